This design comes from an exercise in tuning for small area on the open sky130 flow, not from production work.
Only simulation tests tie the RTL to the original design; equivalence was not proved.
Runs are listed by start time; runs that overlapped did not see each other's results, and the first one shown may already differ from the original design.
Not every run is shown, and edits may drop behaviour that the tests do not exercise.
Power and IR drop assume default switching activity.

==> design.v <==
module RsDecodeMult(
   A,  
   B,  
   P   
);
   input  [5:0]   A;  
   input  [5:0]   B;  
   output [5:0]   P;  
   wire [10:0]   M;
   assign M[0]  = (A[0] & B[0]);
   assign M[1]  = (A[0] & B[1]) ^ (A[1] & B[0]);
   assign M[2]  = (A[0] & B[2]) ^ (A[1] & B[1]) ^ (A[2] & B[0]);
   assign M[3]  = (A[0] & B[3]) ^ (A[1] & B[2]) ^ (A[2] & B[1]) ^ (A[3] & B[0]);
   assign M[4]  = (A[0] & B[4]) ^ (A[1] & B[3]) ^ (A[2] & B[2]) ^ (A[3] & B[1]) ^ (A[4] & B[0]);
   assign M[5]  = (A[0] & B[5]) ^ (A[1] & B[4]) ^ (A[2] & B[3]) ^ (A[3] & B[2]) ^ (A[4] & B[1]) ^ (A[5] & B[0]);
   assign M[6]  = (A[1] & B[5]) ^ (A[2] & B[4]) ^ (A[3] & B[3]) ^ (A[4] & B[2]) ^ (A[5] & B[1]);
   assign M[7]  = (A[2] & B[5]) ^ (A[3] & B[4]) ^ (A[4] & B[3]) ^ (A[5] & B[2]);
   assign M[8]  = (A[3] & B[5]) ^ (A[4] & B[4]) ^ (A[5] & B[3]);
   assign M[9]  = (A[4] & B[5]) ^ (A[5] & B[4]);
   assign M[10] = (A[5] & B[5]);
   assign P[0] =  M[0] ^ M[6] ^ M[7] ^ M[9] ^ M[10] ;
   assign P[1] =  M[1] ^ M[6] ^ M[8] ^ M[9] ;
   assign P[2] =  M[2] ^ M[7] ^ M[9] ^ M[10] ;
   assign P[3] =  M[3] ^ M[8] ^ M[10] ;
   assign P[4] =  M[4] ^ M[6] ^ M[7] ^ M[10] ;
   assign P[5] =  M[5] ^ M[6] ^ M[8] ^ M[9] ^ M[10] ;
endmodule
module RsDecodeInv(
   B,    
   R     
 );
   input  [5:0]   B;  
   output [5:0]   R;  
   reg [5:0]   R;
   always @(B) begin
      case (B)
         6'd0: begin
            R = 6'd0;
         end
         6'd1: begin
            R = 6'd1;
         end
         6'd2: begin
            R = 6'd57;
         end
         6'd3: begin
            R = 6'd46;
         end
         6'd4: begin
            R = 6'd37;
         end
         6'd5: begin
            R = 6'd26;
         end
         6'd6: begin
            R = 6'd23;
         end
         6'd7: begin
            R = 6'd33;
         end
         6'd8: begin
            R = 6'd43;
         end
         6'd9: begin
            R = 6'd31;
         end
         6'd10: begin
            R = 6'd13;
         end
         6'd11: begin
            R = 6'd51;
         end
         6'd12: begin
            R = 6'd50;
         end
         6'd13: begin
            R = 6'd10;
         end
         6'd14: begin
            R = 6'd41;
         end
         6'd15: begin
            R = 6'd39;
         end
         6'd16: begin
            R = 6'd44;
         end
         6'd17: begin
            R = 6'd29;
         end
         6'd18: begin
            R = 6'd54;
         end
         6'd19: begin
            R = 6'd35;
         end
         6'd20: begin
            R = 6'd63;
         end
         6'd21: begin
            R = 6'd60;
         end
         6'd22: begin
            R = 6'd32;
         end
         6'd23: begin
            R = 6'd6;
         end
         6'd24: begin
            R = 6'd25;
         end
         6'd25: begin
            R = 6'd24;
         end
         6'd26: begin
            R = 6'd5;
         end
         6'd27: begin
            R = 6'd36;
         end
         6'd28: begin
            R = 6'd45;
         end
         6'd29: begin
            R = 6'd17;
         end
         6'd30: begin
            R = 6'd42;
         end
         6'd31: begin
            R = 6'd9;
         end
         6'd32: begin
            R = 6'd22;
         end
         6'd33: begin
            R = 6'd7;
         end
         6'd34: begin
            R = 6'd55;
         end
         6'd35: begin
            R = 6'd19;
         end
         6'd36: begin
            R = 6'd27;
         end
         6'd37: begin
            R = 6'd4;
         end
         6'd38: begin
            R = 6'd40;
         end
         6'd39: begin
            R = 6'd15;
         end
         6'd40: begin
            R = 6'd38;
         end
         6'd41: begin
            R = 6'd14;
         end
         6'd42: begin
            R = 6'd30;
         end
         6'd43: begin
            R = 6'd8;
         end
         6'd44: begin
            R = 6'd16;
         end
         6'd45: begin
            R = 6'd28;
         end
         6'd46: begin
            R = 6'd3;
         end
         6'd47: begin
            R = 6'd56;
         end
         6'd48: begin
            R = 6'd53;
         end
         6'd49: begin
            R = 6'd58;
         end
         6'd50: begin
            R = 6'd12;
         end
         6'd51: begin
            R = 6'd11;
         end
         6'd52: begin
            R = 6'd59;
         end
         6'd53: begin
            R = 6'd48;
         end
         6'd54: begin
            R = 6'd18;
         end
         6'd55: begin
            R = 6'd34;
         end
         6'd56: begin
            R = 6'd47;
         end
         6'd57: begin
            R = 6'd2;
         end
         6'd58: begin
            R = 6'd49;
         end
         6'd59: begin
            R = 6'd52;
         end
         6'd60: begin
            R = 6'd21;
         end
         6'd61: begin
            R = 6'd62;
         end
         6'd62: begin
            R = 6'd61;
         end
         default: begin
            R = 6'd20;
         end
      endcase
   end
endmodule
module RsDecodeDegree(
   polynom_0,
   polynom_1,
   polynom_2,
   polynom_3,
   polynom_4,
   polynom_5,
   polynom_6,
   polynom_7,
   polynom_8,
   polynom_9,
   polynom_10,
   polynom_11,
   polynom_12,
   polynom_13,
   polynom_14,
   polynom_15,
   polynom_16,
   polynom_17,
   polynom_18,
   polynom_19,
   degree
);
   input  [5:0]   polynom_0;     
   input  [5:0]   polynom_1;     
   input  [5:0]   polynom_2;     
   input  [5:0]   polynom_3;     
   input  [5:0]   polynom_4;     
   input  [5:0]   polynom_5;     
   input  [5:0]   polynom_6;     
   input  [5:0]   polynom_7;     
   input  [5:0]   polynom_8;     
   input  [5:0]   polynom_9;     
   input  [5:0]   polynom_10;    
   input  [5:0]   polynom_11;    
   input  [5:0]   polynom_12;    
   input  [5:0]   polynom_13;    
   input  [5:0]   polynom_14;    
   input  [5:0]   polynom_15;    
   input  [5:0]   polynom_16;    
   input  [5:0]   polynom_17;    
   input  [5:0]   polynom_18;    
   input  [5:0]   polynom_19;    
   output [4:0]   degree;        
wire [4:0]   winner0Step0;
assign winner0Step0 =(polynom_1 [5:0] == 6'd0) ? ((polynom_0 [5:0] == 6'd0) ? 5'd0 : 5'd0):  5'd1;
wire [4:0]   winner1Step0;
assign winner1Step0 =(polynom_3 [5:0] == 6'd0) ? ((polynom_2 [5:0] == 6'd0) ? 5'd0 : 5'd2):  5'd3;
wire [4:0]   winner2Step0;
assign winner2Step0 =(polynom_5 [5:0] == 6'd0) ? ((polynom_4 [5:0] == 6'd0) ? 5'd0 : 5'd4):  5'd5;
wire [4:0]   winner3Step0;
assign winner3Step0 =(polynom_7 [5:0] == 6'd0) ? ((polynom_6 [5:0] == 6'd0) ? 5'd0 : 5'd6):  5'd7;
wire [4:0]   winner4Step0;
assign winner4Step0 =(polynom_9 [5:0] == 6'd0) ? ((polynom_8 [5:0] == 6'd0) ? 5'd0 : 5'd8):  5'd9;
wire [4:0]   winner5Step0;
assign winner5Step0 =(polynom_11 [5:0] == 6'd0) ? ((polynom_10 [5:0] == 6'd0) ? 5'd0 : 5'd10):  5'd11;
wire [4:0]   winner6Step0;
assign winner6Step0 =(polynom_13 [5:0] == 6'd0) ? ((polynom_12 [5:0] == 6'd0) ? 5'd0 : 5'd12):  5'd13;
wire [4:0]   winner7Step0;
assign winner7Step0 =(polynom_15 [5:0] == 6'd0) ? ((polynom_14 [5:0] == 6'd0) ? 5'd0 : 5'd14):  5'd15;
wire [4:0]   winner8Step0;
assign winner8Step0 =(polynom_17 [5:0] == 6'd0) ? ((polynom_16 [5:0] == 6'd0) ? 5'd0 : 5'd16):  5'd17;
wire [4:0]   winner9Step0;
assign winner9Step0 =(polynom_19 [5:0] == 6'd0) ? ((polynom_18 [5:0] == 6'd0) ? 5'd0 : 5'd18):  5'd19;
wire [4:0]   winner0Step1;
assign winner0Step1 =( winner1Step0 [4:0] < winner0Step0  [4:0]) ? winner0Step0  [4:0]:  winner1Step0  [4:0];
wire [4:0]   winner1Step1;
assign winner1Step1 =( winner3Step0 [4:0] < winner2Step0  [4:0]) ? winner2Step0  [4:0]:  winner3Step0  [4:0];
wire [4:0]   winner2Step1;
assign winner2Step1 =( winner5Step0 [4:0] < winner4Step0  [4:0]) ? winner4Step0  [4:0]:  winner5Step0  [4:0];
wire [4:0]   winner3Step1;
assign winner3Step1 =( winner7Step0 [4:0] < winner6Step0  [4:0]) ? winner6Step0  [4:0]:  winner7Step0  [4:0];
wire [4:0]   winner4Step1;
assign winner4Step1 =( winner9Step0 [4:0] < winner8Step0  [4:0]) ? winner8Step0  [4:0]:  winner9Step0  [4:0];
wire [4:0]   winner0Step2;
assign winner0Step2 =( winner1Step1 [4:0] < winner0Step1  [4:0]) ? winner0Step1  [4:0]:  winner1Step1  [4:0];
wire [4:0]   winner1Step2;
assign winner1Step2 =( winner3Step1 [4:0] < winner2Step1  [4:0]) ? winner2Step1  [4:0]:  winner3Step1  [4:0];
wire [4:0]   winner0Step3;
assign winner0Step3 =( winner1Step2 [4:0] < winner0Step2  [4:0]) ? winner0Step2  [4:0]:  winner1Step2  [4:0];
wire [4:0]   winner0Step4;
assign winner0Step4 =( winner4Step1 [4:0] < winner0Step3  [4:0]) ? winner0Step3  [4:0]:  winner4Step1  [4:0];
assign degree [4:0] =  winner0Step4 [4:0] ;
endmodule
module RsDecodeDpRam ( 
   q,
   clock,
   data,
   rdaddress,
   rden,
   wraddress,
   wren
   );
   output [6:0]   q;
   input          clock;
   input  [6:0]   data;
   input  [7:0]   rdaddress;
   input  [7:0]   wraddress;
   input          rden;
   input          wren;
   reg [6:0]   mem[0:142];
    always@(posedge clock) begin
       if (wren)
         mem[wraddress] <= data;
    end
    reg [7:0] rRdAddr;
    always@(posedge clock) begin
       rRdAddr <= rdaddress;
    end
    reg  rRdEn;
    always@(posedge clock) begin
       rRdEn <= rden;
    end
    reg [6:0] q;
    always@(posedge clock) begin
       if (rRdEn)
          q <= mem[rRdAddr];
    end
 endmodule
module RsDecodeDelay(
   CLK,       
   RESET,     
   enable,    
   dataIn,    
   dataOut    
);
   input          CLK;        
   input          RESET;      
   input          enable;     
   input  [6:0]   dataIn;     
   output [6:0]   dataOut;    
   reg  [7:0]   writePointer;
   reg  [7:0]   readPointer;
   wire [6:0]   dpramRdData;
   RsDecodeDpRam RsDecodeDpRam(
      .q(dpramRdData),
      .clock(CLK),
      .data(dataIn [6:0]),
      .rdaddress(readPointer),
      .rden(enable),
      .wraddress(writePointer),
      .wren(enable)
   );
   assign dataOut[6:0] = dpramRdData;
   always @(posedge CLK or negedge RESET) begin
      if (~RESET) begin
         writePointer   <= 8'd142;
      end
      else if (enable == 1'b1) begin
         if (writePointer == 8'd142) begin
            writePointer <= 8'd0;
         end
         else begin
            writePointer <= writePointer + 8'd1;
         end
      end
   end
   always @(posedge CLK or negedge RESET) begin
      if (~RESET) begin
         readPointer  [7:0] <= 8'd0;
      end 
      else if (enable == 1'b1) begin
         if (readPointer == 8'd142) begin
            readPointer <= 8'd0;
         end
         else begin
            readPointer <= readPointer + 8'd1;
         end
      end
   end
endmodule
module RsDecodeSyndrome(
   CLK,            
   RESET,          
   enable,         
   sync,           
   dataIn,         
   syndrome_0,     
   syndrome_1,     
   syndrome_2,     
   syndrome_3,     
   syndrome_4,     
   syndrome_5,     
   syndrome_6,     
   syndrome_7,     
   syndrome_8,     
   syndrome_9,     
   syndrome_10,    
   syndrome_11,    
   syndrome_12,    
   syndrome_13,    
   syndrome_14,    
   syndrome_15,    
   syndrome_16,    
   syndrome_17,    
   syndrome_18,    
   syndrome_19,    
   done            
);
   input          CLK;            
   input          RESET;          
   input          enable;         
   input          sync;           
   input  [5:0]   dataIn;         
   output [5:0]   syndrome_0;     
   output [5:0]   syndrome_1;     
   output [5:0]   syndrome_2;     
   output [5:0]   syndrome_3;     
   output [5:0]   syndrome_4;     
   output [5:0]   syndrome_5;     
   output [5:0]   syndrome_6;     
   output [5:0]   syndrome_7;     
   output [5:0]   syndrome_8;     
   output [5:0]   syndrome_9;     
   output [5:0]   syndrome_10;    
   output [5:0]   syndrome_11;    
   output [5:0]   syndrome_12;    
   output [5:0]   syndrome_13;    
   output [5:0]   syndrome_14;    
   output [5:0]   syndrome_15;    
   output [5:0]   syndrome_16;    
   output [5:0]   syndrome_17;    
   output [5:0]   syndrome_18;    
   output [5:0]   syndrome_19;    
   output         done;           
   reg    [5:0]   count;
   always @(posedge CLK or negedge RESET) begin
      if (~RESET) begin
         count [5:0] <= 6'd0;
      end
      else if (enable == 1'b1) begin
         if (sync == 1'b1) begin
            count[5:0] <= 6'd1;
         end
         else if ( (count[5:0] ==6'd0) || (count[5:0] ==6'd54)) begin
            count[5:0] <= 6'd0;
         end
         else begin
            count[5:0] <= count[5:0] + 6'd1;
         end
      end
   end
   reg         done;
   always @(count) begin
      if (count ==6'd54) begin
         done = 1'b1;
      end
      else begin
         done = 1'b0;
      end
   end
   wire [5:0]   product_0;
   wire [5:0]   product_1;
   wire [5:0]   product_2;
   wire [5:0]   product_3;
   wire [5:0]   product_4;
   wire [5:0]   product_5;
   wire [5:0]   product_6;
   wire [5:0]   product_7;
   wire [5:0]   product_8;
   wire [5:0]   product_9;
   wire [5:0]   product_10;
   wire [5:0]   product_11;
   wire [5:0]   product_12;
   wire [5:0]   product_13;
   wire [5:0]   product_14;
   wire [5:0]   product_15;
   wire [5:0]   product_16;
   wire [5:0]   product_17;
   wire [5:0]   product_18;
   wire [5:0]   product_19;
   reg  [5:0]    reg_0;
   reg  [5:0]    reg_1;
   reg  [5:0]    reg_2;
   reg  [5:0]    reg_3;
   reg  [5:0]    reg_4;
   reg  [5:0]    reg_5;
   reg  [5:0]    reg_6;
   reg  [5:0]    reg_7;
   reg  [5:0]    reg_8;
   reg  [5:0]    reg_9;
   reg  [5:0]    reg_10;
   reg  [5:0]    reg_11;
   reg  [5:0]    reg_12;
   reg  [5:0]    reg_13;
   reg  [5:0]    reg_14;
   reg  [5:0]    reg_15;
   reg  [5:0]    reg_16;
   reg  [5:0]    reg_17;
   reg  [5:0]    reg_18;
   reg  [5:0]    reg_19;
   assign product_0 [0] = reg_0[0];
   assign product_0 [1] = reg_0[1];
   assign product_0 [2] = reg_0[2];
   assign product_0 [3] = reg_0[3];
   assign product_0 [4] = reg_0[4];
   assign product_0 [5] = reg_0[5];
   assign product_1 [0] = reg_1[5];
   assign product_1 [1] = reg_1[0] ^ reg_1[5];
   assign product_1 [2] = reg_1[1];
   assign product_1 [3] = reg_1[2];
   assign product_1 [4] = reg_1[3] ^ reg_1[5];
   assign product_1 [5] = reg_1[4] ^ reg_1[5];
   assign product_2 [0] = reg_2[4] ^ reg_2[5];
   assign product_2 [1] = reg_2[4];
   assign product_2 [2] = reg_2[0] ^ reg_2[5];
   assign product_2 [3] = reg_2[1];
   assign product_2 [4] = reg_2[2] ^ reg_2[4] ^ reg_2[5];
   assign product_2 [5] = reg_2[3] ^ reg_2[4];
   assign product_3 [0] = reg_3[3] ^ reg_3[4];
   assign product_3 [1] = reg_3[3] ^ reg_3[5];
   assign product_3 [2] = reg_3[4];
   assign product_3 [3] = reg_3[0] ^ reg_3[5];
   assign product_3 [4] = reg_3[1] ^ reg_3[3] ^ reg_3[4];
   assign product_3 [5] = reg_3[2] ^ reg_3[3] ^ reg_3[5];
   assign product_4 [0] = reg_4[2] ^ reg_4[3] ^ reg_4[5];
   assign product_4 [1] = reg_4[2] ^ reg_4[4] ^ reg_4[5];
   assign product_4 [2] = reg_4[3] ^ reg_4[5];
   assign product_4 [3] = reg_4[4];
   assign product_4 [4] = reg_4[0] ^ reg_4[2] ^ reg_4[3];
   assign product_4 [5] = reg_4[1] ^ reg_4[2] ^ reg_4[4] ^ reg_4[5];
   assign product_5 [0] = reg_5[1] ^ reg_5[2] ^ reg_5[4] ^ reg_5[5];
   assign product_5 [1] = reg_5[1] ^ reg_5[3] ^ reg_5[4];
   assign product_5 [2] = reg_5[2] ^ reg_5[4] ^ reg_5[5];
   assign product_5 [3] = reg_5[3] ^ reg_5[5];
   assign product_5 [4] = reg_5[1] ^ reg_5[2] ^ reg_5[5];
   assign product_5 [5] = reg_5[0] ^ reg_5[1] ^ reg_5[3] ^ reg_5[4] ^ reg_5[5];
   assign product_6 [0] = reg_6[0] ^ reg_6[1] ^ reg_6[3] ^ reg_6[4] ^ reg_6[5];
   assign product_6 [1] = reg_6[0] ^ reg_6[2] ^ reg_6[3];
   assign product_6 [2] = reg_6[1] ^ reg_6[3] ^ reg_6[4];
   assign product_6 [3] = reg_6[2] ^ reg_6[4] ^ reg_6[5];
   assign product_6 [4] = reg_6[0] ^ reg_6[1] ^ reg_6[4];
   assign product_6 [5] = reg_6[0] ^ reg_6[2] ^ reg_6[3] ^ reg_6[4];
   assign product_7 [0] = reg_7[0] ^ reg_7[2] ^ reg_7[3] ^ reg_7[4];
   assign product_7 [1] = reg_7[1] ^ reg_7[2] ^ reg_7[5];
   assign product_7 [2] = reg_7[0] ^ reg_7[2] ^ reg_7[3];
   assign product_7 [3] = reg_7[1] ^ reg_7[3] ^ reg_7[4];
   assign product_7 [4] = reg_7[0] ^ reg_7[3] ^ reg_7[5];
   assign product_7 [5] = reg_7[1] ^ reg_7[2] ^ reg_7[3];
   assign product_8 [0] = reg_8[1] ^ reg_8[2] ^ reg_8[3];
   assign product_8 [1] = reg_8[0] ^ reg_8[1] ^ reg_8[4];
   assign product_8 [2] = reg_8[1] ^ reg_8[2] ^ reg_8[5];
   assign product_8 [3] = reg_8[0] ^ reg_8[2] ^ reg_8[3];
   assign product_8 [4] = reg_8[2] ^ reg_8[4];
   assign product_8 [5] = reg_8[0] ^ reg_8[1] ^ reg_8[2] ^ reg_8[5];
   assign product_9 [0] = reg_9[0] ^ reg_9[1] ^ reg_9[2] ^ reg_9[5];
   assign product_9 [1] = reg_9[0] ^ reg_9[3] ^ reg_9[5];
   assign product_9 [2] = reg_9[0] ^ reg_9[1] ^ reg_9[4];
   assign product_9 [3] = reg_9[1] ^ reg_9[2] ^ reg_9[5];
   assign product_9 [4] = reg_9[1] ^ reg_9[3] ^ reg_9[5];
   assign product_9 [5] = reg_9[0] ^ reg_9[1] ^ reg_9[4] ^ reg_9[5];
   assign product_10 [0] = reg_10[0] ^ reg_10[1] ^ reg_10[4] ^ reg_10[5];
   assign product_10 [1] = reg_10[2] ^ reg_10[4];
   assign product_10 [2] = reg_10[0] ^ reg_10[3] ^ reg_10[5];
   assign product_10 [3] = reg_10[0] ^ reg_10[1] ^ reg_10[4];
   assign product_10 [4] = reg_10[0] ^ reg_10[2] ^ reg_10[4];
   assign product_10 [5] = reg_10[0] ^ reg_10[3] ^ reg_10[4];
   assign product_11 [0] = reg_11[0] ^ reg_11[3] ^ reg_11[4];
   assign product_11 [1] = reg_11[1] ^ reg_11[3] ^ reg_11[5];
   assign product_11 [2] = reg_11[2] ^ reg_11[4];
   assign product_11 [3] = reg_11[0] ^ reg_11[3] ^ reg_11[5];
   assign product_11 [4] = reg_11[1] ^ reg_11[3];
   assign product_11 [5] = reg_11[2] ^ reg_11[3];
   assign product_12 [0] = reg_12[2] ^ reg_12[3];
   assign product_12 [1] = reg_12[0] ^ reg_12[2] ^ reg_12[4];
   assign product_12 [2] = reg_12[1] ^ reg_12[3] ^ reg_12[5];
   assign product_12 [3] = reg_12[2] ^ reg_12[4];
   assign product_12 [4] = reg_12[0] ^ reg_12[2] ^ reg_12[5];
   assign product_12 [5] = reg_12[1] ^ reg_12[2];
   assign product_13 [0] = reg_13[1] ^ reg_13[2];
   assign product_13 [1] = reg_13[1] ^ reg_13[3];
   assign product_13 [2] = reg_13[0] ^ reg_13[2] ^ reg_13[4];
   assign product_13 [3] = reg_13[1] ^ reg_13[3] ^ reg_13[5];
   assign product_13 [4] = reg_13[1] ^ reg_13[4];
   assign product_13 [5] = reg_13[0] ^ reg_13[1] ^ reg_13[5];
   assign product_14 [0] = reg_14[0] ^ reg_14[1] ^ reg_14[5];
   assign product_14 [1] = reg_14[0] ^ reg_14[2] ^ reg_14[5];
   assign product_14 [2] = reg_14[1] ^ reg_14[3];
   assign product_14 [3] = reg_14[0] ^ reg_14[2] ^ reg_14[4];
   assign product_14 [4] = reg_14[0] ^ reg_14[3];
   assign product_14 [5] = reg_14[0] ^ reg_14[4] ^ reg_14[5];
   assign product_15 [0] = reg_15[0] ^ reg_15[4] ^ reg_15[5];
   assign product_15 [1] = reg_15[1] ^ reg_15[4];
   assign product_15 [2] = reg_15[0] ^ reg_15[2] ^ reg_15[5];
   assign product_15 [3] = reg_15[1] ^ reg_15[3];
   assign product_15 [4] = reg_15[2] ^ reg_15[5];
   assign product_15 [5] = reg_15[3] ^ reg_15[4] ^ reg_15[5];
   assign product_16 [0] = reg_16[3] ^ reg_16[4] ^ reg_16[5];
   assign product_16 [1] = reg_16[0] ^ reg_16[3];
   assign product_16 [2] = reg_16[1] ^ reg_16[4];
   assign product_16 [3] = reg_16[0] ^ reg_16[2] ^ reg_16[5];
   assign product_16 [4] = reg_16[1] ^ reg_16[4] ^ reg_16[5];
   assign product_16 [5] = reg_16[2] ^ reg_16[3] ^ reg_16[4];
   assign product_17 [0] = reg_17[2] ^ reg_17[3] ^ reg_17[4];
   assign product_17 [1] = reg_17[2] ^ reg_17[5];
   assign product_17 [2] = reg_17[0] ^ reg_17[3];
   assign product_17 [3] = reg_17[1] ^ reg_17[4];
   assign product_17 [4] = reg_17[0] ^ reg_17[3] ^ reg_17[4] ^ reg_17[5];
   assign product_17 [5] = reg_17[1] ^ reg_17[2] ^ reg_17[3] ^ reg_17[5];
   assign product_18 [0] = reg_18[1] ^ reg_18[2] ^ reg_18[3] ^ reg_18[5];
   assign product_18 [1] = reg_18[1] ^ reg_18[4] ^ reg_18[5];
   assign product_18 [2] = reg_18[2] ^ reg_18[5];
   assign product_18 [3] = reg_18[0] ^ reg_18[3];
   assign product_18 [4] = reg_18[2] ^ reg_18[3] ^ reg_18[4] ^ reg_18[5];
   assign product_18 [5] = reg_18[0] ^ reg_18[1] ^ reg_18[2] ^ reg_18[4];
   assign product_19 [0] = reg_19[0] ^ reg_19[1] ^ reg_19[2] ^ reg_19[4];
   assign product_19 [1] = reg_19[0] ^ reg_19[3] ^ reg_19[4] ^ reg_19[5];
   assign product_19 [2] = reg_19[1] ^ reg_19[4] ^ reg_19[5];
   assign product_19 [3] = reg_19[2] ^ reg_19[5];
   assign product_19 [4] = reg_19[1] ^ reg_19[2] ^ reg_19[3] ^ reg_19[4];
   assign product_19 [5] = reg_19[0] ^ reg_19[1] ^ reg_19[3] ^ reg_19[5];
   always @(posedge CLK or negedge RESET) begin
      if (~RESET) begin
         reg_0 [5:0]  <= 6'd0;
         reg_1 [5:0]  <= 6'd0;
         reg_2 [5:0]  <= 6'd0;
         reg_3 [5:0]  <= 6'd0;
         reg_4 [5:0]  <= 6'd0;
         reg_5 [5:0]  <= 6'd0;
         reg_6 [5:0]  <= 6'd0;
         reg_7 [5:0]  <= 6'd0;
         reg_8 [5:0]  <= 6'd0;
         reg_9 [5:0]  <= 6'd0;
         reg_10 [5:0] <= 6'd0;
         reg_11 [5:0] <= 6'd0;
         reg_12 [5:0] <= 6'd0;
         reg_13 [5:0] <= 6'd0;
         reg_14 [5:0] <= 6'd0;
         reg_15 [5:0] <= 6'd0;
         reg_16 [5:0] <= 6'd0;
         reg_17 [5:0] <= 6'd0;
         reg_18 [5:0] <= 6'd0;
         reg_19 [5:0] <= 6'd0;
      end
      else if (enable == 1'b1) begin
         if (sync == 1'b1) begin
            reg_0 [5:0]  <= dataIn[5:0];
            reg_1 [5:0]  <= dataIn[5:0];
            reg_2 [5:0]  <= dataIn[5:0];
            reg_3 [5:0]  <= dataIn[5:0];
            reg_4 [5:0]  <= dataIn[5:0];
            reg_5 [5:0]  <= dataIn[5:0];
            reg_6 [5:0]  <= dataIn[5:0];
            reg_7 [5:0]  <= dataIn[5:0];
            reg_8 [5:0]  <= dataIn[5:0];
            reg_9 [5:0]  <= dataIn[5:0];
            reg_10 [5:0] <= dataIn[5:0];
            reg_11 [5:0] <= dataIn[5:0];
            reg_12 [5:0] <= dataIn[5:0];
            reg_13 [5:0] <= dataIn[5:0];
            reg_14 [5:0] <= dataIn[5:0];
            reg_15 [5:0] <= dataIn[5:0];
            reg_16 [5:0] <= dataIn[5:0];
            reg_17 [5:0] <= dataIn[5:0];
            reg_18 [5:0] <= dataIn[5:0];
            reg_19 [5:0] <= dataIn[5:0];
         end
         else begin
            reg_0 [5:0]  <= dataIn [5:0] ^ product_0[5:0];
            reg_1 [5:0]  <= dataIn [5:0] ^ product_1[5:0];
            reg_2 [5:0]  <= dataIn [5:0] ^ product_2[5:0];
            reg_3 [5:0]  <= dataIn [5:0] ^ product_3[5:0];
            reg_4 [5:0]  <= dataIn [5:0] ^ product_4[5:0];
            reg_5 [5:0]  <= dataIn [5:0] ^ product_5[5:0];
            reg_6 [5:0]  <= dataIn [5:0] ^ product_6[5:0];
            reg_7 [5:0]  <= dataIn [5:0] ^ product_7[5:0];
            reg_8 [5:0]  <= dataIn [5:0] ^ product_8[5:0];
            reg_9 [5:0]  <= dataIn [5:0] ^ product_9[5:0];
            reg_10 [5:0] <= dataIn [5:0] ^ product_10[5:0];
            reg_11 [5:0] <= dataIn [5:0] ^ product_11[5:0];
            reg_12 [5:0] <= dataIn [5:0] ^ product_12[5:0];
            reg_13 [5:0] <= dataIn [5:0] ^ product_13[5:0];
            reg_14 [5:0] <= dataIn [5:0] ^ product_14[5:0];
            reg_15 [5:0] <= dataIn [5:0] ^ product_15[5:0];
            reg_16 [5:0] <= dataIn [5:0] ^ product_16[5:0];
            reg_17 [5:0] <= dataIn [5:0] ^ product_17[5:0];
            reg_18 [5:0] <= dataIn [5:0] ^ product_18[5:0];
            reg_19 [5:0] <= dataIn [5:0] ^ product_19[5:0];
         end
      end
   end
   assign   syndrome_0[5:0]  = reg_0[5:0];
   assign   syndrome_1[5:0]  = reg_1[5:0];
   assign   syndrome_2[5:0]  = reg_2[5:0];
   assign   syndrome_3[5:0]  = reg_3[5:0];
   assign   syndrome_4[5:0]  = reg_4[5:0];
   assign   syndrome_5[5:0]  = reg_5[5:0];
   assign   syndrome_6[5:0]  = reg_6[5:0];
   assign   syndrome_7[5:0]  = reg_7[5:0];
   assign   syndrome_8[5:0]  = reg_8[5:0];
   assign   syndrome_9[5:0]  = reg_9[5:0];
   assign   syndrome_10[5:0] = reg_10[5:0];
   assign   syndrome_11[5:0] = reg_11[5:0];
   assign   syndrome_12[5:0] = reg_12[5:0];
   assign   syndrome_13[5:0] = reg_13[5:0];
   assign   syndrome_14[5:0] = reg_14[5:0];
   assign   syndrome_15[5:0] = reg_15[5:0];
   assign   syndrome_16[5:0] = reg_16[5:0];
   assign   syndrome_17[5:0] = reg_17[5:0];
   assign   syndrome_18[5:0] = reg_18[5:0];
   assign   syndrome_19[5:0] = reg_19[5:0];
endmodule
module RsDecodeErasure(
   CLK,           
   RESET,         
   enable,        
   sync,          
   erasureIn,     
   epsilon_0,     
   epsilon_1,     
   epsilon_2,     
   epsilon_3,     
   epsilon_4,     
   epsilon_5,     
   epsilon_6,     
   epsilon_7,     
   epsilon_8,     
   epsilon_9,     
   epsilon_10,    
   epsilon_11,    
   epsilon_12,    
   epsilon_13,    
   epsilon_14,    
   epsilon_15,    
   epsilon_16,    
   epsilon_17,    
   epsilon_18,    
   epsilon_19,    
   epsilon_20,    
   numErasure,    
   fail,          
   done           
);
   input          CLK;            
   input          RESET;          
   input          enable;         
   input          sync;           
   input          erasureIn;      
   output [5:0]   epsilon_0;      
   output [5:0]   epsilon_1;      
   output [5:0]   epsilon_2;      
   output [5:0]   epsilon_3;      
   output [5:0]   epsilon_4;      
   output [5:0]   epsilon_5;      
   output [5:0]   epsilon_6;      
   output [5:0]   epsilon_7;      
   output [5:0]   epsilon_8;      
   output [5:0]   epsilon_9;      
   output [5:0]   epsilon_10;     
   output [5:0]   epsilon_11;     
   output [5:0]   epsilon_12;     
   output [5:0]   epsilon_13;     
   output [5:0]   epsilon_14;     
   output [5:0]   epsilon_15;     
   output [5:0]   epsilon_16;     
   output [5:0]   epsilon_17;     
   output [5:0]   epsilon_18;     
   output [5:0]   epsilon_19;     
   output [5:0]   epsilon_20;     
   output [4:0]   numErasure;     
   output         fail;           
   output         done;           
   parameter erasureInitialPower = 6'd61;
  reg    [5:0]   count;
   always @(posedge CLK or negedge RESET) begin
      if (~RESET) begin
         count [5:0] <= 6'd0;
      end
      else if (enable == 1'b1) begin
         if (sync == 1'b1) begin
            count[5:0] <= 6'd1;
         end
         else if ( (count[5:0] ==6'd0) || (count[5:0] ==6'd54)) begin
            count[5:0] <= 6'd0;
         end
         else begin
            count[5:0] <= count[5:0] + 6'd1;
         end
      end
   end
   reg         done;
   always @(count) begin
      if (count ==6'd54) begin
         done = 1'b1;
      end
      else begin
         done = 1'b0;
      end
   end
   reg    [5:0]   erasureCount;
   always @(posedge CLK or negedge RESET) begin
      if (~RESET) begin
         erasureCount [5:0] <= 6'd0;
      end
      else if (enable == 1'b1) begin
         if (sync == 1'b1) begin
            if (erasureIn == 1'b1) begin
               erasureCount [5:0] <= 6'd1;
            end
            else begin
               erasureCount [5:0] <= 6'd0;
            end
         end
         else if (erasureIn == 1'b1) begin
            erasureCount [5:0] <= erasureCount [5:0] + 6'd1;
         end
      end
   end
   reg         fail;
   always @(erasureCount) begin
      if (erasureCount [5:0]> 6'd20) begin
         fail = 1'b1;
      end
      else begin
         fail = 1'b0;
      end
   end
   reg    [5:0]    powerReg;
   wire    [5:0]   powerNew;
   wire    [5:0]   powerInitialNew;
   assign powerInitialNew [0] = erasureInitialPower[5];
   assign powerInitialNew [1] = erasureInitialPower[0] ^ erasureInitialPower[5];
   assign powerInitialNew [2] = erasureInitialPower[1];
   assign powerInitialNew [3] = erasureInitialPower[2];
   assign powerInitialNew [4] = erasureInitialPower[3] ^ erasureInitialPower[5];
   assign powerInitialNew [5] = erasureInitialPower[4] ^ erasureInitialPower[5];
   assign powerNew [0] = powerReg[5];
   assign powerNew [1] = powerReg[0] ^ powerReg[5];
   assign powerNew [2] = powerReg[1];
   assign powerNew [3] = powerReg[2];
   assign powerNew [4] = powerReg[3] ^ powerReg[5];
   assign powerNew [5] = powerReg[4] ^ powerReg[5];
   always @(posedge CLK or negedge RESET) begin
      if (~RESET) begin
         powerReg [5:0] <= 6'd0;
      end
      else if (enable == 1'b1) begin
         if (sync == 1'b1) begin
            powerReg[5:0] <= powerInitialNew[5:0];
         end
         else begin
            powerReg[5:0] <= powerNew[5:0];
         end
      end
   end
   wire [5:0]   product_0;
   wire [5:0]   product_1;
   wire [5:0]   product_2;
   wire [5:0]   product_3;
   wire [5:0]   product_4;
   wire [5:0]   product_5;
   wire [5:0]   product_6;
   wire [5:0]   product_7;
   wire [5:0]   product_8;
   wire [5:0]   product_9;
   wire [5:0]   product_10;
   wire [5:0]   product_11;
   wire [5:0]   product_12;
   wire [5:0]   product_13;
   wire [5:0]   product_14;
   wire [5:0]   product_15;
   wire [5:0]   product_16;
   wire [5:0]   product_17;
   wire [5:0]   product_18;
   wire [5:0]   product_19;
   wire [5:0]   product_20;
   reg  [5:0]    epsilonReg_0;
   reg  [5:0]    epsilonReg_1;
   reg  [5:0]    epsilonReg_2;
   reg  [5:0]    epsilonReg_3;
   reg  [5:0]    epsilonReg_4;
   reg  [5:0]    epsilonReg_5;
   reg  [5:0]    epsilonReg_6;
   reg  [5:0]    epsilonReg_7;
   reg  [5:0]    epsilonReg_8;
   reg  [5:0]    epsilonReg_9;
   reg  [5:0]    epsilonReg_10;
   reg  [5:0]    epsilonReg_11;
   reg  [5:0]    epsilonReg_12;
   reg  [5:0]    epsilonReg_13;
   reg  [5:0]    epsilonReg_14;
   reg  [5:0]    epsilonReg_15;
   reg  [5:0]    epsilonReg_16;
   reg  [5:0]    epsilonReg_17;
   reg  [5:0]    epsilonReg_18;
   reg  [5:0]    epsilonReg_19;
   reg  [5:0]    epsilonReg_20;
   RsDecodeMult   RsDecodeMult_0 (.A(powerReg[5:0]), .B(epsilonReg_0[5:0]), .P(product_0[5:0]));
   RsDecodeMult   RsDecodeMult_1 (.A(powerReg[5:0]), .B(epsilonReg_1[5:0]), .P(product_1[5:0]));
   RsDecodeMult   RsDecodeMult_2 (.A(powerReg[5:0]), .B(epsilonReg_2[5:0]), .P(product_2[5:0]));
   RsDecodeMult   RsDecodeMult_3 (.A(powerReg[5:0]), .B(epsilonReg_3[5:0]), .P(product_3[5:0]));
   RsDecodeMult   RsDecodeMult_4 (.A(powerReg[5:0]), .B(epsilonReg_4[5:0]), .P(product_4[5:0]));
   RsDecodeMult   RsDecodeMult_5 (.A(powerReg[5:0]), .B(epsilonReg_5[5:0]), .P(product_5[5:0]));
   RsDecodeMult   RsDecodeMult_6 (.A(powerReg[5:0]), .B(epsilonReg_6[5:0]), .P(product_6[5:0]));
   RsDecodeMult   RsDecodeMult_7 (.A(powerReg[5:0]), .B(epsilonReg_7[5:0]), .P(product_7[5:0]));
   RsDecodeMult   RsDecodeMult_8 (.A(powerReg[5:0]), .B(epsilonReg_8[5:0]), .P(product_8[5:0]));
   RsDecodeMult   RsDecodeMult_9 (.A(powerReg[5:0]), .B(epsilonReg_9[5:0]), .P(product_9[5:0]));
   RsDecodeMult   RsDecodeMult_10 (.A(powerReg[5:0]), .B(epsilonReg_10[5:0]), .P(product_10[5:0]));
   RsDecodeMult   RsDecodeMult_11 (.A(powerReg[5:0]), .B(epsilonReg_11[5:0]), .P(product_11[5:0]));
   RsDecodeMult   RsDecodeMult_12 (.A(powerReg[5:0]), .B(epsilonReg_12[5:0]), .P(product_12[5:0]));
   RsDecodeMult   RsDecodeMult_13 (.A(powerReg[5:0]), .B(epsilonReg_13[5:0]), .P(product_13[5:0]));
   RsDecodeMult   RsDecodeMult_14 (.A(powerReg[5:0]), .B(epsilonReg_14[5:0]), .P(product_14[5:0]));
   RsDecodeMult   RsDecodeMult_15 (.A(powerReg[5:0]), .B(epsilonReg_15[5:0]), .P(product_15[5:0]));
   RsDecodeMult   RsDecodeMult_16 (.A(powerReg[5:0]), .B(epsilonReg_16[5:0]), .P(product_16[5:0]));
   RsDecodeMult   RsDecodeMult_17 (.A(powerReg[5:0]), .B(epsilonReg_17[5:0]), .P(product_17[5:0]));
   RsDecodeMult   RsDecodeMult_18 (.A(powerReg[5:0]), .B(epsilonReg_18[5:0]), .P(product_18[5:0]));
   RsDecodeMult   RsDecodeMult_19 (.A(powerReg[5:0]), .B(epsilonReg_19[5:0]), .P(product_19[5:0]));
   RsDecodeMult   RsDecodeMult_20 (.A(powerReg[5:0]), .B(epsilonReg_20[5:0]), .P(product_20[5:0]));
   always @(posedge CLK or negedge RESET) begin
      if (~RESET) begin
         epsilonReg_0 [5:0]  <= 6'd0;
         epsilonReg_1 [5:0]  <= 6'd0;
         epsilonReg_2 [5:0]  <= 6'd0;
         epsilonReg_3 [5:0]  <= 6'd0;
         epsilonReg_4 [5:0]  <= 6'd0;
         epsilonReg_5 [5:0]  <= 6'd0;
         epsilonReg_6 [5:0]  <= 6'd0;
         epsilonReg_7 [5:0]  <= 6'd0;
         epsilonReg_8 [5:0]  <= 6'd0;
         epsilonReg_9 [5:0]  <= 6'd0;
         epsilonReg_10 [5:0] <= 6'd0;
         epsilonReg_11 [5:0] <= 6'd0;
         epsilonReg_12 [5:0] <= 6'd0;
         epsilonReg_13 [5:0] <= 6'd0;
         epsilonReg_14 [5:0] <= 6'd0;
         epsilonReg_15 [5:0] <= 6'd0;
         epsilonReg_16 [5:0] <= 6'd0;
         epsilonReg_17 [5:0] <= 6'd0;
         epsilonReg_18 [5:0] <= 6'd0;
         epsilonReg_19 [5:0] <= 6'd0;
         epsilonReg_20 [5:0] <= 6'd0;
      end
      else if (enable == 1'b1) begin
         if (sync == 1'b1) begin
            if (erasureIn == 1'b1) begin
               epsilonReg_0 [5:0]   <= erasureInitialPower[5:0];
               epsilonReg_1 [5:0]   <= 6'd1;
               epsilonReg_2 [5:0]   <= 6'd0;
               epsilonReg_3 [5:0]   <= 6'd0;
               epsilonReg_4 [5:0]   <= 6'd0;
               epsilonReg_5 [5:0]   <= 6'd0;
               epsilonReg_6 [5:0]   <= 6'd0;
               epsilonReg_7 [5:0]   <= 6'd0;
               epsilonReg_8 [5:0]   <= 6'd0;
               epsilonReg_9 [5:0]   <= 6'd0;
               epsilonReg_10 [5:0]  <= 6'd0;
               epsilonReg_11 [5:0]  <= 6'd0;
               epsilonReg_12 [5:0]  <= 6'd0;
               epsilonReg_13 [5:0]  <= 6'd0;
               epsilonReg_14 [5:0]  <= 6'd0;
               epsilonReg_15 [5:0]  <= 6'd0;
               epsilonReg_16 [5:0]  <= 6'd0;
               epsilonReg_17 [5:0]  <= 6'd0;
               epsilonReg_18 [5:0]  <= 6'd0;
               epsilonReg_19 [5:0]  <= 6'd0;
               epsilonReg_20 [5:0]  <= 6'd0;
            end
            else begin
               epsilonReg_0 [5:0]  <= 6'd1;
               epsilonReg_1 [5:0]  <= 6'd0;
               epsilonReg_2 [5:0]  <= 6'd0;
               epsilonReg_3 [5:0]  <= 6'd0;
               epsilonReg_4 [5:0]  <= 6'd0;
               epsilonReg_5 [5:0]  <= 6'd0;
               epsilonReg_6 [5:0]  <= 6'd0;
               epsilonReg_7 [5:0]  <= 6'd0;
               epsilonReg_8 [5:0]  <= 6'd0;
               epsilonReg_9 [5:0]  <= 6'd0;
               epsilonReg_10 [5:0] <= 6'd0;
               epsilonReg_11 [5:0] <= 6'd0;
               epsilonReg_12 [5:0] <= 6'd0;
               epsilonReg_13 [5:0] <= 6'd0;
               epsilonReg_14 [5:0] <= 6'd0;
               epsilonReg_15 [5:0] <= 6'd0;
               epsilonReg_16 [5:0] <= 6'd0;
               epsilonReg_17 [5:0] <= 6'd0;
               epsilonReg_18 [5:0] <= 6'd0;
               epsilonReg_19 [5:0] <= 6'd0;
               epsilonReg_20 [5:0] <= 6'd0;
            end
         end
         else if (erasureIn == 1'b1) begin
            epsilonReg_0 [5:0]  <= product_0[5:0];
            epsilonReg_1 [5:0]  <= epsilonReg_0 [5:0] ^ product_1[5:0];
            epsilonReg_2 [5:0]  <= epsilonReg_1 [5:0] ^ product_2[5:0];
            epsilonReg_3 [5:0]  <= epsilonReg_2 [5:0] ^ product_3[5:0];
            epsilonReg_4 [5:0]  <= epsilonReg_3 [5:0] ^ product_4[5:0];
            epsilonReg_5 [5:0]  <= epsilonReg_4 [5:0] ^ product_5[5:0];
            epsilonReg_6 [5:0]  <= epsilonReg_5 [5:0] ^ product_6[5:0];
            epsilonReg_7 [5:0]  <= epsilonReg_6 [5:0] ^ product_7[5:0];
            epsilonReg_8 [5:0]  <= epsilonReg_7 [5:0] ^ product_8[5:0];
            epsilonReg_9 [5:0]  <= epsilonReg_8 [5:0] ^ product_9[5:0];
            epsilonReg_10 [5:0] <= epsilonReg_9 [5:0] ^ product_10[5:0];
            epsilonReg_11 [5:0] <= epsilonReg_10 [5:0] ^ product_11[5:0];
            epsilonReg_12 [5:0] <= epsilonReg_11 [5:0] ^ product_12[5:0];
            epsilonReg_13 [5:0] <= epsilonReg_12 [5:0] ^ product_13[5:0];
            epsilonReg_14 [5:0] <= epsilonReg_13 [5:0] ^ product_14[5:0];
            epsilonReg_15 [5:0] <= epsilonReg_14 [5:0] ^ product_15[5:0];
            epsilonReg_16 [5:0] <= epsilonReg_15 [5:0] ^ product_16[5:0];
            epsilonReg_17 [5:0] <= epsilonReg_16 [5:0] ^ product_17[5:0];
            epsilonReg_18 [5:0] <= epsilonReg_17 [5:0] ^ product_18[5:0];
            epsilonReg_19 [5:0] <= epsilonReg_18 [5:0] ^ product_19[5:0];
            epsilonReg_20 [5:0] <= epsilonReg_19 [5:0] ^ product_20[5:0];
         end
      end
   end
   assign epsilon_0 [5:0]   = epsilonReg_0[5:0];
   assign epsilon_1 [5:0]   = epsilonReg_1[5:0];
   assign epsilon_2 [5:0]   = epsilonReg_2[5:0];
   assign epsilon_3 [5:0]   = epsilonReg_3[5:0];
   assign epsilon_4 [5:0]   = epsilonReg_4[5:0];
   assign epsilon_5 [5:0]   = epsilonReg_5[5:0];
   assign epsilon_6 [5:0]   = epsilonReg_6[5:0];
   assign epsilon_7 [5:0]   = epsilonReg_7[5:0];
   assign epsilon_8 [5:0]   = epsilonReg_8[5:0];
   assign epsilon_9 [5:0]   = epsilonReg_9[5:0];
   assign epsilon_10 [5:0]  = epsilonReg_10[5:0];
   assign epsilon_11 [5:0]  = epsilonReg_11[5:0];
   assign epsilon_12 [5:0]  = epsilonReg_12[5:0];
   assign epsilon_13 [5:0]  = epsilonReg_13[5:0];
   assign epsilon_14 [5:0]  = epsilonReg_14[5:0];
   assign epsilon_15 [5:0]  = epsilonReg_15[5:0];
   assign epsilon_16 [5:0]  = epsilonReg_16[5:0];
   assign epsilon_17 [5:0]  = epsilonReg_17[5:0];
   assign epsilon_18 [5:0]  = epsilonReg_18[5:0];
   assign epsilon_19 [5:0]  = epsilonReg_19[5:0];
   assign epsilon_20 [5:0]  = epsilonReg_20[5:0];
   assign numErasure   = erasureCount[4:0];
endmodule
module RsDecodePolymul(
   CLK,               
   RESET,             
   enable,            
   sync,              
   syndromeIn_0,      
   syndromeIn_1,      
   syndromeIn_2,      
   syndromeIn_3,      
   syndromeIn_4,      
   syndromeIn_5,      
   syndromeIn_6,      
   syndromeIn_7,      
   syndromeIn_8,      
   syndromeIn_9,      
   syndromeIn_10,     
   syndromeIn_11,     
   syndromeIn_12,     
   syndromeIn_13,     
   syndromeIn_14,     
   syndromeIn_15,     
   syndromeIn_16,     
   syndromeIn_17,     
   syndromeIn_18,     
   syndromeIn_19,     
   epsilon_0,         
   epsilon_1,         
   epsilon_2,         
   epsilon_3,         
   epsilon_4,         
   epsilon_5,         
   epsilon_6,         
   epsilon_7,         
   epsilon_8,         
   epsilon_9,         
   epsilon_10,        
   epsilon_11,        
   epsilon_12,        
   epsilon_13,        
   epsilon_14,        
   epsilon_15,        
   epsilon_16,        
   epsilon_17,        
   epsilon_18,        
   epsilon_19,        
   epsilon_20,        
   syndromeOut_0,     
   syndromeOut_1,     
   syndromeOut_2,     
   syndromeOut_3,     
   syndromeOut_4,     
   syndromeOut_5,     
   syndromeOut_6,     
   syndromeOut_7,     
   syndromeOut_8,     
   syndromeOut_9,     
   syndromeOut_10,    
   syndromeOut_11,    
   syndromeOut_12,    
   syndromeOut_13,    
   syndromeOut_14,    
   syndromeOut_15,    
   syndromeOut_16,    
   syndromeOut_17,    
   syndromeOut_18,    
   syndromeOut_19,    
   done               
);
   input          CLK;               
   input          RESET;             
   input          enable;            
   input          sync;              
   input  [5:0]   syndromeIn_0;      
   input  [5:0]   syndromeIn_1;      
   input  [5:0]   syndromeIn_2;      
   input  [5:0]   syndromeIn_3;      
   input  [5:0]   syndromeIn_4;      
   input  [5:0]   syndromeIn_5;      
   input  [5:0]   syndromeIn_6;      
   input  [5:0]   syndromeIn_7;      
   input  [5:0]   syndromeIn_8;      
   input  [5:0]   syndromeIn_9;      
   input  [5:0]   syndromeIn_10;     
   input  [5:0]   syndromeIn_11;     
   input  [5:0]   syndromeIn_12;     
   input  [5:0]   syndromeIn_13;     
   input  [5:0]   syndromeIn_14;     
   input  [5:0]   syndromeIn_15;     
   input  [5:0]   syndromeIn_16;     
   input  [5:0]   syndromeIn_17;     
   input  [5:0]   syndromeIn_18;     
   input  [5:0]   syndromeIn_19;     
   input  [5:0]   epsilon_0;         
   input  [5:0]   epsilon_1;         
   input  [5:0]   epsilon_2;         
   input  [5:0]   epsilon_3;         
   input  [5:0]   epsilon_4;         
   input  [5:0]   epsilon_5;         
   input  [5:0]   epsilon_6;         
   input  [5:0]   epsilon_7;         
   input  [5:0]   epsilon_8;         
   input  [5:0]   epsilon_9;         
   input  [5:0]   epsilon_10;        
   input  [5:0]   epsilon_11;        
   input  [5:0]   epsilon_12;        
   input  [5:0]   epsilon_13;        
   input  [5:0]   epsilon_14;        
   input  [5:0]   epsilon_15;        
   input  [5:0]   epsilon_16;        
   input  [5:0]   epsilon_17;        
   input  [5:0]   epsilon_18;        
   input  [5:0]   epsilon_19;        
   input  [5:0]   epsilon_20;        
   output [5:0]   syndromeOut_0;     
   output [5:0]   syndromeOut_1;     
   output [5:0]   syndromeOut_2;     
   output [5:0]   syndromeOut_3;     
   output [5:0]   syndromeOut_4;     
   output [5:0]   syndromeOut_5;     
   output [5:0]   syndromeOut_6;     
   output [5:0]   syndromeOut_7;     
   output [5:0]   syndromeOut_8;     
   output [5:0]   syndromeOut_9;     
   output [5:0]   syndromeOut_10;    
   output [5:0]   syndromeOut_11;    
   output [5:0]   syndromeOut_12;    
   output [5:0]   syndromeOut_13;    
   output [5:0]   syndromeOut_14;    
   output [5:0]   syndromeOut_15;    
   output [5:0]   syndromeOut_16;    
   output [5:0]   syndromeOut_17;    
   output [5:0]   syndromeOut_18;    
   output [5:0]   syndromeOut_19;    
   output         done;              
   reg    [4:0]   count;
   always @(posedge CLK or negedge RESET) begin
      if (~RESET) begin
         count [4:0] <= 5'd0;
      end
      else if (enable == 1'b1) begin
         if (sync == 1'b1) begin
            count[4:0] <= 5'd1;
         end
         else if ((count[4:0] ==5'd0) || (count[4:0] ==5'd21)) begin
            count[4:0] <= 5'd0;
         end
         else begin
            count[4:0] <= count[4:0] + 5'd1;
         end
      end
   end
   reg         done;
   always @(count) begin
      if (count[4:0] == 5'd21) begin
         done = 1'b1;
      end
      else begin
         done = 1'b0;
      end
   end
   reg [5:0]   syndromeReg_0;
   reg [5:0]   syndromeReg_1;
   reg [5:0]   syndromeReg_2;
   reg [5:0]   syndromeReg_3;
   reg [5:0]   syndromeReg_4;
   reg [5:0]   syndromeReg_5;
   reg [5:0]   syndromeReg_6;
   reg [5:0]   syndromeReg_7;
   reg [5:0]   syndromeReg_8;
   reg [5:0]   syndromeReg_9;
   reg [5:0]   syndromeReg_10;
   reg [5:0]   syndromeReg_11;
   reg [5:0]   syndromeReg_12;
   reg [5:0]   syndromeReg_13;
   reg [5:0]   syndromeReg_14;
   reg [5:0]   syndromeReg_15;
   reg [5:0]   syndromeReg_16;
   reg [5:0]   syndromeReg_17;
   reg [5:0]   syndromeReg_18;
   reg [5:0]   syndromeReg_19;
   always @(posedge CLK or negedge RESET) begin
      if (~RESET) begin
         syndromeReg_0 [5:0]  <= 6'd0;
         syndromeReg_1 [5:0]  <= 6'd0;
         syndromeReg_2 [5:0]  <= 6'd0;
         syndromeReg_3 [5:0]  <= 6'd0;
         syndromeReg_4 [5:0]  <= 6'd0;
         syndromeReg_5 [5:0]  <= 6'd0;
         syndromeReg_6 [5:0]  <= 6'd0;
         syndromeReg_7 [5:0]  <= 6'd0;
         syndromeReg_8 [5:0]  <= 6'd0;
         syndromeReg_9 [5:0]  <= 6'd0;
         syndromeReg_10 [5:0] <= 6'd0;
         syndromeReg_11 [5:0] <= 6'd0;
         syndromeReg_12 [5:0] <= 6'd0;
         syndromeReg_13 [5:0] <= 6'd0;
         syndromeReg_14 [5:0] <= 6'd0;
         syndromeReg_15 [5:0] <= 6'd0;
         syndromeReg_16 [5:0] <= 6'd0;
         syndromeReg_17 [5:0] <= 6'd0;
         syndromeReg_18 [5:0] <= 6'd0;
         syndromeReg_19 [5:0] <= 6'd0;
      end 
      else if ((enable == 1'b1) && (sync == 1'b1)) begin
         syndromeReg_0 [5:0]  <= syndromeIn_0 [5:0];
         syndromeReg_1 [5:0]  <= syndromeIn_1 [5:0];
         syndromeReg_2 [5:0]  <= syndromeIn_2 [5:0];
         syndromeReg_3 [5:0]  <= syndromeIn_3 [5:0];
         syndromeReg_4 [5:0]  <= syndromeIn_4 [5:0];
         syndromeReg_5 [5:0]  <= syndromeIn_5 [5:0];
         syndromeReg_6 [5:0]  <= syndromeIn_6 [5:0];
         syndromeReg_7 [5:0]  <= syndromeIn_7 [5:0];
         syndromeReg_8 [5:0]  <= syndromeIn_8 [5:0];
         syndromeReg_9 [5:0]  <= syndromeIn_9 [5:0];
         syndromeReg_10 [5:0] <= syndromeIn_10 [5:0];
         syndromeReg_11 [5:0] <= syndromeIn_11 [5:0];
         syndromeReg_12 [5:0] <= syndromeIn_12 [5:0];
         syndromeReg_13 [5:0] <= syndromeIn_13 [5:0];
         syndromeReg_14 [5:0] <= syndromeIn_14 [5:0];
         syndromeReg_15 [5:0] <= syndromeIn_15 [5:0];
         syndromeReg_16 [5:0] <= syndromeIn_16 [5:0];
         syndromeReg_17 [5:0] <= syndromeIn_17 [5:0];
         syndromeReg_18 [5:0] <= syndromeIn_18 [5:0];
         syndromeReg_19 [5:0] <= syndromeIn_19 [5:0];
      end
   end
   reg [5:0]   epsilonReg_0;
   reg [5:0]   epsilonReg_1;
   reg [5:0]   epsilonReg_2;
   reg [5:0]   epsilonReg_3;
   reg [5:0]   epsilonReg_4;
   reg [5:0]   epsilonReg_5;
   reg [5:0]   epsilonReg_6;
   reg [5:0]   epsilonReg_7;
   reg [5:0]   epsilonReg_8;
   reg [5:0]   epsilonReg_9;
   reg [5:0]   epsilonReg_10;
   reg [5:0]   epsilonReg_11;
   reg [5:0]   epsilonReg_12;
   reg [5:0]   epsilonReg_13;
   reg [5:0]   epsilonReg_14;
   reg [5:0]   epsilonReg_15;
   reg [5:0]   epsilonReg_16;
   reg [5:0]   epsilonReg_17;
   reg [5:0]   epsilonReg_18;
   reg [5:0]   epsilonReg_19;
   reg [5:0]   epsilonReg_20;
   always @(posedge CLK or negedge RESET) begin
      if (~RESET) begin
         epsilonReg_0 [5:0]  <= 6'd0;
         epsilonReg_1 [5:0]  <= 6'd0;
         epsilonReg_2 [5:0]  <= 6'd0;
         epsilonReg_3 [5:0]  <= 6'd0;
         epsilonReg_4 [5:0]  <= 6'd0;
         epsilonReg_5 [5:0]  <= 6'd0;
         epsilonReg_6 [5:0]  <= 6'd0;
         epsilonReg_7 [5:0]  <= 6'd0;
         epsilonReg_8 [5:0]  <= 6'd0;
         epsilonReg_9 [5:0]  <= 6'd0;
         epsilonReg_10 [5:0] <= 6'd0;
         epsilonReg_11 [5:0] <= 6'd0;
         epsilonReg_12 [5:0] <= 6'd0;
         epsilonReg_13 [5:0] <= 6'd0;
         epsilonReg_14 [5:0] <= 6'd0;
         epsilonReg_15 [5:0] <= 6'd0;
         epsilonReg_16 [5:0] <= 6'd0;
         epsilonReg_17 [5:0] <= 6'd0;
         epsilonReg_18 [5:0] <= 6'd0;
         epsilonReg_19 [5:0] <= 6'd0;
         epsilonReg_20 [5:0] <= 6'd0;
      end
      else if (enable == 1'b1) begin
         if (sync == 1'b1) begin
            epsilonReg_0 [5:0]  <= 6'd0;
            epsilonReg_1 [5:0]  <= epsilon_0[5:0];
            epsilonReg_2 [5:0]  <= epsilon_1[5:0];
            epsilonReg_3 [5:0]  <= epsilon_2[5:0];
            epsilonReg_4 [5:0]  <= epsilon_3[5:0];
            epsilonReg_5 [5:0]  <= epsilon_4[5:0];
            epsilonReg_6 [5:0]  <= epsilon_5[5:0];
            epsilonReg_7 [5:0]  <= epsilon_6[5:0];
            epsilonReg_8 [5:0]  <= epsilon_7[5:0];
            epsilonReg_9 [5:0]  <= epsilon_8[5:0];
            epsilonReg_10 [5:0] <= epsilon_9[5:0];
            epsilonReg_11 [5:0] <= epsilon_10[5:0];
            epsilonReg_12 [5:0] <= epsilon_11[5:0];
            epsilonReg_13 [5:0] <= epsilon_12[5:0];
            epsilonReg_14 [5:0] <= epsilon_13[5:0];
            epsilonReg_15 [5:0] <= epsilon_14[5:0];
            epsilonReg_16 [5:0] <= epsilon_15[5:0];
            epsilonReg_17 [5:0] <= epsilon_16[5:0];
            epsilonReg_18 [5:0] <= epsilon_17[5:0];
            epsilonReg_19 [5:0] <= epsilon_18[5:0];
            epsilonReg_20 [5:0] <= epsilon_19[5:0];
         end
         else begin
            epsilonReg_0 [5:0]  <= 6'd0;
            epsilonReg_1 [5:0]  <= epsilonReg_0[5:0];
            epsilonReg_2 [5:0]  <= epsilonReg_1[5:0];
            epsilonReg_3 [5:0]  <= epsilonReg_2[5:0];
            epsilonReg_4 [5:0]  <= epsilonReg_3[5:0];
            epsilonReg_5 [5:0]  <= epsilonReg_4[5:0];
            epsilonReg_6 [5:0]  <= epsilonReg_5[5:0];
            epsilonReg_7 [5:0]  <= epsilonReg_6[5:0];
            epsilonReg_8 [5:0]  <= epsilonReg_7[5:0];
            epsilonReg_9 [5:0]  <= epsilonReg_8[5:0];
            epsilonReg_10 [5:0] <= epsilonReg_9[5:0];
            epsilonReg_11 [5:0] <= epsilonReg_10[5:0];
            epsilonReg_12 [5:0] <= epsilonReg_11[5:0];
            epsilonReg_13 [5:0] <= epsilonReg_12[5:0];
            epsilonReg_14 [5:0] <= epsilonReg_13[5:0];
            epsilonReg_15 [5:0] <= epsilonReg_14[5:0];
            epsilonReg_16 [5:0] <= epsilonReg_15[5:0];
            epsilonReg_17 [5:0] <= epsilonReg_16[5:0];
            epsilonReg_18 [5:0] <= epsilonReg_17[5:0];
            epsilonReg_19 [5:0] <= epsilonReg_18[5:0];
            epsilonReg_20 [5:0] <= epsilonReg_19[5:0];
         end
      end
   end
    reg [5:0]   epsilonMsb;
   always @(sync or epsilon_20 or epsilonReg_20 ) begin
      if (sync == 1'b1) begin
         epsilonMsb [5:0] = epsilon_20 [5:0];
      end
      else begin
         epsilonMsb [5:0] = epsilonReg_20 [5:0];
      end
   end
   wire [5:0]   product_0;
   wire [5:0]   product_1;
   wire [5:0]   product_2;
   wire [5:0]   product_3;
   wire [5:0]   product_4;
   wire [5:0]   product_5;
   wire [5:0]   product_6;
   wire [5:0]   product_7;
   wire [5:0]   product_8;
   wire [5:0]   product_9;
   wire [5:0]   product_10;
   wire [5:0]   product_11;
   wire [5:0]   product_12;
   wire [5:0]   product_13;
   wire [5:0]   product_14;
   wire [5:0]   product_15;
   wire [5:0]   product_16;
   wire [5:0]   product_17;
   wire [5:0]   product_18;
   wire [5:0]   product_19;
    RsDecodeMult  RsDecodeMult_0  (  .A(epsilonMsb[5:0]), .B(syndromeReg_0[5:0]), .P(product_0[5:0]));
    RsDecodeMult  RsDecodeMult_1  (  .A(epsilonMsb[5:0]), .B(syndromeReg_1[5:0]), .P(product_1[5:0]));
    RsDecodeMult  RsDecodeMult_2  (  .A(epsilonMsb[5:0]), .B(syndromeReg_2[5:0]), .P(product_2[5:0]));
    RsDecodeMult  RsDecodeMult_3  (  .A(epsilonMsb[5:0]), .B(syndromeReg_3[5:0]), .P(product_3[5:0]));
    RsDecodeMult  RsDecodeMult_4  (  .A(epsilonMsb[5:0]), .B(syndromeReg_4[5:0]), .P(product_4[5:0]));
    RsDecodeMult  RsDecodeMult_5  (  .A(epsilonMsb[5:0]), .B(syndromeReg_5[5:0]), .P(product_5[5:0]));
    RsDecodeMult  RsDecodeMult_6  (  .A(epsilonMsb[5:0]), .B(syndromeReg_6[5:0]), .P(product_6[5:0]));
    RsDecodeMult  RsDecodeMult_7  (  .A(epsilonMsb[5:0]), .B(syndromeReg_7[5:0]), .P(product_7[5:0]));
    RsDecodeMult  RsDecodeMult_8  (  .A(epsilonMsb[5:0]), .B(syndromeReg_8[5:0]), .P(product_8[5:0]));
    RsDecodeMult  RsDecodeMult_9  (  .A(epsilonMsb[5:0]), .B(syndromeReg_9[5:0]), .P(product_9[5:0]));
    RsDecodeMult  RsDecodeMult_10 (  .A(epsilonMsb[5:0]), .B(syndromeReg_10[5:0]), .P(product_10[5:0]));
    RsDecodeMult  RsDecodeMult_11 (  .A(epsilonMsb[5:0]), .B(syndromeReg_11[5:0]), .P(product_11[5:0]));
    RsDecodeMult  RsDecodeMult_12 (  .A(epsilonMsb[5:0]), .B(syndromeReg_12[5:0]), .P(product_12[5:0]));
    RsDecodeMult  RsDecodeMult_13 (  .A(epsilonMsb[5:0]), .B(syndromeReg_13[5:0]), .P(product_13[5:0]));
    RsDecodeMult  RsDecodeMult_14 (  .A(epsilonMsb[5:0]), .B(syndromeReg_14[5:0]), .P(product_14[5:0]));
    RsDecodeMult  RsDecodeMult_15 (  .A(epsilonMsb[5:0]), .B(syndromeReg_15[5:0]), .P(product_15[5:0]));
    RsDecodeMult  RsDecodeMult_16 (  .A(epsilonMsb[5:0]), .B(syndromeReg_16[5:0]), .P(product_16[5:0]));
    RsDecodeMult  RsDecodeMult_17 (  .A(epsilonMsb[5:0]), .B(syndromeReg_17[5:0]), .P(product_17[5:0]));
    RsDecodeMult  RsDecodeMult_18 (  .A(epsilonMsb[5:0]), .B(syndromeReg_18[5:0]), .P(product_18[5:0]));
    RsDecodeMult  RsDecodeMult_19 (  .A(epsilonMsb[5:0]), .B(syndromeReg_19[5:0]), .P(product_19[5:0]));
   reg [5:0]   sumReg_0;
   reg [5:0]   sumReg_1;
   reg [5:0]   sumReg_2;
   reg [5:0]   sumReg_3;
   reg [5:0]   sumReg_4;
   reg [5:0]   sumReg_5;
   reg [5:0]   sumReg_6;
   reg [5:0]   sumReg_7;
   reg [5:0]   sumReg_8;
   reg [5:0]   sumReg_9;
   reg [5:0]   sumReg_10;
   reg [5:0]   sumReg_11;
   reg [5:0]   sumReg_12;
   reg [5:0]   sumReg_13;
   reg [5:0]   sumReg_14;
   reg [5:0]   sumReg_15;
   reg [5:0]   sumReg_16;
   reg [5:0]   sumReg_17;
   reg [5:0]   sumReg_18;
   reg [5:0]   sumReg_19;
   always @(posedge CLK or negedge RESET) begin
      if (~RESET) begin
         sumReg_0 [5:0]  <= 6'd0;
         sumReg_1 [5:0]  <= 6'd0;
         sumReg_2 [5:0]  <= 6'd0;
         sumReg_3 [5:0]  <= 6'd0;
         sumReg_4 [5:0]  <= 6'd0;
         sumReg_5 [5:0]  <= 6'd0;
         sumReg_6 [5:0]  <= 6'd0;
         sumReg_7 [5:0]  <= 6'd0;
         sumReg_8 [5:0]  <= 6'd0;
         sumReg_9 [5:0]  <= 6'd0;
         sumReg_10 [5:0] <= 6'd0;
         sumReg_11 [5:0] <= 6'd0;
         sumReg_12 [5:0] <= 6'd0;
         sumReg_13 [5:0] <= 6'd0;
         sumReg_14 [5:0] <= 6'd0;
         sumReg_15 [5:0] <= 6'd0;
         sumReg_16 [5:0] <= 6'd0;
         sumReg_17 [5:0] <= 6'd0;
         sumReg_18 [5:0] <= 6'd0;
         sumReg_19 [5:0] <= 6'd0;
      end
      else if (enable == 1'b1) begin
         if (sync == 1'b1) begin
            if (epsilon_20[5:0] != 6'd0) begin
               sumReg_0 [5:0]  <= syndromeIn_0 [5:0];
               sumReg_1 [5:0]  <= syndromeIn_1 [5:0];
               sumReg_2 [5:0]  <= syndromeIn_2 [5:0];
               sumReg_3 [5:0]  <= syndromeIn_3 [5:0];
               sumReg_4 [5:0]  <= syndromeIn_4 [5:0];
               sumReg_5 [5:0]  <= syndromeIn_5 [5:0];
               sumReg_6 [5:0]  <= syndromeIn_6 [5:0];
               sumReg_7 [5:0]  <= syndromeIn_7 [5:0];
               sumReg_8 [5:0]  <= syndromeIn_8 [5:0];
               sumReg_9 [5:0]  <= syndromeIn_9 [5:0];
               sumReg_10 [5:0] <= syndromeIn_10 [5:0];
               sumReg_11 [5:0] <= syndromeIn_11 [5:0];
               sumReg_12 [5:0] <= syndromeIn_12 [5:0];
               sumReg_13 [5:0] <= syndromeIn_13 [5:0];
               sumReg_14 [5:0] <= syndromeIn_14 [5:0];
               sumReg_15 [5:0] <= syndromeIn_15 [5:0];
               sumReg_16 [5:0] <= syndromeIn_16 [5:0];
               sumReg_17 [5:0] <= syndromeIn_17 [5:0];
               sumReg_18 [5:0] <= syndromeIn_18 [5:0];
               sumReg_19 [5:0] <= syndromeIn_19 [5:0];
            end
            else begin
               sumReg_0 [5:0]  <= 6'd0;
               sumReg_1 [5:0]  <= 6'd0;
               sumReg_2 [5:0]  <= 6'd0;
               sumReg_3 [5:0]  <= 6'd0;
               sumReg_4 [5:0]  <= 6'd0;
               sumReg_5 [5:0]  <= 6'd0;
               sumReg_6 [5:0]  <= 6'd0;
               sumReg_7 [5:0]  <= 6'd0;
               sumReg_8 [5:0]  <= 6'd0;
               sumReg_9 [5:0]  <= 6'd0;
               sumReg_10 [5:0] <= 6'd0;
               sumReg_11 [5:0] <= 6'd0;
               sumReg_12 [5:0] <= 6'd0;
               sumReg_13 [5:0] <= 6'd0;
               sumReg_14 [5:0] <= 6'd0;
               sumReg_15 [5:0] <= 6'd0;
               sumReg_16 [5:0] <= 6'd0;
               sumReg_17 [5:0] <= 6'd0;
               sumReg_18 [5:0] <= 6'd0;
               sumReg_19 [5:0] <= 6'd0;
            end
         end
         else begin
            sumReg_0 [5:0]  <= product_0 [5:0];
            sumReg_1  [5:0] <= sumReg_0  [5:0] ^ product_1  [5:0];
            sumReg_2  [5:0] <= sumReg_1  [5:0] ^ product_2  [5:0];
            sumReg_3  [5:0] <= sumReg_2  [5:0] ^ product_3  [5:0];
            sumReg_4  [5:0] <= sumReg_3  [5:0] ^ product_4  [5:0];
            sumReg_5  [5:0] <= sumReg_4  [5:0] ^ product_5  [5:0];
            sumReg_6  [5:0] <= sumReg_5  [5:0] ^ product_6  [5:0];
            sumReg_7  [5:0] <= sumReg_6  [5:0] ^ product_7  [5:0];
            sumReg_8  [5:0] <= sumReg_7  [5:0] ^ product_8  [5:0];
            sumReg_9  [5:0] <= sumReg_8  [5:0] ^ product_9  [5:0];
            sumReg_10 [5:0] <= sumReg_9 [5:0] ^ product_10 [5:0];
            sumReg_11 [5:0] <= sumReg_10 [5:0] ^ product_11 [5:0];
            sumReg_12 [5:0] <= sumReg_11 [5:0] ^ product_12 [5:0];
            sumReg_13 [5:0] <= sumReg_12 [5:0] ^ product_13 [5:0];
            sumReg_14 [5:0] <= sumReg_13 [5:0] ^ product_14 [5:0];
            sumReg_15 [5:0] <= sumReg_14 [5:0] ^ product_15 [5:0];
            sumReg_16 [5:0] <= sumReg_15 [5:0] ^ product_16 [5:0];
            sumReg_17 [5:0] <= sumReg_16 [5:0] ^ product_17 [5:0];
            sumReg_18 [5:0] <= sumReg_17 [5:0] ^ product_18 [5:0];
            sumReg_19 [5:0] <= sumReg_18 [5:0] ^ product_19 [5:0];
         end
      end
   end
   assign   syndromeOut_0  [5:0] = sumReg_0 [5:0];
   assign   syndromeOut_1  [5:0] = sumReg_1 [5:0];
   assign   syndromeOut_2  [5:0] = sumReg_2 [5:0];
   assign   syndromeOut_3  [5:0] = sumReg_3 [5:0];
   assign   syndromeOut_4  [5:0] = sumReg_4 [5:0];
   assign   syndromeOut_5  [5:0] = sumReg_5 [5:0];
   assign   syndromeOut_6  [5:0] = sumReg_6 [5:0];
   assign   syndromeOut_7  [5:0] = sumReg_7 [5:0];
   assign   syndromeOut_8  [5:0] = sumReg_8 [5:0];
   assign   syndromeOut_9  [5:0] = sumReg_9 [5:0];
   assign   syndromeOut_10 [5:0] = sumReg_10 [5:0];
   assign   syndromeOut_11 [5:0] = sumReg_11 [5:0];
   assign   syndromeOut_12 [5:0] = sumReg_12 [5:0];
   assign   syndromeOut_13 [5:0] = sumReg_13 [5:0];
   assign   syndromeOut_14 [5:0] = sumReg_14 [5:0];
   assign   syndromeOut_15 [5:0] = sumReg_15 [5:0];
   assign   syndromeOut_16 [5:0] = sumReg_16 [5:0];
   assign   syndromeOut_17 [5:0] = sumReg_17 [5:0];
   assign   syndromeOut_18 [5:0] = sumReg_18 [5:0];
   assign   syndromeOut_19 [5:0] = sumReg_19 [5:0];
endmodule
module RsDecodeEuclide(
   CLK,            
   RESET,          
   enable,         
   sync,           
   syndrome_0,     
   syndrome_1,     
   syndrome_2,     
   syndrome_3,     
   syndrome_4,     
   syndrome_5,     
   syndrome_6,     
   syndrome_7,     
   syndrome_8,     
   syndrome_9,     
   syndrome_10,    
   syndrome_11,    
   syndrome_12,    
   syndrome_13,    
   syndrome_14,    
   syndrome_15,    
   syndrome_16,    
   syndrome_17,    
   syndrome_18,    
   syndrome_19,    
   numErasure,     
   lambda_0,       
   lambda_1,       
   lambda_2,       
   lambda_3,       
   lambda_4,       
   lambda_5,       
   lambda_6,       
   lambda_7,       
   lambda_8,       
   lambda_9,       
   lambda_10,      
   lambda_11,      
   lambda_12,      
   lambda_13,      
   lambda_14,      
   lambda_15,      
   lambda_16,      
   lambda_17,      
   lambda_18,      
   lambda_19,      
   omega_0,        
   omega_1,        
   omega_2,        
   omega_3,        
   omega_4,        
   omega_5,        
   omega_6,        
   omega_7,        
   omega_8,        
   omega_9,        
   omega_10,       
   omega_11,       
   omega_12,       
   omega_13,       
   omega_14,       
   omega_15,       
   omega_16,       
   omega_17,       
   omega_18,       
   omega_19,       
   numShifted,     
   done            
);
   input          CLK;            
   input          RESET;          
   input          enable;         
   input          sync;           
   input  [5:0]   syndrome_0;     
   input  [5:0]   syndrome_1;     
   input  [5:0]   syndrome_2;     
   input  [5:0]   syndrome_3;     
   input  [5:0]   syndrome_4;     
   input  [5:0]   syndrome_5;     
   input  [5:0]   syndrome_6;     
   input  [5:0]   syndrome_7;     
   input  [5:0]   syndrome_8;     
   input  [5:0]   syndrome_9;     
   input  [5:0]   syndrome_10;    
   input  [5:0]   syndrome_11;    
   input  [5:0]   syndrome_12;    
   input  [5:0]   syndrome_13;    
   input  [5:0]   syndrome_14;    
   input  [5:0]   syndrome_15;    
   input  [5:0]   syndrome_16;    
   input  [5:0]   syndrome_17;    
   input  [5:0]   syndrome_18;    
   input  [5:0]   syndrome_19;    
   input  [4:0]   numErasure;     
   output [5:0]   lambda_0;        
   output [5:0]   lambda_1;        
   output [5:0]   lambda_2;        
   output [5:0]   lambda_3;        
   output [5:0]   lambda_4;        
   output [5:0]   lambda_5;        
   output [5:0]   lambda_6;        
   output [5:0]   lambda_7;        
   output [5:0]   lambda_8;        
   output [5:0]   lambda_9;        
   output [5:0]   lambda_10;       
   output [5:0]   lambda_11;       
   output [5:0]   lambda_12;       
   output [5:0]   lambda_13;       
   output [5:0]   lambda_14;       
   output [5:0]   lambda_15;       
   output [5:0]   lambda_16;       
   output [5:0]   lambda_17;       
   output [5:0]   lambda_18;       
   output [5:0]   lambda_19;       
   output [5:0]   omega_0;         
   output [5:0]   omega_1;         
   output [5:0]   omega_2;         
   output [5:0]   omega_3;         
   output [5:0]   omega_4;         
   output [5:0]   omega_5;         
   output [5:0]   omega_6;         
   output [5:0]   omega_7;         
   output [5:0]   omega_8;         
   output [5:0]   omega_9;         
   output [5:0]   omega_10;        
   output [5:0]   omega_11;        
   output [5:0]   omega_12;        
   output [5:0]   omega_13;        
   output [5:0]   omega_14;        
   output [5:0]   omega_15;        
   output [5:0]   omega_16;        
   output [5:0]   omega_17;        
   output [5:0]   omega_18;        
   output [5:0]   omega_19;        
   output [4:0]   numShifted;      
   output         done;            
   reg [5:0]   omegaBkp_0;
   reg [5:0]   omegaBkp_1;
   reg [5:0]   omegaBkp_2;
   reg [5:0]   omegaBkp_3;
   reg [5:0]   omegaBkp_4;
   reg [5:0]   omegaBkp_5;
   reg [5:0]   omegaBkp_6;
   reg [5:0]   omegaBkp_7;
   reg [5:0]   omegaBkp_8;
   reg [5:0]   omegaBkp_9;
   reg [5:0]   omegaBkp_10;
   reg [5:0]   omegaBkp_11;
   reg [5:0]   omegaBkp_12;
   reg [5:0]   omegaBkp_13;
   reg [5:0]   omegaBkp_14;
   reg [5:0]   omegaBkp_15;
   reg [5:0]   omegaBkp_16;
   reg [5:0]   omegaBkp_17;
   reg [5:0]   omegaBkp_18;
   reg [5:0]   omegaBkp_19;
   reg [5:0]   lambdaBkp_0;
   reg [5:0]   lambdaBkp_1;
   reg [5:0]   lambdaBkp_2;
   reg [5:0]   lambdaBkp_3;
   reg [5:0]   lambdaBkp_4;
   reg [5:0]   lambdaBkp_5;
   reg [5:0]   lambdaBkp_6;
   reg [5:0]   lambdaBkp_7;
   reg [5:0]   lambdaBkp_8;
   reg [5:0]   lambdaBkp_9;
   reg [5:0]   lambdaBkp_10;
   reg [5:0]   lambdaBkp_11;
   reg [5:0]   lambdaBkp_12;
   reg [5:0]   lambdaBkp_13;
   reg [5:0]   lambdaBkp_14;
   reg [5:0]   lambdaBkp_15;
   reg [5:0]   lambdaBkp_16;
   reg [5:0]   lambdaBkp_17;
   reg [5:0]   lambdaBkp_18;
   reg [5:0]   lambdaBkp_19;
   reg [5:0]   lambdaInner_0;
   reg [5:0]   lambdaInner_1;
   reg [5:0]   lambdaInner_2;
   reg [5:0]   lambdaInner_3;
   reg [5:0]   lambdaInner_4;
   reg [5:0]   lambdaInner_5;
   reg [5:0]   lambdaInner_6;
   reg [5:0]   lambdaInner_7;
   reg [5:0]   lambdaInner_8;
   reg [5:0]   lambdaInner_9;
   reg [5:0]   lambdaInner_10;
   reg [5:0]   lambdaInner_11;
   reg [5:0]   lambdaInner_12;
   reg [5:0]   lambdaInner_13;
   reg [5:0]   lambdaInner_14;
   reg [5:0]   lambdaInner_15;
   reg [5:0]   lambdaInner_16;
   reg [5:0]   lambdaInner_17;
   reg [5:0]   lambdaInner_18;
   reg [5:0]   lambdaInner_19;
   reg [5:0]   lambdaXorReg_0;
   reg [5:0]   lambdaXorReg_1;
   reg [5:0]   lambdaXorReg_2;
   reg [5:0]   lambdaXorReg_3;
   reg [5:0]   lambdaXorReg_4;
   reg [5:0]   lambdaXorReg_5;
   reg [5:0]   lambdaXorReg_6;
   reg [5:0]   lambdaXorReg_7;
   reg [5:0]   lambdaXorReg_8;
   reg [5:0]   lambdaXorReg_9;
   reg [5:0]   lambdaXorReg_10;
   reg [5:0]   lambdaXorReg_11;
   reg [5:0]   lambdaXorReg_12;
   reg [5:0]   lambdaXorReg_13;
   reg [5:0]   lambdaXorReg_14;
   reg [5:0]   lambdaXorReg_15;
   reg [5:0]   lambdaXorReg_16;
   reg [5:0]   lambdaXorReg_17;
   reg [5:0]   lambdaXorReg_18;
   wire [5:0]   omegaMultqNew_0;
   wire [5:0]   omegaMultqNew_1;
   wire [5:0]   omegaMultqNew_2;
   wire [5:0]   omegaMultqNew_3;
   wire [5:0]   omegaMultqNew_4;
   wire [5:0]   omegaMultqNew_5;
   wire [5:0]   omegaMultqNew_6;
   wire [5:0]   omegaMultqNew_7;
   wire [5:0]   omegaMultqNew_8;
   wire [5:0]   omegaMultqNew_9;
   wire [5:0]   omegaMultqNew_10;
   wire [5:0]   omegaMultqNew_11;
   wire [5:0]   omegaMultqNew_12;
   wire [5:0]   omegaMultqNew_13;
   wire [5:0]   omegaMultqNew_14;
   wire [5:0]   omegaMultqNew_15;
   wire [5:0]   omegaMultqNew_16;
   wire [5:0]   omegaMultqNew_17;
   wire [5:0]   omegaMultqNew_18;
   wire [5:0]   lambdaMultqNew_0;
   wire [5:0]   lambdaMultqNew_1;
   wire [5:0]   lambdaMultqNew_2;
   wire [5:0]   lambdaMultqNew_3;
   wire [5:0]   lambdaMultqNew_4;
   wire [5:0]   lambdaMultqNew_5;
   wire [5:0]   lambdaMultqNew_6;
   wire [5:0]   lambdaMultqNew_7;
   wire [5:0]   lambdaMultqNew_8;
   wire [5:0]   lambdaMultqNew_9;
   wire [5:0]   lambdaMultqNew_10;
   wire [5:0]   lambdaMultqNew_11;
   wire [5:0]   lambdaMultqNew_12;
   wire [5:0]   lambdaMultqNew_13;
   wire [5:0]   lambdaMultqNew_14;
   wire [5:0]   lambdaMultqNew_15;
   wire [5:0]   lambdaMultqNew_16;
   wire [5:0]   lambdaMultqNew_17;
   wire [5:0]   lambdaMultqNew_18;
   wire [5:0]   lambdaMultqNew_19;
   reg  [4:0]   offset;
   reg  [4:0]   numShiftedReg;
   reg     [1:0]   phase;
   always @(posedge CLK or negedge RESET) begin
      if (~RESET) begin
         phase [1:0] <= 2'd0;
      end
      else if (enable == 1'b1) begin
         if (sync == 1'b1) begin
            phase [1:0] <= 2'd1;
         end
         else if (phase [1:0] == 2'd2) begin
            phase [1:0] <= 2'd0;
         end
         else begin
            phase [1:0] <= phase [1:0] + 2'd1;
         end
      end
   end
   reg     [5:0]   count;
   always @(posedge CLK or negedge RESET) begin
      if (~RESET) begin
         count [5:0] <= 6'd0;
      end
      else if (enable == 1'b1) begin
         if (sync == 1'b1) begin
            count [5:0] <= 6'd1;
         end
         else if ( (count [5:0]==6'd0) ||  (count [5:0]==6'd63) ) begin
            count [5:0] <= 6'd0;
         end
         else begin
            count [5:0] <=  count [5:0] + 6'd1;
         end
      end
   end
   reg [5:0]   omegaInner_0;
   reg [5:0]   omegaInner_1;
   reg [5:0]   omegaInner_2;
   reg [5:0]   omegaInner_3;
   reg [5:0]   omegaInner_4;
   reg [5:0]   omegaInner_5;
   reg [5:0]   omegaInner_6;
   reg [5:0]   omegaInner_7;
   reg [5:0]   omegaInner_8;
   reg [5:0]   omegaInner_9;
   reg [5:0]   omegaInner_10;
   reg [5:0]   omegaInner_11;
   reg [5:0]   omegaInner_12;
   reg [5:0]   omegaInner_13;
   reg [5:0]   omegaInner_14;
   reg [5:0]   omegaInner_15;
   reg [5:0]   omegaInner_16;
   reg [5:0]   omegaInner_17;
   reg [5:0]   omegaInner_18;
   reg [5:0]   omegaInner_19;
   reg         skip;
   always @(omegaInner_19) begin
      if (omegaInner_19 [5:0] == 6'd0) begin
         skip   = 1'b1;
      end else begin
         skip   = 1'b0;
      end
   end
   reg         done;
   always @(count) begin
      if (count[5:0] == 6'd63) begin
         done = 1'b1;
      end
      else begin
         done = 1'b0;
      end
   end
   reg     [5:0]   euclideSteps;
   always @(posedge CLK or negedge RESET) begin
      if (~RESET) begin
         euclideSteps <= 6'd0;
      end
      else if (sync) begin
      case (numErasure[4:0])
         5'd0: begin
            euclideSteps[5:0] <=  6'd63;  
         end
         5'd1: begin
            euclideSteps[5:0] <=  6'd57;  
         end
         5'd2: begin
            euclideSteps[5:0] <=  6'd57;  
         end
         5'd3: begin
            euclideSteps[5:0] <=  6'd51;  
         end
         5'd4: begin
            euclideSteps[5:0] <=  6'd51;  
         end
         5'd5: begin
            euclideSteps[5:0] <=  6'd45;  
         end
         5'd6: begin
            euclideSteps[5:0] <=  6'd45;  
         end
         5'd7: begin
            euclideSteps[5:0] <=  6'd39;  
         end
         5'd8: begin
            euclideSteps[5:0] <=  6'd39;  
         end
         5'd9: begin
            euclideSteps[5:0] <=  6'd33;  
         end
         5'd10: begin
            euclideSteps[5:0] <=  6'd33;  
         end
         5'd11: begin
            euclideSteps[5:0] <=  6'd27;  
         end
         5'd12: begin
            euclideSteps[5:0] <=  6'd27;  
         end
         5'd13: begin
            euclideSteps[5:0] <=  6'd21;  
         end
         5'd14: begin
            euclideSteps[5:0] <=  6'd21;  
         end
         5'd15: begin
            euclideSteps[5:0] <=  6'd15;  
         end
         5'd16: begin
            euclideSteps[5:0] <=  6'd15;  
         end
         5'd17: begin
            euclideSteps[5:0] <=  6'd9;  
         end
         5'd18: begin
            euclideSteps[5:0] <=  6'd9;  
         end
         5'd19: begin
            euclideSteps[5:0] <=  6'd3;  
         end
         5'd20: begin
            euclideSteps[5:0] <=  6'd3;  
         end
         default: begin
            euclideSteps[5:0] <= 6'd0;
         end
      endcase
     end
   end
   reg          enable_E;
   always @(sync or count or enable or numErasure or euclideSteps) begin
      if (numErasure[4:0] <= 5'd20) begin
         if ((sync == 1'b1) || (count[5:0] <= euclideSteps[5:0])) begin
            enable_E   = enable;
         end
         else begin
            enable_E   = 1'b0;
         end
      end
      else begin
         if ((sync == 1'b1) || (count[5:0] <= 6'd3)) begin
            enable_E   = enable;
         end
         else begin
            enable_E   = 1'b0;
         end
      end
   end
   wire   [5:0]   omegaInv;
   reg    [5:0]   omegaInvReg;
   wire   [5:0]   qNew;
   reg    [5:0]   qNewReg;
   reg    [5:0]   omegaBkpReg;
   RsDecodeInv RsDecodeInv_Q (.B(omegaInner_19[5:0]), .R(omegaInv[5:0]));
   RsDecodeMult RsDecodeMult_Q (.A(omegaBkpReg[5:0]), .B(omegaInvReg[5:0]), .P(qNew[5:0]) );
   always @(posedge CLK or negedge RESET) begin
      if (~RESET) begin
         omegaInvReg   <= 6'd0;
      end
      else if (enable == 1'b1) begin
         omegaInvReg   <= omegaInv;
      end
   end
   always @(posedge CLK or negedge RESET) begin
      if (~RESET) begin
         omegaBkpReg   <= 6'd0;
      end
      else if (enable == 1'b1) begin
         omegaBkpReg   <= omegaBkp_19[5:0];
      end
   end
   always @(posedge CLK or negedge RESET) begin
      if (~RESET) begin
         qNewReg   <= 6'd0;
      end
      else if (enable == 1'b1) begin
         qNewReg   <= qNew;
      end
   end
   RsDecodeMult   RsDecodeMult_PDIV0 (.A(qNewReg[5:0]), .B(omegaInner_0[5:0]), .P(omegaMultqNew_0[5:0]) );
   RsDecodeMult   RsDecodeMult_PDIV1 (.A(qNewReg[5:0]), .B(omegaInner_1[5:0]), .P(omegaMultqNew_1[5:0]) );
   RsDecodeMult   RsDecodeMult_PDIV2 (.A(qNewReg[5:0]), .B(omegaInner_2[5:0]), .P(omegaMultqNew_2[5:0]) );
   RsDecodeMult   RsDecodeMult_PDIV3 (.A(qNewReg[5:0]), .B(omegaInner_3[5:0]), .P(omegaMultqNew_3[5:0]) );
   RsDecodeMult   RsDecodeMult_PDIV4 (.A(qNewReg[5:0]), .B(omegaInner_4[5:0]), .P(omegaMultqNew_4[5:0]) );
   RsDecodeMult   RsDecodeMult_PDIV5 (.A(qNewReg[5:0]), .B(omegaInner_5[5:0]), .P(omegaMultqNew_5[5:0]) );
   RsDecodeMult   RsDecodeMult_PDIV6 (.A(qNewReg[5:0]), .B(omegaInner_6[5:0]), .P(omegaMultqNew_6[5:0]) );
   RsDecodeMult   RsDecodeMult_PDIV7 (.A(qNewReg[5:0]), .B(omegaInner_7[5:0]), .P(omegaMultqNew_7[5:0]) );
   RsDecodeMult   RsDecodeMult_PDIV8 (.A(qNewReg[5:0]), .B(omegaInner_8[5:0]), .P(omegaMultqNew_8[5:0]) );
   RsDecodeMult   RsDecodeMult_PDIV9 (.A(qNewReg[5:0]), .B(omegaInner_9[5:0]), .P(omegaMultqNew_9[5:0]) );
   RsDecodeMult   RsDecodeMult_PDIV10 (.A(qNewReg[5:0]), .B(omegaInner_10[5:0]), .P(omegaMultqNew_10[5:0]) );
   RsDecodeMult   RsDecodeMult_PDIV11 (.A(qNewReg[5:0]), .B(omegaInner_11[5:0]), .P(omegaMultqNew_11[5:0]) );
   RsDecodeMult   RsDecodeMult_PDIV12 (.A(qNewReg[5:0]), .B(omegaInner_12[5:0]), .P(omegaMultqNew_12[5:0]) );
   RsDecodeMult   RsDecodeMult_PDIV13 (.A(qNewReg[5:0]), .B(omegaInner_13[5:0]), .P(omegaMultqNew_13[5:0]) );
   RsDecodeMult   RsDecodeMult_PDIV14 (.A(qNewReg[5:0]), .B(omegaInner_14[5:0]), .P(omegaMultqNew_14[5:0]) );
   RsDecodeMult   RsDecodeMult_PDIV15 (.A(qNewReg[5:0]), .B(omegaInner_15[5:0]), .P(omegaMultqNew_15[5:0]) );
   RsDecodeMult   RsDecodeMult_PDIV16 (.A(qNewReg[5:0]), .B(omegaInner_16[5:0]), .P(omegaMultqNew_16[5:0]) );
   RsDecodeMult   RsDecodeMult_PDIV17 (.A(qNewReg[5:0]), .B(omegaInner_17[5:0]), .P(omegaMultqNew_17[5:0]) );
   RsDecodeMult   RsDecodeMult_PDIV18 (.A(qNewReg[5:0]), .B(omegaInner_18[5:0]), .P(omegaMultqNew_18[5:0]) );
   RsDecodeMult   RsDecodeMult_PMUL0 (.A(qNewReg[5:0]), .B(lambdaInner_0[5:0]), .P(lambdaMultqNew_0[5:0]) );
   RsDecodeMult   RsDecodeMult_PMUL1 (.A(qNewReg[5:0]), .B(lambdaInner_1[5:0]), .P(lambdaMultqNew_1[5:0]) );
   RsDecodeMult   RsDecodeMult_PMUL2 (.A(qNewReg[5:0]), .B(lambdaInner_2[5:0]), .P(lambdaMultqNew_2[5:0]) );
   RsDecodeMult   RsDecodeMult_PMUL3 (.A(qNewReg[5:0]), .B(lambdaInner_3[5:0]), .P(lambdaMultqNew_3[5:0]) );
   RsDecodeMult   RsDecodeMult_PMUL4 (.A(qNewReg[5:0]), .B(lambdaInner_4[5:0]), .P(lambdaMultqNew_4[5:0]) );
   RsDecodeMult   RsDecodeMult_PMUL5 (.A(qNewReg[5:0]), .B(lambdaInner_5[5:0]), .P(lambdaMultqNew_5[5:0]) );
   RsDecodeMult   RsDecodeMult_PMUL6 (.A(qNewReg[5:0]), .B(lambdaInner_6[5:0]), .P(lambdaMultqNew_6[5:0]) );
   RsDecodeMult   RsDecodeMult_PMUL7 (.A(qNewReg[5:0]), .B(lambdaInner_7[5:0]), .P(lambdaMultqNew_7[5:0]) );
   RsDecodeMult   RsDecodeMult_PMUL8 (.A(qNewReg[5:0]), .B(lambdaInner_8[5:0]), .P(lambdaMultqNew_8[5:0]) );
   RsDecodeMult   RsDecodeMult_PMUL9 (.A(qNewReg[5:0]), .B(lambdaInner_9[5:0]), .P(lambdaMultqNew_9[5:0]) );
   RsDecodeMult   RsDecodeMult_PMUL10 (.A(qNewReg[5:0]), .B(lambdaInner_10[5:0]), .P(lambdaMultqNew_10[5:0]) );
   RsDecodeMult   RsDecodeMult_PMUL11 (.A(qNewReg[5:0]), .B(lambdaInner_11[5:0]), .P(lambdaMultqNew_11[5:0]) );
   RsDecodeMult   RsDecodeMult_PMUL12 (.A(qNewReg[5:0]), .B(lambdaInner_12[5:0]), .P(lambdaMultqNew_12[5:0]) );
   RsDecodeMult   RsDecodeMult_PMUL13 (.A(qNewReg[5:0]), .B(lambdaInner_13[5:0]), .P(lambdaMultqNew_13[5:0]) );
   RsDecodeMult   RsDecodeMult_PMUL14 (.A(qNewReg[5:0]), .B(lambdaInner_14[5:0]), .P(lambdaMultqNew_14[5:0]) );
   RsDecodeMult   RsDecodeMult_PMUL15 (.A(qNewReg[5:0]), .B(lambdaInner_15[5:0]), .P(lambdaMultqNew_15[5:0]) );
   RsDecodeMult   RsDecodeMult_PMUL16 (.A(qNewReg[5:0]), .B(lambdaInner_16[5:0]), .P(lambdaMultqNew_16[5:0]) );
   RsDecodeMult   RsDecodeMult_PMUL17 (.A(qNewReg[5:0]), .B(lambdaInner_17[5:0]), .P(lambdaMultqNew_17[5:0]) );
   RsDecodeMult   RsDecodeMult_PMUL18 (.A(qNewReg[5:0]), .B(lambdaInner_18[5:0]), .P(lambdaMultqNew_18[5:0]) );
   RsDecodeMult   RsDecodeMult_PMUL19 (.A(qNewReg[5:0]), .B(lambdaInner_19[5:0]), .P(lambdaMultqNew_19[5:0]) );
      always @(posedge CLK or negedge RESET) begin
         if (~RESET) begin
            omegaBkp_0 [5:0]   <= 6'd0;
            omegaBkp_1 [5:0]   <= 6'd0;
            omegaBkp_2 [5:0]   <= 6'd0;
            omegaBkp_3 [5:0]   <= 6'd0;
            omegaBkp_4 [5:0]   <= 6'd0;
            omegaBkp_5 [5:0]   <= 6'd0;
            omegaBkp_6 [5:0]   <= 6'd0;
            omegaBkp_7 [5:0]   <= 6'd0;
            omegaBkp_8 [5:0]   <= 6'd0;
            omegaBkp_9 [5:0]   <= 6'd0;
            omegaBkp_10 [5:0]  <= 6'd0;
            omegaBkp_11 [5:0]  <= 6'd0;
            omegaBkp_12 [5:0]  <= 6'd0;
            omegaBkp_13 [5:0]  <= 6'd0;
            omegaBkp_14 [5:0]  <= 6'd0;
            omegaBkp_15 [5:0]  <= 6'd0;
            omegaBkp_16 [5:0]  <= 6'd0;
            omegaBkp_17 [5:0]  <= 6'd0;
            omegaBkp_18 [5:0]  <= 6'd0;
            omegaBkp_19 [5:0]  <= 6'd0;
         end
         else if (enable_E == 1'b1) begin
            if (sync == 1'b1) begin
                omegaBkp_0 [5:0]   <= 6'd0;
                omegaBkp_1 [5:0]   <= 6'd0;
                omegaBkp_2 [5:0]   <= 6'd0;
                omegaBkp_3 [5:0]   <= 6'd0;
                omegaBkp_4 [5:0]   <= 6'd0;
                omegaBkp_5 [5:0]   <= 6'd0;
                omegaBkp_6 [5:0]   <= 6'd0;
                omegaBkp_7 [5:0]   <= 6'd0;
                omegaBkp_8 [5:0]   <= 6'd0;
                omegaBkp_9 [5:0]   <= 6'd0;
                omegaBkp_10 [5:0]  <= 6'd0;
                omegaBkp_11 [5:0]  <= 6'd0;
                omegaBkp_12 [5:0]  <= 6'd0;
                omegaBkp_13 [5:0]  <= 6'd0;
                omegaBkp_14 [5:0]  <= 6'd0;
                omegaBkp_15 [5:0]  <= 6'd0;
                omegaBkp_16 [5:0]  <= 6'd0;
                omegaBkp_17 [5:0]  <= 6'd0;
                omegaBkp_18 [5:0]  <= 6'd0;
                omegaBkp_19[5:0]   <= 6'd1;
            end
            else if (phase[1:0] == 2'b00) begin
               if ((skip== 1'b0) && (offset == 5'd0)) begin
                  omegaBkp_0 [5:0]   <= omegaInner_0[5:0];
                  omegaBkp_1 [5:0]   <= omegaInner_1[5:0];
                  omegaBkp_2 [5:0]   <= omegaInner_2[5:0];
                  omegaBkp_3 [5:0]   <= omegaInner_3[5:0];
                  omegaBkp_4 [5:0]   <= omegaInner_4[5:0];
                  omegaBkp_5 [5:0]   <= omegaInner_5[5:0];
                  omegaBkp_6 [5:0]   <= omegaInner_6[5:0];
                  omegaBkp_7 [5:0]   <= omegaInner_7[5:0];
                  omegaBkp_8 [5:0]   <= omegaInner_8[5:0];
                  omegaBkp_9 [5:0]   <= omegaInner_9[5:0];
                  omegaBkp_10 [5:0]  <= omegaInner_10[5:0];
                  omegaBkp_11 [5:0]  <= omegaInner_11[5:0];
                  omegaBkp_12 [5:0]  <= omegaInner_12[5:0];
                  omegaBkp_13 [5:0]  <= omegaInner_13[5:0];
                  omegaBkp_14 [5:0]  <= omegaInner_14[5:0];
                  omegaBkp_15 [5:0]  <= omegaInner_15[5:0];
                  omegaBkp_16 [5:0]  <= omegaInner_16[5:0];
                  omegaBkp_17 [5:0]  <= omegaInner_17[5:0];
                  omegaBkp_18 [5:0]  <= omegaInner_18[5:0];
                  omegaBkp_19 [5:0]  <= omegaInner_19[5:0];
               end
               else if (skip== 1'b0) begin
                  omegaBkp_0 [5:0]   <= 6'd0;
                  omegaBkp_1 [5:0]   <= omegaMultqNew_0[5:0] ^ omegaBkp_0[5:0];
                  omegaBkp_2 [5:0]   <= omegaMultqNew_1[5:0] ^ omegaBkp_1[5:0];
                  omegaBkp_3 [5:0]   <= omegaMultqNew_2[5:0] ^ omegaBkp_2[5:0];
                  omegaBkp_4 [5:0]   <= omegaMultqNew_3[5:0] ^ omegaBkp_3[5:0];
                  omegaBkp_5 [5:0]   <= omegaMultqNew_4[5:0] ^ omegaBkp_4[5:0];
                  omegaBkp_6 [5:0]   <= omegaMultqNew_5[5:0] ^ omegaBkp_5[5:0];
                  omegaBkp_7 [5:0]   <= omegaMultqNew_6[5:0] ^ omegaBkp_6[5:0];
                  omegaBkp_8 [5:0]   <= omegaMultqNew_7[5:0] ^ omegaBkp_7[5:0];
                  omegaBkp_9 [5:0]   <= omegaMultqNew_8[5:0] ^ omegaBkp_8[5:0];
                  omegaBkp_10 [5:0]  <= omegaMultqNew_9[5:0] ^ omegaBkp_9[5:0];
                  omegaBkp_11 [5:0]  <= omegaMultqNew_10[5:0] ^ omegaBkp_10[5:0];
                  omegaBkp_12 [5:0]  <= omegaMultqNew_11[5:0] ^ omegaBkp_11[5:0];
                  omegaBkp_13 [5:0]  <= omegaMultqNew_12[5:0] ^ omegaBkp_12[5:0];
                  omegaBkp_14 [5:0]  <= omegaMultqNew_13[5:0] ^ omegaBkp_13[5:0];
                  omegaBkp_15 [5:0]  <= omegaMultqNew_14[5:0] ^ omegaBkp_14[5:0];
                  omegaBkp_16 [5:0]  <= omegaMultqNew_15[5:0] ^ omegaBkp_15[5:0];
                  omegaBkp_17 [5:0]  <= omegaMultqNew_16[5:0] ^ omegaBkp_16[5:0];
                  omegaBkp_18 [5:0]  <= omegaMultqNew_17[5:0] ^ omegaBkp_17[5:0];
                  omegaBkp_19 [5:0]  <= omegaMultqNew_18[5:0] ^ omegaBkp_18[5:0];
               end
            end
         end
      end
   always @(posedge CLK or negedge RESET) begin
      if (~RESET) begin
         omegaInner_0 [5:0]  <= 6'd0;
         omegaInner_1 [5:0]  <= 6'd0;
         omegaInner_2 [5:0]  <= 6'd0;
         omegaInner_3 [5:0]  <= 6'd0;
         omegaInner_4 [5:0]  <= 6'd0;
         omegaInner_5 [5:0]  <= 6'd0;
         omegaInner_6 [5:0]  <= 6'd0;
         omegaInner_7 [5:0]  <= 6'd0;
         omegaInner_8 [5:0]  <= 6'd0;
         omegaInner_9 [5:0]  <= 6'd0;
         omegaInner_10 [5:0] <= 6'd0;
         omegaInner_11 [5:0] <= 6'd0;
         omegaInner_12 [5:0] <= 6'd0;
         omegaInner_13 [5:0] <= 6'd0;
         omegaInner_14 [5:0] <= 6'd0;
         omegaInner_15 [5:0] <= 6'd0;
         omegaInner_16 [5:0] <= 6'd0;
         omegaInner_17 [5:0] <= 6'd0;
         omegaInner_18 [5:0] <= 6'd0;
         omegaInner_19 [5:0] <= 6'd0;
      end
      else if (enable_E == 1'b1) begin
         if (sync == 1'b1) begin
            omegaInner_0 [5:0]  <= syndrome_0[5:0];
            omegaInner_1 [5:0]  <= syndrome_1[5:0];
            omegaInner_2 [5:0]  <= syndrome_2[5:0];
            omegaInner_3 [5:0]  <= syndrome_3[5:0];
            omegaInner_4 [5:0]  <= syndrome_4[5:0];
            omegaInner_5 [5:0]  <= syndrome_5[5:0];
            omegaInner_6 [5:0]  <= syndrome_6[5:0];
            omegaInner_7 [5:0]  <= syndrome_7[5:0];
            omegaInner_8 [5:0]  <= syndrome_8[5:0];
            omegaInner_9 [5:0]  <= syndrome_9[5:0];
            omegaInner_10 [5:0] <= syndrome_10[5:0];
            omegaInner_11 [5:0] <= syndrome_11[5:0];
            omegaInner_12 [5:0] <= syndrome_12[5:0];
            omegaInner_13 [5:0] <= syndrome_13[5:0];
            omegaInner_14 [5:0] <= syndrome_14[5:0];
            omegaInner_15 [5:0] <= syndrome_15[5:0];
            omegaInner_16 [5:0] <= syndrome_16[5:0];
            omegaInner_17 [5:0] <= syndrome_17[5:0];
            omegaInner_18 [5:0] <= syndrome_18[5:0];
            omegaInner_19 [5:0] <= syndrome_19[5:0];
         end
         else if (phase == 2'b00) begin
            if ((skip == 1'b0) && (offset == 5'd0)) begin
               omegaInner_0 [5:0]  <= 6'd0;
               omegaInner_1 [5:0]  <= omegaMultqNew_0 [5:0] ^ omegaBkp_0 [5:0];
               omegaInner_2 [5:0]  <= omegaMultqNew_1 [5:0] ^ omegaBkp_1 [5:0];
               omegaInner_3 [5:0]  <= omegaMultqNew_2 [5:0] ^ omegaBkp_2 [5:0];
               omegaInner_4 [5:0]  <= omegaMultqNew_3 [5:0] ^ omegaBkp_3 [5:0];
               omegaInner_5 [5:0]  <= omegaMultqNew_4 [5:0] ^ omegaBkp_4 [5:0];
               omegaInner_6 [5:0]  <= omegaMultqNew_5 [5:0] ^ omegaBkp_5 [5:0];
               omegaInner_7 [5:0]  <= omegaMultqNew_6 [5:0] ^ omegaBkp_6 [5:0];
               omegaInner_8 [5:0]  <= omegaMultqNew_7 [5:0] ^ omegaBkp_7 [5:0];
               omegaInner_9 [5:0]  <= omegaMultqNew_8 [5:0] ^ omegaBkp_8 [5:0];
               omegaInner_10 [5:0] <= omegaMultqNew_9 [5:0] ^ omegaBkp_9 [5:0];
               omegaInner_11 [5:0] <= omegaMultqNew_10 [5:0] ^ omegaBkp_10 [5:0];
               omegaInner_12 [5:0] <= omegaMultqNew_11 [5:0] ^ omegaBkp_11 [5:0];
               omegaInner_13 [5:0] <= omegaMultqNew_12 [5:0] ^ omegaBkp_12 [5:0];
               omegaInner_14 [5:0] <= omegaMultqNew_13 [5:0] ^ omegaBkp_13 [5:0];
               omegaInner_15 [5:0] <= omegaMultqNew_14 [5:0] ^ omegaBkp_14 [5:0];
               omegaInner_16 [5:0] <= omegaMultqNew_15 [5:0] ^ omegaBkp_15 [5:0];
               omegaInner_17 [5:0] <= omegaMultqNew_16 [5:0] ^ omegaBkp_16 [5:0];
               omegaInner_18 [5:0] <= omegaMultqNew_17 [5:0] ^ omegaBkp_17 [5:0];
               omegaInner_19 [5:0] <= omegaMultqNew_18 [5:0] ^ omegaBkp_18 [5:0];
            end
            else if (skip == 1'b1) begin
               omegaInner_0 [5:0]  <= 6'd0;
               omegaInner_1 [5:0]  <= omegaInner_0 [5:0];
               omegaInner_2 [5:0]  <= omegaInner_1 [5:0];
               omegaInner_3 [5:0]  <= omegaInner_2 [5:0];
               omegaInner_4 [5:0]  <= omegaInner_3 [5:0];
               omegaInner_5 [5:0]  <= omegaInner_4 [5:0];
               omegaInner_6 [5:0]  <= omegaInner_5 [5:0];
               omegaInner_7 [5:0]  <= omegaInner_6 [5:0];
               omegaInner_8 [5:0]  <= omegaInner_7 [5:0];
               omegaInner_9 [5:0]  <= omegaInner_8 [5:0];
               omegaInner_10 [5:0] <= omegaInner_9 [5:0];
               omegaInner_11 [5:0] <= omegaInner_10 [5:0];
               omegaInner_12 [5:0] <= omegaInner_11 [5:0];
               omegaInner_13 [5:0] <= omegaInner_12 [5:0];
               omegaInner_14 [5:0] <= omegaInner_13 [5:0];
               omegaInner_15 [5:0] <= omegaInner_14 [5:0];
               omegaInner_16 [5:0] <= omegaInner_15 [5:0];
               omegaInner_17 [5:0] <= omegaInner_16 [5:0];
               omegaInner_18 [5:0] <= omegaInner_17 [5:0];
               omegaInner_19 [5:0] <= omegaInner_18 [5:0];
            end
         end
      end
   end
   always @(posedge CLK or negedge RESET) begin
      if (~RESET) begin
         lambdaBkp_0 [5:0]   <= 6'd0;
         lambdaBkp_1 [5:0]   <= 6'd0;
         lambdaBkp_2 [5:0]   <= 6'd0;
         lambdaBkp_3 [5:0]   <= 6'd0;
         lambdaBkp_4 [5:0]   <= 6'd0;
         lambdaBkp_5 [5:0]   <= 6'd0;
         lambdaBkp_6 [5:0]   <= 6'd0;
         lambdaBkp_7 [5:0]   <= 6'd0;
         lambdaBkp_8 [5:0]   <= 6'd0;
         lambdaBkp_9 [5:0]   <= 6'd0;
         lambdaBkp_10 [5:0]  <= 6'd0;
         lambdaBkp_11 [5:0]  <= 6'd0;
         lambdaBkp_12 [5:0]  <= 6'd0;
         lambdaBkp_13 [5:0]  <= 6'd0;
         lambdaBkp_14 [5:0]  <= 6'd0;
         lambdaBkp_15 [5:0]  <= 6'd0;
         lambdaBkp_16 [5:0]  <= 6'd0;
         lambdaBkp_17 [5:0]  <= 6'd0;
         lambdaBkp_18 [5:0]  <= 6'd0;
         lambdaBkp_19 [5:0]  <= 6'd0;
      end
      else if (enable_E == 1'b1) begin
         if (sync == 1'b1) begin
            lambdaBkp_0 [5:0]  <= 6'd0;
            lambdaBkp_1 [5:0]  <= 6'd0;
            lambdaBkp_2 [5:0]  <= 6'd0;
            lambdaBkp_3 [5:0]  <= 6'd0;
            lambdaBkp_4 [5:0]  <= 6'd0;
            lambdaBkp_5 [5:0]  <= 6'd0;
            lambdaBkp_6 [5:0]  <= 6'd0;
            lambdaBkp_7 [5:0]  <= 6'd0;
            lambdaBkp_8 [5:0]  <= 6'd0;
            lambdaBkp_9 [5:0]  <= 6'd0;
            lambdaBkp_10 [5:0] <= 6'd0;
            lambdaBkp_11 [5:0] <= 6'd0;
            lambdaBkp_12 [5:0] <= 6'd0;
            lambdaBkp_13 [5:0] <= 6'd0;
            lambdaBkp_14 [5:0] <= 6'd0;
            lambdaBkp_15 [5:0] <= 6'd0;
            lambdaBkp_16 [5:0] <= 6'd0;
            lambdaBkp_17 [5:0] <= 6'd0;
            lambdaBkp_18 [5:0] <= 6'd0;
            lambdaBkp_19 [5:0] <= 6'd0;
         end
         else if ((phase == 2'b00) && (skip == 1'b0) && (offset == 5'd0)) begin
            lambdaBkp_0 [5:0]  <= lambdaInner_0[5:0];
            lambdaBkp_1 [5:0]  <= lambdaInner_1[5:0];
            lambdaBkp_2 [5:0]  <= lambdaInner_2[5:0];
            lambdaBkp_3 [5:0]  <= lambdaInner_3[5:0];
            lambdaBkp_4 [5:0]  <= lambdaInner_4[5:0];
            lambdaBkp_5 [5:0]  <= lambdaInner_5[5:0];
            lambdaBkp_6 [5:0]  <= lambdaInner_6[5:0];
            lambdaBkp_7 [5:0]  <= lambdaInner_7[5:0];
            lambdaBkp_8 [5:0]  <= lambdaInner_8[5:0];
            lambdaBkp_9 [5:0]  <= lambdaInner_9[5:0];
            lambdaBkp_10 [5:0] <= lambdaInner_10[5:0];
            lambdaBkp_11 [5:0] <= lambdaInner_11[5:0];
            lambdaBkp_12 [5:0] <= lambdaInner_12[5:0];
            lambdaBkp_13 [5:0] <= lambdaInner_13[5:0];
            lambdaBkp_14 [5:0] <= lambdaInner_14[5:0];
            lambdaBkp_15 [5:0] <= lambdaInner_15[5:0];
            lambdaBkp_16 [5:0] <= lambdaInner_16[5:0];
            lambdaBkp_17 [5:0] <= lambdaInner_17[5:0];
            lambdaBkp_18 [5:0] <= lambdaInner_18[5:0];
            lambdaBkp_19 [5:0] <= lambdaInner_19[5:0];
         end
      end
   end
   always @(posedge CLK or negedge RESET) begin
      if (~RESET) begin
         lambdaInner_0 [5:0]  <= 6'd0;
         lambdaInner_1 [5:0]  <= 6'd0;
         lambdaInner_2 [5:0]  <= 6'd0;
         lambdaInner_3 [5:0]  <= 6'd0;
         lambdaInner_4 [5:0]  <= 6'd0;
         lambdaInner_5 [5:0]  <= 6'd0;
         lambdaInner_6 [5:0]  <= 6'd0;
         lambdaInner_7 [5:0]  <= 6'd0;
         lambdaInner_8 [5:0]  <= 6'd0;
         lambdaInner_9 [5:0]  <= 6'd0;
         lambdaInner_10 [5:0] <= 6'd0;
         lambdaInner_11 [5:0] <= 6'd0;
         lambdaInner_12 [5:0] <= 6'd0;
         lambdaInner_13 [5:0] <= 6'd0;
         lambdaInner_14 [5:0] <= 6'd0;
         lambdaInner_15 [5:0] <= 6'd0;
         lambdaInner_16 [5:0] <= 6'd0;
         lambdaInner_17 [5:0] <= 6'd0;
         lambdaInner_18 [5:0] <= 6'd0;
         lambdaInner_19 [5:0] <= 6'd0;
      end
      else if (enable_E == 1'b1) begin
         if (sync == 1'b1) begin
            lambdaInner_0 [5:0]  <= 6'd1;
            lambdaInner_1 [5:0]  <= 6'd0;
            lambdaInner_2 [5:0]  <= 6'd0;
            lambdaInner_3 [5:0]  <= 6'd0;
            lambdaInner_4 [5:0]  <= 6'd0;
            lambdaInner_5 [5:0]  <= 6'd0;
            lambdaInner_6 [5:0]  <= 6'd0;
            lambdaInner_7 [5:0]  <= 6'd0;
            lambdaInner_8 [5:0]  <= 6'd0;
            lambdaInner_9 [5:0]  <= 6'd0;
            lambdaInner_10 [5:0] <= 6'd0;
            lambdaInner_11 [5:0] <= 6'd0;
            lambdaInner_12 [5:0] <= 6'd0;
            lambdaInner_13 [5:0] <= 6'd0;
            lambdaInner_14 [5:0] <= 6'd0;
            lambdaInner_15 [5:0] <= 6'd0;
            lambdaInner_16 [5:0] <= 6'd0;
            lambdaInner_17 [5:0] <= 6'd0;
            lambdaInner_18 [5:0] <= 6'd0;
            lambdaInner_19 [5:0] <= 6'd0;
         end
         else if ((phase[1:0] == 2'b00) && (skip == 1'b0) && (offset== 5'd0)) begin
            lambdaInner_0 [5:0]  <= lambdaBkp_0 [5:0] ^ lambdaMultqNew_0 [5:0];
            lambdaInner_1 [5:0]  <= lambdaBkp_1 [5:0] ^ lambdaMultqNew_1 [5:0] ^ lambdaXorReg_0 [5:0];
            lambdaInner_2 [5:0]  <= lambdaBkp_2 [5:0] ^ lambdaMultqNew_2 [5:0] ^ lambdaXorReg_1 [5:0];
            lambdaInner_3 [5:0]  <= lambdaBkp_3 [5:0] ^ lambdaMultqNew_3 [5:0] ^ lambdaXorReg_2 [5:0];
            lambdaInner_4 [5:0]  <= lambdaBkp_4 [5:0] ^ lambdaMultqNew_4 [5:0] ^ lambdaXorReg_3 [5:0];
            lambdaInner_5 [5:0]  <= lambdaBkp_5 [5:0] ^ lambdaMultqNew_5 [5:0] ^ lambdaXorReg_4 [5:0];
            lambdaInner_6 [5:0]  <= lambdaBkp_6 [5:0] ^ lambdaMultqNew_6 [5:0] ^ lambdaXorReg_5 [5:0];
            lambdaInner_7 [5:0]  <= lambdaBkp_7 [5:0] ^ lambdaMultqNew_7 [5:0] ^ lambdaXorReg_6 [5:0];
            lambdaInner_8 [5:0]  <= lambdaBkp_8 [5:0] ^ lambdaMultqNew_8 [5:0] ^ lambdaXorReg_7 [5:0];
            lambdaInner_9 [5:0]  <= lambdaBkp_9 [5:0] ^ lambdaMultqNew_9 [5:0] ^ lambdaXorReg_8 [5:0];
            lambdaInner_10 [5:0] <= lambdaBkp_10 [5:0] ^ lambdaMultqNew_10 [5:0] ^ lambdaXorReg_9 [5:0];
            lambdaInner_11 [5:0] <= lambdaBkp_11 [5:0] ^ lambdaMultqNew_11 [5:0] ^ lambdaXorReg_10 [5:0];
            lambdaInner_12 [5:0] <= lambdaBkp_12 [5:0] ^ lambdaMultqNew_12 [5:0] ^ lambdaXorReg_11 [5:0];
            lambdaInner_13 [5:0] <= lambdaBkp_13 [5:0] ^ lambdaMultqNew_13 [5:0] ^ lambdaXorReg_12 [5:0];
            lambdaInner_14 [5:0] <= lambdaBkp_14 [5:0] ^ lambdaMultqNew_14 [5:0] ^ lambdaXorReg_13 [5:0];
            lambdaInner_15 [5:0] <= lambdaBkp_15 [5:0] ^ lambdaMultqNew_15 [5:0] ^ lambdaXorReg_14 [5:0];
            lambdaInner_16 [5:0] <= lambdaBkp_16 [5:0] ^ lambdaMultqNew_16 [5:0] ^ lambdaXorReg_15 [5:0];
            lambdaInner_17 [5:0] <= lambdaBkp_17 [5:0] ^ lambdaMultqNew_17 [5:0] ^ lambdaXorReg_16 [5:0];
            lambdaInner_18 [5:0] <= lambdaBkp_18 [5:0] ^ lambdaMultqNew_18 [5:0] ^ lambdaXorReg_17 [5:0];
            lambdaInner_19 [5:0] <= lambdaBkp_19 [5:0] ^ lambdaMultqNew_19 [5:0] ^ lambdaXorReg_18 [5:0];
         end
      end
   end
   always @(posedge CLK or negedge RESET) begin
      if (~RESET) begin
         lambdaXorReg_0 [5:0]  <= 6'd0;
         lambdaXorReg_1 [5:0]  <= 6'd0;
         lambdaXorReg_2 [5:0]  <= 6'd0;
         lambdaXorReg_3 [5:0]  <= 6'd0;
         lambdaXorReg_4 [5:0]  <= 6'd0;
         lambdaXorReg_5 [5:0]  <= 6'd0;
         lambdaXorReg_6 [5:0]  <= 6'd0;
         lambdaXorReg_7 [5:0]  <= 6'd0;
         lambdaXorReg_8 [5:0]  <= 6'd0;
         lambdaXorReg_9 [5:0]  <= 6'd0;
         lambdaXorReg_10 [5:0] <= 6'd0;
         lambdaXorReg_11 [5:0] <= 6'd0;
         lambdaXorReg_12 [5:0] <= 6'd0;
         lambdaXorReg_13 [5:0] <= 6'd0;
         lambdaXorReg_14 [5:0] <= 6'd0;
         lambdaXorReg_15 [5:0] <= 6'd0;
         lambdaXorReg_16 [5:0] <= 6'd0;
         lambdaXorReg_17 [5:0] <= 6'd0;
         lambdaXorReg_18 [5:0] <= 6'd0;
      end
      else if (enable_E == 1'b1) begin
         if (sync == 1'b1) begin
            lambdaXorReg_0 [5:0]  <= 6'd0;
            lambdaXorReg_1 [5:0]  <= 6'd0;
            lambdaXorReg_2 [5:0]  <= 6'd0;
            lambdaXorReg_3 [5:0]  <= 6'd0;
            lambdaXorReg_4 [5:0]  <= 6'd0;
            lambdaXorReg_5 [5:0]  <= 6'd0;
            lambdaXorReg_6 [5:0]  <= 6'd0;
            lambdaXorReg_7 [5:0]  <= 6'd0;
            lambdaXorReg_8 [5:0]  <= 6'd0;
            lambdaXorReg_9 [5:0]  <= 6'd0;
            lambdaXorReg_10 [5:0] <= 6'd0;
            lambdaXorReg_11 [5:0] <= 6'd0;
            lambdaXorReg_12 [5:0] <= 6'd0;
            lambdaXorReg_13 [5:0] <= 6'd0;
            lambdaXorReg_14 [5:0] <= 6'd0;
            lambdaXorReg_15 [5:0] <= 6'd0;
            lambdaXorReg_16 [5:0] <= 6'd0;
            lambdaXorReg_17 [5:0] <= 6'd0;
            lambdaXorReg_18 [5:0] <= 6'd0;
         end
         else if (phase == 2'b00) begin
            if ((skip == 1'b0) && (offset == 5'd0)) begin
               lambdaXorReg_0 [5:0]  <= 6'd0;
               lambdaXorReg_1 [5:0]  <= 6'd0;
               lambdaXorReg_2 [5:0]  <= 6'd0;
               lambdaXorReg_3 [5:0]  <= 6'd0;
               lambdaXorReg_4 [5:0]  <= 6'd0;
               lambdaXorReg_5 [5:0]  <= 6'd0;
               lambdaXorReg_6 [5:0]  <= 6'd0;
               lambdaXorReg_7 [5:0]  <= 6'd0;
               lambdaXorReg_8 [5:0]  <= 6'd0;
               lambdaXorReg_9 [5:0]  <= 6'd0;
               lambdaXorReg_10 [5:0] <= 6'd0;
               lambdaXorReg_11 [5:0] <= 6'd0;
               lambdaXorReg_12 [5:0] <= 6'd0;
               lambdaXorReg_13 [5:0] <= 6'd0;
               lambdaXorReg_14 [5:0] <= 6'd0;
               lambdaXorReg_15 [5:0] <= 6'd0;
               lambdaXorReg_16 [5:0] <= 6'd0;
               lambdaXorReg_17 [5:0] <= 6'd0;
               lambdaXorReg_18 [5:0] <= 6'd0;
            end
            else if (skip == 1'b0) begin
               lambdaXorReg_0 [5:0]  <= lambdaMultqNew_0 [5:0];
               lambdaXorReg_1 [5:0]  <= lambdaMultqNew_1 [5:0] ^ lambdaXorReg_0[5:0];
               lambdaXorReg_2 [5:0]  <= lambdaMultqNew_2 [5:0] ^ lambdaXorReg_1[5:0];
               lambdaXorReg_3 [5:0]  <= lambdaMultqNew_3 [5:0] ^ lambdaXorReg_2[5:0];
               lambdaXorReg_4 [5:0]  <= lambdaMultqNew_4 [5:0] ^ lambdaXorReg_3[5:0];
               lambdaXorReg_5 [5:0]  <= lambdaMultqNew_5 [5:0] ^ lambdaXorReg_4[5:0];
               lambdaXorReg_6 [5:0]  <= lambdaMultqNew_6 [5:0] ^ lambdaXorReg_5[5:0];
               lambdaXorReg_7 [5:0]  <= lambdaMultqNew_7 [5:0] ^ lambdaXorReg_6[5:0];
               lambdaXorReg_8 [5:0]  <= lambdaMultqNew_8 [5:0] ^ lambdaXorReg_7[5:0];
               lambdaXorReg_9 [5:0]  <= lambdaMultqNew_9 [5:0] ^ lambdaXorReg_8[5:0];
               lambdaXorReg_10 [5:0] <= lambdaMultqNew_10 [5:0] ^ lambdaXorReg_9[5:0];
               lambdaXorReg_11 [5:0] <= lambdaMultqNew_11 [5:0] ^ lambdaXorReg_10[5:0];
               lambdaXorReg_12 [5:0] <= lambdaMultqNew_12 [5:0] ^ lambdaXorReg_11[5:0];
               lambdaXorReg_13 [5:0] <= lambdaMultqNew_13 [5:0] ^ lambdaXorReg_12[5:0];
               lambdaXorReg_14 [5:0] <= lambdaMultqNew_14 [5:0] ^ lambdaXorReg_13[5:0];
               lambdaXorReg_15 [5:0] <= lambdaMultqNew_15 [5:0] ^ lambdaXorReg_14[5:0];
               lambdaXorReg_16 [5:0] <= lambdaMultqNew_16 [5:0] ^ lambdaXorReg_15[5:0];
               lambdaXorReg_17 [5:0] <= lambdaMultqNew_17 [5:0] ^ lambdaXorReg_16[5:0];
               lambdaXorReg_18 [5:0] <= lambdaMultqNew_18 [5:0] ^ lambdaXorReg_17[5:0];
            end
         end
      end
   end
   always @(posedge CLK or negedge RESET) begin
      if (~RESET) begin
         offset [4:0] <= 5'd0;
      end
      else if (enable_E == 1'b1) begin
         if (sync == 1'b1) begin
            offset [4:0] <= 5'd1;
         end
         else if (phase [1:0] == 2'b00) begin
            if ((skip == 1'b0) && (offset[4:0]==5'd0)) begin
               offset [4:0] <= 5'd1;
            end
            else if (skip == 1'b1) begin
               offset [4:0] <= offset [4:0] + 5'd1;
            end
            else begin
               offset [4:0] <= offset [4:0] - 5'd1;
            end
         end
      end
   end
   always @(posedge CLK or negedge RESET) begin
      if (~RESET) begin
         numShiftedReg   [4:0] <= 5'd0;
      end
      else if (enable_E == 1'b1) begin
         if (sync == 1'b1) begin
            numShiftedReg   <= 5'd0;
         end
         else if (phase == 2'd0) begin
            if ((skip == 1'b0) && (offset == 5'd0)) begin
               numShiftedReg   <= numShiftedReg + 5'd1;
            end
            else if (skip == 1'b1) begin
               numShiftedReg   <= numShiftedReg + 5'd1;
            end
         end
      end
   end
   assign lambda_0 [5:0]  = lambdaInner_0 [5:0];
   assign lambda_1 [5:0]  = lambdaInner_1 [5:0];
   assign lambda_2 [5:0]  = lambdaInner_2 [5:0];
   assign lambda_3 [5:0]  = lambdaInner_3 [5:0];
   assign lambda_4 [5:0]  = lambdaInner_4 [5:0];
   assign lambda_5 [5:0]  = lambdaInner_5 [5:0];
   assign lambda_6 [5:0]  = lambdaInner_6 [5:0];
   assign lambda_7 [5:0]  = lambdaInner_7 [5:0];
   assign lambda_8 [5:0]  = lambdaInner_8 [5:0];
   assign lambda_9 [5:0]  = lambdaInner_9 [5:0];
   assign lambda_10 [5:0] = lambdaInner_10 [5:0];
   assign lambda_11 [5:0] = lambdaInner_11 [5:0];
   assign lambda_12 [5:0] = lambdaInner_12 [5:0];
   assign lambda_13 [5:0] = lambdaInner_13 [5:0];
   assign lambda_14 [5:0] = lambdaInner_14 [5:0];
   assign lambda_15 [5:0] = lambdaInner_15 [5:0];
   assign lambda_16 [5:0] = lambdaInner_16 [5:0];
   assign lambda_17 [5:0] = lambdaInner_17 [5:0];
   assign lambda_18 [5:0] = lambdaInner_18 [5:0];
   assign lambda_19 [5:0] = lambdaInner_19 [5:0];
   assign omega_0 [5:0]  = omegaInner_0 [5:0];
   assign omega_1 [5:0]  = omegaInner_1 [5:0];
   assign omega_2 [5:0]  = omegaInner_2 [5:0];
   assign omega_3 [5:0]  = omegaInner_3 [5:0];
   assign omega_4 [5:0]  = omegaInner_4 [5:0];
   assign omega_5 [5:0]  = omegaInner_5 [5:0];
   assign omega_6 [5:0]  = omegaInner_6 [5:0];
   assign omega_7 [5:0]  = omegaInner_7 [5:0];
   assign omega_8 [5:0]  = omegaInner_8 [5:0];
   assign omega_9 [5:0]  = omegaInner_9 [5:0];
   assign omega_10 [5:0] = omegaInner_10 [5:0];
   assign omega_11 [5:0] = omegaInner_11 [5:0];
   assign omega_12 [5:0] = omegaInner_12 [5:0];
   assign omega_13 [5:0] = omegaInner_13 [5:0];
   assign omega_14 [5:0] = omegaInner_14 [5:0];
   assign omega_15 [5:0] = omegaInner_15 [5:0];
   assign omega_16 [5:0] = omegaInner_16 [5:0];
   assign omega_17 [5:0] = omegaInner_17 [5:0];
   assign omega_18 [5:0] = omegaInner_18 [5:0];
   assign omega_19 [5:0] = omegaInner_19 [5:0];
   assign numShifted     = numShiftedReg;
endmodule
module RsDecodeShiftOmega(
   omega_0,            
   omega_1,            
   omega_2,            
   omega_3,            
   omega_4,            
   omega_5,            
   omega_6,            
   omega_7,            
   omega_8,            
   omega_9,            
   omega_10,           
   omega_11,           
   omega_12,           
   omega_13,           
   omega_14,           
   omega_15,           
   omega_16,           
   omega_17,           
   omega_18,           
   omega_19,           
   omegaShifted_0,     
   omegaShifted_1,     
   omegaShifted_2,     
   omegaShifted_3,     
   omegaShifted_4,     
   omegaShifted_5,     
   omegaShifted_6,     
   omegaShifted_7,     
   omegaShifted_8,     
   omegaShifted_9,     
   omegaShifted_10,    
   omegaShifted_11,    
   omegaShifted_12,    
   omegaShifted_13,    
   omegaShifted_14,    
   omegaShifted_15,    
   omegaShifted_16,    
   omegaShifted_17,    
   omegaShifted_18,    
   omegaShifted_19,    
   numShifted          
);
   input [5:0] omega_0;             
   input [5:0] omega_1;             
   input [5:0] omega_2;             
   input [5:0] omega_3;             
   input [5:0] omega_4;             
   input [5:0] omega_5;             
   input [5:0] omega_6;             
   input [5:0] omega_7;             
   input [5:0] omega_8;             
   input [5:0] omega_9;             
   input [5:0] omega_10;            
   input [5:0] omega_11;            
   input [5:0] omega_12;            
   input [5:0] omega_13;            
   input [5:0] omega_14;            
   input [5:0] omega_15;            
   input [5:0] omega_16;            
   input [5:0] omega_17;            
   input [5:0] omega_18;            
   input [5:0] omega_19;            
   input [4:0] numShifted;          
   output [5:0] omegaShifted_0;     
   output [5:0] omegaShifted_1;     
   output [5:0] omegaShifted_2;     
   output [5:0] omegaShifted_3;     
   output [5:0] omegaShifted_4;     
   output [5:0] omegaShifted_5;     
   output [5:0] omegaShifted_6;     
   output [5:0] omegaShifted_7;     
   output [5:0] omegaShifted_8;     
   output [5:0] omegaShifted_9;     
   output [5:0] omegaShifted_10;    
   output [5:0] omegaShifted_11;    
   output [5:0] omegaShifted_12;    
   output [5:0] omegaShifted_13;    
   output [5:0] omegaShifted_14;    
   output [5:0] omegaShifted_15;    
   output [5:0] omegaShifted_16;    
   output [5:0] omegaShifted_17;    
   output [5:0] omegaShifted_18;    
   output [5:0] omegaShifted_19;    
   reg [5:0]   omegaShiftedInner_0;
   reg [5:0]   omegaShiftedInner_1;
   reg [5:0]   omegaShiftedInner_2;
   reg [5:0]   omegaShiftedInner_3;
   reg [5:0]   omegaShiftedInner_4;
   reg [5:0]   omegaShiftedInner_5;
   reg [5:0]   omegaShiftedInner_6;
   reg [5:0]   omegaShiftedInner_7;
   reg [5:0]   omegaShiftedInner_8;
   reg [5:0]   omegaShiftedInner_9;
   reg [5:0]   omegaShiftedInner_10;
   reg [5:0]   omegaShiftedInner_11;
   reg [5:0]   omegaShiftedInner_12;
   reg [5:0]   omegaShiftedInner_13;
   reg [5:0]   omegaShiftedInner_14;
   reg [5:0]   omegaShiftedInner_15;
   reg [5:0]   omegaShiftedInner_16;
   reg [5:0]   omegaShiftedInner_17;
   reg [5:0]   omegaShiftedInner_18;
   reg [5:0]   omegaShiftedInner_19;
   always @ (numShifted or omega_0 or omega_1 or omega_2 or omega_3 or omega_4 or omega_5 or omega_6 or omega_7 or omega_8 or omega_9 or omega_10 or omega_11 or omega_12 or omega_13 or omega_14 or omega_15 or omega_16 or omega_17 or omega_18 or omega_19 ) begin
      case (numShifted)
         (5'd0): begin
            omegaShiftedInner_0 [5:0]  = omega_0 [5:0];
            omegaShiftedInner_1 [5:0]  = omega_1 [5:0];
            omegaShiftedInner_2 [5:0]  = omega_2 [5:0];
            omegaShiftedInner_3 [5:0]  = omega_3 [5:0];
            omegaShiftedInner_4 [5:0]  = omega_4 [5:0];
            omegaShiftedInner_5 [5:0]  = omega_5 [5:0];
            omegaShiftedInner_6 [5:0]  = omega_6 [5:0];
            omegaShiftedInner_7 [5:0]  = omega_7 [5:0];
            omegaShiftedInner_8 [5:0]  = omega_8 [5:0];
            omegaShiftedInner_9 [5:0]  = omega_9 [5:0];
            omegaShiftedInner_10 [5:0] = omega_10 [5:0];
            omegaShiftedInner_11 [5:0] = omega_11 [5:0];
            omegaShiftedInner_12 [5:0] = omega_12 [5:0];
            omegaShiftedInner_13 [5:0] = omega_13 [5:0];
            omegaShiftedInner_14 [5:0] = omega_14 [5:0];
            omegaShiftedInner_15 [5:0] = omega_15 [5:0];
            omegaShiftedInner_16 [5:0] = omega_16 [5:0];
            omegaShiftedInner_17 [5:0] = omega_17 [5:0];
            omegaShiftedInner_18 [5:0] = omega_18 [5:0];
            omegaShiftedInner_19 [5:0] = omega_19 [5:0];
         end
         (5'd1): begin
            omegaShiftedInner_0 [5:0]  = omega_1 [5:0];
            omegaShiftedInner_1 [5:0]  = omega_2 [5:0];
            omegaShiftedInner_2 [5:0]  = omega_3 [5:0];
            omegaShiftedInner_3 [5:0]  = omega_4 [5:0];
            omegaShiftedInner_4 [5:0]  = omega_5 [5:0];
            omegaShiftedInner_5 [5:0]  = omega_6 [5:0];
            omegaShiftedInner_6 [5:0]  = omega_7 [5:0];
            omegaShiftedInner_7 [5:0]  = omega_8 [5:0];
            omegaShiftedInner_8 [5:0]  = omega_9 [5:0];
            omegaShiftedInner_9 [5:0]  = omega_10 [5:0];
            omegaShiftedInner_10 [5:0] = omega_11 [5:0];
            omegaShiftedInner_11 [5:0] = omega_12 [5:0];
            omegaShiftedInner_12 [5:0] = omega_13 [5:0];
            omegaShiftedInner_13 [5:0] = omega_14 [5:0];
            omegaShiftedInner_14 [5:0] = omega_15 [5:0];
            omegaShiftedInner_15 [5:0] = omega_16 [5:0];
            omegaShiftedInner_16 [5:0] = omega_17 [5:0];
            omegaShiftedInner_17 [5:0] = omega_18 [5:0];
            omegaShiftedInner_18 [5:0] = omega_19 [5:0];
            omegaShiftedInner_19 [5:0] = 6'd0;
         end
         (5'd2): begin
            omegaShiftedInner_0 [5:0]  = omega_2 [5:0];
            omegaShiftedInner_1 [5:0]  = omega_3 [5:0];
            omegaShiftedInner_2 [5:0]  = omega_4 [5:0];
            omegaShiftedInner_3 [5:0]  = omega_5 [5:0];
            omegaShiftedInner_4 [5:0]  = omega_6 [5:0];
            omegaShiftedInner_5 [5:0]  = omega_7 [5:0];
            omegaShiftedInner_6 [5:0]  = omega_8 [5:0];
            omegaShiftedInner_7 [5:0]  = omega_9 [5:0];
            omegaShiftedInner_8 [5:0]  = omega_10 [5:0];
            omegaShiftedInner_9 [5:0]  = omega_11 [5:0];
            omegaShiftedInner_10 [5:0] = omega_12 [5:0];
            omegaShiftedInner_11 [5:0] = omega_13 [5:0];
            omegaShiftedInner_12 [5:0] = omega_14 [5:0];
            omegaShiftedInner_13 [5:0] = omega_15 [5:0];
            omegaShiftedInner_14 [5:0] = omega_16 [5:0];
            omegaShiftedInner_15 [5:0] = omega_17 [5:0];
            omegaShiftedInner_16 [5:0] = omega_18 [5:0];
            omegaShiftedInner_17 [5:0] = omega_19 [5:0];
            omegaShiftedInner_18 [5:0] = 6'd0;
            omegaShiftedInner_19 [5:0] = 6'd0;
         end
         (5'd3): begin
            omegaShiftedInner_0 [5:0]  = omega_3 [5:0];
            omegaShiftedInner_1 [5:0]  = omega_4 [5:0];
            omegaShiftedInner_2 [5:0]  = omega_5 [5:0];
            omegaShiftedInner_3 [5:0]  = omega_6 [5:0];
            omegaShiftedInner_4 [5:0]  = omega_7 [5:0];
            omegaShiftedInner_5 [5:0]  = omega_8 [5:0];
            omegaShiftedInner_6 [5:0]  = omega_9 [5:0];
            omegaShiftedInner_7 [5:0]  = omega_10 [5:0];
            omegaShiftedInner_8 [5:0]  = omega_11 [5:0];
            omegaShiftedInner_9 [5:0]  = omega_12 [5:0];
            omegaShiftedInner_10 [5:0] = omega_13 [5:0];
            omegaShiftedInner_11 [5:0] = omega_14 [5:0];
            omegaShiftedInner_12 [5:0] = omega_15 [5:0];
            omegaShiftedInner_13 [5:0] = omega_16 [5:0];
            omegaShiftedInner_14 [5:0] = omega_17 [5:0];
            omegaShiftedInner_15 [5:0] = omega_18 [5:0];
            omegaShiftedInner_16 [5:0] = omega_19 [5:0];
            omegaShiftedInner_17 [5:0] = 6'd0;
            omegaShiftedInner_18 [5:0] = 6'd0;
            omegaShiftedInner_19 [5:0] = 6'd0;
         end
         (5'd4): begin
            omegaShiftedInner_0 [5:0]  = omega_4 [5:0];
            omegaShiftedInner_1 [5:0]  = omega_5 [5:0];
            omegaShiftedInner_2 [5:0]  = omega_6 [5:0];
            omegaShiftedInner_3 [5:0]  = omega_7 [5:0];
            omegaShiftedInner_4 [5:0]  = omega_8 [5:0];
            omegaShiftedInner_5 [5:0]  = omega_9 [5:0];
            omegaShiftedInner_6 [5:0]  = omega_10 [5:0];
            omegaShiftedInner_7 [5:0]  = omega_11 [5:0];
            omegaShiftedInner_8 [5:0]  = omega_12 [5:0];
            omegaShiftedInner_9 [5:0]  = omega_13 [5:0];
            omegaShiftedInner_10 [5:0] = omega_14 [5:0];
            omegaShiftedInner_11 [5:0] = omega_15 [5:0];
            omegaShiftedInner_12 [5:0] = omega_16 [5:0];
            omegaShiftedInner_13 [5:0] = omega_17 [5:0];
            omegaShiftedInner_14 [5:0] = omega_18 [5:0];
            omegaShiftedInner_15 [5:0] = omega_19 [5:0];
            omegaShiftedInner_16 [5:0] = 6'd0;
            omegaShiftedInner_17 [5:0] = 6'd0;
            omegaShiftedInner_18 [5:0] = 6'd0;
            omegaShiftedInner_19 [5:0] = 6'd0;
         end
         (5'd5): begin
            omegaShiftedInner_0 [5:0]  = omega_5 [5:0];
            omegaShiftedInner_1 [5:0]  = omega_6 [5:0];
            omegaShiftedInner_2 [5:0]  = omega_7 [5:0];
            omegaShiftedInner_3 [5:0]  = omega_8 [5:0];
            omegaShiftedInner_4 [5:0]  = omega_9 [5:0];
            omegaShiftedInner_5 [5:0]  = omega_10 [5:0];
            omegaShiftedInner_6 [5:0]  = omega_11 [5:0];
            omegaShiftedInner_7 [5:0]  = omega_12 [5:0];
            omegaShiftedInner_8 [5:0]  = omega_13 [5:0];
            omegaShiftedInner_9 [5:0]  = omega_14 [5:0];
            omegaShiftedInner_10 [5:0] = omega_15 [5:0];
            omegaShiftedInner_11 [5:0] = omega_16 [5:0];
            omegaShiftedInner_12 [5:0] = omega_17 [5:0];
            omegaShiftedInner_13 [5:0] = omega_18 [5:0];
            omegaShiftedInner_14 [5:0] = omega_19 [5:0];
            omegaShiftedInner_15 [5:0] = 6'd0;
            omegaShiftedInner_16 [5:0] = 6'd0;
            omegaShiftedInner_17 [5:0] = 6'd0;
            omegaShiftedInner_18 [5:0] = 6'd0;
            omegaShiftedInner_19 [5:0] = 6'd0;
         end
         (5'd6): begin
            omegaShiftedInner_0 [5:0]  = omega_6 [5:0];
            omegaShiftedInner_1 [5:0]  = omega_7 [5:0];
            omegaShiftedInner_2 [5:0]  = omega_8 [5:0];
            omegaShiftedInner_3 [5:0]  = omega_9 [5:0];
            omegaShiftedInner_4 [5:0]  = omega_10 [5:0];
            omegaShiftedInner_5 [5:0]  = omega_11 [5:0];
            omegaShiftedInner_6 [5:0]  = omega_12 [5:0];
            omegaShiftedInner_7 [5:0]  = omega_13 [5:0];
            omegaShiftedInner_8 [5:0]  = omega_14 [5:0];
            omegaShiftedInner_9 [5:0]  = omega_15 [5:0];
            omegaShiftedInner_10 [5:0] = omega_16 [5:0];
            omegaShiftedInner_11 [5:0] = omega_17 [5:0];
            omegaShiftedInner_12 [5:0] = omega_18 [5:0];
            omegaShiftedInner_13 [5:0] = omega_19 [5:0];
            omegaShiftedInner_14 [5:0] = 6'd0;
            omegaShiftedInner_15 [5:0] = 6'd0;
            omegaShiftedInner_16 [5:0] = 6'd0;
            omegaShiftedInner_17 [5:0] = 6'd0;
            omegaShiftedInner_18 [5:0] = 6'd0;
            omegaShiftedInner_19 [5:0] = 6'd0;
         end
         (5'd7): begin
            omegaShiftedInner_0 [5:0]  = omega_7 [5:0];
            omegaShiftedInner_1 [5:0]  = omega_8 [5:0];
            omegaShiftedInner_2 [5:0]  = omega_9 [5:0];
            omegaShiftedInner_3 [5:0]  = omega_10 [5:0];
            omegaShiftedInner_4 [5:0]  = omega_11 [5:0];
            omegaShiftedInner_5 [5:0]  = omega_12 [5:0];
            omegaShiftedInner_6 [5:0]  = omega_13 [5:0];
            omegaShiftedInner_7 [5:0]  = omega_14 [5:0];
            omegaShiftedInner_8 [5:0]  = omega_15 [5:0];
            omegaShiftedInner_9 [5:0]  = omega_16 [5:0];
            omegaShiftedInner_10 [5:0] = omega_17 [5:0];
            omegaShiftedInner_11 [5:0] = omega_18 [5:0];
            omegaShiftedInner_12 [5:0] = omega_19 [5:0];
            omegaShiftedInner_13 [5:0] = 6'd0;
            omegaShiftedInner_14 [5:0] = 6'd0;
            omegaShiftedInner_15 [5:0] = 6'd0;
            omegaShiftedInner_16 [5:0] = 6'd0;
            omegaShiftedInner_17 [5:0] = 6'd0;
            omegaShiftedInner_18 [5:0] = 6'd0;
            omegaShiftedInner_19 [5:0] = 6'd0;
         end
         (5'd8): begin
            omegaShiftedInner_0 [5:0]  = omega_8 [5:0];
            omegaShiftedInner_1 [5:0]  = omega_9 [5:0];
            omegaShiftedInner_2 [5:0]  = omega_10 [5:0];
            omegaShiftedInner_3 [5:0]  = omega_11 [5:0];
            omegaShiftedInner_4 [5:0]  = omega_12 [5:0];
            omegaShiftedInner_5 [5:0]  = omega_13 [5:0];
            omegaShiftedInner_6 [5:0]  = omega_14 [5:0];
            omegaShiftedInner_7 [5:0]  = omega_15 [5:0];
            omegaShiftedInner_8 [5:0]  = omega_16 [5:0];
            omegaShiftedInner_9 [5:0]  = omega_17 [5:0];
            omegaShiftedInner_10 [5:0] = omega_18 [5:0];
            omegaShiftedInner_11 [5:0] = omega_19 [5:0];
            omegaShiftedInner_12 [5:0] = 6'd0;
            omegaShiftedInner_13 [5:0] = 6'd0;
            omegaShiftedInner_14 [5:0] = 6'd0;
            omegaShiftedInner_15 [5:0] = 6'd0;
            omegaShiftedInner_16 [5:0] = 6'd0;
            omegaShiftedInner_17 [5:0] = 6'd0;
            omegaShiftedInner_18 [5:0] = 6'd0;
            omegaShiftedInner_19 [5:0] = 6'd0;
         end
         (5'd9): begin
            omegaShiftedInner_0 [5:0]  = omega_9 [5:0];
            omegaShiftedInner_1 [5:0]  = omega_10 [5:0];
            omegaShiftedInner_2 [5:0]  = omega_11 [5:0];
            omegaShiftedInner_3 [5:0]  = omega_12 [5:0];
            omegaShiftedInner_4 [5:0]  = omega_13 [5:0];
            omegaShiftedInner_5 [5:0]  = omega_14 [5:0];
            omegaShiftedInner_6 [5:0]  = omega_15 [5:0];
            omegaShiftedInner_7 [5:0]  = omega_16 [5:0];
            omegaShiftedInner_8 [5:0]  = omega_17 [5:0];
            omegaShiftedInner_9 [5:0]  = omega_18 [5:0];
            omegaShiftedInner_10 [5:0] = omega_19 [5:0];
            omegaShiftedInner_11 [5:0] = 6'd0;
            omegaShiftedInner_12 [5:0] = 6'd0;
            omegaShiftedInner_13 [5:0] = 6'd0;
            omegaShiftedInner_14 [5:0] = 6'd0;
            omegaShiftedInner_15 [5:0] = 6'd0;
            omegaShiftedInner_16 [5:0] = 6'd0;
            omegaShiftedInner_17 [5:0] = 6'd0;
            omegaShiftedInner_18 [5:0] = 6'd0;
            omegaShiftedInner_19 [5:0] = 6'd0;
         end
         (5'd10): begin
            omegaShiftedInner_0 [5:0]  = omega_10 [5:0];
            omegaShiftedInner_1 [5:0]  = omega_11 [5:0];
            omegaShiftedInner_2 [5:0]  = omega_12 [5:0];
            omegaShiftedInner_3 [5:0]  = omega_13 [5:0];
            omegaShiftedInner_4 [5:0]  = omega_14 [5:0];
            omegaShiftedInner_5 [5:0]  = omega_15 [5:0];
            omegaShiftedInner_6 [5:0]  = omega_16 [5:0];
            omegaShiftedInner_7 [5:0]  = omega_17 [5:0];
            omegaShiftedInner_8 [5:0]  = omega_18 [5:0];
            omegaShiftedInner_9 [5:0]  = omega_19 [5:0];
            omegaShiftedInner_10 [5:0] = 6'd0;
            omegaShiftedInner_11 [5:0] = 6'd0;
            omegaShiftedInner_12 [5:0] = 6'd0;
            omegaShiftedInner_13 [5:0] = 6'd0;
            omegaShiftedInner_14 [5:0] = 6'd0;
            omegaShiftedInner_15 [5:0] = 6'd0;
            omegaShiftedInner_16 [5:0] = 6'd0;
            omegaShiftedInner_17 [5:0] = 6'd0;
            omegaShiftedInner_18 [5:0] = 6'd0;
            omegaShiftedInner_19 [5:0] = 6'd0;
         end
         (5'd11): begin
            omegaShiftedInner_0 [5:0]  = omega_11 [5:0];
            omegaShiftedInner_1 [5:0]  = omega_12 [5:0];
            omegaShiftedInner_2 [5:0]  = omega_13 [5:0];
            omegaShiftedInner_3 [5:0]  = omega_14 [5:0];
            omegaShiftedInner_4 [5:0]  = omega_15 [5:0];
            omegaShiftedInner_5 [5:0]  = omega_16 [5:0];
            omegaShiftedInner_6 [5:0]  = omega_17 [5:0];
            omegaShiftedInner_7 [5:0]  = omega_18 [5:0];
            omegaShiftedInner_8 [5:0]  = omega_19 [5:0];
            omegaShiftedInner_9 [5:0]  = 6'd0;
            omegaShiftedInner_10 [5:0] = 6'd0;
            omegaShiftedInner_11 [5:0] = 6'd0;
            omegaShiftedInner_12 [5:0] = 6'd0;
            omegaShiftedInner_13 [5:0] = 6'd0;
            omegaShiftedInner_14 [5:0] = 6'd0;
            omegaShiftedInner_15 [5:0] = 6'd0;
            omegaShiftedInner_16 [5:0] = 6'd0;
            omegaShiftedInner_17 [5:0] = 6'd0;
            omegaShiftedInner_18 [5:0] = 6'd0;
            omegaShiftedInner_19 [5:0] = 6'd0;
         end
         (5'd12): begin
            omegaShiftedInner_0 [5:0]  = omega_12 [5:0];
            omegaShiftedInner_1 [5:0]  = omega_13 [5:0];
            omegaShiftedInner_2 [5:0]  = omega_14 [5:0];
            omegaShiftedInner_3 [5:0]  = omega_15 [5:0];
            omegaShiftedInner_4 [5:0]  = omega_16 [5:0];
            omegaShiftedInner_5 [5:0]  = omega_17 [5:0];
            omegaShiftedInner_6 [5:0]  = omega_18 [5:0];
            omegaShiftedInner_7 [5:0]  = omega_19 [5:0];
            omegaShiftedInner_8 [5:0]  = 6'd0;
            omegaShiftedInner_9 [5:0]  = 6'd0;
            omegaShiftedInner_10 [5:0] = 6'd0;
            omegaShiftedInner_11 [5:0] = 6'd0;
            omegaShiftedInner_12 [5:0] = 6'd0;
            omegaShiftedInner_13 [5:0] = 6'd0;
            omegaShiftedInner_14 [5:0] = 6'd0;
            omegaShiftedInner_15 [5:0] = 6'd0;
            omegaShiftedInner_16 [5:0] = 6'd0;
            omegaShiftedInner_17 [5:0] = 6'd0;
            omegaShiftedInner_18 [5:0] = 6'd0;
            omegaShiftedInner_19 [5:0] = 6'd0;
         end
         (5'd13): begin
            omegaShiftedInner_0 [5:0]  = omega_13 [5:0];
            omegaShiftedInner_1 [5:0]  = omega_14 [5:0];
            omegaShiftedInner_2 [5:0]  = omega_15 [5:0];
            omegaShiftedInner_3 [5:0]  = omega_16 [5:0];
            omegaShiftedInner_4 [5:0]  = omega_17 [5:0];
            omegaShiftedInner_5 [5:0]  = omega_18 [5:0];
            omegaShiftedInner_6 [5:0]  = omega_19 [5:0];
            omegaShiftedInner_7 [5:0]  = 6'd0;
            omegaShiftedInner_8 [5:0]  = 6'd0;
            omegaShiftedInner_9 [5:0]  = 6'd0;
            omegaShiftedInner_10 [5:0] = 6'd0;
            omegaShiftedInner_11 [5:0] = 6'd0;
            omegaShiftedInner_12 [5:0] = 6'd0;
            omegaShiftedInner_13 [5:0] = 6'd0;
            omegaShiftedInner_14 [5:0] = 6'd0;
            omegaShiftedInner_15 [5:0] = 6'd0;
            omegaShiftedInner_16 [5:0] = 6'd0;
            omegaShiftedInner_17 [5:0] = 6'd0;
            omegaShiftedInner_18 [5:0] = 6'd0;
            omegaShiftedInner_19 [5:0] = 6'd0;
         end
         (5'd14): begin
            omegaShiftedInner_0 [5:0]  = omega_14 [5:0];
            omegaShiftedInner_1 [5:0]  = omega_15 [5:0];
            omegaShiftedInner_2 [5:0]  = omega_16 [5:0];
            omegaShiftedInner_3 [5:0]  = omega_17 [5:0];
            omegaShiftedInner_4 [5:0]  = omega_18 [5:0];
            omegaShiftedInner_5 [5:0]  = omega_19 [5:0];
            omegaShiftedInner_6 [5:0]  = 6'd0;
            omegaShiftedInner_7 [5:0]  = 6'd0;
            omegaShiftedInner_8 [5:0]  = 6'd0;
            omegaShiftedInner_9 [5:0]  = 6'd0;
            omegaShiftedInner_10 [5:0] = 6'd0;
            omegaShiftedInner_11 [5:0] = 6'd0;
            omegaShiftedInner_12 [5:0] = 6'd0;
            omegaShiftedInner_13 [5:0] = 6'd0;
            omegaShiftedInner_14 [5:0] = 6'd0;
            omegaShiftedInner_15 [5:0] = 6'd0;
            omegaShiftedInner_16 [5:0] = 6'd0;
            omegaShiftedInner_17 [5:0] = 6'd0;
            omegaShiftedInner_18 [5:0] = 6'd0;
            omegaShiftedInner_19 [5:0] = 6'd0;
         end
         (5'd15): begin
            omegaShiftedInner_0 [5:0]  = omega_15 [5:0];
            omegaShiftedInner_1 [5:0]  = omega_16 [5:0];
            omegaShiftedInner_2 [5:0]  = omega_17 [5:0];
            omegaShiftedInner_3 [5:0]  = omega_18 [5:0];
            omegaShiftedInner_4 [5:0]  = omega_19 [5:0];
            omegaShiftedInner_5 [5:0]  = 6'd0;
            omegaShiftedInner_6 [5:0]  = 6'd0;
            omegaShiftedInner_7 [5:0]  = 6'd0;
            omegaShiftedInner_8 [5:0]  = 6'd0;
            omegaShiftedInner_9 [5:0]  = 6'd0;
            omegaShiftedInner_10 [5:0] = 6'd0;
            omegaShiftedInner_11 [5:0] = 6'd0;
            omegaShiftedInner_12 [5:0] = 6'd0;
            omegaShiftedInner_13 [5:0] = 6'd0;
            omegaShiftedInner_14 [5:0] = 6'd0;
            omegaShiftedInner_15 [5:0] = 6'd0;
            omegaShiftedInner_16 [5:0] = 6'd0;
            omegaShiftedInner_17 [5:0] = 6'd0;
            omegaShiftedInner_18 [5:0] = 6'd0;
            omegaShiftedInner_19 [5:0] = 6'd0;
         end
         (5'd16): begin
            omegaShiftedInner_0 [5:0]  = omega_16 [5:0];
            omegaShiftedInner_1 [5:0]  = omega_17 [5:0];
            omegaShiftedInner_2 [5:0]  = omega_18 [5:0];
            omegaShiftedInner_3 [5:0]  = omega_19 [5:0];
            omegaShiftedInner_4 [5:0]  = 6'd0;
            omegaShiftedInner_5 [5:0]  = 6'd0;
            omegaShiftedInner_6 [5:0]  = 6'd0;
            omegaShiftedInner_7 [5:0]  = 6'd0;
            omegaShiftedInner_8 [5:0]  = 6'd0;
            omegaShiftedInner_9 [5:0]  = 6'd0;
            omegaShiftedInner_10 [5:0] = 6'd0;
            omegaShiftedInner_11 [5:0] = 6'd0;
            omegaShiftedInner_12 [5:0] = 6'd0;
            omegaShiftedInner_13 [5:0] = 6'd0;
            omegaShiftedInner_14 [5:0] = 6'd0;
            omegaShiftedInner_15 [5:0] = 6'd0;
            omegaShiftedInner_16 [5:0] = 6'd0;
            omegaShiftedInner_17 [5:0] = 6'd0;
            omegaShiftedInner_18 [5:0] = 6'd0;
            omegaShiftedInner_19 [5:0] = 6'd0;
         end
         (5'd17): begin
            omegaShiftedInner_0 [5:0]  = omega_17 [5:0];
            omegaShiftedInner_1 [5:0]  = omega_18 [5:0];
            omegaShiftedInner_2 [5:0]  = omega_19 [5:0];
            omegaShiftedInner_3 [5:0]  = 6'd0;
            omegaShiftedInner_4 [5:0]  = 6'd0;
            omegaShiftedInner_5 [5:0]  = 6'd0;
            omegaShiftedInner_6 [5:0]  = 6'd0;
            omegaShiftedInner_7 [5:0]  = 6'd0;
            omegaShiftedInner_8 [5:0]  = 6'd0;
            omegaShiftedInner_9 [5:0]  = 6'd0;
            omegaShiftedInner_10 [5:0] = 6'd0;
            omegaShiftedInner_11 [5:0] = 6'd0;
            omegaShiftedInner_12 [5:0] = 6'd0;
            omegaShiftedInner_13 [5:0] = 6'd0;
            omegaShiftedInner_14 [5:0] = 6'd0;
            omegaShiftedInner_15 [5:0] = 6'd0;
            omegaShiftedInner_16 [5:0] = 6'd0;
            omegaShiftedInner_17 [5:0] = 6'd0;
            omegaShiftedInner_18 [5:0] = 6'd0;
            omegaShiftedInner_19 [5:0] = 6'd0;
         end
         (5'd18): begin
            omegaShiftedInner_0 [5:0]  = omega_18 [5:0];
            omegaShiftedInner_1 [5:0]  = omega_19 [5:0];
            omegaShiftedInner_2 [5:0]  = 6'd0;
            omegaShiftedInner_3 [5:0]  = 6'd0;
            omegaShiftedInner_4 [5:0]  = 6'd0;
            omegaShiftedInner_5 [5:0]  = 6'd0;
            omegaShiftedInner_6 [5:0]  = 6'd0;
            omegaShiftedInner_7 [5:0]  = 6'd0;
            omegaShiftedInner_8 [5:0]  = 6'd0;
            omegaShiftedInner_9 [5:0]  = 6'd0;
            omegaShiftedInner_10 [5:0] = 6'd0;
            omegaShiftedInner_11 [5:0] = 6'd0;
            omegaShiftedInner_12 [5:0] = 6'd0;
            omegaShiftedInner_13 [5:0] = 6'd0;
            omegaShiftedInner_14 [5:0] = 6'd0;
            omegaShiftedInner_15 [5:0] = 6'd0;
            omegaShiftedInner_16 [5:0] = 6'd0;
            omegaShiftedInner_17 [5:0] = 6'd0;
            omegaShiftedInner_18 [5:0] = 6'd0;
            omegaShiftedInner_19 [5:0] = 6'd0;
         end
         (5'd19): begin
            omegaShiftedInner_0 [5:0]  = omega_19 [5:0];
            omegaShiftedInner_1 [5:0]  = 6'd0;
            omegaShiftedInner_2 [5:0]  = 6'd0;
            omegaShiftedInner_3 [5:0]  = 6'd0;
            omegaShiftedInner_4 [5:0]  = 6'd0;
            omegaShiftedInner_5 [5:0]  = 6'd0;
            omegaShiftedInner_6 [5:0]  = 6'd0;
            omegaShiftedInner_7 [5:0]  = 6'd0;
            omegaShiftedInner_8 [5:0]  = 6'd0;
            omegaShiftedInner_9 [5:0]  = 6'd0;
            omegaShiftedInner_10 [5:0] = 6'd0;
            omegaShiftedInner_11 [5:0] = 6'd0;
            omegaShiftedInner_12 [5:0] = 6'd0;
            omegaShiftedInner_13 [5:0] = 6'd0;
            omegaShiftedInner_14 [5:0] = 6'd0;
            omegaShiftedInner_15 [5:0] = 6'd0;
            omegaShiftedInner_16 [5:0] = 6'd0;
            omegaShiftedInner_17 [5:0] = 6'd0;
            omegaShiftedInner_18 [5:0] = 6'd0;
            omegaShiftedInner_19 [5:0] = 6'd0;
         end
         default: begin
            omegaShiftedInner_0 [5:0]  = 6'd0;
            omegaShiftedInner_1 [5:0]  = 6'd0;
            omegaShiftedInner_2 [5:0]  = 6'd0;
            omegaShiftedInner_3 [5:0]  = 6'd0;
            omegaShiftedInner_4 [5:0]  = 6'd0;
            omegaShiftedInner_5 [5:0]  = 6'd0;
            omegaShiftedInner_6 [5:0]  = 6'd0;
            omegaShiftedInner_7 [5:0]  = 6'd0;
            omegaShiftedInner_8 [5:0]  = 6'd0;
            omegaShiftedInner_9 [5:0]  = 6'd0;
            omegaShiftedInner_10 [5:0] = 6'd0;
            omegaShiftedInner_11 [5:0] = 6'd0;
            omegaShiftedInner_12 [5:0] = 6'd0;
            omegaShiftedInner_13 [5:0] = 6'd0;
            omegaShiftedInner_14 [5:0] = 6'd0;
            omegaShiftedInner_15 [5:0] = 6'd0;
            omegaShiftedInner_16 [5:0] = 6'd0;
            omegaShiftedInner_17 [5:0] = 6'd0;
            omegaShiftedInner_18 [5:0] = 6'd0;
            omegaShiftedInner_19 [5:0] = 6'd0;
         end
        endcase
    end
   assign omegaShifted_0   = omegaShiftedInner_0;
   assign omegaShifted_1   = omegaShiftedInner_1;
   assign omegaShifted_2   = omegaShiftedInner_2;
   assign omegaShifted_3   = omegaShiftedInner_3;
   assign omegaShifted_4   = omegaShiftedInner_4;
   assign omegaShifted_5   = omegaShiftedInner_5;
   assign omegaShifted_6   = omegaShiftedInner_6;
   assign omegaShifted_7   = omegaShiftedInner_7;
   assign omegaShifted_8   = omegaShiftedInner_8;
   assign omegaShifted_9   = omegaShiftedInner_9;
   assign omegaShifted_10  = omegaShiftedInner_10;
   assign omegaShifted_11  = omegaShiftedInner_11;
   assign omegaShifted_12  = omegaShiftedInner_12;
   assign omegaShifted_13  = omegaShiftedInner_13;
   assign omegaShifted_14  = omegaShiftedInner_14;
   assign omegaShifted_15  = omegaShiftedInner_15;
   assign omegaShifted_16  = omegaShiftedInner_16;
   assign omegaShifted_17  = omegaShiftedInner_17;
   assign omegaShifted_18  = omegaShiftedInner_18;
   assign omegaShifted_19  = omegaShiftedInner_19;
endmodule
module RsDecodeChien(
   CLK,             
   RESET,           
   enable,          
   sync,            
   erasureIn,       
   lambdaIn_0,      
   lambdaIn_1,      
   lambdaIn_2,      
   lambdaIn_3,      
   lambdaIn_4,      
   lambdaIn_5,      
   lambdaIn_6,      
   lambdaIn_7,      
   lambdaIn_8,      
   lambdaIn_9,      
   lambdaIn_10,     
   lambdaIn_11,     
   lambdaIn_12,     
   lambdaIn_13,     
   lambdaIn_14,     
   lambdaIn_15,     
   lambdaIn_16,     
   lambdaIn_17,     
   lambdaIn_18,     
   lambdaIn_19,     
   omegaIn_0,       
   omegaIn_1,       
   omegaIn_2,       
   omegaIn_3,       
   omegaIn_4,       
   omegaIn_5,       
   omegaIn_6,       
   omegaIn_7,       
   omegaIn_8,       
   omegaIn_9,       
   omegaIn_10,      
   omegaIn_11,      
   omegaIn_12,      
   omegaIn_13,      
   omegaIn_14,      
   omegaIn_15,      
   omegaIn_16,      
   omegaIn_17,      
   omegaIn_18,      
   omegaIn_19,      
   epsilonIn_0,     
   epsilonIn_1,     
   epsilonIn_2,     
   epsilonIn_3,     
   epsilonIn_4,     
   epsilonIn_5,     
   epsilonIn_6,     
   epsilonIn_7,     
   epsilonIn_8,     
   epsilonIn_9,     
   epsilonIn_10,    
   epsilonIn_11,    
   epsilonIn_12,    
   epsilonIn_13,    
   epsilonIn_14,    
   epsilonIn_15,    
   epsilonIn_16,    
   epsilonIn_17,    
   epsilonIn_18,    
   epsilonIn_19,    
   epsilonIn_20,    
   errorOut,        
   numError,        
   done             
);
   input          CLK;             
   input          RESET;           
   input          enable;          
   input          sync;            
   input          erasureIn;       
   input  [5:0]   lambdaIn_0;      
   input  [5:0]   lambdaIn_1;      
   input  [5:0]   lambdaIn_2;      
   input  [5:0]   lambdaIn_3;      
   input  [5:0]   lambdaIn_4;      
   input  [5:0]   lambdaIn_5;      
   input  [5:0]   lambdaIn_6;      
   input  [5:0]   lambdaIn_7;      
   input  [5:0]   lambdaIn_8;      
   input  [5:0]   lambdaIn_9;      
   input  [5:0]   lambdaIn_10;     
   input  [5:0]   lambdaIn_11;     
   input  [5:0]   lambdaIn_12;     
   input  [5:0]   lambdaIn_13;     
   input  [5:0]   lambdaIn_14;     
   input  [5:0]   lambdaIn_15;     
   input  [5:0]   lambdaIn_16;     
   input  [5:0]   lambdaIn_17;     
   input  [5:0]   lambdaIn_18;     
   input  [5:0]   lambdaIn_19;     
   input  [5:0]   omegaIn_0;       
   input  [5:0]   omegaIn_1;       
   input  [5:0]   omegaIn_2;       
   input  [5:0]   omegaIn_3;       
   input  [5:0]   omegaIn_4;       
   input  [5:0]   omegaIn_5;       
   input  [5:0]   omegaIn_6;       
   input  [5:0]   omegaIn_7;       
   input  [5:0]   omegaIn_8;       
   input  [5:0]   omegaIn_9;       
   input  [5:0]   omegaIn_10;      
   input  [5:0]   omegaIn_11;      
   input  [5:0]   omegaIn_12;      
   input  [5:0]   omegaIn_13;      
   input  [5:0]   omegaIn_14;      
   input  [5:0]   omegaIn_15;      
   input  [5:0]   omegaIn_16;      
   input  [5:0]   omegaIn_17;      
   input  [5:0]   omegaIn_18;      
   input  [5:0]   omegaIn_19;      
   input  [5:0]   epsilonIn_0;     
   input  [5:0]   epsilonIn_1;     
   input  [5:0]   epsilonIn_2;     
   input  [5:0]   epsilonIn_3;     
   input  [5:0]   epsilonIn_4;     
   input  [5:0]   epsilonIn_5;     
   input  [5:0]   epsilonIn_6;     
   input  [5:0]   epsilonIn_7;     
   input  [5:0]   epsilonIn_8;     
   input  [5:0]   epsilonIn_9;     
   input  [5:0]   epsilonIn_10;    
   input  [5:0]   epsilonIn_11;    
   input  [5:0]   epsilonIn_12;    
   input  [5:0]   epsilonIn_13;    
   input  [5:0]   epsilonIn_14;    
   input  [5:0]   epsilonIn_15;    
   input  [5:0]   epsilonIn_16;    
   input  [5:0]   epsilonIn_17;    
   input  [5:0]   epsilonIn_18;    
   input  [5:0]   epsilonIn_19;    
   input  [5:0]   epsilonIn_20;    
   output [5:0]   errorOut;        
   output [4:0]   numError;        
   output         done;            
   reg  [5:0]   lambdaSum;
   reg  [5:0]   lambdaSumReg;
   reg  [5:0]   lambdaEven;
   reg  [5:0]   lambdaEvenReg;
   reg  [5:0]   lambdaEvenReg2;
   reg  [5:0]   lambdaEvenReg3;
   reg  [5:0]   lambdaOdd;
   reg  [5:0]   lambdaOddReg;
   reg  [5:0]   lambdaOddReg2;
   reg  [5:0]   lambdaOddReg3;
   wire [5:0]   denomE0;
   wire [5:0]   denomE1;
   reg  [5:0]   denomE0Reg;
   reg  [5:0]   denomE1Reg;
   wire [5:0]   denomE0Inv;
   wire [5:0]   denomE1Inv;
   reg  [5:0]   denomE0InvReg;
   reg  [5:0]   denomE1InvReg;
   reg  [5:0]   omegaSum;
   reg  [5:0]   omegaSumReg;
   reg  [5:0]   numeReg;
   reg  [5:0]   numeReg2;
   reg  [5:0]   epsilonSum;
   reg  [5:0]   epsilonSumReg;
   reg  [5:0]   epsilonOdd;
   reg  [5:0]   epsilonOddReg;
   wire [5:0]   errorValueE0;
   wire [5:0]   errorValueE1;
   reg  [5:0]   count;
   reg          doneOrg;
   always @(posedge CLK or negedge RESET) begin
      if (~RESET) begin
         count [5:0] <= 6'd0;
      end
      else if (enable == 1'b1) begin
         if (sync == 1'b1) begin
            count[5:0] <= 6'd1;
         end
         else if ((count[5:0] ==6'd0) || (count[5:0] ==6'd54)) begin
            count[5:0] <= 6'd0;
         end
         else begin
            count[5:0] <= count[5:0] + 6'd1;
         end
      end
   end
   always @(count) begin
      if (count[5:0] == 6'd54) begin
         doneOrg   = 1'b1;
      end else begin
         doneOrg   = 1'b0;
      end
   end
   assign   done   = doneOrg;
   wire [5:0]   lambdaIni_0;
   wire [5:0]   lambdaIni_1;
   wire [5:0]   lambdaIni_2;
   wire [5:0]   lambdaIni_3;
   wire [5:0]   lambdaIni_4;
   wire [5:0]   lambdaIni_5;
   wire [5:0]   lambdaIni_6;
   wire [5:0]   lambdaIni_7;
   wire [5:0]   lambdaIni_8;
   wire [5:0]   lambdaIni_9;
   wire [5:0]   lambdaIni_10;
   wire [5:0]   lambdaIni_11;
   wire [5:0]   lambdaIni_12;
   wire [5:0]   lambdaIni_13;
   wire [5:0]   lambdaIni_14;
   wire [5:0]   lambdaIni_15;
   wire [5:0]   lambdaIni_16;
   wire [5:0]   lambdaIni_17;
   wire [5:0]   lambdaIni_18;
   wire [5:0]   lambdaIni_19;
   assign lambdaIni_0 [0] = lambdaIn_0[0];
   assign lambdaIni_0 [1] = lambdaIn_0[1];
   assign lambdaIni_0 [2] = lambdaIn_0[2];
   assign lambdaIni_0 [3] = lambdaIn_0[3];
   assign lambdaIni_0 [4] = lambdaIn_0[4];
   assign lambdaIni_0 [5] = lambdaIn_0[5];
   assign lambdaIni_1 [0] = lambdaIn_1[0] ^ lambdaIn_1[1] ^ lambdaIn_1[4] ^ lambdaIn_1[5];
   assign lambdaIni_1 [1] = lambdaIn_1[2] ^ lambdaIn_1[4];
   assign lambdaIni_1 [2] = lambdaIn_1[0] ^ lambdaIn_1[3] ^ lambdaIn_1[5];
   assign lambdaIni_1 [3] = lambdaIn_1[0] ^ lambdaIn_1[1] ^ lambdaIn_1[4];
   assign lambdaIni_1 [4] = lambdaIn_1[0] ^ lambdaIn_1[2] ^ lambdaIn_1[4];
   assign lambdaIni_1 [5] = lambdaIn_1[0] ^ lambdaIn_1[3] ^ lambdaIn_1[4];
   assign lambdaIni_2 [0] = lambdaIn_2[0] ^ lambdaIn_2[1] ^ lambdaIn_2[3] ^ lambdaIn_2[5];
   assign lambdaIni_2 [1] = lambdaIn_2[2] ^ lambdaIn_2[3] ^ lambdaIn_2[4] ^ lambdaIn_2[5];
   assign lambdaIni_2 [2] = lambdaIn_2[0] ^ lambdaIn_2[3] ^ lambdaIn_2[4] ^ lambdaIn_2[5];
   assign lambdaIni_2 [3] = lambdaIn_2[1] ^ lambdaIn_2[4] ^ lambdaIn_2[5];
   assign lambdaIni_2 [4] = lambdaIn_2[0] ^ lambdaIn_2[1] ^ lambdaIn_2[2] ^ lambdaIn_2[3];
   assign lambdaIni_2 [5] = lambdaIn_2[0] ^ lambdaIn_2[2] ^ lambdaIn_2[4] ^ lambdaIn_2[5];
   assign lambdaIni_3 [0] = lambdaIn_3[0] ^ lambdaIn_3[2] ^ lambdaIn_3[3] ^ lambdaIn_3[5];
   assign lambdaIni_3 [1] = lambdaIn_3[1] ^ lambdaIn_3[2] ^ lambdaIn_3[4] ^ lambdaIn_3[5];
   assign lambdaIni_3 [2] = lambdaIn_3[2] ^ lambdaIn_3[3] ^ lambdaIn_3[5];
   assign lambdaIni_3 [3] = lambdaIn_3[3] ^ lambdaIn_3[4];
   assign lambdaIni_3 [4] = lambdaIn_3[0] ^ lambdaIn_3[2] ^ lambdaIn_3[3] ^ lambdaIn_3[4];
   assign lambdaIni_3 [5] = lambdaIn_3[1] ^ lambdaIn_3[2] ^ lambdaIn_3[4];
   assign lambdaIni_4 [0] = lambdaIn_4[4];
   assign lambdaIni_4 [1] = lambdaIn_4[0] ^ lambdaIn_4[4] ^ lambdaIn_4[5];
   assign lambdaIni_4 [2] = lambdaIn_4[0] ^ lambdaIn_4[1] ^ lambdaIn_4[5];
   assign lambdaIni_4 [3] = lambdaIn_4[1] ^ lambdaIn_4[2];
   assign lambdaIni_4 [4] = lambdaIn_4[2] ^ lambdaIn_4[3] ^ lambdaIn_4[4];
   assign lambdaIni_4 [5] = lambdaIn_4[3] ^ lambdaIn_4[5];
   assign lambdaIni_5 [0] = lambdaIn_5[0] ^ lambdaIn_5[2] ^ lambdaIn_5[4];
   assign lambdaIni_5 [1] = lambdaIn_5[0] ^ lambdaIn_5[1] ^ lambdaIn_5[2] ^ lambdaIn_5[3] ^ lambdaIn_5[4] ^ lambdaIn_5[5];
   assign lambdaIni_5 [2] = lambdaIn_5[1] ^ lambdaIn_5[2] ^ lambdaIn_5[3] ^ lambdaIn_5[4] ^ lambdaIn_5[5];
   assign lambdaIni_5 [3] = lambdaIn_5[0] ^ lambdaIn_5[2] ^ lambdaIn_5[3] ^ lambdaIn_5[4] ^ lambdaIn_5[5];
   assign lambdaIni_5 [4] = lambdaIn_5[0] ^ lambdaIn_5[1] ^ lambdaIn_5[2] ^ lambdaIn_5[3] ^ lambdaIn_5[5];
   assign lambdaIni_5 [5] = lambdaIn_5[1] ^ lambdaIn_5[3];
   assign lambdaIni_6 [0] = lambdaIn_6[0] ^ lambdaIn_6[1] ^ lambdaIn_6[2] ^ lambdaIn_6[3];
   assign lambdaIni_6 [1] = lambdaIn_6[0] ^ lambdaIn_6[4];
   assign lambdaIni_6 [2] = lambdaIn_6[1] ^ lambdaIn_6[5];
   assign lambdaIni_6 [3] = lambdaIn_6[0] ^ lambdaIn_6[2];
   assign lambdaIni_6 [4] = lambdaIn_6[2];
   assign lambdaIni_6 [5] = lambdaIn_6[0] ^ lambdaIn_6[1] ^ lambdaIn_6[2];
   assign lambdaIni_7 [0] = lambdaIn_7[0] ^ lambdaIn_7[2] ^ lambdaIn_7[3] ^ lambdaIn_7[4];
   assign lambdaIni_7 [1] = lambdaIn_7[1] ^ lambdaIn_7[2] ^ lambdaIn_7[5];
   assign lambdaIni_7 [2] = lambdaIn_7[0] ^ lambdaIn_7[2] ^ lambdaIn_7[3];
   assign lambdaIni_7 [3] = lambdaIn_7[1] ^ lambdaIn_7[3] ^ lambdaIn_7[4];
   assign lambdaIni_7 [4] = lambdaIn_7[0] ^ lambdaIn_7[3] ^ lambdaIn_7[5];
   assign lambdaIni_7 [5] = lambdaIn_7[1] ^ lambdaIn_7[2] ^ lambdaIn_7[3];
   assign lambdaIni_8 [0] = lambdaIn_8[2] ^ lambdaIn_8[3] ^ lambdaIn_8[4];
   assign lambdaIni_8 [1] = lambdaIn_8[2] ^ lambdaIn_8[5];
   assign lambdaIni_8 [2] = lambdaIn_8[0] ^ lambdaIn_8[3];
   assign lambdaIni_8 [3] = lambdaIn_8[1] ^ lambdaIn_8[4];
   assign lambdaIni_8 [4] = lambdaIn_8[0] ^ lambdaIn_8[3] ^ lambdaIn_8[4] ^ lambdaIn_8[5];
   assign lambdaIni_8 [5] = lambdaIn_8[1] ^ lambdaIn_8[2] ^ lambdaIn_8[3] ^ lambdaIn_8[5];
   assign lambdaIni_9 [0] = lambdaIn_9[0] ^ lambdaIn_9[1] ^ lambdaIn_9[2] ^ lambdaIn_9[3] ^ lambdaIn_9[5];
   assign lambdaIni_9 [1] = lambdaIn_9[4] ^ lambdaIn_9[5];
   assign lambdaIni_9 [2] = lambdaIn_9[5];
   assign lambdaIni_9 [3] = lambdaIn_9[0];
   assign lambdaIni_9 [4] = lambdaIn_9[2] ^ lambdaIn_9[3] ^ lambdaIn_9[5];
   assign lambdaIni_9 [5] = lambdaIn_9[0] ^ lambdaIn_9[1] ^ lambdaIn_9[2] ^ lambdaIn_9[4] ^ lambdaIn_9[5];
   assign lambdaIni_10 [0] = lambdaIn_10[2];
   assign lambdaIni_10 [1] = lambdaIn_10[2] ^ lambdaIn_10[3];
   assign lambdaIni_10 [2] = lambdaIn_10[0] ^ lambdaIn_10[3] ^ lambdaIn_10[4];
   assign lambdaIni_10 [3] = lambdaIn_10[0] ^ lambdaIn_10[1] ^ lambdaIn_10[4] ^ lambdaIn_10[5];
   assign lambdaIni_10 [4] = lambdaIn_10[0] ^ lambdaIn_10[1] ^ lambdaIn_10[5];
   assign lambdaIni_10 [5] = lambdaIn_10[1];
   assign lambdaIni_11 [0] = lambdaIn_11[0] ^ lambdaIn_11[3] ^ lambdaIn_11[5];
   assign lambdaIni_11 [1] = lambdaIn_11[1] ^ lambdaIn_11[3] ^ lambdaIn_11[4] ^ lambdaIn_11[5];
   assign lambdaIni_11 [2] = lambdaIn_11[0] ^ lambdaIn_11[2] ^ lambdaIn_11[4] ^ lambdaIn_11[5];
   assign lambdaIni_11 [3] = lambdaIn_11[0] ^ lambdaIn_11[1] ^ lambdaIn_11[3] ^ lambdaIn_11[5];
   assign lambdaIni_11 [4] = lambdaIn_11[1] ^ lambdaIn_11[2] ^ lambdaIn_11[3] ^ lambdaIn_11[4] ^ lambdaIn_11[5];
   assign lambdaIni_11 [5] = lambdaIn_11[2] ^ lambdaIn_11[4];
   assign lambdaIni_12 [0] = lambdaIn_12[0] ^ lambdaIn_12[3] ^ lambdaIn_12[4] ^ lambdaIn_12[5];
   assign lambdaIni_12 [1] = lambdaIn_12[0] ^ lambdaIn_12[1] ^ lambdaIn_12[3];
   assign lambdaIni_12 [2] = lambdaIn_12[1] ^ lambdaIn_12[2] ^ lambdaIn_12[4];
   assign lambdaIni_12 [3] = lambdaIn_12[0] ^ lambdaIn_12[2] ^ lambdaIn_12[3] ^ lambdaIn_12[5];
   assign lambdaIni_12 [4] = lambdaIn_12[1] ^ lambdaIn_12[5];
   assign lambdaIni_12 [5] = lambdaIn_12[2] ^ lambdaIn_12[3] ^ lambdaIn_12[4] ^ lambdaIn_12[5];
   assign lambdaIni_13 [0] = lambdaIn_13[2] ^ lambdaIn_13[3] ^ lambdaIn_13[5];
   assign lambdaIni_13 [1] = lambdaIn_13[2] ^ lambdaIn_13[4] ^ lambdaIn_13[5];
   assign lambdaIni_13 [2] = lambdaIn_13[3] ^ lambdaIn_13[5];
   assign lambdaIni_13 [3] = lambdaIn_13[4];
   assign lambdaIni_13 [4] = lambdaIn_13[0] ^ lambdaIn_13[2] ^ lambdaIn_13[3];
   assign lambdaIni_13 [5] = lambdaIn_13[1] ^ lambdaIn_13[2] ^ lambdaIn_13[4] ^ lambdaIn_13[5];
   assign lambdaIni_14 [0] = lambdaIn_14[0] ^ lambdaIn_14[1] ^ lambdaIn_14[5];
   assign lambdaIni_14 [1] = lambdaIn_14[0] ^ lambdaIn_14[2] ^ lambdaIn_14[5];
   assign lambdaIni_14 [2] = lambdaIn_14[1] ^ lambdaIn_14[3];
   assign lambdaIni_14 [3] = lambdaIn_14[0] ^ lambdaIn_14[2] ^ lambdaIn_14[4];
   assign lambdaIni_14 [4] = lambdaIn_14[0] ^ lambdaIn_14[3];
   assign lambdaIni_14 [5] = lambdaIn_14[0] ^ lambdaIn_14[4] ^ lambdaIn_14[5];
   assign lambdaIni_15 [0] = lambdaIn_15[1] ^ lambdaIn_15[2] ^ lambdaIn_15[3] ^ lambdaIn_15[4] ^ lambdaIn_15[5];
   assign lambdaIni_15 [1] = lambdaIn_15[0] ^ lambdaIn_15[1];
   assign lambdaIni_15 [2] = lambdaIn_15[0] ^ lambdaIn_15[1] ^ lambdaIn_15[2];
   assign lambdaIni_15 [3] = lambdaIn_15[0] ^ lambdaIn_15[1] ^ lambdaIn_15[2] ^ lambdaIn_15[3];
   assign lambdaIni_15 [4] = lambdaIn_15[5];
   assign lambdaIni_15 [5] = lambdaIn_15[0] ^ lambdaIn_15[1] ^ lambdaIn_15[2] ^ lambdaIn_15[3] ^ lambdaIn_15[4] ^ lambdaIn_15[5];
   assign lambdaIni_16 [0] = lambdaIn_16[1] ^ lambdaIn_16[5];
   assign lambdaIni_16 [1] = lambdaIn_16[0] ^ lambdaIn_16[1] ^ lambdaIn_16[2] ^ lambdaIn_16[5];
   assign lambdaIni_16 [2] = lambdaIn_16[1] ^ lambdaIn_16[2] ^ lambdaIn_16[3];
   assign lambdaIni_16 [3] = lambdaIn_16[0] ^ lambdaIn_16[2] ^ lambdaIn_16[3] ^ lambdaIn_16[4];
   assign lambdaIni_16 [4] = lambdaIn_16[0] ^ lambdaIn_16[3] ^ lambdaIn_16[4];
   assign lambdaIni_16 [5] = lambdaIn_16[0] ^ lambdaIn_16[4];
   assign lambdaIni_17 [0] = lambdaIn_17[0] ^ lambdaIn_17[2] ^ lambdaIn_17[3];
   assign lambdaIni_17 [1] = lambdaIn_17[0] ^ lambdaIn_17[1] ^ lambdaIn_17[2] ^ lambdaIn_17[4];
   assign lambdaIni_17 [2] = lambdaIn_17[1] ^ lambdaIn_17[2] ^ lambdaIn_17[3] ^ lambdaIn_17[5];
   assign lambdaIni_17 [3] = lambdaIn_17[2] ^ lambdaIn_17[3] ^ lambdaIn_17[4];
   assign lambdaIni_17 [4] = lambdaIn_17[0] ^ lambdaIn_17[2] ^ lambdaIn_17[4] ^ lambdaIn_17[5];
   assign lambdaIni_17 [5] = lambdaIn_17[1] ^ lambdaIn_17[2] ^ lambdaIn_17[5];
   assign lambdaIni_18 [0] = lambdaIn_18[0] ^ lambdaIn_18[3];
   assign lambdaIni_18 [1] = lambdaIn_18[0] ^ lambdaIn_18[1] ^ lambdaIn_18[3] ^ lambdaIn_18[4];
   assign lambdaIni_18 [2] = lambdaIn_18[0] ^ lambdaIn_18[1] ^ lambdaIn_18[2] ^ lambdaIn_18[4] ^ lambdaIn_18[5];
   assign lambdaIni_18 [3] = lambdaIn_18[0] ^ lambdaIn_18[1] ^ lambdaIn_18[2] ^ lambdaIn_18[3] ^ lambdaIn_18[5];
   assign lambdaIni_18 [4] = lambdaIn_18[1] ^ lambdaIn_18[2] ^ lambdaIn_18[4];
   assign lambdaIni_18 [5] = lambdaIn_18[2] ^ lambdaIn_18[5];
   assign lambdaIni_19 [0] = lambdaIn_19[5];
   assign lambdaIni_19 [1] = lambdaIn_19[0] ^ lambdaIn_19[5];
   assign lambdaIni_19 [2] = lambdaIn_19[1];
   assign lambdaIni_19 [3] = lambdaIn_19[2];
   assign lambdaIni_19 [4] = lambdaIn_19[3] ^ lambdaIn_19[5];
   assign lambdaIni_19 [5] = lambdaIn_19[4] ^ lambdaIn_19[5];
   reg  [5:0]   lambdaReg_0;
   reg  [5:0]   lambdaReg_1;
   reg  [5:0]   lambdaReg_2;
   reg  [5:0]   lambdaReg_3;
   reg  [5:0]   lambdaReg_4;
   reg  [5:0]   lambdaReg_5;
   reg  [5:0]   lambdaReg_6;
   reg  [5:0]   lambdaReg_7;
   reg  [5:0]   lambdaReg_8;
   reg  [5:0]   lambdaReg_9;
   reg  [5:0]   lambdaReg_10;
   reg  [5:0]   lambdaReg_11;
   reg  [5:0]   lambdaReg_12;
   reg  [5:0]   lambdaReg_13;
   reg  [5:0]   lambdaReg_14;
   reg  [5:0]   lambdaReg_15;
   reg  [5:0]   lambdaReg_16;
   reg  [5:0]   lambdaReg_17;
   reg  [5:0]   lambdaReg_18;
   reg  [5:0]   lambdaReg_19;
   wire [5:0]   lambdaUp_0;
   wire [5:0]   lambdaUp_1;
   wire [5:0]   lambdaUp_2;
   wire [5:0]   lambdaUp_3;
   wire [5:0]   lambdaUp_4;
   wire [5:0]   lambdaUp_5;
   wire [5:0]   lambdaUp_6;
   wire [5:0]   lambdaUp_7;
   wire [5:0]   lambdaUp_8;
   wire [5:0]   lambdaUp_9;
   wire [5:0]   lambdaUp_10;
   wire [5:0]   lambdaUp_11;
   wire [5:0]   lambdaUp_12;
   wire [5:0]   lambdaUp_13;
   wire [5:0]   lambdaUp_14;
   wire [5:0]   lambdaUp_15;
   wire [5:0]   lambdaUp_16;
   wire [5:0]   lambdaUp_17;
   wire [5:0]   lambdaUp_18;
   wire [5:0]   lambdaUp_19;
   assign lambdaUp_0 [0] = lambdaReg_0[0];
   assign lambdaUp_0 [1] = lambdaReg_0[1];
   assign lambdaUp_0 [2] = lambdaReg_0[2];
   assign lambdaUp_0 [3] = lambdaReg_0[3];
   assign lambdaUp_0 [4] = lambdaReg_0[4];
   assign lambdaUp_0 [5] = lambdaReg_0[5];
   assign lambdaUp_1 [0] = lambdaReg_1[5];
   assign lambdaUp_1 [1] = lambdaReg_1[0] ^ lambdaReg_1[5];
   assign lambdaUp_1 [2] = lambdaReg_1[1];
   assign lambdaUp_1 [3] = lambdaReg_1[2];
   assign lambdaUp_1 [4] = lambdaReg_1[3] ^ lambdaReg_1[5];
   assign lambdaUp_1 [5] = lambdaReg_1[4] ^ lambdaReg_1[5];
   assign lambdaUp_2 [0] = lambdaReg_2[4] ^ lambdaReg_2[5];
   assign lambdaUp_2 [1] = lambdaReg_2[4];
   assign lambdaUp_2 [2] = lambdaReg_2[0] ^ lambdaReg_2[5];
   assign lambdaUp_2 [3] = lambdaReg_2[1];
   assign lambdaUp_2 [4] = lambdaReg_2[2] ^ lambdaReg_2[4] ^ lambdaReg_2[5];
   assign lambdaUp_2 [5] = lambdaReg_2[3] ^ lambdaReg_2[4];
   assign lambdaUp_3 [0] = lambdaReg_3[3] ^ lambdaReg_3[4];
   assign lambdaUp_3 [1] = lambdaReg_3[3] ^ lambdaReg_3[5];
   assign lambdaUp_3 [2] = lambdaReg_3[4];
   assign lambdaUp_3 [3] = lambdaReg_3[0] ^ lambdaReg_3[5];
   assign lambdaUp_3 [4] = lambdaReg_3[1] ^ lambdaReg_3[3] ^ lambdaReg_3[4];
   assign lambdaUp_3 [5] = lambdaReg_3[2] ^ lambdaReg_3[3] ^ lambdaReg_3[5];
   assign lambdaUp_4 [0] = lambdaReg_4[2] ^ lambdaReg_4[3] ^ lambdaReg_4[5];
   assign lambdaUp_4 [1] = lambdaReg_4[2] ^ lambdaReg_4[4] ^ lambdaReg_4[5];
   assign lambdaUp_4 [2] = lambdaReg_4[3] ^ lambdaReg_4[5];
   assign lambdaUp_4 [3] = lambdaReg_4[4];
   assign lambdaUp_4 [4] = lambdaReg_4[0] ^ lambdaReg_4[2] ^ lambdaReg_4[3];
   assign lambdaUp_4 [5] = lambdaReg_4[1] ^ lambdaReg_4[2] ^ lambdaReg_4[4] ^ lambdaReg_4[5];
   assign lambdaUp_5 [0] = lambdaReg_5[1] ^ lambdaReg_5[2] ^ lambdaReg_5[4] ^ lambdaReg_5[5];
   assign lambdaUp_5 [1] = lambdaReg_5[1] ^ lambdaReg_5[3] ^ lambdaReg_5[4];
   assign lambdaUp_5 [2] = lambdaReg_5[2] ^ lambdaReg_5[4] ^ lambdaReg_5[5];
   assign lambdaUp_5 [3] = lambdaReg_5[3] ^ lambdaReg_5[5];
   assign lambdaUp_5 [4] = lambdaReg_5[1] ^ lambdaReg_5[2] ^ lambdaReg_5[5];
   assign lambdaUp_5 [5] = lambdaReg_5[0] ^ lambdaReg_5[1] ^ lambdaReg_5[3] ^ lambdaReg_5[4] ^ lambdaReg_5[5];
   assign lambdaUp_6 [0] = lambdaReg_6[0] ^ lambdaReg_6[1] ^ lambdaReg_6[3] ^ lambdaReg_6[4] ^ lambdaReg_6[5];
   assign lambdaUp_6 [1] = lambdaReg_6[0] ^ lambdaReg_6[2] ^ lambdaReg_6[3];
   assign lambdaUp_6 [2] = lambdaReg_6[1] ^ lambdaReg_6[3] ^ lambdaReg_6[4];
   assign lambdaUp_6 [3] = lambdaReg_6[2] ^ lambdaReg_6[4] ^ lambdaReg_6[5];
   assign lambdaUp_6 [4] = lambdaReg_6[0] ^ lambdaReg_6[1] ^ lambdaReg_6[4];
   assign lambdaUp_6 [5] = lambdaReg_6[0] ^ lambdaReg_6[2] ^ lambdaReg_6[3] ^ lambdaReg_6[4];
   assign lambdaUp_7 [0] = lambdaReg_7[0] ^ lambdaReg_7[2] ^ lambdaReg_7[3] ^ lambdaReg_7[4];
   assign lambdaUp_7 [1] = lambdaReg_7[1] ^ lambdaReg_7[2] ^ lambdaReg_7[5];
   assign lambdaUp_7 [2] = lambdaReg_7[0] ^ lambdaReg_7[2] ^ lambdaReg_7[3];
   assign lambdaUp_7 [3] = lambdaReg_7[1] ^ lambdaReg_7[3] ^ lambdaReg_7[4];
   assign lambdaUp_7 [4] = lambdaReg_7[0] ^ lambdaReg_7[3] ^ lambdaReg_7[5];
   assign lambdaUp_7 [5] = lambdaReg_7[1] ^ lambdaReg_7[2] ^ lambdaReg_7[3];
   assign lambdaUp_8 [0] = lambdaReg_8[1] ^ lambdaReg_8[2] ^ lambdaReg_8[3];
   assign lambdaUp_8 [1] = lambdaReg_8[0] ^ lambdaReg_8[1] ^ lambdaReg_8[4];
   assign lambdaUp_8 [2] = lambdaReg_8[1] ^ lambdaReg_8[2] ^ lambdaReg_8[5];
   assign lambdaUp_8 [3] = lambdaReg_8[0] ^ lambdaReg_8[2] ^ lambdaReg_8[3];
   assign lambdaUp_8 [4] = lambdaReg_8[2] ^ lambdaReg_8[4];
   assign lambdaUp_8 [5] = lambdaReg_8[0] ^ lambdaReg_8[1] ^ lambdaReg_8[2] ^ lambdaReg_8[5];
   assign lambdaUp_9 [0] = lambdaReg_9[0] ^ lambdaReg_9[1] ^ lambdaReg_9[2] ^ lambdaReg_9[5];
   assign lambdaUp_9 [1] = lambdaReg_9[0] ^ lambdaReg_9[3] ^ lambdaReg_9[5];
   assign lambdaUp_9 [2] = lambdaReg_9[0] ^ lambdaReg_9[1] ^ lambdaReg_9[4];
   assign lambdaUp_9 [3] = lambdaReg_9[1] ^ lambdaReg_9[2] ^ lambdaReg_9[5];
   assign lambdaUp_9 [4] = lambdaReg_9[1] ^ lambdaReg_9[3] ^ lambdaReg_9[5];
   assign lambdaUp_9 [5] = lambdaReg_9[0] ^ lambdaReg_9[1] ^ lambdaReg_9[4] ^ lambdaReg_9[5];
   assign lambdaUp_10 [0] = lambdaReg_10[0] ^ lambdaReg_10[1] ^ lambdaReg_10[4] ^ lambdaReg_10[5];
   assign lambdaUp_10 [1] = lambdaReg_10[2] ^ lambdaReg_10[4];
   assign lambdaUp_10 [2] = lambdaReg_10[0] ^ lambdaReg_10[3] ^ lambdaReg_10[5];
   assign lambdaUp_10 [3] = lambdaReg_10[0] ^ lambdaReg_10[1] ^ lambdaReg_10[4];
   assign lambdaUp_10 [4] = lambdaReg_10[0] ^ lambdaReg_10[2] ^ lambdaReg_10[4];
   assign lambdaUp_10 [5] = lambdaReg_10[0] ^ lambdaReg_10[3] ^ lambdaReg_10[4];
   assign lambdaUp_11 [0] = lambdaReg_11[0] ^ lambdaReg_11[3] ^ lambdaReg_11[4];
   assign lambdaUp_11 [1] = lambdaReg_11[1] ^ lambdaReg_11[3] ^ lambdaReg_11[5];
   assign lambdaUp_11 [2] = lambdaReg_11[2] ^ lambdaReg_11[4];
   assign lambdaUp_11 [3] = lambdaReg_11[0] ^ lambdaReg_11[3] ^ lambdaReg_11[5];
   assign lambdaUp_11 [4] = lambdaReg_11[1] ^ lambdaReg_11[3];
   assign lambdaUp_11 [5] = lambdaReg_11[2] ^ lambdaReg_11[3];
   assign lambdaUp_12 [0] = lambdaReg_12[2] ^ lambdaReg_12[3];
   assign lambdaUp_12 [1] = lambdaReg_12[0] ^ lambdaReg_12[2] ^ lambdaReg_12[4];
   assign lambdaUp_12 [2] = lambdaReg_12[1] ^ lambdaReg_12[3] ^ lambdaReg_12[5];
   assign lambdaUp_12 [3] = lambdaReg_12[2] ^ lambdaReg_12[4];
   assign lambdaUp_12 [4] = lambdaReg_12[0] ^ lambdaReg_12[2] ^ lambdaReg_12[5];
   assign lambdaUp_12 [5] = lambdaReg_12[1] ^ lambdaReg_12[2];
   assign lambdaUp_13 [0] = lambdaReg_13[1] ^ lambdaReg_13[2];
   assign lambdaUp_13 [1] = lambdaReg_13[1] ^ lambdaReg_13[3];
   assign lambdaUp_13 [2] = lambdaReg_13[0] ^ lambdaReg_13[2] ^ lambdaReg_13[4];
   assign lambdaUp_13 [3] = lambdaReg_13[1] ^ lambdaReg_13[3] ^ lambdaReg_13[5];
   assign lambdaUp_13 [4] = lambdaReg_13[1] ^ lambdaReg_13[4];
   assign lambdaUp_13 [5] = lambdaReg_13[0] ^ lambdaReg_13[1] ^ lambdaReg_13[5];
   assign lambdaUp_14 [0] = lambdaReg_14[0] ^ lambdaReg_14[1] ^ lambdaReg_14[5];
   assign lambdaUp_14 [1] = lambdaReg_14[0] ^ lambdaReg_14[2] ^ lambdaReg_14[5];
   assign lambdaUp_14 [2] = lambdaReg_14[1] ^ lambdaReg_14[3];
   assign lambdaUp_14 [3] = lambdaReg_14[0] ^ lambdaReg_14[2] ^ lambdaReg_14[4];
   assign lambdaUp_14 [4] = lambdaReg_14[0] ^ lambdaReg_14[3];
   assign lambdaUp_14 [5] = lambdaReg_14[0] ^ lambdaReg_14[4] ^ lambdaReg_14[5];
   assign lambdaUp_15 [0] = lambdaReg_15[0] ^ lambdaReg_15[4] ^ lambdaReg_15[5];
   assign lambdaUp_15 [1] = lambdaReg_15[1] ^ lambdaReg_15[4];
   assign lambdaUp_15 [2] = lambdaReg_15[0] ^ lambdaReg_15[2] ^ lambdaReg_15[5];
   assign lambdaUp_15 [3] = lambdaReg_15[1] ^ lambdaReg_15[3];
   assign lambdaUp_15 [4] = lambdaReg_15[2] ^ lambdaReg_15[5];
   assign lambdaUp_15 [5] = lambdaReg_15[3] ^ lambdaReg_15[4] ^ lambdaReg_15[5];
   assign lambdaUp_16 [0] = lambdaReg_16[3] ^ lambdaReg_16[4] ^ lambdaReg_16[5];
   assign lambdaUp_16 [1] = lambdaReg_16[0] ^ lambdaReg_16[3];
   assign lambdaUp_16 [2] = lambdaReg_16[1] ^ lambdaReg_16[4];
   assign lambdaUp_16 [3] = lambdaReg_16[0] ^ lambdaReg_16[2] ^ lambdaReg_16[5];
   assign lambdaUp_16 [4] = lambdaReg_16[1] ^ lambdaReg_16[4] ^ lambdaReg_16[5];
   assign lambdaUp_16 [5] = lambdaReg_16[2] ^ lambdaReg_16[3] ^ lambdaReg_16[4];
   assign lambdaUp_17 [0] = lambdaReg_17[2] ^ lambdaReg_17[3] ^ lambdaReg_17[4];
   assign lambdaUp_17 [1] = lambdaReg_17[2] ^ lambdaReg_17[5];
   assign lambdaUp_17 [2] = lambdaReg_17[0] ^ lambdaReg_17[3];
   assign lambdaUp_17 [3] = lambdaReg_17[1] ^ lambdaReg_17[4];
   assign lambdaUp_17 [4] = lambdaReg_17[0] ^ lambdaReg_17[3] ^ lambdaReg_17[4] ^ lambdaReg_17[5];
   assign lambdaUp_17 [5] = lambdaReg_17[1] ^ lambdaReg_17[2] ^ lambdaReg_17[3] ^ lambdaReg_17[5];
   assign lambdaUp_18 [0] = lambdaReg_18[1] ^ lambdaReg_18[2] ^ lambdaReg_18[3] ^ lambdaReg_18[5];
   assign lambdaUp_18 [1] = lambdaReg_18[1] ^ lambdaReg_18[4] ^ lambdaReg_18[5];
   assign lambdaUp_18 [2] = lambdaReg_18[2] ^ lambdaReg_18[5];
   assign lambdaUp_18 [3] = lambdaReg_18[0] ^ lambdaReg_18[3];
   assign lambdaUp_18 [4] = lambdaReg_18[2] ^ lambdaReg_18[3] ^ lambdaReg_18[4] ^ lambdaReg_18[5];
   assign lambdaUp_18 [5] = lambdaReg_18[0] ^ lambdaReg_18[1] ^ lambdaReg_18[2] ^ lambdaReg_18[4];
   assign lambdaUp_19 [0] = lambdaReg_19[0] ^ lambdaReg_19[1] ^ lambdaReg_19[2] ^ lambdaReg_19[4];
   assign lambdaUp_19 [1] = lambdaReg_19[0] ^ lambdaReg_19[3] ^ lambdaReg_19[4] ^ lambdaReg_19[5];
   assign lambdaUp_19 [2] = lambdaReg_19[1] ^ lambdaReg_19[4] ^ lambdaReg_19[5];
   assign lambdaUp_19 [3] = lambdaReg_19[2] ^ lambdaReg_19[5];
   assign lambdaUp_19 [4] = lambdaReg_19[1] ^ lambdaReg_19[2] ^ lambdaReg_19[3] ^ lambdaReg_19[4];
   assign lambdaUp_19 [5] = lambdaReg_19[0] ^ lambdaReg_19[1] ^ lambdaReg_19[3] ^ lambdaReg_19[5];
   always @(posedge CLK or negedge RESET) begin
      if (~RESET) begin
         lambdaReg_0 [5:0]  <= 6'd0;
         lambdaReg_1 [5:0]  <= 6'd0;
         lambdaReg_2 [5:0]  <= 6'd0;
         lambdaReg_3 [5:0]  <= 6'd0;
         lambdaReg_4 [5:0]  <= 6'd0;
         lambdaReg_5 [5:0]  <= 6'd0;
         lambdaReg_6 [5:0]  <= 6'd0;
         lambdaReg_7 [5:0]  <= 6'd0;
         lambdaReg_8 [5:0]  <= 6'd0;
         lambdaReg_9 [5:0]  <= 6'd0;
         lambdaReg_10 [5:0] <=  6'd0;
         lambdaReg_11 [5:0] <=  6'd0;
         lambdaReg_12 [5:0] <=  6'd0;
         lambdaReg_13 [5:0] <=  6'd0;
         lambdaReg_14 [5:0] <=  6'd0;
         lambdaReg_15 [5:0] <=  6'd0;
         lambdaReg_16 [5:0] <=  6'd0;
         lambdaReg_17 [5:0] <=  6'd0;
         lambdaReg_18 [5:0] <=  6'd0;
         lambdaReg_19 [5:0] <=  6'd0;
      end
      else if (enable == 1'b1) begin
         if (sync == 1'b1) begin
            lambdaReg_0 [5:0]  <= lambdaIni_0 [5:0];
            lambdaReg_1 [5:0]  <= lambdaIni_1 [5:0];
            lambdaReg_2 [5:0]  <= lambdaIni_2 [5:0];
            lambdaReg_3 [5:0]  <= lambdaIni_3 [5:0];
            lambdaReg_4 [5:0]  <= lambdaIni_4 [5:0];
            lambdaReg_5 [5:0]  <= lambdaIni_5 [5:0];
            lambdaReg_6 [5:0]  <= lambdaIni_6 [5:0];
            lambdaReg_7 [5:0]  <= lambdaIni_7 [5:0];
            lambdaReg_8 [5:0]  <= lambdaIni_8 [5:0];
            lambdaReg_9 [5:0]  <= lambdaIni_9 [5:0];
            lambdaReg_10 [5:0] <= lambdaIni_10 [5:0];
            lambdaReg_11 [5:0] <= lambdaIni_11 [5:0];
            lambdaReg_12 [5:0] <= lambdaIni_12 [5:0];
            lambdaReg_13 [5:0] <= lambdaIni_13 [5:0];
            lambdaReg_14 [5:0] <= lambdaIni_14 [5:0];
            lambdaReg_15 [5:0] <= lambdaIni_15 [5:0];
            lambdaReg_16 [5:0] <= lambdaIni_16 [5:0];
            lambdaReg_17 [5:0] <= lambdaIni_17 [5:0];
            lambdaReg_18 [5:0] <= lambdaIni_18 [5:0];
            lambdaReg_19 [5:0] <= lambdaIni_19 [5:0];
        end
        else begin
           lambdaReg_0 [5:0]  <= lambdaUp_0 [5:0];
           lambdaReg_1 [5:0]  <= lambdaUp_1 [5:0];
           lambdaReg_2 [5:0]  <= lambdaUp_2 [5:0];
           lambdaReg_3 [5:0]  <= lambdaUp_3 [5:0];
           lambdaReg_4 [5:0]  <= lambdaUp_4 [5:0];
           lambdaReg_5 [5:0]  <= lambdaUp_5 [5:0];
           lambdaReg_6 [5:0]  <= lambdaUp_6 [5:0];
           lambdaReg_7 [5:0]  <= lambdaUp_7 [5:0];
           lambdaReg_8 [5:0]  <= lambdaUp_8 [5:0];
           lambdaReg_9 [5:0]  <= lambdaUp_9 [5:0];
           lambdaReg_10 [5:0] <= lambdaUp_10 [5:0];
           lambdaReg_11 [5:0] <= lambdaUp_11 [5:0];
           lambdaReg_12 [5:0] <= lambdaUp_12 [5:0];
           lambdaReg_13 [5:0] <= lambdaUp_13 [5:0];
           lambdaReg_14 [5:0] <= lambdaUp_14 [5:0];
           lambdaReg_15 [5:0] <= lambdaUp_15 [5:0];
           lambdaReg_16 [5:0] <= lambdaUp_16 [5:0];
           lambdaReg_17 [5:0] <= lambdaUp_17 [5:0];
           lambdaReg_18 [5:0] <= lambdaUp_18 [5:0];
           lambdaReg_19 [5:0] <= lambdaUp_19 [5:0];
         end
      end
   end
   wire [5:0]  omegaIni_0;
   wire [5:0]  omegaIni_1;
   wire [5:0]  omegaIni_2;
   wire [5:0]  omegaIni_3;
   wire [5:0]  omegaIni_4;
   wire [5:0]  omegaIni_5;
   wire [5:0]  omegaIni_6;
   wire [5:0]  omegaIni_7;
   wire [5:0]  omegaIni_8;
   wire [5:0]  omegaIni_9;
   wire [5:0]  omegaIni_10;
   wire [5:0]  omegaIni_11;
   wire [5:0]  omegaIni_12;
   wire [5:0]  omegaIni_13;
   wire [5:0]  omegaIni_14;
   wire [5:0]  omegaIni_15;
   wire [5:0]  omegaIni_16;
   wire [5:0]  omegaIni_17;
   wire [5:0]  omegaIni_18;
   wire [5:0]  omegaIni_19;
   assign omegaIni_0 [0] = omegaIn_0[0];
   assign omegaIni_0 [1] = omegaIn_0[1];
   assign omegaIni_0 [2] = omegaIn_0[2];
   assign omegaIni_0 [3] = omegaIn_0[3];
   assign omegaIni_0 [4] = omegaIn_0[4];
   assign omegaIni_0 [5] = omegaIn_0[5];
   assign omegaIni_1 [0] = omegaIn_1[0] ^ omegaIn_1[1] ^ omegaIn_1[4] ^ omegaIn_1[5];
   assign omegaIni_1 [1] = omegaIn_1[2] ^ omegaIn_1[4];
   assign omegaIni_1 [2] = omegaIn_1[0] ^ omegaIn_1[3] ^ omegaIn_1[5];
   assign omegaIni_1 [3] = omegaIn_1[0] ^ omegaIn_1[1] ^ omegaIn_1[4];
   assign omegaIni_1 [4] = omegaIn_1[0] ^ omegaIn_1[2] ^ omegaIn_1[4];
   assign omegaIni_1 [5] = omegaIn_1[0] ^ omegaIn_1[3] ^ omegaIn_1[4];
   assign omegaIni_2 [0] = omegaIn_2[0] ^ omegaIn_2[1] ^ omegaIn_2[3] ^ omegaIn_2[5];
   assign omegaIni_2 [1] = omegaIn_2[2] ^ omegaIn_2[3] ^ omegaIn_2[4] ^ omegaIn_2[5];
   assign omegaIni_2 [2] = omegaIn_2[0] ^ omegaIn_2[3] ^ omegaIn_2[4] ^ omegaIn_2[5];
   assign omegaIni_2 [3] = omegaIn_2[1] ^ omegaIn_2[4] ^ omegaIn_2[5];
   assign omegaIni_2 [4] = omegaIn_2[0] ^ omegaIn_2[1] ^ omegaIn_2[2] ^ omegaIn_2[3];
   assign omegaIni_2 [5] = omegaIn_2[0] ^ omegaIn_2[2] ^ omegaIn_2[4] ^ omegaIn_2[5];
   assign omegaIni_3 [0] = omegaIn_3[0] ^ omegaIn_3[2] ^ omegaIn_3[3] ^ omegaIn_3[5];
   assign omegaIni_3 [1] = omegaIn_3[1] ^ omegaIn_3[2] ^ omegaIn_3[4] ^ omegaIn_3[5];
   assign omegaIni_3 [2] = omegaIn_3[2] ^ omegaIn_3[3] ^ omegaIn_3[5];
   assign omegaIni_3 [3] = omegaIn_3[3] ^ omegaIn_3[4];
   assign omegaIni_3 [4] = omegaIn_3[0] ^ omegaIn_3[2] ^ omegaIn_3[3] ^ omegaIn_3[4];
   assign omegaIni_3 [5] = omegaIn_3[1] ^ omegaIn_3[2] ^ omegaIn_3[4];
   assign omegaIni_4 [0] = omegaIn_4[4];
   assign omegaIni_4 [1] = omegaIn_4[0] ^ omegaIn_4[4] ^ omegaIn_4[5];
   assign omegaIni_4 [2] = omegaIn_4[0] ^ omegaIn_4[1] ^ omegaIn_4[5];
   assign omegaIni_4 [3] = omegaIn_4[1] ^ omegaIn_4[2];
   assign omegaIni_4 [4] = omegaIn_4[2] ^ omegaIn_4[3] ^ omegaIn_4[4];
   assign omegaIni_4 [5] = omegaIn_4[3] ^ omegaIn_4[5];
   assign omegaIni_5 [0] = omegaIn_5[0] ^ omegaIn_5[2] ^ omegaIn_5[4];
   assign omegaIni_5 [1] = omegaIn_5[0] ^ omegaIn_5[1] ^ omegaIn_5[2] ^ omegaIn_5[3] ^ omegaIn_5[4] ^ omegaIn_5[5];
   assign omegaIni_5 [2] = omegaIn_5[1] ^ omegaIn_5[2] ^ omegaIn_5[3] ^ omegaIn_5[4] ^ omegaIn_5[5];
   assign omegaIni_5 [3] = omegaIn_5[0] ^ omegaIn_5[2] ^ omegaIn_5[3] ^ omegaIn_5[4] ^ omegaIn_5[5];
   assign omegaIni_5 [4] = omegaIn_5[0] ^ omegaIn_5[1] ^ omegaIn_5[2] ^ omegaIn_5[3] ^ omegaIn_5[5];
   assign omegaIni_5 [5] = omegaIn_5[1] ^ omegaIn_5[3];
   assign omegaIni_6 [0] = omegaIn_6[0] ^ omegaIn_6[1] ^ omegaIn_6[2] ^ omegaIn_6[3];
   assign omegaIni_6 [1] = omegaIn_6[0] ^ omegaIn_6[4];
   assign omegaIni_6 [2] = omegaIn_6[1] ^ omegaIn_6[5];
   assign omegaIni_6 [3] = omegaIn_6[0] ^ omegaIn_6[2];
   assign omegaIni_6 [4] = omegaIn_6[2];
   assign omegaIni_6 [5] = omegaIn_6[0] ^ omegaIn_6[1] ^ omegaIn_6[2];
   assign omegaIni_7 [0] = omegaIn_7[0] ^ omegaIn_7[2] ^ omegaIn_7[3] ^ omegaIn_7[4];
   assign omegaIni_7 [1] = omegaIn_7[1] ^ omegaIn_7[2] ^ omegaIn_7[5];
   assign omegaIni_7 [2] = omegaIn_7[0] ^ omegaIn_7[2] ^ omegaIn_7[3];
   assign omegaIni_7 [3] = omegaIn_7[1] ^ omegaIn_7[3] ^ omegaIn_7[4];
   assign omegaIni_7 [4] = omegaIn_7[0] ^ omegaIn_7[3] ^ omegaIn_7[5];
   assign omegaIni_7 [5] = omegaIn_7[1] ^ omegaIn_7[2] ^ omegaIn_7[3];
   assign omegaIni_8 [0] = omegaIn_8[2] ^ omegaIn_8[3] ^ omegaIn_8[4];
   assign omegaIni_8 [1] = omegaIn_8[2] ^ omegaIn_8[5];
   assign omegaIni_8 [2] = omegaIn_8[0] ^ omegaIn_8[3];
   assign omegaIni_8 [3] = omegaIn_8[1] ^ omegaIn_8[4];
   assign omegaIni_8 [4] = omegaIn_8[0] ^ omegaIn_8[3] ^ omegaIn_8[4] ^ omegaIn_8[5];
   assign omegaIni_8 [5] = omegaIn_8[1] ^ omegaIn_8[2] ^ omegaIn_8[3] ^ omegaIn_8[5];
   assign omegaIni_9 [0] = omegaIn_9[0] ^ omegaIn_9[1] ^ omegaIn_9[2] ^ omegaIn_9[3] ^ omegaIn_9[5];
   assign omegaIni_9 [1] = omegaIn_9[4] ^ omegaIn_9[5];
   assign omegaIni_9 [2] = omegaIn_9[5];
   assign omegaIni_9 [3] = omegaIn_9[0];
   assign omegaIni_9 [4] = omegaIn_9[2] ^ omegaIn_9[3] ^ omegaIn_9[5];
   assign omegaIni_9 [5] = omegaIn_9[0] ^ omegaIn_9[1] ^ omegaIn_9[2] ^ omegaIn_9[4] ^ omegaIn_9[5];
   assign omegaIni_10 [0] = omegaIn_10[2];
   assign omegaIni_10 [1] = omegaIn_10[2] ^ omegaIn_10[3];
   assign omegaIni_10 [2] = omegaIn_10[0] ^ omegaIn_10[3] ^ omegaIn_10[4];
   assign omegaIni_10 [3] = omegaIn_10[0] ^ omegaIn_10[1] ^ omegaIn_10[4] ^ omegaIn_10[5];
   assign omegaIni_10 [4] = omegaIn_10[0] ^ omegaIn_10[1] ^ omegaIn_10[5];
   assign omegaIni_10 [5] = omegaIn_10[1];
   assign omegaIni_11 [0] = omegaIn_11[0] ^ omegaIn_11[3] ^ omegaIn_11[5];
   assign omegaIni_11 [1] = omegaIn_11[1] ^ omegaIn_11[3] ^ omegaIn_11[4] ^ omegaIn_11[5];
   assign omegaIni_11 [2] = omegaIn_11[0] ^ omegaIn_11[2] ^ omegaIn_11[4] ^ omegaIn_11[5];
   assign omegaIni_11 [3] = omegaIn_11[0] ^ omegaIn_11[1] ^ omegaIn_11[3] ^ omegaIn_11[5];
   assign omegaIni_11 [4] = omegaIn_11[1] ^ omegaIn_11[2] ^ omegaIn_11[3] ^ omegaIn_11[4] ^ omegaIn_11[5];
   assign omegaIni_11 [5] = omegaIn_11[2] ^ omegaIn_11[4];
   assign omegaIni_12 [0] = omegaIn_12[0] ^ omegaIn_12[3] ^ omegaIn_12[4] ^ omegaIn_12[5];
   assign omegaIni_12 [1] = omegaIn_12[0] ^ omegaIn_12[1] ^ omegaIn_12[3];
   assign omegaIni_12 [2] = omegaIn_12[1] ^ omegaIn_12[2] ^ omegaIn_12[4];
   assign omegaIni_12 [3] = omegaIn_12[0] ^ omegaIn_12[2] ^ omegaIn_12[3] ^ omegaIn_12[5];
   assign omegaIni_12 [4] = omegaIn_12[1] ^ omegaIn_12[5];
   assign omegaIni_12 [5] = omegaIn_12[2] ^ omegaIn_12[3] ^ omegaIn_12[4] ^ omegaIn_12[5];
   assign omegaIni_13 [0] = omegaIn_13[2] ^ omegaIn_13[3] ^ omegaIn_13[5];
   assign omegaIni_13 [1] = omegaIn_13[2] ^ omegaIn_13[4] ^ omegaIn_13[5];
   assign omegaIni_13 [2] = omegaIn_13[3] ^ omegaIn_13[5];
   assign omegaIni_13 [3] = omegaIn_13[4];
   assign omegaIni_13 [4] = omegaIn_13[0] ^ omegaIn_13[2] ^ omegaIn_13[3];
   assign omegaIni_13 [5] = omegaIn_13[1] ^ omegaIn_13[2] ^ omegaIn_13[4] ^ omegaIn_13[5];
   assign omegaIni_14 [0] = omegaIn_14[0] ^ omegaIn_14[1] ^ omegaIn_14[5];
   assign omegaIni_14 [1] = omegaIn_14[0] ^ omegaIn_14[2] ^ omegaIn_14[5];
   assign omegaIni_14 [2] = omegaIn_14[1] ^ omegaIn_14[3];
   assign omegaIni_14 [3] = omegaIn_14[0] ^ omegaIn_14[2] ^ omegaIn_14[4];
   assign omegaIni_14 [4] = omegaIn_14[0] ^ omegaIn_14[3];
   assign omegaIni_14 [5] = omegaIn_14[0] ^ omegaIn_14[4] ^ omegaIn_14[5];
   assign omegaIni_15 [0] = omegaIn_15[1] ^ omegaIn_15[2] ^ omegaIn_15[3] ^ omegaIn_15[4] ^ omegaIn_15[5];
   assign omegaIni_15 [1] = omegaIn_15[0] ^ omegaIn_15[1];
   assign omegaIni_15 [2] = omegaIn_15[0] ^ omegaIn_15[1] ^ omegaIn_15[2];
   assign omegaIni_15 [3] = omegaIn_15[0] ^ omegaIn_15[1] ^ omegaIn_15[2] ^ omegaIn_15[3];
   assign omegaIni_15 [4] = omegaIn_15[5];
   assign omegaIni_15 [5] = omegaIn_15[0] ^ omegaIn_15[1] ^ omegaIn_15[2] ^ omegaIn_15[3] ^ omegaIn_15[4] ^ omegaIn_15[5];
   assign omegaIni_16 [0] = omegaIn_16[1] ^ omegaIn_16[5];
   assign omegaIni_16 [1] = omegaIn_16[0] ^ omegaIn_16[1] ^ omegaIn_16[2] ^ omegaIn_16[5];
   assign omegaIni_16 [2] = omegaIn_16[1] ^ omegaIn_16[2] ^ omegaIn_16[3];
   assign omegaIni_16 [3] = omegaIn_16[0] ^ omegaIn_16[2] ^ omegaIn_16[3] ^ omegaIn_16[4];
   assign omegaIni_16 [4] = omegaIn_16[0] ^ omegaIn_16[3] ^ omegaIn_16[4];
   assign omegaIni_16 [5] = omegaIn_16[0] ^ omegaIn_16[4];
   assign omegaIni_17 [0] = omegaIn_17[0] ^ omegaIn_17[2] ^ omegaIn_17[3];
   assign omegaIni_17 [1] = omegaIn_17[0] ^ omegaIn_17[1] ^ omegaIn_17[2] ^ omegaIn_17[4];
   assign omegaIni_17 [2] = omegaIn_17[1] ^ omegaIn_17[2] ^ omegaIn_17[3] ^ omegaIn_17[5];
   assign omegaIni_17 [3] = omegaIn_17[2] ^ omegaIn_17[3] ^ omegaIn_17[4];
   assign omegaIni_17 [4] = omegaIn_17[0] ^ omegaIn_17[2] ^ omegaIn_17[4] ^ omegaIn_17[5];
   assign omegaIni_17 [5] = omegaIn_17[1] ^ omegaIn_17[2] ^ omegaIn_17[5];
   assign omegaIni_18 [0] = omegaIn_18[0] ^ omegaIn_18[3];
   assign omegaIni_18 [1] = omegaIn_18[0] ^ omegaIn_18[1] ^ omegaIn_18[3] ^ omegaIn_18[4];
   assign omegaIni_18 [2] = omegaIn_18[0] ^ omegaIn_18[1] ^ omegaIn_18[2] ^ omegaIn_18[4] ^ omegaIn_18[5];
   assign omegaIni_18 [3] = omegaIn_18[0] ^ omegaIn_18[1] ^ omegaIn_18[2] ^ omegaIn_18[3] ^ omegaIn_18[5];
   assign omegaIni_18 [4] = omegaIn_18[1] ^ omegaIn_18[2] ^ omegaIn_18[4];
   assign omegaIni_18 [5] = omegaIn_18[2] ^ omegaIn_18[5];
   assign omegaIni_19 [0] = omegaIn_19[5];
   assign omegaIni_19 [1] = omegaIn_19[0] ^ omegaIn_19[5];
   assign omegaIni_19 [2] = omegaIn_19[1];
   assign omegaIni_19 [3] = omegaIn_19[2];
   assign omegaIni_19 [4] = omegaIn_19[3] ^ omegaIn_19[5];
   assign omegaIni_19 [5] = omegaIn_19[4] ^ omegaIn_19[5];
   reg [5:0]  omegaReg_0;
   reg [5:0]  omegaReg_1;
   reg [5:0]  omegaReg_2;
   reg [5:0]  omegaReg_3;
   reg [5:0]  omegaReg_4;
   reg [5:0]  omegaReg_5;
   reg [5:0]  omegaReg_6;
   reg [5:0]  omegaReg_7;
   reg [5:0]  omegaReg_8;
   reg [5:0]  omegaReg_9;
   reg [5:0]  omegaReg_10;
   reg [5:0]  omegaReg_11;
   reg [5:0]  omegaReg_12;
   reg [5:0]  omegaReg_13;
   reg [5:0]  omegaReg_14;
   reg [5:0]  omegaReg_15;
   reg [5:0]  omegaReg_16;
   reg [5:0]  omegaReg_17;
   reg [5:0]  omegaReg_18;
   reg [5:0]  omegaReg_19;
   wire [5:0]  omegaNew_0;
   wire [5:0]  omegaNew_1;
   wire [5:0]  omegaNew_2;
   wire [5:0]  omegaNew_3;
   wire [5:0]  omegaNew_4;
   wire [5:0]  omegaNew_5;
   wire [5:0]  omegaNew_6;
   wire [5:0]  omegaNew_7;
   wire [5:0]  omegaNew_8;
   wire [5:0]  omegaNew_9;
   wire [5:0]  omegaNew_10;
   wire [5:0]  omegaNew_11;
   wire [5:0]  omegaNew_12;
   wire [5:0]  omegaNew_13;
   wire [5:0]  omegaNew_14;
   wire [5:0]  omegaNew_15;
   wire [5:0]  omegaNew_16;
   wire [5:0]  omegaNew_17;
   wire [5:0]  omegaNew_18;
   wire [5:0]  omegaNew_19;
   assign omegaNew_0 [0] = omegaReg_0[0];
   assign omegaNew_0 [1] = omegaReg_0[1];
   assign omegaNew_0 [2] = omegaReg_0[2];
   assign omegaNew_0 [3] = omegaReg_0[3];
   assign omegaNew_0 [4] = omegaReg_0[4];
   assign omegaNew_0 [5] = omegaReg_0[5];
   assign omegaNew_1 [0] = omegaReg_1[5];
   assign omegaNew_1 [1] = omegaReg_1[0] ^ omegaReg_1[5];
   assign omegaNew_1 [2] = omegaReg_1[1];
   assign omegaNew_1 [3] = omegaReg_1[2];
   assign omegaNew_1 [4] = omegaReg_1[3] ^ omegaReg_1[5];
   assign omegaNew_1 [5] = omegaReg_1[4] ^ omegaReg_1[5];
   assign omegaNew_2 [0] = omegaReg_2[4] ^ omegaReg_2[5];
   assign omegaNew_2 [1] = omegaReg_2[4];
   assign omegaNew_2 [2] = omegaReg_2[0] ^ omegaReg_2[5];
   assign omegaNew_2 [3] = omegaReg_2[1];
   assign omegaNew_2 [4] = omegaReg_2[2] ^ omegaReg_2[4] ^ omegaReg_2[5];
   assign omegaNew_2 [5] = omegaReg_2[3] ^ omegaReg_2[4];
   assign omegaNew_3 [0] = omegaReg_3[3] ^ omegaReg_3[4];
   assign omegaNew_3 [1] = omegaReg_3[3] ^ omegaReg_3[5];
   assign omegaNew_3 [2] = omegaReg_3[4];
   assign omegaNew_3 [3] = omegaReg_3[0] ^ omegaReg_3[5];
   assign omegaNew_3 [4] = omegaReg_3[1] ^ omegaReg_3[3] ^ omegaReg_3[4];
   assign omegaNew_3 [5] = omegaReg_3[2] ^ omegaReg_3[3] ^ omegaReg_3[5];
   assign omegaNew_4 [0] = omegaReg_4[2] ^ omegaReg_4[3] ^ omegaReg_4[5];
   assign omegaNew_4 [1] = omegaReg_4[2] ^ omegaReg_4[4] ^ omegaReg_4[5];
   assign omegaNew_4 [2] = omegaReg_4[3] ^ omegaReg_4[5];
   assign omegaNew_4 [3] = omegaReg_4[4];
   assign omegaNew_4 [4] = omegaReg_4[0] ^ omegaReg_4[2] ^ omegaReg_4[3];
   assign omegaNew_4 [5] = omegaReg_4[1] ^ omegaReg_4[2] ^ omegaReg_4[4] ^ omegaReg_4[5];
   assign omegaNew_5 [0] = omegaReg_5[1] ^ omegaReg_5[2] ^ omegaReg_5[4] ^ omegaReg_5[5];
   assign omegaNew_5 [1] = omegaReg_5[1] ^ omegaReg_5[3] ^ omegaReg_5[4];
   assign omegaNew_5 [2] = omegaReg_5[2] ^ omegaReg_5[4] ^ omegaReg_5[5];
   assign omegaNew_5 [3] = omegaReg_5[3] ^ omegaReg_5[5];
   assign omegaNew_5 [4] = omegaReg_5[1] ^ omegaReg_5[2] ^ omegaReg_5[5];
   assign omegaNew_5 [5] = omegaReg_5[0] ^ omegaReg_5[1] ^ omegaReg_5[3] ^ omegaReg_5[4] ^ omegaReg_5[5];
   assign omegaNew_6 [0] = omegaReg_6[0] ^ omegaReg_6[1] ^ omegaReg_6[3] ^ omegaReg_6[4] ^ omegaReg_6[5];
   assign omegaNew_6 [1] = omegaReg_6[0] ^ omegaReg_6[2] ^ omegaReg_6[3];
   assign omegaNew_6 [2] = omegaReg_6[1] ^ omegaReg_6[3] ^ omegaReg_6[4];
   assign omegaNew_6 [3] = omegaReg_6[2] ^ omegaReg_6[4] ^ omegaReg_6[5];
   assign omegaNew_6 [4] = omegaReg_6[0] ^ omegaReg_6[1] ^ omegaReg_6[4];
   assign omegaNew_6 [5] = omegaReg_6[0] ^ omegaReg_6[2] ^ omegaReg_6[3] ^ omegaReg_6[4];
   assign omegaNew_7 [0] = omegaReg_7[0] ^ omegaReg_7[2] ^ omegaReg_7[3] ^ omegaReg_7[4];
   assign omegaNew_7 [1] = omegaReg_7[1] ^ omegaReg_7[2] ^ omegaReg_7[5];
   assign omegaNew_7 [2] = omegaReg_7[0] ^ omegaReg_7[2] ^ omegaReg_7[3];
   assign omegaNew_7 [3] = omegaReg_7[1] ^ omegaReg_7[3] ^ omegaReg_7[4];
   assign omegaNew_7 [4] = omegaReg_7[0] ^ omegaReg_7[3] ^ omegaReg_7[5];
   assign omegaNew_7 [5] = omegaReg_7[1] ^ omegaReg_7[2] ^ omegaReg_7[3];
   assign omegaNew_8 [0] = omegaReg_8[1] ^ omegaReg_8[2] ^ omegaReg_8[3];
   assign omegaNew_8 [1] = omegaReg_8[0] ^ omegaReg_8[1] ^ omegaReg_8[4];
   assign omegaNew_8 [2] = omegaReg_8[1] ^ omegaReg_8[2] ^ omegaReg_8[5];
   assign omegaNew_8 [3] = omegaReg_8[0] ^ omegaReg_8[2] ^ omegaReg_8[3];
   assign omegaNew_8 [4] = omegaReg_8[2] ^ omegaReg_8[4];
   assign omegaNew_8 [5] = omegaReg_8[0] ^ omegaReg_8[1] ^ omegaReg_8[2] ^ omegaReg_8[5];
   assign omegaNew_9 [0] = omegaReg_9[0] ^ omegaReg_9[1] ^ omegaReg_9[2] ^ omegaReg_9[5];
   assign omegaNew_9 [1] = omegaReg_9[0] ^ omegaReg_9[3] ^ omegaReg_9[5];
   assign omegaNew_9 [2] = omegaReg_9[0] ^ omegaReg_9[1] ^ omegaReg_9[4];
   assign omegaNew_9 [3] = omegaReg_9[1] ^ omegaReg_9[2] ^ omegaReg_9[5];
   assign omegaNew_9 [4] = omegaReg_9[1] ^ omegaReg_9[3] ^ omegaReg_9[5];
   assign omegaNew_9 [5] = omegaReg_9[0] ^ omegaReg_9[1] ^ omegaReg_9[4] ^ omegaReg_9[5];
   assign omegaNew_10 [0] = omegaReg_10[0] ^ omegaReg_10[1] ^ omegaReg_10[4] ^ omegaReg_10[5];
   assign omegaNew_10 [1] = omegaReg_10[2] ^ omegaReg_10[4];
   assign omegaNew_10 [2] = omegaReg_10[0] ^ omegaReg_10[3] ^ omegaReg_10[5];
   assign omegaNew_10 [3] = omegaReg_10[0] ^ omegaReg_10[1] ^ omegaReg_10[4];
   assign omegaNew_10 [4] = omegaReg_10[0] ^ omegaReg_10[2] ^ omegaReg_10[4];
   assign omegaNew_10 [5] = omegaReg_10[0] ^ omegaReg_10[3] ^ omegaReg_10[4];
   assign omegaNew_11 [0] = omegaReg_11[0] ^ omegaReg_11[3] ^ omegaReg_11[4];
   assign omegaNew_11 [1] = omegaReg_11[1] ^ omegaReg_11[3] ^ omegaReg_11[5];
   assign omegaNew_11 [2] = omegaReg_11[2] ^ omegaReg_11[4];
   assign omegaNew_11 [3] = omegaReg_11[0] ^ omegaReg_11[3] ^ omegaReg_11[5];
   assign omegaNew_11 [4] = omegaReg_11[1] ^ omegaReg_11[3];
   assign omegaNew_11 [5] = omegaReg_11[2] ^ omegaReg_11[3];
   assign omegaNew_12 [0] = omegaReg_12[2] ^ omegaReg_12[3];
   assign omegaNew_12 [1] = omegaReg_12[0] ^ omegaReg_12[2] ^ omegaReg_12[4];
   assign omegaNew_12 [2] = omegaReg_12[1] ^ omegaReg_12[3] ^ omegaReg_12[5];
   assign omegaNew_12 [3] = omegaReg_12[2] ^ omegaReg_12[4];
   assign omegaNew_12 [4] = omegaReg_12[0] ^ omegaReg_12[2] ^ omegaReg_12[5];
   assign omegaNew_12 [5] = omegaReg_12[1] ^ omegaReg_12[2];
   assign omegaNew_13 [0] = omegaReg_13[1] ^ omegaReg_13[2];
   assign omegaNew_13 [1] = omegaReg_13[1] ^ omegaReg_13[3];
   assign omegaNew_13 [2] = omegaReg_13[0] ^ omegaReg_13[2] ^ omegaReg_13[4];
   assign omegaNew_13 [3] = omegaReg_13[1] ^ omegaReg_13[3] ^ omegaReg_13[5];
   assign omegaNew_13 [4] = omegaReg_13[1] ^ omegaReg_13[4];
   assign omegaNew_13 [5] = omegaReg_13[0] ^ omegaReg_13[1] ^ omegaReg_13[5];
   assign omegaNew_14 [0] = omegaReg_14[0] ^ omegaReg_14[1] ^ omegaReg_14[5];
   assign omegaNew_14 [1] = omegaReg_14[0] ^ omegaReg_14[2] ^ omegaReg_14[5];
   assign omegaNew_14 [2] = omegaReg_14[1] ^ omegaReg_14[3];
   assign omegaNew_14 [3] = omegaReg_14[0] ^ omegaReg_14[2] ^ omegaReg_14[4];
   assign omegaNew_14 [4] = omegaReg_14[0] ^ omegaReg_14[3];
   assign omegaNew_14 [5] = omegaReg_14[0] ^ omegaReg_14[4] ^ omegaReg_14[5];
   assign omegaNew_15 [0] = omegaReg_15[0] ^ omegaReg_15[4] ^ omegaReg_15[5];
   assign omegaNew_15 [1] = omegaReg_15[1] ^ omegaReg_15[4];
   assign omegaNew_15 [2] = omegaReg_15[0] ^ omegaReg_15[2] ^ omegaReg_15[5];
   assign omegaNew_15 [3] = omegaReg_15[1] ^ omegaReg_15[3];
   assign omegaNew_15 [4] = omegaReg_15[2] ^ omegaReg_15[5];
   assign omegaNew_15 [5] = omegaReg_15[3] ^ omegaReg_15[4] ^ omegaReg_15[5];
   assign omegaNew_16 [0] = omegaReg_16[3] ^ omegaReg_16[4] ^ omegaReg_16[5];
   assign omegaNew_16 [1] = omegaReg_16[0] ^ omegaReg_16[3];
   assign omegaNew_16 [2] = omegaReg_16[1] ^ omegaReg_16[4];
   assign omegaNew_16 [3] = omegaReg_16[0] ^ omegaReg_16[2] ^ omegaReg_16[5];
   assign omegaNew_16 [4] = omegaReg_16[1] ^ omegaReg_16[4] ^ omegaReg_16[5];
   assign omegaNew_16 [5] = omegaReg_16[2] ^ omegaReg_16[3] ^ omegaReg_16[4];
   assign omegaNew_17 [0] = omegaReg_17[2] ^ omegaReg_17[3] ^ omegaReg_17[4];
   assign omegaNew_17 [1] = omegaReg_17[2] ^ omegaReg_17[5];
   assign omegaNew_17 [2] = omegaReg_17[0] ^ omegaReg_17[3];
   assign omegaNew_17 [3] = omegaReg_17[1] ^ omegaReg_17[4];
   assign omegaNew_17 [4] = omegaReg_17[0] ^ omegaReg_17[3] ^ omegaReg_17[4] ^ omegaReg_17[5];
   assign omegaNew_17 [5] = omegaReg_17[1] ^ omegaReg_17[2] ^ omegaReg_17[3] ^ omegaReg_17[5];
   assign omegaNew_18 [0] = omegaReg_18[1] ^ omegaReg_18[2] ^ omegaReg_18[3] ^ omegaReg_18[5];
   assign omegaNew_18 [1] = omegaReg_18[1] ^ omegaReg_18[4] ^ omegaReg_18[5];
   assign omegaNew_18 [2] = omegaReg_18[2] ^ omegaReg_18[5];
   assign omegaNew_18 [3] = omegaReg_18[0] ^ omegaReg_18[3];
   assign omegaNew_18 [4] = omegaReg_18[2] ^ omegaReg_18[3] ^ omegaReg_18[4] ^ omegaReg_18[5];
   assign omegaNew_18 [5] = omegaReg_18[0] ^ omegaReg_18[1] ^ omegaReg_18[2] ^ omegaReg_18[4];
   assign omegaNew_19 [0] = omegaReg_19[0] ^ omegaReg_19[1] ^ omegaReg_19[2] ^ omegaReg_19[4];
   assign omegaNew_19 [1] = omegaReg_19[0] ^ omegaReg_19[3] ^ omegaReg_19[4] ^ omegaReg_19[5];
   assign omegaNew_19 [2] = omegaReg_19[1] ^ omegaReg_19[4] ^ omegaReg_19[5];
   assign omegaNew_19 [3] = omegaReg_19[2] ^ omegaReg_19[5];
   assign omegaNew_19 [4] = omegaReg_19[1] ^ omegaReg_19[2] ^ omegaReg_19[3] ^ omegaReg_19[4];
   assign omegaNew_19 [5] = omegaReg_19[0] ^ omegaReg_19[1] ^ omegaReg_19[3] ^ omegaReg_19[5];
   always @(posedge CLK or negedge RESET) begin
      if (~RESET) begin
         omegaReg_0 [5:0]  <= 6'd0;
         omegaReg_1 [5:0]  <= 6'd0;
         omegaReg_2 [5:0]  <= 6'd0;
         omegaReg_3 [5:0]  <= 6'd0;
         omegaReg_4 [5:0]  <= 6'd0;
         omegaReg_5 [5:0]  <= 6'd0;
         omegaReg_6 [5:0]  <= 6'd0;
         omegaReg_7 [5:0]  <= 6'd0;
         omegaReg_8 [5:0]  <= 6'd0;
         omegaReg_9 [5:0]  <= 6'd0;
         omegaReg_10 [5:0] <= 6'd0;
         omegaReg_11 [5:0] <= 6'd0;
         omegaReg_12 [5:0] <= 6'd0;
         omegaReg_13 [5:0] <= 6'd0;
         omegaReg_14 [5:0] <= 6'd0;
         omegaReg_15 [5:0] <= 6'd0;
         omegaReg_16 [5:0] <= 6'd0;
         omegaReg_17 [5:0] <= 6'd0;
         omegaReg_18 [5:0] <= 6'd0;
         omegaReg_19 [5:0] <= 6'd0;
      end
      else if (enable == 1'b1) begin
         if (sync == 1'b1) begin
            omegaReg_0 [5:0]  <= omegaIni_0 [5:0];
            omegaReg_1 [5:0]  <= omegaIni_1 [5:0];
            omegaReg_2 [5:0]  <= omegaIni_2 [5:0];
            omegaReg_3 [5:0]  <= omegaIni_3 [5:0];
            omegaReg_4 [5:0]  <= omegaIni_4 [5:0];
            omegaReg_5 [5:0]  <= omegaIni_5 [5:0];
            omegaReg_6 [5:0]  <= omegaIni_6 [5:0];
            omegaReg_7 [5:0]  <= omegaIni_7 [5:0];
            omegaReg_8 [5:0]  <= omegaIni_8 [5:0];
            omegaReg_9 [5:0]  <= omegaIni_9 [5:0];
            omegaReg_10 [5:0] <= omegaIni_10 [5:0];
            omegaReg_11 [5:0] <= omegaIni_11 [5:0];
            omegaReg_12 [5:0] <= omegaIni_12 [5:0];
            omegaReg_13 [5:0] <= omegaIni_13 [5:0];
            omegaReg_14 [5:0] <= omegaIni_14 [5:0];
            omegaReg_15 [5:0] <= omegaIni_15 [5:0];
            omegaReg_16 [5:0] <= omegaIni_16 [5:0];
            omegaReg_17 [5:0] <= omegaIni_17 [5:0];
            omegaReg_18 [5:0] <= omegaIni_18 [5:0];
            omegaReg_19 [5:0] <= omegaIni_19 [5:0];
         end
         else begin
            omegaReg_0 [5:0]  <= omegaNew_0 [5:0];
            omegaReg_1 [5:0]  <= omegaNew_1 [5:0];
            omegaReg_2 [5:0]  <= omegaNew_2 [5:0];
            omegaReg_3 [5:0]  <= omegaNew_3 [5:0];
            omegaReg_4 [5:0]  <= omegaNew_4 [5:0];
            omegaReg_5 [5:0]  <= omegaNew_5 [5:0];
            omegaReg_6 [5:0]  <= omegaNew_6 [5:0];
            omegaReg_7 [5:0]  <= omegaNew_7 [5:0];
            omegaReg_8 [5:0]  <= omegaNew_8 [5:0];
            omegaReg_9 [5:0]  <= omegaNew_9 [5:0];
            omegaReg_10 [5:0] <= omegaNew_10 [5:0];
            omegaReg_11 [5:0] <= omegaNew_11 [5:0];
            omegaReg_12 [5:0] <= omegaNew_12 [5:0];
            omegaReg_13 [5:0] <= omegaNew_13 [5:0];
            omegaReg_14 [5:0] <= omegaNew_14 [5:0];
            omegaReg_15 [5:0] <= omegaNew_15 [5:0];
            omegaReg_16 [5:0] <= omegaNew_16 [5:0];
            omegaReg_17 [5:0] <= omegaNew_17 [5:0];
            omegaReg_18 [5:0] <= omegaNew_18 [5:0];
            omegaReg_19 [5:0] <= omegaNew_19 [5:0];
         end
      end
   end
   wire [5:0]  epsilonIni_0;
   wire [5:0]  epsilonIni_1;
   wire [5:0]  epsilonIni_2;
   wire [5:0]  epsilonIni_3;
   wire [5:0]  epsilonIni_4;
   wire [5:0]  epsilonIni_5;
   wire [5:0]  epsilonIni_6;
   wire [5:0]  epsilonIni_7;
   wire [5:0]  epsilonIni_8;
   wire [5:0]  epsilonIni_9;
   wire [5:0]  epsilonIni_10;
   wire [5:0]  epsilonIni_11;
   wire [5:0]  epsilonIni_12;
   wire [5:0]  epsilonIni_13;
   wire [5:0]  epsilonIni_14;
   wire [5:0]  epsilonIni_15;
   wire [5:0]  epsilonIni_16;
   wire [5:0]  epsilonIni_17;
   wire [5:0]  epsilonIni_18;
   wire [5:0]  epsilonIni_19;
   wire [5:0]  epsilonIni_20;
   assign epsilonIni_0 [0] = epsilonIn_0[0];
   assign epsilonIni_0 [1] = epsilonIn_0[1];
   assign epsilonIni_0 [2] = epsilonIn_0[2];
   assign epsilonIni_0 [3] = epsilonIn_0[3];
   assign epsilonIni_0 [4] = epsilonIn_0[4];
   assign epsilonIni_0 [5] = epsilonIn_0[5];
   assign epsilonIni_1 [0] = epsilonIn_1[0] ^ epsilonIn_1[1] ^ epsilonIn_1[4] ^ epsilonIn_1[5];
   assign epsilonIni_1 [1] = epsilonIn_1[2] ^ epsilonIn_1[4];
   assign epsilonIni_1 [2] = epsilonIn_1[0] ^ epsilonIn_1[3] ^ epsilonIn_1[5];
   assign epsilonIni_1 [3] = epsilonIn_1[0] ^ epsilonIn_1[1] ^ epsilonIn_1[4];
   assign epsilonIni_1 [4] = epsilonIn_1[0] ^ epsilonIn_1[2] ^ epsilonIn_1[4];
   assign epsilonIni_1 [5] = epsilonIn_1[0] ^ epsilonIn_1[3] ^ epsilonIn_1[4];
   assign epsilonIni_2 [0] = epsilonIn_2[0] ^ epsilonIn_2[1] ^ epsilonIn_2[3] ^ epsilonIn_2[5];
   assign epsilonIni_2 [1] = epsilonIn_2[2] ^ epsilonIn_2[3] ^ epsilonIn_2[4] ^ epsilonIn_2[5];
   assign epsilonIni_2 [2] = epsilonIn_2[0] ^ epsilonIn_2[3] ^ epsilonIn_2[4] ^ epsilonIn_2[5];
   assign epsilonIni_2 [3] = epsilonIn_2[1] ^ epsilonIn_2[4] ^ epsilonIn_2[5];
   assign epsilonIni_2 [4] = epsilonIn_2[0] ^ epsilonIn_2[1] ^ epsilonIn_2[2] ^ epsilonIn_2[3];
   assign epsilonIni_2 [5] = epsilonIn_2[0] ^ epsilonIn_2[2] ^ epsilonIn_2[4] ^ epsilonIn_2[5];
   assign epsilonIni_3 [0] = epsilonIn_3[0] ^ epsilonIn_3[2] ^ epsilonIn_3[3] ^ epsilonIn_3[5];
   assign epsilonIni_3 [1] = epsilonIn_3[1] ^ epsilonIn_3[2] ^ epsilonIn_3[4] ^ epsilonIn_3[5];
   assign epsilonIni_3 [2] = epsilonIn_3[2] ^ epsilonIn_3[3] ^ epsilonIn_3[5];
   assign epsilonIni_3 [3] = epsilonIn_3[3] ^ epsilonIn_3[4];
   assign epsilonIni_3 [4] = epsilonIn_3[0] ^ epsilonIn_3[2] ^ epsilonIn_3[3] ^ epsilonIn_3[4];
   assign epsilonIni_3 [5] = epsilonIn_3[1] ^ epsilonIn_3[2] ^ epsilonIn_3[4];
   assign epsilonIni_4 [0] = epsilonIn_4[4];
   assign epsilonIni_4 [1] = epsilonIn_4[0] ^ epsilonIn_4[4] ^ epsilonIn_4[5];
   assign epsilonIni_4 [2] = epsilonIn_4[0] ^ epsilonIn_4[1] ^ epsilonIn_4[5];
   assign epsilonIni_4 [3] = epsilonIn_4[1] ^ epsilonIn_4[2];
   assign epsilonIni_4 [4] = epsilonIn_4[2] ^ epsilonIn_4[3] ^ epsilonIn_4[4];
   assign epsilonIni_4 [5] = epsilonIn_4[3] ^ epsilonIn_4[5];
   assign epsilonIni_5 [0] = epsilonIn_5[0] ^ epsilonIn_5[2] ^ epsilonIn_5[4];
   assign epsilonIni_5 [1] = epsilonIn_5[0] ^ epsilonIn_5[1] ^ epsilonIn_5[2] ^ epsilonIn_5[3] ^ epsilonIn_5[4] ^ epsilonIn_5[5];
   assign epsilonIni_5 [2] = epsilonIn_5[1] ^ epsilonIn_5[2] ^ epsilonIn_5[3] ^ epsilonIn_5[4] ^ epsilonIn_5[5];
   assign epsilonIni_5 [3] = epsilonIn_5[0] ^ epsilonIn_5[2] ^ epsilonIn_5[3] ^ epsilonIn_5[4] ^ epsilonIn_5[5];
   assign epsilonIni_5 [4] = epsilonIn_5[0] ^ epsilonIn_5[1] ^ epsilonIn_5[2] ^ epsilonIn_5[3] ^ epsilonIn_5[5];
   assign epsilonIni_5 [5] = epsilonIn_5[1] ^ epsilonIn_5[3];
   assign epsilonIni_6 [0] = epsilonIn_6[0] ^ epsilonIn_6[1] ^ epsilonIn_6[2] ^ epsilonIn_6[3];
   assign epsilonIni_6 [1] = epsilonIn_6[0] ^ epsilonIn_6[4];
   assign epsilonIni_6 [2] = epsilonIn_6[1] ^ epsilonIn_6[5];
   assign epsilonIni_6 [3] = epsilonIn_6[0] ^ epsilonIn_6[2];
   assign epsilonIni_6 [4] = epsilonIn_6[2];
   assign epsilonIni_6 [5] = epsilonIn_6[0] ^ epsilonIn_6[1] ^ epsilonIn_6[2];
   assign epsilonIni_7 [0] = epsilonIn_7[0] ^ epsilonIn_7[2] ^ epsilonIn_7[3] ^ epsilonIn_7[4];
   assign epsilonIni_7 [1] = epsilonIn_7[1] ^ epsilonIn_7[2] ^ epsilonIn_7[5];
   assign epsilonIni_7 [2] = epsilonIn_7[0] ^ epsilonIn_7[2] ^ epsilonIn_7[3];
   assign epsilonIni_7 [3] = epsilonIn_7[1] ^ epsilonIn_7[3] ^ epsilonIn_7[4];
   assign epsilonIni_7 [4] = epsilonIn_7[0] ^ epsilonIn_7[3] ^ epsilonIn_7[5];
   assign epsilonIni_7 [5] = epsilonIn_7[1] ^ epsilonIn_7[2] ^ epsilonIn_7[3];
   assign epsilonIni_8 [0] = epsilonIn_8[2] ^ epsilonIn_8[3] ^ epsilonIn_8[4];
   assign epsilonIni_8 [1] = epsilonIn_8[2] ^ epsilonIn_8[5];
   assign epsilonIni_8 [2] = epsilonIn_8[0] ^ epsilonIn_8[3];
   assign epsilonIni_8 [3] = epsilonIn_8[1] ^ epsilonIn_8[4];
   assign epsilonIni_8 [4] = epsilonIn_8[0] ^ epsilonIn_8[3] ^ epsilonIn_8[4] ^ epsilonIn_8[5];
   assign epsilonIni_8 [5] = epsilonIn_8[1] ^ epsilonIn_8[2] ^ epsilonIn_8[3] ^ epsilonIn_8[5];
   assign epsilonIni_9 [0] = epsilonIn_9[0] ^ epsilonIn_9[1] ^ epsilonIn_9[2] ^ epsilonIn_9[3] ^ epsilonIn_9[5];
   assign epsilonIni_9 [1] = epsilonIn_9[4] ^ epsilonIn_9[5];
   assign epsilonIni_9 [2] = epsilonIn_9[5];
   assign epsilonIni_9 [3] = epsilonIn_9[0];
   assign epsilonIni_9 [4] = epsilonIn_9[2] ^ epsilonIn_9[3] ^ epsilonIn_9[5];
   assign epsilonIni_9 [5] = epsilonIn_9[0] ^ epsilonIn_9[1] ^ epsilonIn_9[2] ^ epsilonIn_9[4] ^ epsilonIn_9[5];
   assign epsilonIni_10 [0] = epsilonIn_10[2];
   assign epsilonIni_10 [1] = epsilonIn_10[2] ^ epsilonIn_10[3];
   assign epsilonIni_10 [2] = epsilonIn_10[0] ^ epsilonIn_10[3] ^ epsilonIn_10[4];
   assign epsilonIni_10 [3] = epsilonIn_10[0] ^ epsilonIn_10[1] ^ epsilonIn_10[4] ^ epsilonIn_10[5];
   assign epsilonIni_10 [4] = epsilonIn_10[0] ^ epsilonIn_10[1] ^ epsilonIn_10[5];
   assign epsilonIni_10 [5] = epsilonIn_10[1];
   assign epsilonIni_11 [0] = epsilonIn_11[0] ^ epsilonIn_11[3] ^ epsilonIn_11[5];
   assign epsilonIni_11 [1] = epsilonIn_11[1] ^ epsilonIn_11[3] ^ epsilonIn_11[4] ^ epsilonIn_11[5];
   assign epsilonIni_11 [2] = epsilonIn_11[0] ^ epsilonIn_11[2] ^ epsilonIn_11[4] ^ epsilonIn_11[5];
   assign epsilonIni_11 [3] = epsilonIn_11[0] ^ epsilonIn_11[1] ^ epsilonIn_11[3] ^ epsilonIn_11[5];
   assign epsilonIni_11 [4] = epsilonIn_11[1] ^ epsilonIn_11[2] ^ epsilonIn_11[3] ^ epsilonIn_11[4] ^ epsilonIn_11[5];
   assign epsilonIni_11 [5] = epsilonIn_11[2] ^ epsilonIn_11[4];
   assign epsilonIni_12 [0] = epsilonIn_12[0] ^ epsilonIn_12[3] ^ epsilonIn_12[4] ^ epsilonIn_12[5];
   assign epsilonIni_12 [1] = epsilonIn_12[0] ^ epsilonIn_12[1] ^ epsilonIn_12[3];
   assign epsilonIni_12 [2] = epsilonIn_12[1] ^ epsilonIn_12[2] ^ epsilonIn_12[4];
   assign epsilonIni_12 [3] = epsilonIn_12[0] ^ epsilonIn_12[2] ^ epsilonIn_12[3] ^ epsilonIn_12[5];
   assign epsilonIni_12 [4] = epsilonIn_12[1] ^ epsilonIn_12[5];
   assign epsilonIni_12 [5] = epsilonIn_12[2] ^ epsilonIn_12[3] ^ epsilonIn_12[4] ^ epsilonIn_12[5];
   assign epsilonIni_13 [0] = epsilonIn_13[2] ^ epsilonIn_13[3] ^ epsilonIn_13[5];
   assign epsilonIni_13 [1] = epsilonIn_13[2] ^ epsilonIn_13[4] ^ epsilonIn_13[5];
   assign epsilonIni_13 [2] = epsilonIn_13[3] ^ epsilonIn_13[5];
   assign epsilonIni_13 [3] = epsilonIn_13[4];
   assign epsilonIni_13 [4] = epsilonIn_13[0] ^ epsilonIn_13[2] ^ epsilonIn_13[3];
   assign epsilonIni_13 [5] = epsilonIn_13[1] ^ epsilonIn_13[2] ^ epsilonIn_13[4] ^ epsilonIn_13[5];
   assign epsilonIni_14 [0] = epsilonIn_14[0] ^ epsilonIn_14[1] ^ epsilonIn_14[5];
   assign epsilonIni_14 [1] = epsilonIn_14[0] ^ epsilonIn_14[2] ^ epsilonIn_14[5];
   assign epsilonIni_14 [2] = epsilonIn_14[1] ^ epsilonIn_14[3];
   assign epsilonIni_14 [3] = epsilonIn_14[0] ^ epsilonIn_14[2] ^ epsilonIn_14[4];
   assign epsilonIni_14 [4] = epsilonIn_14[0] ^ epsilonIn_14[3];
   assign epsilonIni_14 [5] = epsilonIn_14[0] ^ epsilonIn_14[4] ^ epsilonIn_14[5];
   assign epsilonIni_15 [0] = epsilonIn_15[1] ^ epsilonIn_15[2] ^ epsilonIn_15[3] ^ epsilonIn_15[4] ^ epsilonIn_15[5];
   assign epsilonIni_15 [1] = epsilonIn_15[0] ^ epsilonIn_15[1];
   assign epsilonIni_15 [2] = epsilonIn_15[0] ^ epsilonIn_15[1] ^ epsilonIn_15[2];
   assign epsilonIni_15 [3] = epsilonIn_15[0] ^ epsilonIn_15[1] ^ epsilonIn_15[2] ^ epsilonIn_15[3];
   assign epsilonIni_15 [4] = epsilonIn_15[5];
   assign epsilonIni_15 [5] = epsilonIn_15[0] ^ epsilonIn_15[1] ^ epsilonIn_15[2] ^ epsilonIn_15[3] ^ epsilonIn_15[4] ^ epsilonIn_15[5];
   assign epsilonIni_16 [0] = epsilonIn_16[1] ^ epsilonIn_16[5];
   assign epsilonIni_16 [1] = epsilonIn_16[0] ^ epsilonIn_16[1] ^ epsilonIn_16[2] ^ epsilonIn_16[5];
   assign epsilonIni_16 [2] = epsilonIn_16[1] ^ epsilonIn_16[2] ^ epsilonIn_16[3];
   assign epsilonIni_16 [3] = epsilonIn_16[0] ^ epsilonIn_16[2] ^ epsilonIn_16[3] ^ epsilonIn_16[4];
   assign epsilonIni_16 [4] = epsilonIn_16[0] ^ epsilonIn_16[3] ^ epsilonIn_16[4];
   assign epsilonIni_16 [5] = epsilonIn_16[0] ^ epsilonIn_16[4];
   assign epsilonIni_17 [0] = epsilonIn_17[0] ^ epsilonIn_17[2] ^ epsilonIn_17[3];
   assign epsilonIni_17 [1] = epsilonIn_17[0] ^ epsilonIn_17[1] ^ epsilonIn_17[2] ^ epsilonIn_17[4];
   assign epsilonIni_17 [2] = epsilonIn_17[1] ^ epsilonIn_17[2] ^ epsilonIn_17[3] ^ epsilonIn_17[5];
   assign epsilonIni_17 [3] = epsilonIn_17[2] ^ epsilonIn_17[3] ^ epsilonIn_17[4];
   assign epsilonIni_17 [4] = epsilonIn_17[0] ^ epsilonIn_17[2] ^ epsilonIn_17[4] ^ epsilonIn_17[5];
   assign epsilonIni_17 [5] = epsilonIn_17[1] ^ epsilonIn_17[2] ^ epsilonIn_17[5];
   assign epsilonIni_18 [0] = epsilonIn_18[0] ^ epsilonIn_18[3];
   assign epsilonIni_18 [1] = epsilonIn_18[0] ^ epsilonIn_18[1] ^ epsilonIn_18[3] ^ epsilonIn_18[4];
   assign epsilonIni_18 [2] = epsilonIn_18[0] ^ epsilonIn_18[1] ^ epsilonIn_18[2] ^ epsilonIn_18[4] ^ epsilonIn_18[5];
   assign epsilonIni_18 [3] = epsilonIn_18[0] ^ epsilonIn_18[1] ^ epsilonIn_18[2] ^ epsilonIn_18[3] ^ epsilonIn_18[5];
   assign epsilonIni_18 [4] = epsilonIn_18[1] ^ epsilonIn_18[2] ^ epsilonIn_18[4];
   assign epsilonIni_18 [5] = epsilonIn_18[2] ^ epsilonIn_18[5];
   assign epsilonIni_19 [0] = epsilonIn_19[5];
   assign epsilonIni_19 [1] = epsilonIn_19[0] ^ epsilonIn_19[5];
   assign epsilonIni_19 [2] = epsilonIn_19[1];
   assign epsilonIni_19 [3] = epsilonIn_19[2];
   assign epsilonIni_19 [4] = epsilonIn_19[3] ^ epsilonIn_19[5];
   assign epsilonIni_19 [5] = epsilonIn_19[4] ^ epsilonIn_19[5];
   assign epsilonIni_20 [0] = epsilonIn_20[0] ^ epsilonIn_20[3] ^ epsilonIn_20[4];
   assign epsilonIni_20 [1] = epsilonIn_20[1] ^ epsilonIn_20[3] ^ epsilonIn_20[5];
   assign epsilonIni_20 [2] = epsilonIn_20[2] ^ epsilonIn_20[4];
   assign epsilonIni_20 [3] = epsilonIn_20[0] ^ epsilonIn_20[3] ^ epsilonIn_20[5];
   assign epsilonIni_20 [4] = epsilonIn_20[1] ^ epsilonIn_20[3];
   assign epsilonIni_20 [5] = epsilonIn_20[2] ^ epsilonIn_20[3];
   reg  [5:0]  epsilonReg_0;
   reg  [5:0]  epsilonReg_1;
   reg  [5:0]  epsilonReg_2;
   reg  [5:0]  epsilonReg_3;
   reg  [5:0]  epsilonReg_4;
   reg  [5:0]  epsilonReg_5;
   reg  [5:0]  epsilonReg_6;
   reg  [5:0]  epsilonReg_7;
   reg  [5:0]  epsilonReg_8;
   reg  [5:0]  epsilonReg_9;
   reg  [5:0]  epsilonReg_10;
   reg  [5:0]  epsilonReg_11;
   reg  [5:0]  epsilonReg_12;
   reg  [5:0]  epsilonReg_13;
   reg  [5:0]  epsilonReg_14;
   reg  [5:0]  epsilonReg_15;
   reg  [5:0]  epsilonReg_16;
   reg  [5:0]  epsilonReg_17;
   reg  [5:0]  epsilonReg_18;
   reg  [5:0]  epsilonReg_19;
   reg  [5:0]  epsilonReg_20;
   wire [5:0]  epsilonNew_0;
   wire [5:0]  epsilonNew_1;
   wire [5:0]  epsilonNew_2;
   wire [5:0]  epsilonNew_3;
   wire [5:0]  epsilonNew_4;
   wire [5:0]  epsilonNew_5;
   wire [5:0]  epsilonNew_6;
   wire [5:0]  epsilonNew_7;
   wire [5:0]  epsilonNew_8;
   wire [5:0]  epsilonNew_9;
   wire [5:0]  epsilonNew_10;
   wire [5:0]  epsilonNew_11;
   wire [5:0]  epsilonNew_12;
   wire [5:0]  epsilonNew_13;
   wire [5:0]  epsilonNew_14;
   wire [5:0]  epsilonNew_15;
   wire [5:0]  epsilonNew_16;
   wire [5:0]  epsilonNew_17;
   wire [5:0]  epsilonNew_18;
   wire [5:0]  epsilonNew_19;
   wire [5:0]  epsilonNew_20;
   assign epsilonNew_0 [0] = epsilonReg_0[0];
   assign epsilonNew_0 [1] = epsilonReg_0[1];
   assign epsilonNew_0 [2] = epsilonReg_0[2];
   assign epsilonNew_0 [3] = epsilonReg_0[3];
   assign epsilonNew_0 [4] = epsilonReg_0[4];
   assign epsilonNew_0 [5] = epsilonReg_0[5];
   assign epsilonNew_1 [0] = epsilonReg_1[5];
   assign epsilonNew_1 [1] = epsilonReg_1[0] ^ epsilonReg_1[5];
   assign epsilonNew_1 [2] = epsilonReg_1[1];
   assign epsilonNew_1 [3] = epsilonReg_1[2];
   assign epsilonNew_1 [4] = epsilonReg_1[3] ^ epsilonReg_1[5];
   assign epsilonNew_1 [5] = epsilonReg_1[4] ^ epsilonReg_1[5];
   assign epsilonNew_2 [0] = epsilonReg_2[4] ^ epsilonReg_2[5];
   assign epsilonNew_2 [1] = epsilonReg_2[4];
   assign epsilonNew_2 [2] = epsilonReg_2[0] ^ epsilonReg_2[5];
   assign epsilonNew_2 [3] = epsilonReg_2[1];
   assign epsilonNew_2 [4] = epsilonReg_2[2] ^ epsilonReg_2[4] ^ epsilonReg_2[5];
   assign epsilonNew_2 [5] = epsilonReg_2[3] ^ epsilonReg_2[4];
   assign epsilonNew_3 [0] = epsilonReg_3[3] ^ epsilonReg_3[4];
   assign epsilonNew_3 [1] = epsilonReg_3[3] ^ epsilonReg_3[5];
   assign epsilonNew_3 [2] = epsilonReg_3[4];
   assign epsilonNew_3 [3] = epsilonReg_3[0] ^ epsilonReg_3[5];
   assign epsilonNew_3 [4] = epsilonReg_3[1] ^ epsilonReg_3[3] ^ epsilonReg_3[4];
   assign epsilonNew_3 [5] = epsilonReg_3[2] ^ epsilonReg_3[3] ^ epsilonReg_3[5];
   assign epsilonNew_4 [0] = epsilonReg_4[2] ^ epsilonReg_4[3] ^ epsilonReg_4[5];
   assign epsilonNew_4 [1] = epsilonReg_4[2] ^ epsilonReg_4[4] ^ epsilonReg_4[5];
   assign epsilonNew_4 [2] = epsilonReg_4[3] ^ epsilonReg_4[5];
   assign epsilonNew_4 [3] = epsilonReg_4[4];
   assign epsilonNew_4 [4] = epsilonReg_4[0] ^ epsilonReg_4[2] ^ epsilonReg_4[3];
   assign epsilonNew_4 [5] = epsilonReg_4[1] ^ epsilonReg_4[2] ^ epsilonReg_4[4] ^ epsilonReg_4[5];
   assign epsilonNew_5 [0] = epsilonReg_5[1] ^ epsilonReg_5[2] ^ epsilonReg_5[4] ^ epsilonReg_5[5];
   assign epsilonNew_5 [1] = epsilonReg_5[1] ^ epsilonReg_5[3] ^ epsilonReg_5[4];
   assign epsilonNew_5 [2] = epsilonReg_5[2] ^ epsilonReg_5[4] ^ epsilonReg_5[5];
   assign epsilonNew_5 [3] = epsilonReg_5[3] ^ epsilonReg_5[5];
   assign epsilonNew_5 [4] = epsilonReg_5[1] ^ epsilonReg_5[2] ^ epsilonReg_5[5];
   assign epsilonNew_5 [5] = epsilonReg_5[0] ^ epsilonReg_5[1] ^ epsilonReg_5[3] ^ epsilonReg_5[4] ^ epsilonReg_5[5];
   assign epsilonNew_6 [0] = epsilonReg_6[0] ^ epsilonReg_6[1] ^ epsilonReg_6[3] ^ epsilonReg_6[4] ^ epsilonReg_6[5];
   assign epsilonNew_6 [1] = epsilonReg_6[0] ^ epsilonReg_6[2] ^ epsilonReg_6[3];
   assign epsilonNew_6 [2] = epsilonReg_6[1] ^ epsilonReg_6[3] ^ epsilonReg_6[4];
   assign epsilonNew_6 [3] = epsilonReg_6[2] ^ epsilonReg_6[4] ^ epsilonReg_6[5];
   assign epsilonNew_6 [4] = epsilonReg_6[0] ^ epsilonReg_6[1] ^ epsilonReg_6[4];
   assign epsilonNew_6 [5] = epsilonReg_6[0] ^ epsilonReg_6[2] ^ epsilonReg_6[3] ^ epsilonReg_6[4];
   assign epsilonNew_7 [0] = epsilonReg_7[0] ^ epsilonReg_7[2] ^ epsilonReg_7[3] ^ epsilonReg_7[4];
   assign epsilonNew_7 [1] = epsilonReg_7[1] ^ epsilonReg_7[2] ^ epsilonReg_7[5];
   assign epsilonNew_7 [2] = epsilonReg_7[0] ^ epsilonReg_7[2] ^ epsilonReg_7[3];
   assign epsilonNew_7 [3] = epsilonReg_7[1] ^ epsilonReg_7[3] ^ epsilonReg_7[4];
   assign epsilonNew_7 [4] = epsilonReg_7[0] ^ epsilonReg_7[3] ^ epsilonReg_7[5];
   assign epsilonNew_7 [5] = epsilonReg_7[1] ^ epsilonReg_7[2] ^ epsilonReg_7[3];
   assign epsilonNew_8 [0] = epsilonReg_8[1] ^ epsilonReg_8[2] ^ epsilonReg_8[3];
   assign epsilonNew_8 [1] = epsilonReg_8[0] ^ epsilonReg_8[1] ^ epsilonReg_8[4];
   assign epsilonNew_8 [2] = epsilonReg_8[1] ^ epsilonReg_8[2] ^ epsilonReg_8[5];
   assign epsilonNew_8 [3] = epsilonReg_8[0] ^ epsilonReg_8[2] ^ epsilonReg_8[3];
   assign epsilonNew_8 [4] = epsilonReg_8[2] ^ epsilonReg_8[4];
   assign epsilonNew_8 [5] = epsilonReg_8[0] ^ epsilonReg_8[1] ^ epsilonReg_8[2] ^ epsilonReg_8[5];
   assign epsilonNew_9 [0] = epsilonReg_9[0] ^ epsilonReg_9[1] ^ epsilonReg_9[2] ^ epsilonReg_9[5];
   assign epsilonNew_9 [1] = epsilonReg_9[0] ^ epsilonReg_9[3] ^ epsilonReg_9[5];
   assign epsilonNew_9 [2] = epsilonReg_9[0] ^ epsilonReg_9[1] ^ epsilonReg_9[4];
   assign epsilonNew_9 [3] = epsilonReg_9[1] ^ epsilonReg_9[2] ^ epsilonReg_9[5];
   assign epsilonNew_9 [4] = epsilonReg_9[1] ^ epsilonReg_9[3] ^ epsilonReg_9[5];
   assign epsilonNew_9 [5] = epsilonReg_9[0] ^ epsilonReg_9[1] ^ epsilonReg_9[4] ^ epsilonReg_9[5];
   assign epsilonNew_10 [0] = epsilonReg_10[0] ^ epsilonReg_10[1] ^ epsilonReg_10[4] ^ epsilonReg_10[5];
   assign epsilonNew_10 [1] = epsilonReg_10[2] ^ epsilonReg_10[4];
   assign epsilonNew_10 [2] = epsilonReg_10[0] ^ epsilonReg_10[3] ^ epsilonReg_10[5];
   assign epsilonNew_10 [3] = epsilonReg_10[0] ^ epsilonReg_10[1] ^ epsilonReg_10[4];
   assign epsilonNew_10 [4] = epsilonReg_10[0] ^ epsilonReg_10[2] ^ epsilonReg_10[4];
   assign epsilonNew_10 [5] = epsilonReg_10[0] ^ epsilonReg_10[3] ^ epsilonReg_10[4];
   assign epsilonNew_11 [0] = epsilonReg_11[0] ^ epsilonReg_11[3] ^ epsilonReg_11[4];
   assign epsilonNew_11 [1] = epsilonReg_11[1] ^ epsilonReg_11[3] ^ epsilonReg_11[5];
   assign epsilonNew_11 [2] = epsilonReg_11[2] ^ epsilonReg_11[4];
   assign epsilonNew_11 [3] = epsilonReg_11[0] ^ epsilonReg_11[3] ^ epsilonReg_11[5];
   assign epsilonNew_11 [4] = epsilonReg_11[1] ^ epsilonReg_11[3];
   assign epsilonNew_11 [5] = epsilonReg_11[2] ^ epsilonReg_11[3];
   assign epsilonNew_12 [0] = epsilonReg_12[2] ^ epsilonReg_12[3];
   assign epsilonNew_12 [1] = epsilonReg_12[0] ^ epsilonReg_12[2] ^ epsilonReg_12[4];
   assign epsilonNew_12 [2] = epsilonReg_12[1] ^ epsilonReg_12[3] ^ epsilonReg_12[5];
   assign epsilonNew_12 [3] = epsilonReg_12[2] ^ epsilonReg_12[4];
   assign epsilonNew_12 [4] = epsilonReg_12[0] ^ epsilonReg_12[2] ^ epsilonReg_12[5];
   assign epsilonNew_12 [5] = epsilonReg_12[1] ^ epsilonReg_12[2];
   assign epsilonNew_13 [0] = epsilonReg_13[1] ^ epsilonReg_13[2];
   assign epsilonNew_13 [1] = epsilonReg_13[1] ^ epsilonReg_13[3];
   assign epsilonNew_13 [2] = epsilonReg_13[0] ^ epsilonReg_13[2] ^ epsilonReg_13[4];
   assign epsilonNew_13 [3] = epsilonReg_13[1] ^ epsilonReg_13[3] ^ epsilonReg_13[5];
   assign epsilonNew_13 [4] = epsilonReg_13[1] ^ epsilonReg_13[4];
   assign epsilonNew_13 [5] = epsilonReg_13[0] ^ epsilonReg_13[1] ^ epsilonReg_13[5];
   assign epsilonNew_14 [0] = epsilonReg_14[0] ^ epsilonReg_14[1] ^ epsilonReg_14[5];
   assign epsilonNew_14 [1] = epsilonReg_14[0] ^ epsilonReg_14[2] ^ epsilonReg_14[5];
   assign epsilonNew_14 [2] = epsilonReg_14[1] ^ epsilonReg_14[3];
   assign epsilonNew_14 [3] = epsilonReg_14[0] ^ epsilonReg_14[2] ^ epsilonReg_14[4];
   assign epsilonNew_14 [4] = epsilonReg_14[0] ^ epsilonReg_14[3];
   assign epsilonNew_14 [5] = epsilonReg_14[0] ^ epsilonReg_14[4] ^ epsilonReg_14[5];
   assign epsilonNew_15 [0] = epsilonReg_15[0] ^ epsilonReg_15[4] ^ epsilonReg_15[5];
   assign epsilonNew_15 [1] = epsilonReg_15[1] ^ epsilonReg_15[4];
   assign epsilonNew_15 [2] = epsilonReg_15[0] ^ epsilonReg_15[2] ^ epsilonReg_15[5];
   assign epsilonNew_15 [3] = epsilonReg_15[1] ^ epsilonReg_15[3];
   assign epsilonNew_15 [4] = epsilonReg_15[2] ^ epsilonReg_15[5];
   assign epsilonNew_15 [5] = epsilonReg_15[3] ^ epsilonReg_15[4] ^ epsilonReg_15[5];
   assign epsilonNew_16 [0] = epsilonReg_16[3] ^ epsilonReg_16[4] ^ epsilonReg_16[5];
   assign epsilonNew_16 [1] = epsilonReg_16[0] ^ epsilonReg_16[3];
   assign epsilonNew_16 [2] = epsilonReg_16[1] ^ epsilonReg_16[4];
   assign epsilonNew_16 [3] = epsilonReg_16[0] ^ epsilonReg_16[2] ^ epsilonReg_16[5];
   assign epsilonNew_16 [4] = epsilonReg_16[1] ^ epsilonReg_16[4] ^ epsilonReg_16[5];
   assign epsilonNew_16 [5] = epsilonReg_16[2] ^ epsilonReg_16[3] ^ epsilonReg_16[4];
   assign epsilonNew_17 [0] = epsilonReg_17[2] ^ epsilonReg_17[3] ^ epsilonReg_17[4];
   assign epsilonNew_17 [1] = epsilonReg_17[2] ^ epsilonReg_17[5];
   assign epsilonNew_17 [2] = epsilonReg_17[0] ^ epsilonReg_17[3];
   assign epsilonNew_17 [3] = epsilonReg_17[1] ^ epsilonReg_17[4];
   assign epsilonNew_17 [4] = epsilonReg_17[0] ^ epsilonReg_17[3] ^ epsilonReg_17[4] ^ epsilonReg_17[5];
   assign epsilonNew_17 [5] = epsilonReg_17[1] ^ epsilonReg_17[2] ^ epsilonReg_17[3] ^ epsilonReg_17[5];
   assign epsilonNew_18 [0] = epsilonReg_18[1] ^ epsilonReg_18[2] ^ epsilonReg_18[3] ^ epsilonReg_18[5];
   assign epsilonNew_18 [1] = epsilonReg_18[1] ^ epsilonReg_18[4] ^ epsilonReg_18[5];
   assign epsilonNew_18 [2] = epsilonReg_18[2] ^ epsilonReg_18[5];
   assign epsilonNew_18 [3] = epsilonReg_18[0] ^ epsilonReg_18[3];
   assign epsilonNew_18 [4] = epsilonReg_18[2] ^ epsilonReg_18[3] ^ epsilonReg_18[4] ^ epsilonReg_18[5];
   assign epsilonNew_18 [5] = epsilonReg_18[0] ^ epsilonReg_18[1] ^ epsilonReg_18[2] ^ epsilonReg_18[4];
   assign epsilonNew_19 [0] = epsilonReg_19[0] ^ epsilonReg_19[1] ^ epsilonReg_19[2] ^ epsilonReg_19[4];
   assign epsilonNew_19 [1] = epsilonReg_19[0] ^ epsilonReg_19[3] ^ epsilonReg_19[4] ^ epsilonReg_19[5];
   assign epsilonNew_19 [2] = epsilonReg_19[1] ^ epsilonReg_19[4] ^ epsilonReg_19[5];
   assign epsilonNew_19 [3] = epsilonReg_19[2] ^ epsilonReg_19[5];
   assign epsilonNew_19 [4] = epsilonReg_19[1] ^ epsilonReg_19[2] ^ epsilonReg_19[3] ^ epsilonReg_19[4];
   assign epsilonNew_19 [5] = epsilonReg_19[0] ^ epsilonReg_19[1] ^ epsilonReg_19[3] ^ epsilonReg_19[5];
   assign epsilonNew_20 [0] = epsilonReg_20[0] ^ epsilonReg_20[1] ^ epsilonReg_20[3] ^ epsilonReg_20[5];
   assign epsilonNew_20 [1] = epsilonReg_20[2] ^ epsilonReg_20[3] ^ epsilonReg_20[4] ^ epsilonReg_20[5];
   assign epsilonNew_20 [2] = epsilonReg_20[0] ^ epsilonReg_20[3] ^ epsilonReg_20[4] ^ epsilonReg_20[5];
   assign epsilonNew_20 [3] = epsilonReg_20[1] ^ epsilonReg_20[4] ^ epsilonReg_20[5];
   assign epsilonNew_20 [4] = epsilonReg_20[0] ^ epsilonReg_20[1] ^ epsilonReg_20[2] ^ epsilonReg_20[3];
   assign epsilonNew_20 [5] = epsilonReg_20[0] ^ epsilonReg_20[2] ^ epsilonReg_20[4] ^ epsilonReg_20[5];
   always @(posedge CLK or negedge RESET) begin
      if (~RESET) begin
         epsilonReg_0 [5:0]  <= 6'd0;
         epsilonReg_1 [5:0]  <= 6'd0;
         epsilonReg_2 [5:0]  <= 6'd0;
         epsilonReg_3 [5:0]  <= 6'd0;
         epsilonReg_4 [5:0]  <= 6'd0;
         epsilonReg_5 [5:0]  <= 6'd0;
         epsilonReg_6 [5:0]  <= 6'd0;
         epsilonReg_7 [5:0]  <= 6'd0;
         epsilonReg_8 [5:0]  <= 6'd0;
         epsilonReg_9 [5:0]  <= 6'd0;
         epsilonReg_10 [5:0] <= 6'd0;
         epsilonReg_11 [5:0] <= 6'd0;
         epsilonReg_12 [5:0] <= 6'd0;
         epsilonReg_13 [5:0] <= 6'd0;
         epsilonReg_14 [5:0] <= 6'd0;
         epsilonReg_15 [5:0] <= 6'd0;
         epsilonReg_16 [5:0] <= 6'd0;
         epsilonReg_17 [5:0] <= 6'd0;
         epsilonReg_18 [5:0] <= 6'd0;
         epsilonReg_19 [5:0] <= 6'd0;
         epsilonReg_20 [5:0] <= 6'd0;
      end
      else if (enable == 1'b1) begin
         if (sync == 1'b1) begin
            epsilonReg_0 [5:0]  <= epsilonIni_0 [5:0];
            epsilonReg_1 [5:0]  <= epsilonIni_1 [5:0];
            epsilonReg_2 [5:0]  <= epsilonIni_2 [5:0];
            epsilonReg_3 [5:0]  <= epsilonIni_3 [5:0];
            epsilonReg_4 [5:0]  <= epsilonIni_4 [5:0];
            epsilonReg_5 [5:0]  <= epsilonIni_5 [5:0];
            epsilonReg_6 [5:0]  <= epsilonIni_6 [5:0];
            epsilonReg_7 [5:0]  <= epsilonIni_7 [5:0];
            epsilonReg_8 [5:0]  <= epsilonIni_8 [5:0];
            epsilonReg_9 [5:0]  <= epsilonIni_9 [5:0];
            epsilonReg_10 [5:0] <= epsilonIni_10 [5:0];
            epsilonReg_11 [5:0] <= epsilonIni_11 [5:0];
            epsilonReg_12 [5:0] <= epsilonIni_12 [5:0];
            epsilonReg_13 [5:0] <= epsilonIni_13 [5:0];
            epsilonReg_14 [5:0] <= epsilonIni_14 [5:0];
            epsilonReg_15 [5:0] <= epsilonIni_15 [5:0];
            epsilonReg_16 [5:0] <= epsilonIni_16 [5:0];
            epsilonReg_17 [5:0] <= epsilonIni_17 [5:0];
            epsilonReg_18 [5:0] <= epsilonIni_18 [5:0];
            epsilonReg_19 [5:0] <= epsilonIni_19 [5:0];
            epsilonReg_20 [5:0] <= epsilonIni_20 [5:0];
         end
         else begin
            epsilonReg_0 [5:0]  <= epsilonNew_0 [5:0];
            epsilonReg_1 [5:0]  <= epsilonNew_1 [5:0];
            epsilonReg_2 [5:0]  <= epsilonNew_2 [5:0];
            epsilonReg_3 [5:0]  <= epsilonNew_3 [5:0];
            epsilonReg_4 [5:0]  <= epsilonNew_4 [5:0];
            epsilonReg_5 [5:0]  <= epsilonNew_5 [5:0];
            epsilonReg_6 [5:0]  <= epsilonNew_6 [5:0];
            epsilonReg_7 [5:0]  <= epsilonNew_7 [5:0];
            epsilonReg_8 [5:0]  <= epsilonNew_8 [5:0];
            epsilonReg_9 [5:0]  <= epsilonNew_9 [5:0];
            epsilonReg_10 [5:0] <= epsilonNew_10 [5:0];
            epsilonReg_11 [5:0] <= epsilonNew_11 [5:0];
            epsilonReg_12 [5:0] <= epsilonNew_12 [5:0];
            epsilonReg_13 [5:0] <= epsilonNew_13 [5:0];
            epsilonReg_14 [5:0] <= epsilonNew_14 [5:0];
            epsilonReg_15 [5:0] <= epsilonNew_15 [5:0];
            epsilonReg_16 [5:0] <= epsilonNew_16 [5:0];
            epsilonReg_17 [5:0] <= epsilonNew_17 [5:0];
            epsilonReg_18 [5:0] <= epsilonNew_18 [5:0];
            epsilonReg_19 [5:0] <= epsilonNew_19 [5:0];
            epsilonReg_20 [5:0] <= epsilonNew_20 [5:0];
         end
      end
   end
   always @( lambdaReg_0   or lambdaReg_1   or lambdaReg_2   or lambdaReg_3   or lambdaReg_4   or lambdaReg_5   or lambdaReg_6   or lambdaReg_7   or lambdaReg_8   or lambdaReg_9   or lambdaReg_10   or lambdaReg_11   or lambdaReg_12   or lambdaReg_13   or lambdaReg_14   or lambdaReg_15   or lambdaReg_16   or lambdaReg_17   or lambdaReg_18   or lambdaReg_19 ) begin
      lambdaSum [5:0] = lambdaReg_0[5:0]   ^ lambdaReg_1[5:0]   ^ lambdaReg_2[5:0]   ^ lambdaReg_3[5:0]   ^ lambdaReg_4[5:0]   ^ lambdaReg_5[5:0]   ^ lambdaReg_6[5:0]   ^ lambdaReg_7[5:0]   ^ lambdaReg_8[5:0]   ^ lambdaReg_9[5:0]   ^ lambdaReg_10[5:0]   ^ lambdaReg_11[5:0]   ^ lambdaReg_12[5:0]   ^ lambdaReg_13[5:0]   ^ lambdaReg_14[5:0]   ^ lambdaReg_15[5:0]   ^ lambdaReg_16[5:0]   ^ lambdaReg_17[5:0]   ^ lambdaReg_18[5:0]   ^ lambdaReg_19[5:0];
      lambdaEven [5:0] = lambdaReg_0[5:0]   ^ lambdaReg_2[5:0]   ^ lambdaReg_4[5:0]   ^ lambdaReg_6[5:0]   ^ lambdaReg_8[5:0]   ^ lambdaReg_10[5:0]   ^ lambdaReg_12[5:0]   ^ lambdaReg_14[5:0]   ^ lambdaReg_16[5:0]   ^ lambdaReg_18[5:0];
      lambdaOdd [5:0] =  lambdaReg_1[5:0]   ^ lambdaReg_3[5:0]   ^ lambdaReg_5[5:0]   ^ lambdaReg_7[5:0]   ^ lambdaReg_9[5:0]   ^ lambdaReg_11[5:0]   ^ lambdaReg_13[5:0]   ^ lambdaReg_15[5:0]   ^ lambdaReg_17[5:0]   ^ lambdaReg_19[5:0];
   end
   always @( omegaReg_0   or omegaReg_1   or omegaReg_2   or omegaReg_3   or omegaReg_4   or omegaReg_5   or omegaReg_6   or omegaReg_7   or omegaReg_8   or omegaReg_9   or omegaReg_10   or omegaReg_11   or omegaReg_12   or omegaReg_13   or omegaReg_14   or omegaReg_15   or omegaReg_16   or omegaReg_17   or omegaReg_18   or omegaReg_19 ) begin
      omegaSum [5:0] = omegaReg_0[5:0]   ^ omegaReg_1[5:0]   ^ omegaReg_2[5:0]   ^ omegaReg_3[5:0]   ^ omegaReg_4[5:0]   ^ omegaReg_5[5:0]   ^ omegaReg_6[5:0]   ^ omegaReg_7[5:0]   ^ omegaReg_8[5:0]   ^ omegaReg_9[5:0]   ^ omegaReg_10[5:0]   ^ omegaReg_11[5:0]   ^ omegaReg_12[5:0]   ^ omegaReg_13[5:0]   ^ omegaReg_14[5:0]   ^ omegaReg_15[5:0]   ^ omegaReg_16[5:0]   ^ omegaReg_17[5:0]   ^ omegaReg_18[5:0]   ^ omegaReg_19[5:0];
   end
   always @( epsilonReg_0   or epsilonReg_1   or epsilonReg_2   or epsilonReg_3   or epsilonReg_4   or epsilonReg_5   or epsilonReg_6   or epsilonReg_7   or epsilonReg_8   or epsilonReg_9   or epsilonReg_10   or epsilonReg_11   or epsilonReg_12   or epsilonReg_13   or epsilonReg_14   or epsilonReg_15   or epsilonReg_16   or epsilonReg_17   or epsilonReg_18   or epsilonReg_19   or epsilonReg_20 ) begin
      epsilonSum [5:0] = epsilonReg_0[5:0]   ^ epsilonReg_1[5:0]   ^ epsilonReg_2[5:0]   ^ epsilonReg_3[5:0]   ^ epsilonReg_4[5:0]   ^ epsilonReg_5[5:0]   ^ epsilonReg_6[5:0]   ^ epsilonReg_7[5:0]   ^ epsilonReg_8[5:0]   ^ epsilonReg_9[5:0]   ^ epsilonReg_10[5:0]   ^ epsilonReg_11[5:0]   ^ epsilonReg_12[5:0]   ^ epsilonReg_13[5:0]   ^ epsilonReg_14[5:0]   ^ epsilonReg_15[5:0]   ^ epsilonReg_16[5:0]   ^ epsilonReg_17[5:0]   ^ epsilonReg_18[5:0]   ^ epsilonReg_19[5:0]   ^ epsilonReg_20[5:0];
      epsilonOdd [5:0] =  epsilonReg_1[5:0]   ^ epsilonReg_3[5:0]   ^ epsilonReg_5[5:0]   ^ epsilonReg_7[5:0]   ^ epsilonReg_9[5:0]   ^ epsilonReg_11[5:0]   ^ epsilonReg_13[5:0]   ^ epsilonReg_15[5:0]   ^ epsilonReg_17[5:0]   ^ epsilonReg_19[5:0];
   end
   RsDecodeMult RsDecodeMult_MuldE0 (.A(lambdaOddReg[5:0]), .B(epsilonSumReg[5:0]), .P(denomE0[5:0]));
   RsDecodeMult RsDecodeMult_MuldE1 (.A(lambdaSumReg[5:0]), .B(epsilonOddReg[5:0]), .P(denomE1[5:0]));
   RsDecodeInv RsDecodeInv_InvE0 (.B(denomE0Reg[5:0]), .R(denomE0Inv[5:0]));
   RsDecodeInv RsDecodeInv_InvE1 (.B(denomE1Reg[5:0]), .R(denomE1Inv[5:0]));
   RsDecodeMult RsDecodeMult_MulE0 (.A(numeReg2[5:0]), .B(denomE0InvReg[5:0]), .P(errorValueE0[5:0]));
   RsDecodeMult RsDecodeMult_MulE1 (.A(numeReg2[5:0]), .B(denomE1InvReg[5:0]), .P(errorValueE1[5:0]));
   always @(posedge CLK or negedge RESET) begin
      if (~RESET) begin
         lambdaSumReg   [5:0] <= 6'd0;
         lambdaEvenReg  [5:0] <= 6'd0;
         lambdaEvenReg2 [5:0] <= 6'd0;
         lambdaEvenReg3 [5:0] <= 6'd0;
         lambdaOddReg   [5:0] <= 6'd0;
         lambdaOddReg2  [5:0] <= 6'd0;
         lambdaOddReg3  [5:0] <= 6'd0;
         denomE0Reg     [5:0] <= 6'd0;
         denomE1Reg     [5:0] <= 6'd0;
         denomE0InvReg  [5:0] <= 6'd0;
         denomE1InvReg  [5:0] <= 6'd0;
         omegaSumReg    [5:0] <= 6'd0;
         numeReg        [5:0] <= 6'd0;
         numeReg2       [5:0] <= 6'd0;
         epsilonSumReg  [5:0] <= 6'd0;
         epsilonOddReg  [5:0] <= 6'd0;
      end
      else if (enable == 1'b1) begin
         lambdaSumReg   <= lambdaSum;
         lambdaEvenReg3 <= lambdaEvenReg2;
         lambdaEvenReg2 <= lambdaEvenReg;
         lambdaEvenReg  <= lambdaEven;
         lambdaOddReg3  <= lambdaOddReg2;
         lambdaOddReg2  <= lambdaOddReg;
         lambdaOddReg   <= lambdaOdd;
         denomE0Reg     <= denomE0;
         denomE1Reg     <= denomE1;
         denomE0InvReg  <= denomE0Inv;
         denomE1InvReg  <= denomE1Inv;
         numeReg2       <= numeReg;
         numeReg        <= omegaSumReg;
         omegaSumReg    <= omegaSum;
         epsilonSumReg  <= epsilonSum;
         epsilonOddReg  <= epsilonOdd;
      end
   end
   reg   [5:0]  errorOut;
   always @(erasureIn or lambdaEvenReg3 or lambdaOddReg3 or errorValueE0 or errorValueE1) begin
      if (erasureIn == 1'b1) begin
         errorOut = errorValueE1;
      end
      else if (lambdaEvenReg3 == lambdaOddReg3) begin
         errorOut = errorValueE0;
      end
      else begin
         errorOut = 6'd0;
      end
   end
   reg    [4:0]   numErrorReg;
   always @(posedge CLK or negedge RESET) begin
      if (~RESET) begin
         numErrorReg [4:0]   <= 5'd0;
      end
      else if (enable == 1'b1) begin
         if (sync == 1'b1) begin
            numErrorReg <= 5'd0;
         end
         else if (lambdaEven == lambdaOdd) begin
            numErrorReg <= numErrorReg + 5'd1;
         end
      end
   end
   reg    [4:0]   numErrorReg2;
   always @(posedge CLK or negedge RESET) begin
      if (~RESET) begin
         numErrorReg2 <=  5'd0;
      end
      else if ((enable == 1'b1) && (doneOrg == 1'b1)) begin
         if (lambdaEven == lambdaOdd) begin
            numErrorReg2 <= numErrorReg + 5'd1;
         end
         else begin
            numErrorReg2 <= numErrorReg;
         end
      end
   end
   assign   numError = numErrorReg2;
endmodule
module RsDecodeTop(
   CLK,             
   RESET,           
   enable,          
   startPls,        
   erasureIn,       
   dataIn,          
   outEnable,       
   outStartPls,     
   outDone,         
   errorNum,        
   erasureNum,      
   fail,            
   delayedData,     
   outData          
);
   input          CLK;             
   input          RESET;           
   input          enable;          
   input          startPls;        
   input          erasureIn;       
   input  [5:0]   dataIn;          
   output         outEnable;       
   output         outStartPls;     
   output         outDone;         
   output [5:0]   errorNum;        
   output [5:0]   erasureNum;      
   output         fail;            
   output [5:0]   delayedData;     
   output [5:0]   outData;         
   wire [5:0]   dataInCheck;
   assign dataInCheck = (erasureIn == 1'b0) ? dataIn : 6'd0;
    wire [5:0]   syndrome_0;
    wire [5:0]   syndrome_1;
    wire [5:0]   syndrome_2;
    wire [5:0]   syndrome_3;
    wire [5:0]   syndrome_4;
    wire [5:0]   syndrome_5;
    wire [5:0]   syndrome_6;
    wire [5:0]   syndrome_7;
    wire [5:0]   syndrome_8;
    wire [5:0]   syndrome_9;
    wire [5:0]   syndrome_10;
    wire [5:0]   syndrome_11;
    wire [5:0]   syndrome_12;
    wire [5:0]   syndrome_13;
    wire [5:0]   syndrome_14;
    wire [5:0]   syndrome_15;
    wire [5:0]   syndrome_16;
    wire [5:0]   syndrome_17;
    wire [5:0]   syndrome_18;
    wire [5:0]   syndrome_19;
    wire         doneSyndrome;
   RsDecodeSyndrome RsDecodeSyndrome(
      .CLK           (CLK),
      .RESET         (RESET),
      .enable        (enable),
      .sync          (startPls),
      .dataIn        (dataInCheck),
      .syndrome_0    (syndrome_0),
      .syndrome_1    (syndrome_1),
      .syndrome_2    (syndrome_2),
      .syndrome_3    (syndrome_3),
      .syndrome_4    (syndrome_4),
      .syndrome_5    (syndrome_5),
      .syndrome_6    (syndrome_6),
      .syndrome_7    (syndrome_7),
      .syndrome_8    (syndrome_8),
      .syndrome_9    (syndrome_9),
      .syndrome_10   (syndrome_10),
      .syndrome_11   (syndrome_11),
      .syndrome_12   (syndrome_12),
      .syndrome_13   (syndrome_13),
      .syndrome_14   (syndrome_14),
      .syndrome_15   (syndrome_15),
      .syndrome_16   (syndrome_16),
      .syndrome_17   (syndrome_17),
      .syndrome_18   (syndrome_18),
      .syndrome_19   (syndrome_19),
      .done          (doneSyndrome)
   );
   wire [5:0]   epsilon_0;
   wire [5:0]   epsilon_1;
   wire [5:0]   epsilon_2;
   wire [5:0]   epsilon_3;
   wire [5:0]   epsilon_4;
   wire [5:0]   epsilon_5;
   wire [5:0]   epsilon_6;
   wire [5:0]   epsilon_7;
   wire [5:0]   epsilon_8;
   wire [5:0]   epsilon_9;
   wire [5:0]   epsilon_10;
   wire [5:0]   epsilon_11;
   wire [5:0]   epsilon_12;
   wire [5:0]   epsilon_13;
   wire [5:0]   epsilon_14;
   wire [5:0]   epsilon_15;
   wire [5:0]   epsilon_16;
   wire [5:0]   epsilon_17;
   wire [5:0]   epsilon_18;
   wire [5:0]   epsilon_19;
   wire [5:0]   epsilon_20;
   wire [4:0]   degreeEpsilon;
   wire         failErasure;
   wire         doneErasure;
   RsDecodeErasure RsDecodeErasure(
      .CLK          (CLK),
      .RESET        (RESET),
      .enable       (enable),
      .sync         (startPls),
      .erasureIn    (erasureIn),
      .epsilon_0    (epsilon_0),
      .epsilon_1    (epsilon_1),
      .epsilon_2    (epsilon_2),
      .epsilon_3    (epsilon_3),
      .epsilon_4    (epsilon_4),
      .epsilon_5    (epsilon_5),
      .epsilon_6    (epsilon_6),
      .epsilon_7    (epsilon_7),
      .epsilon_8    (epsilon_8),
      .epsilon_9    (epsilon_9),
      .epsilon_10   (epsilon_10),
      .epsilon_11   (epsilon_11),
      .epsilon_12   (epsilon_12),
      .epsilon_13   (epsilon_13),
      .epsilon_14   (epsilon_14),
      .epsilon_15   (epsilon_15),
      .epsilon_16   (epsilon_16),
      .epsilon_17   (epsilon_17),
      .epsilon_18   (epsilon_18),
      .epsilon_19   (epsilon_19),
      .epsilon_20   (epsilon_20),
      .numErasure   (degreeEpsilon),
      .fail         (failErasure),
      .done         (doneErasure)
   );
    wire [5:0]   polymulSyndrome_0;
    wire [5:0]   polymulSyndrome_1;
    wire [5:0]   polymulSyndrome_2;
    wire [5:0]   polymulSyndrome_3;
    wire [5:0]   polymulSyndrome_4;
    wire [5:0]   polymulSyndrome_5;
    wire [5:0]   polymulSyndrome_6;
    wire [5:0]   polymulSyndrome_7;
    wire [5:0]   polymulSyndrome_8;
    wire [5:0]   polymulSyndrome_9;
    wire [5:0]   polymulSyndrome_10;
    wire [5:0]   polymulSyndrome_11;
    wire [5:0]   polymulSyndrome_12;
    wire [5:0]   polymulSyndrome_13;
    wire [5:0]   polymulSyndrome_14;
    wire [5:0]   polymulSyndrome_15;
    wire [5:0]   polymulSyndrome_16;
    wire [5:0]   polymulSyndrome_17;
    wire [5:0]   polymulSyndrome_18;
    wire [5:0]   polymulSyndrome_19;
    wire         donePolymul;
   RsDecodePolymul RsDecodePolymul(
      .CLK              (CLK),
      .RESET            (RESET),
      .enable           (enable),
      .sync             (doneSyndrome),
      .syndromeIn_0     (syndrome_0),
      .syndromeIn_1     (syndrome_1),
      .syndromeIn_2     (syndrome_2),
      .syndromeIn_3     (syndrome_3),
      .syndromeIn_4     (syndrome_4),
      .syndromeIn_5     (syndrome_5),
      .syndromeIn_6     (syndrome_6),
      .syndromeIn_7     (syndrome_7),
      .syndromeIn_8     (syndrome_8),
      .syndromeIn_9     (syndrome_9),
      .syndromeIn_10    (syndrome_10),
      .syndromeIn_11    (syndrome_11),
      .syndromeIn_12    (syndrome_12),
      .syndromeIn_13    (syndrome_13),
      .syndromeIn_14    (syndrome_14),
      .syndromeIn_15    (syndrome_15),
      .syndromeIn_16    (syndrome_16),
      .syndromeIn_17    (syndrome_17),
      .syndromeIn_18    (syndrome_18),
      .syndromeIn_19    (syndrome_19),
      .epsilon_0        (epsilon_0),
      .epsilon_1        (epsilon_1),
      .epsilon_2        (epsilon_2),
      .epsilon_3        (epsilon_3),
      .epsilon_4        (epsilon_4),
      .epsilon_5        (epsilon_5),
      .epsilon_6        (epsilon_6),
      .epsilon_7        (epsilon_7),
      .epsilon_8        (epsilon_8),
      .epsilon_9        (epsilon_9),
      .epsilon_10       (epsilon_10),
      .epsilon_11       (epsilon_11),
      .epsilon_12       (epsilon_12),
      .epsilon_13       (epsilon_13),
      .epsilon_14       (epsilon_14),
      .epsilon_15       (epsilon_15),
      .epsilon_16       (epsilon_16),
      .epsilon_17       (epsilon_17),
      .epsilon_18       (epsilon_18),
      .epsilon_19       (epsilon_19),
      .epsilon_20       (epsilon_20),
      .syndromeOut_0    (polymulSyndrome_0),
      .syndromeOut_1    (polymulSyndrome_1),
      .syndromeOut_2    (polymulSyndrome_2),
      .syndromeOut_3    (polymulSyndrome_3),
      .syndromeOut_4    (polymulSyndrome_4),
      .syndromeOut_5    (polymulSyndrome_5),
      .syndromeOut_6    (polymulSyndrome_6),
      .syndromeOut_7    (polymulSyndrome_7),
      .syndromeOut_8    (polymulSyndrome_8),
      .syndromeOut_9    (polymulSyndrome_9),
      .syndromeOut_10   (polymulSyndrome_10),
      .syndromeOut_11   (polymulSyndrome_11),
      .syndromeOut_12   (polymulSyndrome_12),
      .syndromeOut_13   (polymulSyndrome_13),
      .syndromeOut_14   (polymulSyndrome_14),
      .syndromeOut_15   (polymulSyndrome_15),
      .syndromeOut_16   (polymulSyndrome_16),
      .syndromeOut_17   (polymulSyndrome_17),
      .syndromeOut_18   (polymulSyndrome_18),
      .syndromeOut_19   (polymulSyndrome_19),
      .done             (donePolymul)
   );
   wire [5:0]   lambda_0;
   wire [5:0]   lambda_1;
   wire [5:0]   lambda_2;
   wire [5:0]   lambda_3;
   wire [5:0]   lambda_4;
   wire [5:0]   lambda_5;
   wire [5:0]   lambda_6;
   wire [5:0]   lambda_7;
   wire [5:0]   lambda_8;
   wire [5:0]   lambda_9;
   wire [5:0]   lambda_10;
   wire [5:0]   lambda_11;
   wire [5:0]   lambda_12;
   wire [5:0]   lambda_13;
   wire [5:0]   lambda_14;
   wire [5:0]   lambda_15;
   wire [5:0]   lambda_16;
   wire [5:0]   lambda_17;
   wire [5:0]   lambda_18;
   wire [5:0]   lambda_19;
   wire [5:0]   omega_0;
   wire [5:0]   omega_1;
   wire [5:0]   omega_2;
   wire [5:0]   omega_3;
   wire [5:0]   omega_4;
   wire [5:0]   omega_5;
   wire [5:0]   omega_6;
   wire [5:0]   omega_7;
   wire [5:0]   omega_8;
   wire [5:0]   omega_9;
   wire [5:0]   omega_10;
   wire [5:0]   omega_11;
   wire [5:0]   omega_12;
   wire [5:0]   omega_13;
   wire [5:0]   omega_14;
   wire [5:0]   omega_15;
   wire [5:0]   omega_16;
   wire [5:0]   omega_17;
   wire [5:0]   omega_18;
   wire [5:0]   omega_19;
   wire         doneEuclide;
   wire [4:0]   numShifted;
   reg  [4:0]   degreeEpsilonReg;
   RsDecodeEuclide  RsDecodeEuclide(
      .CLK           (CLK),
      .RESET         (RESET),
      .enable        (enable),
      .sync          (donePolymul),
      .syndrome_0    (polymulSyndrome_0),
      .syndrome_1    (polymulSyndrome_1),
      .syndrome_2    (polymulSyndrome_2),
      .syndrome_3    (polymulSyndrome_3),
      .syndrome_4    (polymulSyndrome_4),
      .syndrome_5    (polymulSyndrome_5),
      .syndrome_6    (polymulSyndrome_6),
      .syndrome_7    (polymulSyndrome_7),
      .syndrome_8    (polymulSyndrome_8),
      .syndrome_9    (polymulSyndrome_9),
      .syndrome_10   (polymulSyndrome_10),
      .syndrome_11   (polymulSyndrome_11),
      .syndrome_12   (polymulSyndrome_12),
      .syndrome_13   (polymulSyndrome_13),
      .syndrome_14   (polymulSyndrome_14),
      .syndrome_15   (polymulSyndrome_15),
      .syndrome_16   (polymulSyndrome_16),
      .syndrome_17   (polymulSyndrome_17),
      .syndrome_18   (polymulSyndrome_18),
      .syndrome_19   (polymulSyndrome_19),
      .numErasure    (degreeEpsilonReg),
      .lambda_0      (lambda_0),
      .lambda_1      (lambda_1),
      .lambda_2      (lambda_2),
      .lambda_3      (lambda_3),
      .lambda_4      (lambda_4),
      .lambda_5      (lambda_5),
      .lambda_6      (lambda_6),
      .lambda_7      (lambda_7),
      .lambda_8      (lambda_8),
      .lambda_9      (lambda_9),
      .lambda_10     (lambda_10),
      .lambda_11     (lambda_11),
      .lambda_12     (lambda_12),
      .lambda_13     (lambda_13),
      .lambda_14     (lambda_14),
      .lambda_15     (lambda_15),
      .lambda_16     (lambda_16),
      .lambda_17     (lambda_17),
      .lambda_18     (lambda_18),
      .lambda_19     (lambda_19),
      .omega_0       (omega_0),
      .omega_1       (omega_1),
      .omega_2       (omega_2),
      .omega_3       (omega_3),
      .omega_4       (omega_4),
      .omega_5       (omega_5),
      .omega_6       (omega_6),
      .omega_7       (omega_7),
      .omega_8       (omega_8),
      .omega_9       (omega_9),
      .omega_10      (omega_10),
      .omega_11      (omega_11),
      .omega_12      (omega_12),
      .omega_13      (omega_13),
      .omega_14      (omega_14),
      .omega_15      (omega_15),
      .omega_16      (omega_16),
      .omega_17      (omega_17),
      .omega_18      (omega_18),
      .omega_19      (omega_19),
      .numShifted    (numShifted),
      .done          (doneEuclide)
   );
   reg [5:0]   epsilonReg_0;
   reg [5:0]   epsilonReg_1;
   reg [5:0]   epsilonReg_2;
   reg [5:0]   epsilonReg_3;
   reg [5:0]   epsilonReg_4;
   reg [5:0]   epsilonReg_5;
   reg [5:0]   epsilonReg_6;
   reg [5:0]   epsilonReg_7;
   reg [5:0]   epsilonReg_8;
   reg [5:0]   epsilonReg_9;
   reg [5:0]   epsilonReg_10;
   reg [5:0]   epsilonReg_11;
   reg [5:0]   epsilonReg_12;
   reg [5:0]   epsilonReg_13;
   reg [5:0]   epsilonReg_14;
   reg [5:0]   epsilonReg_15;
   reg [5:0]   epsilonReg_16;
   reg [5:0]   epsilonReg_17;
   reg [5:0]   epsilonReg_18;
   reg [5:0]   epsilonReg_19;
   reg [5:0]   epsilonReg_20;
   always @(posedge CLK or negedge RESET) begin
      if (~RESET) begin
         epsilonReg_0 [5:0]  <= 6'd0;
         epsilonReg_1 [5:0]  <= 6'd0;
         epsilonReg_2 [5:0]  <= 6'd0;
         epsilonReg_3 [5:0]  <= 6'd0;
         epsilonReg_4 [5:0]  <= 6'd0;
         epsilonReg_5 [5:0]  <= 6'd0;
         epsilonReg_6 [5:0]  <= 6'd0;
         epsilonReg_7 [5:0]  <= 6'd0;
         epsilonReg_8 [5:0]  <= 6'd0;
         epsilonReg_9 [5:0]  <= 6'd0;
         epsilonReg_10 [5:0] <= 6'd0;
         epsilonReg_11 [5:0] <= 6'd0;
         epsilonReg_12 [5:0] <= 6'd0;
         epsilonReg_13 [5:0] <= 6'd0;
         epsilonReg_14 [5:0] <= 6'd0;
         epsilonReg_15 [5:0] <= 6'd0;
         epsilonReg_16 [5:0] <= 6'd0;
         epsilonReg_17 [5:0] <= 6'd0;
         epsilonReg_18 [5:0] <= 6'd0;
         epsilonReg_19 [5:0] <= 6'd0;
         epsilonReg_20 [5:0] <= 6'd0;
      end
      else if ((enable == 1'b1) && (doneErasure == 1'b1)) begin
         epsilonReg_0 [5:0]  <= epsilon_0 [5:0];
         epsilonReg_1 [5:0]  <= epsilon_1 [5:0];
         epsilonReg_2 [5:0]  <= epsilon_2 [5:0];
         epsilonReg_3 [5:0]  <= epsilon_3 [5:0];
         epsilonReg_4 [5:0]  <= epsilon_4 [5:0];
         epsilonReg_5 [5:0]  <= epsilon_5 [5:0];
         epsilonReg_6 [5:0]  <= epsilon_6 [5:0];
         epsilonReg_7 [5:0]  <= epsilon_7 [5:0];
         epsilonReg_8 [5:0]  <= epsilon_8 [5:0];
         epsilonReg_9 [5:0]  <= epsilon_9 [5:0];
         epsilonReg_10 [5:0] <= epsilon_10 [5:0];
         epsilonReg_11 [5:0] <= epsilon_11 [5:0];
         epsilonReg_12 [5:0] <= epsilon_12 [5:0];
         epsilonReg_13 [5:0] <= epsilon_13 [5:0];
         epsilonReg_14 [5:0] <= epsilon_14 [5:0];
         epsilonReg_15 [5:0] <= epsilon_15 [5:0];
         epsilonReg_16 [5:0] <= epsilon_16 [5:0];
         epsilonReg_17 [5:0] <= epsilon_17 [5:0];
         epsilonReg_18 [5:0] <= epsilon_18 [5:0];
         epsilonReg_19 [5:0] <= epsilon_19 [5:0];
         epsilonReg_20 [5:0] <= epsilon_20 [5:0];
      end
   end
   reg [5:0]   epsilonReg2_0;
   reg [5:0]   epsilonReg2_1;
   reg [5:0]   epsilonReg2_2;
   reg [5:0]   epsilonReg2_3;
   reg [5:0]   epsilonReg2_4;
   reg [5:0]   epsilonReg2_5;
   reg [5:0]   epsilonReg2_6;
   reg [5:0]   epsilonReg2_7;
   reg [5:0]   epsilonReg2_8;
   reg [5:0]   epsilonReg2_9;
   reg [5:0]   epsilonReg2_10;
   reg [5:0]   epsilonReg2_11;
   reg [5:0]   epsilonReg2_12;
   reg [5:0]   epsilonReg2_13;
   reg [5:0]   epsilonReg2_14;
   reg [5:0]   epsilonReg2_15;
   reg [5:0]   epsilonReg2_16;
   reg [5:0]   epsilonReg2_17;
   reg [5:0]   epsilonReg2_18;
   reg [5:0]   epsilonReg2_19;
   reg [5:0]   epsilonReg2_20;
   always @(posedge CLK or negedge RESET) begin
      if (~RESET) begin
         epsilonReg2_0 [5:0]  <= 6'd0;
         epsilonReg2_1 [5:0]  <= 6'd0;
         epsilonReg2_2 [5:0]  <= 6'd0;
         epsilonReg2_3 [5:0]  <= 6'd0;
         epsilonReg2_4 [5:0]  <= 6'd0;
         epsilonReg2_5 [5:0]  <= 6'd0;
         epsilonReg2_6 [5:0]  <= 6'd0;
         epsilonReg2_7 [5:0]  <= 6'd0;
         epsilonReg2_8 [5:0]  <= 6'd0;
         epsilonReg2_9 [5:0]  <= 6'd0;
         epsilonReg2_10 [5:0] <= 6'd0;
         epsilonReg2_11 [5:0] <= 6'd0;
         epsilonReg2_12 [5:0] <= 6'd0;
         epsilonReg2_13 [5:0] <= 6'd0;
         epsilonReg2_14 [5:0] <= 6'd0;
         epsilonReg2_15 [5:0] <= 6'd0;
         epsilonReg2_16 [5:0] <= 6'd0;
         epsilonReg2_17 [5:0] <= 6'd0;
         epsilonReg2_18 [5:0] <= 6'd0;
         epsilonReg2_19 [5:0] <= 6'd0;
         epsilonReg2_20 [5:0] <= 6'd0;
      end
      else if ((enable == 1'b1) && (donePolymul == 1'b1)) begin
         epsilonReg2_0 [5:0]  <= epsilonReg_0 [5:0];
         epsilonReg2_1 [5:0]  <= epsilonReg_1 [5:0];
         epsilonReg2_2 [5:0]  <= epsilonReg_2 [5:0];
         epsilonReg2_3 [5:0]  <= epsilonReg_3 [5:0];
         epsilonReg2_4 [5:0]  <= epsilonReg_4 [5:0];
         epsilonReg2_5 [5:0]  <= epsilonReg_5 [5:0];
         epsilonReg2_6 [5:0]  <= epsilonReg_6 [5:0];
         epsilonReg2_7 [5:0]  <= epsilonReg_7 [5:0];
         epsilonReg2_8 [5:0]  <= epsilonReg_8 [5:0];
         epsilonReg2_9 [5:0]  <= epsilonReg_9 [5:0];
         epsilonReg2_10 [5:0] <= epsilonReg_10 [5:0];
         epsilonReg2_11 [5:0] <= epsilonReg_11 [5:0];
         epsilonReg2_12 [5:0] <= epsilonReg_12 [5:0];
         epsilonReg2_13 [5:0] <= epsilonReg_13 [5:0];
         epsilonReg2_14 [5:0] <= epsilonReg_14 [5:0];
         epsilonReg2_15 [5:0] <= epsilonReg_15 [5:0];
         epsilonReg2_16 [5:0] <= epsilonReg_16 [5:0];
         epsilonReg2_17 [5:0] <= epsilonReg_17 [5:0];
         epsilonReg2_18 [5:0] <= epsilonReg_18 [5:0];
         epsilonReg2_19 [5:0] <= epsilonReg_19 [5:0];
         epsilonReg2_20 [5:0] <= epsilonReg_20 [5:0];
      end
   end
   reg [5:0]   epsilonReg3_0;
   reg [5:0]   epsilonReg3_1;
   reg [5:0]   epsilonReg3_2;
   reg [5:0]   epsilonReg3_3;
   reg [5:0]   epsilonReg3_4;
   reg [5:0]   epsilonReg3_5;
   reg [5:0]   epsilonReg3_6;
   reg [5:0]   epsilonReg3_7;
   reg [5:0]   epsilonReg3_8;
   reg [5:0]   epsilonReg3_9;
   reg [5:0]   epsilonReg3_10;
   reg [5:0]   epsilonReg3_11;
   reg [5:0]   epsilonReg3_12;
   reg [5:0]   epsilonReg3_13;
   reg [5:0]   epsilonReg3_14;
   reg [5:0]   epsilonReg3_15;
   reg [5:0]   epsilonReg3_16;
   reg [5:0]   epsilonReg3_17;
   reg [5:0]   epsilonReg3_18;
   reg [5:0]   epsilonReg3_19;
   reg [5:0]   epsilonReg3_20;
   always @(posedge CLK or negedge RESET) begin
      if (~RESET) begin
         epsilonReg3_0 [5:0]  <= 6'd0;
         epsilonReg3_1 [5:0]  <= 6'd0;
         epsilonReg3_2 [5:0]  <= 6'd0;
         epsilonReg3_3 [5:0]  <= 6'd0;
         epsilonReg3_4 [5:0]  <= 6'd0;
         epsilonReg3_5 [5:0]  <= 6'd0;
         epsilonReg3_6 [5:0]  <= 6'd0;
         epsilonReg3_7 [5:0]  <= 6'd0;
         epsilonReg3_8 [5:0]  <= 6'd0;
         epsilonReg3_9 [5:0]  <= 6'd0;
         epsilonReg3_10 [5:0] <= 6'd0;
         epsilonReg3_11 [5:0] <= 6'd0;
         epsilonReg3_12 [5:0] <= 6'd0;
         epsilonReg3_13 [5:0] <= 6'd0;
         epsilonReg3_14 [5:0] <= 6'd0;
         epsilonReg3_15 [5:0] <= 6'd0;
         epsilonReg3_16 [5:0] <= 6'd0;
         epsilonReg3_17 [5:0] <= 6'd0;
         epsilonReg3_18 [5:0] <= 6'd0;
         epsilonReg3_19 [5:0] <= 6'd0;
         epsilonReg3_20 [5:0] <= 6'd0;
      end
      else if ((enable == 1'b1) && (doneEuclide == 1'b1)) begin
         epsilonReg3_0 [5:0]  <= epsilonReg2_0 [5:0];
         epsilonReg3_1 [5:0]  <= epsilonReg2_1 [5:0];
         epsilonReg3_2 [5:0]  <= epsilonReg2_2 [5:0];
         epsilonReg3_3 [5:0]  <= epsilonReg2_3 [5:0];
         epsilonReg3_4 [5:0]  <= epsilonReg2_4 [5:0];
         epsilonReg3_5 [5:0]  <= epsilonReg2_5 [5:0];
         epsilonReg3_6 [5:0]  <= epsilonReg2_6 [5:0];
         epsilonReg3_7 [5:0]  <= epsilonReg2_7 [5:0];
         epsilonReg3_8 [5:0]  <= epsilonReg2_8 [5:0];
         epsilonReg3_9 [5:0]  <= epsilonReg2_9 [5:0];
         epsilonReg3_10 [5:0] <= epsilonReg2_10 [5:0];
         epsilonReg3_11 [5:0] <= epsilonReg2_11 [5:0];
         epsilonReg3_12 [5:0] <= epsilonReg2_12 [5:0];
         epsilonReg3_13 [5:0] <= epsilonReg2_13 [5:0];
         epsilonReg3_14 [5:0] <= epsilonReg2_14 [5:0];
         epsilonReg3_15 [5:0] <= epsilonReg2_15 [5:0];
         epsilonReg3_16 [5:0] <= epsilonReg2_16 [5:0];
         epsilonReg3_17 [5:0] <= epsilonReg2_17 [5:0];
         epsilonReg3_18 [5:0] <= epsilonReg2_18 [5:0];
         epsilonReg3_19 [5:0] <= epsilonReg2_19 [5:0];
         epsilonReg3_20 [5:0] <= epsilonReg2_20 [5:0];
      end
   end
   always @(posedge CLK or negedge RESET) begin
      if (~RESET) begin
         degreeEpsilonReg   [4:0] <= 5'd0;
      end
      else if ((enable == 1'b1) && (doneErasure == 1'b1)) begin
         degreeEpsilonReg   <= degreeEpsilon;
      end
   end
   reg    [4:0]   degreeEpsilonReg2;
   always @(posedge CLK or negedge RESET) begin
      if (~RESET) begin
         degreeEpsilonReg2   [4:0] <= 5'd0;
      end
      else if ((enable == 1'b1) && (donePolymul == 1'b1)) begin
         degreeEpsilonReg2   <= degreeEpsilonReg;
      end
   end
   reg    [4:0]   degreeEpsilonReg3;
   always @(posedge CLK or negedge RESET) begin
      if (~RESET) begin
         degreeEpsilonReg3   [4:0] <= 5'd0;
      end
      else if ((enable == 1'b1) && (doneEuclide == 1'b1)) begin
         degreeEpsilonReg3   <= degreeEpsilonReg2;
      end
   end
   reg          doneShiftReg;
   reg    [4:0]   degreeEpsilonReg4;
   always @(posedge CLK or negedge RESET) begin
      if (~RESET) begin
         degreeEpsilonReg4   [4:0] <= 5'd0;
      end
      else if ((enable == 1'b1) && (doneShiftReg == 1'b1)) begin
         degreeEpsilonReg4   <= degreeEpsilonReg3;
      end
   end
   wire         doneChien;
   reg    [4:0]   degreeEpsilonReg5;
   always @(posedge CLK or negedge RESET) begin
      if (~RESET) begin
         degreeEpsilonReg5 [4:0] <= 5'd0;
      end
      else if ((enable == 1'b1) && (doneChien == 1'b1)) begin
         degreeEpsilonReg5   <= degreeEpsilonReg4;
      end
   end
   reg [2:0]   doneReg;
   reg [4:0]   numErasureReg;
   always @(posedge CLK or negedge RESET) begin
      if (~RESET) begin
         numErasureReg   <= 5'd0;
      end
      else if ((enable == 1'b1) && (doneReg[0] == 1'b1)) begin
         numErasureReg   <= degreeEpsilonReg5;
      end
   end
   reg          doneShift;
   always @(posedge CLK or negedge RESET) begin
      if (~RESET) begin
         doneShift <= 1'b0;
      end
      else if (enable == 1'b1) begin
         doneShift <= doneEuclide;
      end
   end
   reg [4:0]   numShiftedReg;
   always @(posedge CLK or negedge RESET) begin
      if (~RESET) begin
         numShiftedReg <= 5'd0;
      end
      else if ((enable == 1'b1) && (doneEuclide == 1'b1)) begin
         numShiftedReg <= numShifted;
      end
   end
   reg [5:0]   lambdaReg_0;
   reg [5:0]   lambdaReg_1;
   reg [5:0]   lambdaReg_2;
   reg [5:0]   lambdaReg_3;
   reg [5:0]   lambdaReg_4;
   reg [5:0]   lambdaReg_5;
   reg [5:0]   lambdaReg_6;
   reg [5:0]   lambdaReg_7;
   reg [5:0]   lambdaReg_8;
   reg [5:0]   lambdaReg_9;
   reg [5:0]   lambdaReg_10;
   reg [5:0]   lambdaReg_11;
   reg [5:0]   lambdaReg_12;
   reg [5:0]   lambdaReg_13;
   reg [5:0]   lambdaReg_14;
   reg [5:0]   lambdaReg_15;
   reg [5:0]   lambdaReg_16;
   reg [5:0]   lambdaReg_17;
   reg [5:0]   lambdaReg_18;
   reg [5:0]   lambdaReg_19;
   always @(posedge CLK or negedge RESET) begin
      if (~RESET) begin
         lambdaReg_0 [5:0]  <= 6'd0;
         lambdaReg_1 [5:0]  <= 6'd0;
         lambdaReg_2 [5:0]  <= 6'd0;
         lambdaReg_3 [5:0]  <= 6'd0;
         lambdaReg_4 [5:0]  <= 6'd0;
         lambdaReg_5 [5:0]  <= 6'd0;
         lambdaReg_6 [5:0]  <= 6'd0;
         lambdaReg_7 [5:0]  <= 6'd0;
         lambdaReg_8 [5:0]  <= 6'd0;
         lambdaReg_9 [5:0]  <= 6'd0;
         lambdaReg_10 [5:0] <= 6'd0;
         lambdaReg_11 [5:0] <= 6'd0;
         lambdaReg_12 [5:0] <= 6'd0;
         lambdaReg_13 [5:0] <= 6'd0;
         lambdaReg_14 [5:0] <= 6'd0;
         lambdaReg_15 [5:0] <= 6'd0;
         lambdaReg_16 [5:0] <= 6'd0;
         lambdaReg_17 [5:0] <= 6'd0;
         lambdaReg_18 [5:0] <= 6'd0;
         lambdaReg_19 [5:0] <= 6'd0;
      end
      else if ((enable == 1'b1) && (doneEuclide == 1'b1)) begin
         lambdaReg_0 [5:0]  <= lambda_0 [5:0];
         lambdaReg_1 [5:0]  <= lambda_1 [5:0];
         lambdaReg_2 [5:0]  <= lambda_2 [5:0];
         lambdaReg_3 [5:0]  <= lambda_3 [5:0];
         lambdaReg_4 [5:0]  <= lambda_4 [5:0];
         lambdaReg_5 [5:0]  <= lambda_5 [5:0];
         lambdaReg_6 [5:0]  <= lambda_6 [5:0];
         lambdaReg_7 [5:0]  <= lambda_7 [5:0];
         lambdaReg_8 [5:0]  <= lambda_8 [5:0];
         lambdaReg_9 [5:0]  <= lambda_9 [5:0];
         lambdaReg_10 [5:0] <= lambda_10 [5:0];
         lambdaReg_11 [5:0] <= lambda_11 [5:0];
         lambdaReg_12 [5:0] <= lambda_12 [5:0];
         lambdaReg_13 [5:0] <= lambda_13 [5:0];
         lambdaReg_14 [5:0] <= lambda_14 [5:0];
         lambdaReg_15 [5:0] <= lambda_15 [5:0];
         lambdaReg_16 [5:0] <= lambda_16 [5:0];
         lambdaReg_17 [5:0] <= lambda_17 [5:0];
         lambdaReg_18 [5:0] <= lambda_18 [5:0];
         lambdaReg_19 [5:0] <= lambda_19 [5:0];
      end
   end
   reg [5:0]   omegaReg_0;
   reg [5:0]   omegaReg_1;
   reg [5:0]   omegaReg_2;
   reg [5:0]   omegaReg_3;
   reg [5:0]   omegaReg_4;
   reg [5:0]   omegaReg_5;
   reg [5:0]   omegaReg_6;
   reg [5:0]   omegaReg_7;
   reg [5:0]   omegaReg_8;
   reg [5:0]   omegaReg_9;
   reg [5:0]   omegaReg_10;
   reg [5:0]   omegaReg_11;
   reg [5:0]   omegaReg_12;
   reg [5:0]   omegaReg_13;
   reg [5:0]   omegaReg_14;
   reg [5:0]   omegaReg_15;
   reg [5:0]   omegaReg_16;
   reg [5:0]   omegaReg_17;
   reg [5:0]   omegaReg_18;
   reg [5:0]   omegaReg_19;
   always @(posedge CLK or negedge RESET) begin
      if (~RESET) begin
         omegaReg_0 [5:0]  <= 6'd0;
         omegaReg_1 [5:0]  <= 6'd0;
         omegaReg_2 [5:0]  <= 6'd0;
         omegaReg_3 [5:0]  <= 6'd0;
         omegaReg_4 [5:0]  <= 6'd0;
         omegaReg_5 [5:0]  <= 6'd0;
         omegaReg_6 [5:0]  <= 6'd0;
         omegaReg_7 [5:0]  <= 6'd0;
         omegaReg_8 [5:0]  <= 6'd0;
         omegaReg_9 [5:0]  <= 6'd0;
         omegaReg_10 [5:0] <= 6'd0;
         omegaReg_11 [5:0] <= 6'd0;
         omegaReg_12 [5:0] <= 6'd0;
         omegaReg_13 [5:0] <= 6'd0;
         omegaReg_14 [5:0] <= 6'd0;
         omegaReg_15 [5:0] <= 6'd0;
         omegaReg_16 [5:0] <= 6'd0;
         omegaReg_17 [5:0] <= 6'd0;
         omegaReg_18 [5:0] <= 6'd0;
         omegaReg_19 [5:0] <= 6'd0;
      end
      else if ((enable == 1'b1) && (doneEuclide == 1'b1)) begin
         omegaReg_0 [5:0]  <= omega_0 [5:0];
         omegaReg_1 [5:0]  <= omega_1 [5:0];
         omegaReg_2 [5:0]  <= omega_2 [5:0];
         omegaReg_3 [5:0]  <= omega_3 [5:0];
         omegaReg_4 [5:0]  <= omega_4 [5:0];
         omegaReg_5 [5:0]  <= omega_5 [5:0];
         omegaReg_6 [5:0]  <= omega_6 [5:0];
         omegaReg_7 [5:0]  <= omega_7 [5:0];
         omegaReg_8 [5:0]  <= omega_8 [5:0];
         omegaReg_9 [5:0]  <= omega_9 [5:0];
         omegaReg_10 [5:0] <= omega_10 [5:0];
         omegaReg_11 [5:0] <= omega_11 [5:0];
         omegaReg_12 [5:0] <= omega_12 [5:0];
         omegaReg_13 [5:0] <= omega_13 [5:0];
         omegaReg_14 [5:0] <= omega_14 [5:0];
         omegaReg_15 [5:0] <= omega_15 [5:0];
         omegaReg_16 [5:0] <= omega_16 [5:0];
         omegaReg_17 [5:0] <= omega_17 [5:0];
         omegaReg_18 [5:0] <= omega_18 [5:0];
         omegaReg_19 [5:0] <= omega_19 [5:0];
      end
   end
    wire [5:0]   omegaShifted_0;
    wire [5:0]   omegaShifted_1;
    wire [5:0]   omegaShifted_2;
    wire [5:0]   omegaShifted_3;
    wire [5:0]   omegaShifted_4;
    wire [5:0]   omegaShifted_5;
    wire [5:0]   omegaShifted_6;
    wire [5:0]   omegaShifted_7;
    wire [5:0]   omegaShifted_8;
    wire [5:0]   omegaShifted_9;
    wire [5:0]   omegaShifted_10;
    wire [5:0]   omegaShifted_11;
    wire [5:0]   omegaShifted_12;
    wire [5:0]   omegaShifted_13;
    wire [5:0]   omegaShifted_14;
    wire [5:0]   omegaShifted_15;
    wire [5:0]   omegaShifted_16;
    wire [5:0]   omegaShifted_17;
    wire [5:0]   omegaShifted_18;
    wire [5:0]   omegaShifted_19;
   RsDecodeShiftOmega RsDecodeShiftOmega(
      .omega_0           (omegaReg_0),
      .omega_1           (omegaReg_1),
      .omega_2           (omegaReg_2),
      .omega_3           (omegaReg_3),
      .omega_4           (omegaReg_4),
      .omega_5           (omegaReg_5),
      .omega_6           (omegaReg_6),
      .omega_7           (omegaReg_7),
      .omega_8           (omegaReg_8),
      .omega_9           (omegaReg_9),
      .omega_10          (omegaReg_10),
      .omega_11          (omegaReg_11),
      .omega_12          (omegaReg_12),
      .omega_13          (omegaReg_13),
      .omega_14          (omegaReg_14),
      .omega_15          (omegaReg_15),
      .omega_16          (omegaReg_16),
      .omega_17          (omegaReg_17),
      .omega_18          (omegaReg_18),
      .omega_19          (omegaReg_19),
      .omegaShifted_0    (omegaShifted_0),
      .omegaShifted_1    (omegaShifted_1),
      .omegaShifted_2    (omegaShifted_2),
      .omegaShifted_3    (omegaShifted_3),
      .omegaShifted_4    (omegaShifted_4),
      .omegaShifted_5    (omegaShifted_5),
      .omegaShifted_6    (omegaShifted_6),
      .omegaShifted_7    (omegaShifted_7),
      .omegaShifted_8    (omegaShifted_8),
      .omegaShifted_9    (omegaShifted_9),
      .omegaShifted_10   (omegaShifted_10),
      .omegaShifted_11   (omegaShifted_11),
      .omegaShifted_12   (omegaShifted_12),
      .omegaShifted_13   (omegaShifted_13),
      .omegaShifted_14   (omegaShifted_14),
      .omegaShifted_15   (omegaShifted_15),
      .omegaShifted_16   (omegaShifted_16),
      .omegaShifted_17   (omegaShifted_17),
      .omegaShifted_18   (omegaShifted_18),
      .omegaShifted_19   (omegaShifted_19),
      .numShifted        (numShiftedReg)
   );
    reg [5:0]   omegaShiftedReg_0;
    reg [5:0]   omegaShiftedReg_1;
    reg [5:0]   omegaShiftedReg_2;
    reg [5:0]   omegaShiftedReg_3;
    reg [5:0]   omegaShiftedReg_4;
    reg [5:0]   omegaShiftedReg_5;
    reg [5:0]   omegaShiftedReg_6;
    reg [5:0]   omegaShiftedReg_7;
    reg [5:0]   omegaShiftedReg_8;
    reg [5:0]   omegaShiftedReg_9;
    reg [5:0]   omegaShiftedReg_10;
    reg [5:0]   omegaShiftedReg_11;
    reg [5:0]   omegaShiftedReg_12;
    reg [5:0]   omegaShiftedReg_13;
    reg [5:0]   omegaShiftedReg_14;
    reg [5:0]   omegaShiftedReg_15;
    reg [5:0]   omegaShiftedReg_16;
    reg [5:0]   omegaShiftedReg_17;
    reg [5:0]   omegaShiftedReg_18;
    reg [5:0]   omegaShiftedReg_19;
   always @(posedge CLK or negedge RESET) begin
      if (~RESET) begin
         omegaShiftedReg_0 [5:0]  <= 6'd0;
         omegaShiftedReg_1 [5:0]  <= 6'd0;
         omegaShiftedReg_2 [5:0]  <= 6'd0;
         omegaShiftedReg_3 [5:0]  <= 6'd0;
         omegaShiftedReg_4 [5:0]  <= 6'd0;
         omegaShiftedReg_5 [5:0]  <= 6'd0;
         omegaShiftedReg_6 [5:0]  <= 6'd0;
         omegaShiftedReg_7 [5:0]  <= 6'd0;
         omegaShiftedReg_8 [5:0]  <= 6'd0;
         omegaShiftedReg_9 [5:0]  <= 6'd0;
         omegaShiftedReg_10 [5:0] <= 6'd0;
         omegaShiftedReg_11 [5:0] <= 6'd0;
         omegaShiftedReg_12 [5:0] <= 6'd0;
         omegaShiftedReg_13 [5:0] <= 6'd0;
         omegaShiftedReg_14 [5:0] <= 6'd0;
         omegaShiftedReg_15 [5:0] <= 6'd0;
         omegaShiftedReg_16 [5:0] <= 6'd0;
         omegaShiftedReg_17 [5:0] <= 6'd0;
         omegaShiftedReg_18 [5:0] <= 6'd0;
         omegaShiftedReg_19 [5:0] <= 6'd0;
      end
      else if (enable == 1'b1) begin
         omegaShiftedReg_0 [5:0]  <= omegaShifted_0 [5:0];
         omegaShiftedReg_1 [5:0]  <= omegaShifted_1 [5:0];
         omegaShiftedReg_2 [5:0]  <= omegaShifted_2 [5:0];
         omegaShiftedReg_3 [5:0]  <= omegaShifted_3 [5:0];
         omegaShiftedReg_4 [5:0]  <= omegaShifted_4 [5:0];
         omegaShiftedReg_5 [5:0]  <= omegaShifted_5 [5:0];
         omegaShiftedReg_6 [5:0]  <= omegaShifted_6 [5:0];
         omegaShiftedReg_7 [5:0]  <= omegaShifted_7 [5:0];
         omegaShiftedReg_8 [5:0]  <= omegaShifted_8 [5:0];
         omegaShiftedReg_9 [5:0]  <= omegaShifted_9 [5:0];
         omegaShiftedReg_10 [5:0] <= omegaShifted_10 [5:0];
         omegaShiftedReg_11 [5:0] <= omegaShifted_11 [5:0];
         omegaShiftedReg_12 [5:0] <= omegaShifted_12 [5:0];
         omegaShiftedReg_13 [5:0] <= omegaShifted_13 [5:0];
         omegaShiftedReg_14 [5:0] <= omegaShifted_14 [5:0];
         omegaShiftedReg_15 [5:0] <= omegaShifted_15 [5:0];
         omegaShiftedReg_16 [5:0] <= omegaShifted_16 [5:0];
         omegaShiftedReg_17 [5:0] <= omegaShifted_17 [5:0];
         omegaShiftedReg_18 [5:0] <= omegaShifted_18 [5:0];
         omegaShiftedReg_19 [5:0] <= omegaShifted_19 [5:0];
      end
   end
   wire   [4:0]   degreeOmega;
   RsDecodeDegree  RsDecodeDegree_1(
      .polynom_0   (omegaShiftedReg_0),
      .polynom_1   (omegaShiftedReg_1),
      .polynom_2   (omegaShiftedReg_2),
      .polynom_3   (omegaShiftedReg_3),
      .polynom_4   (omegaShiftedReg_4),
      .polynom_5   (omegaShiftedReg_5),
      .polynom_6   (omegaShiftedReg_6),
      .polynom_7   (omegaShiftedReg_7),
      .polynom_8   (omegaShiftedReg_8),
      .polynom_9   (omegaShiftedReg_9),
      .polynom_10  (omegaShiftedReg_10),
      .polynom_11  (omegaShiftedReg_11),
      .polynom_12  (omegaShiftedReg_12),
      .polynom_13  (omegaShiftedReg_13),
      .polynom_14  (omegaShiftedReg_14),
      .polynom_15  (omegaShiftedReg_15),
      .polynom_16  (omegaShiftedReg_16),
      .polynom_17  (omegaShiftedReg_17),
      .polynom_18  (omegaShiftedReg_18),
      .polynom_19  (omegaShiftedReg_19),
      .degree      (degreeOmega)
   );
   reg [5:0]   lambdaReg2_0;
   reg [5:0]   lambdaReg2_1;
   reg [5:0]   lambdaReg2_2;
   reg [5:0]   lambdaReg2_3;
   reg [5:0]   lambdaReg2_4;
   reg [5:0]   lambdaReg2_5;
   reg [5:0]   lambdaReg2_6;
   reg [5:0]   lambdaReg2_7;
   reg [5:0]   lambdaReg2_8;
   reg [5:0]   lambdaReg2_9;
   reg [5:0]   lambdaReg2_10;
   reg [5:0]   lambdaReg2_11;
   reg [5:0]   lambdaReg2_12;
   reg [5:0]   lambdaReg2_13;
   reg [5:0]   lambdaReg2_14;
   reg [5:0]   lambdaReg2_15;
   reg [5:0]   lambdaReg2_16;
   reg [5:0]   lambdaReg2_17;
   reg [5:0]   lambdaReg2_18;
   reg [5:0]   lambdaReg2_19;
   always @(posedge CLK or negedge RESET) begin
      if (~RESET) begin
         lambdaReg2_0 [5:0]  <= 6'd0;
         lambdaReg2_1 [5:0]  <= 6'd0;
         lambdaReg2_2 [5:0]  <= 6'd0;
         lambdaReg2_3 [5:0]  <= 6'd0;
         lambdaReg2_4 [5:0]  <= 6'd0;
         lambdaReg2_5 [5:0]  <= 6'd0;
         lambdaReg2_6 [5:0]  <= 6'd0;
         lambdaReg2_7 [5:0]  <= 6'd0;
         lambdaReg2_8 [5:0]  <= 6'd0;
         lambdaReg2_9 [5:0]  <= 6'd0;
         lambdaReg2_10 [5:0] <= 6'd0;
         lambdaReg2_11 [5:0] <= 6'd0;
         lambdaReg2_12 [5:0] <= 6'd0;
         lambdaReg2_13 [5:0] <= 6'd0;
         lambdaReg2_14 [5:0] <= 6'd0;
         lambdaReg2_15 [5:0] <= 6'd0;
         lambdaReg2_16 [5:0] <= 6'd0;
         lambdaReg2_17 [5:0] <= 6'd0;
         lambdaReg2_18 [5:0] <= 6'd0;
         lambdaReg2_19 [5:0] <= 6'd0;
      end
      else if (enable == 1'b1) begin
         lambdaReg2_0 [5:0]  <= lambdaReg_0 [5:0];
         lambdaReg2_1 [5:0]  <= lambdaReg_1 [5:0];
         lambdaReg2_2 [5:0]  <= lambdaReg_2 [5:0];
         lambdaReg2_3 [5:0]  <= lambdaReg_3 [5:0];
         lambdaReg2_4 [5:0]  <= lambdaReg_4 [5:0];
         lambdaReg2_5 [5:0]  <= lambdaReg_5 [5:0];
         lambdaReg2_6 [5:0]  <= lambdaReg_6 [5:0];
         lambdaReg2_7 [5:0]  <= lambdaReg_7 [5:0];
         lambdaReg2_8 [5:0]  <= lambdaReg_8 [5:0];
         lambdaReg2_9 [5:0]  <= lambdaReg_9 [5:0];
         lambdaReg2_10 [5:0] <= lambdaReg_10 [5:0];
         lambdaReg2_11 [5:0] <= lambdaReg_11 [5:0];
         lambdaReg2_12 [5:0] <= lambdaReg_12 [5:0];
         lambdaReg2_13 [5:0] <= lambdaReg_13 [5:0];
         lambdaReg2_14 [5:0] <= lambdaReg_14 [5:0];
         lambdaReg2_15 [5:0] <= lambdaReg_15 [5:0];
         lambdaReg2_16 [5:0] <= lambdaReg_16 [5:0];
         lambdaReg2_17 [5:0] <= lambdaReg_17 [5:0];
         lambdaReg2_18 [5:0] <= lambdaReg_18 [5:0];
         lambdaReg2_19 [5:0] <= lambdaReg_19 [5:0];
      end
   end
   wire [4:0]   degreeLambda;
   RsDecodeDegree  RsDecodeDegree_2(
      .polynom_0   (lambdaReg2_0),
      .polynom_1   (lambdaReg2_1),
      .polynom_2   (lambdaReg2_2),
      .polynom_3   (lambdaReg2_3),
      .polynom_4   (lambdaReg2_4),
      .polynom_5   (lambdaReg2_5),
      .polynom_6   (lambdaReg2_6),
      .polynom_7   (lambdaReg2_7),
      .polynom_8   (lambdaReg2_8),
      .polynom_9   (lambdaReg2_9),
      .polynom_10  (lambdaReg2_10),
      .polynom_11  (lambdaReg2_11),
      .polynom_12  (lambdaReg2_12),
      .polynom_13  (lambdaReg2_13),
      .polynom_14  (lambdaReg2_14),
      .polynom_15  (lambdaReg2_15),
      .polynom_16  (lambdaReg2_16),
      .polynom_17  (lambdaReg2_17),
      .polynom_18  (lambdaReg2_18),
      .polynom_19  (lambdaReg2_19),
      .degree      (degreeLambda)
   );
   reg [4:0]   degreeOmegaReg;
   reg [4:0]   degreeLambdaReg;
   always @(posedge CLK or negedge RESET) begin
      if (~RESET) begin
         degreeOmegaReg  <= 5'd0;
         degreeLambdaReg <= 5'd0;
      end
      else if ((enable == 1'b1) && (doneShiftReg == 1'b1)) begin
         degreeOmegaReg  <= degreeOmega;
         degreeLambdaReg <= degreeLambda;
      end
   end
   always @(posedge CLK or negedge RESET) begin
      if (~RESET) begin
         doneShiftReg <= 1'b0;
      end 
      else if (enable == 1'b1) begin
         doneShiftReg <= doneShift;
      end
   end
   wire [4:0]   numErrorChien;
   wire [5:0]   error;
   wire         delayedErasureIn;
   RsDecodeChien RsDecodeChien(
      .CLK            (CLK),
      .RESET          (RESET),
      .enable         (enable),
      .sync           (doneShiftReg),
      .erasureIn      (delayedErasureIn),
      .lambdaIn_0     (lambdaReg2_0),
      .lambdaIn_1     (lambdaReg2_1),
      .lambdaIn_2     (lambdaReg2_2),
      .lambdaIn_3     (lambdaReg2_3),
      .lambdaIn_4     (lambdaReg2_4),
      .lambdaIn_5     (lambdaReg2_5),
      .lambdaIn_6     (lambdaReg2_6),
      .lambdaIn_7     (lambdaReg2_7),
      .lambdaIn_8     (lambdaReg2_8),
      .lambdaIn_9     (lambdaReg2_9),
      .lambdaIn_10    (lambdaReg2_10),
      .lambdaIn_11    (lambdaReg2_11),
      .lambdaIn_12    (lambdaReg2_12),
      .lambdaIn_13    (lambdaReg2_13),
      .lambdaIn_14    (lambdaReg2_14),
      .lambdaIn_15    (lambdaReg2_15),
      .lambdaIn_16    (lambdaReg2_16),
      .lambdaIn_17    (lambdaReg2_17),
      .lambdaIn_18    (lambdaReg2_18),
      .lambdaIn_19    (lambdaReg2_19),
      .omegaIn_0      (omegaShiftedReg_0),
      .omegaIn_1      (omegaShiftedReg_1),
      .omegaIn_2      (omegaShiftedReg_2),
      .omegaIn_3      (omegaShiftedReg_3),
      .omegaIn_4      (omegaShiftedReg_4),
      .omegaIn_5      (omegaShiftedReg_5),
      .omegaIn_6      (omegaShiftedReg_6),
      .omegaIn_7      (omegaShiftedReg_7),
      .omegaIn_8      (omegaShiftedReg_8),
      .omegaIn_9      (omegaShiftedReg_9),
      .omegaIn_10     (omegaShiftedReg_10),
      .omegaIn_11     (omegaShiftedReg_11),
      .omegaIn_12     (omegaShiftedReg_12),
      .omegaIn_13     (omegaShiftedReg_13),
      .omegaIn_14     (omegaShiftedReg_14),
      .omegaIn_15     (omegaShiftedReg_15),
      .omegaIn_16     (omegaShiftedReg_16),
      .omegaIn_17     (omegaShiftedReg_17),
      .omegaIn_18     (omegaShiftedReg_18),
      .omegaIn_19     (omegaShiftedReg_19),
      .epsilonIn_0    (epsilonReg3_0),
      .epsilonIn_1    (epsilonReg3_1),
      .epsilonIn_2    (epsilonReg3_2),
      .epsilonIn_3    (epsilonReg3_3),
      .epsilonIn_4    (epsilonReg3_4),
      .epsilonIn_5    (epsilonReg3_5),
      .epsilonIn_6    (epsilonReg3_6),
      .epsilonIn_7    (epsilonReg3_7),
      .epsilonIn_8    (epsilonReg3_8),
      .epsilonIn_9    (epsilonReg3_9),
      .epsilonIn_10   (epsilonReg3_10),
      .epsilonIn_11   (epsilonReg3_11),
      .epsilonIn_12   (epsilonReg3_12),
      .epsilonIn_13   (epsilonReg3_13),
      .epsilonIn_14   (epsilonReg3_14),
      .epsilonIn_15   (epsilonReg3_15),
      .epsilonIn_16   (epsilonReg3_16),
      .epsilonIn_17   (epsilonReg3_17),
      .epsilonIn_18   (epsilonReg3_18),
      .epsilonIn_19   (epsilonReg3_19),
      .epsilonIn_20   (epsilonReg3_20),
      .errorOut       (error),
      .numError       (numErrorChien),
      .done           (doneChien)
   );
   wire [6:0]   delayOut;
   wire [6:0]   delayIn;
   RsDecodeDelay  RsDecodeDelay(
      .CLK      (CLK),
      .RESET    (RESET),
      .enable   (enable),
      .dataIn   (delayIn),
      .dataOut  (delayOut)
   );
   wire [5:0]   delayedDataIn;
   assign   delayIn          = {erasureIn, dataInCheck};
   assign   delayedErasureIn = delayOut[6];
   assign   delayedDataIn    = delayOut[5:0];
   reg         OutputValidReg;
   reg [3:0]   startReg;
   always @(posedge CLK or negedge RESET) begin
      if (~RESET) begin
         OutputValidReg   <= 1'b0;
      end
      else if (enable == 1'b1) begin
         if (startReg[1] == 1'b1) begin
            OutputValidReg   <= 1'b1;
         end
         else if (doneReg[0] == 1'b1) begin
            OutputValidReg   <= 1'b0;
         end
      end
   end
   always @(posedge CLK or negedge RESET) begin
      if (~RESET) begin
         startReg   [3:0] <= 4'd0;
         doneReg   [2:0]  <= 3'd0;
      end
      else if (enable == 1'b1) begin
         startReg [3:0] <= {doneShiftReg, startReg[3:1]};
         doneReg  [2:0] <= {doneChien, doneReg[2:1]};
      end
   end
   reg [4:0]   numErrorLambdaReg;
   always @(posedge CLK or negedge RESET) begin
      if (~RESET) begin
         numErrorLambdaReg   [4:0] <= 5'd0;
      end
      else if ((enable == 1'b1) && (startReg[1] == 1'b1)) begin
         numErrorLambdaReg   <= degreeLambdaReg;
      end
   end
   reg         degreeErrorReg;
   always @(posedge CLK or negedge RESET) begin
      if (~RESET) begin
         degreeErrorReg   <= 1'b0;
      end
      else if ((enable == 1'b1) && (startReg[1] == 1'b1)) begin
         if (({1'b0, degreeOmegaReg}) <= ({1'b0, degreeLambdaReg}) + ({1'b0, degreeEpsilonReg4})) begin
            degreeErrorReg   <= 1'b0;
         end
         else begin
            degreeErrorReg   <= 1'b1;
         end
      end
   end
   reg    [4:0]   numErrorReg;
   always @(posedge CLK or negedge RESET) begin
      if (~RESET) begin
         numErrorReg [4:0] <= 5'd0;
      end
      else if ((enable == 1'b1) && (doneReg[0] == 1'b1)) begin
         numErrorReg [4:0] <= numErrorChien[4:0];
      end
   end
   reg failErasureReg;
   always @(posedge CLK or negedge RESET) begin
      if (~RESET) begin
         failErasureReg   <= 1'b0;
      end
      else if ((enable == 1'b1) && (doneErasure == 1'b1)) begin
         failErasureReg   <= failErasure;
      end
   end
   reg failErasureReg2;
   always @(posedge CLK or negedge RESET) begin
      if (~RESET) begin
         failErasureReg2   <= 1'b0;
      end
      else if ((enable == 1'b1) && (donePolymul == 1'b1)) begin
         failErasureReg2   <= failErasureReg;
      end
   end
   reg failErasureReg3;
   always @(posedge CLK or negedge RESET) begin
      if (~RESET) begin
         failErasureReg3   <= 1'b0;
      end
      else if ((enable == 1'b1) && (doneEuclide == 1'b1)) begin
         failErasureReg3   <= failErasureReg2;
      end
   end
   reg failErasureReg4;
   always @(posedge CLK or negedge RESET) begin
      if (~RESET) begin
         failErasureReg4   <= 1'b0;
      end
      else if ((enable == 1'b1) && (doneShiftReg == 1'b1)) begin
         failErasureReg4   <= failErasureReg3;
      end
   end
   reg failErasureReg5;
   always @(posedge CLK or negedge RESET) begin
      if (~RESET) begin
         failErasureReg5   <= 1'b0;
      end
      else if ((enable == 1'b1) && (startReg[1]  == 1'b1)) begin
         failErasureReg5   <= failErasureReg4;
      end
   end
   reg          failReg;
   always @(posedge CLK or negedge RESET) begin
      if (~RESET) begin
         failReg <= 1'b0;
      end
      else if ((enable == 1'b1) && (doneReg[0] == 1'b1)) begin
         if ((numErrorLambdaReg == numErrorChien) && (degreeErrorReg == 1'b0) && (failErasureReg5 == 1'b0)) begin
            failReg <= 1'b0;
         end
         else begin
            failReg <= 1'b1;
         end
      end
   end
   reg [5:0]   DataOutInner;
   always @(posedge CLK or negedge RESET) begin
      if (~RESET) begin
         DataOutInner <= 6'd0;
      end
      else begin
         DataOutInner <= delayedDataIn ^ error;
      end
   end
   reg [5:0]   DelayedDataOutInner;
   always @(posedge CLK or negedge RESET) begin
      if (~RESET) begin
         DelayedDataOutInner <= 6'd0;
      end
      else begin
         DelayedDataOutInner <= delayedDataIn;
      end
   end
   reg       enableFF;
   always @(posedge CLK or negedge RESET) begin
      if (~RESET) begin
         enableFF <= 1'b0;
      end
      else begin
         enableFF <= enable;
      end
   end
   reg         startRegInner;
   reg         doneRegInner;
   reg [5:0]   numErrorRegInner;
   reg [5:0]   numErasureRegInner;
   reg         failRegInner;
   always @(posedge CLK or negedge RESET) begin
      if (~RESET) begin
         startRegInner       <= 1'b0;
         doneRegInner        <= 1'b0;
         numErrorRegInner    <= 6'd0;
         numErasureRegInner  <= 6'd0;
         failRegInner        <= 1'b0;
      end
      else begin
         startRegInner       <= startReg[0];
         doneRegInner        <= doneReg[0];
         numErrorRegInner    <= { 1'd0, numErrorReg[4:0]};
         numErasureRegInner  <= { 1'd0, numErasureReg[4:0]};
         failRegInner        <= failReg;
      end
   end
   reg         OutputValidRegInner;
   always @(posedge CLK or negedge RESET) begin
      if (~RESET) begin
         OutputValidRegInner <= 1'b0;
      end
      else if (enableFF == 1'b1) begin
         OutputValidRegInner <= OutputValidReg;
      end
      else begin
         OutputValidRegInner <= 1'b0;
      end
   end
   assign   outEnable   = OutputValidRegInner;
   assign   outStartPls = startRegInner;
   assign   outDone     = doneRegInner;
   assign   outData     = DataOutInner;
   assign   errorNum    = numErrorRegInner;
   assign   erasureNum  = numErasureRegInner;
   assign   delayedData = DelayedDataOutInner;
   assign   fail        = failRegInner;
endmodule
==> run.sh <==
#!/bin/bash
# synth_recipe.tcl (not shown) runs the flow's synth.tcl, then flattens the netlist and writes it again
# the make line also repeats each setting of config.mk as NAME=value (left out here)
make -C /OpenROAD-flow-scripts/flow DESIGN_CONFIG=/design/flow/config.mk WORK_HOME=/design/flow/orfs CLKGATE_MAP_FILE= SYNTH_SCRIPT=/design/flow/synth_recipe.tcl finish
==> config.mk <==
export PLATFORM = sky130hd
export DESIGN_NAME = RsDecodeTop
export DESIGN_NICKNAME = RsDecodeTop
export VERILOG_FILES = /design/flow/design.v
export SDC_FILE = /design/flow/constraint.sdc
export NUM_CORES = 4
export LEC_CHECK = 0
export CAP_MARGIN = 20
export CORE_MARGIN = 2
export CORE_UTILIZATION = 40
export SLEW_MARGIN = 20
==> constraint.sdc <==
create_clock -name core_clock -period 10.0 [get_ports {CLK}]
set_input_delay 2.0000 -clock core_clock [delete_from_list [all_inputs] [get_ports {CLK}]]
set_output_delay 2.0000 -clock core_clock [all_outputs]
set_load 0.01 [all_outputs]
==> results.txt, run 1 <==
clk sinks -> 3739
Post-Syn Area -> 225000 um2
reg2reg end -> degreeLambdaReg[0]
number of buffers created by CTS -> 409
crit-path max cell delay -> 0.60 ns
Seq pwr share -> 0.302
worst slew pin tran -> 1.25 ns
Worst Path Arrival -> 6.01 ns
vias per inst -> 5.53
RSZ-0062 raised after global routing -> false
Top cell by count, worst path -> ha_1
r2r setup slk -> 4.83 ns
WHS -> 0.379 ns
Starting DRT DRC Count -> 18400
Hold Crit Class -> register to register
total grt overflow -> 0
IO Count -> 39
Startpoint Class -> register
Critical path origin -> lambdaReg2_11[0]
Post-synth ARST share -> 0.728
vias -> 166000
top_reg_cell synth -> dfrtp_1
CTS tree -> done
fin cells -> 30000
clock period minus worst slack -> 5.17 ns
WS Path Type -> register to register
post-synthesis cell type count -> 94
DP Wirelength -> 416000 um
CTS max path bufs -> 4
Comb power frac -> 0.493
Yosys reg bits -> 3739
wire per inst -> 21.8 um
Clock Skew -> 0.106 ns
Row Count -> 275
Clock Tree Root -> clkbuf_16
Initial Util -> 0.401
final setup vio count -> 0
CP endpoint -> degreeLambdaReg[0]
post-CTS resize count -> 0
Synth-to-Final Area Change -> 8.27%
share of power burned in the clock network -> 0.205
Seq/Total Area, Yosys -> 0.438
all-layer global routing usage -> 0.223
Critical-path top delay cell -> or4b_2
CTS HTree Levels -> 5
Critical Path End Type -> register
core area -> 561000 um2
Setup TNS Final -> 0 ns
WP data required -> 10.84 ns
Leak -> 0.0945 uW
Synth Area per Inst -> 9.57 um2
CP Cell Sequence -> inv_1 -> ha_1 -> or4b_2 -> or3b_2 -> nor4_1 -> ha_1 -> a21oi_1 -> mux2i_1 -> inv_1 -> ha_1 -> o21ai_0 -> nand2_1 -> inv_1 -> a41o_1 -> mux2_2 -> ha_1 -> o31ai_1 -> a211oi_1 -> o31ai_1
DRC Markers -> 0
global-route wire length before repair -> 1010000 um
setup bufs post-CTS -> 0
CTS Hold Bufs -> 0
worst r2r path cells -> 19
Nets -> 22300
endpoints failing hold -> 0
RD Place Congestion -> 0.915
status -> timing/DRC/antenna clean
final wirelength -> 653000 um
period utilisation layout -> 0.517
crit-path max FO -> 3
clk slew on worst S/H paths -> 0.06 ns
final antenna-violating net count -> 0
DRT Pass-1 Iters -> 12
Int Pwr -> 44300 uW
Post-Synthesis Cells -> 23500
Power Dens Cells -> 314 nW/um2
RR Startpoint -> lambdaReg2_11[0]
Finished Core Util -> 0.434
area of the die -> 568000 um2
largest net degree at the start of global routing -> 231
Die Y -> 754 um
number of I/O port buffers -> 36
max frequency -> 193 MHz
Post-Place Cells -> 29200
max-slew violations -> 0
warnings from Yosys -> 10
VDD IR max -> 0.336 mV
max cap viols -> 0
Fillers -> 53100
Slew HR -> 0.165
antenna violations before repair -> 14
clock latency (worst-skew pair) -> 1.05 ns
Post-synth EDFFs -> 1008
post-route cell area -> 243000 um2
Area after DPL -> 230000 um2
vias in the first global route -> 161000
Switching Fraction -> 0.421
Net Sw Power -> 32200 uW
share of cells above drive strength 1 -> 0.0857
Die W -> 754 um
[worst max-delay path, delay by kind of cell, from the launching register on]
kind	cells	cell delay, ns
buffers and inverters	3	0.25
adders and majority gates	4	1.05
and+or+nand+nor	4	1.60
DFF	1	0.41
AOI/OAI and AO/OA	6	1.03
muxes	2	0.70
[placed cells by master, fill, tap and decap left out, types with 37 or more instances in the layout]
master / instances
a21boi_0: 64
clkinv_2: 81
a31oi_1: 174
nor2b_1: 40
clkbuf_16: 412
ha_1: 131
a221oi_1: 130
mux4_2: 340
o22ai_1: 91
clkbuf_1: 80
o211ai_1: 121
xnor3_1: 103
a211oi_1: 120
dfrtp_1: 2704
a21oi_1: 580
inv_1: 298
mux2i_1: 68
a22oi_1: 600
clkbuf_8: 74
a21o_1: 66
buf_4: 242
nor3_1: 55
nor2_1: 1109
nand3_1: 185
mux2_2: 502
o31ai_1: 133
bufinv_16: 37
xor2_1: 1310
nand2_1: 5634
a22o_1: 502
xnor2_1: 3747
a222oi_1: 39
o21ai_0: 955
o2bb2ai_1: 38
nand4_1: 63
o311ai_0: 43
edfxtp_1: 1008
[area by class of cell]
class                   count  area [um2]  area share
well taps                7479        9360      0.0384
clock inverters           184        2180     0.00895
clock buffers             566       11600      0.0478
diodes                     15        37.5    0.000154
multi-input cells       17400      117000       0.483
inverters                 308        1200     0.00492
repair buffers            316        2960      0.0121
flip-flops and latches   3739       98600       0.405
[through the flow]
step | setup WS (ns) | power (uW)
final | 4.83 | 76500
after global routing | 4.49 | 81100
after CTS | 4.88 | 76800
after detailed placement | 4.27 | 60800
after global placement | 4.31 | 60400
after floorplan | 4.12 | 51200
[cell usage after synthesis, drive strengths merged, types with 68 or more instances]
cell type	n	area (um2)
o211ai	121	908
o22ai	91	569
xnor3	107	2410
xnor2	3765	33100
xor2	1315	11600
a22oi	600	4500
o31ai	133	998
nand2	5649	21200
a31oi	174	1090
mux2	503	5670
a21oi	580	2900
mux2i	68	681
buf	424	1780
clkbuf	1661	6230
nor2	1127	4230
a22o	502	4400
a221oi	130	1140
nor3	72	372
mux4	340	7660
o21ai	989	4960
ha	131	1640
edfxtp	1008	30300
a211oi	120	901
inv	304	1140
dfrtp	2718	68000
nand3	186	931
[per-layer routing]
layer	vias to the layer above	GRT usage	routed length, um
met5	-	0	35
li1	76100	-	-
met4	6	0.0683	21900
met2	5801	0.351	297000
met3	1296	0.0357	46300
met1	82400	0.316	288000
[how the worst min path moves through the flow]
stage | startpoint | end | slack [ns] | cells past startpoint
detailed placement | numErasureReg[1] | numErasureRegInner[1] | 0.36 | 0
finish | numErasureReg[4] | numErasureRegInner[4] | 0.38 | 0
CTS | numErasureReg[1] | numErasureRegInner[1] | 0.38 | 0
global placement | numErrorReg[3] | numErrorRegInner[3] | 0.36 | 0
global route | numErasureReg[1] | numErasureRegInner[1] | 0.39 | 0
floorplan | numErasureReg[0] | numErasureRegInner[0] | 0.35 | 0
[registers in the layout, indices dropped and copies added (netlist names), 7 cells and up]
register / count
RsDecodeDelay.RsDecodeDpRam.mem: 1001
RsDecodeDelay.RsDecodeDpRam.rRdAddr: 8
RsDecodeDelay.writePointer: 8
RsDecodeDelay.RsDecodeDpRam.q: 7
RsDecodeDelay.readPointer: 8
[cells by family (layout without fill, tap and decap cells)]
family,count (synthesis),count (layout),synth area share
compound gates,3829,3829,0.114
xor+xnor,5188,5188,0.209
fa+ha+maj,133,133,0.00747
buf+inv,2393,1374,0.0408
flops,3739,3739,0.438
mux,911,911,0.0623
other cells,1,17,0.0000167
simple gates,7310,7310,0.127
[power by group through the flow]
stage	combinational [uW]	clock (uW)	sequential [uW]
2_1_floorplan	31400	0	19800
5_1_grt	41000	16500	23600
3_5_place_dp	37400	0	23400
4_1_cts	37700	16000	23100
3_3_place_gp	37100	0	23300
6_report	37700	15700	23100
==> run 2, diff against run 1 <==
==> design.v (replaced) <==
module RsDecodeMult(
   A,  
   B,  
   P   
);
   input  [5:0]   A;  
   input  [5:0]   B;  
   output [5:0]   P;  
   wire [10:0]   M;
   assign M[0]  = (A[0] & B[0]);
   assign M[1]  = (A[0] & B[1]) ^ (A[1] & B[0]);
   assign M[2]  = (A[0] & B[2]) ^ (A[1] & B[1]) ^ (A[2] & B[0]);
   assign M[3]  = (A[0] & B[3]) ^ (A[1] & B[2]) ^ (A[2] & B[1]) ^ (A[3] & B[0]);
   assign M[4]  = (A[0] & B[4]) ^ (A[1] & B[3]) ^ (A[2] & B[2]) ^ (A[3] & B[1]) ^ (A[4] & B[0]);
   assign M[5]  = (A[0] & B[5]) ^ (A[1] & B[4]) ^ (A[2] & B[3]) ^ (A[3] & B[2]) ^ (A[4] & B[1]) ^ (A[5] & B[0]);
   assign M[6]  = (A[1] & B[5]) ^ (A[2] & B[4]) ^ (A[3] & B[3]) ^ (A[4] & B[2]) ^ (A[5] & B[1]);
   assign M[7]  = (A[2] & B[5]) ^ (A[3] & B[4]) ^ (A[4] & B[3]) ^ (A[5] & B[2]);
   assign M[8]  = (A[3] & B[5]) ^ (A[4] & B[4]) ^ (A[5] & B[3]);
   assign M[9]  = (A[4] & B[5]) ^ (A[5] & B[4]);
   assign M[10] = (A[5] & B[5]);
   assign P[0] =  M[0] ^ M[6] ^ M[7] ^ M[9] ^ M[10] ;
   assign P[1] =  M[1] ^ M[6] ^ M[8] ^ M[9] ;
   assign P[2] =  M[2] ^ M[7] ^ M[9] ^ M[10] ;
   assign P[3] =  M[3] ^ M[8] ^ M[10] ;
   assign P[4] =  M[4] ^ M[6] ^ M[7] ^ M[10] ;
   assign P[5] =  M[5] ^ M[6] ^ M[8] ^ M[9] ^ M[10] ;
endmodule
module RsDecodeInv(
   B,    
   R     
 );
   input  [5:0]   B;  
   output [5:0]   R;  
   reg [5:0]   R;
   always @(B) begin
      case (B)
         6'd0: begin
            R = 6'd0;
         end
         6'd1: begin
            R = 6'd1;
         end
         6'd2: begin
            R = 6'd57;
         end
         6'd3: begin
            R = 6'd46;
         end
         6'd4: begin
            R = 6'd37;
         end
         6'd5: begin
            R = 6'd26;
         end
         6'd6: begin
            R = 6'd23;
         end
         6'd7: begin
            R = 6'd33;
         end
         6'd8: begin
            R = 6'd43;
         end
         6'd9: begin
            R = 6'd31;
         end
         6'd10: begin
            R = 6'd13;
         end
         6'd11: begin
            R = 6'd51;
         end
         6'd12: begin
            R = 6'd50;
         end
         6'd13: begin
            R = 6'd10;
         end
         6'd14: begin
            R = 6'd41;
         end
         6'd15: begin
            R = 6'd39;
         end
         6'd16: begin
            R = 6'd44;
         end
         6'd17: begin
            R = 6'd29;
         end
         6'd18: begin
            R = 6'd54;
         end
         6'd19: begin
            R = 6'd35;
         end
         6'd20: begin
            R = 6'd63;
         end
         6'd21: begin
            R = 6'd60;
         end
         6'd22: begin
            R = 6'd32;
         end
         6'd23: begin
            R = 6'd6;
         end
         6'd24: begin
            R = 6'd25;
         end
         6'd25: begin
            R = 6'd24;
         end
         6'd26: begin
            R = 6'd5;
         end
         6'd27: begin
            R = 6'd36;
         end
         6'd28: begin
            R = 6'd45;
         end
         6'd29: begin
            R = 6'd17;
         end
         6'd30: begin
            R = 6'd42;
         end
         6'd31: begin
            R = 6'd9;
         end
         6'd32: begin
            R = 6'd22;
         end
         6'd33: begin
            R = 6'd7;
         end
         6'd34: begin
            R = 6'd55;
         end
         6'd35: begin
            R = 6'd19;
         end
         6'd36: begin
            R = 6'd27;
         end
         6'd37: begin
            R = 6'd4;
         end
         6'd38: begin
            R = 6'd40;
         end
         6'd39: begin
            R = 6'd15;
         end
         6'd40: begin
            R = 6'd38;
         end
         6'd41: begin
            R = 6'd14;
         end
         6'd42: begin
            R = 6'd30;
         end
         6'd43: begin
            R = 6'd8;
         end
         6'd44: begin
            R = 6'd16;
         end
         6'd45: begin
            R = 6'd28;
         end
         6'd46: begin
            R = 6'd3;
         end
         6'd47: begin
            R = 6'd56;
         end
         6'd48: begin
            R = 6'd53;
         end
         6'd49: begin
            R = 6'd58;
         end
         6'd50: begin
            R = 6'd12;
         end
         6'd51: begin
            R = 6'd11;
         end
         6'd52: begin
            R = 6'd59;
         end
         6'd53: begin
            R = 6'd48;
         end
         6'd54: begin
            R = 6'd18;
         end
         6'd55: begin
            R = 6'd34;
         end
         6'd56: begin
            R = 6'd47;
         end
         6'd57: begin
            R = 6'd2;
         end
         6'd58: begin
            R = 6'd49;
         end
         6'd59: begin
            R = 6'd52;
         end
         6'd60: begin
            R = 6'd21;
         end
         6'd61: begin
            R = 6'd62;
         end
         6'd62: begin
            R = 6'd61;
         end
         default: begin
            R = 6'd20;
         end
      endcase
   end
endmodule
module RsDecodeTop(
   CLK,
   RESET,
   enable,
   startPls,
   erasureIn,
   dataIn,
   outEnable,
   outStartPls,
   outDone,
   errorNum,
   erasureNum,
   fail,
   delayedData,
   outData
);
   input          CLK;
   input          RESET;
   input          enable;
   input          startPls;
   input          erasureIn;
   input  [5:0]   dataIn;
   output         outEnable;
   output         outStartPls;
   output         outDone;
   output [5:0]   errorNum;
   output [5:0]   erasureNum;
   output         fail;
   output [5:0]   delayedData;
   output [5:0]   outData;
   function [5:0] gm;
      input [5:0] A;
      input [5:0] B;
      reg   [10:0] M;
      begin
         M[0]  = (A[0] & B[0]);
         M[1]  = (A[0] & B[1]) ^ (A[1] & B[0]);
         M[2]  = (A[0] & B[2]) ^ (A[1] & B[1]) ^ (A[2] & B[0]);
         M[3]  = (A[0] & B[3]) ^ (A[1] & B[2]) ^ (A[2] & B[1]) ^ (A[3] & B[0]);
         M[4]  = (A[0] & B[4]) ^ (A[1] & B[3]) ^ (A[2] & B[2]) ^ (A[3] & B[1]) ^ (A[4] & B[0]);
         M[5]  = (A[0] & B[5]) ^ (A[1] & B[4]) ^ (A[2] & B[3]) ^ (A[3] & B[2]) ^ (A[4] & B[1]) ^ (A[5] & B[0]);
         M[6]  = (A[1] & B[5]) ^ (A[2] & B[4]) ^ (A[3] & B[3]) ^ (A[4] & B[2]) ^ (A[5] & B[1]);
         M[7]  = (A[2] & B[5]) ^ (A[3] & B[4]) ^ (A[4] & B[3]) ^ (A[5] & B[2]);
         M[8]  = (A[3] & B[5]) ^ (A[4] & B[4]) ^ (A[5] & B[3]);
         M[9]  = (A[4] & B[5]) ^ (A[5] & B[4]);
         M[10] = (A[5] & B[5]);
         gm[0] = M[0] ^ M[6] ^ M[7] ^ M[9] ^ M[10];
         gm[1] = M[1] ^ M[6] ^ M[8] ^ M[9];
         gm[2] = M[2] ^ M[7] ^ M[9] ^ M[10];
         gm[3] = M[3] ^ M[8] ^ M[10];
         gm[4] = M[4] ^ M[6] ^ M[7] ^ M[10];
         gm[5] = M[5] ^ M[6] ^ M[8] ^ M[9] ^ M[10];
      end
   endfunction
   function [5:0] apw;
      input integer j;
      begin
         case (j)
            0: apw = 6'd1;   1: apw = 6'd2;   2: apw = 6'd4;   3: apw = 6'd8;
            4: apw = 6'd16;  5: apw = 6'd32;  6: apw = 6'd51;  7: apw = 6'd21;
            8: apw = 6'd42;  9: apw = 6'd39;  10: apw = 6'd61; 11: apw = 6'd9;
            12: apw = 6'd18; 13: apw = 6'd36; 14: apw = 6'd59; 15: apw = 6'd5;
            16: apw = 6'd10; 17: apw = 6'd20; 18: apw = 6'd40; 19: apw = 6'd35;
            default: apw = 6'd53;
         endcase
      end
   endfunction
   function [5:0] ini;
      input integer j;
      begin
         case (j)
            0: ini = 6'd1;   1: ini = 6'd61;  2: ini = 6'd53;  3: ini = 6'd17;
            4: ini = 6'd6;   5: ini = 6'd27;  6: ini = 6'd43;  7: ini = 6'd21;
            8: ini = 6'd20;  9: ini = 6'd41;  10: ini = 6'd28; 11: ini = 6'd13;
            12: ini = 6'd11; 13: ini = 6'd16; 14: ini = 6'd59; 15: ini = 6'd46;
            16: ini = 6'd58; 17: ini = 6'd19; 18: ini = 6'd15; 19: ini = 6'd2;
            default: ini = 6'd9;
         endcase
      end
   endfunction
   genvar j;
   wire [5:0] dIn = (erasureIn == 1'b0) ? dataIn : 6'd0;
   reg [5:0] cnt1;
   always @(posedge CLK or negedge RESET) begin
      if (~RESET) cnt1 <= 6'd0;
      else if (enable) begin
         if (startPls) cnt1 <= 6'd1;
         else if ((cnt1 == 6'd0) || (cnt1 == 6'd54)) cnt1 <= 6'd0;
         else cnt1 <= cnt1 + 6'd1;
      end
   end
   wire done1 = (cnt1 == 6'd54);
   reg [119:0] S;
   generate for (j = 0; j < 20; j = j + 1) begin : g_syn
      always @(posedge CLK) begin
         if (enable) begin
            if (startPls) S[6*j +: 6] <= dIn;
            else          S[6*j +: 6] <= dIn ^ gm(S[6*j +: 6], apw(j));
         end
      end
   end endgenerate
   reg [5:0]   pw;
   reg [5:0]   eraCnt;
   reg [125:0] EPS;
   always @(posedge CLK) begin
      if (enable) begin
         if (startPls) pw <= 6'd9;
         else          pw <= gm(pw, 6'd2);
      end
   end
   always @(posedge CLK or negedge RESET) begin
      if (~RESET) eraCnt <= 6'd0;
      else if (enable) begin
         if (startPls) eraCnt <= {5'd0, erasureIn};
         else if (erasureIn) eraCnt <= eraCnt + 6'd1;
      end
   end
   generate for (j = 0; j < 21; j = j + 1) begin : g_era
      wire [5:0] prev;
      if (j == 0) begin : g0
         assign prev = 6'd0;
      end else begin : gn
         assign prev = EPS[6*j-6 +: 6];
      end
      always @(posedge CLK) begin
         if (enable) begin
            if (startPls) begin
               if (j == 0)      EPS[6*j +: 6] <= erasureIn ? 6'd61 : 6'd1;
               else if (j == 1) EPS[6*j +: 6] <= erasureIn ? 6'd1 : 6'd0;
               else             EPS[6*j +: 6] <= 6'd0;
            end
            else if (erasureIn) EPS[6*j +: 6] <= prev ^ gm(pw, EPS[6*j +: 6]);
         end
      end
   end endgenerate
   reg [125:0] H1;
   reg [125:0] H2;
   reg [4:0]   degE1, degE2, degE3, degE4, degE5;
   reg         failE1, failE2, failE3, failE4, failE5;
   always @(posedge CLK) begin
      if (enable && done1) H1 <= EPS;
   end
   reg [4:0] cntP;
   always @(posedge CLK or negedge RESET) begin
      if (~RESET) cntP <= 5'd0;
      else if (enable) begin
         if (done1) cntP <= 5'd1;
         else if ((cntP == 5'd0) || (cntP == 5'd21)) cntP <= 5'd0;
         else cntP <= cntP + 5'd1;
      end
   end
   wire done2 = (cntP == 5'd21);
   reg  [119:0] R;
   wire [119:0] pterm;
   generate for (j = 0; j < 20; j = j + 1) begin : g_pm
      wire       mk = ({1'b0, cntP} + j) <= 6'd20;
      wire [5:0] e  = mk ? H1[6*j +: 6] : 6'd0;
      wire [5:0] p  = gm(e, R[6*(19-j) +: 6]);
      if (j == 0) begin : g0
         assign pterm[5:0] = p;
      end else begin : gn
         assign pterm[6*j +: 6] = pterm[6*j-6 +: 6] ^ p;
      end
   end endgenerate
   wire [5:0] gam = pterm[119:114];
   always @(posedge CLK) begin
      if (enable) begin
         if (done1) R <= S;
         else if ((cntP != 5'd0) && (cntP <= 5'd20)) R <= {R[113:0], gam};
      end
   end
   always @(posedge CLK) begin
      if (enable && done2) H2 <= H1;
   end
   reg [1:0] phase;
   reg [5:0] cntE;
   reg [5:0] steps;
   reg [4:0] offset;
   reg [4:0] numShifted;
   always @(posedge CLK or negedge RESET) begin
      if (~RESET) phase <= 2'd0;
      else if (enable) begin
         if (done2) phase <= 2'd1;
         else if (phase == 2'd2) phase <= 2'd0;
         else phase <= phase + 2'd1;
      end
   end
   always @(posedge CLK or negedge RESET) begin
      if (~RESET) cntE <= 6'd0;
      else if (enable) begin
         if (done2) cntE <= 6'd1;
         else if ((cntE == 6'd0) || (cntE == 6'd63)) cntE <= 6'd0;
         else cntE <= cntE + 6'd1;
      end
   end
   wire done3 = (cntE == 6'd63);
   always @(posedge CLK or negedge RESET) begin
      if (~RESET) steps <= 6'd0;
      else if (done2) begin
         case (degE1)
            5'd0:           steps <= 6'd63;
            5'd1, 5'd2:     steps <= 6'd57;
            5'd3, 5'd4:     steps <= 6'd51;
            5'd5, 5'd6:     steps <= 6'd45;
            5'd7, 5'd8:     steps <= 6'd39;
            5'd9, 5'd10:    steps <= 6'd33;
            5'd11, 5'd12:   steps <= 6'd27;
            5'd13, 5'd14:   steps <= 6'd21;
            5'd15, 5'd16:   steps <= 6'd15;
            5'd17, 5'd18:   steps <= 6'd9;
            5'd19, 5'd20:   steps <= 6'd3;
            default:        steps <= 6'd0;
         endcase
      end
   end
   wire enE = (degE1 <= 5'd20) ? (cntE <= steps) : (cntE <= 6'd3);
   reg [119:0] W;     
   reg [119:0] WB;    
   reg [119:0] L;     
   reg [119:0] LB;    
   reg [113:0] X;     
   wire [5:0] w19 = W[119:114];
   wire [5:0] w19inv;
   RsDecodeInv RsDecodeInv_Q (.B(w19), .R(w19inv));
   wire [5:0] qC   = gm(WB[119:114], w19inv);
   wire       skip = (w19 == 6'd0);
   wire       offz = (offset == 5'd0);
   wire go0 = enable && !done2 && (phase == 2'd0) && (cntE != 6'd0) && (cntE <= 6'd60) && enE;
   reg       act;
   reg [5:0] qR;
   reg       cAR, cBR, cCR;
   always @(posedge CLK or negedge RESET) begin
      if (~RESET) act <= 1'b0;
      else if (enable) begin
         if (done2) act <= 1'b0;
         else if (phase == 2'd0) act <= go0;
      end
   end
   always @(posedge CLK) begin
      if (enable && (phase == 2'd0)) begin
         qR  <= qC;
         cAR <= !skip && offz;
         cBR <= !skip && !offz;
         cCR <= skip;
      end
   end
   wire       ph0 = (phase == 2'd0);
   wire [5:0] qU  = ph0 ? qC : qR;
   wire       cA  = ph0 ? (!skip && offz)  : cAR;
   wire       cB  = ph0 ? (!skip && !offz) : cBR;
   wire       cC  = ph0 ? skip : cCR;
   wire       updAny = ph0 ? go0 : (enable && act && !done2);
   wire       upd0 = updAny && (phase == 2'd0);
   wire       upd1 = updAny && (phase == 2'd1);
   wire       upd2 = updAny && (phase == 2'd2);
   always @(posedge CLK or negedge RESET) begin
      if (~RESET) begin
         offset     <= 5'd0;
         numShifted <= 5'd0;
      end
      else if (enable && done2) begin
         offset     <= 5'd1;
         numShifted <= 5'd0;
      end
      else if (go0) begin
         if (!skip && offz) begin
            offset     <= 5'd1;
            numShifted <= numShifted + 5'd1;
         end
         else if (skip) begin
            offset     <= offset + 5'd1;
            numShifted <= numShifted + 5'd1;
         end
         else begin
            offset     <= offset - 5'd1;
         end
      end
   end
   wire [41:0] mwP;   
   wire [41:0] mlP;   
   generate for (j = 0; j < 7; j = j + 1) begin : g_em
      wire [5:0] wop;
      wire [5:0] lop;
      if (j == 0) begin : g0
         assign wop = (phase == 2'd0) ? W[6*(12+j) +: 6] : (phase == 2'd1) ? W[6*(5+j) +: 6] : 6'd0;
      end else begin : gn
         assign wop = (phase == 2'd0) ? W[6*(12+j) +: 6] : (phase == 2'd1) ? W[6*(5+j) +: 6] : W[6*(j-1) +: 6];
      end
      if (j == 6) begin : g6
         assign lop = (phase == 2'd0) ? L[6*(13+j) +: 6] : L[6*(6+j) +: 6];
      end else begin : gl
         assign lop = (phase == 2'd0) ? L[6*(13+j) +: 6] : (phase == 2'd1) ? L[6*(6+j) +: 6] : L[6*j +: 6];
      end
      assign mwP[6*j +: 6] = gm(qU, wop);
      assign mlP[6*j +: 6] = gm(qU, lop);
   end endgenerate
   generate for (j = 0; j < 20; j = j + 1) begin : g_eu
      localparam integer SLOT = (j >= 13) ? (j - 13) : (j >= 6) ? (j - 6) : j;
      wire upd = (j >= 13) ? upd0 : (j >= 6) ? upd1 : upd2;
      wire [5:0] pw_ = mwP[6*SLOT +: 6];
      wire [5:0] pl_ = mlP[6*SLOT +: 6];
      wire [5:0] wPrev;
      wire [5:0] wbPrev;
      wire [5:0] xPrev;
      if (j == 0) begin : g0
         assign wPrev  = 6'd0;
         assign wbPrev = 6'd0;
         assign xPrev  = 6'd0;
      end else begin : gn
         assign wPrev  = W[6*j-6 +: 6];
         assign wbPrev = WB[6*j-6 +: 6];
         assign xPrev  = X[6*j-6 +: 6];
      end
      wire [5:0] wNew  = (j == 0) ? 6'd0 : (pw_ ^ wbPrev);
      always @(posedge CLK) begin
         if (enable && done2) begin
            W[6*j +: 6]  <= R[6*j +: 6];
            WB[6*j +: 6] <= (j == 19) ? 6'd1 : 6'd0;
            L[6*j +: 6]  <= (j == 0) ? 6'd1 : 6'd0;
            LB[6*j +: 6] <= 6'd0;
         end
         else if (upd) begin
            if (cA) begin
               WB[6*j +: 6] <= W[6*j +: 6];
               W[6*j +: 6]  <= wNew;
               LB[6*j +: 6] <= L[6*j +: 6];
               L[6*j +: 6]  <= LB[6*j +: 6] ^ pl_ ^ xPrev;
            end
            else if (cB) begin
               WB[6*j +: 6] <= wNew;
            end
            else if (cC) begin
               W[6*j +: 6]  <= wPrev;
            end
         end
      end
      if (j < 19) begin : gx
         always @(posedge CLK) begin
            if (enable && done2) X[6*j +: 6] <= 6'd0;
            else if (upd) begin
               if (cA)      X[6*j +: 6] <= 6'd0;
               else if (cB) X[6*j +: 6] <= pl_ ^ xPrev;
            end
         end
      end
   end endgenerate
   reg [119:0] Wsh;
   integer k;
   always @(*) begin
      Wsh = 120'd0;
      for (k = 0; k < 20; k = k + 1) begin
         if ({1'b0, numShifted} + k <= 6'd19) Wsh[6*k +: 6] = W[6*(k + numShifted) +: 6];
      end
   end
   reg doneShift, doneShiftReg;
   always @(posedge CLK or negedge RESET) begin
      if (~RESET) begin
         doneShift    <= 1'b0;
         doneShiftReg <= 1'b0;
      end
      else if (enable) begin
         doneShift    <= done3;
         doneShiftReg <= doneShift;
      end
   end
   reg [119:0] CL;
   reg [119:0] CW;
   reg [125:0] CE;
   wire chHold = doneShift || doneShiftReg;
   generate for (j = 0; j < 21; j = j + 1) begin : g_ch
      if (j < 20) begin : glw
         always @(posedge CLK) begin
            if (enable) begin
               if (done3) begin
                  CL[6*j +: 6] <= gm(L[6*j +: 6], ini(j));
                  CW[6*j +: 6] <= gm(Wsh[6*j +: 6], ini(j));
               end
               else if (!chHold) begin
                  CL[6*j +: 6] <= gm(CL[6*j +: 6], apw(j));
                  CW[6*j +: 6] <= gm(CW[6*j +: 6], apw(j));
               end
            end
         end
      end
      always @(posedge CLK) begin
         if (enable) begin
            if (done3) CE[6*j +: 6] <= gm(H2[6*j +: 6], ini(j));
            else if (!chHold) CE[6*j +: 6] <= gm(CE[6*j +: 6], apw(j));
         end
      end
   end endgenerate
   reg [5:0] lamEven, lamOdd, omSum, epsSum, epsOdd;
   reg [4:0] degOm, degLa;
   integer m;
   always @(*) begin
      lamEven = 6'd0; lamOdd = 6'd0; omSum = 6'd0; epsSum = 6'd0; epsOdd = 6'd0;
      degOm = 5'd0; degLa = 5'd0;
      for (m = 0; m < 20; m = m + 1) begin
         if (m % 2 == 0) lamEven = lamEven ^ CL[6*m +: 6];
         else            lamOdd  = lamOdd  ^ CL[6*m +: 6];
         omSum = omSum ^ CW[6*m +: 6];
         if (CL[6*m +: 6] != 6'd0) degLa = m;
         if (CW[6*m +: 6] != 6'd0) degOm = m;
      end
      for (m = 0; m < 21; m = m + 1) begin
         epsSum = epsSum ^ CE[6*m +: 6];
         if (m % 2 == 1) epsOdd = epsOdd ^ CE[6*m +: 6];
      end
   end
   wire lamEq = (lamEven == lamOdd);
   reg [5:0] cntC;
   always @(posedge CLK or negedge RESET) begin
      if (~RESET) cntC <= 6'd0;
      else if (enable) begin
         if (doneShiftReg) cntC <= 6'd1;
         else if ((cntC == 6'd0) || (cntC == 6'd54)) cntC <= 6'd0;
         else cntC <= cntC + 6'd1;
      end
   end
   wire doneChien = (cntC == 6'd54);
   reg [5:0] lamSumR, lamOddR, epsSumR, epsOddR, omSumR, nume1, nume2;
   reg [5:0] denE0R, denE1R, invE0R, invE1R;
   reg       eq1, eq2, eq3;
   wire [5:0] denE0Inv, denE1Inv;
   RsDecodeInv RsDecodeInv_E0 (.B(denE0R), .R(denE0Inv));
   RsDecodeInv RsDecodeInv_E1 (.B(denE1R), .R(denE1Inv));
   always @(posedge CLK) begin
      if (enable) begin
         lamSumR <= lamEven ^ lamOdd;
         lamOddR <= lamOdd;
         eq1     <= lamEq;
         eq2     <= eq1;
         eq3     <= eq2;
         epsSumR <= epsSum;
         epsOddR <= epsOdd;
         denE0R  <= gm(lamOddR, epsSumR);
         denE1R  <= gm(lamSumR, epsOddR);
         invE0R  <= denE0Inv;
         invE1R  <= denE1Inv;
         omSumR  <= omSum;
         nume1   <= omSumR;
         nume2   <= nume1;
      end
   end
   wire [5:0] errE0 = gm(nume2, invE0R);
   wire [5:0] errE1 = gm(nume2, invE1R);
   reg [4:0] numErrCnt, numErrChien;
   always @(posedge CLK or negedge RESET) begin
      if (~RESET) numErrCnt <= 5'd0;
      else if (enable) begin
         if (doneShiftReg) numErrCnt <= 5'd0;
         else if (lamEq) numErrCnt <= numErrCnt + 5'd1;
      end
   end
   always @(posedge CLK or negedge RESET) begin
      if (~RESET) numErrChien <= 5'd0;
      else if (enable && doneChien) numErrChien <= lamEq ? (numErrCnt + 5'd1) : numErrCnt;
   end
   reg [1000:0] SR;
   reg          rdEn;
   reg [6:0]    dq;
   always @(posedge CLK) begin
      if (enable) SR <= {SR[993:0], erasureIn, dIn};
   end
   always @(posedge CLK) begin
      rdEn <= enable;
      if (rdEn) dq <= SR[1000:994];
   end
   wire       delayedErasureIn = dq[6];
   wire [5:0] delayedDataIn    = dq[5:0];
   wire [5:0] error = delayedErasureIn ? errE1 : (eq3 ? errE0 : 6'd0);
   reg [3:0] startReg;
   reg [2:0] doneReg;
   always @(posedge CLK or negedge RESET) begin
      if (~RESET) begin
         startReg <= 4'd0;
         doneReg  <= 3'd0;
      end
      else if (enable) begin
         startReg <= {doneShiftReg, startReg[3:1]};
         doneReg  <= {doneChien, doneReg[2:1]};
      end
   end
   always @(posedge CLK or negedge RESET) begin
      if (~RESET) begin
         degE1 <= 5'd0; failE1 <= 1'b0;
      end
      else if (enable && done1) begin
         degE1  <= eraCnt[4:0];
         failE1 <= (eraCnt > 6'd20);
      end
   end
   always @(posedge CLK or negedge RESET) begin
      if (~RESET) begin
         degE2 <= 5'd0; failE2 <= 1'b0;
      end
      else if (enable && done2) begin
         degE2 <= degE1; failE2 <= failE1;
      end
   end
   always @(posedge CLK or negedge RESET) begin
      if (~RESET) begin
         degE3 <= 5'd0; failE3 <= 1'b0;
      end
      else if (enable && done3) begin
         degE3 <= degE2; failE3 <= failE2;
      end
   end
   always @(posedge CLK or negedge RESET) begin
      if (~RESET) begin
         degE4 <= 5'd0; failE4 <= 1'b0;
      end
      else if (enable && doneShiftReg) begin
         degE4 <= degE3; failE4 <= failE3;
      end
   end
   always @(posedge CLK or negedge RESET) begin
      if (~RESET) degE5 <= 5'd0;
      else if (enable && doneChien) degE5 <= degE4;
   end
   always @(posedge CLK or negedge RESET) begin
      if (~RESET) failE5 <= 1'b0;
      else if (enable && startReg[1]) failE5 <= failE4;
   end
   reg [4:0] numErasureReg;
   always @(posedge CLK or negedge RESET) begin
      if (~RESET) numErasureReg <= 5'd0;
      else if (enable && doneReg[0]) numErasureReg <= degE5;
   end
   reg [4:0] degreeOmegaReg, degreeLambdaReg;
   always @(posedge CLK or negedge RESET) begin
      if (~RESET) begin
         degreeOmegaReg  <= 5'd0;
         degreeLambdaReg <= 5'd0;
      end
      else if (enable && doneShiftReg) begin
         degreeOmegaReg  <= degOm;
         degreeLambdaReg <= degLa;
      end
   end
   reg OutputValidReg;
   always @(posedge CLK or negedge RESET) begin
      if (~RESET) OutputValidReg <= 1'b0;
      else if (enable) begin
         if (startReg[1]) OutputValidReg <= 1'b1;
         else if (doneReg[0]) OutputValidReg <= 1'b0;
      end
   end
   reg [4:0] numErrorLambdaReg;
   reg       degreeErrorReg;
   always @(posedge CLK or negedge RESET) begin
      if (~RESET) begin
         numErrorLambdaReg <= 5'd0;
         degreeErrorReg    <= 1'b0;
      end
      else if (enable && startReg[1]) begin
         numErrorLambdaReg <= degreeLambdaReg;
         degreeErrorReg    <= !(({1'b0, degreeOmegaReg}) <= ({1'b0, degreeLambdaReg}) + ({1'b0, degE4}));
      end
   end
   reg [4:0] numErrorReg;
   reg       failReg;
   always @(posedge CLK or negedge RESET) begin
      if (~RESET) begin
         numErrorReg <= 5'd0;
         failReg     <= 1'b0;
      end
      else if (enable && doneReg[0]) begin
         numErrorReg <= numErrChien;
         failReg     <= !((numErrorLambdaReg == numErrChien) && !degreeErrorReg && !failE5);
      end
   end
   reg [5:0] DataOutInner, DelayedDataOutInner;
   reg       enableFF;
   reg       startRegInner, doneRegInner, failRegInner, OutputValidRegInner;
   reg [4:0] numErrorRegInner, numErasureRegInner;
   always @(posedge CLK or negedge RESET) begin
      if (~RESET) begin
         DataOutInner        <= 6'd0;
         DelayedDataOutInner <= 6'd0;
         enableFF            <= 1'b0;
         startRegInner       <= 1'b0;
         doneRegInner        <= 1'b0;
         numErrorRegInner    <= 5'd0;
         numErasureRegInner  <= 5'd0;
         failRegInner        <= 1'b0;
         OutputValidRegInner <= 1'b0;
      end
      else begin
         DataOutInner        <= delayedDataIn ^ error;
         DelayedDataOutInner <= delayedDataIn;
         enableFF            <= enable;
         startRegInner       <= startReg[0];
         doneRegInner        <= doneReg[0];
         numErrorRegInner    <= numErrorReg;
         numErasureRegInner  <= numErasureReg;
         failRegInner        <= failReg;
         OutputValidRegInner <= enableFF ? OutputValidReg : 1'b0;
      end
   end
   assign outEnable   = OutputValidRegInner;
   assign outStartPls = startRegInner;
   assign outDone     = doneRegInner;
   assign outData     = DataOutInner;
   assign errorNum    = {1'b0, numErrorRegInner};
   assign erasureNum  = {1'b0, numErasureRegInner};
   assign delayedData = DelayedDataOutInner;
   assign fail        = failRegInner;
endmodule
==> results.txt, run 2 <==
most common cell in the synthesized netlist -> nand2_1 (unchanged)
clock period minus worst slack -> 6.64 ns (was 5.17 ns)
r2r setup slk -> 3.36 ns (was 4.83 ns)
Starting DRT DRC Count -> 13400 (was 18400)
final antenna-violating net count -> 0 (unchanged)
setup bufs post-CTS -> 0 (unchanged)
Nets -> 15800 (was 22300)
Post-Place Cells -> 20700 (was 29200)
RR Startpoint -> WB[119] (was lambdaReg2_11[0])
final wirelength -> 492000 um (was 653000 um)
Crit. path cell count -> 17 (was 19)
Top reg by flops -> SR (was RsDecodeDelay.RsDecodeDpRam.mem)
DRT Pass-1 Iters -> 6 (was 12)
IO Count -> 39 (unchanged)
Post-Syn Area -> 162000 um2 (was 225000 um2)
max frequency -> 151 MHz (was 193 MHz)
all-layer global routing usage -> 0.234 (was 0.223)
clk sinks -> 2829 (was 3739)
max FFs per register -> 1001 (unchanged)
CP Cell Sequence -> nand2_1 -> xnor3_2 -> xnor2_2 -> xnor3_2 -> mux2i_4 -> buf_4 -> buf_4 -> nor2_1 -> xnor3_2 -> xor2_2 -> xnor3_1 -> o21a_2 -> o21a_1 -> nand2_1 -> a311o_1 -> o21a_1 -> mux2_4 (was inv_1 -> ha_1 -> or4b_2 -> or3b_2 -> nor4_1 -> ha_1 -> a21oi_1 -> mux2i_1 -> inv_1 -> ha_1 -> o21ai_0 -> nand2_1 -> inv_1 -> a41o_1 -> mux2_2 -> ha_1 -> o31ai_1 -> a211oi_1 -> o31ai_1)
Seq/Total Area, Yosys -> 0.491 (was 0.438)
antenna violations before repair -> 17 (was 14)
clk slew on worst S/H paths -> 0.06 ns (about the same)
crit-path max cell delay -> 0.86 ns (was 0.60 ns)
Worst Min Path Start -> SR[159] (was numErasureReg[4])
endpoints failing hold -> 0 (unchanged)
Synth-to-Final Area Change -> 9.66% (was 8.27%)
Slew HR -> 0.145 (was 0.165)
Post-synth ARST share -> 0.0537 (was 0.728)
commonest non-fill, non-tap cell in the layout -> nand2_1 (unchanged)
cell taking the most area after synthesis -> edfxtp_1 (was dfrtp_1)
post-CTS resize count -> 0 (unchanged)
reg2reg end -> w19inv[2] (was degreeLambdaReg[0])
post-synth top area share -> 0.408 (was 0.302)
Yosys reg bits -> 2829 (was 3739)
Synth Area per Inst -> 9.99 um2 (was 9.57 um2)
Crit path buffers/inverters -> 2 (was 3)
CTS HTree Levels -> 5 (unchanged)
Post-Synthesis Cells -> 16200 (was 23500)
worst hold path cell count -> 0 (unchanged)
status -> timing/DRC/antenna clean (unchanged)
CTS tree -> done (unchanged)
Die Y -> 640 um (was 754 um)
Fillers -> 38000 (was 53100)
top_reg_cell synth -> edfxtp_1 (was dfrtp_1)
worst r2r path cells -> 17 (was 19)
Die W -> 640 um (was 754 um)
cell family with most CP delay -> XOR/XNOR gates (was simple AND/OR/NAND/NOR gates)
vias -> 113000 (was 166000)
vias in the first global route -> 106000 (was 161000)
RSZ-0062 raised after global routing -> false (unchanged)
crit-path max FO -> 62 (was 3)
multi-input logic area -> 77700 um2 (was 117000 um2)
Initial Util -> 0.401 (about the same)
post-synthesis cell type count -> 105 (was 94)
WP data required -> 10.82 ns (was 10.84 ns)
largest net degree at the start of global routing -> 212 (was 231)
Clock Skew -> 0.0730 ns (was 0.106 ns)
Critical-path top delay cell -> o21a_1 (was or4b_2)
CTS Hold Bufs -> 0 (unchanged)
hold endpoint -> SR[166] (was numErasureRegInner[4])
clock latency (worst-skew pair) -> 0.95 ns (was 1.05 ns)
Startpoint Class -> register (unchanged)
max-slew violations -> 0 (unchanged)
vias per inst -> 5.31 (was 5.53)
DRC Markers -> 0 (unchanged)
RD Place Congestion -> 1.01 (was 0.915)
top post-synthesis cells by count -> nand2_1 (3152), xnor2_1 (3121), edfxtp_1 (2196), nor2_1 (1574), xor2_1 (1198) (was nand2_1 (5643), xnor2_1 (3747), dfrtp_1 (2718), clkbuf_1 (1661), xor2_1 (1311))
Row Count -> 233 (was 275)
period utilisation layout -> 0.664 (was 0.517)
WS Path Type -> register to register (unchanged)
Clock Tree Root -> clkbuf_16 (unchanged)
number of buffers created by CTS -> 320 (was 409)
global-route wire length before repair -> 721000 um (was 1010000 um)
worst slew pin tran -> 1.27 ns (was 1.25 ns)
total grt overflow -> 0 (unchanged)
Hold Crit Class -> register to register (unchanged)
max cap viols -> 0 (unchanged)
wire per inst -> 23.1 um (was 21.8 um)
share of cells above drive strength 1 -> 0.0568 (was 0.0857)
final setup vio count -> 0 (unchanged)
number of I/O port buffers -> 36 (unchanged)
Setup TNS Final -> 0 ns (unchanged)
Storage cell area -> 79400 um2 (was 98600 um2)
Worst Path Arrival -> 7.46 ns (was 6.01 ns)
CTS max path bufs -> 4 (unchanged)
Critical Path End Type -> register (unchanged)
DP Wirelength -> 345000 um (was 416000 um)
commonest cells after routing, fill and taps aside -> nand2_1 (3149), xnor2_1 (3115), edfxtp_1 (2196) (was nand2_1 (5634), xnor2_1 (3747), dfrtp_1 (2704))
fin cells -> 21300 (was 30000)
Synth area leaders -> edfxtp_1 (41%), xnor2_1 (17%), nand2_1 (7.3%) (was dfrtp_1 (30%), xnor2_1 (15%), edfxtp_1 (13%))
warnings from Yosys -> 2 (was 10)
Post-synth EDFFs -> 2196 (was 1008)
Top cell by count, worst path -> xnor3_2 (was ha_1)
area of the die -> 409000 um2 (was 568000 um2)
core area -> 403000 um2 (was 561000 um2)
## run 2: cells by family after synthesis
family | Yosys count | share of synthesized area
and+or+nand+nor | 5241 | 0.128
adders and majority gates | 116 | 0.00907
other | 1 | 0.0000232
AOI/OAI and AO/OA | 1979 | 0.0730
buffers and inverters | 1264 | 0.0302
xor gates and xnor gates | 4383 | 0.243
muxes | 368 | 0.0253
DFF | 2829 | 0.491
## run 2: worst reg2reg max path: stages, from the launching register on
cell and delay [ns]:
dfxtp_1 0.61, nand2_1 0.14, xnor3_2 0.46, xnor2_2 0.26
xnor3_2 0.52, mux2i_4 0.18, buf_4 0.41, buf_4 0.69
nor2_1 0.22, xnor3_2 0.47, xor2_2 0.19, xnor3_1 0.31
o21a_2 0.20, o21a_1 0.86, nand2_1 0.25, a311o_1 0.41
o21a_1 0.10, mux2_4 0.25
## run 2: how the worst max path moves through the flow
stage / start / end / slack, ns
finish: WB[119] / w19inv[2] / 3.36
floorplan: enable / CE[100] / 0.94
global placement: enable / w19inv[3] / 3.13
global route: WB[119] / w19inv[2] / 3.11
CTS: WB[119] / w19inv[2] / 3.43
detailed placement: enable / w19inv[2] / 3.16
## run 2: final cells by class
cell class | count | share of cell area
multi-input cells | 12100 | 0.438
clock inverters | 168 | 0.0112
inverters | 169 | 0.00362
flip-flops and latches | 2829 | 0.448
repair buffers | 228 | 0.0111
diodes | 7 | 0.0000988
well taps | 5405 | 0.0382
clock buffers | 419 | 0.0493
## run 2: through the flow
| stage | cell area [um2] | hold slack, ns | worst slack, ns | utilization |
|---|---|---|---|---|
| floorplan | 162000 | 0.349 | 0.943 | - |
| global placement | 166000 | 0.355 | 3.13 | 0.413 |
| detailed placement | 166000 | 0.359 | 3.16 | 0.413 |
| CTS | 177000 | 0.367 | 3.43 | 0.440 |
| global route | 177000 | 0.376 | 3.11 | 0.440 |
| finish | 177000 | 0.360 | 3.36 | 0.440 |
## run 2: per-layer routing
metal  up-vias  global-route usage  routed length [um]
met5         -                   0                  56
met4         8               0.104               24700
met3       935              0.0406               40900
met2      4581               0.345              210000
met1     54900               0.334              216000
li1      52800                   -                   -
Power of run 2 is not shown: default switching activity piles up to over one toggle a cycle in this logic, so the estimate is an artifact.
==> run 3, diff against run 2 <==
--- a/design.v
+++ b/design.v
@@ -283,6 +283,15 @@
          gm[5] = M[5] ^ M[6] ^ M[8] ^ M[9] ^ M[10];
       end
    endfunction
+   function [5:0] gmb;
+      input [35:0] Bb;
+      input [5:0]  A;
+      integer i;
+      begin
+         gmb = 6'd0;
+         for (i = 0; i < 6; i = i + 1) gmb = gmb ^ (Bb[6*i +: 6] & {6{A[i]}});
+      end
+   endfunction
    function [5:0] apw;
       input integer j;
       begin
@@ -311,6 +320,7 @@
    endfunction
    genvar j;
    wire [5:0] dIn = (erasureIn == 1'b0) ? dataIn : 6'd0;
+   reg [1000:0] SR;
    reg [5:0] cnt1;
    always @(posedge CLK or negedge RESET) begin
       if (~RESET) cnt1 <= 6'd0;
@@ -321,17 +331,20 @@
       end
    end
    wire done1 = (cnt1 == 6'd54);
-   reg [119:0] S;
+   reg  [119:0] S;
+   wire [119:0] Sa;    
    generate for (j = 0; j < 20; j = j + 1) begin : g_syn
+      assign Sa[6*j +: 6] = gm(S[6*j +: 6], apw(j));
       always @(posedge CLK) begin
          if (enable) begin
             if (startPls) S[6*j +: 6] <= dIn;
-            else          S[6*j +: 6] <= dIn ^ gm(S[6*j +: 6], apw(j));
+            else          S[6*j +: 6] <= dIn ^ Sa[6*j +: 6];
          end
       end
    end endgenerate
    reg [5:0]   pw;
    reg [5:0]   eraCnt;
+   reg [5:0]   K;
    reg [125:0] EPS;
    always @(posedge CLK) begin
       if (enable) begin
@@ -339,6 +352,12 @@
          else          pw <= gm(pw, 6'd2);
       end
    end
+   always @(posedge CLK) begin
+      if (enable) begin
+         if (startPls)       K <= erasureIn ? 6'd61 : 6'd1;
+         else if (erasureIn) K <= gm(K, pw);
+      end
+   end
    always @(posedge CLK or negedge RESET) begin
       if (~RESET) eraCnt <= 6'd0;
       else if (enable) begin
@@ -353,23 +372,26 @@
       end else begin : gn
          assign prev = EPS[6*j-6 +: 6];
       end
+      wire [5:0] hn = EPS[6*j +: 6] ^ (erasureIn ? prev : 6'd0);
       always @(posedge CLK) begin
          if (enable) begin
             if (startPls) begin
-               if (j == 0)      EPS[6*j +: 6] <= erasureIn ? 6'd61 : 6'd1;
-               else if (j == 1) EPS[6*j +: 6] <= erasureIn ? 6'd1 : 6'd0;
+               if (j == 0)      EPS[6*j +: 6] <= 6'd1;
+               else if (j == 1) EPS[6*j +: 6] <= erasureIn ? 6'd2 : 6'd0;
                else             EPS[6*j +: 6] <= 6'd0;
             end
-            else if (erasureIn) EPS[6*j +: 6] <= prev ^ gm(pw, EPS[6*j +: 6]);
+            else if ((cnt1 != 6'd0) && (cnt1 != 6'd54)) EPS[6*j +: 6] <= gm(hn, apw(j));
          end
       end
    end endgenerate
    reg [125:0] H1;
-   reg [125:0] H2;
+   wire        epsLate;
    reg [4:0]   degE1, degE2, degE3, degE4, degE5;
    reg         failE1, failE2, failE3, failE4, failE5;
+   reg [5:0] K1, K2, K3;
    always @(posedge CLK) begin
-      if (enable && done1) H1 <= EPS;
+      if (enable && done1) K1 <= K;
+      if (enable && (startPls || epsLate)) H1 <= EPS;
    end
    reg [4:0] cntP;
    always @(posedge CLK or negedge RESET) begin
@@ -382,10 +404,17 @@
    end
    wire done2 = (cntP == 5'd21);
    reg  [119:0] R;
+   reg  [5:0]   KP;    
+   always @(posedge CLK) begin
+      if (enable) begin
+         if (done1) KP <= gm(K, 6'd19);
+         else       KP <= gm(KP, 6'd2);
+      end
+   end
    wire [119:0] pterm;
    generate for (j = 0; j < 20; j = j + 1) begin : g_pm
-      wire       mk = ({1'b0, cntP} + j) <= 6'd20;
-      wire [5:0] e  = mk ? H1[6*j +: 6] : 6'd0;
+      wire       mk = (cntP <= (20 - j));
+      wire [5:0] e  = mk ? ((cnt1 == 6'd0) ? EPS[6*j +: 6] : H1[6*j +: 6]) : 6'd0;
       wire [5:0] p  = gm(e, R[6*(19-j) +: 6]);
       if (j == 0) begin : g0
          assign pterm[5:0] = p;
@@ -396,12 +425,14 @@
    wire [5:0] gam = pterm[119:114];
    always @(posedge CLK) begin
       if (enable) begin
-         if (done1) R <= S;
-         else if ((cntP != 5'd0) && (cntP <= 5'd20)) R <= {R[113:0], gam};
+         if (done1) R <= Sa;
+         else if ((cntP != 5'd0) && (cntP <= 5'd20)) R <= {R[113:0], gm(gam, KP)};
       end
    end
    always @(posedge CLK) begin
-      if (enable && done2) H2 <= H1;
+      if (enable && done2) begin
+         K2 <= K1;
+      end
    end
    reg [1:0] phase;
    reg [5:0] cntE;
@@ -477,6 +508,11 @@
    end
    wire       ph0 = (phase == 2'd0);
    wire [5:0] qU  = ph0 ? qC : qR;
+   wire [35:0] qB;
+   assign qB[5:0] = qU;
+   generate for (j = 1; j < 6; j = j + 1) begin : g_qb
+      assign qB[6*j +: 6] = {qB[6*j-6 +: 5], qB[6*j-1]} ^ {qB[6*j-1], qB[6*j-1], 2'b00, qB[6*j-1], 1'b0};
+   end endgenerate
    wire       cA  = ph0 ? (!skip && offz)  : cAR;
    wire       cB  = ph0 ? (!skip && !offz) : cBR;
    wire       cC  = ph0 ? skip : cCR;
@@ -522,8 +558,8 @@
       end else begin : gl
          assign lop = (phase == 2'd0) ? L[6*(13+j) +: 6] : (phase == 2'd1) ? L[6*(6+j) +: 6] : L[6*j +: 6];
       end
-      assign mwP[6*j +: 6] = gm(qU, wop);
-      assign mlP[6*j +: 6] = gm(qU, lop);
+      assign mwP[6*j +: 6] = gmb(qB, wop);
+      assign mlP[6*j +: 6] = gmb(qB, lop);
    end endgenerate
    generate for (j = 0; j < 20; j = j + 1) begin : g_eu
       localparam integer SLOT = (j >= 13) ? (j - 13) : (j >= 6) ? (j - 6) : j;
@@ -575,14 +611,36 @@
          end
       end
    end endgenerate
-   reg [119:0] Wsh;
-   integer k;
-   always @(*) begin
-      Wsh = 120'd0;
-      for (k = 0; k < 20; k = k + 1) begin
-         if ({1'b0, numShifted} + k <= 6'd19) Wsh[6*k +: 6] = W[6*(k + numShifted) +: 6];
+   function [5:0] ainv;
+      input [4:0] k;
+      begin
+         case (k)
+            5'd0: ainv = 6'd1;   5'd1: ainv = 6'd57;  5'd2: ainv = 6'd37;  5'd3: ainv = 6'd43;
+            5'd4: ainv = 6'd44;  5'd5: ainv = 6'd22;  5'd6: ainv = 6'd11;  5'd7: ainv = 6'd60;
+            5'd8: ainv = 6'd30;  5'd9: ainv = 6'd15;  5'd10: ainv = 6'd62; 5'd11: ainv = 6'd31;
+            5'd12: ainv = 6'd54; 5'd13: ainv = 6'd27; 5'd14: ainv = 6'd52; 5'd15: ainv = 6'd26;
+            5'd16: ainv = 6'd13; 5'd17: ainv = 6'd63; 5'd18: ainv = 6'd38; 5'd19: ainv = 6'd19;
+            5'd20: ainv = 6'd48; 5'd21: ainv = 6'd24; 5'd22: ainv = 6'd12; 5'd23: ainv = 6'd6;
+            5'd24: ainv = 6'd3;  5'd25: ainv = 6'd56; 5'd26: ainv = 6'd28; 5'd27: ainv = 6'd14;
+            5'd28: ainv = 6'd7;  5'd29: ainv = 6'd58; 5'd30: ainv = 6'd29; default: ainv = 6'd55;
+         endcase
       end
-   end
+   endfunction
+   function [5:0] ainv10;
+      input [4:0] k;
+      begin
+         case (k)
+            5'd0: ainv10 = 6'd1;   5'd1: ainv10 = 6'd62;  5'd2: ainv10 = 6'd48;  5'd3: ainv10 = 6'd29;
+            5'd4: ainv10 = 6'd23;  5'd5: ainv10 = 6'd36;  5'd6: ainv10 = 6'd8;   5'd7: ainv10 = 6'd60;
+            5'd8: ainv10 = 6'd63;  5'd9: ainv10 = 6'd14;  5'd10: ainv10 = 6'd45; 5'd11: ainv10 = 6'd10;
+            5'd12: ainv10 = 6'd51; 5'd13: ainv10 = 6'd44; 5'd14: ainv10 = 6'd52; 5'd15: ainv10 = 6'd3;
+            5'd16: ainv10 = 6'd49; 5'd17: ainv10 = 6'd35; 5'd18: ainv10 = 6'd39; 5'd19: ainv10 = 6'd57;
+            5'd20: ainv10 = 6'd31; 5'd21: ainv10 = 6'd24; 5'd22: ainv10 = 6'd55; 5'd23: ainv10 = 6'd50;
+            5'd24: ainv10 = 6'd18; 5'd25: ainv10 = 6'd4;  5'd26: ainv10 = 6'd30; 5'd27: ainv10 = 6'd38;
+            5'd28: ainv10 = 6'd7;  5'd29: ainv10 = 6'd47; 5'd30: ainv10 = 6'd5;  default: ainv10 = 6'd32;
+         endcase
+      end
+   endfunction
    reg doneShift, doneShiftReg;
    always @(posedge CLK or negedge RESET) begin
       if (~RESET) begin
@@ -598,13 +656,35 @@
    reg [119:0] CW;
    reg [125:0] CE;
    wire chHold = doneShift || doneShiftReg;
+   wire ceLoad = (cntE == 6'd53);
+   reg  epsMoved;
+   assign epsLate = (cntE == 6'd52) && !epsMoved;
+   always @(posedge CLK or negedge RESET) begin
+      if (~RESET) epsMoved <= 1'b0;
+      else if (enable) begin
+         if (done2) epsMoved <= (cnt1 != 6'd0) || startPls;
+         else if (startPls) epsMoved <= 1'b1;
+      end
+   end
+   reg [4:0] kReg;
+   reg [5:0] PK;
+   always @(posedge CLK) begin
+      if (enable) begin
+         if (done3) begin
+            kReg <= numShifted;
+            PK   <= ainv10(numShifted);
+            K3   <= K2;
+         end
+         else if (!chHold) PK <= gm(PK, ainv(kReg));
+      end
+   end
    generate for (j = 0; j < 21; j = j + 1) begin : g_ch
       if (j < 20) begin : glw
          always @(posedge CLK) begin
             if (enable) begin
                if (done3) begin
                   CL[6*j +: 6] <= gm(L[6*j +: 6], ini(j));
-                  CW[6*j +: 6] <= gm(Wsh[6*j +: 6], ini(j));
+                  CW[6*j +: 6] <= gm(W[6*j +: 6], ini(j));
                end
                else if (!chHold) begin
                   CL[6*j +: 6] <= gm(CL[6*j +: 6], apw(j));
@@ -615,23 +695,24 @@
       end
       always @(posedge CLK) begin
          if (enable) begin
-            if (done3) CE[6*j +: 6] <= gm(H2[6*j +: 6], ini(j));
-            else if (!chHold) CE[6*j +: 6] <= gm(CE[6*j +: 6], apw(j));
+            if (ceLoad) CE[6*j +: 6] <= H1[6*j +: 6];
+            else        CE[6*j +: 6] <= gm(CE[6*j +: 6], apw(j));
          end
       end
    end endgenerate
    reg [5:0] lamEven, lamOdd, omSum, epsSum, epsOdd;
-   reg [4:0] degOm, degLa;
+   reg [4:0] degOmU, degLa;
+   wire [4:0] degOm = (degOmU >= kReg) ? (degOmU - kReg) : 5'd0;
    integer m;
    always @(*) begin
       lamEven = 6'd0; lamOdd = 6'd0; omSum = 6'd0; epsSum = 6'd0; epsOdd = 6'd0;
-      degOm = 5'd0; degLa = 5'd0;
+      degOmU = 5'd0; degLa = 5'd0;
       for (m = 0; m < 20; m = m + 1) begin
          if (m % 2 == 0) lamEven = lamEven ^ CL[6*m +: 6];
          else            lamOdd  = lamOdd  ^ CL[6*m +: 6];
          omSum = omSum ^ CW[6*m +: 6];
          if (CL[6*m +: 6] != 6'd0) degLa = m;
-         if (CW[6*m +: 6] != 6'd0) degOm = m;
+         if (CW[6*m +: 6] != 6'd0) degOmU = m;
       end
       for (m = 0; m < 21; m = m + 1) begin
          epsSum = epsSum ^ CE[6*m +: 6];
@@ -649,32 +730,31 @@
       end
    end
    wire doneChien = (cntC == 6'd54);
-   reg [5:0] lamSumR, lamOddR, epsSumR, epsOddR, omSumR, nume1, nume2;
-   reg [5:0] denE0R, denE1R, invE0R, invE1R;
+   wire eraAhead = SR[140*7+6];
+   wire eraAhead3 = SR[137*7+6];
+   reg [5:0] eps0, eps1, eps2;
+   reg [5:0] selLamR, selEpsR, denR, invR, omSumR, nume1, nume2;
    reg       eq1, eq2, eq3;
-   wire [5:0] denE0Inv, denE1Inv;
-   RsDecodeInv RsDecodeInv_E0 (.B(denE0R), .R(denE0Inv));
-   RsDecodeInv RsDecodeInv_E1 (.B(denE1R), .R(denE1Inv));
+   wire [5:0] denInv;
+   RsDecodeInv RsDecodeInv_E (.B(denR), .R(denInv));
    always @(posedge CLK) begin
       if (enable) begin
-         lamSumR <= lamEven ^ lamOdd;
-         lamOddR <= lamOdd;
+         selLamR <= eraAhead ? (lamEven ^ lamOdd) : lamOdd;
+         eps0    <= eraAhead3 ? epsOdd : epsSum;
+         eps1    <= eps0;
+         eps2    <= eps1;
+         selEpsR <= gm(eps2, K3);
          eq1     <= lamEq;
          eq2     <= eq1;
          eq3     <= eq2;
-         epsSumR <= epsSum;
-         epsOddR <= epsOdd;
-         denE0R  <= gm(lamOddR, epsSumR);
-         denE1R  <= gm(lamSumR, epsOddR);
-         invE0R  <= denE0Inv;
-         invE1R  <= denE1Inv;
-         omSumR  <= omSum;
+         denR    <= gm(selLamR, selEpsR);
+         invR    <= denInv;
+         omSumR  <= gm(omSum, PK);
          nume1   <= omSumR;
          nume2   <= nume1;
       end
    end
-   wire [5:0] errE0 = gm(nume2, invE0R);
-   wire [5:0] errE1 = gm(nume2, invE1R);
+   wire [5:0] errV = gm(nume2, invR);
    reg [4:0] numErrCnt, numErrChien;
    always @(posedge CLK or negedge RESET) begin
       if (~RESET) numErrCnt <= 5'd0;
@@ -687,7 +767,6 @@
       if (~RESET) numErrChien <= 5'd0;
       else if (enable && doneChien) numErrChien <= lamEq ? (numErrCnt + 5'd1) : numErrCnt;
    end
-   reg [1000:0] SR;
    reg          rdEn;
    reg [6:0]    dq;
    always @(posedge CLK) begin
@@ -699,7 +778,7 @@
    end
    wire       delayedErasureIn = dq[6];
    wire [5:0] delayedDataIn    = dq[5:0];
-   wire [5:0] error = delayedErasureIn ? errE1 : (eq3 ? errE0 : 6'd0);
+   wire [5:0] error = (delayedErasureIn || eq3) ? errV : 6'd0;
    reg [3:0] startReg;
    reg [2:0] doneReg;
    always @(posedge CLK or negedge RESET) begin
--- a/config.mk
+++ b/config.mk
@@ -8,4 +8,5 @@
 export CAP_MARGIN = 20
 export CORE_MARGIN = 2
 export CORE_UTILIZATION = 40
+export CTS_BUF_LIST = sky130_fd_sc_hd__clkbuf_4 sky130_fd_sc_hd__clkbuf_8
 export SLEW_MARGIN = 20
==> results.txt, run 3 <==
Die W -> 609 um (was 640 um)
CTS max path bufs -> 4 (unchanged)
total grt overflow -> 0 (unchanged)
multi-input logic area -> 66600 um2 (was 77700 um2)
RD Place Congestion -> 1.06 (was 1.01)
DRC Markers -> 0 (unchanged)
final wirelength -> 497000 um (was 492000 um)
warnings from Yosys -> 2 (unchanged)
Clock Tree Root -> clkbuf_8 (was clkbuf_16)
core area -> 365000 um2 (was 403000 um2)
Setup TNS Final -> 0 ns (unchanged)
clk sinks -> 2727 (was 2829)
clock period minus worst slack -> 7.48 ns (was 6.64 ns)
Fillers -> 34700 (was 38000)
setup bufs post-CTS -> 0 (unchanged)
post-synthesis cell type count -> 95 (was 105)
Slew HR -> 0.105 (was 0.145)
Die Y -> 609 um (was 640 um)
vias per inst -> 5.45 (was 5.31)
Synth Area per Inst -> 10.5 um2 (was 9.99 um2)
Storage cell area -> 76300 um2 (was 79400 um2)
Post-synth ARST share -> 0.0561 (was 0.0537)
Post-synth EDFFs -> 2087 (was 2196)
final antenna-violating net count -> 0 (unchanged)
largest net degree at the start of global routing -> 206 (was 212)
clock latency (worst-skew pair) -> 1.17 ns (was 0.95 ns)
max cap viols -> 0 (unchanged)
CTS HTree Levels -> 5 (unchanged)
WP data required -> 10.96 ns (was 10.82 ns)
max FFs per register -> 1001 (unchanged)
worst slew pin tran -> 1.33 ns (was 1.27 ns)
Top cell by count, worst path -> xnor3_1 (was xnor3_2)
antenna violations before repair -> 25 (was 17)
Critical-path top delay cell -> or4b_4 (was o21a_1)
status -> timing/DRC/antenna clean (unchanged)
commonest cells after routing, fill and taps aside -> xnor2_1 (2368), edfxtp_1 (2087), nand2_1 (1769) (was nand2_1 (3149), xnor2_1 (3115), edfxtp_1 (2196))
Post-Syn Area -> 146000 um2 (was 162000 um2)
final setup vio count -> 0 (unchanged)
most common cell in the synthesized netlist -> xnor2_1 (was nand2_1)
top_reg_cell synth -> edfxtp_1 (unchanged)
vias -> 104000 (was 113000)
Nets -> 14000 (was 15800)
Area after DPL -> 152000 um2 (was 166000 um2)
Starting DRT DRC Count -> 12700 (was 13400)
Post-Synthesis Cells -> 13900 (was 16200)
number of buffers created by CTS -> 457 (was 320)
period utilisation layout -> 0.748 (was 0.664)
area of the die -> 371000 um2 (was 409000 um2)
global-route wire length before repair -> 704000 um (was 721000 um)
max frequency -> 134 MHz (was 151 MHz)
DP Wirelength -> 360000 um (was 345000 um)
CTS tree -> done (unchanged)
Hold Crit Class -> register to register (unchanged)
post-route cell area -> 161000 um2 (was 177000 um2)
top post-synthesis cells by count -> xnor2_1 (2380), edfxtp_1 (2087), nand2_1 (1778), nor2_1 (1592), a21oi_1 (1021) (was nand2_1 (3152), xnor2_1 (3121), edfxtp_1 (2196), nor2_1 (1574), xor2_1 (1198))
vias in the first global route -> 96500 (was 106000)
number of I/O port buffers -> 36 (unchanged)
Synth area leaders -> edfxtp_1 (43%), xnor2_1 (14%), dfxtp_1 (6.7%) (was edfxtp_1 (41%), xnor2_1 (17%), nand2_1 (7.3%))
WHS -> 0.343 ns (was 0.360 ns)
crit-path max cell delay -> 0.77 ns (was 0.86 ns)
IO Count -> 39 (unchanged)
crit-path max FO -> 44 (was 62)
Startpoint Class -> register (unchanged)
all-layer global routing usage -> 0.260 (was 0.234)
Seq/Total Area, Yosys -> 0.521 (was 0.491)
Crit path buffers/inverters -> 2 (unchanged)
share of cells above drive strength 1 -> 0.0807 (was 0.0568)
Synth-to-Final Area Change -> 10.0% (was 9.66%)
Row Count -> 222 (was 233)
DRT Pass-1 Iters -> 8 (was 6)
Initial Util -> 0.401 (about the same)
Clock Skew -> 0.0910 ns (was 0.0730 ns)
Top reg by flops -> SR (unchanged)
cell family with most CP delay -> XOR/XNOR gates (unchanged)
max-slew violations -> 0 (unchanged)
commonest non-fill, non-tap cell in the layout -> xnor2_1 (was nand2_1)
RSZ-0062 raised after global routing -> false (unchanged)
CTS Hold Bufs -> 0 (unchanged)
Critical Path End Type -> register (unchanged)
post-synth top area share -> 0.428 (was 0.408)
post-CTS resize count -> 0 (unchanged)
WS Path Type -> register to register (unchanged)
CP Cell Sequence -> inv_1 -> ha_1 -> or4b_4 -> buf_4 -> o21ai_0 -> a21oi_1 -> xnor2_1 -> xnor3_1 -> xnor3_1 -> xnor3_1 -> xnor3_2 -> xnor2_2 -> xnor3_1 -> nand2_1 -> xor2_1 -> xnor3_1 -> xnor2_2 -> xnor3_1 -> o21ai_1 (was nand2_1 -> xnor3_2 -> xnor2_2 -> xnor3_2 -> mux2i_4 -> buf_4 -> buf_4 -> nor2_1 -> xnor3_2 -> xor2_2 -> xnor3_1 -> o21a_2 -> o21a_1 -> nand2_1 -> a311o_1 -> o21a_1 -> mux2_4)
cell taking the most area after synthesis -> edfxtp_1 (unchanged)
clk slew on worst S/H paths -> 0.07 ns (was 0.06 ns)
endpoints failing hold -> 0 (unchanged)
Yosys reg bits -> 2727 (was 2829)
Worst Path Arrival -> 8.44 ns (was 7.46 ns)
wire per inst -> 26.1 um (was 23.1 um)
run 3: cell count changes in the layout (fill, tap and decap cells not counted), sizes merged, moves of 117 or more:
cell | before | now
a21oi | 723 | 1022
mux2i | 257 | 140
xnor2 | 3131 | 2382
xor2 | 1201 | 948
clkbuf | 421 | 647
o21ai | 524 | 714
nand2 | 3152 | 1779
run 3: metal layers:
| layer | GRT usage | wire [um] | up-vias |
|---|---|---|---|
| li1 | - | - | 47600 |
| met1 | 0.362 | 212000 | 50700 |
| met2 | 0.390 | 215000 | 4511 |
| met3 | 0.0413 | 39300 | 1015 |
| met4 | 0.138 | 30400 | 8 |
| met5 | 0 | 57 | - |
run 3: area by class of cell:
type                       count  share of cell area
antenna                       22            0.000342
sequential                  2727               0.474
inverter                     185             0.00437
tap                         4816              0.0374
multi-input combinational  10200               0.414
clock buffer                 646              0.0492
timing repair buffer         242              0.0127
clock inverter               199             0.00852
run 3: cells by family after synthesis:
family | synth area share
other | 0.0000256
AOI/OAI and AO/OA | 0.0991
DFF | 0.521
and+or+nand+nor | 0.109
xor gates and xnor gates | 0.220
buffers and inverters | 0.0265
adders and majority gates | 0.00964
muxes | 0.0153
run 3: through the flow:
stage | setup WS, ns | cells | utilization
after global placement | 2.65 | 18200 | 0.415
after detailed placement | 2.87 | 18200 | 0.416
after floorplan | 0.551 | 13900 | -
final | 2.52 | 19100 | 0.441
after CTS | 2.76 | 19000 | 0.441
after global routing | 2.41 | 19000 | 0.441
run 3: final timing paths:
check	end	slack, ns	cells past startpoint	from
min in group asynchronous	numErrorReg[1]	0.87	1	RESET
worst min-delay path	SR[344]	0.34	0	SR[337]
worst max-delay path	R[5]	2.52	19	cnt1[0]
max in group asynchronous	cnt1[3]	7.65	2	RESET
worst min register to register	SR[344]	0.34	0	SR[337]
worst max register to register	R[5]	2.52	19	cnt1[0]
Power of run 3 is left out for the same reason.
==> run 4, diff against run 3 <==
--- a/config.mk
+++ b/config.mk
@@ -7,6 +7,7 @@
 export LEC_CHECK = 0
 export CAP_MARGIN = 20
 export CORE_MARGIN = 2
-export CORE_UTILIZATION = 40
-export CTS_BUF_LIST = sky130_fd_sc_hd__clkbuf_4 sky130_fd_sc_hd__clkbuf_8
+export CORE_UTILIZATION = 60
+export CTS_CLUSTER_DIAMETER = 70
+export CTS_CLUSTER_SIZE = 24
 export SLEW_MARGIN = 20
==> results.txt, run 4 <==
Top reg by flops -> SR (unchanged)
post-synth top area share -> 0.428 (unchanged)
Slew HR -> 0.0743 (was 0.105)
Post-synth ARST share -> 0.0561 (unchanged)
DP Wirelength -> 382000 um (was 360000 um)
CTS HTree Levels -> 4 (was 5)
CP endpoint -> R[5] (unchanged)
GR Util met1 -> 0.533 (was 0.362)
total grt overflow -> 0 (unchanged)
GRT met3 Usage -> 0.0913 (was 0.0413)
vias -> 108000 (was 104000)
final antenna-violating net count -> 0 (unchanged)
commonest cells after routing, fill and taps aside -> xnor2_1 (2375), edfxtp_1 (2087), nand2_1 (1775) (was xnor2_1 (2368), edfxtp_1 (2087), nand2_1 (1769))
Seq/Total Area, Yosys -> 0.521 (unchanged)
WS Path Type -> register to register (unchanged)
CTS tree -> done (unchanged)
Critical path origin -> cnt1[3] (was cnt1[0])
max cap viols -> 0 (unchanged)
crit-path max FO -> 42 (was 44)
worst r2r path cells -> 16 (was 19)
Die W -> 498 um (was 609 um)
area of the die -> 248000 um2 (was 371000 um2)
core area -> 243000 um2 (was 365000 um2)
RR Startpoint -> cnt1[3] (was cnt1[0])
setup bufs post-CTS -> 0 (unchanged)
CTS max path bufs -> 3 (was 4)
number of buffers created by CTS -> 159 (was 457)
Clock Skew -> 0.0942 ns (was 0.0910 ns)
number of I/O port buffers -> 36 (unchanged)
Synth Area per Inst -> 10.5 um2 (unchanged)
Post-synth EDFFs -> 2087 (unchanged)
final wirelength -> 521000 um (was 497000 um)
post-CTS resize count -> 0 (unchanged)
Initial Util -> 0.603 (was 0.401)
Post-Synthesis Cells -> 13900 (unchanged)
Worst Path Arrival -> 8.81 ns (was 8.44 ns)
Row Count -> 181 (was 222)
global-route wire length before repair -> 731000 um (was 704000 um)
Critical Path End Type -> register (unchanged)
clk sinks -> 2727 (unchanged)
DRC Markers -> 0 (unchanged)
reg2reg end -> R[5] (unchanged)
Yosys reg bits -> 2727 (unchanged)
max FFs per register -> 1001 (unchanged)
GR peak layer -> met2 (unchanged)
Post-Syn Area -> 146000 um2 (unchanged)
period utilisation layout -> 0.806 (was 0.748)
worst slew pin tran -> 1.38 ns (was 1.33 ns)
max frequency -> 124 MHz (was 134 MHz)
Hold Crit Class -> register to register (unchanged)
CTS Hold Bufs -> 0 (unchanged)
antenna violations before repair -> 52 (was 25)
Startpoint Class -> register (unchanged)
endpoints failing hold -> 0 (unchanged)
status -> timing/DRC/antenna clean (unchanged)
final setup vio count -> 0 (unchanged)
share of cells above drive strength 1 -> 0.0464 (was 0.0807)
Clock Tree Root -> clkbuf_16 (was clkbuf_8)
RD Place Congestion -> 1.07 (was 1.06)
clock latency (worst-skew pair) -> 0.93 ns (was 1.17 ns)
Synth-to-Final Area Change -> 5.96% (was 10.0%)
all-layer global routing usage -> 0.410 (was 0.260)
IO Count -> 39 (unchanged)
post-synthesis cell type count -> 95 (unchanged)
cell taking the most area after synthesis -> edfxtp_1 (unchanged)
WP data required -> 10.76 ns (was 10.96 ns)
Setup TNS Final -> 0 ns (unchanged)
Synth area leaders -> edfxtp_1 (43%), xnor2_1 (14%), dfxtp_1 (6.7%) (unchanged)
most common cell in the synthesized netlist -> xnor2_1 (unchanged)
max-slew violations -> 0 (unchanged)
Starting DRT DRC Count -> 17300 (was 12700)
vias per inst -> 6.38 (was 5.45)
grt met2 use -> 0.629 (was 0.390)
wire per inst -> 30.9 um (was 26.1 um)
DRT Pass-1 Iters -> 8 (unchanged)
Nets -> 13700 (was 14000)
top_reg_cell synth -> edfxtp_1 (unchanged)
warnings from Yosys -> 2 (unchanged)
r2r setup slk -> 1.94 ns (was 2.52 ns)
RSZ-0062 raised after global routing -> false (unchanged)
Die Y -> 498 um (was 609 um)
top post-synthesis cells by count -> xnor2_1 (2380), edfxtp_1 (2087), nand2_1 (1778), nor2_1 (1592), a21oi_1 (1021) (unchanged)
commonest non-fill, non-tap cell in the layout -> xnor2_1 (unchanged)
vias in the first global route -> 101000 (was 96500)
largest net degree at the start of global routing -> 242 (was 206)
clock period minus worst slack -> 8.06 ns (was 7.48 ns)
clk slew on worst S/H paths -> 0.10 ns (was 0.07 ns)
[run 4: cell types whose count changed in the layout (fill, tap and decap cells not counted), sizes merged]
cell,change
clkbuf,-449
clkinv,-127
inv,+23
clkinvlp,-10
bufinv,-7
buf,-6
diode,+4
[run 4: metal layers]
| metal | part of all wire | vias up |
|---|---|---|
| met3 | 0.11 | 1457 |
| li1 | - | 46700 |
| met5 | 0.00064 | - |
| met1 | 0.37 | 52400 |
| met2 | 0.45 | 7029 |
| met4 | 0.073 | 40 |
[run 4: cell type report]
type                       count  area, um2
fill                       18600      87700
sequential                  2727      76300
multi-input combinational  10200      66600
clock buffer                 196       4200
tap                         3202       4010
timing repair buffer         237       2010
clock inverter                78       1270
inverter                     185        703
antenna                       26       65.1
[run 4: how the worst min path moves through the flow]
stage	slack, ns	startpoint	cells past startpoint	end
2_1_floorplan	0.35	numErasureReg[0]	0	numErasureRegInner[0]
3_3_place_gp	0.36	numErasureReg[2]	0	numErasureRegInner[2]
3_5_place_dp	0.36	numErasureReg[1]	0	numErasureRegInner[1]
4_1_cts	0.37	SR[487]	0	SR[494]
5_1_grt	0.37	SR[487]	0	SR[494]
6_report	0.38	SR[891]	0	SR[898]
[run 4: kinds of logic (layout without fill, tap and decap cells)]
family	count (synthesis)	count (layout)	share of synthesized area
simple gates	3943	3943	0.109
xor+xnor	3461	3461	0.220
flops	2727	2727	0.521
compound gates	2494	2494	0.0991
buf+inv	993	696	0.0265
mux	210	210	0.0153
fa+ha+maj	111	111	0.00964
other cells	1	28	0.0000256
[run 4: through the flow]
step / worst slack, ns / instances / area (um2) / hold slack (ns) / util
final: 1.94 / 16900 / 155000 / 0.377 / 0.639
after global routing: 1.99 / 16800 / 155000 / 0.373 / 0.638
after CTS: 2.16 / 16800 / 155000 / 0.366 / 0.638
after detailed placement: 2.20 / 16600 / 149000 / 0.359 / 0.616
after global placement: 2.05 / 16600 / 149000 / 0.357 / 0.616
after floorplan: 0.551 / 13900 / 146000 / 0.349 / -
[run 4: critical path, cell delays in order (launching register included)]
cell	delay, ns
dfrtp_4	0.83
clkinv_2	0.79
nand2_2	0.93
mux2i_1	0.89
nor2_1	0.14
xnor2_1	0.45
xnor3_1	0.53
xnor3_1	0.44
xnor3_2	0.51
xnor2_2	0.19
xnor3_1	0.62
nand2_1	0.13
xor2_1	0.25
xnor3_1	0.41
xnor2_2	0.26
xnor3_1	0.37
o21ai_1	0.13
Power of run 4 is left out for the same reason.
==> run 5, diff against run 4 <==
==> flow/run.sh (new file) <==
#!/bin/bash
set -o pipefail
cp standard.sh standard_sh.txt
export CTS_ARGS="-sink_clustering_enable -repair_clock_nets -dont_use_dummy_load -sink_clustering_size 24 -sink_clustering_max_diameter 70"
bash standard.sh > standard.log 2>&1
==> standard.sh (new file) <==
#!/bin/bash
# synth_recipe.tcl (not shown) runs the flow's synth.tcl, then flattens the netlist and writes it again
# the make line also repeats each setting of config.mk as NAME=value (left out here)
make -C /OpenROAD-flow-scripts/flow DESIGN_CONFIG=/design/flow/config.mk WORK_HOME=/design/flow/orfs CLKGATE_MAP_FILE= SYNTH_SCRIPT=/design/flow/synth_recipe.tcl "${@:-finish}"
--- a/config.mk
+++ b/config.mk
@@ -8,6 +8,4 @@
 export CAP_MARGIN = 20
 export CORE_MARGIN = 2
 export CORE_UTILIZATION = 60
-export CTS_CLUSTER_DIAMETER = 70
-export CTS_CLUSTER_SIZE = 24
 export SLEW_MARGIN = 20
removed: run.sh
==> results.txt, run 5 <==
status -> timing/DRC/antenna clean (unchanged)
Worst Min Path Start -> SR[651] (was SR[891])
core area -> 243000 um2 (unchanged)
CTS tree -> done (unchanged)
vias in the first global route -> 101000 (about the same)
top post-synthesis cells by count -> xnor2_1 (2380), edfxtp_1 (2087), nand2_1 (1778), nor2_1 (1592), a21oi_1 (1021) (unchanged)
cell taking the most area after synthesis -> edfxtp_1 (unchanged)
clock period minus worst slack -> 8.00 ns (was 8.06 ns)
worst hold path cell count -> 0 (unchanged)
Post-synth EDFFs -> 2087 (unchanged)
crit-path max FO -> 42 (unchanged)
Critical path origin -> cnt1[3] (unchanged)
share of cells above drive strength 1 -> 0.0407 (was 0.0464)
Synth-to-Final Area Change -> 4.94% (was 5.96%)
Crit path buffers/inverters -> 1 (unchanged)
DRT Pass-1 Iters -> 7 (was 8)
number of I/O port buffers -> 36 (unchanged)
Nets -> 13700 (unchanged)
clk sinks -> 2727 (unchanged)
RR Startpoint -> cnt1[3] (unchanged)
all-layer global routing usage -> 0.410 (about the same)
CTS max path bufs -> 3 (unchanged)
cell family with most CP delay -> XOR/XNOR gates (unchanged)
Die W -> 498 um (unchanged)
largest net degree at the start of global routing -> 242 (unchanged)
period utilisation layout -> 0.800 (was 0.806)
Die Y -> 498 um (unchanged)
setup bufs post-CTS -> 0 (unchanged)
Initial Util -> 0.603 (unchanged)
Post-Synthesis Cells -> 13900 (unchanged)
Top cell by count, worst path -> xnor3_1 (unchanged)
Startpoint Class -> register (unchanged)
final setup vio count -> 0 (unchanged)
vias per inst -> 6.40 (was 6.38)
warnings from Yosys -> 2 (unchanged)
Post-synth ARST share -> 0.0561 (unchanged)
worst slack, placed -> 2.20 ns (unchanged)
global-route wire length before repair -> 731000 um (about the same)
fin cells -> 16800 (was 16900)
GRT met3 Usage -> 0.0959 (was 0.0913)
Starting DRT DRC Count -> 16700 (was 17300)
Storage cell area -> 76300 um2 (unchanged)
top_reg_cell synth -> edfxtp_1 (unchanged)
multi-input logic area -> 66600 um2 (unchanged)
clock latency (worst-skew pair) -> 0.88 ns (was 0.93 ns)
DRC Markers -> 0 (unchanged)
commonest non-fill, non-tap cell in the layout -> xnor2_1 (unchanged)
Setup TNS Final -> 0 ns (unchanged)
Clock Tree Root -> clkbuf_16 (unchanged)
total grt overflow -> 0 (unchanged)
CP Cell Sequence -> clkinv_2 -> nand2_2 -> mux2i_1 -> nor2_1 -> xnor2_1 -> xnor3_1 -> xnor3_1 -> xnor3_2 -> xnor2_2 -> xnor3_1 -> nand2_1 -> xor2_1 -> xnor3_1 -> xnor2_2 -> xnor3_1 -> o21ai_1 (unchanged)
DP Wirelength -> 382000 um (unchanged)
post-synth top area share -> 0.428 (unchanged)
Clock Skew -> 0.113 ns (was 0.0942 ns)
Hold Crit Class -> register to register (unchanged)
vias -> 107000 (was 108000)
Synth Area per Inst -> 10.5 um2 (unchanged)
Critical-path top delay cell -> nand2_2 (unchanged)
wire per inst -> 31.1 um (was 30.9 um)
IO Count -> 39 (unchanged)
Critical Path End Type -> register (unchanged)
post-CTS resize count -> 0 (unchanged)
final wirelength -> 521000 um (about the same)
max cap viols -> 0 (unchanged)
Seq/Total Area, Yosys -> 0.521 (unchanged)
crit-path max cell delay -> 0.92 ns (was 0.93 ns)
endpoints failing hold -> 0 (unchanged)
max frequency -> 125 MHz (was 124 MHz)
grt met2 use -> 0.632 (was 0.629)
RSZ-0062 raised after global routing -> false (unchanged)
area of the die -> 248000 um2 (unchanged)
Post-Place Cells -> 16600 (unchanged)
WP data required -> 10.72 ns (was 10.76 ns)
Row Count -> 181 (unchanged)
final antenna-violating net count -> 0 (unchanged)
Synth area leaders -> edfxtp_1 (43%), xnor2_1 (14%), dfxtp_1 (6.7%) (unchanged)
max FFs per register -> 1001 (unchanged)
Yosys reg bits -> 2727 (unchanged)
Worst Path Arrival -> 8.72 ns (was 8.81 ns)
worst slew pin tran -> 1.29 ns (was 1.38 ns)
Post-Syn Area -> 146000 um2 (unchanged)
post-route setup slack -> 2.00 ns (was 1.94 ns)
GR Util met1 -> 0.530 (was 0.533)
most common cell in the synthesized netlist -> xnor2_1 (unchanged)
WS Path Type -> register to register (unchanged)
post-synthesis cell type count -> 95 (unchanged)
Fillers -> 18700 (was 18600)
Slew HR -> 0.135 (was 0.0743)
number of buffers created by CTS -> 159 (unchanged)
worst r2r path cells -> 16 (unchanged)
CTS Hold Bufs -> 0 (unchanged)
CTS HTree Levels -> 4 (unchanged)
commonest cells after routing, fill and taps aside -> xnor2_1 (2375), edfxtp_1 (2087), nand2_1 (1775) (unchanged)
antenna violations before repair -> 46 (was 52)
Top reg by flops -> SR (unchanged)
RD Place Congestion -> 1.07 (unchanged)
GR peak layer -> met2 (unchanged)
max-slew violations -> 0 (unchanged)
clk slew on worst S/H paths -> 0.10 ns (about the same)
Crit. path cell count -> 16 (unchanged)
[run 5: metal layers]
| metal | vias up | wire length, um |
|---|---|---|
| li1 | 46600 | - |
| met1 | 52200 | 194000 |
| met2 | 6875 | 232000 |
| met3 | 1491 | 57900 |
| met4 | 38 | 37000 |
| met5 | - | 257 |
[run 5: worst paths after layout]
| check | endpoint | slack, ns |
|---|---|---|
| setup / recovery | R[5] | 2.00 |
| hold / removal | SR[658] | 0.37 |
| setup reg to reg | R[5] | 2.00 |
| hold reg to reg | SR[658] | 0.37 |
| max in group asynchronous | phase[1] | 7.21 |
| min in group asynchronous | DataOutInner[1] | 1.27 |
[run 5: cell type report]
type,count,share of cell area
Sequential cell,2727,0.497
Multi-Input combinational cell,10200,0.433
Tap cell,3202,0.0261
Clock buffer,159,0.0259
Timing Repair Buffer,237,0.0131
Inverter,185,0.00458
Antenna cell,25,0.000407
[run 5: through the flow]
| step | utilization | cell area, um2 | hold WS [ns] |
|---|---|---|---|
| floorplan | - | 146000 | 0.349 |
| global placement | 0.616 | 149000 | 0.357 |
| global route | 0.632 | 154000 | 0.360 |
| finish | 0.633 | 154000 | 0.374 |
| detailed placement | 0.616 | 149000 | 0.359 |
| CTS | 0.632 | 153000 | 0.351 |
[run 5: kinds of logic (layout without fill, tap and decap cells)]
group / after synthesis / after routing / synth area share
adders and majority gates: 111 / 111 / 0.00964
xor gates and xnor gates: 3461 / 3461 / 0.220
other: 1 / 27 / 0.0000256
AOI/OAI and AO/OA: 2494 / 2494 / 0.0991
DFF: 2727 / 2727 / 0.521
and+or+nand+nor: 3943 / 3943 / 0.109
buffers and inverters: 993 / 581 / 0.0265
muxes: 210 / 210 / 0.0153
Power of run 5 is left out for the same reason.
==> run 6, diff against run 5 <==
--- a/design.v
+++ b/design.v
@@ -642,6 +642,8 @@
       end
    endfunction
    reg doneShift, doneShiftReg;
+   reg [3:0] startReg;
+   reg [2:0] doneReg;
    always @(posedge CLK or negedge RESET) begin
       if (~RESET) begin
          doneShift    <= 1'b0;
@@ -656,6 +658,7 @@
    reg [119:0] CW;
    reg [125:0] CE;
    wire chHold = doneShift || doneShiftReg;
+   wire cwHold = chHold || startReg[3] || startReg[2];
    wire ceLoad = (cntE == 6'd53);
    reg  epsMoved;
    assign epsLate = (cntE == 6'd52) && !epsMoved;
@@ -675,7 +678,7 @@
             PK   <= ainv10(numShifted);
             K3   <= K2;
          end
-         else if (!chHold) PK <= gm(PK, ainv(kReg));
+         else if (!cwHold) PK <= gm(PK, ainv(kReg));
       end
    end
    generate for (j = 0; j < 21; j = j + 1) begin : g_ch
@@ -686,9 +689,9 @@
                   CL[6*j +: 6] <= gm(L[6*j +: 6], ini(j));
                   CW[6*j +: 6] <= gm(W[6*j +: 6], ini(j));
                end
-               else if (!chHold) begin
-                  CL[6*j +: 6] <= gm(CL[6*j +: 6], apw(j));
-                  CW[6*j +: 6] <= gm(CW[6*j +: 6], apw(j));
+               else begin
+                  if (!chHold) CL[6*j +: 6] <= gm(CL[6*j +: 6], apw(j));
+                  if (!cwHold) CW[6*j +: 6] <= gm(CW[6*j +: 6], apw(j));
                end
             end
          end
@@ -733,7 +736,7 @@
    wire eraAhead = SR[140*7+6];
    wire eraAhead3 = SR[137*7+6];
    reg [5:0] eps0, eps1, eps2;
-   reg [5:0] selLamR, selEpsR, denR, invR, omSumR, nume1, nume2;
+   reg [5:0] selLamR, selEpsR, denR, invR, omSumR;
    reg       eq1, eq2, eq3;
    wire [5:0] denInv;
    RsDecodeInv RsDecodeInv_E (.B(denR), .R(denInv));
@@ -750,11 +753,9 @@
          denR    <= gm(selLamR, selEpsR);
          invR    <= denInv;
          omSumR  <= gm(omSum, PK);
-         nume1   <= omSumR;
-         nume2   <= nume1;
       end
    end
-   wire [5:0] errV = gm(nume2, invR);
+   wire [5:0] errV = gm(omSumR, invR);
    reg [4:0] numErrCnt, numErrChien;
    always @(posedge CLK or negedge RESET) begin
       if (~RESET) numErrCnt <= 5'd0;
@@ -767,20 +768,16 @@
       if (~RESET) numErrChien <= 5'd0;
       else if (enable && doneChien) numErrChien <= lamEq ? (numErrCnt + 5'd1) : numErrCnt;
    end
-   reg          rdEn;
    reg [6:0]    dq;
    always @(posedge CLK) begin
       if (enable) SR <= {SR[993:0], erasureIn, dIn};
    end
    always @(posedge CLK) begin
-      rdEn <= enable;
-      if (rdEn) dq <= SR[1000:994];
+      dq <= SR[1000:994];
    end
    wire       delayedErasureIn = dq[6];
    wire [5:0] delayedDataIn    = dq[5:0];
    wire [5:0] error = (delayedErasureIn || eq3) ? errV : 6'd0;
-   reg [3:0] startReg;
-   reg [2:0] doneReg;
    always @(posedge CLK or negedge RESET) begin
       if (~RESET) begin
          startReg <= 4'd0;
==> flow/run.sh (replaced) <==
#!/bin/bash
set -o pipefail
cp standard.sh standard_sh.txt
export CTS_ARGS="-sink_clustering_enable -repair_clock_nets -dont_use_dummy_load -sink_clustering_size 28 -sink_clustering_max_diameter 70"
bash standard.sh > standard.log 2>&1
--- a/config.mk
+++ b/config.mk
@@ -7,5 +7,5 @@
 export LEC_CHECK = 0
 export CAP_MARGIN = 20
 export CORE_MARGIN = 2
-export CORE_UTILIZATION = 60
+export CORE_UTILIZATION = 45
 export SLEW_MARGIN = 20
==> results.txt, run 6 <==
Clock Skew -> 0.127 ns (was 0.113 ns)
final wirelength -> 482000 um (was 521000 um)
grt met2 use -> 0.440 (was 0.632)
largest net degree at the start of global routing -> 213 (was 242)
max-slew violations -> 0 (unchanged)
Crit path buffers/inverters -> 3 (was 1)
WS Path Type -> register to register (unchanged)
Synth-to-Final Area Change -> 6.11% (was 4.94%)
Top cell by count, worst path -> xnor3_1 (unchanged)
Worst Path Arrival -> 8.57 ns (was 8.72 ns)
Post-Synth Simple-Gate Area -> 0.106 (was 0.109)
post-synthesis cell type count -> 98 (was 95)
Seq/Total Area, Yosys -> 0.520 (was 0.521)
Critical Path End Type -> register (unchanged)
worst slew pin tran -> 1.29 ns (about the same)
setup bufs post-CTS -> 0 (unchanged)
max frequency -> 125 MHz (about the same)
clock latency (worst-skew pair) -> 0.94 ns (was 0.88 ns)
final setup vio count -> 0 (unchanged)
max FFs per register -> 1001 (unchanged)
GR Util met1 -> 0.400 (was 0.530)
Hold Crit Class -> register to register (unchanged)
IO Count -> 39 (unchanged)
total grt overflow -> 0 (unchanged)
post-CTS resize count -> 0 (unchanged)
crit-path max FO -> 26 (was 42)
Post-synth ARST share -> 0.0564 (was 0.0561)
Yosys reg bits -> 2714 (was 2727)
cell taking the most area after synthesis -> edfxtp_1 (unchanged)
DRT Pass-1 Iters -> 6 (was 7)
Post-Syn Area -> 146000 um2 (about the same)
number of I/O port buffers -> 36 (unchanged)
core area -> 323000 um2 (was 243000 um2)
Synth Area per Inst -> 10.5 um2 (about the same)
WP data required -> 10.55 ns (was 10.72 ns)
clk sinks -> 2714 (was 2727)
CTS HTree Levels -> 4 (unchanged)
CP Cell Sequence -> clkinv_1 -> buf_4 -> a21oi_1 -> buf_4 -> a211oi_1 -> xor2_1 -> xnor2_1 -> xnor3_1 -> xnor3_1 -> xnor3_2 -> xnor3_1 -> xnor3_1 -> nand2_1 -> xor2_2 -> xnor2_2 -> xnor3_1 -> xnor2_1 -> o21ai_1 (was clkinv_2 -> nand2_2 -> mux2i_1 -> nor2_1 -> xnor2_1 -> xnor3_1 -> xnor3_1 -> xnor3_2 -> xnor2_2 -> xnor3_1 -> nand2_1 -> xor2_1 -> xnor3_1 -> xnor2_2 -> xnor3_1 -> o21ai_1)
Slew HR -> 0.134 (was 0.135)
vias in the first global route -> 93000 (was 101000)
antenna violations before repair -> 10 (was 46)
crit-path max cell delay -> 0.94 ns (was 0.92 ns)
clock period minus worst slack -> 8.02 ns (was 8.00 ns)
number of buffers created by CTS -> 171 (was 159)
max cap viols -> 0 (unchanged)
final antenna-violating net count -> 0 (unchanged)
wire per inst -> 27.1 um (was 31.1 um)
share of cells above drive strength 1 -> 0.0459 (was 0.0407)
GR peak layer -> met2 (unchanged)
Post-Synth XOR/XNOR Area -> 0.219 (was 0.220)
CTS max path bufs -> 4 (was 3)
CTS Hold Bufs -> 0 (unchanged)
mux contribution to synthesized area -> 0.0171 (was 0.0153)
DRC Markers -> 0 (unchanged)
commonest cells after routing, fill and taps aside -> xnor2_1 (2359), edfxtp_1 (2068), nand2_1 (1689) (was xnor2_1 (2375), edfxtp_1 (2087), nand2_1 (1775))
vias -> 100000 (was 107000)
Setup TNS Final -> 0 ns (unchanged)
Die Y -> 573 um (was 498 um)
warnings from Yosys -> 2 (unchanged)
post-synth top area share -> 0.426 (was 0.428)
GRT met3 Usage -> 0.0408 (was 0.0959)
Die W -> 573 um (was 498 um)
CTS tree -> done (unchanged)
clk slew on worst S/H paths -> 0.11 ns (was 0.10 ns)
global-route wire length before repair -> 685000 um (was 731000 um)
all-layer global routing usage -> 0.285 (was 0.410)
Initial Util -> 0.451 (was 0.603)
area of the die -> 329000 um2 (was 248000 um2)
commonest non-fill, non-tap cell in the layout -> xnor2_1 (unchanged)
Compound-Gate Fraction of Synth Area -> 0.102 (was 0.0991)
period utilisation layout -> 0.802 (was 0.800)
Synth area leaders -> edfxtp_1 (43%), xnor2_1 (14%), dfxtp_1 (6.8%) (was edfxtp_1 (43%), xnor2_1 (14%), dfxtp_1 (6.7%))
top_reg_cell synth -> edfxtp_1 (unchanged)
Row Count -> 209 (was 181)
Startpoint Class -> register (unchanged)
top post-synthesis cells by count -> xnor2_1 (2371), edfxtp_1 (2068), nand2_1 (1697), nor2_1 (1499), a21oi_1 (1124) (was xnor2_1 (2380), edfxtp_1 (2087), nand2_1 (1778), nor2_1 (1592), a21oi_1 (1021))
Clock Tree Root -> clkbuf_16 (unchanged)
RSZ-0062 raised after global routing -> false (unchanged)
Fillers -> 29800 (was 18700)
Post-Synthesis Cells -> 13900 (about the same)
status -> timing/DRC/antenna clean (unchanged)
vias per inst -> 5.64 (was 6.40)
Post-synth EDFFs -> 2068 (was 2087)
most common cell in the synthesized netlist -> xnor2_1 (unchanged)
DP Wirelength -> 356000 um (was 382000 um)
Critical-path top delay cell -> dfrtp_1 (was nand2_2)
cell family with most CP delay -> XOR/XNOR gates (unchanged)
largest family of logic cells by synthesized area -> XOR/XNOR gates (unchanged)
Top reg by flops -> SR (unchanged)
endpoints failing hold -> 0 (unchanged)
Starting DRT DRC Count -> 12000 (was 16700)
Nets -> 13600 (was 13700)
area share of fa/ha/maj cells after synthesis -> 0.00968 (was 0.00964)
RD Place Congestion -> 1.03 (was 1.07)
## run 6: cell count changes in the layout (fill, tap and decap cells not counted), sizes merged, moves of 15 or more
| cell | before | now |
|---|---|---|
| diode | 25 | 4 |
| a311oi | 6 | 26 |
| nand3 | 218 | 189 |
| mux2 | 66 | 83 |
| a211oi | 173 | 188 |
| xnor3 | 126 | 95 |
| a21oi | 1022 | 1126 |
| xor2 | 948 | 996 |
| edfxtp | 2087 | 2068 |
| nor2 | 1592 | 1500 |
| o21a | 42 | 20 |
| nand2 | 1779 | 1698 |
## run 6: layout make-up
type                       count  area [um2]  area share
multi-input combinational  10200       66600       0.430
tap                         4325        5410      0.0350
inverter                     193         734     0.00474
sequential                  2714       75800       0.490
clock buffer                 171        4280      0.0276
antenna                        4        10.0   0.0000647
timing repair buffer         227        1970      0.0128
## run 6: path summary, 6_finish.rpt
check                      slack, ns  cells after the start                endpoint    start
setup / recovery                1.98                     18                    R[5]  cntP[4]
max in group asynchronous       7.27                      2                 cntC[3]    RESET
min in group asynchronous       1.17                      1  DelayedDataOutInner[5]    RESET
hold / removal                  0.34                      0  DelayedDataOutInner[2]    dq[2]
setup reg to reg                1.98                     18                    R[5]  cntP[4]
hold reg to reg                 0.34                      0  DelayedDataOutInner[2]    dq[2]
## run 6: cells by family after synthesis
| logic type | Yosys count |
|---|---|
| adder cells (fa/ha/maj) | 111 |
| XOR/XNOR | 3476 |
| AO/OA/AOI/OAI | 2549 |
| multiplexers | 228 |
| AND/OR/NAND/NOR | 3784 |
| other | 1 |
| buffers and inverters | 1000 |
| flip-flops | 2714 |
## run 6: per-layer routing
metal  part of all wire  wire (um)
met4              0.050      23900
met1               0.43     208000
met3              0.070      33900
met5            0.00012         57
met2               0.45     216000
## run 6: through the flow
| stage | cells | hold WS, ns | setup slack [ns] | utilization | instance area [um2] |
|---|---|---|---|---|---|
| after floorplan | 13900 | 0.323 | 0.863 | - | 146000 |
| after global placement | 17600 | 0.327 | 2.37 | 0.465 | 150000 |
| after detailed placement | 17600 | 0.330 | 2.36 | 0.465 | 150000 |
| after CTS | 17800 | 0.339 | 2.23 | 0.478 | 155000 |
| after global routing | 17800 | 0.345 | 1.76 | 0.478 | 155000 |
| final | 17800 | 0.341 | 1.98 | 0.479 | 155000 |
Power of run 6 is left out for the same reason.
==> run 7, diff against run 6 <==
--- a/config.mk
+++ b/config.mk
@@ -5,7 +5,7 @@
 export SDC_FILE = /design/flow/constraint.sdc
 export NUM_CORES = 4
 export LEC_CHECK = 0
-export CAP_MARGIN = 20
+export CAP_MARGIN = 10
 export CORE_MARGIN = 2
 export CORE_UTILIZATION = 45
-export SLEW_MARGIN = 20
+export SLEW_MARGIN = 10
==> results.txt, run 7 <==
Post-synth ARST share -> 0.0564 (unchanged)
Starting DRT DRC Count -> 11600 (was 12000)
final antenna-violating net count -> 0 (unchanged)
warnings from Yosys -> 2 (unchanged)
Top reg by flops -> SR (unchanged)
final wirelength -> 482000 um (about the same)
commonest non-fill, non-tap cell in the layout -> xnor2_1 (unchanged)
WS Path Type -> register to register (unchanged)
Initial Util -> 0.451 (unchanged)
global-route wire length before repair -> 686000 um (was 685000 um)
DRC Markers -> 0 (unchanged)
Worst Path Arrival -> 8.37 ns (was 8.57 ns)
all-layer global routing usage -> 0.285 (about the same)
Startpoint Class -> register (unchanged)
CTS HTree Levels -> 4 (unchanged)
max frequency -> 128 MHz (was 125 MHz)
Clock Tree Root -> clkbuf_16 (unchanged)
CTS max path bufs -> 4 (unchanged)
cell family with most CP delay -> XOR/XNOR gates (unchanged)
post-synthesis cell type count -> 98 (unchanged)
clock period minus worst slack -> 7.81 ns (was 8.02 ns)
Clock Skew -> 0.104 ns (was 0.127 ns)
Nets -> 13600 (about the same)
IO Count -> 39 (unchanged)
Die W -> 573 um (unchanged)
Yosys reg bits -> 2714 (unchanged)
CP endpoint -> R[5] (unchanged)
core area -> 323000 um2 (unchanged)
max FFs per register -> 1001 (unchanged)
top post-synthesis cells by count -> xnor2_1 (2371), edfxtp_1 (2068), nand2_1 (1697), nor2_1 (1499), a21oi_1 (1124) (unchanged)
vias per inst -> 5.65 (was 5.64)
max cap viols -> 0 (unchanged)
CTS tree -> done (unchanged)
reg2reg end -> R[5] (unchanged)
Critical-path top delay cell -> dfrtp_1 (unchanged)
area of the die -> 329000 um2 (unchanged)
vias -> 100000 (about the same)
post-synth top area share -> 0.426 (unchanged)
Crit. path cell count -> 18 (unchanged)
top_reg_cell synth -> edfxtp_1 (unchanged)
worst slack, placed -> 2.35 ns (was 2.36 ns)
Synth Area per Inst -> 10.5 um2 (unchanged)
wire per inst -> 27.1 um (about the same)
vias in the first global route -> 93100 (was 93000)
clock latency (worst-skew pair) -> 0.92 ns (was 0.94 ns)
Slew HR -> 0.121 (was 0.134)
Storage cell area -> 75800 um2 (unchanged)
setup bufs post-CTS -> 0 (unchanged)
most common cell in the synthesized netlist -> xnor2_1 (unchanged)
total grt overflow -> 0 (unchanged)
cell taking the most area after synthesis -> edfxtp_1 (unchanged)
Critical path origin -> cntP[4] (unchanged)
worst slew pin tran -> 1.31 ns (was 1.29 ns)
number of buffers created by CTS -> 169 (was 171)
max-slew violations -> 0 (unchanged)
Hold Crit Class -> register to register (unchanged)
CP Cell Sequence -> clkinv_1 -> buf_4 -> a21oi_1 -> buf_4 -> a211oi_1 -> xor2_1 -> xnor2_1 -> xnor3_1 -> xnor3_1 -> xnor3_2 -> xnor3_1 -> xnor3_1 -> nand2_1 -> xor2_2 -> xnor2_2 -> xnor3_1 -> xnor2_1 -> o21ai_1 (unchanged)
clk sinks -> 2714 (unchanged)
commonest cells after routing, fill and taps aside -> xnor2_1 (2364), edfxtp_1 (2068), nand2_1 (1689) (was xnor2_1 (2359), edfxtp_1 (2068), nand2_1 (1689))
Critical Path End Type -> register (unchanged)
RR Startpoint -> cntP[4] (unchanged)
endpoints failing hold -> 0 (unchanged)
worst r2r path cells -> 18 (unchanged)
antenna violations before repair -> 9 (was 10)
Synth-to-Final Area Change -> 6.03% (was 6.11%)
RSZ-0062 raised after global routing -> false (unchanged)
crit-path max FO -> 26 (unchanged)
post-route setup slack -> 2.19 ns (was 1.98 ns)
Top cell by count, worst path -> xnor3_1 (unchanged)
clk slew on worst S/H paths -> 0.09 ns (was 0.11 ns)
CTS Hold Bufs -> 0 (unchanged)
multi-input logic area -> 66500 um2 (was 66600 um2)
DRT Pass-1 Iters -> 6 (unchanged)
final setup vio count -> 0 (unchanged)
Die Y -> 573 um (unchanged)
period utilisation layout -> 0.781 (was 0.802)
Seq/Total Area, Yosys -> 0.520 (unchanged)
share of cells above drive strength 1 -> 0.0452 (was 0.0459)
status -> timing/DRC/antenna clean (unchanged)
DP Wirelength -> 356000 um (about the same)
Post-Syn Area -> 146000 um2 (unchanged)
largest net degree at the start of global routing -> 213 (unchanged)
Fillers -> 30000 (was 29800)
Synth area leaders -> edfxtp_1 (43%), xnor2_1 (14%), dfxtp_1 (6.8%) (unchanged)
crit-path max cell delay -> 0.90 ns (was 0.94 ns)
WHS -> 0.336 ns (was 0.341 ns)
Post-Synthesis Cells -> 13900 (unchanged)
Crit path buffers/inverters -> 3 (unchanged)
number of I/O port buffers -> 36 (unchanged)
r2r setup slk -> 2.19 ns (was 1.98 ns)
WP data required -> 10.56 ns (was 10.55 ns)
Post-synth EDFFs -> 2068 (unchanged)
RD Place Congestion -> 1.03 (unchanged)
Setup TNS Final -> 0 ns (unchanged)
Row Count -> 209 (unchanged)
post-CTS resize count -> 0 (unchanged)
==> run 7: cell counts after synthesis <==
Identical to the previous run, type by type.
==> run 7: per-layer routing <==
metal	share of wire	GRT usage	routed length [um]	vias up
li1	-	-	-	46500
met1	0.43	0.398	207000	49400
met2	0.44	0.438	214000	3748
met3	0.072	0.0411	34500	776
met4	0.054	0.131	25800	4
met5	0.000054	0	26	-
==> run 7: worst min path at each step <==
stage,depth (start not counted),end,slack [ns],start
after floorplan,0,dq[0],0.32,SR[994]
after global placement,0,dq[6],0.33,SR[1000]
after detailed placement,0,dq[6],0.33,SR[1000]
after CTS,0,DelayedDataOutInner[0],0.34,dq[0]
after global routing,0,SR[618],0.34,SR[611]
final,0,DelayedDataOutInner[0],0.34,dq[0]
==> run 7: stage by stage <==
| step | std cells | util | instance area (um2) |
|---|---|---|---|
| final | 17800 | 0.478 | 155000 |
| after global routing | 17800 | 0.478 | 155000 |
| after global placement | 17600 | 0.465 | 150000 |
| after detailed placement | 17600 | 0.465 | 150000 |
| after CTS | 17800 | 0.478 | 155000 |
| after floorplan | 13900 | - | 146000 |
==> run 7: logic make-up (layout without fill, tap and decap cells) <==
logic type / after synthesis / in the layout / synth area share
AOI/OAI and AO/OA: 2549 / 2549 / 0.102
xor gates and xnor gates: 3476 / 3476 / 0.219
adders and majority gates: 111 / 111 / 0.00968
buffers and inverters: 1000 / 588 / 0.0271
DFF: 2714 / 2714 / 0.520
muxes: 228 / 228 / 0.0171
other: 1 / 7 / 0.0000257
and+or+nand+nor: 3784 / 3784 / 0.106
==> run 7: layout make-up <==
cell class                 instances  share of cell area
antenna                            5           0.0000809
clock buffer                     169              0.0273
inverter                         193             0.00475
multi-input combinational      10200               0.430
sequential                      2714               0.490
tap                             4325              0.0350
timing repair buffer             226              0.0126
Power of run 7 is left out for the same reason.
==> run 8, diff against run 7 <==
==> flow/run.sh (replaced) <==
#!/bin/bash
set -o pipefail
cp standard.sh standard_sh.txt
export CTS_ARGS="-sink_clustering_enable -repair_clock_nets -dont_use_dummy_load -sink_clustering_size 18 -sink_clustering_max_diameter 50 -sink_clustering_buffer sky130_fd_sc_hd__clkbuf_8"
bash standard.sh > standard.log 2>&1
--- a/config.mk
+++ b/config.mk
@@ -5,7 +5,7 @@
 export SDC_FILE = /design/flow/constraint.sdc
 export NUM_CORES = 4
 export LEC_CHECK = 0
-export CAP_MARGIN = 10
+export CAP_MARGIN = 20
 export CORE_MARGIN = 2
 export CORE_UTILIZATION = 45
-export SLEW_MARGIN = 10
+export SLEW_MARGIN = 20
==> results.txt, run 8 <==
DRT Pass-1 Iters -> 7 (was 6)
Post-synth EDFFs -> 2068 (unchanged)
DP Wirelength -> 356000 um (about the same)
commonest non-fill, non-tap cell in the layout -> xnor2_1 (unchanged)
Crit path buffers/inverters -> 3 (unchanged)
DRC Markers -> 0 (unchanged)
clk sinks -> 2714 (unchanged)
area share of fa/ha/maj cells after synthesis -> 0.00968 (unchanged)
Die W -> 573 um (unchanged)
fin cells -> 17900 (was 17800)
vias in the first global route -> 94200 (was 93100)
Startpoint Class -> register (unchanged)
largest net degree at the start of global routing -> 213 (unchanged)
RR Startpoint -> cntP[4] (unchanged)
max FFs per register -> 1001 (unchanged)
Hold Crit Class -> register to register (unchanged)
crit-path max cell delay -> 0.90 ns (about the same)
largest family of logic cells by synthesized area -> XOR/XNOR gates (unchanged)
RSZ-0062 raised after global routing -> false (unchanged)
total grt overflow -> 0 (unchanged)
RD Place Congestion -> 1.03 (unchanged)
max-slew violations -> 0 (unchanged)
Post-Place Cells -> 17600 (about the same)
vias -> 101000 (was 100000)
CTS HTree Levels -> 5 (was 4)
worst r2r path cells -> 18 (unchanged)
commonest cells after routing, fill and taps aside -> xnor2_1 (2360), edfxtp_1 (2068), nand2_1 (1689) (was xnor2_1 (2364), edfxtp_1 (2068), nand2_1 (1689))
Critical Path End Type -> register (unchanged)
crit-path max FO -> 26 (unchanged)
clock period minus worst slack -> 7.85 ns (was 7.81 ns)
Row Count -> 209 (unchanged)
vias per inst -> 5.63 (was 5.65)
warnings from Yosys -> 2 (unchanged)
Clock Tree Root -> clkbuf_16 (unchanged)
Synth-to-Final Area Change -> 6.55% (was 6.03%)
global-route wire length before repair -> 689000 um (was 686000 um)
Setup TNS Final -> 0 ns (unchanged)
Post-Synth XOR/XNOR Area -> 0.219 (unchanged)
status -> timing/DRC/antenna clean (unchanged)
Storage cell area -> 75800 um2 (unchanged)
Starting DRT DRC Count -> 12200 (was 11600)
area of the die -> 329000 um2 (unchanged)
number of I/O port buffers -> 36 (unchanged)
Yosys reg bits -> 2714 (unchanged)
Post-Synth Simple-Gate Area -> 0.106 (unchanged)
cell taking the most area after synthesis -> edfxtp_1 (unchanged)
Critical-path top delay cell -> dfrtp_1 (unchanged)
core area -> 323000 um2 (unchanged)
Compound-Gate Fraction of Synth Area -> 0.102 (unchanged)
WS Path Type -> register to register (unchanged)
Nets -> 13700 (was 13600)
top post-synthesis cells by count -> xnor2_1 (2371), edfxtp_1 (2068), nand2_1 (1697), nor2_1 (1499), a21oi_1 (1124) (unchanged)
Die Y -> 573 um (unchanged)
Post-synth ARST share -> 0.0564 (unchanged)
Worst Min Path Start -> SR[1000] (was dq[0])
period utilisation layout -> 0.785 (was 0.781)
max cap viols -> 0 (unchanged)
Post-Synthesis Cells -> 13900 (unchanged)
post-synthesis cell type count -> 98 (unchanged)
Worst Path Arrival -> 8.43 ns (was 8.37 ns)
number of buffers created by CTS -> 328 (was 169)
final antenna-violating net count -> 0 (unchanged)
top_reg_cell synth -> edfxtp_1 (unchanged)
post-synth top area share -> 0.426 (unchanged)
endpoints failing hold -> 0 (unchanged)
most common cell in the synthesized netlist -> xnor2_1 (unchanged)
mux contribution to synthesized area -> 0.0171 (unchanged)
share of cells above drive strength 1 -> 0.0568 (was 0.0452)
WP data required -> 10.57 ns (was 10.56 ns)
Clock Skew -> 0.106 ns (was 0.104 ns)
post-CTS resize count -> 0 (unchanged)
worst hold path cell count -> 0 (unchanged)
WHS -> 0.346 ns (was 0.336 ns)
reg2reg end -> R[4] (was R[5])
CTS Hold Bufs -> 0 (unchanged)
max frequency -> 127 MHz (was 128 MHz)
hold endpoint -> dq[6] (was DelayedDataOutInner[0])
clock latency (worst-skew pair) -> 0.95 ns (was 0.92 ns)
cell family with most CP delay -> XOR/XNOR gates (unchanged)
IO Count -> 39 (unchanged)
Post-Syn Area -> 146000 um2 (unchanged)
CTS max path bufs -> 4 (unchanged)
wire per inst -> 27.0 um (was 27.1 um)
Finished Core Util -> 0.481 (was 0.478)
CP Cell Sequence -> clkinv_1 -> buf_4 -> a21oi_1 -> buf_4 -> a211oi_1 -> xor2_1 -> xnor2_1 -> xnor3_1 -> xnor3_1 -> xnor3_2 -> xnor3_1 -> xor3_2 -> xor2_4 -> mux2_2 -> o32a_1 -> xnor2_1 -> xnor2_1 -> a21oi_1 (was clkinv_1 -> buf_4 -> a21oi_1 -> buf_4 -> a211oi_1 -> xor2_1 -> xnor2_1 -> xnor3_1 -> xnor3_1 -> xnor3_2 -> xnor3_1 -> xnor3_1 -> nand2_1 -> xor2_2 -> xnor2_2 -> xnor3_1 -> xnor2_1 -> o21ai_1)
worst slew pin tran -> 1.33 ns (was 1.31 ns)
final wirelength -> 485000 um (was 482000 um)
antenna violations before repair -> 10 (was 9)
Top reg by flops -> SR (unchanged)
Synth Area per Inst -> 10.5 um2 (unchanged)
Slew HR -> 0.104 (was 0.121)
all-layer global routing usage -> 0.287 (was 0.285)
Fillers -> 29900 (was 30000)
Seq/Total Area, Yosys -> 0.520 (unchanged)
Initial Util -> 0.451 (unchanged)
CTS tree -> done (unchanged)
multi-input logic area -> 66600 um2 (was 66500 um2)
r2r setup slk -> 2.15 ns (was 2.19 ns)
clk slew on worst S/H paths -> 0.08 ns (was 0.09 ns)
setup bufs post-CTS -> 0 (unchanged)
Synth area leaders -> edfxtp_1 (43%), xnor2_1 (14%), dfxtp_1 (6.8%) (unchanged)
final setup vio count -> 0 (unchanged)
[run 8: changes by cell type in the layout (fill, tap and decap cells not counted), sizes merged]
cell / before / now
diode: 5 / 6
clkbuf: 172 / 330
buf: 191 / 193
[run 8: final cells by class]
cell class / count / area share
Timing Repair Buffer: 227 / 0.0127
Tap cell: 4325 / 0.0348
Sequential cell: 2714 / 0.488
Inverter: 193 / 0.00473
Clock buffer: 328 / 0.0317
Antenna cell: 6 / 0.0000966
Multi-Input combinational cell: 10200 / 0.428
[run 8: worst max-delay path by stage]
stage / to / start / depth (start not counted) / slack [ns]
after global placement: R[5] / cntP[4] / 18 / 2.37
after global routing: R[5] / cntP[4] / 18 / 1.89
final: R[4] / cntP[4] / 18 / 2.15
after detailed placement: R[5] / cntP[4] / 18 / 2.36
after floorplan: CW[100] / enable / 5 / 0.86
after CTS: R[4] / cntP[4] / 18 / 2.36
[run 8: through the flow]
stage	cell area, um2	worst slack [ns]
after floorplan	146000	0.863
after global placement	150000	2.37
after detailed placement	150000	2.36
after CTS	155000	2.36
after global routing	155000	1.89
final	155000	2.15
[run 8: routing by layer]
metal  track usage  wire length (um)  vias up
li1              -                 -    46700
met3        0.0428             34700      864
met2         0.441            216000     3996
met1         0.399            208000    49500
met5             0                54        -
met4         0.131             25400        8
[run 8: cell families (layout without fill, tap and decap cells)]
| logic type | after synthesis | count (layout) |
|---|---|---|
| AO/OA/AOI/OAI | 2549 | 2549 |
| adder cells (fa/ha/maj) | 111 | 111 |
| XOR/XNOR | 3476 | 3476 |
| other | 1 | 8 |
| buffers and inverters | 1000 | 748 |
| multiplexers | 228 | 228 |
| AND/OR/NAND/NOR | 3784 | 3784 |
| flip-flops | 2714 | 2714 |
Power of run 8 is left out for the same reason.

[re-timing with driven ports]
In the flow no input, the clock included, has a driving cell. The finished layouts below were timed again as built, in two steps.
Step 1, drivers: a clkbuf_16 drives CLK and a buf_2 each remaining input, both assumed.
Step 2, shift: input delay + t, output delay - t, t = (earliest + latest rising clock arrival at the registers) / 2. This alone moves slack from input paths to output paths.
Slacks: ideal ports / drivers / drivers and shift; pairs: ideal ports / drivers.
run	t, ns	setup WS [ns]	worst slew at a driven data input, ns
run 1	1.117	4.827 / 4.827 / 4.166	0.11
run 2	1.036	3.360 / 3.360 / 3.135	0.10
run 3	1.234	2.522 / 2.522 / 2.522	0.10
run 4	0.983	1.945 / 1.945 / 1.945	0.08
run 5	0.934	2.000 / 2.000 / 2.000	0.08
run 6	0.983	1.981 / 1.981 / 1.981	0.09
run 7	0.975	2.195 / 2.195 / 2.195	0.08
run 8	0.985	2.146 / 2.146 / 2.146	0.09
After both steps every run listed still meets setup and hold. The setup slack of run 1, which loses most, moves by 0.000 ns with the drivers and by -0.661 ns with both steps.
